What follows belongs to an exercise in optimizing a design on an open flow for small area; a production flow would make more cautious choices.
RTL that was checked went through simulation tests only; none was proved equivalent to the original.
Order is by start time. A run may have started before the one above it ended, and the first run may already hold edits.
Not every run is shown, and edits may drop behaviour that the tests do not exercise.
Only the layout flow was run in run 1; the RTL was not checked for function there.
Power figures rest on the tool's default switching activity, not on a simulated workload.

--- flow/design.v ---
`timescale 1ns / 1ps
module turn_points_rom(
    input                   clk,
    input                   reset,
    input                   load_raw,
    input [ 1:0]            song,
    input [10:0]            refer_x, refer_y,
    input [ 9:0]            current_block_x, current_block_y,
    input [ 9:0]            x1, y1, x2, y2,
    output reg              fail,
    output                  is_road,
    output [2:0]            debug
    );
    reg                     load;
    wire                    shift_enable;
    reg  [ 8:0]             cnt, cnt_next;
    reg  [21:0]             memory  [0:453];
    reg  [21:0]             memory2 [0:428];
    reg  [21:0]             memory3 [0:186];
    reg  [21:0]             memory4 [0:240];
    wire [21:0]             rd1, rd2, rd3, rd4;
    assign rd1 = (cnt < 9'd454) ? memory [cnt] : 22'd0;
    assign rd2 = (cnt < 9'd429) ? memory2[cnt] : 22'd0;
    assign rd3 = (cnt < 9'd187) ? memory3[cnt] : 22'd0;
    assign rd4 = (cnt < 9'd241) ? memory4[cnt] : 22'd0;
    reg [21:0] turn1, turn2, turn3, turn4, turn5, turn6, turn7, turn8, turn9, 
				turn10, turn11, turn12, turn13, turn14, turn15, turn16, turn17, 
				turn18;
	wire scan_in_turn12, scan_in_turn23, scan_in_turn34, scan_in_turn45, scan_in_turn56, scan_in_turn67, scan_in_turn78, scan_in_turn89, scan_in_turn910, 
				scan_in_turn1011, scan_in_turn1112, scan_in_turn1213, scan_in_turn1314, scan_in_turn1415, scan_in_turn1516, scan_in_turn1617, scan_in_turn1718;
	wire dot1_in_turn12, dot1_in_turn23, dot1_in_turn34, dot1_in_turn45, dot1_in_turn56, dot1_in_turn67, dot1_in_turn78, dot1_in_turn89, dot1_in_turn910, 
				dot1_in_turn1011, dot1_in_turn1112, dot1_in_turn1213, dot1_in_turn1314, dot1_in_turn1415, dot1_in_turn1516, dot1_in_turn1617, dot1_in_turn1718;
	wire dot2_in_turn12, dot2_in_turn23, dot2_in_turn34, dot2_in_turn45, dot2_in_turn56, dot2_in_turn67, dot2_in_turn78, dot2_in_turn89, dot2_in_turn910, 
				dot2_in_turn1011, dot2_in_turn1112, dot2_in_turn1213, dot2_in_turn1314, dot2_in_turn1415, dot2_in_turn1516, dot2_in_turn1617, dot2_in_turn1718;
    assign debug = {shift_enable,load_raw,fail}; 
    assign shift_enable = (turn2[21:11] <= refer_x + 21) & (turn2[10:0] <= refer_y + 16);
    always@(posedge clk) begin
        load <= load_raw;
        if(load) begin  
			case(song)
				2'd0: begin
					turn1 <= memory[16]; turn2 <= memory[15]; turn3 <= memory[14]; 
					turn4 <= memory[13]; turn5 <= memory[12]; turn6 <= memory[11]; 
					turn7 <= memory[10]; turn8 <= memory[ 9]; turn9 <= memory[ 8]; 
					turn10 <= memory[ 7]; turn11 <= memory[ 6]; turn12 <= memory[ 5]; 
					turn13 <= memory[ 4]; turn14 <= memory[ 3]; turn15 <= memory[ 2]; 
					turn16 <= memory[ 1]; turn17 <= memory[ 0]; turn18 <= memory[ 0]; 
				end
				2'd1: begin
					turn1 <= memory2[16]; turn2 <= memory2[15]; turn3 <= memory2[14]; 
					turn4 <= memory2[13]; turn5 <= memory2[12]; turn6 <= memory2[11]; 
					turn7 <= memory2[10]; turn8 <= memory2[ 9]; turn9 <= memory2[ 8]; 
					turn10 <= memory2[ 7]; turn11 <= memory2[ 6]; turn12 <= memory2[ 5]; 
					turn13 <= memory2[ 4]; turn14 <= memory2[ 3]; turn15 <= memory2[ 2]; 
					turn16 <= memory2[ 1]; turn17 <= memory2[ 0]; turn18 <= memory2[ 0]; 
				end
				2'd2: begin
					turn1 <= memory3[16]; turn2 <= memory3[15]; turn3 <= memory3[14]; 
					turn4 <= memory3[13]; turn5 <= memory3[12]; turn6 <= memory3[11]; 
					turn7 <= memory3[10]; turn8 <= memory3[ 9]; turn9 <= memory3[ 8]; 
					turn10 <= memory3[ 7]; turn11 <= memory3[ 6]; turn12 <= memory3[ 5]; 
					turn13 <= memory3[ 4]; turn14 <= memory3[ 3]; turn15 <= memory3[ 2]; 
					turn16 <= memory3[ 1]; turn17 <= memory3[ 0]; turn18 <= memory3[ 0]; 
				end
				2'd3: begin
					turn1 <= memory4[16]; turn2 <= memory4[15]; turn3 <= memory4[14]; 
					turn4 <= memory4[13]; turn5 <= memory4[12]; turn6 <= memory4[11]; 
					turn7 <= memory4[10]; turn8 <= memory4[ 9]; turn9 <= memory4[ 8]; 
					turn10 <= memory4[ 7]; turn11 <= memory4[ 6]; turn12 <= memory4[ 5]; 
					turn13 <= memory4[ 4]; turn14 <= memory4[ 3]; turn15 <= memory4[ 2]; 
					turn16 <= memory4[ 1]; turn17 <= memory4[ 0]; turn18 <= memory4[ 0]; 
				end
			endcase
        end else begin
            if(shift_enable) begin
                case(song)
                    2'd0: turn1 <= rd1;
                    2'd1: turn1 <= rd2;
                    2'd2: turn1 <= rd3;
                    2'd3: turn1 <= rd4;                    
                endcase
				turn2 <= turn1; turn3 <= turn2; turn4 <= turn3; 
				turn5 <= turn4; turn6 <= turn5; turn7 <= turn6; 
				turn8 <= turn7; turn9 <= turn8; turn10 <= turn9; 
				turn11 <= turn10; turn12 <= turn11; turn13 <= turn12; 
				turn14 <= turn13; turn15 <= turn14; turn16 <= turn15; 
				turn17 <= turn16; turn18 <= turn17; 
            end
        end
    end
    always @(posedge clk or posedge reset) begin
        if(reset) begin
            cnt <= 17;
        end else begin 
            cnt <= cnt_next;
        end 
    end
    always@(*)begin
        if(load) begin
            cnt_next = 17;
        end else begin
            if(shift_enable) begin
                cnt_next = cnt + 1;
            end else begin
                cnt_next = cnt;
            end
        end
    end
	assign is_road = (scan_in_turn12 | scan_in_turn23 | scan_in_turn34 | 
		scan_in_turn45 | scan_in_turn56 | scan_in_turn67 | scan_in_turn78 | 
		scan_in_turn89 | scan_in_turn910 | scan_in_turn1011 | scan_in_turn1112 | 
		scan_in_turn1213 | scan_in_turn1314 | scan_in_turn1415 | scan_in_turn1516 | 
		scan_in_turn1617 | scan_in_turn1718);
	assign scan_in_turn12 = 
    (
        turn1[10:0]==turn2[10:0] ? (current_block_x >= turn2[21:11] && current_block_x <= turn1[21:11])
        && current_block_y == turn1[10:0]
        : (current_block_y >= turn2[10:0] && current_block_y <= turn1[10:0])
        && current_block_x == turn1[21:11]
    );
	assign scan_in_turn23 = 
    (
        turn2[10:0]==turn3[10:0] ? (current_block_x >= turn3[21:11] && current_block_x <= turn2[21:11])
        && current_block_y == turn2[10:0]
        : (current_block_y >= turn3[10:0] && current_block_y <= turn2[10:0])
        && current_block_x == turn2[21:11]
    );
	assign scan_in_turn34 = 
    (
        turn3[10:0]==turn4[10:0] ? (current_block_x >= turn4[21:11] && current_block_x <= turn3[21:11])
        && current_block_y == turn3[10:0]
        : (current_block_y >= turn4[10:0] && current_block_y <= turn3[10:0])
        && current_block_x == turn3[21:11]
    );
	assign scan_in_turn45 = 
    (
        turn4[10:0]==turn5[10:0] ? (current_block_x >= turn5[21:11] && current_block_x <= turn4[21:11])
        && current_block_y == turn4[10:0]
        : (current_block_y >= turn5[10:0] && current_block_y <= turn4[10:0])
        && current_block_x == turn4[21:11]
    );
	assign scan_in_turn56 = 
    (
        turn5[10:0]==turn6[10:0] ? (current_block_x >= turn6[21:11] && current_block_x <= turn5[21:11])
        && current_block_y == turn5[10:0]
        : (current_block_y >= turn6[10:0] && current_block_y <= turn5[10:0])
        && current_block_x == turn5[21:11]
    );
	assign scan_in_turn67 = 
    (
        turn6[10:0]==turn7[10:0] ? (current_block_x >= turn7[21:11] && current_block_x <= turn6[21:11])
        && current_block_y == turn6[10:0]
        : (current_block_y >= turn7[10:0] && current_block_y <= turn6[10:0])
        && current_block_x == turn6[21:11]
    );
	assign scan_in_turn78 = 
    (
        turn7[10:0]==turn8[10:0] ? (current_block_x >= turn8[21:11] && current_block_x <= turn7[21:11])
        && current_block_y == turn7[10:0]
        : (current_block_y >= turn8[10:0] && current_block_y <= turn7[10:0])
        && current_block_x == turn7[21:11]
    );
	assign scan_in_turn89 = 
    (
        turn8[10:0]==turn9[10:0] ? (current_block_x >= turn9[21:11] && current_block_x <= turn8[21:11])
        && current_block_y == turn8[10:0]
        : (current_block_y >= turn9[10:0] && current_block_y <= turn8[10:0])
        && current_block_x == turn8[21:11]
    );
	assign scan_in_turn910 = 
    (
        turn9[10:0]==turn10[10:0] ? (current_block_x >= turn10[21:11] && current_block_x <= turn9[21:11])
        && current_block_y == turn9[10:0]
        : (current_block_y >= turn10[10:0] && current_block_y <= turn9[10:0])
        && current_block_x == turn9[21:11]
    );
	assign scan_in_turn1011 = 
    (
        turn10[10:0]==turn11[10:0] ? (current_block_x >= turn11[21:11] && current_block_x <= turn10[21:11])
        && current_block_y == turn10[10:0]
        : (current_block_y >= turn11[10:0] && current_block_y <= turn10[10:0])
        && current_block_x == turn10[21:11]
    );
	assign scan_in_turn1112 = 
    (
        turn11[10:0]==turn12[10:0] ? (current_block_x >= turn12[21:11] && current_block_x <= turn11[21:11])
        && current_block_y == turn11[10:0]
        : (current_block_y >= turn12[10:0] && current_block_y <= turn11[10:0])
        && current_block_x == turn11[21:11]
    );
	assign scan_in_turn1213 = 
    (
        turn12[10:0]==turn13[10:0] ? (current_block_x >= turn13[21:11] && current_block_x <= turn12[21:11])
        && current_block_y == turn12[10:0]
        : (current_block_y >= turn13[10:0] && current_block_y <= turn12[10:0])
        && current_block_x == turn12[21:11]
    );
	assign scan_in_turn1314 = 
    (
        turn13[10:0]==turn14[10:0] ? (current_block_x >= turn14[21:11] && current_block_x <= turn13[21:11])
        && current_block_y == turn13[10:0]
        : (current_block_y >= turn14[10:0] && current_block_y <= turn13[10:0])
        && current_block_x == turn13[21:11]
    );
	assign scan_in_turn1415 = 
    (
        turn14[10:0]==turn15[10:0] ? (current_block_x >= turn15[21:11] && current_block_x <= turn14[21:11])
        && current_block_y == turn14[10:0]
        : (current_block_y >= turn15[10:0] && current_block_y <= turn14[10:0])
        && current_block_x == turn14[21:11]
    );
	assign scan_in_turn1516 = 
    (
        turn15[10:0]==turn16[10:0] ? (current_block_x >= turn16[21:11] && current_block_x <= turn15[21:11])
        && current_block_y == turn15[10:0]
        : (current_block_y >= turn16[10:0] && current_block_y <= turn15[10:0])
        && current_block_x == turn15[21:11]
    );
	assign scan_in_turn1617 = 
    (
        turn16[10:0]==turn17[10:0] ? (current_block_x >= turn17[21:11] && current_block_x <= turn16[21:11])
        && current_block_y == turn16[10:0]
        : (current_block_y >= turn17[10:0] && current_block_y <= turn16[10:0])
        && current_block_x == turn16[21:11]
    );
	assign scan_in_turn1718 = 
    (
        turn17[10:0]==turn18[10:0] ? (current_block_x >= turn18[21:11] && current_block_x <= turn17[21:11])
        && current_block_y == turn17[10:0]
        : (current_block_y >= turn18[10:0] && current_block_y <= turn17[10:0])
        && current_block_x == turn17[21:11]
    );
    always@(posedge clk) begin
     fail = 
        ~(
            (dot1_in_turn12 | dot1_in_turn23 | dot1_in_turn34 | 
            dot1_in_turn45 | dot1_in_turn56 | dot1_in_turn67 | dot1_in_turn78 | 
            dot1_in_turn89 | dot1_in_turn910 | dot1_in_turn1011 | dot1_in_turn1112 | 
            dot1_in_turn1213 | dot1_in_turn1314 | dot1_in_turn1415 | dot1_in_turn1516 | 
            dot1_in_turn1617 | dot1_in_turn1718) | 
            (dot2_in_turn12 | dot2_in_turn23 | dot2_in_turn34 | 
            dot2_in_turn45 | dot2_in_turn56 | dot2_in_turn67 | dot2_in_turn78 | 
            dot2_in_turn89 | dot2_in_turn910 | dot2_in_turn1011 | dot2_in_turn1112 | 
            dot2_in_turn1213 | dot2_in_turn1314 | dot2_in_turn1415 | dot2_in_turn1516 | 
            dot2_in_turn1617 | dot2_in_turn1718) | 
            shift_enable 
        );
    end
    assign dot1_in_turn12 = (x1 >= turn2[21:11] && x1 <= turn1[21:11] && y1 >= turn2[10:0] && y1 <= turn1[10:0]);
    assign dot1_in_turn23 = (x1 >= turn3[21:11] && x1 <= turn2[21:11] && y1 >= turn3[10:0] && y1 <= turn2[10:0]);
    assign dot1_in_turn34 = (x1 >= turn4[21:11] && x1 <= turn3[21:11] && y1 >= turn4[10:0] && y1 <= turn3[10:0]);
    assign dot1_in_turn45 = (x1 >= turn5[21:11] && x1 <= turn4[21:11] && y1 >= turn5[10:0] && y1 <= turn4[10:0]);
    assign dot1_in_turn56 = (x1 >= turn6[21:11] && x1 <= turn5[21:11] && y1 >= turn6[10:0] && y1 <= turn5[10:0]);
    assign dot1_in_turn67 = (x1 >= turn7[21:11] && x1 <= turn6[21:11] && y1 >= turn7[10:0] && y1 <= turn6[10:0]);
    assign dot1_in_turn78 = (x1 >= turn8[21:11] && x1 <= turn7[21:11] && y1 >= turn8[10:0] && y1 <= turn7[10:0]);
    assign dot1_in_turn89 = (x1 >= turn9[21:11] && x1 <= turn8[21:11] && y1 >= turn9[10:0] && y1 <= turn8[10:0]);
    assign dot1_in_turn910 = (x1 >= turn10[21:11] && x1 <= turn9[21:11] && y1 >= turn10[10:0] && y1 <= turn9[10:0]);
    assign dot1_in_turn1011 = (x1 >= turn11[21:11] && x1 <= turn10[21:11] && y1 >= turn11[10:0] && y1 <= turn10[10:0]);
    assign dot1_in_turn1112 = (x1 >= turn12[21:11] && x1 <= turn11[21:11] && y1 >= turn12[10:0] && y1 <= turn11[10:0]);
    assign dot1_in_turn1213 = (x1 >= turn13[21:11] && x1 <= turn12[21:11] && y1 >= turn13[10:0] && y1 <= turn12[10:0]);
    assign dot1_in_turn1314 = (x1 >= turn14[21:11] && x1 <= turn13[21:11] && y1 >= turn14[10:0] && y1 <= turn13[10:0]);
    assign dot1_in_turn1415 = (x1 >= turn15[21:11] && x1 <= turn14[21:11] && y1 >= turn15[10:0] && y1 <= turn14[10:0]);
    assign dot1_in_turn1516 = (x1 >= turn16[21:11] && x1 <= turn15[21:11] && y1 >= turn16[10:0] && y1 <= turn15[10:0]);
    assign dot1_in_turn1617 = (x1 >= turn17[21:11] && x1 <= turn16[21:11] && y1 >= turn17[10:0] && y1 <= turn16[10:0]);
    assign dot1_in_turn1718 = (x1 >= turn18[21:11] && x1 <= turn17[21:11] && y1 >= turn18[10:0] && y1 <= turn17[10:0]);
    assign dot2_in_turn12 = (x2 >= turn2[21:11] && x2 <= turn1[21:11] && y2 >= turn2[10:0] && y2 <= turn1[10:0]);
    assign dot2_in_turn23 = (x2 >= turn3[21:11] && x2 <= turn2[21:11] && y2 >= turn3[10:0] && y2 <= turn2[10:0]);
    assign dot2_in_turn34 = (x2 >= turn4[21:11] && x2 <= turn3[21:11] && y2 >= turn4[10:0] && y2 <= turn3[10:0]);
    assign dot2_in_turn45 = (x2 >= turn5[21:11] && x2 <= turn4[21:11] && y2 >= turn5[10:0] && y2 <= turn4[10:0]);
    assign dot2_in_turn56 = (x2 >= turn6[21:11] && x2 <= turn5[21:11] && y2 >= turn6[10:0] && y2 <= turn5[10:0]);
    assign dot2_in_turn67 = (x2 >= turn7[21:11] && x2 <= turn6[21:11] && y2 >= turn7[10:0] && y2 <= turn6[10:0]);
    assign dot2_in_turn78 = (x2 >= turn8[21:11] && x2 <= turn7[21:11] && y2 >= turn8[10:0] && y2 <= turn7[10:0]);
    assign dot2_in_turn89 = (x2 >= turn9[21:11] && x2 <= turn8[21:11] && y2 >= turn9[10:0] && y2 <= turn8[10:0]);
    assign dot2_in_turn910 = (x2 >= turn10[21:11] && x2 <= turn9[21:11] && y2 >= turn10[10:0] && y2 <= turn9[10:0]);
    assign dot2_in_turn1011 = (x2 >= turn11[21:11] && x2 <= turn10[21:11] && y2 >= turn11[10:0] && y2 <= turn10[10:0]);
    assign dot2_in_turn1112 = (x2 >= turn12[21:11] && x2 <= turn11[21:11] && y2 >= turn12[10:0] && y2 <= turn11[10:0]);
    assign dot2_in_turn1213 = (x2 >= turn13[21:11] && x2 <= turn12[21:11] && y2 >= turn13[10:0] && y2 <= turn12[10:0]);
    assign dot2_in_turn1314 = (x2 >= turn14[21:11] && x2 <= turn13[21:11] && y2 >= turn14[10:0] && y2 <= turn13[10:0]);
    assign dot2_in_turn1415 = (x2 >= turn15[21:11] && x2 <= turn14[21:11] && y2 >= turn15[10:0] && y2 <= turn14[10:0]);
    assign dot2_in_turn1516 = (x2 >= turn16[21:11] && x2 <= turn15[21:11] && y2 >= turn16[10:0] && y2 <= turn15[10:0]);
    assign dot2_in_turn1617 = (x2 >= turn17[21:11] && x2 <= turn16[21:11] && y2 >= turn17[10:0] && y2 <= turn16[10:0]);
    assign dot2_in_turn1718 = (x2 >= turn18[21:11] && x2 <= turn17[21:11] && y2 >= turn18[10:0] && y2 <= turn17[10:0]);
    initial begin
        $readmemh("map_song0.hex", memory);
        $readmemh("map_song1.hex", memory2);
        $readmemh("map_song2.hex", memory3);
        $readmemh("map_song3.hex", memory4);
    end
endmodule
--- flow/map_song2.hex ---
005007
009007
00900f
00d00f
00d011
00e011
00e015
010015
010019
014019
014021
015021
015023
017023
017025
018025
018027
019027
01902b
01b02b
01b03b
01e03b
01e041
020041
020045
026045
02604b
02904b
02904f
03104f
031055
034055
034059
036059
036065
039065
03906b
03b06b
03b07b
03f07b
03f07d
04007d
040081
044081
044083
045083
045087
049087
049089
04a089
04a08b
04b08b
04b095
04c095
04c097
04d097
04d09b
04f09b
04f09d
05009d
0500a1
0520a1
0520a3
0530a3
0530a5
0550a5
0550a7
05a0a7
05a0a9
05c0a9
05c0b1
05d0b1
05d0b3
05e0b3
05e0b5
0640b5
0640b7
0650b7
0650c3
0670c3
0670c5
06a0c5
06a0c7
06b0c7
06b0cb
06d0cb
06d0cd
06e0cd
06e0d1
06f0d1
06f0d3
0740d3
0740d5
0760d5
0760d9
07a0d9
07a0dd
07b0dd
07b0df
07c0df
07c0e1
07e0e1
07e0e5
0820e5
0820ed
0840ed
0840f1
0850f1
0850f3
0870f3
0870f7
0890f7
0890f9
08a0f9
08a0fd
08c0fd
08c101
08d101
08d103
08f103
08f107
091107
091109
092109
09210d
09410d
094111
095111
095113
097113
097117
099117
099119
09a119
09a11d
09d11d
09d123
09f123
09f12b
0a012b
0a012d
0a212d
0a2131
0a3131
0a3133
0a4133
0a4135
0a6135
0a6139
0a8139
0a813b
0a913b
0a913f
0ab13f
0ab141
0ac141
0ac143
0ad143
0ad147
0af147
0af14b
0b014b
0b014d
0b214d
0b2151
0b3151
0b3153
0b4153
0b4155
0b6155
0b6159
0b8159
0b815b
0b915b
0b915f
0bc15f
0bc165
0be165
0be16d
0bf16d
0bf16f
0c116f
0c117f
0c917f
0c918f
0d518f
0df18f
--- flow/run.sh ---
#!/bin/bash
# synth_recipe.tcl (not shown) runs the flow's synth.tcl, then flattens the netlist and writes it again
# the make line also repeats each setting of config.mk as NAME=value (left out here)
make -C /OpenROAD-flow-scripts/flow DESIGN_CONFIG=/design/flow/config.mk WORK_HOME=/design/flow/orfs CLKGATE_MAP_FILE= SYNTH_SCRIPT=/design/flow/synth_recipe.tcl finish
--- flow/map_song1.hex ---
005007
007007
00700b
00900b
00900f
00b00f
00b013
00d013
00d017
00f017
00f01b
01101b
01101f
01301f
013023
015023
015027
017027
01702b
01902b
01902f
01b02f
01b033
01d033
01d037
01f037
01f03b
02103b
02103f
02303f
023043
025043
025047
027047
027049
028049
02804d
02904d
02904f
02b04f
02b051
02c051
02c055
02d055
02d056
02d856
02d85a
02e85a
02e85c
03085c
03085e
03185e
031862
032862
032864
034864
034866
035866
03586a
03686a
03686c
03886c
03886e
03986e
039872
03a872
03a874
03c874
03c876
03d076
03d077
03f077
03f079
040079
04007d
04107d
04107f
04307f
043081
044081
044083
044883
044884
045884
045885
046085
046089
048089
048091
04a091
04a095
04b095
04b09b
04d09b
04d09f
05109f
0510a3
0530a3
0530a5
0560a5
0560a9
0580a9
0580b1
05a0b1
05a0b5
05b0b5
05b0bb
05d0bb
05d0bf
0610bf
0610c3
0630c3
0630c7
0650c7
0650c9
0660c9
0660cb
0670cb
0670cf
0680cf
0680d1
06a0d1
06a0d5
06b0d5
06b0d7
06c0d7
06c0d9
06d0d9
06d0db
06e0db
06e0dd
0700dd
0700df
0710df
0710e1
0720e1
0720e3
0730e3
0730e5
0740e5
0740e7
0750e7
0750e9
0760e9
0760eb
0770eb
0770ef
0780ef
0780f1
07a0f1
07a0f5
07b0f5
07b0f7
07c0f7
07c0f9
07d0f9
07d0fb
07e0fb
07e0fd
0800fd
0800ff
0810ff
081103
083103
083107
085107
085109
086109
08610b
08710b
08710f
08810f
088111
08a111
08a115
08b115
08b117
08c117
08c119
08d119
08d11b
08e11b
08e11d
09011d
09011f
09111f
091121
092121
092123
093123
093125
094125
094127
095127
095129
096129
09612b
09712b
09712f
09812f
098131
09a131
09a135
09b135
09b137
09c137
09c139
09d139
09d13b
09e13b
09e13d
0a013d
0a013f
0a113f
0a1143
0a3143
0a3147
0a5147
0a5149
0a6149
0a614b
0a714b
0a714f
0a814f
0a8151
0a9151
0a9153
0aa153
0aa155
0ac155
0ac157
0ad157
0ad159
0ae159
0ae15b
0af15b
0af15f
0b015f
0b0161
0b1161
0b1163
0b2163
0b2165
0b4165
0b4167
0b5167
0b5169
0b6169
0b616b
0b716b
0b716f
0b816f
0b8171
0b9171
0b9173
0ba173
0ba175
0bc175
0bc177
0bd177
0bd179
0be179
0be17b
0bf17b
0bf17f
0c017f
0c0181
0c1181
0c1183
0c2183
0c2185
0c4185
0c4187
0c5187
0c5189
0c6189
0c618b
0c718b
0c718f
0c818f
0c8191
0c9191
0c9193
0ca193
0ca195
0cc195
0cc197
0cd197
0cd199
0ce199
0ce19b
0cf19b
0cf19f
0d019f
0d01a1
0d11a1
0d11a3
0d21a3
0d21a5
0d41a5
0d41a7
0d51a7
0d51a9
0d61a9
0d61ab
0d71ab
0d71af
0d81af
0d81b1
0d91b1
0d91b3
0da1b3
0da1b5
0dc1b5
0dc1b7
0dd1b7
0dd1b9
0de1b9
0de1bb
0df1bb
0df1bf
0e01bf
0e01c1
0e11c1
0e11c3
0e21c3
0e21c5
0e61c5
0e61cd
0ea1cd
0ea1d5
0ee1d5
0ee1dd
0f21dd
0f21e5
0f61e5
0f61ed
0fa1ed
0fa1f5
0fe1f5
0fe1fd
1021fd
1021ff
1031ff
103201
104201
104205
105205
105207
106207
106209
107209
10720b
10920b
10920d
10a20d
10a20f
10b20f
10b211
10c211
10c215
10d215
10d217
10e217
10e219
10f219
10f21b
11121b
11121d
11221d
11221f
11321f
113221
114221
114225
115225
115227
116227
116229
117229
11722b
11922b
11922d
11a22d
11a22f
11b22f
11b231
11c231
11c235
11d235
11d237
11e237
11e239
11f239
11f23b
12123b
12123d
12223d
12223f
12323f
123241
124241
124249
125a49
125a4c
126a4c
126a4f
12824f
128251
129a51
129a54
12aa54
12aa57
12c257
12c259
12da59
12da5c
12ea5c
12ea5f
13025f
130261
131a61
131a64
132a64
132a67
134267
134269
138269
142269
--- flow/constraint.sdc ---
create_clock -name core_clock -period 10.0 [get_ports {clk}]
set_input_delay 2.0000 -clock core_clock [delete_from_list [all_inputs] [get_ports {clk}]]
set_output_delay 2.0000 -clock core_clock [all_outputs]
set_load 0.01 [all_outputs]
--- flow/map_song0.hex ---
005007
007007
00700f
00b00f
00b017
00f017
00f01f
01101f
011022
012822
012824
014824
014828
016828
01682c
01882c
018830
019830
019832
01a832
01a834
01c834
01c838
01e838
01e83c
01f83c
01f83e
02083e
020840
022840
022844
023844
023846
024846
024848
026848
02684c
02984c
02984e
02b84e
02b852
02c852
02c854
02d854
02d856
02e856
02e858
02f858
02f85a
03085a
03085c
03185c
03185e
03785e
037862
039862
039866
03b866
03b86a
03c86a
03c86c
03d86c
03d86e
03f86e
03f872
041872
041876
043876
04387a
04487a
04487c
04587c
04587e
04787e
047880
048880
048884
04a884
04a888
04c888
04c88a
04d88a
04d88c
04e88c
04e890
050890
050894
052894
052896
053896
053898
054898
0548a4
0568a4
0568a8
0578a8
0578aa
0598aa
0598ac
05a8ac
05a8ae
05b8ae
05b8b0
05c8b0
05c8b4
05e8b4
05e8b8
05f8b8
05f8ba
0618ba
0618bc
0628bc
0628be
0638be
0638c0
0648c0
0648c4
0658c4
0658c6
0678c6
0678c8
0688c8
0688ca
0698ca
0698cc
06a8cc
06a8ce
06b8ce
06b8d0
06c8d0
06c8d4
06e8d4
06e8d8
06f8d8
06f8da
0708da
0708dc
0718dc
0718de
0778de
0778e2
07b8e2
07b8ea
07f8ea
07f8f2
0858f2
0858f6
0898f6
0898fa
08b8fa
08b902
08f902
08f90a
09390a
093916
095916
09591a
09791a
09791e
09991e
099926
09d926
09d92e
0a192e
0a193a
0a393a
0a3942
0a5942
0a5946
0a9946
0a994e
0ad94e
0ad956
0b3956
0b395a
0b595a
0b595e
0b795e
0b7966
0bb966
0bb96e
0bf96e
0bf976
0c3976
0c397a
0c517a
0c517d
0c617d
0c6185
0c8185
0c8187
0c9187
0c918b
0ca18b
0ca18d
0cb18d
0cb18f
0cc18f
0cc191
0ce191
0ce193
0cf193
0cf197
0d0197
0d0199
0d1199
0d119b
0d219b
0d219d
0d419d
0d419f
0d519f
0d51a1
0d61a1
0d61a3
0d71a3
0d71a5
0d81a5
0d81a7
0d91a7
0d91ad
0da1ad
0da1b1
0dc1b1
0dc1b3
0dd1b3
0dd1b5
0de1b5
0de1b7
0df1b7
0df1b9
0e01b9
0e01bb
0e11bb
0e11bd
0e21bd
0e21c9
0e41c9
0e41cd
0e51cd
0e51cf
0e71cf
0e71d1
0e81d1
0e81d3
0e91d3
0e91d5
0ea1d5
0ea1d9
0ec1d9
0ec1dd
0ed1dd
0ed1df
0ef1df
0ef1e1
0f01e1
0f01e3
0f11e3
0f11e5
0f21e5
0f21e9
0f31e9
0f31eb
0f51eb
0f51ed
0f61ed
0f61ef
0f71ef
0f71f1
0f81f1
0f81f3
0f91f3
0f91f5
0fa1f5
0fa1f9
0fc1f9
0fc1fd
0fd1fd
0fd1ff
0fe1ff
0fe201
0ff201
0ff203
105203
105205
106205
106209
107209
10720b
10920b
10920d
10a20d
10a20f
10b20f
10b211
10c211
10c215
10e215
10e219
10f219
10f21b
11021b
11021d
11121d
11121f
11221f
112221
113221
113223
115223
115225
116225
116229
117229
11722b
11822b
11822d
11922d
11922f
11a22f
11a231
11b231
11b233
11d233
11d237
11f237
11f239
120239
12023b
12123b
12123d
12223d
122249
123249
12324b
12524b
12524d
12624d
126251
127251
127253
128253
128255
129255
129257
12b257
12b259
12c259
12c25d
12d25d
12d25f
12e25f
12e261
12f261
12f263
130263
130265
131265
131267
133267
133269
134269
13426d
13526d
13526f
13626f
136271
137271
137273
138273
138275
139275
139277
13b277
13b279
13c279
13c27d
13d27d
13d27f
13e27f
13e281
13f281
13f283
145283
145285
146285
146289
147289
14728b
14928b
14928d
14a28d
14a28f
14b28f
14b291
14c291
14c295
14d295
14d297
14f297
14f299
150299
15029b
15129b
15129d
15229d
15229f
15329f
1532a1
1542a1
1542a5
1552a5
1552a7
1572a7
1572a9
1582a9
1582ab
1592ab
1592ad
15a2ad
15a2af
15b2af
15b2b1
15c2b1
15c2b5
15d2b5
15d2b7
15f2b7
15f2b9
1602b9
1602bb
1612bb
1612bd
1622bd
1622c9
1632c9
1632cb
1662cb
1662cd
1692cd
1692cf
16c2cf
16c2d1
16e2d1
16e2d5
1712d5
1712d7
1732d7
1732db
174adb
174ade
175ade
175ae6
175afa
--- flow/config.mk ---
export PLATFORM = sky130hd
export DESIGN_NAME = turn_points_rom
export DESIGN_NICKNAME = turn_points_rom
export VERILOG_FILES = /design/flow/design.v
export SDC_FILE = /design/flow/constraint.sdc
export NUM_CORES = 8
export LEC_CHECK = 0
export CAP_MARGIN = 20
export CORE_MARGIN = 2
export CORE_UTILIZATION = 40
export SLEW_MARGIN = 20
export SYNTH_MEMORY_MAX_BITS = 16384
--- flow/map_song3.hex ---
005007
007007
00700f
00b00f
00b011
00b811
00b814
00c814
00c81c
00e81c
00e820
012820
012828
016828
016830
01a830
01a832
01b032
01b035
01c035
01c03d
01e03d
01e041
01f041
01f043
020043
020045
023845
02384e
02584e
025852
026852
026854
028854
028858
02a858
02a85a
02b85a
02b85e
02d85e
02d862
02e862
02e864
02f864
02f866
031866
031868
032868
03286c
03486c
03486d
03606d
03606e
03786e
03786f
03906f
039073
039873
039876
03a076
03a079
03a879
03a87c
03c87c
03c87d
03e07d
03e07e
03f87e
03f87f
04107f
041080
042880
042881
044081
044082
045882
045886
047886
047887
049087
049088
04a888
04a889
04c089
04c08d
04c88d
04c890
04d090
04d093
051093
051095
052095
052097
053097
053098
054898
054899
056099
05609a
05789a
05789b
05909b
0590a3
05a0a3
05a0a5
05b0a5
05b0a7
05b8a7
05b8aa
05c0aa
05c0ad
05c8ad
05c8b0
05d0b0
05d0b3
0650b3
0650b7
0670b7
0670bb
0690bb
0690bf
06b0bf
06b0c3
06d0c3
06d0cb
06f0cb
06f0cf
0710cf
0710d3
0730d3
0730d7
0770d7
0770db
0790db
0790dd
07a0dd
07a0e1
07c0e1
07c0e3
07d0e3
07d0eb
07f0eb
07f0ef
0810ef
0810f3
0830f3
0830f7
0840f7
0840f9
0860f9
0860fd
0880fd
088101
08a101
08a10d
08c10d
08c10e
08d90e
08d90f
08f10f
08f110
090910
090914
091114
091117
091917
09191a
09211a
09211d
09411d
09411e
09591e
09591f
09711f
097120
098920
098921
09a121
09a122
09b922
09b923
09d123
09d12b
09d92b
09d92e
09e12e
09e131
09e931
09e934
0a0934
0a0935
0a2135
0a2136
0a3936
0a393e
0a493e
0a4940
0a5940
0a5942
0a6142
0a6145
0a6945
0a6948
0a7148
0a714b
0a794b
0a794e
0ab94e
0ab950
0ac950
0ac952
0ad952
0ad953
0af153
0af154
0b0954
0b0955
0b2155
0b2156
0b3956
0b395e
0b495e
0b4960
0b5960
0b5962
0b6162
0b6165
0b6965
0b6968
0b7168
0b716b
0b796b
0b796e
0bb96e
0bb972
0bd972
0bd976
0bf976
0bf97a
0d397a
0dd97a
==> results of run 1 <==
## per-stage QoR
step / hold WS, ps / instances / total power [mW] / cell area [sq um] / setup WS [ps]
final: 535 / 8242 / 10.4 / 57700 / 1330
after detailed placement: 520 / 8152 / 8.34 / 56100 / 1520
after CTS: 538 / 8238 / 10.2 / 57600 / 1520
after global placement: 520 / 8152 / 8.25 / 56000 / 1510
after floorplan: 507 / 6456 / 6.19 / 53000 / 1390
after global routing: 553 / 8239 / 11.0 / 57600 / 1320
## cell type report
| class | count | share of cell area |
|---|---|---|
| multi-input combinational | 5325 | 0.675 |
| sequential | 371 | 0.193 |
| tap | 1755 | 0.0381 |
| timing repair buffer | 247 | 0.0374 |
| inverter | 455 | 0.0296 |
| clock buffer | 53 | 0.0215 |
| clock inverter | 33 | 0.00586 |
| antenna | 3 | 0.000130 |
## power by group through the flow
stage                     Clock (mW)  Combinational [mW]  Sequential [mW]
final                           1.82                6.15             2.42
after global routing            1.88                6.64             2.44
after CTS                       1.83                5.93             2.41
after detailed placement           0                5.90             2.44
after global placement             0                5.81             2.43
after floorplan                    0                3.88             2.31
## worst max-delay path, stage by stage
cell	delay (ps)
clkdlybuf4s50_1	1170
buf_4	380
ha_1	270
and3_1	180
a221oi_1	410
a21oi_1	160
nor3_1	740
a31oi_1	210
o2111ai_1	190
nor4_1	70
nand3_1	250
clkdlybuf4s50_1	600
## placed cells by master (no fill, tap or decap), types with 61 or more instances in the layout
cell             instances
nand3_1                233
edfxtp_1               360
ha_1                  1141
nand2b_1                81
o22ai_1                 63
inv_1                  448
o211ai_1                72
a21oi_1                547
nor3_1                 138
clkdlybuf4s50_1         91
nand4_1                161
nand2_1                386
o21ai_0                544
a31oi_1                 65
buf_4                  149
xnor2_1                106
nor2_1                 506
a21o_1                 113
or2_2                   66
a211oi_1               135
o21a_1                  61
nor2b_1                 81
xor2_1                  87
## layer usage
metal	routed length, microns	track usage	vias up
met3	23700	0.0639	1096
met2	108000	0.559	3497
met5	54	0	-
met4	24100	0.281	8
li1	-	-	24500
met1	94200	0.429	26200
## cell families after synthesis
logic type,synth area share
DFF,0.209
and+or+nand+nor,0.177
adders and majority gates,0.269
xor gates and xnor gates,0.0319
buffers and inverters,0.0574
muxes,0.00829
AOI/OAI and AO/OA,0.247
## worst paths after layout
kind / startpoint / end / slack (ps)
max reg2reg: cnt[1] / turn1[12] / 4330
max: current_block_x[9] / is_road / 1330
min: turn3[13] / turn4[13] / 530
min reg2reg: turn3[13] / turn4[13] / 530
max in group asynchronous: reset / cnt[3] / 7960
min in group asynchronous: reset / cnt[7] / 1690
==> impl_metrics.toml, run 1 <==
[place]
dp.final_hpwl_microns = 178000
globalplace.congestion = 1.04
numPortBuffers = 91

[logic_synthesis]
yosys-top-cells-count = "1,141 x ha_1, 547 x a21oi_1, 544 x o21ai_0"
dominantRegCellSynth = "edfxtp_1"
syn_area_sq_um = 53000
post-synth-top-count-cell = "ha_1"
synth_top_cell_by_area = "ha_1"
ys_ff_latch = 371
synth_edf_count = 360
synth_top_area_frac = 0.269
async_flop_share = 0.0243
seq_area_frac_synth = 0.209
avgSynthCellArea_sq_um = 8.21
synthDistinctLibCells = 98
netlist_instances = 6456
synthTopCellsByArea = "ha_1 27%, edfxtp_1 20%, a21oi_1 5.2%"
synth_warnings = 1
synth_nets = 7684

[final_layout]
drive_above_1_share = 0.0571
final_util = 0.439
multi_input_comb_area_sq_um = 38900
fillers = 13200
nNetsFinal = 7674
area_growth_pct = 8.84
seq_area_sq_um = 11100

[timing]
slew_headroom = 0.175
period_minus_slack_ps = 8670
maxSlewViolCount = 0
timing.final.crit_share = 0.867
tns_ps = 0
setup_violations = 0
worst_pin_slew_ps = 1230
clock_skew_ps = 27.6
rsz0062_at_grt = "false"
finalHoldViolations = 0
fmax_mhz = 115

[power]
p_per_area_nw_per_um2 = 180
swShare = 0.497
combPwrFrac = 0.592
p_sw_mw = 5.16
vdd_drop_max_uv = 171
p_int_mw = 5.22
p_clk_frac = 0.175
pwr-share-seq = 0.233
power.leakage_nw = 24.0

[floorplan]
io_pins = 92
start_util = 0.403
core-area_sq_um = 131000
fp.dieArea_sq_um = 135000
die_y_microns = 368
die_width_microns = 368
rows = 133

[critical_path]
cp-end-kind = "output pin"
cp_data_required_time_ps = 8000
worst-setup-path-type = "input pin to output pin"
start_kind = "input pin"
path_max_fanout = 10
reg2reg_depth = 12
cp.arrival_ps = 6670

[detailed_routing]
drc = 0
via_per_inst = 6.71
wire_per_inst_microns = 30.3
drt_pass1_iterations = 10
ant_nets = 0
drt_wl_total_microns = 250000
drt-initial-drc-count = 7141
num_vias = 55300

[global_routing]
grt_max_degree = 144
antenna_found_initial = 9
grt_pass1_vias = 53400
grt_pass1_wl_microns = 361000
track_usage = 0.356
grt_overflow = 0

[clock_tree]
cts_setup_buffers = 0
h-tree-depth = 2
clk_latency_ps = 640
cts-buffers-inserted = 46
root_buffer = "clkbuf_16"
cts.sinks = 371
cts_resized = 0
clkTransAtPathRegs_ps = 60
cts_tree = "done"
cts_buffer_depth = 3
hold_buffers = 0

[min_path]
hold_depth = 1
hp-class = "flop to flop"

[job]
drv_cap = 0

[status]
status = "no timing/DRC/antenna violations"
==> run 2: changes to the inputs <==
==> flow/design.v (replaced) <==
`timescale 1ns / 1ps
module turn_points_rom(
    input                   clk,
    input                   reset,
    input                   load_raw,
    input [ 1:0]            song,
    input [10:0]            refer_x, refer_y,
    input [ 9:0]            current_block_x, current_block_y,
    input [ 9:0]            x1, y1, x2, y2,
    output reg              fail,
    output                  is_road,
    output [2:0]            debug
    );
    reg        load;
    reg  [8:0] cnt;
    reg        phi;       
    reg  [1:0] wsong;     
    reg        spwrap;    
    reg  [9:0] curx, cury;     
    reg  [9:0] prvx, pry;      
    wire       shift_enable;
    reg  [9:0] s1;
    reg  [9:0] s2;
    reg  [9:0] s3;
    reg  [9:0] s4;
    reg  [9:0] s5;
    reg  [9:0] s6;
    reg  [9:0] s7;
    reg  [9:0] s8;
    reg  [9:0] s9;
    reg  [9:0] s10;
    reg  [9:0] s11;
    reg  [9:0] s12;
    reg  [9:0] s13;
    reg  [9:0] s14;
    reg  [9:0] s15;
    reg  [9:0] s16;
    reg  [9:0] s17;
    reg  [9:0] s18;
    reg  [9:0] s19;
    reg        isc1;
    reg        isc2;
    reg        isc3;
    reg        isc4;
    reg        isc5;
    reg        isc6;
    reg        isc7;
    reg        isc8;
    reg        isc9;
    reg        isc10;
    reg        isc11;
    reg        isc12;
    reg        isc13;
    reg        isc14;
    reg        isc15;
    reg        isc16;
    reg        isc17;
    reg        isc18;
    reg        isc19;
    reg        issp1, al1;
    reg        issp2, al2;
    reg        issp3, al3;
    reg        issp4, al4;
    reg        issp5, al5;
    reg        issp6, al6;
    reg        issp7, al7;
    reg        issp8, al8;
    reg        issp9, al9;
    reg        issp10, al10;
    reg        issp11, al11;
    reg        issp12, al12;
    reg        issp13, al13;
    reg        issp14, al14;
    reg        issp15, al15;
    reg        issp16, al16;
    reg        issp17, al17;
    reg        issp18, al18;
    assign debug = {shift_enable, load_raw, fail};
    wire [11:0] rxs = {1'b0, refer_x} + 12'd21;
    wire [11:0] rys = {1'b0, refer_y} + 12'd16;
    assign shift_enable = ({2'b0, prvx} <= rxs) & ({2'b0, pry} <= rys);
    reg [5:0] dlt;
    always @(*) begin
        case ({wsong, cnt})
            {2'd0, 9'd1}: dlt = 6'd4;
            {2'd0, 9'd2}: dlt = 6'd8;
            {2'd0, 9'd3}: dlt = 6'd8;
            {2'd0, 9'd4}: dlt = 6'd8;
            {2'd0, 9'd5}: dlt = 6'd8;
            {2'd0, 9'd6}: dlt = 6'd8;
            {2'd0, 9'd7}: dlt = 6'd4;
            {2'd0, 9'd8}: dlt = 6'd3;
            {2'd0, 9'd9}: dlt = 6'd3;
            {2'd0, 9'd10}: dlt = 6'd2;
            {2'd0, 9'd11}: dlt = 6'd4;
            {2'd0, 9'd12}: dlt = 6'd4;
            {2'd0, 9'd13}: dlt = 6'd4;
            {2'd0, 9'd14}: dlt = 6'd4;
            {2'd0, 9'd15}: dlt = 6'd4;
            {2'd0, 9'd16}: dlt = 6'd4;
            {2'd0, 9'd18}: dlt = 6'd2;
            {2'd0, 9'd19}: dlt = 6'd2;
            {2'd0, 9'd20}: dlt = 6'd2;
            {2'd0, 9'd21}: dlt = 6'd4;
            {2'd0, 9'd22}: dlt = 6'd4;
            {2'd0, 9'd23}: dlt = 6'd4;
            {2'd0, 9'd24}: dlt = 6'd4;
            {2'd0, 9'd25}: dlt = 6'd2;
            {2'd0, 9'd26}: dlt = 6'd2;
            {2'd0, 9'd27}: dlt = 6'd2;
            {2'd0, 9'd28}: dlt = 6'd2;
            {2'd0, 9'd29}: dlt = 6'd4;
            {2'd0, 9'd30}: dlt = 6'd4;
            {2'd0, 9'd31}: dlt = 6'd2;
            {2'd0, 9'd32}: dlt = 6'd2;
            {2'd0, 9'd33}: dlt = 6'd2;
            {2'd0, 9'd34}: dlt = 6'd2;
            {2'd0, 9'd35}: dlt = 6'd4;
            {2'd0, 9'd36}: dlt = 6'd4;
            {2'd0, 9'd37}: dlt = 6'd6;
            {2'd0, 9'd38}: dlt = 6'd2;
            {2'd0, 9'd39}: dlt = 6'd4;
            {2'd0, 9'd40}: dlt = 6'd4;
            {2'd0, 9'd41}: dlt = 6'd2;
            {2'd0, 9'd42}: dlt = 6'd2;
            {2'd0, 9'd43}: dlt = 6'd2;
            {2'd0, 9'd44}: dlt = 6'd2;
            {2'd0, 9'd45}: dlt = 6'd2;
            {2'd0, 9'd46}: dlt = 6'd2;
            {2'd0, 9'd47}: dlt = 6'd2;
            {2'd0, 9'd48}: dlt = 6'd2;
            {2'd0, 9'd49}: dlt = 6'd2;
            {2'd0, 9'd50}: dlt = 6'd2;
            {2'd0, 9'd51}: dlt = 6'd2;
            {2'd0, 9'd52}: dlt = 6'd2;
            {2'd0, 9'd53}: dlt = 6'd12;
            {2'd0, 9'd54}: dlt = 6'd4;
            {2'd0, 9'd55}: dlt = 6'd4;
            {2'd0, 9'd56}: dlt = 6'd4;
            {2'd0, 9'd57}: dlt = 6'd4;
            {2'd0, 9'd58}: dlt = 6'd4;
            {2'd0, 9'd59}: dlt = 6'd2;
            {2'd0, 9'd60}: dlt = 6'd2;
            {2'd0, 9'd61}: dlt = 6'd2;
            {2'd0, 9'd62}: dlt = 6'd2;
            {2'd0, 9'd63}: dlt = 6'd4;
            {2'd0, 9'd64}: dlt = 6'd4;
            {2'd0, 9'd65}: dlt = 6'd4;
            {2'd0, 9'd66}: dlt = 6'd4;
            {2'd0, 9'd67}: dlt = 6'd4;
            {2'd0, 9'd68}: dlt = 6'd4;
            {2'd0, 9'd69}: dlt = 6'd2;
            {2'd0, 9'd70}: dlt = 6'd2;
            {2'd0, 9'd71}: dlt = 6'd2;
            {2'd0, 9'd72}: dlt = 6'd2;
            {2'd0, 9'd73}: dlt = 6'd4;
            {2'd0, 9'd74}: dlt = 6'd2;
            {2'd0, 9'd75}: dlt = 6'd2;
            {2'd0, 9'd76}: dlt = 6'd4;
            {2'd0, 9'd77}: dlt = 6'd4;
            {2'd0, 9'd78}: dlt = 6'd4;
            {2'd0, 9'd79}: dlt = 6'd4;
            {2'd0, 9'd80}: dlt = 6'd2;
            {2'd0, 9'd81}: dlt = 6'd2;
            {2'd0, 9'd82}: dlt = 6'd2;
            {2'd0, 9'd83}: dlt = 6'd2;
            {2'd0, 9'd84}: dlt = 6'd4;
            {2'd0, 9'd85}: dlt = 6'd4;
            {2'd0, 9'd86}: dlt = 6'd4;
            {2'd0, 9'd87}: dlt = 6'd4;
            {2'd0, 9'd88}: dlt = 6'd2;
            {2'd0, 9'd89}: dlt = 6'd2;
            {2'd0, 9'd90}: dlt = 6'd2;
            {2'd0, 9'd91}: dlt = 6'd2;
            {2'd0, 9'd92}: dlt = 6'd12;
            {2'd0, 9'd93}: dlt = 6'd4;
            {2'd0, 9'd94}: dlt = 6'd4;
            {2'd0, 9'd95}: dlt = 6'd2;
            {2'd0, 9'd96}: dlt = 6'd2;
            {2'd0, 9'd97}: dlt = 6'd4;
            {2'd0, 9'd98}: dlt = 6'd2;
            {2'd0, 9'd99}: dlt = 6'd2;
            {2'd0, 9'd100}: dlt = 6'd2;
            {2'd0, 9'd101}: dlt = 6'd2;
            {2'd0, 9'd102}: dlt = 6'd2;
            {2'd0, 9'd103}: dlt = 6'd2;
            {2'd0, 9'd104}: dlt = 6'd4;
            {2'd0, 9'd105}: dlt = 6'd4;
            {2'd0, 9'd106}: dlt = 6'd4;
            {2'd0, 9'd107}: dlt = 6'd2;
            {2'd0, 9'd108}: dlt = 6'd2;
            {2'd0, 9'd109}: dlt = 6'd4;
            {2'd0, 9'd110}: dlt = 6'd2;
            {2'd0, 9'd111}: dlt = 6'd2;
            {2'd0, 9'd112}: dlt = 6'd2;
            {2'd0, 9'd113}: dlt = 6'd2;
            {2'd0, 9'd114}: dlt = 6'd2;
            {2'd0, 9'd115}: dlt = 6'd2;
            {2'd0, 9'd116}: dlt = 6'd4;
            {2'd0, 9'd117}: dlt = 6'd2;
            {2'd0, 9'd118}: dlt = 6'd2;
            {2'd0, 9'd119}: dlt = 6'd4;
            {2'd0, 9'd120}: dlt = 6'd2;
            {2'd0, 9'd121}: dlt = 6'd2;
            {2'd0, 9'd122}: dlt = 6'd2;
            {2'd0, 9'd123}: dlt = 6'd2;
            {2'd0, 9'd124}: dlt = 6'd2;
            {2'd0, 9'd125}: dlt = 6'd2;
            {2'd0, 9'd126}: dlt = 6'd2;
            {2'd0, 9'd127}: dlt = 6'd2;
            {2'd0, 9'd128}: dlt = 6'd2;
            {2'd0, 9'd129}: dlt = 6'd2;
            {2'd0, 9'd130}: dlt = 6'd4;
            {2'd0, 9'd131}: dlt = 6'd4;
            {2'd0, 9'd132}: dlt = 6'd4;
            {2'd0, 9'd133}: dlt = 6'd2;
            {2'd0, 9'd134}: dlt = 6'd2;
            {2'd0, 9'd135}: dlt = 6'd2;
            {2'd0, 9'd136}: dlt = 6'd2;
            {2'd0, 9'd137}: dlt = 6'd2;
            {2'd0, 9'd138}: dlt = 6'd2;
            {2'd0, 9'd139}: dlt = 6'd12;
            {2'd0, 9'd140}: dlt = 6'd4;
            {2'd0, 9'd141}: dlt = 6'd8;
            {2'd0, 9'd142}: dlt = 6'd8;
            {2'd0, 9'd143}: dlt = 6'd8;
            {2'd0, 9'd144}: dlt = 6'd8;
            {2'd0, 9'd145}: dlt = 6'd12;
            {2'd0, 9'd146}: dlt = 6'd4;
            {2'd0, 9'd147}: dlt = 6'd8;
            {2'd0, 9'd148}: dlt = 6'd4;
            {2'd0, 9'd149}: dlt = 6'd4;
            {2'd0, 9'd150}: dlt = 6'd8;
            {2'd0, 9'd151}: dlt = 6'd8;
            {2'd0, 9'd152}: dlt = 6'd8;
            {2'd0, 9'd153}: dlt = 6'd8;
            {2'd0, 9'd154}: dlt = 6'd12;
            {2'd0, 9'd155}: dlt = 6'd4;
            {2'd0, 9'd156}: dlt = 6'd4;
            {2'd0, 9'd157}: dlt = 6'd4;
            {2'd0, 9'd158}: dlt = 6'd4;
            {2'd0, 9'd159}: dlt = 6'd4;
            {2'd0, 9'd160}: dlt = 6'd8;
            {2'd0, 9'd161}: dlt = 6'd8;
            {2'd0, 9'd162}: dlt = 6'd8;
            {2'd0, 9'd163}: dlt = 6'd8;
            {2'd0, 9'd164}: dlt = 6'd12;
            {2'd0, 9'd165}: dlt = 6'd4;
            {2'd0, 9'd166}: dlt = 6'd8;
            {2'd0, 9'd167}: dlt = 6'd4;
            {2'd0, 9'd168}: dlt = 6'd4;
            {2'd0, 9'd169}: dlt = 6'd8;
            {2'd0, 9'd170}: dlt = 6'd8;
            {2'd0, 9'd171}: dlt = 6'd8;
            {2'd0, 9'd172}: dlt = 6'd8;
            {2'd0, 9'd173}: dlt = 6'd12;
            {2'd0, 9'd174}: dlt = 6'd4;
            {2'd0, 9'd175}: dlt = 6'd4;
            {2'd0, 9'd176}: dlt = 6'd4;
            {2'd0, 9'd177}: dlt = 6'd4;
            {2'd0, 9'd178}: dlt = 6'd8;
            {2'd0, 9'd179}: dlt = 6'd8;
            {2'd0, 9'd180}: dlt = 6'd8;
            {2'd0, 9'd181}: dlt = 6'd8;
            {2'd0, 9'd182}: dlt = 6'd8;
            {2'd0, 9'd183}: dlt = 6'd8;
            {2'd0, 9'd184}: dlt = 6'd4;
            {2'd0, 9'd185}: dlt = 6'd3;
            {2'd0, 9'd186}: dlt = 6'd3;
            {2'd0, 9'd187}: dlt = 6'd2;
            {2'd0, 9'd188}: dlt = 6'd8;
            {2'd0, 9'd189}: dlt = 6'd4;
            {2'd0, 9'd190}: dlt = 6'd2;
            {2'd0, 9'd191}: dlt = 6'd2;
            {2'd0, 9'd192}: dlt = 6'd4;
            {2'd0, 9'd193}: dlt = 6'd2;
            {2'd0, 9'd194}: dlt = 6'd2;
            {2'd0, 9'd195}: dlt = 6'd2;
            {2'd0, 9'd196}: dlt = 6'd2;
            {2'd0, 9'd197}: dlt = 6'd2;
            {2'd0, 9'd198}: dlt = 6'd2;
            {2'd0, 9'd199}: dlt = 6'd4;
            {2'd0, 9'd200}: dlt = 6'd2;
            {2'd0, 9'd201}: dlt = 6'd2;
            {2'd0, 9'd202}: dlt = 6'd4;
            {2'd0, 9'd203}: dlt = 6'd2;
            {2'd0, 9'd204}: dlt = 6'd2;
            {2'd0, 9'd205}: dlt = 6'd2;
            {2'd0, 9'd206}: dlt = 6'd2;
            {2'd0, 9'd207}: dlt = 6'd2;
            {2'd0, 9'd208}: dlt = 6'd2;
            {2'd0, 9'd209}: dlt = 6'd4;
            {2'd0, 9'd210}: dlt = 6'd2;
            {2'd0, 9'd211}: dlt = 6'd2;
            {2'd0, 9'd212}: dlt = 6'd2;
            {2'd0, 9'd213}: dlt = 6'd2;
            {2'd0, 9'd214}: dlt = 6'd2;
            {2'd0, 9'd215}: dlt = 6'd2;
            {2'd0, 9'd216}: dlt = 6'd2;
            {2'd0, 9'd217}: dlt = 6'd2;
            {2'd0, 9'd218}: dlt = 6'd2;
            {2'd0, 9'd219}: dlt = 6'd2;
            {2'd0, 9'd220}: dlt = 6'd6;
            {2'd0, 9'd221}: dlt = 6'd2;
            {2'd0, 9'd222}: dlt = 6'd4;
            {2'd0, 9'd223}: dlt = 6'd4;
            {2'd0, 9'd224}: dlt = 6'd2;
            {2'd0, 9'd225}: dlt = 6'd2;
            {2'd0, 9'd226}: dlt = 6'd2;
            {2'd0, 9'd227}: dlt = 6'd2;
            {2'd0, 9'd228}: dlt = 6'd2;
            {2'd0, 9'd229}: dlt = 6'd2;
            {2'd0, 9'd230}: dlt = 6'd2;
            {2'd0, 9'd231}: dlt = 6'd2;
            {2'd0, 9'd232}: dlt = 6'd2;
            {2'd0, 9'd233}: dlt = 6'd2;
            {2'd0, 9'd234}: dlt = 6'd2;
            {2'd0, 9'd235}: dlt = 6'd2;
            {2'd0, 9'd236}: dlt = 6'd12;
            {2'd0, 9'd237}: dlt = 6'd4;
            {2'd0, 9'd238}: dlt = 6'd4;
            {2'd0, 9'd239}: dlt = 6'd2;
            {2'd0, 9'd240}: dlt = 6'd2;
            {2'd0, 9'd241}: dlt = 6'd4;
            {2'd0, 9'd242}: dlt = 6'd2;
            {2'd0, 9'd243}: dlt = 6'd2;
            {2'd0, 9'd244}: dlt = 6'd2;
            {2'd0, 9'd245}: dlt = 6'd2;
            {2'd0, 9'd246}: dlt = 6'd2;
            {2'd0, 9'd247}: dlt = 6'd2;
            {2'd0, 9'd248}: dlt = 6'd4;
            {2'd0, 9'd249}: dlt = 6'd4;
            {2'd0, 9'd250}: dlt = 6'd4;
            {2'd0, 9'd251}: dlt = 6'd2;
            {2'd0, 9'd252}: dlt = 6'd2;
            {2'd0, 9'd253}: dlt = 6'd4;
            {2'd0, 9'd254}: dlt = 6'd2;
            {2'd0, 9'd255}: dlt = 6'd2;
            {2'd0, 9'd256}: dlt = 6'd2;
            {2'd0, 9'd257}: dlt = 6'd2;
            {2'd0, 9'd258}: dlt = 6'd2;
            {2'd0, 9'd259}: dlt = 6'd2;
            {2'd0, 9'd260}: dlt = 6'd4;
            {2'd0, 9'd261}: dlt = 6'd2;
            {2'd0, 9'd262}: dlt = 6'd2;
            {2'd0, 9'd263}: dlt = 6'd4;
            {2'd0, 9'd264}: dlt = 6'd2;
            {2'd0, 9'd265}: dlt = 6'd2;
            {2'd0, 9'd266}: dlt = 6'd2;
            {2'd0, 9'd267}: dlt = 6'd2;
            {2'd0, 9'd268}: dlt = 6'd2;
            {2'd0, 9'd269}: dlt = 6'd2;
            {2'd0, 9'd270}: dlt = 6'd2;
            {2'd0, 9'd271}: dlt = 6'd2;
            {2'd0, 9'd272}: dlt = 6'd2;
            {2'd0, 9'd273}: dlt = 6'd2;
            {2'd0, 9'd274}: dlt = 6'd4;
            {2'd0, 9'd275}: dlt = 6'd4;
            {2'd0, 9'd276}: dlt = 6'd4;
            {2'd0, 9'd277}: dlt = 6'd2;
            {2'd0, 9'd278}: dlt = 6'd2;
            {2'd0, 9'd279}: dlt = 6'd2;
            {2'd0, 9'd280}: dlt = 6'd2;
            {2'd0, 9'd281}: dlt = 6'd2;
            {2'd0, 9'd282}: dlt = 6'd2;
            {2'd0, 9'd283}: dlt = 6'd12;
            {2'd0, 9'd284}: dlt = 6'd2;
            {2'd0, 9'd285}: dlt = 6'd2;
            {2'd0, 9'd286}: dlt = 6'd4;
            {2'd0, 9'd287}: dlt = 6'd2;
            {2'd0, 9'd288}: dlt = 6'd2;
            {2'd0, 9'd289}: dlt = 6'd4;
            {2'd0, 9'd290}: dlt = 6'd2;
            {2'd0, 9'd291}: dlt = 6'd2;
            {2'd0, 9'd292}: dlt = 6'd2;
            {2'd0, 9'd293}: dlt = 6'd2;
            {2'd0, 9'd294}: dlt = 6'd2;
            {2'd0, 9'd295}: dlt = 6'd2;
            {2'd0, 9'd296}: dlt = 6'd4;
            {2'd0, 9'd297}: dlt = 6'd4;
            {2'd0, 9'd298}: dlt = 6'd4;
            {2'd0, 9'd299}: dlt = 6'd2;
            {2'd0, 9'd300}: dlt = 6'd2;
            {2'd0, 9'd301}: dlt = 6'd2;
            {2'd0, 9'd302}: dlt = 6'd2;
            {2'd0, 9'd303}: dlt = 6'd2;
            {2'd0, 9'd304}: dlt = 6'd2;
            {2'd0, 9'd305}: dlt = 6'd2;
            {2'd0, 9'd306}: dlt = 6'd2;
            {2'd0, 9'd307}: dlt = 6'd2;
            {2'd0, 9'd308}: dlt = 6'd2;
            {2'd0, 9'd309}: dlt = 6'd4;
            {2'd0, 9'd310}: dlt = 6'd2;
            {2'd0, 9'd311}: dlt = 6'd2;
            {2'd0, 9'd312}: dlt = 6'd4;
            {2'd0, 9'd313}: dlt = 6'd2;
            {2'd0, 9'd314}: dlt = 6'd2;
            {2'd0, 9'd315}: dlt = 6'd2;
            {2'd0, 9'd316}: dlt = 6'd2;
            {2'd0, 9'd317}: dlt = 6'd2;
            {2'd0, 9'd318}: dlt = 6'd2;
            {2'd0, 9'd319}: dlt = 6'd2;
            {2'd0, 9'd320}: dlt = 6'd2;
            {2'd0, 9'd321}: dlt = 6'd2;
            {2'd0, 9'd322}: dlt = 6'd2;
            {2'd0, 9'd323}: dlt = 6'd4;
            {2'd0, 9'd324}: dlt = 6'd4;
            {2'd0, 9'd325}: dlt = 6'd4;
            {2'd0, 9'd326}: dlt = 6'd2;
            {2'd0, 9'd327}: dlt = 6'd2;
            {2'd0, 9'd328}: dlt = 6'd2;
            {2'd0, 9'd329}: dlt = 6'd2;
            {2'd0, 9'd330}: dlt = 6'd2;
            {2'd0, 9'd331}: dlt = 6'd2;
            {2'd0, 9'd332}: dlt = 6'd12;
            {2'd0, 9'd333}: dlt = 6'd2;
            {2'd0, 9'd334}: dlt = 6'd2;
            {2'd0, 9'd335}: dlt = 6'd4;
            {2'd0, 9'd336}: dlt = 6'd2;
            {2'd0, 9'd337}: dlt = 6'd2;
            {2'd0, 9'd338}: dlt = 6'd4;
            {2'd0, 9'd339}: dlt = 6'd2;
            {2'd0, 9'd340}: dlt = 6'd2;
            {2'd0, 9'd341}: dlt = 6'd2;
            {2'd0, 9'd342}: dlt = 6'd2;
            {2'd0, 9'd343}: dlt = 6'd2;
            {2'd0, 9'd344}: dlt = 6'd2;
            {2'd0, 9'd345}: dlt = 6'd4;
            {2'd0, 9'd346}: dlt = 6'd2;
            {2'd0, 9'd347}: dlt = 6'd2;
            {2'd0, 9'd348}: dlt = 6'd4;
            {2'd0, 9'd349}: dlt = 6'd2;
            {2'd0, 9'd350}: dlt = 6'd2;
            {2'd0, 9'd351}: dlt = 6'd2;
            {2'd0, 9'd352}: dlt = 6'd2;
            {2'd0, 9'd353}: dlt = 6'd2;
            {2'd0, 9'd354}: dlt = 6'd2;
            {2'd0, 9'd355}: dlt = 6'd2;
            {2'd0, 9'd356}: dlt = 6'd2;
            {2'd0, 9'd357}: dlt = 6'd2;
            {2'd0, 9'd358}: dlt = 6'd2;
            {2'd0, 9'd359}: dlt = 6'd4;
            {2'd0, 9'd360}: dlt = 6'd2;
            {2'd0, 9'd361}: dlt = 6'd2;
            {2'd0, 9'd362}: dlt = 6'd4;
            {2'd0, 9'd363}: dlt = 6'd2;
            {2'd0, 9'd364}: dlt = 6'd2;
            {2'd0, 9'd365}: dlt = 6'd2;
            {2'd0, 9'd366}: dlt = 6'd2;
            {2'd0, 9'd367}: dlt = 6'd2;
            {2'd0, 9'd368}: dlt = 6'd2;
            {2'd0, 9'd369}: dlt = 6'd2;
            {2'd0, 9'd370}: dlt = 6'd2;
            {2'd0, 9'd371}: dlt = 6'd2;
            {2'd0, 9'd372}: dlt = 6'd2;
            {2'd0, 9'd373}: dlt = 6'd4;
            {2'd0, 9'd374}: dlt = 6'd2;
            {2'd0, 9'd375}: dlt = 6'd2;
            {2'd0, 9'd376}: dlt = 6'd4;
            {2'd0, 9'd377}: dlt = 6'd2;
            {2'd0, 9'd378}: dlt = 6'd2;
            {2'd0, 9'd379}: dlt = 6'd2;
            {2'd0, 9'd380}: dlt = 6'd2;
            {2'd0, 9'd381}: dlt = 6'd2;
            {2'd0, 9'd382}: dlt = 6'd2;
            {2'd0, 9'd383}: dlt = 6'd12;
            {2'd0, 9'd384}: dlt = 6'd2;
            {2'd0, 9'd385}: dlt = 6'd2;
            {2'd0, 9'd386}: dlt = 6'd4;
            {2'd0, 9'd387}: dlt = 6'd2;
            {2'd0, 9'd388}: dlt = 6'd2;
            {2'd0, 9'd389}: dlt = 6'd4;
            {2'd0, 9'd390}: dlt = 6'd2;
            {2'd0, 9'd391}: dlt = 6'd2;
            {2'd0, 9'd392}: dlt = 6'd2;
            {2'd0, 9'd393}: dlt = 6'd2;
            {2'd0, 9'd394}: dlt = 6'd2;
            {2'd0, 9'd395}: dlt = 6'd2;
            {2'd0, 9'd396}: dlt = 6'd4;
            {2'd0, 9'd397}: dlt = 6'd2;
            {2'd0, 9'd398}: dlt = 6'd2;
            {2'd0, 9'd399}: dlt = 6'd4;
            {2'd0, 9'd400}: dlt = 6'd2;
            {2'd0, 9'd401}: dlt = 6'd2;
            {2'd0, 9'd402}: dlt = 6'd2;
            {2'd0, 9'd403}: dlt = 6'd2;
            {2'd0, 9'd404}: dlt = 6'd2;
            {2'd0, 9'd405}: dlt = 6'd2;
            {2'd0, 9'd406}: dlt = 6'd2;
            {2'd0, 9'd407}: dlt = 6'd2;
            {2'd0, 9'd408}: dlt = 6'd2;
            {2'd0, 9'd409}: dlt = 6'd2;
            {2'd0, 9'd410}: dlt = 6'd4;
            {2'd0, 9'd411}: dlt = 6'd2;
            {2'd0, 9'd412}: dlt = 6'd2;
            {2'd0, 9'd413}: dlt = 6'd4;
            {2'd0, 9'd414}: dlt = 6'd2;
            {2'd0, 9'd415}: dlt = 6'd2;
            {2'd0, 9'd416}: dlt = 6'd2;
            {2'd0, 9'd417}: dlt = 6'd2;
            {2'd0, 9'd418}: dlt = 6'd2;
            {2'd0, 9'd419}: dlt = 6'd2;
            {2'd0, 9'd420}: dlt = 6'd2;
            {2'd0, 9'd421}: dlt = 6'd2;
            {2'd0, 9'd422}: dlt = 6'd2;
            {2'd0, 9'd423}: dlt = 6'd2;
            {2'd0, 9'd424}: dlt = 6'd4;
            {2'd0, 9'd425}: dlt = 6'd2;
            {2'd0, 9'd426}: dlt = 6'd2;
            {2'd0, 9'd427}: dlt = 6'd4;
            {2'd0, 9'd428}: dlt = 6'd2;
            {2'd0, 9'd429}: dlt = 6'd2;
            {2'd0, 9'd430}: dlt = 6'd2;
            {2'd0, 9'd431}: dlt = 6'd2;
            {2'd0, 9'd432}: dlt = 6'd2;
            {2'd0, 9'd433}: dlt = 6'd2;
            {2'd0, 9'd434}: dlt = 6'd12;
            {2'd0, 9'd435}: dlt = 6'd2;
            {2'd0, 9'd436}: dlt = 6'd2;
            {2'd0, 9'd437}: dlt = 6'd6;
            {2'd0, 9'd438}: dlt = 6'd2;
            {2'd0, 9'd439}: dlt = 6'd6;
            {2'd0, 9'd440}: dlt = 6'd2;
            {2'd0, 9'd441}: dlt = 6'd6;
            {2'd0, 9'd442}: dlt = 6'd2;
            {2'd0, 9'd443}: dlt = 6'd4;
            {2'd0, 9'd444}: dlt = 6'd4;
            {2'd0, 9'd445}: dlt = 6'd6;
            {2'd0, 9'd446}: dlt = 6'd2;
            {2'd0, 9'd447}: dlt = 6'd4;
            {2'd0, 9'd448}: dlt = 6'd4;
            {2'd0, 9'd449}: dlt = 6'd3;
            {2'd0, 9'd450}: dlt = 6'd3;
            {2'd0, 9'd451}: dlt = 6'd2;
            {2'd0, 9'd452}: dlt = 6'd8;
            {2'd0, 9'd453}: dlt = 6'd20;
            {2'd1, 9'd1}: dlt = 6'd4;
            {2'd1, 9'd2}: dlt = 6'd4;
            {2'd1, 9'd3}: dlt = 6'd4;
            {2'd1, 9'd4}: dlt = 6'd4;
            {2'd1, 9'd5}: dlt = 6'd4;
            {2'd1, 9'd6}: dlt = 6'd4;
            {2'd1, 9'd7}: dlt = 6'd4;
            {2'd1, 9'd8}: dlt = 6'd4;
            {2'd1, 9'd9}: dlt = 6'd4;
            {2'd1, 9'd10}: dlt = 6'd4;
            {2'd1, 9'd11}: dlt = 6'd4;
            {2'd1, 9'd12}: dlt = 6'd4;
            {2'd1, 9'd13}: dlt = 6'd4;
            {2'd1, 9'd14}: dlt = 6'd4;
            {2'd1, 9'd15}: dlt = 6'd4;
            {2'd1, 9'd16}: dlt = 6'd4;
            {2'd1, 9'd18}: dlt = 6'd4;
            {2'd1, 9'd19}: dlt = 6'd4;
            {2'd1, 9'd20}: dlt = 6'd4;
            {2'd1, 9'd21}: dlt = 6'd4;
            {2'd1, 9'd22}: dlt = 6'd4;
            {2'd1, 9'd23}: dlt = 6'd4;
            {2'd1, 9'd24}: dlt = 6'd4;
            {2'd1, 9'd25}: dlt = 6'd4;
            {2'd1, 9'd26}: dlt = 6'd4;
            {2'd1, 9'd27}: dlt = 6'd4;
            {2'd1, 9'd28}: dlt = 6'd4;
            {2'd1, 9'd29}: dlt = 6'd4;
            {2'd1, 9'd30}: dlt = 6'd4;
            {2'd1, 9'd31}: dlt = 6'd4;
            {2'd1, 9'd32}: dlt = 6'd4;
            {2'd1, 9'd33}: dlt = 6'd4;
            {2'd1, 9'd34}: dlt = 6'd2;
            {2'd1, 9'd35}: dlt = 6'd2;
            {2'd1, 9'd36}: dlt = 6'd4;
            {2'd1, 9'd37}: dlt = 6'd2;
            {2'd1, 9'd38}: dlt = 6'd2;
            {2'd1, 9'd39}: dlt = 6'd4;
            {2'd1, 9'd40}: dlt = 6'd2;
            {2'd1, 9'd41}: dlt = 6'd2;
            {2'd1, 9'd42}: dlt = 6'd4;
            {2'd1, 9'd43}: dlt = 6'd2;
            {2'd1, 9'd44}: dlt = 6'd1;
            {2'd1, 9'd45}: dlt = 6'd1;
            {2'd1, 9'd46}: dlt = 6'd4;
            {2'd1, 9'd47}: dlt = 6'd2;
            {2'd1, 9'd48}: dlt = 6'd2;
            {2'd1, 9'd49}: dlt = 6'd4;
            {2'd1, 9'd50}: dlt = 6'd2;
            {2'd1, 9'd51}: dlt = 6'd2;
            {2'd1, 9'd52}: dlt = 6'd4;
            {2'd1, 9'd53}: dlt = 6'd2;
            {2'd1, 9'd54}: dlt = 6'd2;
            {2'd1, 9'd55}: dlt = 6'd4;
            {2'd1, 9'd56}: dlt = 6'd2;
            {2'd1, 9'd57}: dlt = 6'd2;
            {2'd1, 9'd58}: dlt = 6'd4;
            {2'd1, 9'd59}: dlt = 6'd2;
            {2'd1, 9'd60}: dlt = 6'd2;
            {2'd1, 9'd61}: dlt = 6'd4;
            {2'd1, 9'd62}: dlt = 6'd2;
            {2'd1, 9'd63}: dlt = 6'd2;
            {2'd1, 9'd64}: dlt = 6'd4;
            {2'd1, 9'd65}: dlt = 6'd2;
            {2'd1, 9'd66}: dlt = 6'd2;
            {2'd1, 9'd67}: dlt = 6'd4;
            {2'd1, 9'd68}: dlt = 6'd2;
            {2'd1, 9'd69}: dlt = 6'd1;
            {2'd1, 9'd70}: dlt = 6'd1;
            {2'd1, 9'd71}: dlt = 6'd4;
            {2'd1, 9'd72}: dlt = 6'd2;
            {2'd1, 9'd73}: dlt = 6'd2;
            {2'd1, 9'd74}: dlt = 6'd4;
            {2'd1, 9'd75}: dlt = 6'd2;
            {2'd1, 9'd76}: dlt = 6'd2;
            {2'd1, 9'd77}: dlt = 6'd4;
            {2'd1, 9'd78}: dlt = 6'd2;
            {2'd1, 9'd79}: dlt = 6'd2;
            {2'd1, 9'd80}: dlt = 6'd2;
            {2'd1, 9'd81}: dlt = 6'd1;
            {2'd1, 9'd82}: dlt = 6'd1;
            {2'd1, 9'd83}: dlt = 6'd2;
            {2'd1, 9'd84}: dlt = 6'd1;
            {2'd1, 9'd85}: dlt = 6'd1;
            {2'd1, 9'd86}: dlt = 6'd4;
            {2'd1, 9'd87}: dlt = 6'd4;
            {2'd1, 9'd88}: dlt = 6'd8;
            {2'd1, 9'd89}: dlt = 6'd4;
            {2'd1, 9'd90}: dlt = 6'd4;
            {2'd1, 9'd91}: dlt = 6'd2;
            {2'd1, 9'd92}: dlt = 6'd6;
            {2'd1, 9'd93}: dlt = 6'd4;
            {2'd1, 9'd94}: dlt = 6'd4;
            {2'd1, 9'd95}: dlt = 6'd8;
            {2'd1, 9'd96}: dlt = 6'd4;
            {2'd1, 9'd97}: dlt = 6'd4;
            {2'd1, 9'd98}: dlt = 6'd2;
            {2'd1, 9'd99}: dlt = 6'd6;
            {2'd1, 9'd100}: dlt = 6'd4;
            {2'd1, 9'd101}: dlt = 6'd4;
            {2'd1, 9'd102}: dlt = 6'd8;
            {2'd1, 9'd103}: dlt = 6'd4;
            {2'd1, 9'd104}: dlt = 6'd4;
            {2'd1, 9'd105}: dlt = 6'd2;
            {2'd1, 9'd106}: dlt = 6'd6;
            {2'd1, 9'd107}: dlt = 6'd4;
            {2'd1, 9'd108}: dlt = 6'd4;
            {2'd1, 9'd109}: dlt = 6'd8;
            {2'd1, 9'd110}: dlt = 6'd4;
            {2'd1, 9'd111}: dlt = 6'd4;
            {2'd1, 9'd112}: dlt = 6'd4;
            {2'd1, 9'd113}: dlt = 6'd4;
            {2'd1, 9'd114}: dlt = 6'd2;
            {2'd1, 9'd115}: dlt = 6'd2;
            {2'd1, 9'd116}: dlt = 6'd2;
            {2'd1, 9'd117}: dlt = 6'd2;
            {2'd1, 9'd118}: dlt = 6'd4;
            {2'd1, 9'd119}: dlt = 6'd2;
            {2'd1, 9'd120}: dlt = 6'd2;
            {2'd1, 9'd121}: dlt = 6'd4;
            {2'd1, 9'd122}: dlt = 6'd4;
            {2'd1, 9'd123}: dlt = 6'd2;
            {2'd1, 9'd124}: dlt = 6'd2;
            {2'd1, 9'd125}: dlt = 6'd2;
            {2'd1, 9'd126}: dlt = 6'd2;
            {2'd1, 9'd127}: dlt = 6'd2;
            {2'd1, 9'd128}: dlt = 6'd2;
            {2'd1, 9'd129}: dlt = 6'd2;
            {2'd1, 9'd130}: dlt = 6'd2;
            {2'd1, 9'd131}: dlt = 6'd4;
            {2'd1, 9'd132}: dlt = 6'd2;
            {2'd1, 9'd133}: dlt = 6'd2;
            {2'd1, 9'd134}: dlt = 6'd2;
            {2'd1, 9'd135}: dlt = 6'd2;
            {2'd1, 9'd136}: dlt = 6'd2;
            {2'd1, 9'd137}: dlt = 6'd2;
            {2'd1, 9'd138}: dlt = 6'd2;
            {2'd1, 9'd139}: dlt = 6'd2;
            {2'd1, 9'd140}: dlt = 6'd2;
            {2'd1, 9'd141}: dlt = 6'd2;
            {2'd1, 9'd142}: dlt = 6'd2;
            {2'd1, 9'd143}: dlt = 6'd2;
            {2'd1, 9'd144}: dlt = 6'd2;
            {2'd1, 9'd145}: dlt = 6'd2;
            {2'd1, 9'd146}: dlt = 6'd4;
            {2'd1, 9'd147}: dlt = 6'd2;
            {2'd1, 9'd148}: dlt = 6'd2;
            {2'd1, 9'd149}: dlt = 6'd4;
            {2'd1, 9'd150}: dlt = 6'd4;
            {2'd1, 9'd151}: dlt = 6'd2;
            {2'd1, 9'd152}: dlt = 6'd2;
            {2'd1, 9'd153}: dlt = 6'd2;
            {2'd1, 9'd154}: dlt = 6'd2;
            {2'd1, 9'd155}: dlt = 6'd2;
            {2'd1, 9'd156}: dlt = 6'd2;
            {2'd1, 9'd157}: dlt = 6'd2;
            {2'd1, 9'd158}: dlt = 6'd2;
            {2'd1, 9'd159}: dlt = 6'd4;
            {2'd1, 9'd160}: dlt = 6'd2;
            {2'd1, 9'd161}: dlt = 6'd2;
            {2'd1, 9'd162}: dlt = 6'd4;
            {2'd1, 9'd163}: dlt = 6'd4;
            {2'd1, 9'd164}: dlt = 6'd4;
            {2'd1, 9'd165}: dlt = 6'd4;
            {2'd1, 9'd166}: dlt = 6'd2;
            {2'd1, 9'd167}: dlt = 6'd2;
            {2'd1, 9'd168}: dlt = 6'd2;
            {2'd1, 9'd169}: dlt = 6'd2;
            {2'd1, 9'd170}: dlt = 6'd4;
            {2'd1, 9'd171}: dlt = 6'd2;
            {2'd1, 9'd172}: dlt = 6'd2;
            {2'd1, 9'd173}: dlt = 6'd4;
            {2'd1, 9'd174}: dlt = 6'd4;
            {2'd1, 9'd175}: dlt = 6'd2;
            {2'd1, 9'd176}: dlt = 6'd2;
            {2'd1, 9'd177}: dlt = 6'd2;
            {2'd1, 9'd178}: dlt = 6'd2;
            {2'd1, 9'd179}: dlt = 6'd2;
            {2'd1, 9'd180}: dlt = 6'd2;
            {2'd1, 9'd181}: dlt = 6'd2;
            {2'd1, 9'd182}: dlt = 6'd2;
            {2'd1, 9'd183}: dlt = 6'd4;
            {2'd1, 9'd184}: dlt = 6'd2;
            {2'd1, 9'd185}: dlt = 6'd2;
            {2'd1, 9'd186}: dlt = 6'd2;
            {2'd1, 9'd187}: dlt = 6'd2;
            {2'd1, 9'd188}: dlt = 6'd2;
            {2'd1, 9'd189}: dlt = 6'd2;
            {2'd1, 9'd190}: dlt = 6'd2;
            {2'd1, 9'd191}: dlt = 6'd2;
            {2'd1, 9'd192}: dlt = 6'd2;
            {2'd1, 9'd193}: dlt = 6'd2;
            {2'd1, 9'd194}: dlt = 6'd2;
            {2'd1, 9'd195}: dlt = 6'd2;
            {2'd1, 9'd196}: dlt = 6'd2;
            {2'd1, 9'd197}: dlt = 6'd2;
            {2'd1, 9'd198}: dlt = 6'd4;
            {2'd1, 9'd199}: dlt = 6'd2;
            {2'd1, 9'd200}: dlt = 6'd2;
            {2'd1, 9'd201}: dlt = 6'd4;
            {2'd1, 9'd202}: dlt = 6'd4;
            {2'd1, 9'd203}: dlt = 6'd2;
            {2'd1, 9'd204}: dlt = 6'd2;
            {2'd1, 9'd205}: dlt = 6'd2;
            {2'd1, 9'd206}: dlt = 6'd2;
            {2'd1, 9'd207}: dlt = 6'd2;
            {2'd1, 9'd208}: dlt = 6'd2;
            {2'd1, 9'd209}: dlt = 6'd2;
            {2'd1, 9'd210}: dlt = 6'd2;
            {2'd1, 9'd211}: dlt = 6'd4;
            {2'd1, 9'd212}: dlt = 6'd2;
            {2'd1, 9'd213}: dlt = 6'd2;
            {2'd1, 9'd214}: dlt = 6'd4;
            {2'd1, 9'd215}: dlt = 6'd4;
            {2'd1, 9'd216}: dlt = 6'd4;
            {2'd1, 9'd217}: dlt = 6'd4;
            {2'd1, 9'd218}: dlt = 6'd2;
            {2'd1, 9'd219}: dlt = 6'd2;
            {2'd1, 9'd220}: dlt = 6'd2;
            {2'd1, 9'd221}: dlt = 6'd2;
            {2'd1, 9'd222}: dlt = 6'd4;
            {2'd1, 9'd223}: dlt = 6'd2;
            {2'd1, 9'd224}: dlt = 6'd2;
            {2'd1, 9'd225}: dlt = 6'd2;
            {2'd1, 9'd226}: dlt = 6'd2;
            {2'd1, 9'd227}: dlt = 6'd2;
            {2'd1, 9'd228}: dlt = 6'd2;
            {2'd1, 9'd229}: dlt = 6'd4;
            {2'd1, 9'd230}: dlt = 6'd2;
            {2'd1, 9'd231}: dlt = 6'd2;
            {2'd1, 9'd232}: dlt = 6'd2;
            {2'd1, 9'd233}: dlt = 6'd2;
            {2'd1, 9'd234}: dlt = 6'd2;
            {2'd1, 9'd235}: dlt = 6'd2;
            {2'd1, 9'd236}: dlt = 6'd4;
            {2'd1, 9'd237}: dlt = 6'd2;
            {2'd1, 9'd238}: dlt = 6'd2;
            {2'd1, 9'd239}: dlt = 6'd2;
            {2'd1, 9'd240}: dlt = 6'd2;
            {2'd1, 9'd241}: dlt = 6'd2;
            {2'd1, 9'd242}: dlt = 6'd2;
            {2'd1, 9'd243}: dlt = 6'd4;
            {2'd1, 9'd244}: dlt = 6'd2;
            {2'd1, 9'd245}: dlt = 6'd2;
            {2'd1, 9'd246}: dlt = 6'd2;
            {2'd1, 9'd247}: dlt = 6'd2;
            {2'd1, 9'd248}: dlt = 6'd2;
            {2'd1, 9'd249}: dlt = 6'd2;
            {2'd1, 9'd250}: dlt = 6'd4;
            {2'd1, 9'd251}: dlt = 6'd2;
            {2'd1, 9'd252}: dlt = 6'd2;
            {2'd1, 9'd253}: dlt = 6'd2;
            {2'd1, 9'd254}: dlt = 6'd2;
            {2'd1, 9'd255}: dlt = 6'd2;
            {2'd1, 9'd256}: dlt = 6'd2;
            {2'd1, 9'd257}: dlt = 6'd4;
            {2'd1, 9'd258}: dlt = 6'd2;
            {2'd1, 9'd259}: dlt = 6'd2;
            {2'd1, 9'd260}: dlt = 6'd2;
            {2'd1, 9'd261}: dlt = 6'd2;
            {2'd1, 9'd262}: dlt = 6'd2;
            {2'd1, 9'd263}: dlt = 6'd2;
            {2'd1, 9'd264}: dlt = 6'd4;
            {2'd1, 9'd265}: dlt = 6'd2;
            {2'd1, 9'd266}: dlt = 6'd2;
            {2'd1, 9'd267}: dlt = 6'd2;
            {2'd1, 9'd268}: dlt = 6'd2;
            {2'd1, 9'd269}: dlt = 6'd2;
            {2'd1, 9'd270}: dlt = 6'd2;
            {2'd1, 9'd271}: dlt = 6'd4;
            {2'd1, 9'd272}: dlt = 6'd2;
            {2'd1, 9'd273}: dlt = 6'd2;
            {2'd1, 9'd274}: dlt = 6'd2;
            {2'd1, 9'd275}: dlt = 6'd2;
            {2'd1, 9'd276}: dlt = 6'd2;
            {2'd1, 9'd277}: dlt = 6'd2;
            {2'd1, 9'd278}: dlt = 6'd4;
            {2'd1, 9'd279}: dlt = 6'd2;
            {2'd1, 9'd280}: dlt = 6'd2;
            {2'd1, 9'd281}: dlt = 6'd2;
            {2'd1, 9'd282}: dlt = 6'd2;
            {2'd1, 9'd283}: dlt = 6'd2;
            {2'd1, 9'd284}: dlt = 6'd2;
            {2'd1, 9'd285}: dlt = 6'd4;
            {2'd1, 9'd286}: dlt = 6'd2;
            {2'd1, 9'd287}: dlt = 6'd2;
            {2'd1, 9'd288}: dlt = 6'd2;
            {2'd1, 9'd289}: dlt = 6'd2;
            {2'd1, 9'd290}: dlt = 6'd2;
            {2'd1, 9'd291}: dlt = 6'd2;
            {2'd1, 9'd292}: dlt = 6'd4;
            {2'd1, 9'd293}: dlt = 6'd2;
            {2'd1, 9'd294}: dlt = 6'd2;
            {2'd1, 9'd295}: dlt = 6'd2;
            {2'd1, 9'd296}: dlt = 6'd2;
            {2'd1, 9'd297}: dlt = 6'd2;
            {2'd1, 9'd298}: dlt = 6'd2;
            {2'd1, 9'd299}: dlt = 6'd4;
            {2'd1, 9'd300}: dlt = 6'd2;
            {2'd1, 9'd301}: dlt = 6'd2;
            {2'd1, 9'd302}: dlt = 6'd2;
            {2'd1, 9'd303}: dlt = 6'd2;
            {2'd1, 9'd304}: dlt = 6'd2;
            {2'd1, 9'd305}: dlt = 6'd2;
            {2'd1, 9'd306}: dlt = 6'd4;
            {2'd1, 9'd307}: dlt = 6'd2;
            {2'd1, 9'd308}: dlt = 6'd2;
            {2'd1, 9'd309}: dlt = 6'd2;
            {2'd1, 9'd310}: dlt = 6'd2;
            {2'd1, 9'd311}: dlt = 6'd2;
            {2'd1, 9'd312}: dlt = 6'd2;
            {2'd1, 9'd313}: dlt = 6'd4;
            {2'd1, 9'd314}: dlt = 6'd2;
            {2'd1, 9'd315}: dlt = 6'd2;
            {2'd1, 9'd316}: dlt = 6'd2;
            {2'd1, 9'd317}: dlt = 6'd2;
            {2'd1, 9'd318}: dlt = 6'd2;
            {2'd1, 9'd319}: dlt = 6'd2;
            {2'd1, 9'd320}: dlt = 6'd4;
            {2'd1, 9'd321}: dlt = 6'd2;
            {2'd1, 9'd322}: dlt = 6'd2;
            {2'd1, 9'd323}: dlt = 6'd2;
            {2'd1, 9'd324}: dlt = 6'd2;
            {2'd1, 9'd325}: dlt = 6'd2;
            {2'd1, 9'd326}: dlt = 6'd2;
            {2'd1, 9'd327}: dlt = 6'd8;
            {2'd1, 9'd328}: dlt = 6'd8;
            {2'd1, 9'd329}: dlt = 6'd8;
            {2'd1, 9'd330}: dlt = 6'd8;
            {2'd1, 9'd331}: dlt = 6'd8;
            {2'd1, 9'd332}: dlt = 6'd8;
            {2'd1, 9'd333}: dlt = 6'd8;
            {2'd1, 9'd334}: dlt = 6'd8;
            {2'd1, 9'd335}: dlt = 6'd8;
            {2'd1, 9'd336}: dlt = 6'd8;
            {2'd1, 9'd337}: dlt = 6'd8;
            {2'd1, 9'd338}: dlt = 6'd8;
            {2'd1, 9'd339}: dlt = 6'd8;
            {2'd1, 9'd340}: dlt = 6'd8;
            {2'd1, 9'd341}: dlt = 6'd8;
            {2'd1, 9'd342}: dlt = 6'd2;
            {2'd1, 9'd343}: dlt = 6'd2;
            {2'd1, 9'd344}: dlt = 6'd2;
            {2'd1, 9'd345}: dlt = 6'd2;
            {2'd1, 9'd346}: dlt = 6'd4;
            {2'd1, 9'd347}: dlt = 6'd2;
            {2'd1, 9'd348}: dlt = 6'd2;
            {2'd1, 9'd349}: dlt = 6'd2;
            {2'd1, 9'd350}: dlt = 6'd2;
            {2'd1, 9'd351}: dlt = 6'd2;
            {2'd1, 9'd352}: dlt = 6'd2;
            {2'd1, 9'd353}: dlt = 6'd4;
            {2'd1, 9'd354}: dlt = 6'd2;
            {2'd1, 9'd355}: dlt = 6'd2;
            {2'd1, 9'd356}: dlt = 6'd2;
            {2'd1, 9'd357}: dlt = 6'd2;
            {2'd1, 9'd358}: dlt = 6'd2;
            {2'd1, 9'd359}: dlt = 6'd2;
            {2'd1, 9'd360}: dlt = 6'd4;
            {2'd1, 9'd361}: dlt = 6'd2;
            {2'd1, 9'd362}: dlt = 6'd2;
            {2'd1, 9'd363}: dlt = 6'd2;
            {2'd1, 9'd364}: dlt = 6'd2;
            {2'd1, 9'd365}: dlt = 6'd2;
            {2'd1, 9'd366}: dlt = 6'd2;
            {2'd1, 9'd367}: dlt = 6'd4;
            {2'd1, 9'd368}: dlt = 6'd2;
            {2'd1, 9'd369}: dlt = 6'd2;
            {2'd1, 9'd370}: dlt = 6'd2;
            {2'd1, 9'd371}: dlt = 6'd2;
            {2'd1, 9'd372}: dlt = 6'd2;
            {2'd1, 9'd373}: dlt = 6'd2;
            {2'd1, 9'd374}: dlt = 6'd4;
            {2'd1, 9'd375}: dlt = 6'd2;
            {2'd1, 9'd376}: dlt = 6'd2;
            {2'd1, 9'd377}: dlt = 6'd2;
            {2'd1, 9'd378}: dlt = 6'd2;
            {2'd1, 9'd379}: dlt = 6'd2;
            {2'd1, 9'd380}: dlt = 6'd2;
            {2'd1, 9'd381}: dlt = 6'd4;
            {2'd1, 9'd382}: dlt = 6'd2;
            {2'd1, 9'd383}: dlt = 6'd2;
            {2'd1, 9'd384}: dlt = 6'd2;
            {2'd1, 9'd385}: dlt = 6'd2;
            {2'd1, 9'd386}: dlt = 6'd2;
            {2'd1, 9'd387}: dlt = 6'd2;
            {2'd1, 9'd388}: dlt = 6'd4;
            {2'd1, 9'd389}: dlt = 6'd2;
            {2'd1, 9'd390}: dlt = 6'd2;
            {2'd1, 9'd391}: dlt = 6'd2;
            {2'd1, 9'd392}: dlt = 6'd2;
            {2'd1, 9'd393}: dlt = 6'd2;
            {2'd1, 9'd394}: dlt = 6'd2;
            {2'd1, 9'd395}: dlt = 6'd4;
            {2'd1, 9'd396}: dlt = 6'd2;
            {2'd1, 9'd397}: dlt = 6'd2;
            {2'd1, 9'd398}: dlt = 6'd2;
            {2'd1, 9'd399}: dlt = 6'd2;
            {2'd1, 9'd400}: dlt = 6'd2;
            {2'd1, 9'd401}: dlt = 6'd2;
            {2'd1, 9'd402}: dlt = 6'd8;
            {2'd1, 9'd403}: dlt = 6'd3;
            {2'd1, 9'd404}: dlt = 6'd3;
            {2'd1, 9'd405}: dlt = 6'd2;
            {2'd1, 9'd406}: dlt = 6'd3;
            {2'd1, 9'd407}: dlt = 6'd3;
            {2'd1, 9'd408}: dlt = 6'd2;
            {2'd1, 9'd409}: dlt = 6'd3;
            {2'd1, 9'd410}: dlt = 6'd3;
            {2'd1, 9'd411}: dlt = 6'd2;
            {2'd1, 9'd412}: dlt = 6'd3;
            {2'd1, 9'd413}: dlt = 6'd3;
            {2'd1, 9'd414}: dlt = 6'd2;
            {2'd1, 9'd415}: dlt = 6'd3;
            {2'd1, 9'd416}: dlt = 6'd3;
            {2'd1, 9'd417}: dlt = 6'd2;
            {2'd1, 9'd418}: dlt = 6'd3;
            {2'd1, 9'd419}: dlt = 6'd3;
            {2'd1, 9'd420}: dlt = 6'd2;
            {2'd1, 9'd421}: dlt = 6'd3;
            {2'd1, 9'd422}: dlt = 6'd3;
            {2'd1, 9'd423}: dlt = 6'd2;
            {2'd1, 9'd424}: dlt = 6'd3;
            {2'd1, 9'd425}: dlt = 6'd3;
            {2'd1, 9'd426}: dlt = 6'd2;
            {2'd1, 9'd427}: dlt = 6'd8;
            {2'd1, 9'd428}: dlt = 6'd20;
            {2'd2, 9'd1}: dlt = 6'd8;
            {2'd2, 9'd2}: dlt = 6'd8;
            {2'd2, 9'd3}: dlt = 6'd8;
            {2'd2, 9'd4}: dlt = 6'd2;
            {2'd2, 9'd5}: dlt = 6'd2;
            {2'd2, 9'd6}: dlt = 6'd4;
            {2'd2, 9'd7}: dlt = 6'd4;
            {2'd2, 9'd8}: dlt = 6'd4;
            {2'd2, 9'd9}: dlt = 6'd8;
            {2'd2, 9'd10}: dlt = 6'd8;
            {2'd2, 9'd11}: dlt = 6'd2;
            {2'd2, 9'd12}: dlt = 6'd2;
            {2'd2, 9'd13}: dlt = 6'd4;
            {2'd2, 9'd14}: dlt = 6'd2;
            {2'd2, 9'd15}: dlt = 6'd2;
            {2'd2, 9'd16}: dlt = 6'd2;
            {2'd2, 9'd18}: dlt = 6'd4;
            {2'd2, 9'd19}: dlt = 6'd4;
            {2'd2, 9'd20}: dlt = 6'd16;
            {2'd2, 9'd21}: dlt = 6'd6;
            {2'd2, 9'd22}: dlt = 6'd6;
            {2'd2, 9'd23}: dlt = 6'd4;
            {2'd2, 9'd24}: dlt = 6'd4;
            {2'd2, 9'd25}: dlt = 6'd12;
            {2'd2, 9'd26}: dlt = 6'd6;
            {2'd2, 9'd27}: dlt = 6'd6;
            {2'd2, 9'd28}: dlt = 6'd4;
            {2'd2, 9'd29}: dlt = 6'd16;
            {2'd2, 9'd30}: dlt = 6'd6;
            {2'd2, 9'd31}: dlt = 6'd6;
            {2'd2, 9'd32}: dlt = 6'd4;
            {2'd2, 9'd33}: dlt = 6'd4;
            {2'd2, 9'd34}: dlt = 6'd12;
            {2'd2, 9'd35}: dlt = 6'd6;
            {2'd2, 9'd36}: dlt = 6'd6;
            {2'd2, 9'd37}: dlt = 6'd4;
            {2'd2, 9'd38}: dlt = 6'd16;
            {2'd2, 9'd39}: dlt = 6'd8;
            {2'd2, 9'd40}: dlt = 6'd2;
            {2'd2, 9'd41}: dlt = 6'd2;
            {2'd2, 9'd42}: dlt = 6'd4;
            {2'd2, 9'd43}: dlt = 6'd8;
            {2'd2, 9'd44}: dlt = 6'd2;
            {2'd2, 9'd45}: dlt = 6'd2;
            {2'd2, 9'd46}: dlt = 6'd4;
            {2'd2, 9'd47}: dlt = 6'd8;
            {2'd2, 9'd48}: dlt = 6'd2;
            {2'd2, 9'd49}: dlt = 6'd2;
            {2'd2, 9'd50}: dlt = 6'd2;
            {2'd2, 9'd51}: dlt = 6'd2;
            {2'd2, 9'd52}: dlt = 6'd10;
            {2'd2, 9'd53}: dlt = 6'd2;
            {2'd2, 9'd54}: dlt = 6'd2;
            {2'd2, 9'd55}: dlt = 6'd2;
            {2'd2, 9'd56}: dlt = 6'd4;
            {2'd2, 9'd57}: dlt = 6'd4;
            {2'd2, 9'd58}: dlt = 6'd2;
            {2'd2, 9'd59}: dlt = 6'd2;
            {2'd2, 9'd60}: dlt = 6'd4;
            {2'd2, 9'd61}: dlt = 6'd4;
            {2'd2, 9'd62}: dlt = 6'd2;
            {2'd2, 9'd63}: dlt = 6'd2;
            {2'd2, 9'd64}: dlt = 6'd2;
            {2'd2, 9'd65}: dlt = 6'd4;
            {2'd2, 9'd66}: dlt = 6'd2;
            {2'd2, 9'd67}: dlt = 6'd10;
            {2'd2, 9'd68}: dlt = 6'd2;
            {2'd2, 9'd69}: dlt = 6'd4;
            {2'd2, 9'd70}: dlt = 6'd8;
            {2'd2, 9'd71}: dlt = 6'd2;
            {2'd2, 9'd72}: dlt = 6'd2;
            {2'd2, 9'd73}: dlt = 6'd2;
            {2'd2, 9'd74}: dlt = 6'd2;
            {2'd2, 9'd75}: dlt = 6'd12;
            {2'd2, 9'd76}: dlt = 6'd2;
            {2'd2, 9'd77}: dlt = 6'd2;
            {2'd2, 9'd78}: dlt = 6'd12;
            {2'd2, 9'd79}: dlt = 6'd4;
            {2'd2, 9'd80}: dlt = 6'd2;
            {2'd2, 9'd81}: dlt = 6'd6;
            {2'd2, 9'd82}: dlt = 6'd2;
            {2'd2, 9'd83}: dlt = 6'd2;
            {2'd2, 9'd84}: dlt = 6'd4;
            {2'd2, 9'd85}: dlt = 6'd4;
            {2'd2, 9'd86}: dlt = 6'd2;
            {2'd2, 9'd87}: dlt = 6'd2;
            {2'd2, 9'd88}: dlt = 6'd4;
            {2'd2, 9'd89}: dlt = 6'd2;
            {2'd2, 9'd90}: dlt = 6'd2;
            {2'd2, 9'd91}: dlt = 6'd10;
            {2'd2, 9'd92}: dlt = 6'd2;
            {2'd2, 9'd93}: dlt = 6'd4;
            {2'd2, 9'd94}: dlt = 6'd4;
            {2'd2, 9'd95}: dlt = 6'd8;
            {2'd2, 9'd96}: dlt = 6'd4;
            {2'd2, 9'd97}: dlt = 6'd2;
            {2'd2, 9'd98}: dlt = 6'd2;
            {2'd2, 9'd99}: dlt = 6'd2;
            {2'd2, 9'd100}: dlt = 6'd2;
            {2'd2, 9'd101}: dlt = 6'd4;
            {2'd2, 9'd102}: dlt = 6'd4;
            {2'd2, 9'd103}: dlt = 6'd8;
            {2'd2, 9'd104}: dlt = 6'd8;
            {2'd2, 9'd105}: dlt = 6'd4;
            {2'd2, 9'd106}: dlt = 6'd4;
            {2'd2, 9'd107}: dlt = 6'd2;
            {2'd2, 9'd108}: dlt = 6'd2;
            {2'd2, 9'd109}: dlt = 6'd4;
            {2'd2, 9'd110}: dlt = 6'd4;
            {2'd2, 9'd111}: dlt = 6'd4;
            {2'd2, 9'd112}: dlt = 6'd2;
            {2'd2, 9'd113}: dlt = 6'd2;
            {2'd2, 9'd114}: dlt = 6'd4;
            {2'd2, 9'd115}: dlt = 6'd4;
            {2'd2, 9'd116}: dlt = 6'd4;
            {2'd2, 9'd117}: dlt = 6'd2;
            {2'd2, 9'd118}: dlt = 6'd2;
            {2'd2, 9'd119}: dlt = 6'd4;
            {2'd2, 9'd120}: dlt = 6'd4;
            {2'd2, 9'd121}: dlt = 6'd4;
            {2'd2, 9'd122}: dlt = 6'd2;
            {2'd2, 9'd123}: dlt = 6'd2;
            {2'd2, 9'd124}: dlt = 6'd4;
            {2'd2, 9'd125}: dlt = 6'd4;
            {2'd2, 9'd126}: dlt = 6'd4;
            {2'd2, 9'd127}: dlt = 6'd2;
            {2'd2, 9'd128}: dlt = 6'd2;
            {2'd2, 9'd129}: dlt = 6'd4;
            {2'd2, 9'd130}: dlt = 6'd4;
            {2'd2, 9'd131}: dlt = 6'd4;
            {2'd2, 9'd132}: dlt = 6'd2;
            {2'd2, 9'd133}: dlt = 6'd2;
            {2'd2, 9'd134}: dlt = 6'd4;
            {2'd2, 9'd135}: dlt = 6'd6;
            {2'd2, 9'd136}: dlt = 6'd6;
            {2'd2, 9'd137}: dlt = 6'd4;
            {2'd2, 9'd138}: dlt = 6'd8;
            {2'd2, 9'd139}: dlt = 6'd2;
            {2'd2, 9'd140}: dlt = 6'd2;
            {2'd2, 9'd141}: dlt = 6'd4;
            {2'd2, 9'd142}: dlt = 6'd4;
            {2'd2, 9'd143}: dlt = 6'd2;
            {2'd2, 9'd144}: dlt = 6'd2;
            {2'd2, 9'd145}: dlt = 6'd2;
            {2'd2, 9'd146}: dlt = 6'd2;
            {2'd2, 9'd147}: dlt = 6'd4;
            {2'd2, 9'd148}: dlt = 6'd4;
            {2'd2, 9'd149}: dlt = 6'd4;
            {2'd2, 9'd150}: dlt = 6'd2;
            {2'd2, 9'd151}: dlt = 6'd2;
            {2'd2, 9'd152}: dlt = 6'd4;
            {2'd2, 9'd153}: dlt = 6'd4;
            {2'd2, 9'd154}: dlt = 6'd2;
            {2'd2, 9'd155}: dlt = 6'd2;
            {2'd2, 9'd156}: dlt = 6'd2;
            {2'd2, 9'd157}: dlt = 6'd2;
            {2'd2, 9'd158}: dlt = 6'd4;
            {2'd2, 9'd159}: dlt = 6'd4;
            {2'd2, 9'd160}: dlt = 6'd4;
            {2'd2, 9'd161}: dlt = 6'd2;
            {2'd2, 9'd162}: dlt = 6'd2;
            {2'd2, 9'd163}: dlt = 6'd4;
            {2'd2, 9'd164}: dlt = 6'd4;
            {2'd2, 9'd165}: dlt = 6'd2;
            {2'd2, 9'd166}: dlt = 6'd2;
            {2'd2, 9'd167}: dlt = 6'd2;
            {2'd2, 9'd168}: dlt = 6'd2;
            {2'd2, 9'd169}: dlt = 6'd4;
            {2'd2, 9'd170}: dlt = 6'd4;
            {2'd2, 9'd171}: dlt = 6'd4;
            {2'd2, 9'd172}: dlt = 6'd2;
            {2'd2, 9'd173}: dlt = 6'd2;
            {2'd2, 9'd174}: dlt = 6'd4;
            {2'd2, 9'd175}: dlt = 6'd6;
            {2'd2, 9'd176}: dlt = 6'd6;
            {2'd2, 9'd177}: dlt = 6'd4;
            {2'd2, 9'd178}: dlt = 6'd8;
            {2'd2, 9'd179}: dlt = 6'd2;
            {2'd2, 9'd180}: dlt = 6'd2;
            {2'd2, 9'd181}: dlt = 6'd4;
            {2'd2, 9'd182}: dlt = 6'd16;
            {2'd2, 9'd183}: dlt = 6'd16;
            {2'd2, 9'd184}: dlt = 6'd16;
            {2'd2, 9'd185}: dlt = 6'd24;
            {2'd2, 9'd186}: dlt = 6'd20;
            {2'd3, 9'd1}: dlt = 6'd4;
            {2'd3, 9'd2}: dlt = 6'd8;
            {2'd3, 9'd3}: dlt = 6'd8;
            {2'd3, 9'd4}: dlt = 6'd2;
            {2'd3, 9'd5}: dlt = 6'd1;
            {2'd3, 9'd6}: dlt = 6'd3;
            {2'd3, 9'd7}: dlt = 6'd2;
            {2'd3, 9'd8}: dlt = 6'd8;
            {2'd3, 9'd9}: dlt = 6'd4;
            {2'd3, 9'd10}: dlt = 6'd4;
            {2'd3, 9'd11}: dlt = 6'd8;
            {2'd3, 9'd12}: dlt = 6'd8;
            {2'd3, 9'd13}: dlt = 6'd8;
            {2'd3, 9'd14}: dlt = 6'd8;
            {2'd3, 9'd15}: dlt = 6'd8;
            {2'd3, 9'd16}: dlt = 6'd2;
            {2'd3, 9'd18}: dlt = 6'd3;
            {2'd3, 9'd19}: dlt = 6'd2;
            {2'd3, 9'd20}: dlt = 6'd8;
            {2'd3, 9'd21}: dlt = 6'd4;
            {2'd3, 9'd22}: dlt = 6'd4;
            {2'd3, 9'd23}: dlt = 6'd2;
            {2'd3, 9'd24}: dlt = 6'd2;
            {2'd3, 9'd25}: dlt = 6'd2;
            {2'd3, 9'd26}: dlt = 6'd2;
            {2'd3, 9'd27}: dlt = 6'd7;
            {2'd3, 9'd28}: dlt = 6'd9;
            {2'd3, 9'd29}: dlt = 6'd4;
            {2'd3, 9'd30}: dlt = 6'd4;
            {2'd3, 9'd31}: dlt = 6'd2;
            {2'd3, 9'd32}: dlt = 6'd2;
            {2'd3, 9'd33}: dlt = 6'd4;
            {2'd3, 9'd34}: dlt = 6'd4;
            {2'd3, 9'd35}: dlt = 6'd4;
            {2'd3, 9'd36}: dlt = 6'd2;
            {2'd3, 9'd37}: dlt = 6'd2;
            {2'd3, 9'd38}: dlt = 6'd4;
            {2'd3, 9'd39}: dlt = 6'd4;
            {2'd3, 9'd40}: dlt = 6'd4;
            {2'd3, 9'd41}: dlt = 6'd2;
            {2'd3, 9'd42}: dlt = 6'd2;
            {2'd3, 9'd43}: dlt = 6'd2;
            {2'd3, 9'd44}: dlt = 6'd2;
            {2'd3, 9'd45}: dlt = 6'd4;
            {2'd3, 9'd46}: dlt = 6'd2;
            {2'd3, 9'd47}: dlt = 6'd2;
            {2'd3, 9'd48}: dlt = 6'd4;
            {2'd3, 9'd49}: dlt = 6'd4;
            {2'd3, 9'd50}: dlt = 6'd1;
            {2'd3, 9'd51}: dlt = 6'd3;
            {2'd3, 9'd52}: dlt = 6'd1;
            {2'd3, 9'd53}: dlt = 6'd3;
            {2'd3, 9'd54}: dlt = 6'd1;
            {2'd3, 9'd55}: dlt = 6'd3;
            {2'd3, 9'd56}: dlt = 6'd4;
            {2'd3, 9'd57}: dlt = 6'd1;
            {2'd3, 9'd58}: dlt = 6'd3;
            {2'd3, 9'd59}: dlt = 6'd1;
            {2'd3, 9'd60}: dlt = 6'd3;
            {2'd3, 9'd61}: dlt = 6'd1;
            {2'd3, 9'd62}: dlt = 6'd3;
            {2'd3, 9'd63}: dlt = 6'd4;
            {2'd3, 9'd64}: dlt = 6'd1;
            {2'd3, 9'd65}: dlt = 6'd3;
            {2'd3, 9'd66}: dlt = 6'd1;
            {2'd3, 9'd67}: dlt = 6'd3;
            {2'd3, 9'd68}: dlt = 6'd1;
            {2'd3, 9'd69}: dlt = 6'd3;
            {2'd3, 9'd70}: dlt = 6'd1;
            {2'd3, 9'd71}: dlt = 6'd3;
            {2'd3, 9'd72}: dlt = 6'd1;
            {2'd3, 9'd73}: dlt = 6'd3;
            {2'd3, 9'd74}: dlt = 6'd1;
            {2'd3, 9'd75}: dlt = 6'd3;
            {2'd3, 9'd76}: dlt = 6'd4;
            {2'd3, 9'd77}: dlt = 6'd4;
            {2'd3, 9'd78}: dlt = 6'd1;
            {2'd3, 9'd79}: dlt = 6'd3;
            {2'd3, 9'd80}: dlt = 6'd1;
            {2'd3, 9'd81}: dlt = 6'd3;
            {2'd3, 9'd82}: dlt = 6'd1;
            {2'd3, 9'd83}: dlt = 6'd3;
            {2'd3, 9'd84}: dlt = 6'd4;
            {2'd3, 9'd85}: dlt = 6'd1;
            {2'd3, 9'd86}: dlt = 6'd3;
            {2'd3, 9'd87}: dlt = 6'd1;
            {2'd3, 9'd88}: dlt = 6'd3;
            {2'd3, 9'd89}: dlt = 6'd8;
            {2'd3, 9'd90}: dlt = 6'd2;
            {2'd3, 9'd91}: dlt = 6'd2;
            {2'd3, 9'd92}: dlt = 6'd2;
            {2'd3, 9'd93}: dlt = 6'd2;
            {2'd3, 9'd94}: dlt = 6'd1;
            {2'd3, 9'd95}: dlt = 6'd3;
            {2'd3, 9'd96}: dlt = 6'd1;
            {2'd3, 9'd97}: dlt = 6'd3;
            {2'd3, 9'd98}: dlt = 6'd1;
            {2'd3, 9'd99}: dlt = 6'd3;
            {2'd3, 9'd100}: dlt = 6'd1;
            {2'd3, 9'd101}: dlt = 6'd3;
            {2'd3, 9'd102}: dlt = 6'd8;
            {2'd3, 9'd103}: dlt = 6'd2;
            {2'd3, 9'd104}: dlt = 6'd2;
            {2'd3, 9'd105}: dlt = 6'd2;
            {2'd3, 9'd106}: dlt = 6'd2;
            {2'd3, 9'd107}: dlt = 6'd1;
            {2'd3, 9'd108}: dlt = 6'd3;
            {2'd3, 9'd109}: dlt = 6'd1;
            {2'd3, 9'd110}: dlt = 6'd3;
            {2'd3, 9'd111}: dlt = 6'd1;
            {2'd3, 9'd112}: dlt = 6'd3;
            {2'd3, 9'd113}: dlt = 6'd1;
            {2'd3, 9'd114}: dlt = 6'd3;
            {2'd3, 9'd115}: dlt = 6'd16;
            {2'd3, 9'd116}: dlt = 6'd4;
            {2'd3, 9'd117}: dlt = 6'd4;
            {2'd3, 9'd118}: dlt = 6'd4;
            {2'd3, 9'd119}: dlt = 6'd4;
            {2'd3, 9'd120}: dlt = 6'd4;
            {2'd3, 9'd121}: dlt = 6'd4;
            {2'd3, 9'd122}: dlt = 6'd4;
            {2'd3, 9'd123}: dlt = 6'd4;
            {2'd3, 9'd124}: dlt = 6'd8;
            {2'd3, 9'd125}: dlt = 6'd4;
            {2'd3, 9'd126}: dlt = 6'd4;
            {2'd3, 9'd127}: dlt = 6'd4;
            {2'd3, 9'd128}: dlt = 6'd4;
            {2'd3, 9'd129}: dlt = 6'd4;
            {2'd3, 9'd130}: dlt = 6'd4;
            {2'd3, 9'd131}: dlt = 6'd8;
            {2'd3, 9'd132}: dlt = 6'd4;
            {2'd3, 9'd133}: dlt = 6'd4;
            {2'd3, 9'd134}: dlt = 6'd2;
            {2'd3, 9'd135}: dlt = 6'd2;
            {2'd3, 9'd136}: dlt = 6'd4;
            {2'd3, 9'd137}: dlt = 6'd4;
            {2'd3, 9'd138}: dlt = 6'd2;
            {2'd3, 9'd139}: dlt = 6'd2;
            {2'd3, 9'd140}: dlt = 6'd8;
            {2'd3, 9'd141}: dlt = 6'd4;
            {2'd3, 9'd142}: dlt = 6'd4;
            {2'd3, 9'd143}: dlt = 6'd4;
            {2'd3, 9'd144}: dlt = 6'd4;
            {2'd3, 9'd145}: dlt = 6'd4;
            {2'd3, 9'd146}: dlt = 6'd4;
            {2'd3, 9'd147}: dlt = 6'd2;
            {2'd3, 9'd148}: dlt = 6'd2;
            {2'd3, 9'd149}: dlt = 6'd4;
            {2'd3, 9'd150}: dlt = 6'd4;
            {2'd3, 9'd151}: dlt = 6'd4;
            {2'd3, 9'd152}: dlt = 6'd4;
            {2'd3, 9'd153}: dlt = 6'd4;
            {2'd3, 9'd154}: dlt = 6'd12;
            {2'd3, 9'd155}: dlt = 6'd4;
            {2'd3, 9'd156}: dlt = 6'd1;
            {2'd3, 9'd157}: dlt = 6'd3;
            {2'd3, 9'd158}: dlt = 6'd1;
            {2'd3, 9'd159}: dlt = 6'd3;
            {2'd3, 9'd160}: dlt = 6'd1;
            {2'd3, 9'd161}: dlt = 6'd3;
            {2'd3, 9'd162}: dlt = 6'd4;
            {2'd3, 9'd163}: dlt = 6'd1;
            {2'd3, 9'd164}: dlt = 6'd3;
            {2'd3, 9'd165}: dlt = 6'd1;
            {2'd3, 9'd166}: dlt = 6'd3;
            {2'd3, 9'd167}: dlt = 6'd1;
            {2'd3, 9'd168}: dlt = 6'd3;
            {2'd3, 9'd169}: dlt = 6'd4;
            {2'd3, 9'd170}: dlt = 6'd1;
            {2'd3, 9'd171}: dlt = 6'd3;
            {2'd3, 9'd172}: dlt = 6'd1;
            {2'd3, 9'd173}: dlt = 6'd3;
            {2'd3, 9'd174}: dlt = 6'd1;
            {2'd3, 9'd175}: dlt = 6'd3;
            {2'd3, 9'd176}: dlt = 6'd1;
            {2'd3, 9'd177}: dlt = 6'd3;
            {2'd3, 9'd178}: dlt = 6'd1;
            {2'd3, 9'd179}: dlt = 6'd3;
            {2'd3, 9'd180}: dlt = 6'd1;
            {2'd3, 9'd181}: dlt = 6'd3;
            {2'd3, 9'd182}: dlt = 6'd8;
            {2'd3, 9'd183}: dlt = 6'd1;
            {2'd3, 9'd184}: dlt = 6'd3;
            {2'd3, 9'd185}: dlt = 6'd1;
            {2'd3, 9'd186}: dlt = 6'd3;
            {2'd3, 9'd187}: dlt = 6'd1;
            {2'd3, 9'd188}: dlt = 6'd3;
            {2'd3, 9'd189}: dlt = 6'd4;
            {2'd3, 9'd190}: dlt = 6'd1;
            {2'd3, 9'd191}: dlt = 6'd3;
            {2'd3, 9'd192}: dlt = 6'd1;
            {2'd3, 9'd193}: dlt = 6'd3;
            {2'd3, 9'd194}: dlt = 6'd8;
            {2'd3, 9'd195}: dlt = 6'd2;
            {2'd3, 9'd196}: dlt = 6'd2;
            {2'd3, 9'd197}: dlt = 6'd2;
            {2'd3, 9'd198}: dlt = 6'd2;
            {2'd3, 9'd199}: dlt = 6'd1;
            {2'd3, 9'd200}: dlt = 6'd3;
            {2'd3, 9'd201}: dlt = 6'd1;
            {2'd3, 9'd202}: dlt = 6'd3;
            {2'd3, 9'd203}: dlt = 6'd1;
            {2'd3, 9'd204}: dlt = 6'd3;
            {2'd3, 9'd205}: dlt = 6'd1;
            {2'd3, 9'd206}: dlt = 6'd3;
            {2'd3, 9'd207}: dlt = 6'd8;
            {2'd3, 9'd208}: dlt = 6'd2;
            {2'd3, 9'd209}: dlt = 6'd2;
            {2'd3, 9'd210}: dlt = 6'd2;
            {2'd3, 9'd211}: dlt = 6'd2;
            {2'd3, 9'd212}: dlt = 6'd1;
            {2'd3, 9'd213}: dlt = 6'd3;
            {2'd3, 9'd214}: dlt = 6'd1;
            {2'd3, 9'd215}: dlt = 6'd3;
            {2'd3, 9'd216}: dlt = 6'd1;
            {2'd3, 9'd217}: dlt = 6'd3;
            {2'd3, 9'd218}: dlt = 6'd1;
            {2'd3, 9'd219}: dlt = 6'd3;
            {2'd3, 9'd220}: dlt = 6'd8;
            {2'd3, 9'd221}: dlt = 6'd2;
            {2'd3, 9'd222}: dlt = 6'd2;
            {2'd3, 9'd223}: dlt = 6'd2;
            {2'd3, 9'd224}: dlt = 6'd2;
            {2'd3, 9'd225}: dlt = 6'd1;
            {2'd3, 9'd226}: dlt = 6'd3;
            {2'd3, 9'd227}: dlt = 6'd1;
            {2'd3, 9'd228}: dlt = 6'd3;
            {2'd3, 9'd229}: dlt = 6'd1;
            {2'd3, 9'd230}: dlt = 6'd3;
            {2'd3, 9'd231}: dlt = 6'd1;
            {2'd3, 9'd232}: dlt = 6'd3;
            {2'd3, 9'd233}: dlt = 6'd8;
            {2'd3, 9'd234}: dlt = 6'd4;
            {2'd3, 9'd235}: dlt = 6'd4;
            {2'd3, 9'd236}: dlt = 6'd4;
            {2'd3, 9'd237}: dlt = 6'd4;
            {2'd3, 9'd238}: dlt = 6'd4;
            {2'd3, 9'd239}: dlt = 6'd40;
            {2'd3, 9'd240}: dlt = 6'd20;
            default: dlt = 6'bxxxxxx;
        endcase
    end
    reg [8:0] len; reg lastd; reg [9:0] c17x, c17y, spend;
    always @(*) begin
        case (wsong)
            2'd0: begin len = 9'd454; lastd = 1'b1; c17x = 10'd51; c17y = 10'd48; spend = 10'd762; end
            2'd1: begin len = 9'd429; lastd = 1'b0; c17x = 10'd46; c17y = 10'd39; spend = 10'd644; end
            2'd2: begin len = 9'd187; lastd = 1'b0; c17x = 10'd50; c17y = 10'd39; spend = 10'd446; end
            2'd3: begin len = 9'd241; lastd = 1'b0; c17x = 10'd54; c17y = 10'd50; spend = 10'd443; end
        endcase
    end
    wire is17  = (cnt == 9'd17);
    wire is0   = (cnt == 9'd0);
    wire past  = (cnt >= len);
    wire islast = (cnt == len - 9'd1);
    wire sdir  = islast ? lastd : ~cnt[0];    
    wire t     = phi;                          
    reg [9:0] nx, ny;
    always @(*) begin
        if (is17) begin
            nx = c17x; ny = c17y;
        end else if (is0) begin
            nx = 10'd10; ny = 10'd7;
        end else if (past) begin
            nx = 10'd0; ny = 10'd0;
        end else begin
            nx = curx + (sdir ? 10'd0 : {4'd0, dlt});
            ny = cury + (sdir ? {4'd0, dlt} : 10'd0);
        end
    end
    reg n_isc, n_issp, n_al;
    always @(*) begin
        n_isc = 1'b0; n_issp = 1'b0;
        if (is17) begin
            n_isc = 1'b1;
            n_al = (c17y == cury) ^ t;
        end else if (is0) begin
            n_issp = t; n_al = 1'b0;
        end else if (past) begin
            n_al = (cnt != len);
        end else if (islast) begin
            n_issp = 1'b1; n_al = (t == lastd);
        end else begin
            n_al = (t == sdir);
        end
    end
    wire [9:0] n_own  = t ? ny : nx;         
    wire [9:0] n_lend = t ? cury : curx;     
    wire       n_bank = n_isc | (n_issp & n_al);
    always @(posedge clk or posedge reset) begin
        if (reset) cnt <= 9'd17;
        else if (load) cnt <= 9'd17;
        else if (shift_enable) cnt <= cnt + 9'd1;
    end
    always @(posedge clk) begin
        load <= load_raw;
        if (load) begin
            phi <= 1'b0;
            wsong <= song;
            case (song)
            2'd0: begin
                curx <= 10'd49; cury <= 10'd48; prvx <= 10'd49; pry <= 10'd44;
                s1 <= 10'd48;
                s2 <= 10'd49;
                s3 <= 10'd44;
                s4 <= 10'd45;
                s5 <= 10'd40;
                s6 <= 10'd41;
                s7 <= 10'd36;
                s8 <= 10'd37;
                s9 <= 10'd34;
                s10 <= 10'd34;
                s11 <= 10'd31;
                s12 <= 10'd30;
                s13 <= 10'd23;
                s14 <= 10'd22;
                s15 <= 10'd15;
                s16 <= 10'd14;
                s17 <= 10'd7;
                s18 <= 10'd10;
            end
            2'd1: begin
                curx <= 10'd42; cury <= 10'd39; prvx <= 10'd42; pry <= 10'd35;
                s1 <= 10'd39;
                s2 <= 10'd42;
                s3 <= 10'd35;
                s4 <= 10'd38;
                s5 <= 10'd31;
                s6 <= 10'd34;
                s7 <= 10'd27;
                s8 <= 10'd30;
                s9 <= 10'd23;
                s10 <= 10'd26;
                s11 <= 10'd19;
                s12 <= 10'd22;
                s13 <= 10'd15;
                s14 <= 10'd18;
                s15 <= 10'd11;
                s16 <= 10'd14;
                s17 <= 10'd7;
                s18 <= 10'd10;
            end
            2'd2: begin
                curx <= 10'd48; cury <= 10'd39; prvx <= 10'd48; pry <= 10'd37;
                s1 <= 10'd39;
                s2 <= 10'd48;
                s3 <= 10'd37;
                s4 <= 10'd46;
                s5 <= 10'd35;
                s6 <= 10'd42;
                s7 <= 10'd33;
                s8 <= 10'd40;
                s9 <= 10'd25;
                s10 <= 10'd32;
                s11 <= 10'd21;
                s12 <= 10'd28;
                s13 <= 10'd17;
                s14 <= 10'd26;
                s15 <= 10'd15;
                s16 <= 10'd18;
                s17 <= 10'd7;
                s18 <= 10'd10;
            end
            2'd3: begin
                curx <= 10'd53; cury <= 10'd50; prvx <= 10'd53; pry <= 10'd48;
                s1 <= 10'd50;
                s2 <= 10'd53;
                s3 <= 10'd48;
                s4 <= 10'd45;
                s5 <= 10'd40;
                s6 <= 10'd37;
                s7 <= 10'd32;
                s8 <= 10'd29;
                s9 <= 10'd28;
                s10 <= 10'd25;
                s11 <= 10'd20;
                s12 <= 10'd23;
                s13 <= 10'd17;
                s14 <= 10'd22;
                s15 <= 10'd15;
                s16 <= 10'd14;
                s17 <= 10'd7;
                s18 <= 10'd10;
            end
            endcase
            isc1 <= 1'b0; issp1 <= 1'b0; al1 <= 1'b1;
            isc2 <= 1'b0; issp2 <= 1'b0; al2 <= 1'b1;
            isc3 <= 1'b0; issp3 <= 1'b0; al3 <= 1'b1;
            isc4 <= 1'b0; issp4 <= 1'b0; al4 <= 1'b1;
            isc5 <= 1'b0; issp5 <= 1'b0; al5 <= 1'b1;
            isc6 <= 1'b0; issp6 <= 1'b0; al6 <= 1'b1;
            isc7 <= 1'b0; issp7 <= 1'b0; al7 <= 1'b1;
            isc8 <= 1'b0; issp8 <= 1'b0; al8 <= 1'b1;
            isc9 <= 1'b0; issp9 <= 1'b0; al9 <= 1'b1;
            isc10 <= 1'b0; issp10 <= 1'b0; al10 <= 1'b1;
            isc11 <= 1'b0; issp11 <= 1'b0; al11 <= 1'b1;
            isc12 <= 1'b0; issp12 <= 1'b0; al12 <= 1'b1;
            isc13 <= 1'b0; issp13 <= 1'b0; al13 <= 1'b1;
            isc14 <= 1'b0; issp14 <= 1'b0; al14 <= 1'b1;
            isc15 <= 1'b0; issp15 <= 1'b0; al15 <= 1'b1;
            isc16 <= 1'b0; issp16 <= 1'b0; al16 <= 1'b1;
            isc17 <= 1'b0; issp17 <= 1'b0; al17 <= 1'b1;
            isc18 <= 1'b0; issp18 <= 1'b0; al18 <= 1'b0;
            isc19 <= 1'b0;
        end else if (shift_enable) begin
            phi <= ~phi;
            if (is17) spwrap <= spwrap;
            if (islast & ~past) spwrap <= 1'b0;
            if (is0) spwrap <= 1'b1;
            curx <= nx; cury <= ny; prvx <= curx; pry <= cury;
            s1 <= n_bank ? n_lend : n_own;
            isc1 <= n_isc; issp1 <= n_issp; al1 <= n_al;
            s2 <= s1; isc2 <= isc1; issp2 <= issp1; al2 <= al1;
            s3 <= s2; isc3 <= isc2; issp3 <= issp2; al3 <= al2;
            s4 <= s3; isc4 <= isc3; issp4 <= issp3; al4 <= al3;
            s5 <= s4; isc5 <= isc4; issp5 <= issp4; al5 <= al4;
            s6 <= s5; isc6 <= isc5; issp6 <= issp5; al6 <= al5;
            s7 <= s6; isc7 <= isc6; issp7 <= issp6; al7 <= al6;
            s8 <= s7; isc8 <= isc7; issp8 <= issp7; al8 <= al7;
            s9 <= s8; isc9 <= isc8; issp9 <= issp8; al9 <= al8;
            s10 <= s9; isc10 <= isc9; issp10 <= issp9; al10 <= al9;
            s11 <= s10; isc11 <= isc10; issp11 <= issp10; al11 <= al10;
            s12 <= s11; isc12 <= isc11; issp12 <= issp11; al12 <= al11;
            s13 <= s12; isc13 <= isc12; issp13 <= issp12; al13 <= al12;
            s14 <= s13; isc14 <= isc13; issp14 <= issp13; al14 <= al13;
            s15 <= s14; isc15 <= isc14; issp15 <= issp14; al15 <= al14;
            s16 <= s15; isc16 <= isc15; issp16 <= issp15; al16 <= al15;
            s17 <= s16; isc17 <= isc16; issp17 <= issp16; al17 <= al16;
            s18 <= s17; isc18 <= isc17; issp18 <= issp17; al18 <= al17;
            s19 <= s18; isc19 <= isc18;
        end
    end
    function [1:0] cmp;   
        input [9:0] u, v;
        integer i;
        reg ge, gt;
        begin
            ge = 1'b1; gt = 1'b0;
            for (i = 0; i < 10; i = i + 1) begin
                ge = (u[i] & ~v[i]) | (u[i] & ge) | (~v[i] & ge);
                gt = (u[i] & ~v[i]) | (u[i] & gt) | (~v[i] & gt);
            end
            cmp = {ge, ~gt};
        end
    endfunction
    wire [9:0] ecx = phi ? current_block_y : current_block_x;
    wire [9:0] eax = phi ? y1 : x1;
    wire [9:0] ebx = phi ? y2 : x2;
    wire [9:0] ocx = phi ? current_block_x : current_block_y;
    wire [9:0] oax = phi ? x1 : y1;
    wire [9:0] obx = phi ? x2 : y2;
    function [5:0] cmp3;
        input [9:0] c, a, b, v;
        cmp3 = {cmp(c, v), cmp(a, v), cmp(b, v)};
    endfunction
    wire [5:0] c17_x = cmp3(current_block_x, x1, x2, c17x);
    wire [5:0] c17_y = cmp3(current_block_y, y1, y2, c17y);
    wire [5:0] c17_e = phi ? c17_y : c17_x;    
    wire [5:0] c17_o = phi ? c17_x : c17_y;
    wire       sp_t = spwrap ? 1'b0 : lastd;
    wire [9:0] sp_v = spwrap ? 10'd10 : spend;
    wire [5:0] sp = sp_t ? cmp3(current_block_y, y1, y2, sp_v) : cmp3(current_block_x, x1, x2, sp_v);
    wire [5:0] S1 = cmp3(ocx, oax, obx, s1);
    wire [5:0] S2 = cmp3(ecx, eax, ebx, s2);
    wire [5:0] S3 = cmp3(ocx, oax, obx, s3);
    wire [5:0] S4 = cmp3(ecx, eax, ebx, s4);
    wire [5:0] S5 = cmp3(ocx, oax, obx, s5);
    wire [5:0] S6 = cmp3(ecx, eax, ebx, s6);
    wire [5:0] S7 = cmp3(ocx, oax, obx, s7);
    wire [5:0] S8 = cmp3(ecx, eax, ebx, s8);
    wire [5:0] S9 = cmp3(ocx, oax, obx, s9);
    wire [5:0] S10 = cmp3(ecx, eax, ebx, s10);
    wire [5:0] S11 = cmp3(ocx, oax, obx, s11);
    wire [5:0] S12 = cmp3(ecx, eax, ebx, s12);
    wire [5:0] S13 = cmp3(ocx, oax, obx, s13);
    wire [5:0] S14 = cmp3(ecx, eax, ebx, s14);
    wire [5:0] S15 = cmp3(ocx, oax, obx, s15);
    wire [5:0] S16 = cmp3(ecx, eax, ebx, s16);
    wire [5:0] S17 = cmp3(ocx, oax, obx, s17);
    wire [5:0] S18 = cmp3(ecx, eax, ebx, s18);
    wire [5:0] S19 = cmp3(ocx, oax, obx, s19);
    wire [9:0] oth1 = phi ? cury : curx;    
    wire [5:0] S1o = cmp3(ecx, eax, ebx, oth1);
    wire [5:0] E1 = isc1 ? c17_o : (issp1 & al1) ? sp : S1;
    wire [5:0] O1 = S1o;
    wire r1 = isc1 ? al1 : (al1 ^ (issp1 & spwrap));
    wire [5:0] E2 = isc2 ? c17_e : (issp2 & al2) ? sp : S2;
    wire [5:0] O2 = isc2 ? c17_o : (issp2 & ~al2) ? sp : al2 ? (isc3 ? c17_o : S3) : S1;
    wire r2 = isc2 ? al2 : (al2 ^ (issp2 & spwrap));
    wire [5:0] E3 = isc3 ? c17_o : (issp3 & al3) ? sp : S3;
    wire [5:0] O3 = isc3 ? c17_e : (issp3 & ~al3) ? sp : al3 ? (isc4 ? c17_e : S4) : S2;
    wire r3 = isc3 ? al3 : (al3 ^ (issp3 & spwrap));
    wire [5:0] E4 = isc4 ? c17_e : (issp4 & al4) ? sp : S4;
    wire [5:0] O4 = isc4 ? c17_o : (issp4 & ~al4) ? sp : al4 ? (isc5 ? c17_o : S5) : S3;
    wire r4 = isc4 ? al4 : (al4 ^ (issp4 & spwrap));
    wire [5:0] E5 = isc5 ? c17_o : (issp5 & al5) ? sp : S5;
    wire [5:0] O5 = isc5 ? c17_e : (issp5 & ~al5) ? sp : al5 ? (isc6 ? c17_e : S6) : S4;
    wire r5 = isc5 ? al5 : (al5 ^ (issp5 & spwrap));
    wire [5:0] E6 = isc6 ? c17_e : (issp6 & al6) ? sp : S6;
    wire [5:0] O6 = isc6 ? c17_o : (issp6 & ~al6) ? sp : al6 ? (isc7 ? c17_o : S7) : S5;
    wire r6 = isc6 ? al6 : (al6 ^ (issp6 & spwrap));
    wire [5:0] E7 = isc7 ? c17_o : (issp7 & al7) ? sp : S7;
    wire [5:0] O7 = isc7 ? c17_e : (issp7 & ~al7) ? sp : al7 ? (isc8 ? c17_e : S8) : S6;
    wire r7 = isc7 ? al7 : (al7 ^ (issp7 & spwrap));
    wire [5:0] E8 = isc8 ? c17_e : (issp8 & al8) ? sp : S8;
    wire [5:0] O8 = isc8 ? c17_o : (issp8 & ~al8) ? sp : al8 ? (isc9 ? c17_o : S9) : S7;
    wire r8 = isc8 ? al8 : (al8 ^ (issp8 & spwrap));
    wire [5:0] E9 = isc9 ? c17_o : (issp9 & al9) ? sp : S9;
    wire [5:0] O9 = isc9 ? c17_e : (issp9 & ~al9) ? sp : al9 ? (isc10 ? c17_e : S10) : S8;
    wire r9 = isc9 ? al9 : (al9 ^ (issp9 & spwrap));
    wire [5:0] E10 = isc10 ? c17_e : (issp10 & al10) ? sp : S10;
    wire [5:0] O10 = isc10 ? c17_o : (issp10 & ~al10) ? sp : al10 ? (isc11 ? c17_o : S11) : S9;
    wire r10 = isc10 ? al10 : (al10 ^ (issp10 & spwrap));
    wire [5:0] E11 = isc11 ? c17_o : (issp11 & al11) ? sp : S11;
    wire [5:0] O11 = isc11 ? c17_e : (issp11 & ~al11) ? sp : al11 ? (isc12 ? c17_e : S12) : S10;
    wire r11 = isc11 ? al11 : (al11 ^ (issp11 & spwrap));
    wire [5:0] E12 = isc12 ? c17_e : (issp12 & al12) ? sp : S12;
    wire [5:0] O12 = isc12 ? c17_o : (issp12 & ~al12) ? sp : al12 ? (isc13 ? c17_o : S13) : S11;
    wire r12 = isc12 ? al12 : (al12 ^ (issp12 & spwrap));
    wire [5:0] E13 = isc13 ? c17_o : (issp13 & al13) ? sp : S13;
    wire [5:0] O13 = isc13 ? c17_e : (issp13 & ~al13) ? sp : al13 ? (isc14 ? c17_e : S14) : S12;
    wire r13 = isc13 ? al13 : (al13 ^ (issp13 & spwrap));
    wire [5:0] E14 = isc14 ? c17_e : (issp14 & al14) ? sp : S14;
    wire [5:0] O14 = isc14 ? c17_o : (issp14 & ~al14) ? sp : al14 ? (isc15 ? c17_o : S15) : S13;
    wire r14 = isc14 ? al14 : (al14 ^ (issp14 & spwrap));
    wire [5:0] E15 = isc15 ? c17_o : (issp15 & al15) ? sp : S15;
    wire [5:0] O15 = isc15 ? c17_e : (issp15 & ~al15) ? sp : al15 ? (isc16 ? c17_e : S16) : S14;
    wire r15 = isc15 ? al15 : (al15 ^ (issp15 & spwrap));
    wire [5:0] E16 = isc16 ? c17_e : (issp16 & al16) ? sp : S16;
    wire [5:0] O16 = isc16 ? c17_o : (issp16 & ~al16) ? sp : al16 ? (isc17 ? c17_o : S17) : S15;
    wire r16 = isc16 ? al16 : (al16 ^ (issp16 & spwrap));
    wire [5:0] E17 = isc17 ? c17_o : (issp17 & al17) ? sp : S17;
    wire [5:0] O17 = isc17 ? c17_e : (issp17 & ~al17) ? sp : al17 ? (isc18 ? c17_e : S18) : S16;
    wire r17 = isc17 ? al17 : (al17 ^ (issp17 & spwrap));
    wire [5:0] E18 = isc18 ? c17_e : (issp18 & al18) ? sp : S18;
    wire [5:0] O18 = isc18 ? c17_o : (issp18 & ~al18) ? sp : al18 ? (isc19 ? c17_o : S19) : S17;
    wire r18 = isc18 ? al18 : (al18 ^ (issp18 & spwrap));
    wire in1_1 = E1[2] & O1[2] & O2[3] & E2[3];
    wire in2_1 = E1[0] & O1[0] & O2[1] & E2[1];
    wire road1 = r1 ? (O2[5] & E1[4] & O1[5] & O1[4]) : (E2[5] & O1[4] & E1[5] & E1[4]);
    wire in1_2 = E2[2] & O2[2] & O3[3] & E3[3];
    wire in2_2 = E2[0] & O2[0] & O3[1] & E3[1];
    wire road2 = r2 ? (O3[5] & E2[4] & O2[5] & O2[4]) : (E3[5] & O2[4] & E2[5] & E2[4]);
    wire in1_3 = E3[2] & O3[2] & O4[3] & E4[3];
    wire in2_3 = E3[0] & O3[0] & O4[1] & E4[1];
    wire road3 = r3 ? (O4[5] & E3[4] & O3[5] & O3[4]) : (E4[5] & O3[4] & E3[5] & E3[4]);
    wire in1_4 = E4[2] & O4[2] & O5[3] & E5[3];
    wire in2_4 = E4[0] & O4[0] & O5[1] & E5[1];
    wire road4 = r4 ? (O5[5] & E4[4] & O4[5] & O4[4]) : (E5[5] & O4[4] & E4[5] & E4[4]);
    wire in1_5 = E5[2] & O5[2] & O6[3] & E6[3];
    wire in2_5 = E5[0] & O5[0] & O6[1] & E6[1];
    wire road5 = r5 ? (O6[5] & E5[4] & O5[5] & O5[4]) : (E6[5] & O5[4] & E5[5] & E5[4]);
    wire in1_6 = E6[2] & O6[2] & O7[3] & E7[3];
    wire in2_6 = E6[0] & O6[0] & O7[1] & E7[1];
    wire road6 = r6 ? (O7[5] & E6[4] & O6[5] & O6[4]) : (E7[5] & O6[4] & E6[5] & E6[4]);
    wire in1_7 = E7[2] & O7[2] & O8[3] & E8[3];
    wire in2_7 = E7[0] & O7[0] & O8[1] & E8[1];
    wire road7 = r7 ? (O8[5] & E7[4] & O7[5] & O7[4]) : (E8[5] & O7[4] & E7[5] & E7[4]);
    wire in1_8 = E8[2] & O8[2] & O9[3] & E9[3];
    wire in2_8 = E8[0] & O8[0] & O9[1] & E9[1];
    wire road8 = r8 ? (O9[5] & E8[4] & O8[5] & O8[4]) : (E9[5] & O8[4] & E8[5] & E8[4]);
    wire in1_9 = E9[2] & O9[2] & O10[3] & E10[3];
    wire in2_9 = E9[0] & O9[0] & O10[1] & E10[1];
    wire road9 = r9 ? (O10[5] & E9[4] & O9[5] & O9[4]) : (E10[5] & O9[4] & E9[5] & E9[4]);
    wire in1_10 = E10[2] & O10[2] & O11[3] & E11[3];
    wire in2_10 = E10[0] & O10[0] & O11[1] & E11[1];
    wire road10 = r10 ? (O11[5] & E10[4] & O10[5] & O10[4]) : (E11[5] & O10[4] & E10[5] & E10[4]);
    wire in1_11 = E11[2] & O11[2] & O12[3] & E12[3];
    wire in2_11 = E11[0] & O11[0] & O12[1] & E12[1];
    wire road11 = r11 ? (O12[5] & E11[4] & O11[5] & O11[4]) : (E12[5] & O11[4] & E11[5] & E11[4]);
    wire in1_12 = E12[2] & O12[2] & O13[3] & E13[3];
    wire in2_12 = E12[0] & O12[0] & O13[1] & E13[1];
    wire road12 = r12 ? (O13[5] & E12[4] & O12[5] & O12[4]) : (E13[5] & O12[4] & E12[5] & E12[4]);
    wire in1_13 = E13[2] & O13[2] & O14[3] & E14[3];
    wire in2_13 = E13[0] & O13[0] & O14[1] & E14[1];
    wire road13 = r13 ? (O14[5] & E13[4] & O13[5] & O13[4]) : (E14[5] & O13[4] & E13[5] & E13[4]);
    wire in1_14 = E14[2] & O14[2] & O15[3] & E15[3];
    wire in2_14 = E14[0] & O14[0] & O15[1] & E15[1];
    wire road14 = r14 ? (O15[5] & E14[4] & O14[5] & O14[4]) : (E15[5] & O14[4] & E14[5] & E14[4]);
    wire in1_15 = E15[2] & O15[2] & O16[3] & E16[3];
    wire in2_15 = E15[0] & O15[0] & O16[1] & E16[1];
    wire road15 = r15 ? (O16[5] & E15[4] & O15[5] & O15[4]) : (E16[5] & O15[4] & E15[5] & E15[4]);
    wire in1_16 = E16[2] & O16[2] & O17[3] & E17[3];
    wire in2_16 = E16[0] & O16[0] & O17[1] & E17[1];
    wire road16 = r16 ? (O17[5] & E16[4] & O16[5] & O16[4]) : (E17[5] & O16[4] & E16[5] & E16[4]);
    wire in1_17 = E17[2] & O17[2] & O18[3] & E18[3];
    wire in2_17 = E17[0] & O17[0] & O18[1] & E18[1];
    wire road17 = r17 ? (O18[5] & E17[4] & O17[5] & O17[4]) : (E18[5] & O17[4] & E17[5] & E17[4]);
    assign is_road = road1 | road2 | road3 | road4 | road5 | road6 | road7 | road8 | road9 | road10 | road11 | road12 | road13 | road14 | road15 | road16 | road17;
    always @(posedge clk) fail <= ~(in1_1 | in2_1 | in1_2 | in2_2 | in1_3 | in2_3 | in1_4 | in2_4 | in1_5 | in2_5 | in1_6 | in2_6 | in1_7 | in2_7 | in1_8 | in2_8 | in1_9 | in2_9 | in1_10 | in2_10 | in1_11 | in2_11 | in1_12 | in2_12 | in1_13 | in2_13 | in1_14 | in2_14 | in1_15 | in2_15 | in1_16 | in2_16 | in1_17 | in2_17 | shift_enable);
endmodule
removed: flow/map_song0.hex
removed: flow/map_song1.hex
removed: flow/map_song2.hex
removed: flow/map_song3.hex
==> run 2 against run 1 <==
- still clean on timing, DRC and antenna
- combinational power is 69% higher
- sequential power is 41% higher
- via count is 0.66% higher
- first-iteration DRC count is 34% higher
- die area is 18% lower
- design area is 18% lower
- area after synthesis is 18% lower
- cell count is 10% lower
- flip-flop and latch count is 71 lower
- routed wire length is 14% higher
- largest power group unchanged
- highest routed layer unchanged
==> impl_metrics.toml, run 2 <==
[status]
status = "no timing/DRC/antenna violations"

[clock_tree]
h-tree-depth = 2
cts_tree = "done"
cts-buffers-inserted = 42
root_buffer = "clkbuf_16"
cts_resized = 0
cts_buffer_depth = 3
hold_buffers = 0
clkTransAtPathRegs_ps = 60
clk_latency_ps = 710
cts_setup_buffers = 0
cts.sinks = 300

[logic_synthesis]
netlist_instances = 6265
dominantRegCellSynth = "edfxtp_1"
avgSynthCellArea_sq_um = 6.94
post-synth-top-count-cell = "nor2_1"
synthTopCellsByArea = "edfxtp_1 16%, a21oi_1 5.8%, o21ai_0 5.6%"
synth_warnings = 1
synthDistinctLibCells = 107
yosys-top-cells-count = "627 x nor2_1, 569 x nand2_1, 503 x a21oi_1"
synth_edf_count = 233
synth_top_area_frac = 0.161
syn_area_sq_um = 43500
ys_ff_latch = 300
seq_area_frac_synth = 0.193
synth_nets = 6429
synth_top_cell_by_area = "edfxtp_1"
async_flop_share = 0.0300

[global_routing]
grt_pass1_vias = 50700
grt_max_degree = 111
grt_overflow = 0
track_usage = 0.495
antenna_found_initial = 16
grt_pass1_wl_microns = 394000

[final_layout]
drive_above_1_share = 0.0950
layout_commonest_cell = "nor2_1"
final_area_sq_um = 47200
nNetsFinal = 6140
final_util = 0.440
instances_no_fill = 7419
area_growth_pct = 8.66
layout_common_cells = "624 x nor2_1, 568 x nand2_1, 503 x a21oi_1"

[timing]
tns_ps = 0
timing.final.crit_share = 0.949
rsz0062_at_grt = "false"
period_minus_slack_ps = 9490
maxSlewViolCount = 0
slew_headroom = 0.0700
worst_pin_slew_ps = 1380
worst_hold_slack_ps = 643
fmax_mhz = 105
setup_violations = 0
clock_skew_ps = 43.8
finalHoldViolations = 0
setup_ws_ps = 506

[min_path]
hp-class = "flop to flop"

[floorplan]
die_width_microns = 334
io_pins = 92
fp.dieArea_sq_um = 111000
core-area_sq_um = 107000
start_util = 0.405
die_y_microns = 334
rows = 120

[critical_path]
max_stage_delay_ps = 820
cp-end-kind = "output pin"
worst-setup-path-type = "input pin to output pin"
cpMaxStageDelayCell = "clkdlybuf4s50_1"
cp_data_required_time_ps = 8000
cp.arrival_ps = 7490
path_max_fanout = 22
start_kind = "input pin"
path_cells = "clkdlybuf4s50_1 -> buf_4 -> mux2i_4 -> a22oi_1 -> a21oi_1 -> o211ai_1 -> a21oi_1 -> o21ai_0 -> a211oi_1 -> and3b_1 -> o221ai_1 -> o221ai_1 -> nor4_1 -> nand4_1 -> clkdlybuf4s50_1"

[place]
dp.final_hpwl_microns = 214000
globalplace.congestion = 1.09
dpl_cell_area_sq_um = 45700
numPortBuffers = 91
placed_cells = 7330
place_ws_ps = 736

[detailed_routing]
drc = 0
via_per_inst = 7.50
num_vias = 55700
ant_nets = 0
drt-initial-drc-count = 9569
drt_pass1_iterations = 13
wire_per_inst_microns = 38.5
drt_wl_total_microns = 286000

[power]
power.leakage_nw = 16.5
totalPowerFinal_mw = 15.4
vdd_drop_max_uv = 294
p_per_area_nw_per_um2 = 327

[job]
drv_cap = 0
-- run 2: cell count changes after synthesis, moves of 73 or more --
cell and delta:
a31oi_1 +98, a22oi_1 +92, ha_1 -1066, edfxtp_1 -127, clkbuf_1 +335, nand4_1 -125
o31ai_1 +73, nor2_1 +113, o22ai_1 +99, inv_1 -246, nand2_1 +183, maj3_1 +76
-- run 2: worst paths after layout --
check / from / end / slack, ps / cells past startpoint
hold reg to reg: curx[9] / prvx[9] / 640 / 1
max in group asynchronous: reset / cnt[2] / 7790 / 2
setup / recovery: current_block_x[1] / is_road / 510 / 15
min in group asynchronous: reset / cnt[8] / 1700 / 2
hold / removal: curx[9] / prvx[9] / 640 / 1
setup reg to reg: cnt[1] / s1[9] / 2500 / 24
-- run 2: report_power, final --
group | internal, mW | switching [mW] | leakage, nW
Clock | 0.919 | 0.751 | 0.684
Sequential | 1.93 | 1.49 | 3.15
Combinational | 3.30 | 7.05 | 12.6
-- run 2: kinds of logic after synthesis --
group / count (synthesis) / synth area share
xor gates and xnor gates: 60 / 0.0121
muxes: 140 / 0.0378
buffers and inverters: 921 / 0.0886
adders and majority gates: 162 / 0.0424
DFF: 300 / 0.193
and+or+nand+nor: 2159 / 0.234
AOI/OAI and AO/OA: 2523 / 0.392
-- run 2: cell type report --
cell class / count / area (sq um)
Antenna cell: 6 / 15.0
Clock buffer: 53 / 1130
Clock inverter: 25 / 288
Fill cell: 11200 / 60100
Inverter: 225 / 845
Multi-Input combinational cell: 5044 / 31800
Sequential cell: 300 / 8400
Tap cell: 1403 / 1760
Timing Repair Buffer: 363 / 3010
-- run 2: critical path: cells and delay by family --
kind / cells / cell delay [ps]
AOI/OAI and AO/OA: 8 / 2260
buffers and inverters: 3 / 1730
muxes: 1 / 730
and+or+nand+nor: 3 / 750
-- run 2: metal layers --
layer  GRT usage  share of wire
met1       0.561           0.34
met2       0.743           0.42
met3       0.153           0.12
met4       0.455           0.12
met5           0       0.000042
==> run 3: changes to the inputs <==
--- a/flow/design.v
+++ b/flow/design.v
@@ -59,20 +59,21 @@
     reg        isc19;
-    reg        issp1, al1;
-    reg        issp2, al2;
-    reg        issp3, al3;
-    reg        issp4, al4;
-    reg        issp5, al5;
-    reg        issp6, al6;
-    reg        issp7, al7;
-    reg        issp8, al8;
-    reg        issp9, al9;
-    reg        issp10, al10;
-    reg        issp11, al11;
-    reg        issp12, al12;
-    reg        issp13, al13;
-    reg        issp14, al14;
-    reg        issp15, al15;
-    reg        issp16, al16;
-    reg        issp17, al17;
-    reg        issp18, al18;
+    reg        al1;
+    reg        al2;
+    reg        al3;
+    reg        al4;
+    reg        al5;
+    reg        al6;
+    reg        al7;
+    reg        al8;
+    reg        al9;
+    reg        al10;
+    reg        al11;
+    reg        al12;
+    reg        al13;
+    reg        al14;
+    reg        al15;
+    reg        al16;
+    reg        al17;
+    reg        al18;
+    reg  [4:0] sp_pos;    
     assign debug = {shift_enable, load_raw, fail};
@@ -1390,9 +1391,9 @@
     end
-    reg [8:0] len; reg lastd; reg [9:0] c17x, c17y, spend;
+    reg [8:0] len; reg lastd; reg [9:0] c17x, c17y, spendx, spendy;
     always @(*) begin
         case (wsong)
-            2'd0: begin len = 9'd454; lastd = 1'b1; c17x = 10'd51; c17y = 10'd48; spend = 10'd762; end
-            2'd1: begin len = 9'd429; lastd = 1'b0; c17x = 10'd46; c17y = 10'd39; spend = 10'd644; end
-            2'd2: begin len = 9'd187; lastd = 1'b0; c17x = 10'd50; c17y = 10'd39; spend = 10'd446; end
-            2'd3: begin len = 9'd241; lastd = 1'b0; c17x = 10'd54; c17y = 10'd50; spend = 10'd443; end
+            2'd0: begin len = 9'd454; lastd = 1'b1; c17x = 10'd51; c17y = 10'd48; spendx = 10'd747; spendy = 10'd762; end
+            2'd1: begin len = 9'd429; lastd = 1'b0; c17x = 10'd46; c17y = 10'd39; spendx = 10'd644; spendy = 10'd617; end
+            2'd2: begin len = 9'd187; lastd = 1'b0; c17x = 10'd50; c17y = 10'd39; spendx = 10'd446; spendy = 10'd399; end
+            2'd3: begin len = 9'd241; lastd = 1'b0; c17x = 10'd54; c17y = 10'd50; spendx = 10'd443; spendy = 10'd378; end
         endcase
@@ -1418,21 +1419,13 @@
     end
-    reg n_isc, n_issp, n_al;
+    reg n_al;
     always @(*) begin
-        n_isc = 1'b0; n_issp = 1'b0;
-        if (is17) begin
-            n_isc = 1'b1;
-            n_al = (c17y == cury) ^ t;
-        end else if (is0) begin
-            n_issp = t; n_al = 1'b0;
-        end else if (past) begin
-            n_al = (cnt != len);
-        end else if (islast) begin
-            n_issp = 1'b1; n_al = (t == lastd);
-        end else begin
-            n_al = (t == sdir);
-        end
+        if (is17)      n_al = (c17y == cury);
+        else if (past) n_al = (cnt != len);
+        else           n_al = (t == sdir);
     end
+    wire n_isc = is17;
+    wire n_sp  = is0 | (islast & ~past);
     wire [9:0] n_own  = t ? ny : nx;         
     wire [9:0] n_lend = t ? cury : curx;     
-    wire       n_bank = n_isc | (n_issp & n_al);
+    wire       n_bank = is17 | (islast & ~past);
     always @(posedge clk or posedge reset) begin
@@ -1533,46 +1526,47 @@
             endcase
-            isc1 <= 1'b0; issp1 <= 1'b0; al1 <= 1'b1;
-            isc2 <= 1'b0; issp2 <= 1'b0; al2 <= 1'b1;
-            isc3 <= 1'b0; issp3 <= 1'b0; al3 <= 1'b1;
-            isc4 <= 1'b0; issp4 <= 1'b0; al4 <= 1'b1;
-            isc5 <= 1'b0; issp5 <= 1'b0; al5 <= 1'b1;
-            isc6 <= 1'b0; issp6 <= 1'b0; al6 <= 1'b1;
-            isc7 <= 1'b0; issp7 <= 1'b0; al7 <= 1'b1;
-            isc8 <= 1'b0; issp8 <= 1'b0; al8 <= 1'b1;
-            isc9 <= 1'b0; issp9 <= 1'b0; al9 <= 1'b1;
-            isc10 <= 1'b0; issp10 <= 1'b0; al10 <= 1'b1;
-            isc11 <= 1'b0; issp11 <= 1'b0; al11 <= 1'b1;
-            isc12 <= 1'b0; issp12 <= 1'b0; al12 <= 1'b1;
-            isc13 <= 1'b0; issp13 <= 1'b0; al13 <= 1'b1;
-            isc14 <= 1'b0; issp14 <= 1'b0; al14 <= 1'b1;
-            isc15 <= 1'b0; issp15 <= 1'b0; al15 <= 1'b1;
-            isc16 <= 1'b0; issp16 <= 1'b0; al16 <= 1'b1;
-            isc17 <= 1'b0; issp17 <= 1'b0; al17 <= 1'b1;
-            isc18 <= 1'b0; issp18 <= 1'b0; al18 <= 1'b0;
+            isc1 <= 1'b0; al1 <= 1'b1;
+            isc2 <= 1'b0; al2 <= 1'b1;
+            isc3 <= 1'b0; al3 <= 1'b1;
+            isc4 <= 1'b0; al4 <= 1'b1;
+            isc5 <= 1'b0; al5 <= 1'b1;
+            isc6 <= 1'b0; al6 <= 1'b1;
+            isc7 <= 1'b0; al7 <= 1'b1;
+            isc8 <= 1'b0; al8 <= 1'b1;
+            isc9 <= 1'b0; al9 <= 1'b1;
+            isc10 <= 1'b0; al10 <= 1'b1;
+            isc11 <= 1'b0; al11 <= 1'b1;
+            isc12 <= 1'b0; al12 <= 1'b1;
+            isc13 <= 1'b0; al13 <= 1'b1;
+            isc14 <= 1'b0; al14 <= 1'b1;
+            isc15 <= 1'b0; al15 <= 1'b1;
+            isc16 <= 1'b0; al16 <= 1'b1;
+            isc17 <= 1'b0; al17 <= 1'b1;
+            isc18 <= 1'b0; al18 <= 1'b0;
             isc19 <= 1'b0;
+            sp_pos <= 5'd0;
         end else if (shift_enable) begin
             phi <= ~phi;
-            if (is17) spwrap <= spwrap;
-            if (islast & ~past) spwrap <= 1'b0;
-            if (is0) spwrap <= 1'b1;
+            if (n_sp) begin
+                spwrap <= is0; sp_pos <= 5'd1;
+            end else if (sp_pos != 5'd0 && sp_pos != 5'd19) sp_pos <= sp_pos + 5'd1;
             curx <= nx; cury <= ny; prvx <= curx; pry <= cury;
             s1 <= n_bank ? n_lend : n_own;
-            isc1 <= n_isc; issp1 <= n_issp; al1 <= n_al;
-            s2 <= s1; isc2 <= isc1; issp2 <= issp1; al2 <= al1;
-            s3 <= s2; isc3 <= isc2; issp3 <= issp2; al3 <= al2;
-            s4 <= s3; isc4 <= isc3; issp4 <= issp3; al4 <= al3;
-            s5 <= s4; isc5 <= isc4; issp5 <= issp4; al5 <= al4;
-            s6 <= s5; isc6 <= isc5; issp6 <= issp5; al6 <= al5;
-            s7 <= s6; isc7 <= isc6; issp7 <= issp6; al7 <= al6;
-            s8 <= s7; isc8 <= isc7; issp8 <= issp7; al8 <= al7;
-            s9 <= s8; isc9 <= isc8; issp9 <= issp8; al9 <= al8;
-            s10 <= s9; isc10 <= isc9; issp10 <= issp9; al10 <= al9;
-            s11 <= s10; isc11 <= isc10; issp11 <= issp10; al11 <= al10;
-            s12 <= s11; isc12 <= isc11; issp12 <= issp11; al12 <= al11;
-            s13 <= s12; isc13 <= isc12; issp13 <= issp12; al13 <= al12;
-            s14 <= s13; isc14 <= isc13; issp14 <= issp13; al14 <= al13;
-            s15 <= s14; isc15 <= isc14; issp15 <= issp14; al15 <= al14;
-            s16 <= s15; isc16 <= isc15; issp16 <= issp15; al16 <= al15;
-            s17 <= s16; isc17 <= isc16; issp17 <= issp16; al17 <= al16;
-            s18 <= s17; isc18 <= isc17; issp18 <= issp17; al18 <= al17;
+            isc1 <= n_isc; al1 <= n_al;
+            s2 <= s1; isc2 <= isc1; al2 <= al1;
+            s3 <= s2; isc3 <= isc2; al3 <= al2;
+            s4 <= s3; isc4 <= isc3; al4 <= al3;
+            s5 <= s4; isc5 <= isc4; al5 <= al4;
+            s6 <= s5; isc6 <= isc5; al6 <= al5;
+            s7 <= s6; isc7 <= isc6; al7 <= al6;
+            s8 <= s7; isc8 <= isc7; al8 <= al7;
+            s9 <= s8; isc9 <= isc8; al9 <= al8;
+            s10 <= s9; isc10 <= isc9; al10 <= al9;
+            s11 <= s10; isc11 <= isc10; al11 <= al10;
+            s12 <= s11; isc12 <= isc11; al12 <= al11;
+            s13 <= s12; isc13 <= isc12; al13 <= al12;
+            s14 <= s13; isc14 <= isc13; al14 <= al13;
+            s15 <= s14; isc15 <= isc14; al15 <= al14;
+            s16 <= s15; isc16 <= isc15; al16 <= al15;
+            s17 <= s16; isc17 <= isc16; al17 <= al16;
+            s18 <= s17; isc18 <= isc17; al18 <= al17;
             s19 <= s18; isc19 <= isc18;
@@ -1607,5 +1601,13 @@
     wire [5:0] c17_o = phi ? c17_x : c17_y;
-    wire       sp_t = spwrap ? 1'b0 : lastd;
-    wire [9:0] sp_v = spwrap ? 10'd10 : spend;
-    wire [5:0] sp = sp_t ? cmp3(current_block_y, y1, y2, sp_v) : cmp3(current_block_x, x1, x2, sp_v);
+    wire [2:0] c17_le = {c17_x[4] & c17_y[4], c17_x[2] & c17_y[2], c17_x[0] & c17_y[0]};
+    wire [2:0] c17_ge = {c17_x[5] & c17_y[5], c17_x[3] & c17_y[3], c17_x[1] & c17_y[1]};
+    wire       c17_cond = c17_y[4] & c17_x[5] & c17_x[4];    
+    wire [9:0] spx = spwrap ? 10'd10 : spendx;
+    wire [9:0] spy = spwrap ? 10'd7  : spendy;
+    wire [5:0] sp_x = cmp3(current_block_x, x1, x2, spx);
+    wire [5:0] sp_y = cmp3(current_block_y, y1, y2, spy);
+    wire [2:0] sp_le = {sp_x[4] & sp_y[4], sp_x[2] & sp_y[2], sp_x[0] & sp_y[0]};
+    wire [2:0] sp_ge = {sp_x[5] & sp_y[5], sp_x[3] & sp_y[3], sp_x[1] & sp_y[1]};
+    wire       sp_gey = sp_y[5];
+    wire       wrap_road = (current_block_y <= 10'd7) & (current_block_x == 10'd10);
     wire [5:0] S1 = cmp3(ocx, oax, obx, s1);
@@ -1631,109 +1633,163 @@
     wire [5:0] S1o = cmp3(ecx, eax, ebx, oth1);
-    wire [5:0] E1 = isc1 ? c17_o : (issp1 & al1) ? sp : S1;
-    wire [5:0] O1 = S1o;
-    wire r1 = isc1 ? al1 : (al1 ^ (issp1 & spwrap));
-    wire [5:0] E2 = isc2 ? c17_e : (issp2 & al2) ? sp : S2;
-    wire [5:0] O2 = isc2 ? c17_o : (issp2 & ~al2) ? sp : al2 ? (isc3 ? c17_o : S3) : S1;
-    wire r2 = isc2 ? al2 : (al2 ^ (issp2 & spwrap));
-    wire [5:0] E3 = isc3 ? c17_o : (issp3 & al3) ? sp : S3;
-    wire [5:0] O3 = isc3 ? c17_e : (issp3 & ~al3) ? sp : al3 ? (isc4 ? c17_e : S4) : S2;
-    wire r3 = isc3 ? al3 : (al3 ^ (issp3 & spwrap));
-    wire [5:0] E4 = isc4 ? c17_e : (issp4 & al4) ? sp : S4;
-    wire [5:0] O4 = isc4 ? c17_o : (issp4 & ~al4) ? sp : al4 ? (isc5 ? c17_o : S5) : S3;
-    wire r4 = isc4 ? al4 : (al4 ^ (issp4 & spwrap));
-    wire [5:0] E5 = isc5 ? c17_o : (issp5 & al5) ? sp : S5;
-    wire [5:0] O5 = isc5 ? c17_e : (issp5 & ~al5) ? sp : al5 ? (isc6 ? c17_e : S6) : S4;
-    wire r5 = isc5 ? al5 : (al5 ^ (issp5 & spwrap));
-    wire [5:0] E6 = isc6 ? c17_e : (issp6 & al6) ? sp : S6;
-    wire [5:0] O6 = isc6 ? c17_o : (issp6 & ~al6) ? sp : al6 ? (isc7 ? c17_o : S7) : S5;
-    wire r6 = isc6 ? al6 : (al6 ^ (issp6 & spwrap));
-    wire [5:0] E7 = isc7 ? c17_o : (issp7 & al7) ? sp : S7;
-    wire [5:0] O7 = isc7 ? c17_e : (issp7 & ~al7) ? sp : al7 ? (isc8 ? c17_e : S8) : S6;
-    wire r7 = isc7 ? al7 : (al7 ^ (issp7 & spwrap));
-    wire [5:0] E8 = isc8 ? c17_e : (issp8 & al8) ? sp : S8;
-    wire [5:0] O8 = isc8 ? c17_o : (issp8 & ~al8) ? sp : al8 ? (isc9 ? c17_o : S9) : S7;
-    wire r8 = isc8 ? al8 : (al8 ^ (issp8 & spwrap));
-    wire [5:0] E9 = isc9 ? c17_o : (issp9 & al9) ? sp : S9;
-    wire [5:0] O9 = isc9 ? c17_e : (issp9 & ~al9) ? sp : al9 ? (isc10 ? c17_e : S10) : S8;
-    wire r9 = isc9 ? al9 : (al9 ^ (issp9 & spwrap));
-    wire [5:0] E10 = isc10 ? c17_e : (issp10 & al10) ? sp : S10;
-    wire [5:0] O10 = isc10 ? c17_o : (issp10 & ~al10) ? sp : al10 ? (isc11 ? c17_o : S11) : S9;
-    wire r10 = isc10 ? al10 : (al10 ^ (issp10 & spwrap));
-    wire [5:0] E11 = isc11 ? c17_o : (issp11 & al11) ? sp : S11;
-    wire [5:0] O11 = isc11 ? c17_e : (issp11 & ~al11) ? sp : al11 ? (isc12 ? c17_e : S12) : S10;
-    wire r11 = isc11 ? al11 : (al11 ^ (issp11 & spwrap));
-    wire [5:0] E12 = isc12 ? c17_e : (issp12 & al12) ? sp : S12;
-    wire [5:0] O12 = isc12 ? c17_o : (issp12 & ~al12) ? sp : al12 ? (isc13 ? c17_o : S13) : S11;
-    wire r12 = isc12 ? al12 : (al12 ^ (issp12 & spwrap));
-    wire [5:0] E13 = isc13 ? c17_o : (issp13 & al13) ? sp : S13;
-    wire [5:0] O13 = isc13 ? c17_e : (issp13 & ~al13) ? sp : al13 ? (isc14 ? c17_e : S14) : S12;
-    wire r13 = isc13 ? al13 : (al13 ^ (issp13 & spwrap));
-    wire [5:0] E14 = isc14 ? c17_e : (issp14 & al14) ? sp : S14;
-    wire [5:0] O14 = isc14 ? c17_o : (issp14 & ~al14) ? sp : al14 ? (isc15 ? c17_o : S15) : S13;
-    wire r14 = isc14 ? al14 : (al14 ^ (issp14 & spwrap));
-    wire [5:0] E15 = isc15 ? c17_o : (issp15 & al15) ? sp : S15;
-    wire [5:0] O15 = isc15 ? c17_e : (issp15 & ~al15) ? sp : al15 ? (isc16 ? c17_e : S16) : S14;
-    wire r15 = isc15 ? al15 : (al15 ^ (issp15 & spwrap));
-    wire [5:0] E16 = isc16 ? c17_e : (issp16 & al16) ? sp : S16;
-    wire [5:0] O16 = isc16 ? c17_o : (issp16 & ~al16) ? sp : al16 ? (isc17 ? c17_o : S17) : S15;
-    wire r16 = isc16 ? al16 : (al16 ^ (issp16 & spwrap));
-    wire [5:0] E17 = isc17 ? c17_o : (issp17 & al17) ? sp : S17;
-    wire [5:0] O17 = isc17 ? c17_e : (issp17 & ~al17) ? sp : al17 ? (isc18 ? c17_e : S18) : S16;
-    wire r17 = isc17 ? al17 : (al17 ^ (issp17 & spwrap));
-    wire [5:0] E18 = isc18 ? c17_e : (issp18 & al18) ? sp : S18;
-    wire [5:0] O18 = isc18 ? c17_o : (issp18 & ~al18) ? sp : al18 ? (isc19 ? c17_o : S19) : S17;
-    wire r18 = isc18 ? al18 : (al18 ^ (issp18 & spwrap));
-    wire in1_1 = E1[2] & O1[2] & O2[3] & E2[3];
-    wire in2_1 = E1[0] & O1[0] & O2[1] & E2[1];
-    wire road1 = r1 ? (O2[5] & E1[4] & O1[5] & O1[4]) : (E2[5] & O1[4] & E1[5] & E1[4]);
-    wire in1_2 = E2[2] & O2[2] & O3[3] & E3[3];
-    wire in2_2 = E2[0] & O2[0] & O3[1] & E3[1];
-    wire road2 = r2 ? (O3[5] & E2[4] & O2[5] & O2[4]) : (E3[5] & O2[4] & E2[5] & E2[4]);
-    wire in1_3 = E3[2] & O3[2] & O4[3] & E4[3];
-    wire in2_3 = E3[0] & O3[0] & O4[1] & E4[1];
-    wire road3 = r3 ? (O4[5] & E3[4] & O3[5] & O3[4]) : (E4[5] & O3[4] & E3[5] & E3[4]);
-    wire in1_4 = E4[2] & O4[2] & O5[3] & E5[3];
-    wire in2_4 = E4[0] & O4[0] & O5[1] & E5[1];
-    wire road4 = r4 ? (O5[5] & E4[4] & O4[5] & O4[4]) : (E5[5] & O4[4] & E4[5] & E4[4]);
-    wire in1_5 = E5[2] & O5[2] & O6[3] & E6[3];
-    wire in2_5 = E5[0] & O5[0] & O6[1] & E6[1];
-    wire road5 = r5 ? (O6[5] & E5[4] & O5[5] & O5[4]) : (E6[5] & O5[4] & E5[5] & E5[4]);
-    wire in1_6 = E6[2] & O6[2] & O7[3] & E7[3];
-    wire in2_6 = E6[0] & O6[0] & O7[1] & E7[1];
-    wire road6 = r6 ? (O7[5] & E6[4] & O6[5] & O6[4]) : (E7[5] & O6[4] & E6[5] & E6[4]);
-    wire in1_7 = E7[2] & O7[2] & O8[3] & E8[3];
-    wire in2_7 = E7[0] & O7[0] & O8[1] & E8[1];
-    wire road7 = r7 ? (O8[5] & E7[4] & O7[5] & O7[4]) : (E8[5] & O7[4] & E7[5] & E7[4]);
-    wire in1_8 = E8[2] & O8[2] & O9[3] & E9[3];
-    wire in2_8 = E8[0] & O8[0] & O9[1] & E9[1];
-    wire road8 = r8 ? (O9[5] & E8[4] & O8[5] & O8[4]) : (E9[5] & O8[4] & E8[5] & E8[4]);
-    wire in1_9 = E9[2] & O9[2] & O10[3] & E10[3];
-    wire in2_9 = E9[0] & O9[0] & O10[1] & E10[1];
-    wire road9 = r9 ? (O10[5] & E9[4] & O9[5] & O9[4]) : (E10[5] & O9[4] & E9[5] & E9[4]);
-    wire in1_10 = E10[2] & O10[2] & O11[3] & E11[3];
-    wire in2_10 = E10[0] & O10[0] & O11[1] & E11[1];
-    wire road10 = r10 ? (O11[5] & E10[4] & O10[5] & O10[4]) : (E11[5] & O10[4] & E10[5] & E10[4]);
-    wire in1_11 = E11[2] & O11[2] & O12[3] & E12[3];
-    wire in2_11 = E11[0] & O11[0] & O12[1] & E12[1];
-    wire road11 = r11 ? (O12[5] & E11[4] & O11[5] & O11[4]) : (E12[5] & O11[4] & E11[5] & E11[4]);
-    wire in1_12 = E12[2] & O12[2] & O13[3] & E13[3];
-    wire in2_12 = E12[0] & O12[0] & O13[1] & E13[1];
-    wire road12 = r12 ? (O13[5] & E12[4] & O12[5] & O12[4]) : (E13[5] & O12[4] & E12[5] & E12[4]);
-    wire in1_13 = E13[2] & O13[2] & O14[3] & E14[3];
-    wire in2_13 = E13[0] & O13[0] & O14[1] & E14[1];
-    wire road13 = r13 ? (O14[5] & E13[4] & O13[5] & O13[4]) : (E14[5] & O13[4] & E13[5] & E13[4]);
-    wire in1_14 = E14[2] & O14[2] & O15[3] & E15[3];
-    wire in2_14 = E14[0] & O14[0] & O15[1] & E15[1];
-    wire road14 = r14 ? (O15[5] & E14[4] & O14[5] & O14[4]) : (E15[5] & O14[4] & E14[5] & E14[4]);
-    wire in1_15 = E15[2] & O15[2] & O16[3] & E16[3];
-    wire in2_15 = E15[0] & O15[0] & O16[1] & E16[1];
-    wire road15 = r15 ? (O16[5] & E15[4] & O15[5] & O15[4]) : (E16[5] & O15[4] & E15[5] & E15[4]);
-    wire in1_16 = E16[2] & O16[2] & O17[3] & E17[3];
-    wire in2_16 = E16[0] & O16[0] & O17[1] & E17[1];
-    wire road16 = r16 ? (O17[5] & E16[4] & O16[5] & O16[4]) : (E17[5] & O16[4] & E16[5] & E16[4]);
-    wire in1_17 = E17[2] & O17[2] & O18[3] & E18[3];
-    wire in2_17 = E17[0] & O17[0] & O18[1] & E18[1];
-    wire road17 = r17 ? (O18[5] & E17[4] & O17[5] & O17[4]) : (E18[5] & O17[4] & E17[5] & E17[4]);
+    wire isp1 = (sp_pos == 5'd1);
+    wire [5:0] H1 = S1o;
+    wire [2:0] LEn1 = {S1[4] & H1[4], S1[2] & H1[2], S1[0] & H1[0]};
+    wire [2:0] GEn1 = {S1[5] & H1[5], S1[3] & H1[3], S1[1] & H1[1]};
+    wire [2:0] LE1 = isc1 ? c17_le : isp1 ? sp_le : LEn1;
+    wire [2:0] GE1 = isc1 ? c17_ge : isp1 ? sp_ge : GEn1;
+    wire isp2 = (sp_pos == 5'd2);
+    wire [5:0] H2 = al2 ? (isc3 ? c17_o : S3) : S1;
+    wire [2:0] LEn2 = {S2[4] & H2[4], S2[2] & H2[2], S2[0] & H2[0]};
+    wire [2:0] GEn2 = {S2[5] & H2[5], S2[3] & H2[3], S2[1] & H2[1]};
+    wire [2:0] LE2 = isc2 ? c17_le : isp2 ? sp_le : LEn2;
+    wire [2:0] GE2 = isc2 ? c17_ge : isp2 ? sp_ge : GEn2;
+    wire gey2 = isp2 ? sp_gey : ((phi ^ 1'b0) ? S2[5] : H2[5]);
+    wire isp3 = (sp_pos == 5'd3);
+    wire [5:0] H3 = al3 ? (isc4 ? c17_e : S4) : S2;
+    wire [2:0] LEn3 = {S3[4] & H3[4], S3[2] & H3[2], S3[0] & H3[0]};
+    wire [2:0] GEn3 = {S3[5] & H3[5], S3[3] & H3[3], S3[1] & H3[1]};
+    wire [2:0] LE3 = isc3 ? c17_le : isp3 ? sp_le : LEn3;
+    wire [2:0] GE3 = isc3 ? c17_ge : isp3 ? sp_ge : GEn3;
+    wire gey3 = isp3 ? sp_gey : ((phi ^ 1'b1) ? S3[5] : H3[5]);
+    wire isp4 = (sp_pos == 5'd4);
+    wire [5:0] H4 = al4 ? (isc5 ? c17_o : S5) : S3;
+    wire [2:0] LEn4 = {S4[4] & H4[4], S4[2] & H4[2], S4[0] & H4[0]};
+    wire [2:0] GEn4 = {S4[5] & H4[5], S4[3] & H4[3], S4[1] & H4[1]};
+    wire [2:0] LE4 = isc4 ? c17_le : isp4 ? sp_le : LEn4;
+    wire [2:0] GE4 = isc4 ? c17_ge : isp4 ? sp_ge : GEn4;
+    wire gey4 = isp4 ? sp_gey : ((phi ^ 1'b0) ? S4[5] : H4[5]);
+    wire isp5 = (sp_pos == 5'd5);
+    wire [5:0] H5 = al5 ? (isc6 ? c17_e : S6) : S4;
+    wire [2:0] LEn5 = {S5[4] & H5[4], S5[2] & H5[2], S5[0] & H5[0]};
+    wire [2:0] GEn5 = {S5[5] & H5[5], S5[3] & H5[3], S5[1] & H5[1]};
+    wire [2:0] LE5 = isc5 ? c17_le : isp5 ? sp_le : LEn5;
+    wire [2:0] GE5 = isc5 ? c17_ge : isp5 ? sp_ge : GEn5;
+    wire gey5 = isp5 ? sp_gey : ((phi ^ 1'b1) ? S5[5] : H5[5]);
+    wire isp6 = (sp_pos == 5'd6);
+    wire [5:0] H6 = al6 ? (isc7 ? c17_o : S7) : S5;
+    wire [2:0] LEn6 = {S6[4] & H6[4], S6[2] & H6[2], S6[0] & H6[0]};
+    wire [2:0] GEn6 = {S6[5] & H6[5], S6[3] & H6[3], S6[1] & H6[1]};
+    wire [2:0] LE6 = isc6 ? c17_le : isp6 ? sp_le : LEn6;
+    wire [2:0] GE6 = isc6 ? c17_ge : isp6 ? sp_ge : GEn6;
+    wire gey6 = isp6 ? sp_gey : ((phi ^ 1'b0) ? S6[5] : H6[5]);
+    wire isp7 = (sp_pos == 5'd7);
+    wire [5:0] H7 = al7 ? (isc8 ? c17_e : S8) : S6;
+    wire [2:0] LEn7 = {S7[4] & H7[4], S7[2] & H7[2], S7[0] & H7[0]};
+    wire [2:0] GEn7 = {S7[5] & H7[5], S7[3] & H7[3], S7[1] & H7[1]};
+    wire [2:0] LE7 = isc7 ? c17_le : isp7 ? sp_le : LEn7;
+    wire [2:0] GE7 = isc7 ? c17_ge : isp7 ? sp_ge : GEn7;
+    wire gey7 = isp7 ? sp_gey : ((phi ^ 1'b1) ? S7[5] : H7[5]);
+    wire isp8 = (sp_pos == 5'd8);
+    wire [5:0] H8 = al8 ? (isc9 ? c17_o : S9) : S7;
+    wire [2:0] LEn8 = {S8[4] & H8[4], S8[2] & H8[2], S8[0] & H8[0]};
+    wire [2:0] GEn8 = {S8[5] & H8[5], S8[3] & H8[3], S8[1] & H8[1]};
+    wire [2:0] LE8 = isc8 ? c17_le : isp8 ? sp_le : LEn8;
+    wire [2:0] GE8 = isc8 ? c17_ge : isp8 ? sp_ge : GEn8;
+    wire gey8 = isp8 ? sp_gey : ((phi ^ 1'b0) ? S8[5] : H8[5]);
+    wire isp9 = (sp_pos == 5'd9);
+    wire [5:0] H9 = al9 ? (isc10 ? c17_e : S10) : S8;
+    wire [2:0] LEn9 = {S9[4] & H9[4], S9[2] & H9[2], S9[0] & H9[0]};
+    wire [2:0] GEn9 = {S9[5] & H9[5], S9[3] & H9[3], S9[1] & H9[1]};
+    wire [2:0] LE9 = isc9 ? c17_le : isp9 ? sp_le : LEn9;
+    wire [2:0] GE9 = isc9 ? c17_ge : isp9 ? sp_ge : GEn9;
+    wire gey9 = isp9 ? sp_gey : ((phi ^ 1'b1) ? S9[5] : H9[5]);
+    wire isp10 = (sp_pos == 5'd10);
+    wire [5:0] H10 = al10 ? (isc11 ? c17_o : S11) : S9;
+    wire [2:0] LEn10 = {S10[4] & H10[4], S10[2] & H10[2], S10[0] & H10[0]};
+    wire [2:0] GEn10 = {S10[5] & H10[5], S10[3] & H10[3], S10[1] & H10[1]};
+    wire [2:0] LE10 = isc10 ? c17_le : isp10 ? sp_le : LEn10;
+    wire [2:0] GE10 = isc10 ? c17_ge : isp10 ? sp_ge : GEn10;
+    wire gey10 = isp10 ? sp_gey : ((phi ^ 1'b0) ? S10[5] : H10[5]);
+    wire isp11 = (sp_pos == 5'd11);
+    wire [5:0] H11 = al11 ? (isc12 ? c17_e : S12) : S10;
+    wire [2:0] LEn11 = {S11[4] & H11[4], S11[2] & H11[2], S11[0] & H11[0]};
+    wire [2:0] GEn11 = {S11[5] & H11[5], S11[3] & H11[3], S11[1] & H11[1]};
+    wire [2:0] LE11 = isc11 ? c17_le : isp11 ? sp_le : LEn11;
+    wire [2:0] GE11 = isc11 ? c17_ge : isp11 ? sp_ge : GEn11;
+    wire gey11 = isp11 ? sp_gey : ((phi ^ 1'b1) ? S11[5] : H11[5]);
+    wire isp12 = (sp_pos == 5'd12);
+    wire [5:0] H12 = al12 ? (isc13 ? c17_o : S13) : S11;
+    wire [2:0] LEn12 = {S12[4] & H12[4], S12[2] & H12[2], S12[0] & H12[0]};
+    wire [2:0] GEn12 = {S12[5] & H12[5], S12[3] & H12[3], S12[1] & H12[1]};
+    wire [2:0] LE12 = isc12 ? c17_le : isp12 ? sp_le : LEn12;
+    wire [2:0] GE12 = isc12 ? c17_ge : isp12 ? sp_ge : GEn12;
+    wire gey12 = isp12 ? sp_gey : ((phi ^ 1'b0) ? S12[5] : H12[5]);
+    wire isp13 = (sp_pos == 5'd13);
+    wire [5:0] H13 = al13 ? (isc14 ? c17_e : S14) : S12;
+    wire [2:0] LEn13 = {S13[4] & H13[4], S13[2] & H13[2], S13[0] & H13[0]};
+    wire [2:0] GEn13 = {S13[5] & H13[5], S13[3] & H13[3], S13[1] & H13[1]};
+    wire [2:0] LE13 = isc13 ? c17_le : isp13 ? sp_le : LEn13;
+    wire [2:0] GE13 = isc13 ? c17_ge : isp13 ? sp_ge : GEn13;
+    wire gey13 = isp13 ? sp_gey : ((phi ^ 1'b1) ? S13[5] : H13[5]);
+    wire isp14 = (sp_pos == 5'd14);
+    wire [5:0] H14 = al14 ? (isc15 ? c17_o : S15) : S13;
+    wire [2:0] LEn14 = {S14[4] & H14[4], S14[2] & H14[2], S14[0] & H14[0]};
+    wire [2:0] GEn14 = {S14[5] & H14[5], S14[3] & H14[3], S14[1] & H14[1]};
+    wire [2:0] LE14 = isc14 ? c17_le : isp14 ? sp_le : LEn14;
+    wire [2:0] GE14 = isc14 ? c17_ge : isp14 ? sp_ge : GEn14;
+    wire gey14 = isp14 ? sp_gey : ((phi ^ 1'b0) ? S14[5] : H14[5]);
+    wire isp15 = (sp_pos == 5'd15);
+    wire [5:0] H15 = al15 ? (isc16 ? c17_e : S16) : S14;
+    wire [2:0] LEn15 = {S15[4] & H15[4], S15[2] & H15[2], S15[0] & H15[0]};
+    wire [2:0] GEn15 = {S15[5] & H15[5], S15[3] & H15[3], S15[1] & H15[1]};
+    wire [2:0] LE15 = isc15 ? c17_le : isp15 ? sp_le : LEn15;
+    wire [2:0] GE15 = isc15 ? c17_ge : isp15 ? sp_ge : GEn15;
+    wire gey15 = isp15 ? sp_gey : ((phi ^ 1'b1) ? S15[5] : H15[5]);
+    wire isp16 = (sp_pos == 5'd16);
+    wire [5:0] H16 = al16 ? (isc17 ? c17_o : S17) : S15;
+    wire [2:0] LEn16 = {S16[4] & H16[4], S16[2] & H16[2], S16[0] & H16[0]};
+    wire [2:0] GEn16 = {S16[5] & H16[5], S16[3] & H16[3], S16[1] & H16[1]};
+    wire [2:0] LE16 = isc16 ? c17_le : isp16 ? sp_le : LEn16;
+    wire [2:0] GE16 = isc16 ? c17_ge : isp16 ? sp_ge : GEn16;
+    wire gey16 = isp16 ? sp_gey : ((phi ^ 1'b0) ? S16[5] : H16[5]);
+    wire isp17 = (sp_pos == 5'd17);
+    wire [5:0] H17 = al17 ? (isc18 ? c17_e : S18) : S16;
+    wire [2:0] LEn17 = {S17[4] & H17[4], S17[2] & H17[2], S17[0] & H17[0]};
+    wire [2:0] GEn17 = {S17[5] & H17[5], S17[3] & H17[3], S17[1] & H17[1]};
+    wire [2:0] LE17 = isc17 ? c17_le : isp17 ? sp_le : LEn17;
+    wire [2:0] GE17 = isc17 ? c17_ge : isp17 ? sp_ge : GEn17;
+    wire gey17 = isp17 ? sp_gey : ((phi ^ 1'b1) ? S17[5] : H17[5]);
+    wire isp18 = (sp_pos == 5'd18);
+    wire [5:0] H18 = al18 ? (isc19 ? c17_o : S19) : S17;
+    wire [2:0] LEn18 = {S18[4] & H18[4], S18[2] & H18[2], S18[0] & H18[0]};
+    wire [2:0] GEn18 = {S18[5] & H18[5], S18[3] & H18[3], S18[1] & H18[1]};
+    wire [2:0] LE18 = isc18 ? c17_le : isp18 ? sp_le : LEn18;
+    wire [2:0] GE18 = isc18 ? c17_ge : isp18 ? sp_ge : GEn18;
+    wire gey18 = isp18 ? sp_gey : ((phi ^ 1'b0) ? S18[5] : H18[5]);
+    wire [2:0] in1 = LE1 & GE2;
+    wire road1 = isc1 ? (al1 ? in1[2] : (gey2 & c17_cond)) : (isp1 & spwrap) ? wrap_road : in1[2];
+    wire [2:0] in2 = LE2 & GE3;
+    wire road2 = isc2 ? (al2 ? in2[2] : (gey3 & c17_cond)) : (isp2 & spwrap) ? wrap_road : in2[2];
+    wire [2:0] in3 = LE3 & GE4;
+    wire road3 = isc3 ? (al3 ? in3[2] : (gey4 & c17_cond)) : (isp3 & spwrap) ? wrap_road : in3[2];
+    wire [2:0] in4 = LE4 & GE5;
+    wire road4 = isc4 ? (al4 ? in4[2] : (gey5 & c17_cond)) : (isp4 & spwrap) ? wrap_road : in4[2];
+    wire [2:0] in5 = LE5 & GE6;
+    wire road5 = isc5 ? (al5 ? in5[2] : (gey6 & c17_cond)) : (isp5 & spwrap) ? wrap_road : in5[2];
+    wire [2:0] in6 = LE6 & GE7;
+    wire road6 = isc6 ? (al6 ? in6[2] : (gey7 & c17_cond)) : (isp6 & spwrap) ? wrap_road : in6[2];
+    wire [2:0] in7 = LE7 & GE8;
+    wire road7 = isc7 ? (al7 ? in7[2] : (gey8 & c17_cond)) : (isp7 & spwrap) ? wrap_road : in7[2];
+    wire [2:0] in8 = LE8 & GE9;
+    wire road8 = isc8 ? (al8 ? in8[2] : (gey9 & c17_cond)) : (isp8 & spwrap) ? wrap_road : in8[2];
+    wire [2:0] in9 = LE9 & GE10;
+    wire road9 = isc9 ? (al9 ? in9[2] : (gey10 & c17_cond)) : (isp9 & spwrap) ? wrap_road : in9[2];
+    wire [2:0] in10 = LE10 & GE11;
+    wire road10 = isc10 ? (al10 ? in10[2] : (gey11 & c17_cond)) : (isp10 & spwrap) ? wrap_road : in10[2];
+    wire [2:0] in11 = LE11 & GE12;
+    wire road11 = isc11 ? (al11 ? in11[2] : (gey12 & c17_cond)) : (isp11 & spwrap) ? wrap_road : in11[2];
+    wire [2:0] in12 = LE12 & GE13;
+    wire road12 = isc12 ? (al12 ? in12[2] : (gey13 & c17_cond)) : (isp12 & spwrap) ? wrap_road : in12[2];
+    wire [2:0] in13 = LE13 & GE14;
+    wire road13 = isc13 ? (al13 ? in13[2] : (gey14 & c17_cond)) : (isp13 & spwrap) ? wrap_road : in13[2];
+    wire [2:0] in14 = LE14 & GE15;
+    wire road14 = isc14 ? (al14 ? in14[2] : (gey15 & c17_cond)) : (isp14 & spwrap) ? wrap_road : in14[2];
+    wire [2:0] in15 = LE15 & GE16;
+    wire road15 = isc15 ? (al15 ? in15[2] : (gey16 & c17_cond)) : (isp15 & spwrap) ? wrap_road : in15[2];
+    wire [2:0] in16 = LE16 & GE17;
+    wire road16 = isc16 ? (al16 ? in16[2] : (gey17 & c17_cond)) : (isp16 & spwrap) ? wrap_road : in16[2];
+    wire [2:0] in17 = LE17 & GE18;
+    wire road17 = isc17 ? (al17 ? in17[2] : (gey18 & c17_cond)) : (isp17 & spwrap) ? wrap_road : in17[2];
     assign is_road = road1 | road2 | road3 | road4 | road5 | road6 | road7 | road8 | road9 | road10 | road11 | road12 | road13 | road14 | road15 | road16 | road17;
-    always @(posedge clk) fail <= ~(in1_1 | in2_1 | in1_2 | in2_2 | in1_3 | in2_3 | in1_4 | in2_4 | in1_5 | in2_5 | in1_6 | in2_6 | in1_7 | in2_7 | in1_8 | in2_8 | in1_9 | in2_9 | in1_10 | in2_10 | in1_11 | in2_11 | in1_12 | in2_12 | in1_13 | in2_13 | in1_14 | in2_14 | in1_15 | in2_15 | in1_16 | in2_16 | in1_17 | in2_17 | shift_enable);
+    always @(posedge clk) fail <= ~(in1[1] | in1[0] | in2[1] | in2[0] | in3[1] | in3[0] | in4[1] | in4[0] | in5[1] | in5[0] | in6[1] | in6[0] | in7[1] | in7[0] | in8[1] | in8[0] | in9[1] | in9[0] | in10[1] | in10[0] | in11[1] | in11[0] | in12[1] | in12[0] | in13[1] | in13[0] | in14[1] | in14[0] | in15[1] | in15[0] | in16[1] | in16[0] | in17[1] | in17[0] | shift_enable);
 endmodule
==> flow/flow/run.sh (new file) <==
#!/bin/bash
# Own layout flow: the standard synthesis (same script, same register mapping) with
# two changes to the combinational mapping: Yosys's extract_fa (half/full adder cells)
# is skipped and ABC runs the area-oriented script flow/abc.script instead of ORFS's
# delay script. Then the standard layout steps, with port buffers of buf_2.
set -euo pipefail
W=$(pwd)
F=$W/flow
python3 - "$FLOW_HOME/scripts/synth.tcl" "$W/synth_area.tcl" "$F/abc.script" <<'PY'
import sys
src, dst, script = sys.argv[1:4]
s = open(src).read()
old = "  log_cmd abc {*}$abc_args\n"
assert s.count(old) == 1
new = ("  set abc_args [lreplace $abc_args 1 1 " + script + "]\n"
       "  set i [lsearch $abc_args -D]\n"
       "  if { $i >= 0 } { set abc_args [lreplace $abc_args $i [expr {$i + 1}]] }\n" + old)
s = s.replace(old, new)
old = "  extract_fa {*}[dont_use_extract_fa_args]\n"
assert s.count(old) == 1
s = s.replace(old, "")
open(dst, "w").write(s)
PY
python3 - "$W/synth_recipe.tcl" "$W/synth_top.tcl" "$W/synth_area.tcl" <<'PY'
import sys
src, dst, inner = sys.argv[1:4]
s = open(src).read()
old = "source $::env(SCRIPTS_DIR)/synth.tcl"
assert s.count(old) == 1
open(dst, "w").write(s.replace(old, "source " + inner))
PY
make -C "$FLOW_HOME" DESIGN_CONFIG="$W/config.mk" WORK_HOME="$W/orfs" CLKGATE_MAP_FILE= \
    SYNTH_SCRIPT="$W/synth_top.tcl" synth > "$W/synth.log" 2>&1
bash standard.sh "BUFFER_PORTS_ARGS=-buffer_cell sky130_fd_sc_hd__buf_2" finish > "$W/layout.log" 2>&1
==> flow/flow/abc.script (new file) <==
strash
balance -l
resub -K 6 -l
rewrite -l
resub -K 6 -N 2 -l
refactor -l
resub -K 8 -l
balance -l
resub -K 8 -N 2 -l
rewrite -l
resub -K 10 -l
rewrite -z -l
resub -K 10 -N 2 -l
balance -l
resub -K 12 -l
refactor -z -l
resub -K 12 -N 2 -l
rewrite -z -l
balance -l
&get -n
&deepsyn -T 120
&put
dch -f
map -a
topo
==> flow/standard.sh (new file) <==
#!/bin/bash
# synth_recipe.tcl (not shown) runs the flow's synth.tcl, then flattens the netlist and writes it again
# the make line also repeats each setting of config.mk as NAME=value (left out here)
make -C /OpenROAD-flow-scripts/flow DESIGN_CONFIG=/design/flow/config.mk WORK_HOME=/design/flow/orfs CLKGATE_MAP_FILE= SYNTH_SCRIPT=/design/flow/synth_recipe.tcl "${@:-finish}"
--- a/flow/config.mk
+++ b/flow/config.mk
@@ -10,2 +10,4 @@
 export CORE_UTILIZATION = 40
+export CTS_BUF_LIST = sky130_fd_sc_hd__clkbuf_4
+export SETUP_SLACK_MARGIN = 0.3
 export SLEW_MARGIN = 20
removed: flow/run.sh
==> run 3 against run 2 <==
- still clean on timing, DRC and antenna
- design area decreased by 31%
- clock power down 25%
- via count decreased by 25%
- utilization up 1.9 points
- global-route usage grew 2.1 points
- first-iteration DRC count fell by 16%
- clock-buffer cell count up 73
- combinational power decreased by 62%
- flip-flop and latch count fell by 13
- largest power group unchanged
==> impl_metrics.toml, run 3 <==
[critical_path]
max_stage_delay_ps = 650
cp-end-kind = "output pin"
r2r_setup_slack_ps = 2380
start_kind = "flop"
cpMostUsedCell = "clkinv_1"
cp_data_required_time_ps = 8000
r2r_start = "cnt[3]"
critPathBufInv = 6
worst-setup-path-type = "flop to output pin"
path_max_fanout = 15
cpMaxStageDelayCell = "nor2_1"
path_cells = "clkinv_1 -> nor2_1 -> clkinv_1 -> o22ai_1 -> clkinv_1 -> a21oi_1 -> o211ai_1 -> o21ai_1 -> clkinv_1 -> nand2_1 -> buf_4 -> o22ai_1 -> nor2_1 -> a21oi_1 -> a211oi_1 -> o2111ai_1 -> a21oi_1 -> nor4b_1 -> o221ai_1 -> buf_2"
cp.arrival_ps = 7470
r2r_end = "s1[9]"
crit_family = "compound AO/OA/AOI/OAI gates"
reg2reg_depth = 33

[clock_tree]
cts_tree = "done"
root_buffer = "clkbuf_4"
clk_latency_ps = 940
clkTransAtPathRegs_ps = 70
cts_resized = 0
cts.sinks = 287
h-tree-depth = 3
cts_setup_buffers = 0
cts-buffers-inserted = 88
hold_buffers = 0
cts_buffer_depth = 3

[detailed_routing]
via_per_inst = 7.25
num_vias = 41500
drt-initial-drc-count = 8058
drt_pass1_iterations = 9
drc = 0
drt_wl_total_microns = 199000
wire_per_inst_microns = 34.7
ant_nets = 0

[floorplan]
core-area_sq_um = 71100
rows = 98
die_y_microns = 271
fp.dieArea_sq_um = 73700
start_util = 0.402
die_width_microns = 271
io_pins = 92

[logic_synthesis]
synth_top_area_frac = 0.244
avgSynthCellArea_sq_um = 6.56
synth_nets = 4447
post-synth-top-count-cell = "clkinv_1"
seq_area_frac_synth = 0.284
synth_warnings = 1
dominantRegCellSynth = "edfxtp_1"
netlist_instances = 4360
ys_ff_latch = 287
yosys-top-cells-count = "747 x clkinv_1, 665 x nor2_1, 554 x nand2_1"
async_flop_share = 0.0314
synth_top_cell_by_area = "edfxtp_1"
syn_area_sq_um = 28600
synth_edf_count = 233
synthDistinctLibCells = 50
synthTopCellsByArea = "edfxtp_1 24%, clkinv_1 9.8%, nor2_1 8.7%"

[min_path]
min_from = "sp_pos[3]"
hold_depth = 2
hp-class = "flop to flop"
hold_end = "sp_pos[3]"

[place]
dp.final_hpwl_microns = 153000
globalplace.congestion = 1.18
numPortBuffers = 91

[global_routing]
grt_max_degree = 149
grt_overflow = 0
antenna_found_initial = 19
grt_pass1_wl_microns = 274000
grt_pass1_vias = 37100
track_usage = 0.516

[timing]
worst_pin_slew_ps = 1300
tns_ps = 0
rsz0062_at_grt = "false"
slew_headroom = 0.129
maxSlewViolCount = 0
clock_skew_ps = 78.2
period_minus_slack_ps = 9470
timing.final.crit_share = 0.947
setup_violations = 0
finalHoldViolations = 0
fmax_mhz = 106

[final_layout]
nNetsFinal = 4780
final_util = 0.459
area_growth_pct = 14.0
layout_common_cells = "769 x clkinv_1, 663 x nor2_1, 554 x nand2_1"
drive_above_1_share = 0.0892
layout_commonest_cell = "clkinv_1"

[status]
status = "no timing/DRC/antenna violations"

[power]
p_per_area_nw_per_um2 = 218
vdd_drop_max_uv = 131
power.leakage_nw = 11.4

[job]
drv_cap = 0
## run 3: kinds of logic after synthesis
group / synth area share
AO/OA/AOI/OAI: 0.400
XOR/XNOR: 0.00275
adder cells (fa/ha/maj): 0.000350
buffers and inverters: 0.0988
flip-flops: 0.284
AND/OR/NAND/NOR: 0.215
## run 3: layer usage
metal / vias to the layer above / GRT usage / routed length, microns
li1: 17000 / - / -
met1: 19200 / 0.638 / 70700
met2: 4171 / 0.704 / 75000
met3: 1207 / 0.235 / 34000
met4: 16 / 0.370 / 18800
met5: - / 0 / 138
## run 3: how the worst max path moves through the flow
stage | startpoint | to | slack, ps | cells past startpoint
floorplan | phi | is_road | 330 | 19
global placement | current_block_y[5] | is_road | 930 | 18
detailed placement | current_block_y[5] | is_road | 900 | 18
CTS | phi | is_road | 820 | 18
global route | wsong[1] | is_road | 590 | 20
finish | wsong[1] | is_road | 530 | 20
## run 3: power by group
group | internal, mW | total (mW) | switching [mW]
clock network | 0.591 | 1.25 | 0.661
registers | 1.56 | 1.90 | 0.343
logic | 0.998 | 3.96 | 2.96
## run 3: tightest hold or removal path, stage by stage (launching register included)
cell	delay, ps
dfxtp_1	340
nor2_1	110
nor3_1	50
## run 3: area by class of cell
cell class	instances	area, sq um
multi-input combinational	3323	17700
timing repair buffer	246	1630
clock inverter	34	180
fill	7655	38500
tap	950	1190
clock buffer	126	946
inverter	747	2820
antenna	13	32.5
sequential	287	8130
## run 3: through the flow
stage | instances | power [mW] | area, sq um | setup WS, ps | hold WS [ps]
finish | 5726 | 7.11 | 32600 | 527 | 538
global route | 5718 | 7.23 | 32600 | 588 | 567
CTS | 5711 | 6.76 | 32600 | 823 | 538
detailed placement | 5551 | 5.51 | 31500 | 898 | 526
global placement | 5551 | 5.54 | 31400 | 932 | 522
floorplan | 4360 | 3.81 | 28600 | 333 | 457
==> run 4: changes to the inputs <==
--- a/flow/flow/run.sh
+++ b/flow/flow/run.sh
@@ -33,2 +33,2 @@
     SYNTH_SCRIPT="$W/synth_top.tcl" synth > "$W/synth.log" 2>&1
-bash standard.sh "BUFFER_PORTS_ARGS=-buffer_cell sky130_fd_sc_hd__buf_2" finish > "$W/layout.log" 2>&1
+bash standard.sh "BUFFER_PORTS_ARGS=-buffer_cell sky130_fd_sc_hd__buf_2" "CTS_ARGS=-sink_clustering_enable -repair_clock_nets -buf_list sky130_fd_sc_hd__clkbuf_4 -dont_use_dummy_load -sink_clustering_size 10 -sink_clustering_max_diameter 50" finish > "$W/layout.log" 2>&1
--- a/flow/flow/abc.script
+++ b/flow/flow/abc.script
@@ -20,2 +20,3 @@
 &get -n
+&get -n
 &deepsyn -T 120
@@ -23,3 +24,3 @@
 dch -f
-map -a
+amap
 topo
--- a/flow/config.mk
+++ b/flow/config.mk
@@ -11,3 +11,3 @@
 export CTS_BUF_LIST = sky130_fd_sc_hd__clkbuf_4
-export SETUP_SLACK_MARGIN = 0.3
+export SETUP_SLACK_MARGIN = 0.4
 export SLEW_MARGIN = 20
==> run 4 against run 3 <==
- synthesized cell count shrank 5.0%
- critical path depth grew 4
- clock skew grew 87 ps
- critical endpoint unchanged
- largest cell class unchanged
==> impl_metrics.toml, run 4 <==
[critical_path]
path_max_fanout = 11
cp_data_required_time_ps = 8000
worst-setup-path-type = "flop to output pin"
cp-end-kind = "output pin"
start_kind = "flop"
cp.arrival_ps = 7490
r2r_start = "cnt[0]"
reg2reg_depth = 34
r2r_end = "s1[9]"
r2r_setup_slack_ps = 2190

[clock_tree]
clk_latency_ps = 940
root_buffer = "clkbuf_4"
cts_buffer_depth = 3
cts.sinks = 287
cts_setup_buffers = 0
clkTransAtPathRegs_ps = 100
cts_resized = 0
hold_buffers = 0
cts-buffers-inserted = 48
h-tree-depth = 2
cts_tree = "done"

[logic_synthesis]
async_flop_share = 0.0314
dominantRegCellSynth = "edfxtp_1"
synth_nets = 4229
synth_edf_count = 233
synthTopCellsByArea = "edfxtp_1 25%, nor2_1 12%, clkinv_1 8.4%"
avgSynthCellArea_sq_um = 6.83
synth_warnings = 1
seq_area_frac_synth = 0.287
netlist_instances = 4142
synth_top_area_frac = 0.247
synthDistinctLibCells = 61
post-synth-top-count-cell = "nor2_1"
synth_top_cell_by_area = "edfxtp_1"
syn_area_sq_um = 28300
ys_ff_latch = 287
yosys-top-cells-count = "903 x nor2_1, 630 x clkinv_1, 352 x o22ai_1"

[final_layout]
layout_commonest_cell = "nor2_1"
fillers = 7488
seq_area_sq_um = 8130
area_growth_pct = 12.2
layout_common_cells = "899 x nor2_1, 628 x clkinv_1, 349 x o22ai_1"
multi_input_comb_area_sq_um = 17900
nNetsFinal = 4547
drive_above_1_share = 0.0760

[place]
dp.final_hpwl_microns = 149000
numPortBuffers = 91
place_ws_ps = 1040
globalplace.congestion = 1.16

[floorplan]
start_util = 0.404
io_pins = 92
die_y_microns = 270
fp.dieArea_sq_um = 72900
core-area_sq_um = 70000
die_width_microns = 270
rows = 97

[global_routing]
grt_pass1_vias = 36900
grt_overflow = 0
grt_max_degree = 113
antenna_found_initial = 13
grt_pass1_wl_microns = 268000
track_usage = 0.506

[power]
vdd_drop_max_uv = 98.3
p_per_area_nw_per_um2 = 198
power.leakage_nw = 10.7

[min_path]
min_from = "sp_pos[4]"
hold_end = "sp_pos[4]"
hp-class = "flop to flop"
hold_depth = 1

[timing]
worst_pin_slew_ps = 1430
timing.final.crit_share = 0.949
setup_ws_ps = 510
tns_ps = 0
finalHoldViolations = 0
period_minus_slack_ps = 9490
rsz0062_at_grt = "false"
fmax_mhz = 105
maxSlewViolCount = 0
setup_violations = 0
clock_skew_ps = 165
slew_headroom = 0.0454

[job]
drv_cap = 0

[detailed_routing]
via_per_inst = 7.42
drt-initial-drc-count = 7832
num_vias = 40100
wire_per_inst_microns = 35.6
drc = 0
drt_wl_total_microns = 193000
ant_nets = 0
drt_pass1_iterations = 12

[status]
status = "no timing/DRC/antenna violations"
run 4: cell count changes after synthesis, moves of 65 or more:
| cell | delta |
|---|---|
| a21oi_1 | -94 |
| a22oi_1 | -72 |
| nand2_1 | -280 |
| nor2_1 | +238 |
| clkinv_1 | -117 |
| o21ai_0 | -132 |
| nand3_1 | -65 |
run 4: cell type report:
cell class                 instances  area share
multi-input combinational       3222       0.563
sequential                       287       0.256
inverter                         630      0.0745
timing repair buffer             271      0.0574
tap                              940      0.0370
clock buffer                      48      0.0113
antenna                            9    0.000709
run 4: worst max-delay path by stage:
stage	from	end	slack, ps	depth (start not counted)
final	wsong[0]	is_road	510	24
after detailed placement	current_block_y[9]	is_road	1040	24
after floorplan	load	curx[0]	960	2
after global placement	current_block_x[7]	is_road	1160	22
after global routing	wsong[0]	is_road	400	24
after CTS	wsong[0]	is_road	840	24
run 4: worst max-delay path, stage by stage, from the launching register on:
cell and delay [ps]:
edfxtp_1 700, clkinv_1 600, nor2_1 580, nor2_1 130
clkinv_1 270, nor2_1 140, nor3_1 140, o21ai_0 120
o41ai_1 280, buf_4 210, clkinv_1 80, o22ai_1 220
clkinv_1 400, a221oi_1 450, nor3_1 80, a221oi_1 300
nor2_1 90, nor4_1 380, nand3b_1 120, nor4b_1 400
o21ai_0 160, nor2b_1 250, nand2_1 90, nand2b_1 170
buf_2 160
run 4: layer usage:
layer	global-route usage	share of wire	up-vias
li1	-	-	16400
met1	0.611	0.35	18700
met2	0.722	0.39	3899
met3	0.172	0.15	1092
met4	0.423	0.11	10
met5	0	0.00036	-
run 4: logic make-up (layout without fill, tap and decap cells):
group | Yosys count | after routing | synth area share
other | 0 | 9 | 0
buffers and inverters | 633 | 949 | 0.0843
flip-flops | 287 | 287 | 0.287
AO/OA/AOI/OAI | 1706 | 1706 | 0.404
AND/OR/NAND/NOR | 1516 | 1516 | 0.225
run 4: per-stage QoR:
stage / utilization / hold slack [ps] / power (mW) / cells / area [sq um]
after global routing: 0.453 / 527 / 6.39 / 5401 / 31700
final: 0.454 / 477 / 6.28 / 5407 / 31800
after floorplan: - / 445 / 3.68 / 4142 / 28300
after detailed placement: 0.448 / 461 / 5.27 / 5346 / 31400
after global placement: 0.447 / 463 / 5.29 / 5346 / 31300
after CTS: 0.453 / 479 / 5.96 / 5394 / 31700
run 4: report_power, final:
| group | internal [mW] | switching, mW |
|---|---|---|
| sequential | 1.52 | 0.257 |
| combinational | 1.05 | 2.75 |
| clock | 0.217 | 0.487 |
| total | 2.79 | 3.50 |
==> run 5: changes to the inputs <==
--- a/flow/flow/run.sh
+++ b/flow/flow/run.sh
@@ -33,2 +33,2 @@
     SYNTH_SCRIPT="$W/synth_top.tcl" synth > "$W/synth.log" 2>&1
-bash standard.sh "BUFFER_PORTS_ARGS=-buffer_cell sky130_fd_sc_hd__buf_2" "CTS_ARGS=-sink_clustering_enable -repair_clock_nets -buf_list sky130_fd_sc_hd__clkbuf_4 -dont_use_dummy_load -sink_clustering_size 10 -sink_clustering_max_diameter 50" finish > "$W/layout.log" 2>&1
+bash standard.sh "BUFFER_PORTS_ARGS=-buffer_cell sky130_fd_sc_hd__buf_2" "CTS_ARGS=-sink_clustering_enable -repair_clock_nets -buf_list sky130_fd_sc_hd__clkbuf_4 -dont_use_dummy_load -sink_clustering_size 8 -sink_clustering_max_diameter 40" finish > "$W/layout.log" 2>&1
--- a/flow/flow/abc.script
+++ b/flow/flow/abc.script
@@ -24,3 +24,5 @@
 dch -f
-amap
+map -D 4000
 topo
+upsize -D 4000
+dnsize -D 4000
--- a/flow/config.mk
+++ b/flow/config.mk
@@ -11,3 +11,4 @@
 export CTS_BUF_LIST = sky130_fd_sc_hd__clkbuf_4
-export SETUP_SLACK_MARGIN = 0.4
+export GPL_TIMING_DRIVEN = 0
+export SETUP_SLACK_MARGIN = 0.3
 export SLEW_MARGIN = 20
==> run 5 against run 4 <==
- the layout now fails its checks (setup timing)
- sequential share of layout area shrank 0.31 points
- critical path type is now input pin to output pin
- non-clock buffer count shrank 110
- cell count grew 2.7%
- area after synthesis grew 1.2%
- design area grew 1.2%
- routed wire length grew 1.3%
- critical path depth shrank 7
- total power grew 7.4%
- largest power group unchanged
- utilization shrank 0.23 points
==> impl_metrics.toml, run 5 <==
[clock_tree]
clkTransAtPathRegs_ps = 80
cts_tree = "done"
cts-buffers-inserted = 70
h-tree-depth = 3
cts_buffer_depth = 3
cts.sinks = 287
clk_latency_ps = 910
root_buffer = "clkbuf_4"

[logic_synthesis]
seq_area_frac_synth = 0.284
synthTopCellsByArea = "edfxtp_1 24%, clkinv_1 9.7%, nor2_1 8.7%"
synth_warnings = 1
ys_ff_latch = 287
yosys-top-cells-count = "742 x clkinv_1, 665 x nor2_1, 554 x nand2_1"
avgSynthCellArea_sq_um = 6.57
synthDistinctLibCells = 57
synth_top_cell_by_area = "edfxtp_1"
synth_top_area_frac = 0.244
dominantRegCellSynth = "edfxtp_1"
async_flop_share = 0.0314
synth_nets = 4447
synth_edf_count = 233
syn_area_sq_um = 28600
netlist_instances = 4360
post-synth-top-count-cell = "clkinv_1"

[job]
drv_cap = 0

[detailed_routing]
via_per_inst = 7.26
ant_nets = 0
num_vias = 40300
wire_per_inst_microns = 35.1
drt_wl_total_microns = 195000
drt_pass1_iterations = 10
drt-initial-drc-count = 8081
drc = 0

[floorplan]
start_util = 0.402
rows = 98
fp.dieArea_sq_um = 73800
core-area_sq_um = 71200
io_pins = 92
die_width_microns = 272
die_y_microns = 272

[timing]
finalHoldViolations = 0
maxSlewViolCount = 0
fmax_mhz = 98.9
timing.final.crit_share = 1.01
worst_pin_slew_ps = 1310
worst_hold_slack_ps = 502
slew_headroom = 0.120
period_minus_slack_ps = 10110
rsz0062_at_grt = "false"
tns_ps = -111
setup_ws_ps = -111
clock_skew_ps = 153
setup_violations = 1

[final_layout]
final_area_sq_um = 32100
drive_above_1_share = 0.0737
nNetsFinal = 4677
instances_no_fill = 5551
final_util = 0.451
seq_area_sq_um = 8130
layout_common_cells = "738 x clkinv_1, 658 x nor2_1, 553 x nand2_1"
area_growth_pct = 12.2
layout_commonest_cell = "clkinv_1"
multi_input_comb_area_sq_um = 18100
fillers = 7777

[critical_path]
r2r_start = "cnt[5]"
cp-end-kind = "output pin"
start_kind = "input pin"
reg2reg_depth = 31
r2r_end = "s1[9]"
path_max_fanout = 14
worst-setup-path-type = "input pin to output pin"
cp.arrival_ps = 8110
r2r_setup_slack_ps = 690
cp_data_required_time_ps = 8000

[place]
globalplace.congestion = 1.14
dp.final_hpwl_microns = 152000
placed_cells = 5463
place_ws_ps = 312
dpl_cell_area_sq_um = 31500
numPortBuffers = 91

[global_routing]
track_usage = 0.507
antenna_found_initial = 9
grt_pass1_wl_microns = 268000
grt_overflow = 0
grt_pass1_vias = 36000
grt_max_degree = 124

[min_path]
hold_depth = 2
min_from = "al1"
hp-class = "flop to flop"
hold_end = "al1"

[power]
p_per_area_nw_per_um2 = 210
vdd_drop_max_uv = 192
totalPowerFinal_mw = 6.75
power.leakage_nw = 10.8

[status]
failed_checks = "setup timing"
status = "finished with violations"
[run 5: worst max-delay path by stage]
stage                                   from  endpoint
final                     current_block_x[7]   is_road
after CTS                           wsong[0]   is_road
after detailed placement  current_block_y[5]   is_road
after global routing      current_block_y[8]   is_road
after floorplan                          phi   is_road
after global placement                   phi   is_road
[run 5: what timing repair did]
action	CTS	global route
hold buffers	0	0
setup endpoints to repair	1	1
setup buffers	0	4
gates cloned	0	0
resized for setup	4	4
hold endpoints to repair	0	0
[run 5: area by class of cell]
type	instances	share of cell area
clock buffer	70	0.0163
timing repair buffer	158	0.0414
buffer	3	0.000701
sequential	287	0.253
antenna	13	0.00101
tap	950	0.0370
multi-input combinational	3323	0.562
inverter	747	0.0888
[run 5: critical path: stages]
cell	delay [ps]
buf_2	170
o21ai_2	660
clkinv_1	840
o22ai_1	410
clkinv_1	120
a21oi_1	250
o221ai_1	330
o21ai_0	890
o221ai_1	320
nand3_1	130
o221ai_1	220
a211oi_1	300
o2111ai_1	200
a21oi_1	270
nor4b_1	560
o221ai_1	240
buf_2	190
[run 5: cell families (layout without fill, tap and decap cells)]
kind of cell             after synthesis  after routing  synth area share
AO/OA/AOI/OAI                       1803           1803             0.399
AND/OR/NAND/NOR                     1510           1510             0.214
buffers and inverters                750            978            0.0998
flip-flops                           287            287             0.284
XOR/XNOR                               9              9           0.00275
adder cells (fa/ha/maj)                1              1          0.000350
other                                  0             13                 0
[run 5: where the power goes]
group	total [mW]	switching, mW	internal, mW
registers	1.88	0.327	1.56
clock network	0.837	0.521	0.316
logic	4.03	3.01	1.01
total	6.75	3.86	2.89
[run 5: metal layers]
layer	wire length, microns	GRT usage
met2	71500	0.665
met3	35200	0.269
met4	15400	0.298
met5	467	0.0404
met1	72500	0.646
==> run 6: changes to the inputs <==
--- a/flow/flow/abc.script
+++ b/flow/flow/abc.script
@@ -21,8 +21,6 @@
 &get -n
-&deepsyn -T 120
+&deepsyn -T 300
 &put
 dch -f
-map -D 4000
+amap
 topo
-upsize -D 4000
-dnsize -D 4000
--- a/flow/config.mk
+++ b/flow/config.mk
@@ -11,4 +11,3 @@
 export CTS_BUF_LIST = sky130_fd_sc_hd__clkbuf_4
-export GPL_TIMING_DRIVEN = 0
-export SETUP_SLACK_MARGIN = 0.3
+export SETUP_SLACK_MARGIN = 0.4
 export SLEW_MARGIN = 20
==> run 6 against run 5 <==
- the run now finishes clean
- critical path depth up 3
- first-iteration DRC count rose by 0.85%
- design area decreased by 1.7%
- die area decreased by 2.0%
- global-route usage up 3.4 points
- highest routed layer unchanged
- via count is 0.64% higher
- non-clock buffer count rose by 90
- area after synthesis shrank 2.1%
- register-to-register slack better by 1800 ps
- clock skew is 32 ps higher
- routed wire length grew 2.4%
==> impl_metrics.toml, run 6 <==
[power]
p_sw_mw = 6.44
p_int_mw = 4.05
p_clk_frac = 0.080
pwr-share-seq = 0.217
p_per_area_nw_per_um2 = 332
vdd_drop_max_uv = 154
totalPowerFinal_mw = 10.5
swShare = 0.614
combPwrFrac = 0.703
power.leakage_nw = 10.7

[place]
dpl_cell_area_sq_um = 31000
numPortBuffers = 91
dp.final_hpwl_microns = 149000
globalplace.congestion = 1.16
place_ws_ps = 1410

[timing]
fmax_mhz = 108
setup_violations = 0
setup_ws_ps = 733
rsz0062_at_grt = "false"
maxSlewViolCount = 0
finalHoldViolations = 0
period_minus_slack_ps = 9270
timing.final.crit_share = 0.927
tns_ps = 0
clock_skew_ps = 185
slew_headroom = 0.0763
worst_pin_slew_ps = 1380

[critical_path]
worst-setup-path-type = "input pin to output pin"
path_cells = "buf_2 -> clkinv_1 -> o22ai_1 -> clkinv_1 -> a21oi_1 -> o21ai_0 -> a222oi_1 -> nand3_1 -> a222oi_1 -> nor3_1 -> a311oi_1 -> nor2_1 -> nor4_1 -> nand2_1 -> nor2_1 -> nand2_1 -> nor2b_1 -> clkinv_1 -> nand2b_1 -> buf_2"
cp-end-kind = "output pin"
cp_data_required_time_ps = 8000
start_kind = "input pin"
cp.arrival_ps = 7270
cpMostUsedCell = "clkinv_1"
critPathBufInv = 5
max_stage_delay_ps = 960
cpMaxStageDelayCell = "a222oi_1"
crit_family = "compound AO/OA/AOI/OAI gates"
path_max_fanout = 6

[clock_tree]
h-tree-depth = 3
cts.sinks = 287
root_buffer = "clkbuf_4"
cts-buffers-inserted = 69
cts_buffer_depth = 3
clk_latency_ps = 950
cts_tree = "done"
hold_buffers = 0
clkTransAtPathRegs_ps = 50

[status]
status = "no timing/DRC/antenna violations"

[detailed_routing]
drc = 0
drt_pass1_iterations = 14
via_per_inst = 7.56
num_vias = 40600
drt-initial-drc-count = 8150
wire_per_inst_microns = 37.2
drt_wl_total_microns = 200000
ant_nets = 0

[global_routing]
grt_pass1_wl_microns = 276000
track_usage = 0.541
grtUsageMet1 = 0.624
top_usage_layer = "met2"
globalRouteMet2Util = 0.747
grt_overflow = 0
antenna_found_initial = 26
grt_max_degree = 97
grt_pass1_vias = 37400
grt_util_met3 = 0.248

[floorplan]
fp.dieArea_sq_um = 72300
core-area_sq_um = 69800
io_pins = 92
rows = 97
start_util = 0.402
die_y_microns = 269
die_width_microns = 269

[logic_synthesis]
synth_warnings = 1
synth_nets = 4172
async_flop_share = 0.0314
synth_edf_count = 233
synthTopCellsByArea = "edfxtp_1 25%, nor2_1 12%, o22ai_1 8.6%"
netlist_instances = 4085
avgSynthCellArea_sq_um = 6.87
synth_top_area_frac = 0.249
ys_ff_latch = 287
seq_area_frac_synth = 0.290
dominantRegCellSynth = "edfxtp_1"
syn_area_sq_um = 28000
yosys-top-cells-count = "894 x nor2_1, 608 x clkinv_1, 385 x o22ai_1"
synthDistinctLibCells = 59
post-synth-top-count-cell = "nor2_1"
synth_top_cell_by_area = "edfxtp_1"

[final_layout]
fillers = 7400
final_area_sq_um = 31600
final_util = 0.453
layout_commonest_cell = "nor2_1"
nNetsFinal = 4491
layout_common_cells = "889 x nor2_1, 604 x clkinv_1, 380 x o22ai_1"
drive_above_1_share = 0.0784
area_growth_pct = 12.6

[job]
drv_cap = 0

[min_path]
hp-class = "flop to flop"
==> run 6: cell types whose count changed after synthesis, moves of 67 or more <==
cell,change
nand2_1,-279
nor2_1,+229
o21ai_0,-150
clkinv_1,-134
a21oi_1,-123
a22oi_1,-72
o22ai_1,+67
==> run 6: through the flow <==
step | hold slack (ps) | std cells
after detailed placement | 492 | 5273
after global routing | 548 | 5353
final | 526 | 5367
after CTS | 523 | 5342
after floorplan | 435 | 4085
after global placement | 499 | 5273
==> run 6: final timing paths <==
| path | start | endpoint | slack, ps | cells after the start |
|---|---|---|---|---|
| min in group asynchronous | reset | cnt[7] | 1100 | 2 |
| worst max-delay path | current_block_y[4] | is_road | 730 | 20 |
| max in group asynchronous | reset | cnt[4] | 8620 | 2 |
| worst min register to register | al1 | al2 | 530 | 2 |
| worst min-delay path | al1 | al2 | 530 | 2 |
| worst max register to register | phi | fail | 2440 | 21 |
==> run 6: area by class of cell <==
cell class | count | area, sq um | area share
Antenna cell | 25 | 62.6 | 0.00198
Multi-Input combinational cell | 3187 | 17700 | 0.561
Timing Repair Buffer | 251 | 1690 | 0.0536
Tap cell | 940 | 1180 | 0.0372
Inverter | 608 | 2290 | 0.0724
Sequential cell | 287 | 8130 | 0.257
Clock buffer | 69 | 518 | 0.0164
==> run 6: what timing repair did <==
| item | CTS | global route |
|---|---|---|
| resized for setup | 0 | 2 |
| hold endpoints to repair | 0 | 0 |
| setup endpoints to repair | 0 | 1 |
| buffers inserted | 0 | 0 |
==> run 6: tightest hold or removal path, stage by stage (launching register included) <==
cell	delay, ps
dfxtp_1	340
clkinv_1	80
a21oi_1	60
==> run 6: kinds of logic (layout without fill, tap and decap cells) <==
| group | Yosys count | after routing | synth area share |
|---|---|---|---|
| AOI/OAI and AO/OA | 1657 | 1657 | 0.398 |
| and+or+nand+nor | 1530 | 1530 | 0.231 |
| buffers and inverters | 611 | 928 | 0.0822 |
| DFF | 287 | 287 | 0.290 |
| other | 0 | 25 | 0 |
==> run 6: per-layer routing <==
metal / routed length [microns] / vias up / part of all wire
met2: 77500 / 4178 / 0.39
met5: 307 / - / 0.0015
li1: - / 16300 / -
met1: 66800 / 18800 / 0.33
met4: 22500 / 16 / 0.11
met3: 32500 / 1318 / 0.16
==> run 6: power by group through the flow <==
stage / clock network [mW] / registers, mW / logic, mW
2_1_floorplan: 0 / 2.08 / 3.76
3_3_place_gp: 0 / 2.25 / 6.70
3_5_place_dp: 0 / 2.24 / 6.66
4_1_cts: 0.821 / 2.22 / 6.68
5_1_grt: 0.863 / 2.28 / 7.46
6_report: 0.837 / 2.27 / 7.38
==> run 7: changes to the inputs <==
--- a/flow/flow/run.sh
+++ b/flow/flow/run.sh
@@ -33,2 +33,2 @@
     SYNTH_SCRIPT="$W/synth_top.tcl" synth > "$W/synth.log" 2>&1
-bash standard.sh "BUFFER_PORTS_ARGS=-buffer_cell sky130_fd_sc_hd__buf_2" "CTS_ARGS=-sink_clustering_enable -repair_clock_nets -buf_list sky130_fd_sc_hd__clkbuf_4 -dont_use_dummy_load -sink_clustering_size 8 -sink_clustering_max_diameter 40" finish > "$W/layout.log" 2>&1
+bash standard.sh "BUFFER_PORTS_ARGS=-buffer_cell sky130_fd_sc_hd__buf_2" "CTS_ARGS=-sink_clustering_enable -repair_clock_nets -buf_list sky130_fd_sc_hd__clkbuf_8 -dont_use_dummy_load -sink_clustering_size 20 -sink_clustering_max_diameter 60" finish > "$W/layout.log" 2>&1
--- a/flow/config.mk
+++ b/flow/config.mk
@@ -9,4 +9,4 @@
 export CORE_MARGIN = 2
-export CORE_UTILIZATION = 40
-export CTS_BUF_LIST = sky130_fd_sc_hd__clkbuf_4
+export CORE_UTILIZATION = 45
+export CTS_BUF_LIST = sky130_fd_sc_hd__clkbuf_8
 export SETUP_SLACK_MARGIN = 0.4
==> run 7 against run 6 <==
- still clean on timing, DRC and antenna
- routed wire length fell by 5.4%
- combinational power fell by 2%
- setup slack improved by 210 ps
- critical path depth fell by 1
- hold slack improved by 12 ps
- global-route usage rose by 2.4 points
- critical path type unchanged
- largest cell class unchanged
- highest routed layer unchanged
==> impl_metrics.toml, run 7 <==
[critical_path]
start_kind = "input pin"
cp_data_required_time_ps = 8000
cp-end-kind = "output pin"
cp.arrival_ps = 7050
reg2reg_depth = 21
r2r_setup_slack_ps = 2080
r2r_start = "phi"
cp_num_cells = 19
critPathBufInv = 5
max_stage_delay_ps = 910
r2r_end = "fail"
worst-setup-path-type = "input pin to output pin"
path_max_fanout = 11
path_cells = "buf_2 -> clkinv_1 -> o22ai_1 -> clkinv_1 -> o22ai_1 -> a31o_1 -> a31oi_1 -> a31oi_1 -> clkinv_1 -> a222oi_1 -> o22ai_1 -> a2111oi_0 -> nor4_1 -> nand2_1 -> o21ai_0 -> nand3_1 -> nand2_1 -> nand2b_1 -> buf_2"
cpMaxStageDelayCell = "a2111oi_0"
crit_family = "compound AO/OA/AOI/OAI gates"

[timing]
maxSlewViolCount = 0
rsz0062_at_grt = "false"
tns_ps = 0
fmax_mhz = 110
clock_skew_ps = 85.4
finalHoldViolations = 0
setup_violations = 0
timing.final.crit_share = 0.905
slew_headroom = 0.0911
worst_pin_slew_ps = 1350
period_minus_slack_ps = 9050

[min_path]
hold_depth = 2
min_from = "sp_pos[1]"
hold_end = "sp_pos[1]"
hp-class = "flop to flop"

[floorplan]
rows = 91
die_width_microns = 254
fp.dieArea_sq_um = 64300
die_y_microns = 254
io_pins = 92
start_util = 0.455
core-area_sq_um = 61700

[clock_tree]
h-tree-depth = 2
clk_latency_ps = 690
cts-buffers-inserted = 36
clkTransAtPathRegs_ps = 90
cts.sinks = 287
cts_resized = 0
cts_tree = "done"
hold_buffers = 0
cts_setup_buffers = 0
root_buffer = "clkbuf_8"
cts_buffer_depth = 3

[global_routing]
antenna_found_initial = 12
track_usage = 0.566
grt_max_degree = 174
grt_pass1_wl_microns = 262000
grt_overflow = 0
grt_pass1_vias = 36000

[status]
status = "no timing/DRC/antenna violations"

[logic_synthesis]
ys_ff_latch = 287
dominantRegCellSynth = "edfxtp_1"
synth_top_cell_by_area = "edfxtp_1"
syn_area_sq_um = 28000
netlist_instances = 4085
avgSynthCellArea_sq_um = 6.87
async_flop_share = 0.0314
synth_edf_count = 233
post-synth-top-count-cell = "nor2_1"
seq_area_frac_synth = 0.290
synthTopCellsByArea = "edfxtp_1 25%, nor2_1 12%, o22ai_1 8.6%"
synth_warnings = 1
synth_nets = 4172
synth_top_area_frac = 0.249
synthDistinctLibCells = 59
yosys-top-cells-count = "894 x nor2_1, 608 x clkinv_1, 385 x o22ai_1"

[place]
dp.final_hpwl_microns = 145000
numPortBuffers = 91
globalplace.congestion = 1.21

[detailed_routing]
wire_per_inst_microns = 36.3
drt-initial-drc-count = 9772
drt_pass1_iterations = 11
drc = 0
ant_nets = 0
via_per_inst = 7.80
drt_wl_total_microns = 189000
num_vias = 40500

[final_layout]
final_util = 0.507
layout_commonest_cell = "nor2_1"
layout_common_cells = "893 x nor2_1, 606 x clkinv_1, 380 x o22ai_1"
nNetsFinal = 4443
area_growth_pct = 11.5
drive_above_1_share = 0.0675

[power]
power.leakage_nw = 10.5
p_per_area_nw_per_um2 = 333
vdd_drop_max_uv = 228

[job]
drv_cap = 0
==> run 7: cell count changes in the layout (fill, tap and decap cells not counted), sizes merged <==
cell / delta
buf: -15
clkinv: +2
inv: -1
clkbuf: -33
diode: -20
clkinvlp: -1
==> run 7: worst max path at each step <==
stage / startpoint / end / slack, ps
floorplan: load / curx[0] / 1130
global placement: current_block_y[7] / is_road / 1360
detailed placement: current_block_y[7] / is_road / 1340
CTS: current_block_y[7] / is_road / 1330
global route: current_block_x[3] / is_road / 680
finish: current_block_y[4] / is_road / 950
==> run 7: worst min-delay path: stages, from the launching register on <==
cell and delay, ps:
dfxtp_1 330, clkinv_1 80, a211oi_1 70
==> run 7: logic make-up (layout without fill, tap and decap cells) <==
group,Yosys count,in the layout,synth area share
buffers and inverters,611,880,0.0822
other,0,5,0
DFF,287,287,0.290
and+or+nand+nor,1530,1530,0.231
AOI/OAI and AO/OA,1657,1657,0.398
==> run 7: final cells by class <==
type,count,area (sq um)
multi-input combinational,3187,17800
fill,6448,30400
antenna,5,12.5
inverter,608,2280
sequential,287,8130
tap,837,1050
clock buffer,36,495
timing repair buffer,236,1560
==> run 7: power by group <==
group / internal [mW] / switching (mW) / leakage, nW
Clock: 0.319 / 0.482 / 0.259
Sequential: 1.75 / 0.647 / 3.01
Combinational: 1.99 / 5.24 / 7.26
==> run 7: per-layer routing <==
layer  track usage  part of all wire  vias to the layer above
met5        0.0803            0.0051                        -
met4         0.395             0.098                       20
met3         0.323              0.20                     1394
met2         0.727              0.35                     4631
met1         0.690              0.34                    18300
li1              -                 -                    16100
==> run 7: through the flow <==
| stage | instance area, sq um | power [mW] | std cells | hold slack [ps] | worst slack (ps) |
|---|---|---|---|---|---|
| after global routing | 31300 | 10.4 | 5192 | 560 | 683 |
| after floorplan | 28100 | 5.84 | 4085 | 435 | 1130 |
| after detailed placement | 30700 | 8.77 | 5155 | 526 | 1340 |
| final | 31300 | 10.4 | 5196 | 537 | 946 |
| after global placement | 30700 | 8.80 | 5155 | 503 | 1360 |
| after CTS | 31200 | 9.57 | 5191 | 538 | 1330 |
==> run 8: changes to the inputs <==
--- a/flow/flow/run.sh
+++ b/flow/flow/run.sh
@@ -33,2 +33,2 @@
     SYNTH_SCRIPT="$W/synth_top.tcl" synth > "$W/synth.log" 2>&1
-bash standard.sh "BUFFER_PORTS_ARGS=-buffer_cell sky130_fd_sc_hd__buf_2" "CTS_ARGS=-sink_clustering_enable -repair_clock_nets -buf_list sky130_fd_sc_hd__clkbuf_8 -dont_use_dummy_load -sink_clustering_size 20 -sink_clustering_max_diameter 60" finish > "$W/layout.log" 2>&1
+bash standard.sh "BUFFER_PORTS_ARGS=-buffer_cell sky130_fd_sc_hd__buf_2" "CTS_ARGS=-sink_clustering_enable -repair_clock_nets -buf_list sky130_fd_sc_hd__clkbuf_4 -dont_use_dummy_load -sink_clustering_size 8 -sink_clustering_max_diameter 40" finish > "$W/layout.log" 2>&1
--- a/flow/config.mk
+++ b/flow/config.mk
@@ -9,4 +9,5 @@
 export CORE_MARGIN = 2
-export CORE_UTILIZATION = 45
-export CTS_BUF_LIST = sky130_fd_sc_hd__clkbuf_8
+export CORE_UTILIZATION = 40
+export CTS_BUF_LIST = sky130_fd_sc_hd__clkbuf_4
+export PLACE_DENSITY = 0.75
 export SETUP_SLACK_MARGIN = 0.4
==> run 8 against run 7 <==
- global-route usage down 0.71 points
- maximum frequency down 2.4%
- first-iteration DRC count down 12%
- sequential share of layout area down 0.42 points
- still clean
- critical path type unchanged
- clock skew up 27 ps
- critical path depth up 3
- area after synthesis unchanged
- utilization down 5.1 points
- total power up 3.1%
==> impl_metrics.toml, run 8 <==
[floorplan]
die_width_microns = 269
fp.dieArea_sq_um = 72300
start_util = 0.402
core-area_sq_um = 69800
rows = 97
io_pins = 92
die_y_microns = 269

[clock_tree]
cts_setup_buffers = 0
cts.sinks = 287
h-tree-depth = 3
cts_buffer_depth = 3
cts_tree = "done"
clkTransAtPathRegs_ps = 50
cts-buffers-inserted = 72
hold_buffers = 0
root_buffer = "clkbuf_4"
cts_resized = 0
clk_latency_ps = 920

[critical_path]
start_kind = "input pin"
reg2reg_depth = 23
r2r_start = "phi"
cp-end-kind = "output pin"
cp.arrival_ps = 7280
worst-setup-path-type = "input pin to output pin"
r2r_setup_slack_ps = 2690
r2r_end = "fail"
path_max_fanout = 9
cp_data_required_time_ps = 8000

[logic_synthesis]
synthTopCellsByArea = "edfxtp_1 25%, nor2_1 12%, o22ai_1 8.6%"
post-synth-top-count-cell = "nor2_1"
async_flop_share = 0.0314
synthDistinctLibCells = 59
seq_area_frac_synth = 0.290
avgSynthCellArea_sq_um = 6.87
synth_nets = 4172
synth_edf_count = 233
dominantRegCellSynth = "edfxtp_1"
synth_top_cell_by_area = "edfxtp_1"
ys_ff_latch = 287
netlist_instances = 4085
syn_area_sq_um = 28000
synth_top_area_frac = 0.249
yosys-top-cells-count = "894 x nor2_1, 608 x clkinv_1, 385 x o22ai_1"
synth_warnings = 1

[timing]
maxSlewViolCount = 0
tns_ps = 0
setup_ws_ps = 721
setup_violations = 0
timing.final.crit_share = 0.928
finalHoldViolations = 0
period_minus_slack_ps = 9280
clock_skew_ps = 112
fmax_mhz = 108
slew_headroom = 0.0928
worst_pin_slew_ps = 1360
rsz0062_at_grt = "false"

[global_routing]
grt_overflow = 0
antenna_found_initial = 20
grt_max_degree = 95
grt_pass1_wl_microns = 284000
track_usage = 0.558
grt_pass1_vias = 37500

[place]
globalplace.congestion = 1.22
place_ws_ps = 1370
dp.final_hpwl_microns = 152000
dpl_cell_area_sq_um = 31100
placed_cells = 5294
numPortBuffers = 91

[detailed_routing]
via_per_inst = 7.66
drt-initial-drc-count = 8553
drt_pass1_iterations = 17
ant_nets = 0
drc = 0
wire_per_inst_microns = 38.4
num_vias = 41300
drt_wl_total_microns = 207000

[final_layout]
final_area_sq_um = 31800
layout_commonest_cell = "nor2_1"
layout_common_cells = "891 x nor2_1, 606 x clkinv_1, 377 x o22ai_1"
final_util = 0.456
area_growth_pct = 13.3
drive_above_1_share = 0.0842
instances_no_fill = 5388
nNetsFinal = 4518

[power]
vdd_drop_max_uv = 193
p_per_area_nw_per_um2 = 338
power.leakage_nw = 10.8

[status]
status = "no timing/DRC/antenna violations"

[min_path]
hold_depth = 1
min_from = "sp_pos[4]"
hp-class = "flop to flop"
hold_end = "sp_pos[4]"

[job]
drv_cap = 0
## run 8: changes by cell type in the layout (fill, tap and decap cells not counted), sizes merged
| cell | change |
|---|---|
| buf | +38 |
| clkbuf | +37 |
| diode | +14 |
| clkinv | -1 |
| inv | +1 |
## run 8: through the flow
| stage | total power, mW | hold WS [ps] |
|---|---|---|
| floorplan | 5.84 | 435 |
| global placement | 9.11 | 500 |
| detailed placement | 9.05 | 512 |
| CTS | 9.90 | 524 |
| global route | 10.8 | 557 |
| finish | 10.8 | 524 |
## run 8: worst max path at each step
stage / from / endpoint / cells after the start
floorplan: load / curx[0] / 2
global placement: current_block_y[4] / is_road / 23
global route: current_block_y[6] / is_road / 23
CTS: current_block_x[3] / is_road / 27
detailed placement: current_block_x[3] / is_road / 27
finish: current_block_x[7] / is_road / 22
## run 8: routing by layer
metal / track usage / vias up / wire length [microns]
met2: 0.761 / 4366 / 78800
met4: 0.466 / 15 / 22700
li1: - / 16300 / -
met1: 0.645 / 19200 / 69500
met3: 0.285 / 1380 / 35700
met5: 0.000676 / - / 183
## run 8: layout make-up
cell class,instances,area (sq um)
fill,7376,38000
multi-input combinational,3187,17700
sequential,287,8130
inverter,608,2280
timing repair buffer,275,1860
tap,940,1180
clock buffer,72,541
antenna,19,47.5
## run 8: where the power goes
part           switching [mW]  internal (mW)  leakage, nW  total (mW)
registers               0.522           1.75         3.01        2.27
logic                    5.57           2.06         7.46        7.62
clock network           0.534          0.325        0.331       0.859
total                    6.62           4.13         10.8        10.8
## run 8: worst max-delay path, cell delays in order
cell	delay (ps)
buf_2	140
clkinv_1	100
o22ai_1	330
clkinv_1	950
o21ai_0	840
or3_1	190
nor3_1	40
nor3_1	620
buf_4	250
nor2_1	40
o311a_1	320
o21a_1	230
nor4_1	230
o211ai_1	120
nor2_1	110
clkinv_1	70
nor2_1	120
nand2_1	60
nor2b_1	110
clkinv_1	80
nand2b_1	140
buf_2	140
## run 8: logic make-up (layout without fill, tap and decap cells)
family,count (synthesis),after routing,share of synthesized area
AO/OA/AOI/OAI,1657,1657,0.398
AND/OR/NAND/NOR,1530,1530,0.231
buffers and inverters,611,955,0.0822
flip-flops,287,287,0.290
other,0,19,0
==> run 9: changes to the inputs <==
--- a/flow/design.v
+++ b/flow/design.v
@@ -1443,20 +1443,20 @@
                 curx <= 10'd49; cury <= 10'd48; prvx <= 10'd49; pry <= 10'd44;
-                s1 <= 10'd48;
-                s2 <= 10'd49;
-                s3 <= 10'd44;
-                s4 <= 10'd45;
-                s5 <= 10'd40;
-                s6 <= 10'd41;
-                s7 <= 10'd36;
-                s8 <= 10'd37;
-                s9 <= 10'd34;
-                s10 <= 10'd34;
-                s11 <= 10'd31;
-                s12 <= 10'd30;
-                s13 <= 10'd23;
-                s14 <= 10'd22;
-                s15 <= 10'd15;
-                s16 <= 10'd14;
-                s17 <= 10'd7;
-                s18 <= 10'd10;
+                s1 <= ~10'd48;
+                s2 <= ~10'd49;
+                s3 <= ~10'd44;
+                s4 <= ~10'd45;
+                s5 <= ~10'd40;
+                s6 <= ~10'd41;
+                s7 <= ~10'd36;
+                s8 <= ~10'd37;
+                s9 <= ~10'd34;
+                s10 <= ~10'd34;
+                s11 <= ~10'd31;
+                s12 <= ~10'd30;
+                s13 <= ~10'd23;
+                s14 <= ~10'd22;
+                s15 <= ~10'd15;
+                s16 <= ~10'd14;
+                s17 <= ~10'd7;
+                s18 <= ~10'd10;
             end
@@ -1464,20 +1464,20 @@
                 curx <= 10'd42; cury <= 10'd39; prvx <= 10'd42; pry <= 10'd35;
-                s1 <= 10'd39;
-                s2 <= 10'd42;
-                s3 <= 10'd35;
-                s4 <= 10'd38;
-                s5 <= 10'd31;
-                s6 <= 10'd34;
-                s7 <= 10'd27;
-                s8 <= 10'd30;
-                s9 <= 10'd23;
-                s10 <= 10'd26;
-                s11 <= 10'd19;
-                s12 <= 10'd22;
-                s13 <= 10'd15;
-                s14 <= 10'd18;
-                s15 <= 10'd11;
-                s16 <= 10'd14;
-                s17 <= 10'd7;
-                s18 <= 10'd10;
+                s1 <= ~10'd39;
+                s2 <= ~10'd42;
+                s3 <= ~10'd35;
+                s4 <= ~10'd38;
+                s5 <= ~10'd31;
+                s6 <= ~10'd34;
+                s7 <= ~10'd27;
+                s8 <= ~10'd30;
+                s9 <= ~10'd23;
+                s10 <= ~10'd26;
+                s11 <= ~10'd19;
+                s12 <= ~10'd22;
+                s13 <= ~10'd15;
+                s14 <= ~10'd18;
+                s15 <= ~10'd11;
+                s16 <= ~10'd14;
+                s17 <= ~10'd7;
+                s18 <= ~10'd10;
             end
@@ -1485,20 +1485,20 @@
                 curx <= 10'd48; cury <= 10'd39; prvx <= 10'd48; pry <= 10'd37;
-                s1 <= 10'd39;
-                s2 <= 10'd48;
-                s3 <= 10'd37;
-                s4 <= 10'd46;
-                s5 <= 10'd35;
-                s6 <= 10'd42;
-                s7 <= 10'd33;
-                s8 <= 10'd40;
-                s9 <= 10'd25;
-                s10 <= 10'd32;
-                s11 <= 10'd21;
-                s12 <= 10'd28;
-                s13 <= 10'd17;
-                s14 <= 10'd26;
-                s15 <= 10'd15;
-                s16 <= 10'd18;
-                s17 <= 10'd7;
-                s18 <= 10'd10;
+                s1 <= ~10'd39;
+                s2 <= ~10'd48;
+                s3 <= ~10'd37;
+                s4 <= ~10'd46;
+                s5 <= ~10'd35;
+                s6 <= ~10'd42;
+                s7 <= ~10'd33;
+                s8 <= ~10'd40;
+                s9 <= ~10'd25;
+                s10 <= ~10'd32;
+                s11 <= ~10'd21;
+                s12 <= ~10'd28;
+                s13 <= ~10'd17;
+                s14 <= ~10'd26;
+                s15 <= ~10'd15;
+                s16 <= ~10'd18;
+                s17 <= ~10'd7;
+                s18 <= ~10'd10;
             end
@@ -1506,20 +1506,20 @@
                 curx <= 10'd53; cury <= 10'd50; prvx <= 10'd53; pry <= 10'd48;
-                s1 <= 10'd50;
-                s2 <= 10'd53;
-                s3 <= 10'd48;
-                s4 <= 10'd45;
-                s5 <= 10'd40;
-                s6 <= 10'd37;
-                s7 <= 10'd32;
-                s8 <= 10'd29;
-                s9 <= 10'd28;
-                s10 <= 10'd25;
-                s11 <= 10'd20;
-                s12 <= 10'd23;
-                s13 <= 10'd17;
-                s14 <= 10'd22;
-                s15 <= 10'd15;
-                s16 <= 10'd14;
-                s17 <= 10'd7;
-                s18 <= 10'd10;
+                s1 <= ~10'd50;
+                s2 <= ~10'd53;
+                s3 <= ~10'd48;
+                s4 <= ~10'd45;
+                s5 <= ~10'd40;
+                s6 <= ~10'd37;
+                s7 <= ~10'd32;
+                s8 <= ~10'd29;
+                s9 <= ~10'd28;
+                s10 <= ~10'd25;
+                s11 <= ~10'd20;
+                s12 <= ~10'd23;
+                s13 <= ~10'd17;
+                s14 <= ~10'd22;
+                s15 <= ~10'd15;
+                s16 <= ~10'd14;
+                s17 <= ~10'd7;
+                s18 <= ~10'd10;
             end
@@ -1552,3 +1552,3 @@
             curx <= nx; cury <= ny; prvx <= curx; pry <= cury;
-            s1 <= n_bank ? n_lend : n_own;
+            s1 <= ~(n_bank ? n_lend : n_own);    
             isc1 <= n_isc; al1 <= n_al;
@@ -1610,23 +1610,23 @@
     wire [2:0] sp_ge = {sp_x[5] & sp_y[5], sp_x[3] & sp_y[3], sp_x[1] & sp_y[1]};
-    wire       sp_gey = sp_y[5];
     wire       wrap_road = (current_block_y <= 10'd7) & (current_block_x == 10'd10);
-    wire [5:0] S1 = cmp3(ocx, oax, obx, s1);
-    wire [5:0] S2 = cmp3(ecx, eax, ebx, s2);
-    wire [5:0] S3 = cmp3(ocx, oax, obx, s3);
-    wire [5:0] S4 = cmp3(ecx, eax, ebx, s4);
-    wire [5:0] S5 = cmp3(ocx, oax, obx, s5);
-    wire [5:0] S6 = cmp3(ecx, eax, ebx, s6);
-    wire [5:0] S7 = cmp3(ocx, oax, obx, s7);
-    wire [5:0] S8 = cmp3(ecx, eax, ebx, s8);
-    wire [5:0] S9 = cmp3(ocx, oax, obx, s9);
-    wire [5:0] S10 = cmp3(ecx, eax, ebx, s10);
-    wire [5:0] S11 = cmp3(ocx, oax, obx, s11);
-    wire [5:0] S12 = cmp3(ecx, eax, ebx, s12);
-    wire [5:0] S13 = cmp3(ocx, oax, obx, s13);
-    wire [5:0] S14 = cmp3(ecx, eax, ebx, s14);
-    wire [5:0] S15 = cmp3(ocx, oax, obx, s15);
-    wire [5:0] S16 = cmp3(ecx, eax, ebx, s16);
-    wire [5:0] S17 = cmp3(ocx, oax, obx, s17);
-    wire [5:0] S18 = cmp3(ecx, eax, ebx, s18);
-    wire [5:0] S19 = cmp3(ocx, oax, obx, s19);
+    wire       sp_rle = spwrap ? wrap_road : sp_le[2];
+    wire [5:0] S1 = cmp3(ocx, oax, obx, ~s1);
+    wire [5:0] S2 = cmp3(ecx, eax, ebx, ~s2);
+    wire [5:0] S3 = cmp3(ocx, oax, obx, ~s3);
+    wire [5:0] S4 = cmp3(ecx, eax, ebx, ~s4);
+    wire [5:0] S5 = cmp3(ocx, oax, obx, ~s5);
+    wire [5:0] S6 = cmp3(ecx, eax, ebx, ~s6);
+    wire [5:0] S7 = cmp3(ocx, oax, obx, ~s7);
+    wire [5:0] S8 = cmp3(ecx, eax, ebx, ~s8);
+    wire [5:0] S9 = cmp3(ocx, oax, obx, ~s9);
+    wire [5:0] S10 = cmp3(ecx, eax, ebx, ~s10);
+    wire [5:0] S11 = cmp3(ocx, oax, obx, ~s11);
+    wire [5:0] S12 = cmp3(ecx, eax, ebx, ~s12);
+    wire [5:0] S13 = cmp3(ocx, oax, obx, ~s13);
+    wire [5:0] S14 = cmp3(ecx, eax, ebx, ~s14);
+    wire [5:0] S15 = cmp3(ocx, oax, obx, ~s15);
+    wire [5:0] S16 = cmp3(ecx, eax, ebx, ~s16);
+    wire [5:0] S17 = cmp3(ocx, oax, obx, ~s17);
+    wire [5:0] S18 = cmp3(ecx, eax, ebx, ~s18);
+    wire [5:0] S19 = cmp3(ocx, oax, obx, ~s19);
     wire [9:0] oth1 = phi ? cury : curx;    
@@ -1637,3 +1637,4 @@
     wire [2:0] GEn1 = {S1[5] & H1[5], S1[3] & H1[3], S1[1] & H1[1]};
-    wire [2:0] LE1 = isc1 ? c17_le : isp1 ? sp_le : LEn1;
+    wire [1:0] LE1 = isc1 ? c17_le[1:0] : isp1 ? sp_le[1:0] : LEn1[1:0];
+    wire rle1 = isc1 ? (al1 ? c17_le[2] : c17_cond) : isp1 ? sp_rle : LEn1[2];
     wire [2:0] GE1 = isc1 ? c17_ge : isp1 ? sp_ge : GEn1;
@@ -1643,5 +1644,5 @@
     wire [2:0] GEn2 = {S2[5] & H2[5], S2[3] & H2[3], S2[1] & H2[1]};
-    wire [2:0] LE2 = isc2 ? c17_le : isp2 ? sp_le : LEn2;
+    wire [1:0] LE2 = isc2 ? c17_le[1:0] : isp2 ? sp_le[1:0] : LEn2[1:0];
+    wire rle2 = isc2 ? (al2 ? c17_le[2] : c17_cond) : isp2 ? sp_rle : LEn2[2];
     wire [2:0] GE2 = isc2 ? c17_ge : isp2 ? sp_ge : GEn2;
-    wire gey2 = isp2 ? sp_gey : ((phi ^ 1'b0) ? S2[5] : H2[5]);
     wire isp3 = (sp_pos == 5'd3);
@@ -1650,5 +1651,5 @@
     wire [2:0] GEn3 = {S3[5] & H3[5], S3[3] & H3[3], S3[1] & H3[1]};
-    wire [2:0] LE3 = isc3 ? c17_le : isp3 ? sp_le : LEn3;
+    wire [1:0] LE3 = isc3 ? c17_le[1:0] : isp3 ? sp_le[1:0] : LEn3[1:0];
+    wire rle3 = isc3 ? (al3 ? c17_le[2] : c17_cond) : isp3 ? sp_rle : LEn3[2];
     wire [2:0] GE3 = isc3 ? c17_ge : isp3 ? sp_ge : GEn3;
-    wire gey3 = isp3 ? sp_gey : ((phi ^ 1'b1) ? S3[5] : H3[5]);
     wire isp4 = (sp_pos == 5'd4);
@@ -1657,5 +1658,5 @@
     wire [2:0] GEn4 = {S4[5] & H4[5], S4[3] & H4[3], S4[1] & H4[1]};
-    wire [2:0] LE4 = isc4 ? c17_le : isp4 ? sp_le : LEn4;
+    wire [1:0] LE4 = isc4 ? c17_le[1:0] : isp4 ? sp_le[1:0] : LEn4[1:0];
+    wire rle4 = isc4 ? (al4 ? c17_le[2] : c17_cond) : isp4 ? sp_rle : LEn4[2];
     wire [2:0] GE4 = isc4 ? c17_ge : isp4 ? sp_ge : GEn4;
-    wire gey4 = isp4 ? sp_gey : ((phi ^ 1'b0) ? S4[5] : H4[5]);
     wire isp5 = (sp_pos == 5'd5);
@@ -1664,5 +1665,5 @@
     wire [2:0] GEn5 = {S5[5] & H5[5], S5[3] & H5[3], S5[1] & H5[1]};
-    wire [2:0] LE5 = isc5 ? c17_le : isp5 ? sp_le : LEn5;
+    wire [1:0] LE5 = isc5 ? c17_le[1:0] : isp5 ? sp_le[1:0] : LEn5[1:0];
+    wire rle5 = isc5 ? (al5 ? c17_le[2] : c17_cond) : isp5 ? sp_rle : LEn5[2];
     wire [2:0] GE5 = isc5 ? c17_ge : isp5 ? sp_ge : GEn5;
-    wire gey5 = isp5 ? sp_gey : ((phi ^ 1'b1) ? S5[5] : H5[5]);
     wire isp6 = (sp_pos == 5'd6);
@@ -1671,5 +1672,5 @@
     wire [2:0] GEn6 = {S6[5] & H6[5], S6[3] & H6[3], S6[1] & H6[1]};
-    wire [2:0] LE6 = isc6 ? c17_le : isp6 ? sp_le : LEn6;
+    wire [1:0] LE6 = isc6 ? c17_le[1:0] : isp6 ? sp_le[1:0] : LEn6[1:0];
+    wire rle6 = isc6 ? (al6 ? c17_le[2] : c17_cond) : isp6 ? sp_rle : LEn6[2];
     wire [2:0] GE6 = isc6 ? c17_ge : isp6 ? sp_ge : GEn6;
-    wire gey6 = isp6 ? sp_gey : ((phi ^ 1'b0) ? S6[5] : H6[5]);
     wire isp7 = (sp_pos == 5'd7);
@@ -1678,5 +1679,5 @@
     wire [2:0] GEn7 = {S7[5] & H7[5], S7[3] & H7[3], S7[1] & H7[1]};
-    wire [2:0] LE7 = isc7 ? c17_le : isp7 ? sp_le : LEn7;
+    wire [1:0] LE7 = isc7 ? c17_le[1:0] : isp7 ? sp_le[1:0] : LEn7[1:0];
+    wire rle7 = isc7 ? (al7 ? c17_le[2] : c17_cond) : isp7 ? sp_rle : LEn7[2];
     wire [2:0] GE7 = isc7 ? c17_ge : isp7 ? sp_ge : GEn7;
-    wire gey7 = isp7 ? sp_gey : ((phi ^ 1'b1) ? S7[5] : H7[5]);
     wire isp8 = (sp_pos == 5'd8);
@@ -1685,5 +1686,5 @@
     wire [2:0] GEn8 = {S8[5] & H8[5], S8[3] & H8[3], S8[1] & H8[1]};
-    wire [2:0] LE8 = isc8 ? c17_le : isp8 ? sp_le : LEn8;
+    wire [1:0] LE8 = isc8 ? c17_le[1:0] : isp8 ? sp_le[1:0] : LEn8[1:0];
+    wire rle8 = isc8 ? (al8 ? c17_le[2] : c17_cond) : isp8 ? sp_rle : LEn8[2];
     wire [2:0] GE8 = isc8 ? c17_ge : isp8 ? sp_ge : GEn8;
-    wire gey8 = isp8 ? sp_gey : ((phi ^ 1'b0) ? S8[5] : H8[5]);
     wire isp9 = (sp_pos == 5'd9);
@@ -1692,5 +1693,5 @@
     wire [2:0] GEn9 = {S9[5] & H9[5], S9[3] & H9[3], S9[1] & H9[1]};
-    wire [2:0] LE9 = isc9 ? c17_le : isp9 ? sp_le : LEn9;
+    wire [1:0] LE9 = isc9 ? c17_le[1:0] : isp9 ? sp_le[1:0] : LEn9[1:0];
+    wire rle9 = isc9 ? (al9 ? c17_le[2] : c17_cond) : isp9 ? sp_rle : LEn9[2];
     wire [2:0] GE9 = isc9 ? c17_ge : isp9 ? sp_ge : GEn9;
-    wire gey9 = isp9 ? sp_gey : ((phi ^ 1'b1) ? S9[5] : H9[5]);
     wire isp10 = (sp_pos == 5'd10);
@@ -1699,5 +1700,5 @@
     wire [2:0] GEn10 = {S10[5] & H10[5], S10[3] & H10[3], S10[1] & H10[1]};
-    wire [2:0] LE10 = isc10 ? c17_le : isp10 ? sp_le : LEn10;
+    wire [1:0] LE10 = isc10 ? c17_le[1:0] : isp10 ? sp_le[1:0] : LEn10[1:0];
+    wire rle10 = isc10 ? (al10 ? c17_le[2] : c17_cond) : isp10 ? sp_rle : LEn10[2];
     wire [2:0] GE10 = isc10 ? c17_ge : isp10 ? sp_ge : GEn10;
-    wire gey10 = isp10 ? sp_gey : ((phi ^ 1'b0) ? S10[5] : H10[5]);
     wire isp11 = (sp_pos == 5'd11);
@@ -1706,5 +1707,5 @@
     wire [2:0] GEn11 = {S11[5] & H11[5], S11[3] & H11[3], S11[1] & H11[1]};
-    wire [2:0] LE11 = isc11 ? c17_le : isp11 ? sp_le : LEn11;
+    wire [1:0] LE11 = isc11 ? c17_le[1:0] : isp11 ? sp_le[1:0] : LEn11[1:0];
+    wire rle11 = isc11 ? (al11 ? c17_le[2] : c17_cond) : isp11 ? sp_rle : LEn11[2];
     wire [2:0] GE11 = isc11 ? c17_ge : isp11 ? sp_ge : GEn11;
-    wire gey11 = isp11 ? sp_gey : ((phi ^ 1'b1) ? S11[5] : H11[5]);
     wire isp12 = (sp_pos == 5'd12);
@@ -1713,5 +1714,5 @@
     wire [2:0] GEn12 = {S12[5] & H12[5], S12[3] & H12[3], S12[1] & H12[1]};
-    wire [2:0] LE12 = isc12 ? c17_le : isp12 ? sp_le : LEn12;
+    wire [1:0] LE12 = isc12 ? c17_le[1:0] : isp12 ? sp_le[1:0] : LEn12[1:0];
+    wire rle12 = isc12 ? (al12 ? c17_le[2] : c17_cond) : isp12 ? sp_rle : LEn12[2];
     wire [2:0] GE12 = isc12 ? c17_ge : isp12 ? sp_ge : GEn12;
-    wire gey12 = isp12 ? sp_gey : ((phi ^ 1'b0) ? S12[5] : H12[5]);
     wire isp13 = (sp_pos == 5'd13);
@@ -1720,5 +1721,5 @@
     wire [2:0] GEn13 = {S13[5] & H13[5], S13[3] & H13[3], S13[1] & H13[1]};
-    wire [2:0] LE13 = isc13 ? c17_le : isp13 ? sp_le : LEn13;
+    wire [1:0] LE13 = isc13 ? c17_le[1:0] : isp13 ? sp_le[1:0] : LEn13[1:0];
+    wire rle13 = isc13 ? (al13 ? c17_le[2] : c17_cond) : isp13 ? sp_rle : LEn13[2];
     wire [2:0] GE13 = isc13 ? c17_ge : isp13 ? sp_ge : GEn13;
-    wire gey13 = isp13 ? sp_gey : ((phi ^ 1'b1) ? S13[5] : H13[5]);
     wire isp14 = (sp_pos == 5'd14);
@@ -1727,5 +1728,5 @@
     wire [2:0] GEn14 = {S14[5] & H14[5], S14[3] & H14[3], S14[1] & H14[1]};
-    wire [2:0] LE14 = isc14 ? c17_le : isp14 ? sp_le : LEn14;
+    wire [1:0] LE14 = isc14 ? c17_le[1:0] : isp14 ? sp_le[1:0] : LEn14[1:0];
+    wire rle14 = isc14 ? (al14 ? c17_le[2] : c17_cond) : isp14 ? sp_rle : LEn14[2];
     wire [2:0] GE14 = isc14 ? c17_ge : isp14 ? sp_ge : GEn14;
-    wire gey14 = isp14 ? sp_gey : ((phi ^ 1'b0) ? S14[5] : H14[5]);
     wire isp15 = (sp_pos == 5'd15);
@@ -1734,5 +1735,5 @@
     wire [2:0] GEn15 = {S15[5] & H15[5], S15[3] & H15[3], S15[1] & H15[1]};
-    wire [2:0] LE15 = isc15 ? c17_le : isp15 ? sp_le : LEn15;
+    wire [1:0] LE15 = isc15 ? c17_le[1:0] : isp15 ? sp_le[1:0] : LEn15[1:0];
+    wire rle15 = isc15 ? (al15 ? c17_le[2] : c17_cond) : isp15 ? sp_rle : LEn15[2];
     wire [2:0] GE15 = isc15 ? c17_ge : isp15 ? sp_ge : GEn15;
-    wire gey15 = isp15 ? sp_gey : ((phi ^ 1'b1) ? S15[5] : H15[5]);
     wire isp16 = (sp_pos == 5'd16);
@@ -1741,5 +1742,5 @@
     wire [2:0] GEn16 = {S16[5] & H16[5], S16[3] & H16[3], S16[1] & H16[1]};
-    wire [2:0] LE16 = isc16 ? c17_le : isp16 ? sp_le : LEn16;
+    wire [1:0] LE16 = isc16 ? c17_le[1:0] : isp16 ? sp_le[1:0] : LEn16[1:0];
+    wire rle16 = isc16 ? (al16 ? c17_le[2] : c17_cond) : isp16 ? sp_rle : LEn16[2];
     wire [2:0] GE16 = isc16 ? c17_ge : isp16 ? sp_ge : GEn16;
-    wire gey16 = isp16 ? sp_gey : ((phi ^ 1'b0) ? S16[5] : H16[5]);
     wire isp17 = (sp_pos == 5'd17);
@@ -1748,5 +1749,5 @@
     wire [2:0] GEn17 = {S17[5] & H17[5], S17[3] & H17[3], S17[1] & H17[1]};
-    wire [2:0] LE17 = isc17 ? c17_le : isp17 ? sp_le : LEn17;
+    wire [1:0] LE17 = isc17 ? c17_le[1:0] : isp17 ? sp_le[1:0] : LEn17[1:0];
+    wire rle17 = isc17 ? (al17 ? c17_le[2] : c17_cond) : isp17 ? sp_rle : LEn17[2];
     wire [2:0] GE17 = isc17 ? c17_ge : isp17 ? sp_ge : GEn17;
-    wire gey17 = isp17 ? sp_gey : ((phi ^ 1'b1) ? S17[5] : H17[5]);
     wire isp18 = (sp_pos == 5'd18);
@@ -1755,39 +1756,39 @@
     wire [2:0] GEn18 = {S18[5] & H18[5], S18[3] & H18[3], S18[1] & H18[1]};
-    wire [2:0] LE18 = isc18 ? c17_le : isp18 ? sp_le : LEn18;
+    wire [1:0] LE18 = isc18 ? c17_le[1:0] : isp18 ? sp_le[1:0] : LEn18[1:0];
+    wire rle18 = isc18 ? (al18 ? c17_le[2] : c17_cond) : isp18 ? sp_rle : LEn18[2];
     wire [2:0] GE18 = isc18 ? c17_ge : isp18 ? sp_ge : GEn18;
-    wire gey18 = isp18 ? sp_gey : ((phi ^ 1'b0) ? S18[5] : H18[5]);
-    wire [2:0] in1 = LE1 & GE2;
-    wire road1 = isc1 ? (al1 ? in1[2] : (gey2 & c17_cond)) : (isp1 & spwrap) ? wrap_road : in1[2];
-    wire [2:0] in2 = LE2 & GE3;
-    wire road2 = isc2 ? (al2 ? in2[2] : (gey3 & c17_cond)) : (isp2 & spwrap) ? wrap_road : in2[2];
-    wire [2:0] in3 = LE3 & GE4;
-    wire road3 = isc3 ? (al3 ? in3[2] : (gey4 & c17_cond)) : (isp3 & spwrap) ? wrap_road : in3[2];
-    wire [2:0] in4 = LE4 & GE5;
-    wire road4 = isc4 ? (al4 ? in4[2] : (gey5 & c17_cond)) : (isp4 & spwrap) ? wrap_road : in4[2];
-    wire [2:0] in5 = LE5 & GE6;
-    wire road5 = isc5 ? (al5 ? in5[2] : (gey6 & c17_cond)) : (isp5 & spwrap) ? wrap_road : in5[2];
-    wire [2:0] in6 = LE6 & GE7;
-    wire road6 = isc6 ? (al6 ? in6[2] : (gey7 & c17_cond)) : (isp6 & spwrap) ? wrap_road : in6[2];
-    wire [2:0] in7 = LE7 & GE8;
-    wire road7 = isc7 ? (al7 ? in7[2] : (gey8 & c17_cond)) : (isp7 & spwrap) ? wrap_road : in7[2];
-    wire [2:0] in8 = LE8 & GE9;
-    wire road8 = isc8 ? (al8 ? in8[2] : (gey9 & c17_cond)) : (isp8 & spwrap) ? wrap_road : in8[2];
-    wire [2:0] in9 = LE9 & GE10;
-    wire road9 = isc9 ? (al9 ? in9[2] : (gey10 & c17_cond)) : (isp9 & spwrap) ? wrap_road : in9[2];
-    wire [2:0] in10 = LE10 & GE11;
-    wire road10 = isc10 ? (al10 ? in10[2] : (gey11 & c17_cond)) : (isp10 & spwrap) ? wrap_road : in10[2];
-    wire [2:0] in11 = LE11 & GE12;
-    wire road11 = isc11 ? (al11 ? in11[2] : (gey12 & c17_cond)) : (isp11 & spwrap) ? wrap_road : in11[2];
-    wire [2:0] in12 = LE12 & GE13;
-    wire road12 = isc12 ? (al12 ? in12[2] : (gey13 & c17_cond)) : (isp12 & spwrap) ? wrap_road : in12[2];
-    wire [2:0] in13 = LE13 & GE14;
-    wire road13 = isc13 ? (al13 ? in13[2] : (gey14 & c17_cond)) : (isp13 & spwrap) ? wrap_road : in13[2];
-    wire [2:0] in14 = LE14 & GE15;
-    wire road14 = isc14 ? (al14 ? in14[2] : (gey15 & c17_cond)) : (isp14 & spwrap) ? wrap_road : in14[2];
-    wire [2:0] in15 = LE15 & GE16;
-    wire road15 = isc15 ? (al15 ? in15[2] : (gey16 & c17_cond)) : (isp15 & spwrap) ? wrap_road : in15[2];
-    wire [2:0] in16 = LE16 & GE17;
-    wire road16 = isc16 ? (al16 ? in16[2] : (gey17 & c17_cond)) : (isp16 & spwrap) ? wrap_road : in16[2];
-    wire [2:0] in17 = LE17 & GE18;
-    wire road17 = isc17 ? (al17 ? in17[2] : (gey18 & c17_cond)) : (isp17 & spwrap) ? wrap_road : in17[2];
+    wire [1:0] in1 = LE1 & GE2[1:0];
+    wire road1 = rle1 & GE2[2];
+    wire [1:0] in2 = LE2 & GE3[1:0];
+    wire road2 = rle2 & GE3[2];
+    wire [1:0] in3 = LE3 & GE4[1:0];
+    wire road3 = rle3 & GE4[2];
+    wire [1:0] in4 = LE4 & GE5[1:0];
+    wire road4 = rle4 & GE5[2];
+    wire [1:0] in5 = LE5 & GE6[1:0];
+    wire road5 = rle5 & GE6[2];
+    wire [1:0] in6 = LE6 & GE7[1:0];
+    wire road6 = rle6 & GE7[2];
+    wire [1:0] in7 = LE7 & GE8[1:0];
+    wire road7 = rle7 & GE8[2];
+    wire [1:0] in8 = LE8 & GE9[1:0];
+    wire road8 = rle8 & GE9[2];
+    wire [1:0] in9 = LE9 & GE10[1:0];
+    wire road9 = rle9 & GE10[2];
+    wire [1:0] in10 = LE10 & GE11[1:0];
+    wire road10 = rle10 & GE11[2];
+    wire [1:0] in11 = LE11 & GE12[1:0];
+    wire road11 = rle11 & GE12[2];
+    wire [1:0] in12 = LE12 & GE13[1:0];
+    wire road12 = rle12 & GE13[2];
+    wire [1:0] in13 = LE13 & GE14[1:0];
+    wire road13 = rle13 & GE14[2];
+    wire [1:0] in14 = LE14 & GE15[1:0];
+    wire road14 = rle14 & GE15[2];
+    wire [1:0] in15 = LE15 & GE16[1:0];
+    wire road15 = rle15 & GE16[2];
+    wire [1:0] in16 = LE16 & GE17[1:0];
+    wire road16 = rle16 & GE17[2];
+    wire [1:0] in17 = LE17 & GE18[1:0];
+    wire road17 = rle17 & GE18[2];
     assign is_road = road1 | road2 | road3 | road4 | road5 | road6 | road7 | road8 | road9 | road10 | road11 | road12 | road13 | road14 | road15 | road16 | road17;
--- a/flow/flow/run.sh
+++ b/flow/flow/run.sh
@@ -33,2 +33,2 @@
     SYNTH_SCRIPT="$W/synth_top.tcl" synth > "$W/synth.log" 2>&1
-bash standard.sh "BUFFER_PORTS_ARGS=-buffer_cell sky130_fd_sc_hd__buf_2" "CTS_ARGS=-sink_clustering_enable -repair_clock_nets -buf_list sky130_fd_sc_hd__clkbuf_4 -dont_use_dummy_load -sink_clustering_size 8 -sink_clustering_max_diameter 40" finish > "$W/layout.log" 2>&1
+bash standard.sh "BUFFER_PORTS_ARGS=-buffer_cell sky130_fd_sc_hd__buf_1" "CTS_ARGS=-sink_clustering_enable -repair_clock_nets -buf_list sky130_fd_sc_hd__clkbuf_2 -dont_use_dummy_load -sink_clustering_size 6 -sink_clustering_max_diameter 30" finish > "$W/layout.log" 2>&1
--- a/flow/flow/abc.script
+++ b/flow/flow/abc.script
@@ -21,3 +21,3 @@
 &get -n
-&deepsyn -T 300
+&deepsyn -T 600
 &put
@@ -25,2 +25,5 @@
 amap
+strash
+dch -f
+amap
 topo
--- a/flow/config.mk
+++ b/flow/config.mk
@@ -10,4 +10,3 @@
 export CORE_UTILIZATION = 40
-export CTS_BUF_LIST = sky130_fd_sc_hd__clkbuf_4
-export PLACE_DENSITY = 0.75
+export CTS_BUF_LIST = sky130_fd_sc_hd__clkbuf_2
 export SETUP_SLACK_MARGIN = 0.4
==> run 9 against run 8 <==
- global-route usage down 3.6 points
- critical endpoint unchanged
- total power down 45%
- critical path depth down 1
- clock-buffer cell count up 18
- sequential share of layout area up 0.98 points
==> impl_metrics.toml, run 9 <==
[place]
globalplace.congestion = 1.11
dpl_cell_area_sq_um = 30100
placed_cells = 5074
dp.final_hpwl_microns = 145000
numPortBuffers = 91

[floorplan]
io_pins = 92
die_y_microns = 265
start_util = 0.405
core-area_sq_um = 67400
fp.dieArea_sq_um = 70400
rows = 95
die_width_microns = 265

[detailed_routing]
drt-initial-drc-count = 8217
wire_per_inst_microns = 36.6
num_vias = 38700
via_per_inst = 7.47
drc = 0
ant_nets = 0
drt_pass1_iterations = 14
drt_wl_total_microns = 190000

[timing]
fmax_mhz = 109
worst_hold_slack_ps = 508
period_minus_slack_ps = 9210
setup_violations = 0
rsz0062_at_grt = "false"
finalHoldViolations = 0
worst_pin_slew_ps = 1260
tns_ps = 0
clock_skew_ps = 275
timing.final.crit_share = 0.921
maxSlewViolCount = 0
slew_headroom = 0.159

[logic_synthesis]
synthDistinctLibCells = 60
synth_top_cell_by_area = "edfxtp_1"
yosys-top-cells-count = "764 x nor2_1, 514 x clkinv_1, 394 x nand2_1"
synth-adder-area-share = 0
dominantRegCellSynth = "edfxtp_1"
ys_ff_latch = 287
post-synth-top-count-cell = "nor2_1"
synth_xor_area_frac = 0
synth_edf_count = 233
async_flop_share = 0.0314
synth_top_family_by_area = "compound AO/OA/AOI/OAI gates"
synth_nets = 4028
synthTopCellsByArea = "edfxtp_1 26%, nor2_1 11%, o22ai_1 8.6%"
synth_compound_area_frac = 0.392
synth_simple_gate_area_frac = 0.239
synth_warnings = 1
synthMuxAreaShare = 0
netlist_instances = 3941
syn_area_sq_um = 27300
seq_area_frac_synth = 0.298
avgSynthCellArea_sq_um = 6.93
synth_top_area_frac = 0.256

[clock_tree]
cts_tree = "done"
cts_setup_buffers = 0
cts.sinks = 287
cts_resized = 0
clkTransAtPathRegs_ps = 70
h-tree-depth = 3
cts-buffers-inserted = 90
hold_buffers = 0
cts_buffer_depth = 3
clk_latency_ps = 1180
root_buffer = "clkbuf_2"

[critical_path]
r2r_setup_slack_ps = 1900
reg2reg_depth = 30
crit_family = "compound AO/OA/AOI/OAI gates"
r2r_start = "cnt[6]"
worst-setup-path-type = "flop to output pin"
start_kind = "flop"
cpMaxStageDelayCell = "o22ai_1"
max_stage_delay_ps = 930
r2r_end = "s1[9]"
cp-end-kind = "output pin"
path_max_fanout = 37
cp_data_required_time_ps = 8000
cp.arrival_ps = 7210
critPathBufInv = 6
path_cells = "inv_2 -> buf_4 -> o22ai_1 -> clkinv_1 -> o22ai_1 -> a31o_1 -> a21oi_1 -> a21oi_1 -> o21ai_0 -> clkinv_1 -> nor2_1 -> or4_1 -> o32ai_1 -> o32a_1 -> nor2_1 -> nand3b_1 -> clkinv_1 -> nand2_1 -> nor2_1 -> nand2_1 -> buf_1"

[final_layout]
layout_common_cells = "762 x nor2_1, 511 x clkinv_1, 394 x nand2_1"
final_area_sq_um = 30600
area_growth_pct = 12.1
layout_commonest_cell = "nor2_1"
seq_area_sq_um = 8130
nNetsFinal = 4384
instances_no_fill = 5177
drive_above_1_share = 0.0666
multi_input_comb_area_sq_um = 17300
fillers = 7072

[global_routing]
grt_pass1_wl_microns = 263000
antenna_found_initial = 15
grt_max_degree = 166
grt_overflow = 0
track_usage = 0.523
grt_pass1_vias = 35800

[power]
totalPowerFinal_mw = 5.95
power.leakage_nw = 10.1
vdd_drop_max_uv = 87.4
p_per_area_nw_per_um2 = 195

[job]
drv_cap = 0

[min_path]
hold_depth = 1
hold_end = "al2"
min_from = "al1"
hp-class = "flop to flop"

[status]
status = "no timing/DRC/antenna violations"
-- run 9: cell types whose count changed after synthesis, sizes merged, moves of 15 or more --
| cell | before | now |
|---|---|---|
| nor2 | 894 | 764 |
| nand2 | 275 | 394 |
| clkinv | 608 | 514 |
| or2 | 30 | 69 |
| o21ai | 297 | 268 |
| a31oi | 94 | 115 |
| nor4 | 51 | 32 |
| nand3 | 49 | 64 |
-- run 9: worst max-delay path by stage --
stage,from,to,cells after the start
2_1_floorplan,phi,is_road,20
3_3_place_gp,current_block_x[5],is_road,22
3_5_place_dp,current_block_y[7],is_road,18
4_1_cts,phi,is_road,21
5_1_grt,phi,is_road,19
6_report,phi,is_road,21
-- run 9: per-stage QoR --
| step | util | setup WS (ps) |
|---|---|---|
| global placement | 0.446 | 1470 |
| CTS | 0.453 | 1220 |
| detailed placement | 0.446 | 1520 |
| global route | 0.454 | 761 |
| floorplan | - | 672 |
| finish | 0.454 | 794 |
-- run 9: layout make-up --
type                    count  share of cell area
well taps                 873              0.0357
multi-input cells        3137               0.565
clock buffers              90              0.0147
flip-flops and latches    287               0.266
repair buffers            267              0.0547
inverters                 514              0.0635
diodes                      9            0.000736
-- run 9: worst register-to-register path, delay by kind of cell, from the launching register on --
family / cells / cell delay, ps
AOI/OAI and AO/OA: 14 / 3400
buffers and inverters: 2 / 840
DFF: 1 / 720
and+or+nand+nor: 14 / 2930
-- run 9: cells by family after synthesis --
| group | after synthesis |
|---|---|
| AOI/OAI and AO/OA | 1600 |
| and+or+nand+nor | 1537 |
| buffers and inverters | 517 |
| DFF | 287 |
-- run 9: layer usage --
layer  up-vias  part of all wire  track usage
met5         -           0.00061       0.0111
met4         6              0.11        0.455
met3      1205              0.15        0.210
met2      3852              0.40        0.754
met1     17800              0.33        0.599
li1      15800                 -            -
-- run 9: report_power, final --
group | internal, mW | leakage (nW) | switching [mW]
Sequential | 1.51 | 2.73 | 0.296
Combinational | 0.902 | 6.97 | 2.48
Clock | 0.232 | 0.374 | 0.534
==> run 10: changes to the inputs <==
--- a/flow/flow/run.sh
+++ b/flow/flow/run.sh
@@ -33,2 +33,2 @@
     SYNTH_SCRIPT="$W/synth_top.tcl" synth > "$W/synth.log" 2>&1
-bash standard.sh "BUFFER_PORTS_ARGS=-buffer_cell sky130_fd_sc_hd__buf_1" "CTS_ARGS=-sink_clustering_enable -repair_clock_nets -buf_list sky130_fd_sc_hd__clkbuf_2 -dont_use_dummy_load -sink_clustering_size 6 -sink_clustering_max_diameter 30" finish > "$W/layout.log" 2>&1
+bash standard.sh "BUFFER_PORTS_ARGS=-buffer_cell sky130_fd_sc_hd__buf_2" "CTS_ARGS=-sink_clustering_enable -repair_clock_nets -buf_list sky130_fd_sc_hd__clkbuf_4 -dont_use_dummy_load -sink_clustering_size 8 -sink_clustering_max_diameter 40" finish > "$W/layout.log" 2>&1
--- a/flow/config.mk
+++ b/flow/config.mk
@@ -10,3 +10,3 @@
 export CORE_UTILIZATION = 40
-export CTS_BUF_LIST = sky130_fd_sc_hd__clkbuf_2
+export CTS_BUF_LIST = sky130_fd_sc_hd__clkbuf_4
 export SETUP_SLACK_MARGIN = 0.4
==> run 10 against run 9 <==
- still clean on timing, DRC and antenna
- flip-flop and latch count stayed put
- critical path depth fell by 3
- register-to-register slack improved by 490 ps
- non-clock buffer count fell by 11
- global-route usage shrank 0.55 points
- largest cell class unchanged
==> impl_metrics.toml, run 10 <==
[critical_path]
worst-setup-path-type = "input pin to output pin"
r2r_setup_slack_ps = 2390
critPathLaunch = "current_block_y[7]"
path_max_fanout = 17
start_kind = "input pin"
r2r_end = "s1[9]"
cp_data_required_time_ps = 8000
r2r_start = "cnt[7]"
cp.arrival_ps = 6930
crit_end = "is_road"
cp-end-kind = "output pin"
reg2reg_depth = 30

[timing]
period_minus_slack_ps = 8930
slew_headroom = 0.149
timing.final.crit_share = 0.893
tns_ps = 0
rsz0062_at_grt = "false"
maxSlewViolCount = 0
setup_violations = 0
finalHoldViolations = 0
clock_skew_ps = 152
fmax_mhz = 112
setup_ws_ps = 1070
worst_pin_slew_ps = 1270

[final_layout]
nNetsFinal = 4355
layout_commonest_cell = "nor2_1"
drive_above_1_share = 0.0825
layout_common_cells = "763 x nor2_1, 511 x clkinv_1, 394 x nand2_1"
area_growth_pct = 12.6

[logic_synthesis]
netlist_instances = 3941
synth_nets = 4028
synth_top_cell_by_area = "edfxtp_1"
synth_edf_count = 233
async_flop_share = 0.0314
dominantRegCellSynth = "edfxtp_1"
synthTopCellsByArea = "edfxtp_1 26%, nor2_1 11%, o22ai_1 8.6%"
synth_warnings = 1
seq_area_frac_synth = 0.298
yosys-top-cells-count = "764 x nor2_1, 514 x clkinv_1, 394 x nand2_1"
synth_top_area_frac = 0.256
syn_area_sq_um = 27300
synthDistinctLibCells = 60
avgSynthCellArea_sq_um = 6.93
post-synth-top-count-cell = "nor2_1"
ys_ff_latch = 287

[power]
vdd_drop_max_uv = 91.1
power.leakage_nw = 10.3
totalPowerFinal_mw = 6.02
p_per_area_nw_per_um2 = 196

[job]
drv_cap = 0

[clock_tree]
clkTransAtPathRegs_ps = 60
cts_tree = "done"
cts_setup_buffers = 0
clk_latency_ps = 930
cts_buffer_depth = 3
hold_buffers = 0
root_buffer = "clkbuf_4"
cts.sinks = 287
cts-buffers-inserted = 72
cts_resized = 0
h-tree-depth = 3

[detailed_routing]
drt_wl_total_microns = 187000
drt_pass1_iterations = 12
drt-initial-drc-count = 7894
ant_nets = 0
num_vias = 38600
drc = 0
wire_per_inst_microns = 36.2
via_per_inst = 7.49

[floorplan]
core-area_sq_um = 67400
start_util = 0.405
die_width_microns = 265
io_pins = 92
fp.dieArea_sq_um = 70400
rows = 95
die_y_microns = 265

[status]
status = "no timing/DRC/antenna violations"

[place]
dp.final_hpwl_microns = 142000
globalplace.congestion = 1.15
numPortBuffers = 91
place_ws_ps = 1490

[global_routing]
track_usage = 0.517
grt_pass1_wl_microns = 261000
antenna_found_initial = 10
grt_overflow = 0
grt_max_degree = 118
grt_pass1_vias = 35300

[min_path]
hp-class = "flop to flop"
min_from = "sp_pos[4]"
[run 10: cell counts after synthesis]
No cell type changed its count.
[run 10: area by class of cell]
| class | count | area [sq um] |
|---|---|---|
| Tap cell | 873 | 1090 |
| Sequential cell | 287 | 8130 |
| Inverter | 514 | 1940 |
| Clock buffer | 72 | 541 |
| Antenna cell | 10 | 25.0 |
| Timing Repair Buffer | 256 | 1700 |
| Fill cell | 7081 | 36600 |
| Multi-Input combinational cell | 3137 | 17300 |
[run 10: report_power, final]
group	leakage [nW]	total (mW)	internal, mW	switching, mW
clock network	0.331	0.860	0.325	0.535
logic	7.19	3.37	0.907	2.46
registers	2.73	1.79	1.51	0.285
[run 10: worst max-delay path, cell delays in order]
cell	delay [ps]
buf_2	150
o22ai_1	850
clkinv_1	900
nor2_1	340
nor2_1	70
a222oi_1	340
nand2_1	130
o21ai_0	550
nor2_1	110
o221ai_1	210
a31oi_1	170
or2_0	240
nor3_1	150
and2_0	180
nand2_1	150
nor2_1	120
nand2_1	100
buf_2	160
[run 10: through the flow]
stage / instances / hold slack, ps / util / area [sq um]
finish: 5149 / 524 / 0.456 / 30800
detailed placement: 5063 / 499 / 0.447 / 30100
CTS: 5135 / 519 / 0.455 / 30600
global placement: 5063 / 495 / 0.447 / 30100
global route: 5142 / 537 / 0.456 / 30700
floorplan: 3941 / 466 / - / 27300
[run 10: how the worst min path moves through the flow]
stage | depth (start not counted) | end | slack [ps]
5_1_grt | 1 | al1 | 540
3_5_place_dp | 1 | al2 | 500
2_1_floorplan | 1 | sp_pos[4] | 470
6_report | 1 | sp_pos[4] | 520
4_1_cts | 1 | al2 | 520
3_3_place_gp | 1 | al2 | 500
[run 10: routing by layer]
metal,vias up,GRT usage,wire [microns]
met5,-,0.0194,246
met4,10,0.408,19500
met3,1138,0.212,29200
met2,3802,0.738,73500
met1,17800,0.612,64100
li1,15800,-,-
[run 10: cells by family (layout without fill, tap and decap cells)]
family / Yosys count / count (layout) / synth area share
AOI/OAI and AO/OA: 1600 / 1600 / 0.392
DFF: 287 / 287 / 0.298
buffers and inverters: 517 / 842 / 0.0715
other: 0 / 10 / 0
and+or+nand+nor: 1537 / 1537 / 0.239
==> run 11: changes to the inputs <==
--- a/flow/flow/run.sh
+++ b/flow/flow/run.sh
@@ -4,3 +4,5 @@
 # is skipped and ABC runs the area-oriented script flow/abc.script instead of ORFS's
-# delay script. Then the standard layout steps, with port buffers of buf_2.
+# delay script. Then the standard layout steps (standard.sh), with every port still
+# buffered (by buf_1 cells), and clock tree synthesis with clkbuf_4 cells, small sink
+# clusters and no dummy loads. Each tool's output goes to synth.log / layout.log here.
 set -euo pipefail
@@ -33,2 +35,2 @@
     SYNTH_SCRIPT="$W/synth_top.tcl" synth > "$W/synth.log" 2>&1
-bash standard.sh "BUFFER_PORTS_ARGS=-buffer_cell sky130_fd_sc_hd__buf_2" "CTS_ARGS=-sink_clustering_enable -repair_clock_nets -buf_list sky130_fd_sc_hd__clkbuf_4 -dont_use_dummy_load -sink_clustering_size 8 -sink_clustering_max_diameter 40" finish > "$W/layout.log" 2>&1
+bash standard.sh "BUFFER_PORTS_ARGS=-buffer_cell sky130_fd_sc_hd__buf_1" "CTS_ARGS=-sink_clustering_enable -repair_clock_nets -buf_list sky130_fd_sc_hd__clkbuf_4 -dont_use_dummy_load -sink_clustering_size 8 -sink_clustering_max_diameter 40" finish > "$W/layout.log" 2>&1
==> run 11 against run 10 <==
- global-route usage up 0.85 points
- utilization down 0.071 points
- area after synthesis unchanged
- clock power down 1%
- setup slack worse by 14 ps
- routed wire length up 2.2%
- via count up 0.51%
- clock skew down 76 ps
- combinational power about the same
==> impl_metrics.toml, run 11 <==
[floorplan]
start_util = 0.405
fp.dieArea_sq_um = 70400
die_y_microns = 265
die_width_microns = 265
io_pins = 92
rows = 95
core-area_sq_um = 67400

[critical_path]
cp-end-kind = "output pin"
start_kind = "input pin"
worst-setup-path-type = "input pin to output pin"
cp.arrival_ps = 6940
cp_data_required_time_ps = 8000
path_max_fanout = 12

[clock_tree]
clk_latency_ps = 890
cts_resized = 0
cts.sinks = 287
hold_buffers = 0
h-tree-depth = 3
cts_tree = "done"
cts_buffer_depth = 3
cts-buffers-inserted = 72
cts_setup_buffers = 0
root_buffer = "clkbuf_4"
clkTransAtPathRegs_ps = 40

[global_routing]
track_usage = 0.526
grt_pass1_wl_microns = 264000
grt_pass1_vias = 35800
grt_max_degree = 166
grt_overflow = 0
antenna_found_initial = 14

[power]
power.leakage_nw = 10.0
p_per_area_nw_per_um2 = 197
vdd_drop_max_uv = 98.7
totalPowerFinal_mw = 6.06

[timing]
worst_pin_slew_ps = 1320
fmax_mhz = 112
slew_headroom = 0.120
tns_ps = 0
rsz0062_at_grt = "false"
setup_violations = 0
clock_skew_ps = 76.8
period_minus_slack_ps = 8940
finalHoldViolations = 0
maxSlewViolCount = 0
timing.final.crit_share = 0.894

[logic_synthesis]
synth-adder-area-share = 0
synth_top_area_frac = 0.256
synthTopCellsByArea = "edfxtp_1 26%, nor2_1 11%, o22ai_1 8.6%"
syn_area_sq_um = 27300
netlist_instances = 3941
avgSynthCellArea_sq_um = 6.93
synth_top_cell_by_area = "edfxtp_1"
synth_edf_count = 233
ys_ff_latch = 287
synth_top_family_by_area = "compound AO/OA/AOI/OAI gates"
synthDistinctLibCells = 60
synth_xor_area_frac = 0
synth_warnings = 1
yosys-top-cells-count = "764 x nor2_1, 514 x clkinv_1, 394 x nand2_1"
post-synth-top-count-cell = "nor2_1"
synth_nets = 4028
seq_area_frac_synth = 0.298
dominantRegCellSynth = "edfxtp_1"
async_flop_share = 0.0314
synthMuxAreaShare = 0
synth_compound_area_frac = 0.392
synth_simple_gate_area_frac = 0.239

[detailed_routing]
drt-initial-drc-count = 8162
num_vias = 38800
wire_per_inst_microns = 36.9
dr_wl_met2_microns = 75700
met1Wirelength_microns = 63800
via_per_inst = 7.51
ant_nets = 0
drc = 0
top_layer = "met5"
route.met3.wl_microns = 29200
drt_wl_total_microns = 191000
drt_pass1_iterations = 12

[final_layout]
layout_common_cells = "762 x nor2_1, 511 x clkinv_1, 394 x nand2_1"
final_util = 0.456
fillers = 7060
area_growth_pct = 12.5
layout_commonest_cell = "nor2_1"
nNetsFinal = 4367
drive_above_1_share = 0.0626

[status]
status = "no timing/DRC/antenna violations"

[min_path]
hp-class = "flop to flop"

[place]
dp.final_hpwl_microns = 145000
numPortBuffers = 91
globalplace.congestion = 1.11

[job]
drv_cap = 0
## run 11: layout make-up
| cell class | instances | area (sq um) | area share |
|---|---|---|---|
| flip-flops and latches | 287 | 8130 | 0.265 |
| repair buffers | 268 | 1680 | 0.0547 |
| well taps | 873 | 1090 | 0.0356 |
| clock buffers | 72 | 541 | 0.0176 |
| diodes | 13 | 32.5 | 0.00106 |
| inverters | 514 | 1940 | 0.0633 |
| multi-input cells | 3137 | 17300 | 0.563 |
## run 11: worst paths after layout
kind,from,endpoint,slack (ps),cells past startpoint
max in group asynchronous,reset,cnt[0],8620,2
hold / removal,al1,al2,510,1
hold reg to reg,al1,al2,510,1
setup / recovery,current_block_x[5],is_road,1060,22
setup reg to reg,cnt[3],s1[9],2010,32
min in group asynchronous,reset,cnt[3],1100,2
## run 11: power by group
group / internal (mW) / switching, mW
Sequential: 1.51 / 0.299
Combinational: 0.904 / 2.50
Clock: 0.325 / 0.526
## run 11: cell families (layout without fill, tap and decap cells)
group	count (synthesis)	in the layout
AOI/OAI and AO/OA	1600	1600
and+or+nand+nor	1537	1537
buffers and inverters	517	854
DFF	287	287
other	0	13
## run 11: worst max-delay path: stages
cell and delay [ps]:
buf_1 170, o22ai_1 790, clkinv_1 720, o22ai_1 350, or2_0 160, a31o_1 140
o211ai_1 90, a22oi_1 530, o21ai_0 350, clkinv_1 100, nor2_1 40, o211ai_1 190
o221ai_1 150, o21a_1 130, nor2_1 100, clkinv_1 80, nor3_1 180, and2_0 150
nand2_1 120, nor2_1 120, nand2_1 90, buf_1 150
## run 11: layer usage
metal / vias to the layer above / global-route usage
li1: 15800 / -
met1: 17800 / 0.607
met2: 3870 / 0.756
met3: 1242 / 0.203
met4: 6 / 0.463
met5: - / 0.00554
## run 11: per-stage QoR
step | instances | cell area (sq um) | hold slack [ps] | setup slack [ps]
after floorplan | 3941 | 27300 | 466 | 672
after global placement | 5074 | 30100 | 491 | 1470
after detailed placement | 5074 | 30100 | 499 | 1520
after CTS | 5146 | 30600 | 506 | 1500
after global routing | 5157 | 30700 | 522 | 1100
final | 5164 | 30700 | 506 | 1060
==> run 12: changes to the inputs <==
--- a/flow/flow/run.sh
+++ b/flow/flow/run.sh
@@ -35,2 +35,2 @@
     SYNTH_SCRIPT="$W/synth_top.tcl" synth > "$W/synth.log" 2>&1
-bash standard.sh "BUFFER_PORTS_ARGS=-buffer_cell sky130_fd_sc_hd__buf_1" "CTS_ARGS=-sink_clustering_enable -repair_clock_nets -buf_list sky130_fd_sc_hd__clkbuf_4 -dont_use_dummy_load -sink_clustering_size 8 -sink_clustering_max_diameter 40" finish > "$W/layout.log" 2>&1
+bash standard.sh "BUFFER_PORTS_ARGS=-buffer_cell sky130_fd_sc_hd__buf_1" "CTS_ARGS=-sink_clustering_enable -repair_clock_nets -buf_list sky130_fd_sc_hd__clkbuf_8 -dont_use_dummy_load -sink_clustering_size 16 -sink_clustering_max_diameter 40" finish > "$W/layout.log" 2>&1
--- a/flow/config.mk
+++ b/flow/config.mk
@@ -10,3 +10,3 @@
 export CORE_UTILIZATION = 40
-export CTS_BUF_LIST = sky130_fd_sc_hd__clkbuf_4
+export CTS_BUF_LIST = sky130_fd_sc_hd__clkbuf_8
 export SETUP_SLACK_MARGIN = 0.4
==> run 12 against run 11 <==
- still clean on timing, DRC and antenna
- area after synthesis stayed put
- routed wire length is 0.46% lower
- global-route usage is 0.25 points lower
- maximum frequency is 0.30% lower
- critical path type unchanged
- critical endpoint unchanged
==> impl_metrics.toml, run 12 <==
[critical_path]
path_max_fanout = 17
r2r_setup_slack_ps = 2080
cp.arrival_ps = 6970
start_kind = "input pin"
max_stage_delay_ps = 910
crit_family = "compound AO/OA/AOI/OAI gates"
cp_data_required_time_ps = 8000
cpMaxStageDelayCell = "clkinv_1"
r2r_end = "s1[9]"
reg2reg_depth = 30
worst-setup-path-type = "input pin to output pin"
critPathBufInv = 5
r2r_start = "cnt[7]"
path_cells = "buf_1 -> o22ai_1 -> clkinv_1 -> o22ai_1 -> a31o_1 -> a21oi_1 -> a21oi_1 -> o21ai_0 -> clkinv_1 -> nor2_1 -> or4_1 -> o32ai_1 -> o32a_1 -> nor2_1 -> nand3b_1 -> clkinv_1 -> nand2_1 -> nor2_1 -> nand2_1 -> buf_1"
cp-end-kind = "output pin"

[timing]
clock_skew_ps = 87.1
setup_violations = 0
finalHoldViolations = 0
tns_ps = 0
maxSlewViolCount = 0
rsz0062_at_grt = "false"
timing.final.crit_share = 0.897
worst_pin_slew_ps = 1290
fmax_mhz = 112
slew_headroom = 0.117
period_minus_slack_ps = 8970

[clock_tree]
cts_setup_buffers = 0
cts-buffers-inserted = 69
clk_latency_ps = 710
clkTransAtPathRegs_ps = 30
root_buffer = "clkbuf_8"
cts_resized = 0
h-tree-depth = 3
cts_tree = "done"
cts_buffer_depth = 3
cts.sinks = 287
hold_buffers = 0

[logic_synthesis]
synth_top_area_frac = 0.256
netlist_instances = 3941
synthDistinctLibCells = 60
synth_warnings = 1
avgSynthCellArea_sq_um = 6.93
syn_area_sq_um = 27300
ys_ff_latch = 287
synth_nets = 4028
seq_area_frac_synth = 0.298
async_flop_share = 0.0314
synth_edf_count = 233
synthTopCellsByArea = "edfxtp_1 26%, nor2_1 11%, o22ai_1 8.6%"
post-synth-top-count-cell = "nor2_1"
synth_top_cell_by_area = "edfxtp_1"
dominantRegCellSynth = "edfxtp_1"
yosys-top-cells-count = "764 x nor2_1, 514 x clkinv_1, 394 x nand2_1"

[floorplan]
die_y_microns = 265
core-area_sq_um = 67400
io_pins = 92
die_width_microns = 265
rows = 95
fp.dieArea_sq_um = 70400
start_util = 0.405

[detailed_routing]
drc = 0
num_vias = 38700
ant_nets = 0
drt-initial-drc-count = 8078
drt_wl_total_microns = 190000
via_per_inst = 7.51
wire_per_inst_microns = 36.8
drt_pass1_iterations = 20

[status]
status = "no timing/DRC/antenna violations"

[min_path]
min_from = "al1"
hold_depth = 1
hp-class = "flop to flop"
hold_end = "al2"

[final_layout]
nNetsFinal = 4361
layout_commonest_cell = "nor2_1"
layout_common_cells = "762 x nor2_1, 511 x clkinv_1, 394 x nand2_1"
instances_no_fill = 5157
area_growth_pct = 13.9
drive_above_1_share = 0.0609

[global_routing]
grt_pass1_vias = 35700
grt_max_degree = 166
antenna_found_initial = 15
track_usage = 0.523
grt_overflow = 0
grt_pass1_wl_microns = 263000

[place]
placed_cells = 5074
dp.final_hpwl_microns = 145000
numPortBuffers = 91
globalplace.congestion = 1.11

[power]
power.leakage_nw = 10.2
p_per_area_nw_per_um2 = 205
vdd_drop_max_uv = 95.2

[job]
drv_cap = 0
[run 12: final cells by class]
type	instances	area [sq um]
inverter	514	1940
timing repair buffer	265	1660
clock buffer	69	950
sequential	287	8130
tap	873	1090
multi-input combinational	3137	17300
antenna	12	30.0
fill	6989	36300
[run 12: per-stage QoR]
stage	hold WS [ps]	worst slack, ps	utilization	area [sq um]	power [mW]
after floorplan	466	672	-	27300	3.40
after global routing	522	1180	0.461	31100	6.46
final	507	1030	0.461	31100	6.36
after CTS	505	1500	0.460	31000	6.04
after detailed placement	499	1520	0.446	30100	4.89
after global placement	491	1470	0.446	30100	4.94
[run 12: kinds of logic (layout without fill, tap and decap cells)]
kind of cell / count (synthesis) / in the layout / share of synthesized area
AO/OA/AOI/OAI: 1600 / 1600 / 0.392
buffers and inverters: 517 / 848 / 0.0715
flip-flops: 287 / 287 / 0.298
other: 0 / 12 / 0
AND/OR/NAND/NOR: 1537 / 1537 / 0.239
[run 12: worst max path at each step]
stage,start,to,slack [ps],depth (start not counted)
5_1_grt,current_block_y[7],is_road,1180,18
4_1_cts,current_block_y[7],is_road,1500,20
3_3_place_gp,current_block_x[5],is_road,1470,22
6_report,current_block_y[7],is_road,1030,20
2_1_floorplan,phi,is_road,670,20
3_5_place_dp,current_block_y[7],is_road,1520,18
[run 12: metal layers]
metal,share of wire,vias to the layer above,track usage
met1,0.33,17800,0.605
met4,0.11,2,0.453
met5,0.000074,-,0.00485
met2,0.40,3881,0.754
li1,-,15800,-
met3,0.16,1238,0.204
[run 12: where the power goes]
part           internal, mW  switching, mW  leakage, nW  total (mW)
Sequential             1.51          0.294         2.73        1.81
Clock                 0.599          0.564        0.496        1.16
Combinational         0.901           2.49         6.96        3.39
==> run 13: changes to the inputs <==
--- a/flow/flow/run.sh
+++ b/flow/flow/run.sh
@@ -35,2 +35,2 @@
     SYNTH_SCRIPT="$W/synth_top.tcl" synth > "$W/synth.log" 2>&1
-bash standard.sh "BUFFER_PORTS_ARGS=-buffer_cell sky130_fd_sc_hd__buf_1" "CTS_ARGS=-sink_clustering_enable -repair_clock_nets -buf_list sky130_fd_sc_hd__clkbuf_8 -dont_use_dummy_load -sink_clustering_size 16 -sink_clustering_max_diameter 40" finish > "$W/layout.log" 2>&1
+bash standard.sh "BUFFER_PORTS_ARGS=-buffer_cell sky130_fd_sc_hd__buf_1" "CTS_ARGS=-sink_clustering_enable -repair_clock_nets -buf_list sky130_fd_sc_hd__clkbuf_4 -dont_use_dummy_load -sink_clustering_size 8 -sink_clustering_max_diameter 40" finish > "$W/layout.log" 2>&1
--- a/flow/flow/abc.script
+++ b/flow/flow/abc.script
@@ -21,3 +21,4 @@
 &get -n
-&deepsyn -T 600
+&stochsyn -I 30 -P 4 -T 300 &dc2
+&deepsyn -T 300
 &put
--- a/flow/config.mk
+++ b/flow/config.mk
@@ -10,3 +10,4 @@
 export CORE_UTILIZATION = 40
-export CTS_BUF_LIST = sky130_fd_sc_hd__clkbuf_8
+export CTS_BUF_LIST = sky130_fd_sc_hd__clkbuf_4
+export PLACE_DENSITY = 0.4
 export SETUP_SLACK_MARGIN = 0.4
==> run 13 against run 12 <==
- flip-flop and latch count unchanged
- synthesized cell count down 0.13%
- non-clock buffer count up 19
- cell count up 0.52%
- register-to-register slack better by 740 ps
- area after synthesis up 0.58%
- critical path depth down 1
==> impl_metrics.toml, run 13 <==
[detailed_routing]
drt-initial-drc-count = 7247
via_per_inst = 7.48
drt_wl_total_microns = 189000
drt_pass1_iterations = 11
wire_per_inst_microns = 36.4
ant_nets = 0
num_vias = 38800
drc = 0

[clock_tree]
cts_resized = 0
h-tree-depth = 3
root_buffer = "clkbuf_4"
clk_latency_ps = 940
cts-buffers-inserted = 73
clkTransAtPathRegs_ps = 60
cts_buffer_depth = 3
cts_tree = "done"
cts.sinks = 287
hold_buffers = 0
cts_setup_buffers = 0

[power]
p_int_mw = 2.66
p_clk_frac = 0.147
swShare = 0.538
combPwrFrac = 0.552
power.leakage_nw = 10.1
vdd_drop_max_uv = 80.0
p_per_area_nw_per_um2 = 185
pwr-share-seq = 0.301
p_sw_mw = 3.10

[logic_synthesis]
synth_edf_count = 233
synthDistinctLibCells = 58
dominantRegCellSynth = "edfxtp_1"
syn_area_sq_um = 27500
avgSynthCellArea_sq_um = 6.98
post-synth-top-count-cell = "nor2_1"
synth_top_cell_by_area = "edfxtp_1"
synth_nets = 4023
synthTopCellsByArea = "edfxtp_1 25%, nor2_1 10%, o22ai_1 8.4%"
yosys-top-cells-count = "759 x nor2_1, 523 x clkinv_1, 370 x o22ai_1"
synth_top_area_frac = 0.255
synth_warnings = 1
seq_area_frac_synth = 0.296
ys_ff_latch = 287
async_flop_share = 0.0314
netlist_instances = 3936

[status]
status = "no timing/DRC/antenna violations"

[critical_path]
cp-end-kind = "output pin"
r2r_setup_slack_ps = 2820
path_cells = "buf_1 -> o22ai_1 -> clkinv_1 -> o21ai_0 -> o31ai_1 -> nor3_1 -> o21ai_0 -> o21ai_0 -> nor2_1 -> a221oi_1 -> or3_1 -> a31oi_1 -> nor4_1 -> buf_4 -> nor2b_1 -> nor2b_1 -> nand2_1 -> nand3b_1 -> buf_1"
cpMaxStageDelayCell = "o22ai_1"
path_max_fanout = 8
cp.arrival_ps = 7290
start_kind = "input pin"
cp_data_required_time_ps = 8000
critPathLaunch = "current_block_x[8]"
reg2reg_depth = 27
max_stage_delay_ps = 960
worst-setup-path-type = "input pin to output pin"
cpMostUsedCell = "o21ai_0"
r2r_start = "cnt[3]"
r2r_end = "s1[9]"

[final_layout]
drive_above_1_share = 0.0685
area_growth_pct = 13.3
instances_no_fill = 5184
multi_input_comb_area_sq_um = 17500
layout_common_cells = "758 x nor2_1, 520 x clkinv_1, 363 x o22ai_1"
final_area_sq_um = 31100
fillers = 7236
nNetsFinal = 4379
seq_area_sq_um = 8130
layout_commonest_cell = "nor2_1"
final_util = 0.456

[global_routing]
grt_pass1_wl_microns = 262000
grt_max_degree = 111
grt_overflow = 0
track_usage = 0.520
antenna_found_initial = 17
grt_pass1_vias = 35200

[floorplan]
die_y_microns = 266
die_width_microns = 266
fp.dieArea_sq_um = 70800
start_util = 0.402
rows = 96
core-area_sq_um = 68200
io_pins = 92

[timing]
maxSlewViolCount = 0
setup_violations = 0
rsz0062_at_grt = "false"
worst_pin_slew_ps = 1380
timing.final.crit_share = 0.929
fmax_mhz = 108
worst_hold_slack_ps = 528
slew_headroom = 0.0805
tns_ps = 0
period_minus_slack_ps = 9290
clock_skew_ps = 191
finalHoldViolations = 0

[min_path]
hold_end = "al18"
min_from = "al18"
hp-class = "flop to flop"
hold_depth = 2

[place]
globalplace.congestion = 1.15
dp.final_hpwl_microns = 144000
dpl_cell_area_sq_um = 30400
numPortBuffers = 91
placed_cells = 5092

[job]
drv_cap = 0
## run 13: changes by cell type in the layout (fill, tap and decap cells not counted), moves of 24 or more
cell,previous run,this run
clkbuf_8,69,0
a22oi_1,89,114
nand2_1,394,343
a21oi_1,230,206
clkbuf_4,1,76
o21a_1,54,78
a31oi_1,114,142
## run 13: logic make-up after synthesis
kind of cell | synth area share
AOI/OAI and AO/OA | 0.403
buffers and inverters | 0.0723
DFF | 0.296
and+or+nand+nor | 0.229
## run 13: worst max path at each step
stage	slack, ps	to	cells after the start
5_1_grt	600	is_road	19
4_1_cts	1150	is_road	19
6_report	710	is_road	19
3_5_place_dp	1170	is_road	19
3_3_place_gp	1270	is_road	19
2_1_floorplan	530	is_road	26
## run 13: per-stage QoR
stage	worst slack, ps	power, mW
5_1_grt	597	5.83
6_report	711	5.76
3_5_place_dp	1170	4.61
2_1_floorplan	530	3.24
3_3_place_gp	1270	4.64
4_1_cts	1150	5.44
## run 13: power by group through the flow
stage                     clock network [mW]  logic [mW]  registers (mW)
after floorplan                            0        1.58            1.66
after detailed placement                   0        2.88            1.72
after global placement                     0        2.91            1.73
final                                  0.847        3.18            1.73
after CTS                              0.840        2.90            1.70
after global routing                   0.886        3.21            1.73
## run 13: final cells by class
| class | instances | share of cell area |
|---|---|---|
| well taps | 882 | 0.0355 |
| flip-flops and latches | 287 | 0.261 |
| clock buffers | 73 | 0.0176 |
| diodes | 12 | 0.000965 |
| inverters | 523 | 0.0636 |
| repair buffers | 284 | 0.0579 |
| multi-input cells | 3123 | 0.563 |
## run 13: per-layer routing
| layer | wire length (microns) | vias up | global-route usage | part of all wire |
|---|---|---|---|---|
| met4 | 18400 | 18 | 0.407 | 0.097 |
| met5 | 182 | - | 0.0166 | 0.00096 |
| met2 | 73900 | 3733 | 0.723 | 0.39 |
| li1 | - | 15900 | - | - |
| met3 | 30100 | 1026 | 0.218 | 0.16 |
| met1 | 66300 | 18100 | 0.627 | 0.35 |
## run 13: critical path: cells and delay by family
family          cells  cell delay [ps]
buf+inv             4             1050
compound gates      7             2550
simple gates        8             1680
==> run 14: changes to the inputs <==
--- a/flow/flow/run.sh
+++ b/flow/flow/run.sh
@@ -6,3 +6,4 @@
 # buffered (by buf_1 cells), and clock tree synthesis with clkbuf_4 cells, small sink
-# clusters and no dummy loads. Each tool's output goes to synth.log / layout.log here.
+# clusters and no dummy loads, and ORFS power recovery (downsizing gates off the
+# critical paths) after global routing. Each tool's output goes to synth.log / layout.log here.
 set -euo pipefail
@@ -35,2 +36,2 @@
     SYNTH_SCRIPT="$W/synth_top.tcl" synth > "$W/synth.log" 2>&1
-bash standard.sh "BUFFER_PORTS_ARGS=-buffer_cell sky130_fd_sc_hd__buf_1" "CTS_ARGS=-sink_clustering_enable -repair_clock_nets -buf_list sky130_fd_sc_hd__clkbuf_4 -dont_use_dummy_load -sink_clustering_size 8 -sink_clustering_max_diameter 40" finish > "$W/layout.log" 2>&1
+bash standard.sh RECOVER_POWER=100 "BUFFER_PORTS_ARGS=-buffer_cell sky130_fd_sc_hd__buf_1" "CTS_ARGS=-sink_clustering_enable -repair_clock_nets -buf_list sky130_fd_sc_hd__clkbuf_4 -dont_use_dummy_load -sink_clustering_size 8 -sink_clustering_max_diameter 40" finish > "$W/layout.log" 2>&1
--- a/flow/flow/abc.script
+++ b/flow/flow/abc.script
@@ -21,4 +21,3 @@
 &get -n
-&stochsyn -I 30 -P 4 -T 300 &dc2
-&deepsyn -T 300
+&deepsyn -T 600
 &put
==> run 14 against run 13 <==
- the layout now fails its checks (capacitance limit, slew limit)
- utilization decreased by 0.34 points
- non-clock buffer count decreased by 28
- area after synthesis decreased by 0.25%
- critical path type is now flop to output pin
==> impl_metrics.toml, run 14 <==
[logic_synthesis]
dominantRegCellSynth = "edfxtp_1"
avgSynthCellArea_sq_um = 6.95
post-synth-top-count-cell = "nor2_1"
synth_warnings = 1
syn_area_sq_um = 27400
synthDistinctLibCells = 59
yosys-top-cells-count = "760 x nor2_1, 519 x clkinv_1, 379 x nand2_1"
synth_edf_count = 233
synth_top_cell_by_area = "edfxtp_1"
synth_nets = 4029
async_flop_share = 0.0314
synth_top_area_frac = 0.255
ys_ff_latch = 287
synthTopCellsByArea = "edfxtp_1 26%, nor2_1 10%, o22ai_1 8.5%"
netlist_instances = 3942
seq_area_frac_synth = 0.297

[floorplan]
start_util = 0.406
core-area_sq_um = 67500
rows = 95
die_y_microns = 266
io_pins = 92
fp.dieArea_sq_um = 70600
die_width_microns = 266

[timing]
period_minus_slack_ps = 9340
tns_ps = 0
fmax_mhz = 107
clock_skew_ps = 114
finalHoldViolations = 0
timing.final.crit_share = 0.934
maxSlewViolCount = 370
rsz0062_at_grt = "false"
worst_pin_slew_ps = 4220
setup_violations = 0
slew_headroom = -1.81

[detailed_routing]
num_vias = 37700
drt_wl_total_microns = 175000
drc = 0
drt_pass1_iterations = 8
via_per_inst = 7.34
ant_nets = 0
wire_per_inst_microns = 34.0
drt-initial-drc-count = 6898

[final_layout]
layout_commonest_cell = "nor2_1"
final_area_sq_um = 30600
layout_common_cells = "760 x nor2_1, 515 x clkinv_1, 379 x nand2_1"
final_util = 0.453
drive_above_1_share = 0.0533
area_growth_pct = 11.5
instances_no_fill = 5134
nNetsFinal = 4345

[place]
placed_cells = 5068
numPortBuffers = 91
dp.final_hpwl_microns = 135000
dpl_cell_area_sq_um = 30100
globalplace.congestion = 1.11

[critical_path]
cp.arrival_ps = 7340
cp_data_required_time_ps = 8000
path_max_fanout = 18
cp-end-kind = "output pin"
worst-setup-path-type = "flop to output pin"
start_kind = "flop"

[clock_tree]
cts.sinks = 287
clk_latency_ps = 930
clkTransAtPathRegs_ps = 70
cts_buffer_depth = 3
root_buffer = "clkbuf_4"
cts_tree = "done"
cts-buffers-inserted = 61
hold_buffers = 0
h-tree-depth = 2
cts_setup_buffers = 0

[global_routing]
grt_max_degree = 104
grt_pass1_vias = 34500
grt_pass1_wl_microns = 246000
grt_overflow = 0
track_usage = 0.480
antenna_found_initial = 9

[power]
totalPowerFinal_mw = 5.94
power.leakage_nw = 9.85
p_per_area_nw_per_um2 = 194
vdd_drop_max_uv = 133

[status]
failed_checks = "capacitance limit, slew limit"
status = "finished with violations"

[min_path]
hp-class = "flop to flop"

[job]
drv_cap = 7
-- run 14: cell count changes after synthesis, sizes merged, moves of 9 or more --
cell    change
nor3       +28
o221ai     +12
a22oi      -15
a221oi     +12
nand3      -22
o21bai     +13
a31oi      -41
nand2      +36
o21ai       -9
o22a       -12
-- run 14: report_power, final --
part	internal [mW]	total, mW	switching (mW)
clock	0.274	0.748	0.475
combinational	0.961	3.40	2.44
sequential	1.52	1.79	0.269
-- run 14: timing repair --
item / in CTS / in global routing
hold endpoints to repair: 0 / 0
resized for setup: 0 / 2
setup endpoints to repair: 0 / 1
-- run 14: path summary, 6_finish.rpt --
path	slack [ps]	start	endpoint	depth (start not counted)
setup / recovery	660	wsong[0]	is_road	17
hold / removal	510	isc19	isc19	2
setup reg to reg	1710	cnt[4]	s1[5]	28
hold reg to reg	510	isc19	isc19	2
max in group asynchronous	8710	reset	cnt[0]	2
min in group asynchronous	1020	reset	cnt[3]	2
-- run 14: cells by family after synthesis --
group / synth area share
buffers and inverters: 0.0719
AND/OR/NAND/NOR: 0.241
flip-flops: 0.297
AO/OA/AOI/OAI: 0.391
-- run 14: area by class of cell --
cell class	instances	area [sq um]
Multi-Input combinational cell	3133	17400
Sequential cell	287	8130
Fill cell	7244	37000
Clock buffer	61	458
Inverter	519	1960
Antenna cell	5	12.5
Tap cell	873	1090
Timing Repair Buffer	256	1530
-- run 14: critical path: stages, from the launching register on --
cell and delay (ps):
edfxtp_1 650, clkinv_1 840, nor2_1 780, clkinv_1 390, o21ai_0 350, clkinv_1 100, o31ai_1 710, o22ai_1 530
clkinv_1 310, nor2_1 60, o311ai_0 320, a31oi_1 160, nor3_1 260, o21ai_0 160, nand2b_1 200, nand2b_1 150
nand4bb_1 270, buf_1 200
-- run 14: per-layer routing --
layer	up-vias	GRT usage	wire, microns
met2	3498	0.683	68800
li1	15800	-	-
met1	17500	0.601	62500
met5	-	0	46
met4	6	0.399	18400
met3	909	0.137	24800
-- run 14: through the flow --
step	hold slack, ps	worst slack (ps)
after floorplan	448	1120
after global placement	484	970
after detailed placement	499	972
after CTS	506	930
after global routing	590	292
final	507	657
==> run 15: changes to the inputs <==
--- a/flow/flow/run.sh
+++ b/flow/flow/run.sh
@@ -6,4 +6,3 @@
 # buffered (by buf_1 cells), and clock tree synthesis with clkbuf_4 cells, small sink
-# clusters and no dummy loads, and ORFS power recovery (downsizing gates off the
-# critical paths) after global routing. Each tool's output goes to synth.log / layout.log here.
+# clusters and no dummy loads. Each tool's output goes to synth.log / layout.log here.
 set -euo pipefail
@@ -36,2 +35,2 @@
     SYNTH_SCRIPT="$W/synth_top.tcl" synth > "$W/synth.log" 2>&1
-bash standard.sh RECOVER_POWER=100 "BUFFER_PORTS_ARGS=-buffer_cell sky130_fd_sc_hd__buf_1" "CTS_ARGS=-sink_clustering_enable -repair_clock_nets -buf_list sky130_fd_sc_hd__clkbuf_4 -dont_use_dummy_load -sink_clustering_size 8 -sink_clustering_max_diameter 40" finish > "$W/layout.log" 2>&1
+bash standard.sh "BUFFER_PORTS_ARGS=-buffer_cell sky130_fd_sc_hd__buf_1" "CTS_ARGS=-sink_clustering_enable -repair_clock_nets -buf_list sky130_fd_sc_hd__clkbuf_4 -dont_use_dummy_load -sink_clustering_size 8 -sink_clustering_max_diameter 40" finish > "$W/layout.log" 2>&1
==> run 15 against run 14 <==
- now clean on timing, DRC and antenna
- clock-buffer cell count fell by 2
- maximum frequency rose by 4.8%
- critical path depth did not move
- die area barely moved
- area after synthesis barely moved
- clock power fell by 0.5%
- global-route usage fell by 0.62 points
- combinational power rose by 2%
- cell count fell by 0.37%
- hold slack improved by 3.9 ps
==> impl_metrics.toml, run 15 <==
[final_layout]
layout_common_cells = "731 x nor2_1, 512 x clkinv_1, 373 x o22ai_1"
multi_input_comb_area_sq_um = 17400
area_growth_pct = 11.2
drive_above_1_share = 0.0543
fillers = 7226
instances_no_fill = 5115
nNetsFinal = 4328
seq_area_sq_um = 8130
layout_commonest_cell = "nor2_1"
final_area_sq_um = 30500

[detailed_routing]
drt_wl_total_microns = 173000
drt-initial-drc-count = 7083
num_vias = 37600
via_per_inst = 7.35
wire_per_inst_microns = 33.9
ant_nets = 0
drt_pass1_iterations = 8
drc = 0

[logic_synthesis]
synth_simple_gate_area_frac = 0.240
synthDistinctLibCells = 61
ys_ff_latch = 287
synth_top_area_frac = 0.255
seq_area_frac_synth = 0.296
synth_compound_area_frac = 0.392
synthMuxAreaShare = 0
synth_edf_count = 233
synthTopCellsByArea = "edfxtp_1 26%, nor2_1 10%, o22ai_1 8.6%"
netlist_instances = 3939
synth_warnings = 1
dominantRegCellSynth = "edfxtp_1"
yosys-top-cells-count = "733 x nor2_1, 515 x clkinv_1, 376 x o22ai_1"
synth_nets = 4026
post-synth-top-count-cell = "nor2_1"
synth_top_family_by_area = "compound AO/OA/AOI/OAI gates"
synth-adder-area-share = 0
avgSynthCellArea_sq_um = 6.96
synth_top_cell_by_area = "edfxtp_1"
async_flop_share = 0.0314
syn_area_sq_um = 27400
synth_xor_area_frac = 0.000320

[power]
p_int_mw = 2.76
pwr-share-seq = 0.302
p_clk_frac = 0.123
power.leakage_nw = 9.91
p_sw_mw = 3.29
p_per_area_nw_per_um2 = 198
combPwrFrac = 0.575
totalPowerFinal_mw = 6.05
vdd_drop_max_uv = 142
swShare = 0.543

[critical_path]
r2r_end = "s1[9]"
cp-end-kind = "output pin"
r2r_setup_slack_ps = 1990
path_max_fanout = 9
r2r_start = "cnt[5]"
crit_family = "compound AO/OA/AOI/OAI gates"
critPathLaunch = "current_block_y[9]"
cpMaxStageDelayCell = "o22ai_1"
cp_num_cells = 17
reg2reg_depth = 30
cp.arrival_ps = 6920
start_kind = "input pin"
critPathBufInv = 4
crit_end = "is_road"
cp_data_required_time_ps = 8000
worst-setup-path-type = "input pin to output pin"
max_stage_delay_ps = 960
path_cells = "buf_1 -> o22ai_1 -> clkinv_1 -> o22a_1 -> o22a_1 -> o21ai_0 -> clkinv_1 -> a31oi_1 -> nor2_1 -> o311ai_0 -> a31oi_1 -> or4_1 -> nor2_1 -> nand2_1 -> nand2b_1 -> nand2b_1 -> buf_1"

[floorplan]
die_y_microns = 266
rows = 95
io_pins = 92
core-area_sq_um = 67500
start_util = 0.406
fp.dieArea_sq_um = 70600
die_width_microns = 266

[clock_tree]
h-tree-depth = 2
clk_latency_ps = 940
cts-buffers-inserted = 59
root_buffer = "clkbuf_4"
cts_resized = 0
cts.sinks = 287
cts_tree = "done"
clkTransAtPathRegs_ps = 70
hold_buffers = 0
cts_buffer_depth = 3
cts_setup_buffers = 0

[timing]
period_minus_slack_ps = 8920
slew_headroom = 0.181
setup_violations = 0
setup_ws_ps = 1080
finalHoldViolations = 0
tns_ps = 0
maxSlewViolCount = 0
rsz0062_at_grt = "false"
fmax_mhz = 112
worst_pin_slew_ps = 1230
timing.final.crit_share = 0.892
clock_skew_ps = 158

[global_routing]
grt_pass1_vias = 34600
grt_max_degree = 107
grt_pass1_wl_microns = 244000
track_usage = 0.474
grt_overflow = 0
antenna_found_initial = 3

[place]
dp.final_hpwl_microns = 134000
dpl_cell_area_sq_um = 30000
place_ws_ps = 1390
placed_cells = 5050
globalplace.congestion = 1.13
numPortBuffers = 91

[job]
drv_cap = 0

[min_path]
hp-class = "flop to flop"

[status]
status = "no timing/DRC/antenna violations"
[run 15: cells by family (layout without fill, tap and decap cells)]
group | Yosys count | after routing
XOR/XNOR | 1 | 1
AND/OR/NAND/NOR | 1525 | 1525
flip-flops | 287 | 287
AO/OA/AOI/OAI | 1608 | 1608
other | 0 | 3
buffers and inverters | 518 | 818
[run 15: layout make-up]
type	instances	area share
Antenna cell	3	0.000246
Clock buffer	59	0.0145
Inverter	515	0.0639
Multi-Input combinational cell	3134	0.570
Sequential cell	287	0.267
Tap cell	873	0.0358
Timing Repair Buffer	244	0.0486
[run 15: worst min path at each step]
stage                    from   endpoint  slack (ps)  cells past startpoint
floorplan           sp_pos[4]  sp_pos[4]         470                      1
global placement        isc19      isc19         510                      2
detailed placement  sp_pos[4]  sp_pos[4]         500                      1
CTS                 sp_pos[4]  sp_pos[4]         510                      1
global route        sp_pos[4]  sp_pos[4]         540                      1
finish              sp_pos[4]  sp_pos[4]         510                      1
[run 15: metal layers]
layer	up-vias	global-route usage	share of wire
met5	-	0	0
met3	926	0.122	0.14
met2	3408	0.701	0.41
met1	17600	0.586	0.36
met4	0	0.376	0.10
li1	15700	-	-
[run 15: power groups by stage]
stage	sequential, mW	combinational (mW)	clock (mW)
5_1_grt	1.83	3.59	0.787
3_5_place_dp	1.83	3.24	0
2_1_floorplan	1.74	1.86	0
3_3_place_gp	1.83	3.26	0
4_1_cts	1.80	3.26	0.750
6_report	1.83	3.48	0.744
[run 15: through the flow]
stage               hold WS, ps  utilization
finish                      511        0.452
floorplan                   467            -
detailed placement          499        0.445
global route                539        0.452
global placement            510        0.445
CTS                         513        0.451

what the ideal ports hide:
Ports are ideal in the flow. The routed layouts listed here were re-timed in OpenROAD.
Step 1: set_driving_cell puts a clkbuf_16 on clk and a buf_2 on each other input, an assumption about the parent block.
Step 2, shift: input delay + t, output delay - t, t = (earliest + latest rising clock arrival at the registers) / 2. This alone moves slack from input paths to output paths.
Three values: ideal, step 1, step 2; two values: the first two.
run | t (ns) | slack for setup (ns) | clock arrival spread, ns | worst slew at a driven data input, ns
run 1 | 0.697 | 1.332 / 1.303 / 1.303 | 0.034 / 0.034 | 0.16
run 2 | 0.758 | 0.506 / 0.482 / 0.482 | 0.045 / 0.045 | 0.06
run 3 | 0.963 | 0.527 / 0.463 / 0.667 | 0.080 / 0.080 | 0.11
run 4 | 0.925 | 0.510 / 0.446 / 0.567 | 0.165 / 0.165 | 0.05
run 5 | 0.899 | -0.111 / -0.132 / -0.132 | 0.153 / 0.154 | 0.08
run 6 | 0.925 | 0.733 / 0.678 / 0.709 | 0.185 / 0.185 | 0.12
run 7 | 0.716 | 0.946 / 0.920 / 0.920 | 0.085 / 0.085 | 0.08
run 8 | 0.930 | 0.721 / 0.668 / 0.668 | 0.115 / 0.116 | 0.11
run 9 | 1.131 | 0.794 / 0.730 / 1.003 | 0.320 / 0.319 | 0.08
run 10 | 0.931 | 1.073 / 1.043 / 1.043 | 0.156 / 0.156 | 0.07
run 11 | 0.924 | 1.059 / 1.027 / 1.031 | 0.089 / 0.088 | 0.08
run 12 | 0.735 | 1.032 / 1.008 / 1.008 | 0.099 / 0.099 | 0.10
run 13 | 0.913 | 0.711 / 0.691 / 0.691 | 0.191 / 0.191 | 0.14
run 14 | 0.935 | 0.657 / 0.594 / 0.246 | 0.118 / 0.119 | 0.13
run 15 | 0.926 | 1.082 / 1.027 / 1.061 | 0.159 / 0.159 | 0.05
In run 9 the clock reaches the registers at very different times; t lies between them, and the last value is a rough guide only. For run 14, which loses most, drivers alone change the setup slack by -0.063 ns; drivers and shift together by -0.411 ns.
